Source: an optimization exercise on an open RTL-to-GDS flow (aim: small area). Production flows keep margins and buffers that such runs may drop. At most, simulation tests tie the RTL to the original design; equivalence was not proved. Runs are listed by start time; runs that overlapped did not see each other's results, and the first one shown may already differ from the original design. The series may have gaps, and a smaller design here may also do less where the tests do not look. The RTL of runs 4 to 7, 11, 12 and 19 was laid out without a check of its function. Power is estimated from default activity; no workload was simulated.

<file path="flow/design.v">
module top(
	input						clk,
	input						rst_n,
	input 	[8-1:0]	pixel_in,
	input						valid_in,
	input	[2-1:0]color_in,
	input						last_col_in,
	input						last_pic_in,
	input	[3-1:0]	mode_in,
	output 	[8-1:0]	pixel_out,
	output						valid_out,
	output  [2-1:0]color_out,
	output						last_col_out,
	output						last_pic_out,
	output						finish_operation
);
	reg	[8-1:0]	pixel_in_reg;    
	reg						valid_in_reg;    
	reg	[2-1:0]color_in_reg;    
	reg						last_col_in_reg; 
	reg						last_pic_in_reg; 
	reg	[3-1:0]	mode_reg;       
	reg	[8-1:0]	pixel_out_reg,   n_pixel_out_reg;
	reg						valid_out_reg,   n_valid_out_reg;
	reg	[2-1:0]color_out_reg,   n_color_out_reg;
	reg						last_col_out_reg,n_last_col_out_reg;
	reg						last_pic_out_reg,n_last_pic_out_reg;
	reg						finish_reg, n_finish_reg;
	assign pixel_out   		= pixel_out_reg;
	assign valid_out   		= valid_out_reg;
	assign color_out   		= color_out_reg;
	assign last_col_out		= last_col_out_reg;
	assign last_pic_out		= last_pic_out_reg;
	assign finish_operation = finish_reg;
	localparam  r_mean_local = 8'b00010110;
	localparam  g_mean_local = 8'b00100110;
	localparam  b_mean_local = 8'b00010110;
	localparam 	k_r_local = 16'b0000000100111010;
	localparam 	k_g_local = 16'b0000000010110101;
	localparam 	k_b_local = 16'b0000000100111010;
	wire 	[8-1:0]	pixel_in_dem;
	wire 						valid_in_dem;
	wire 	[2-1:0]color_in_dem;
	wire 						last_col_in_dem;
	wire 						last_pic_in_dem;
	wire 	[8-1:0]	pixel_out_dem;
	wire 						valid_out_dem;
	wire 	[2-1:0]color_out_dem;
	wire 						last_col_out_dem;
	wire 						last_pic_out_dem;
	assign pixel_in_dem		= mode_reg == 3'd6 || mode_reg == 3'd0 ? pixel_in_reg : 8'd0;
	assign valid_in_dem		= mode_reg == 3'd6 || mode_reg == 3'd0 ? valid_in_reg : 1'b0;		
	assign color_in_dem		= mode_reg == 3'd6 || mode_reg == 3'd0 ? color_in_reg : 2'd3;		
	assign last_col_in_dem	= mode_reg == 3'd6 || mode_reg == 3'd0 ? last_col_in_reg : 1'b0;	
	assign last_pic_in_dem	= mode_reg == 3'd6 || mode_reg == 3'd0 ? last_pic_in_reg : 1'b0;	
	wire 	[8-1:0]	pixel_in_den;
	wire 						valid_in_den;
	wire 	[2-1:0]color_in_den;
	wire 						last_col_in_den;
	wire 						last_pic_in_den;
	wire 	[8-1:0]	pixel_out_den;
	wire 						valid_out_den;
	wire 	[2-1:0]color_out_den;
	wire 						last_col_out_den;
	wire 						last_pic_out_den;
	assign pixel_in_den		= mode_reg == 3'd1 ? pixel_in_reg : pixel_out_dem;
	assign valid_in_den		= mode_reg == 3'd1 ? valid_in_reg : valid_out_dem;		
	assign color_in_den		= mode_reg == 3'd1 ? color_in_reg : color_out_dem;
	assign last_col_in_den	= mode_reg == 3'd1 ? last_col_in_reg	: last_col_out_dem;
	assign last_pic_in_den	= mode_reg == 3'd1 ? last_pic_in_reg	: last_pic_out_dem;
	wire 	[8-1:0]	pixel_in_mean;
	wire 						valid_in_mean;
	wire 	[2-1:0]color_in_mean;
	wire 						last_pic_in_mean;
	wire 	[8-1:0]	r_mean_out_mean;
	wire 	[8-1:0]	g_mean_out_mean;
	wire 	[8-1:0]	b_mean_out_mean;
	wire 						valid_out_mean;
	wire 	[2-1:0]color_out_mean;
	wire 						last_pic_out_mean;
	wire 						finish_out_mean;
	assign pixel_in_mean	=  mode_reg == 3'd2 ? pixel_in_reg : pixel_out_den;
	assign valid_in_mean	=  mode_reg == 3'd2 ? valid_in_reg : valid_out_den;		
	assign color_in_mean	=  mode_reg == 3'd2 ? color_in_reg : color_out_den;
	assign last_pic_in_mean	=  mode_reg == 3'd2 ? last_pic_in_reg	: last_pic_out_den;
	wire 						valid_in_gain;
	wire 	[8-1:0]	r_mean_in_gain;
	wire 	[8-1:0]	g_mean_in_gain;
	wire 	[8-1:0]	b_mean_in_gain;
	wire 						valid_out_gain;
	wire 	[16-1:0]	k_r_out_gain;
	wire 	[16-1:0]	k_g_out_gain;
	wire 	[16-1:0]	k_b_out_gain;
	assign valid_in_gain 	= mode_reg == 3'd3 ? valid_in_reg : finish_out_mean;
	assign r_mean_in_gain	= mode_reg == 3'd3 ? r_mean_local : r_mean_out_mean;
	assign g_mean_in_gain	= mode_reg == 3'd3 ? g_mean_local : g_mean_out_mean;
	assign b_mean_in_gain	= mode_reg == 3'd3 ? b_mean_local : b_mean_out_mean;
	wire						valid_value_in_wb;
	wire 	[8-1:0]	pixel_in_wb;
	wire 	[2-1:0]color_in_wb;
	wire						valid_gain_in_wb;
	wire 						last_pic_in_wb;
	wire 	[16-1:0]	k_r_in_wb;
	wire 	[16-1:0]	k_g_in_wb;
	wire 	[16-1:0]	k_b_in_wb;
	wire						valid_value_out_wb;
	wire 	[8-1:0]	pixel_out_wb;
	wire 	[2-1:0]color_out_wb;
	wire 						last_pic_out_wb;
	assign valid_value_in_wb	= valid_in_reg;
	assign pixel_in_wb			= pixel_in_reg; 
	assign color_in_wb			= color_in_reg;
	assign last_pic_in_wb		= last_pic_in_reg;
	assign valid_gain_in_wb		= mode_reg == 3'd4 ? last_col_in : valid_out_gain;  
	assign k_r_in_wb			= mode_reg == 3'd4 ? k_r_local :  k_r_out_gain;
	assign k_g_in_wb			= mode_reg == 3'd4 ? k_g_local :  k_g_out_gain;
	assign k_b_in_wb			= mode_reg == 3'd4 ? k_b_local :  k_b_out_gain;
	wire 	[8-1:0]	pixel_in_gamma;
	wire 						valid_in_gamma;
	wire 	[2-1:0]color_in_gamma;
	wire 						last_pic_in_gamma;
	wire 	[8-1:0]	pixel_out_gamma;
	wire 						valid_out_gamma;
	wire 	[2-1:0]color_out_gamma;
	wire 						last_pic_out_gamma;
	assign pixel_in_gamma 		= mode_reg == 3'd5 ? pixel_in_reg : pixel_out_wb;
	assign valid_in_gamma		= mode_reg == 3'd5 ? valid_in_reg : valid_value_out_wb;
	assign color_in_gamma		= mode_reg == 3'd5 ? color_in_reg : color_out_wb;
	assign last_pic_in_gamma	= mode_reg == 3'd5 ? last_pic_out_reg : last_pic_out_wb;
demosaic demosaic(
	.clk(clk),
	.rst_n(rst_n),
	.valid(valid_in_dem),
	.data_in(pixel_in_dem),
	.end_col(last_col_in_dem),
	.end_pic(last_pic_in_dem),
	.RGB_valid(valid_out_dem),
	.RGB_data(pixel_out_dem),
	.color(color_out_dem),
	.col_last(last_col_out_dem),
	.pic_last(last_pic_out_dem)
);
denoise denoise(
	.clk(clk),
	.rst_n(rst_n),
	.pixel_in(pixel_in_den),
	.valid_in(valid_in_den),
	.color_in(color_in_den),
	.last_col_in(last_col_in_den),
	.last_pic_in(last_pic_in_den),
	.pixel_out(pixel_out_den),
	.valid_out(valid_out_den),
	.color_out(color_out_den),
	.last_col_out(last_col_out_den),
	.last_pic_out(last_pic_out_den)
);
Mean mean(
	.clk(clk), 
	.rst_n(rst_n),
	.valid_i(valid_in_mean),   
	.color_i(color_in_mean),
	.value_i(pixel_in_mean),
	.last_i(last_pic_in_mean),  
	.size_i(5'd20),  
	.r_mean_o(r_mean_out_mean),
	.g_mean_o(g_mean_out_mean),
	.b_mean_o(b_mean_out_mean),
	.valid_o(valid_out_mean),	 
	.color_o(color_out_mean),	 
	.last_o(last_pic_out_mean),	 
	.finish_o(finish_out_mean)
);
Gain gain(
	.clk(clk),
	.rst_n(rst_n),
	.valid_i(valid_in_gain),
	.r_mean_i(r_mean_in_gain),
	.g_mean_i(g_mean_in_gain),
	.b_mean_i(b_mean_in_gain),
	.K_R_o(k_r_out_gain),
	.K_G_o(k_g_out_gain),
	.K_B_o(k_b_out_gain),
	.valid_gain_o(valid_out_gain)  
	);
WB wb(
	.clk(clk),
	.rst_n(rst_n),
	.valid_value_i(valid_value_in_wb),  
	.color_i(color_in_wb),
	.value_i(pixel_in_wb),
	.valid_gain_i(valid_gain_in_wb),
	.last_i(last_pic_in_wb),
	.K_R(k_r_in_wb),
	.K_G(k_g_in_wb),
	.K_B(k_b_in_wb),
	.value_o(pixel_out_wb),
	.valid_o(valid_value_out_wb),
	.color_o(color_out_wb),
	.last_o(last_pic_out_wb)
	);
gamma_122 gamma(
	.clk(clk),
	.rst_n(rst_n),
	.pixel_in(pixel_in_gamma),
	.valid_in(valid_in_gamma),
	.color_in(color_in_gamma),
	.last_pic_in(last_pic_in_gamma),
	.pixel_out(pixel_out_gamma),
	.valid_out(valid_out_gamma),
	.color_out(color_out_gamma),
	.last_pic_out(last_pic_out_gamma)
);
always@(*) begin
	n_pixel_out_reg = pixel_out_reg;
	n_valid_out_reg = valid_out_reg;
	n_color_out_reg = color_out_reg;
	n_last_col_out_reg = 1'b0;
	n_last_pic_out_reg = 1'b0;
	n_finish_reg = 1'b0; 
	case(mode_reg)
		3'd0:begin
			n_pixel_out_reg =    pixel_out_dem;
			n_valid_out_reg =    valid_out_dem;
			n_color_out_reg =    color_out_dem;
			n_last_col_out_reg = last_col_out_dem;
			n_last_pic_out_reg = last_pic_out_dem;
			n_finish_reg = color_out_dem == 2'd2 && last_col_out_dem; 
		end
		3'd1:begin
			n_pixel_out_reg =    pixel_out_den;
			n_valid_out_reg =    valid_out_den;
			n_color_out_reg =    color_out_den;
			n_last_col_out_reg = last_col_out_den;
			n_last_pic_out_reg = last_pic_out_den;
			n_finish_reg = color_out_den == 2'd2 && last_col_out_den; 
		end
		3'd2:begin
			n_pixel_out_reg =    color_out_mean == 2'd0 ? r_mean_out_mean :
								 color_out_mean == 2'd1 ? g_mean_out_mean :
								 b_mean_out_mean;
			n_valid_out_reg =    valid_out_mean;
			n_color_out_reg =    color_out_mean;
			n_last_pic_out_reg = last_pic_out_mean;
			n_finish_reg = finish_out_mean; 
		end
		3'd3:begin
			n_pixel_out_reg = 	 k_r_out_gain;
			n_valid_out_reg =    valid_out_gain;
			n_color_out_reg =    2'd0;
			n_last_pic_out_reg = 1'b0;
			n_finish_reg = valid_out_gain; 
		end
		3'd4:begin
			n_pixel_out_reg = 	 pixel_out_wb;
			n_valid_out_reg =    valid_value_out_wb;
			n_color_out_reg =    color_out_wb;
			n_last_pic_out_reg = last_pic_out_wb;
			n_finish_reg = color_out_wb == 2'd2 && last_pic_out_wb; 
		end
		3'd5: begin
			n_pixel_out_reg = 	 pixel_out_gamma;
			n_valid_out_reg = 	 valid_out_gamma;
			n_color_out_reg = 	 color_out_gamma;
			n_last_pic_out_reg = last_pic_out_gamma;
			n_finish_reg	= 	 color_out_gamma == 2'd2 && last_pic_out_gamma;
		end
		3'd6: begin
			n_pixel_out_reg = 	 pixel_out_den;   
			n_valid_out_reg =    valid_out_den;  
			n_color_out_reg =    color_out_den;  
			n_last_col_out_reg = last_col_out_den;
			n_last_pic_out_reg = last_pic_out_den;
			n_finish_reg = valid_out_gain; 
		end
		3'd7: begin
			n_pixel_out_reg =    pixel_out_gamma;
			n_valid_out_reg = 	 valid_out_gamma;
			n_color_out_reg = 	 color_out_gamma;
			n_last_pic_out_reg = last_pic_out_gamma;
			n_finish_reg	= 	 color_out_gamma == 2'd2 && last_pic_out_gamma;
		end
	endcase
end
always@(posedge clk or negedge rst_n) begin
	if(!rst_n) begin
		pixel_in_reg	<= 0;    
		valid_in_reg    <= 0;
		color_in_reg    <= 2'd3;
		last_col_in_reg <= 0; 
		last_pic_in_reg <= 0;
		mode_reg		<= 3'd0;
		pixel_out_reg	<= 0 ;  
		valid_out_reg	<= 0;
		color_out_reg	<= 2'd3;   
		last_col_out_reg <= 0;
		last_pic_out_reg <= 0;
		finish_reg 		<=  0;
	end 
	else begin
		pixel_in_reg 	<= pixel_in;     
		valid_in_reg 	<= valid_in;
		color_in_reg 	<= color_in;
		last_col_in_reg <=  last_col_in;
		last_pic_in_reg <=  last_pic_in;
		mode_reg 		<= mode_in;
		pixel_out_reg 	<= n_pixel_out_reg;
		valid_out_reg 	<= n_valid_out_reg;
		color_out_reg 	<= n_color_out_reg;
		last_col_out_reg <= n_last_col_out_reg;
		last_pic_out_reg <= n_last_pic_out_reg;
		finish_reg 		<=  n_finish_reg;
	end
end
endmodule
module demosaic(
        clk,
        rst_n,
        valid,
        data_in,
        end_col,
        end_pic,
        RGB_valid,
        RGB_data,
        color,
        col_last,
        pic_last
        );
input           clk;
input           rst_n;
input           valid;
input   [7:0]   data_in;
input           end_col;
input           end_pic;
output          RGB_valid;
output  [7:0]   RGB_data;
output  [1:0]   color;
output          col_last;
output          pic_last;
parameter   IDLE        = 4'b0000;
parameter   INIT_COL1   = 4'b0001;
parameter   INIT_COL2   = 4'b0010;
parameter   NEW_COL_RG  = 4'b0011;
parameter   NEW_COL_GR  = 4'b0100;
parameter   NEW_COL_GB  = 4'b0101;
parameter   NEW_COL_BG  = 4'b0110;
parameter   PATTERN_RGR = 4'b0111;
parameter   PATTERN_GRG = 4'b1000;
parameter   PATTERN_GBG = 4'b1001;
parameter   PATTERN_BGB = 4'b1010;
parameter   STAGE1      = 3'b000;
parameter   RGR_STAGE2  = 3'b001;  
parameter   GRG_STAGE2  = 3'b010;  
parameter   GBG_STAGE2  = 3'b011;  
parameter   BGB_STAGE2  = 3'b100;  
parameter   OUTPUT_G    = 3'b101;
parameter   OUTPUT_B    = 3'b110;  
integer i;
reg         valid_r;
reg [7:0]   data_in_r;
reg         end_col_r;
reg         end_pic_r;
reg [3:0]   state_r, state_w;
reg [2:0]   logic_state_r, logic_state_w;
reg [2:0]   counter_r, counter_w;
reg         RGB_valid_r, RGB_valid_w;
reg [7:0]   RGB_data_r, RGB_data_w;
reg [7:0]   G_data_r, G_data_w;
reg [7:0]   B_data_r, B_data_w;
reg [1:0]   color_r, color_w;
reg [9:0]   col1_r[0:7], col1_w[0:7];
reg [9:0]   col2_r[0:7], col2_w[0:7];
reg [9:0]   col3_r[0:7], col3_w[0:7];
reg         col_last_r, col_last_w;
reg         col_last_buf_r, col_last_buf_w;
reg         pic_last_r, pic_last_w;
reg         pic_last_buf_r, pic_last_buf_w;
reg [9:0]   up_sum_r, up_sum_w;
reg [9:0]   down_sum_r, down_sum_w;
reg [9:0]   hor_sum_r, hor_sum_w;
reg [9:0]   ver_sum_r, ver_sum_w;
reg [9:0]   cen_r, cen_w;
wire [9:0]  pixel1, pixel2, pixel3, pixel4, pixel5, pixel6, pixel7, pixel8, pixel9;
assign RGB_valid = RGB_valid_r;
assign RGB_data = RGB_data_r;
assign color = color_r;
assign col_last = col_last_r;
assign pic_last = pic_last_r;
assign pixel1 = col1_r[counter_r - 3'd2];
assign pixel2 = col2_r[counter_r - 3'd2];
assign pixel3 = col3_r[counter_r - 3'd2];
assign pixel4 = col1_r[counter_r - 3'd1];
assign pixel5 = col2_r[counter_r - 3'd1];
assign pixel6 = col3_r[counter_r - 3'd1];
assign pixel7 = col1_r[counter_r];
assign pixel8 = col2_r[counter_r];
assign pixel9 = data_in_r;
always@(*) begin
    logic_state_w = logic_state_r;
    up_sum_w = up_sum_r;
    down_sum_w = down_sum_r;
    hor_sum_w = hor_sum_r;
    ver_sum_w = ver_sum_r;
    cen_w = cen_r;
    RGB_valid_w = RGB_valid_r;
    RGB_data_w = RGB_data_r;
    G_data_w = G_data_r;
    B_data_w = B_data_r;
    color_w = color_r;
    col_last_w = col_last_r;
    pic_last_w = pic_last_r;
    col_last_buf_w = col_last_buf_r;
    pic_last_buf_w = pic_last_buf_r;
    case(logic_state_r)
        STAGE1: begin
            if (valid_r) begin
                if (state_r == PATTERN_RGR) begin
                    logic_state_w = RGR_STAGE2;
                end
                else if (state_r == PATTERN_GRG) begin
                    logic_state_w = GRG_STAGE2;
                end
                else if (state_r == PATTERN_GBG) begin
                    logic_state_w = GBG_STAGE2;
                end
                else if (state_r == PATTERN_BGB) begin
                    logic_state_w = BGB_STAGE2;
                end
                else begin
                    logic_state_w = STAGE1;
                end
                up_sum_w = pixel1 + pixel3;
                down_sum_w = pixel7 + pixel9;
                hor_sum_w = pixel4 + pixel6;
                ver_sum_w = pixel2 + pixel8;
                cen_w = pixel5;
                if (end_col_r) begin
                    col_last_buf_w = 1'b1;
                end
                else begin
                    col_last_buf_w = 1'b0;
                end
                if (end_pic_r) begin
                    pic_last_buf_w = 1'b1;
                end
                else begin
                    pic_last_buf_w = 1'b0;
                end
            end
            else begin
                logic_state_w = STAGE1;
                up_sum_w = up_sum_r;
                down_sum_w = down_sum_r;
                hor_sum_w = hor_sum_r;
                ver_sum_w = ver_sum_r;
                cen_w = cen_r;
                col_last_buf_w = col_last_buf_r;
                pic_last_buf_w = pic_last_buf_r;
            end
            RGB_valid_w = 1'b0;
            color_w = color_r;
            col_last_w = 1'b0;
            pic_last_w = 1'b0;
        end
        RGR_STAGE2: begin
            logic_state_w = OUTPUT_G;
            RGB_valid_w = 1'b1;
            RGB_data_w = (up_sum_r + down_sum_r) >> 2;  
            G_data_w = (hor_sum_r + ver_sum_r) >> 2;
            B_data_w = cen_r;
            color_w = 2'b00;  
            col_last_w = col_last_buf_r;
            pic_last_w = pic_last_buf_r;
        end
        GRG_STAGE2: begin
            logic_state_w = OUTPUT_G;
            RGB_valid_w = 1'b1;
            RGB_data_w = hor_sum_r >> 1;  
            G_data_w = cen_r;
            B_data_w = ver_sum_r >> 1;
            color_w = 2'b00;  
            col_last_w = col_last_buf_r;
            pic_last_w = pic_last_buf_r;
        end
        GBG_STAGE2: begin
            logic_state_w = OUTPUT_G;
            RGB_valid_w = 1'b1;
            RGB_data_w = ver_sum_r >> 1;  
            G_data_w = cen_r;
            B_data_w = hor_sum_r >> 1;
            color_w = 2'b00;  
            col_last_w = col_last_buf_r;
            pic_last_w = pic_last_buf_r;
        end
        BGB_STAGE2: begin
            logic_state_w = OUTPUT_G;
            RGB_valid_w = 1'b1;
            RGB_data_w = cen_r;  
            G_data_w = (hor_sum_r + ver_sum_r) >> 2;
            B_data_w = (up_sum_r + down_sum_r) >> 2;
            color_w = 2'b00;  
            col_last_w = col_last_buf_r;
            pic_last_w = pic_last_buf_r;
        end
        OUTPUT_G: begin
            logic_state_w = OUTPUT_B;
            RGB_valid_w = 1'b1;
            RGB_data_w = G_data_r;  
            G_data_w = G_data_r;
            B_data_w = B_data_r;
            color_w = 2'b01;  
            col_last_w = col_last_r;
            pic_last_w = pic_last_r;
        end
        OUTPUT_B: begin
            if (valid_r) begin
                if (state_r == PATTERN_RGR) begin
                    logic_state_w = RGR_STAGE2;
                end
                else if (state_r == PATTERN_GRG) begin
                    logic_state_w = GRG_STAGE2;
                end
                else if (state_r == PATTERN_GBG) begin
                    logic_state_w = GBG_STAGE2;
                end
                else if (state_r == PATTERN_BGB) begin
                    logic_state_w = BGB_STAGE2;
                end
                else begin
                    logic_state_w = STAGE1;
                end
                up_sum_w = pixel1 + pixel3;
                down_sum_w = pixel7 + pixel9;
                hor_sum_w = pixel4 + pixel6;
                ver_sum_w = pixel2 + pixel8;
                cen_w = pixel5;
                if (end_col_r) begin
                    col_last_buf_w = 1'b1;
                end
                else begin
                    col_last_buf_w = 1'b0;
                end
                if (end_pic_r) begin
                    pic_last_buf_w = 1'b1;
                end
                else begin
                    pic_last_buf_w = 1'b0;
                end
            end
            else begin
                logic_state_w = STAGE1;
                up_sum_w = up_sum_r;
                down_sum_w = down_sum_r;
                hor_sum_w = hor_sum_r;
                ver_sum_w = ver_sum_r;
                cen_w = cen_r;
                col_last_buf_w = col_last_buf_r;
                pic_last_buf_w = pic_last_buf_r;
            end
            RGB_valid_w = 1'b1;
            RGB_data_w = B_data_r;  
            G_data_w = G_data_r;
            B_data_w = B_data_r;
            color_w = 2'b10;  
            col_last_w = col_last_r;
            pic_last_w = pic_last_r;
        end
    endcase
end
always@(*) begin
    state_w = state_r;
    counter_w = counter_r;
    for (i = 0; i < 8; i = i + 1) begin
        col1_w[i] = col1_r[i];
        col2_w[i] = col2_r[i];
        col3_w[i] = col3_r[i];
    end
    case(state_r)
        INIT_COL1: begin
            for (i = 0; i < 8; i = i + 1) col1_w[i] = col1_r[i];
            if (valid_r) begin
                if (counter_r == 3'd7) begin
                    state_w = INIT_COL2;
                    counter_w = 3'b0;
                end
                else begin
                    state_w = INIT_COL1;
                    counter_w = counter_r + 1;
                end
                col1_w[counter_r] = data_in_r;
            end
            else begin
                state_w = INIT_COL1;
                counter_w = counter_r;
            end
        end
        INIT_COL2: begin
            for (i = 0; i < 8; i = i + 1) col2_w[i] = col2_r[i];
            if (valid_r) begin
                if (counter_r == 3'd7) begin
                    state_w = NEW_COL_RG;
                    counter_w = 3'b0;
                end
                else begin
                    state_w = INIT_COL2;
                    counter_w = counter_r + 1;
                end
                col2_w[counter_r] = data_in_r;
            end
            else begin
                state_w = INIT_COL2;
                counter_w = counter_r;
            end
        end
        NEW_COL_RG: begin
            for (i = 0; i < 8; i = i + 1) col3_w[i] = col3_r[i];
            if (valid_r) begin
                if (counter_r == 3'd1) begin
                    state_w = PATTERN_RGR;
                    counter_w = counter_r + 1;
                end
                else begin
                    state_w = NEW_COL_RG;
                    counter_w = counter_r + 1;
                end
                col3_w[counter_r] = data_in_r;
            end
            else begin
                state_w = NEW_COL_RG;
                counter_w = counter_r;
            end
        end
        NEW_COL_GR: begin
            for (i = 0; i < 8; i = i + 1) col3_w[i] = col3_r[i];
            if (valid_r) begin
                if (counter_r == 3'd1) begin
                    state_w = PATTERN_GRG;
                    counter_w = counter_r + 1;
                end
                else begin
                    state_w = NEW_COL_GR;
                    counter_w = counter_r + 1;
                end
                col3_w[counter_r] = data_in_r;
            end
            else begin
                state_w = NEW_COL_GR;
                counter_w = counter_r;
            end
        end
        NEW_COL_GB: begin
            for (i = 0; i < 8; i = i + 1) col3_w[i] = col3_r[i];
            if (valid_r) begin
                if (counter_r == 3'd1) begin
                    state_w = PATTERN_GBG;
                    counter_w = counter_r + 1;
                end
                else begin
                    state_w = NEW_COL_GB;
                    counter_w = counter_r + 1;
                end
                col3_w[counter_r] = data_in_r;
            end
            else begin
                state_w = NEW_COL_GB;
                counter_w = counter_r;
            end
        end
        NEW_COL_BG: begin
            for (i = 0; i < 8; i = i + 1) col3_w[i] = col3_r[i];
            if (valid_r) begin
                if (counter_r == 3'd1) begin
                    state_w = PATTERN_BGB;
                    counter_w = counter_r + 1;
                end
                else begin
                    state_w = NEW_COL_BG;
                    counter_w = counter_r + 1;
                end
                col3_w[counter_r] = data_in_r;
            end
            else begin
                state_w = NEW_COL_BG;
                counter_w = counter_r;
            end
        end
        PATTERN_RGR: begin
            if (valid_r) begin
                for (i = 0; i < 8; i = i + 1) begin
                    col1_w[i] = col1_r[i];
                    col2_w[i] = col2_r[i];
                    col3_w[i] = col3_r[i];
                end
                if (end_col_r) begin
                    state_w = INIT_COL1;
                    counter_w = 3'b0;
                end
                else if (counter_r == 3'd7) begin
                    state_w = NEW_COL_BG;
                    counter_w = 3'b0;
                    for (i = 0; i < 8; i = i + 1) col1_w[i] = col2_r[i];
                    for (i = 0; i < 8; i = i + 1) col2_w[i] = col3_r[i];
                    col2_w[7] = data_in_r;
                end
                else begin
                    state_w = PATTERN_GRG;
                    counter_w = counter_r + 1;
                end
                col3_w[counter_r] = data_in_r;
            end
            else begin
                state_w = PATTERN_RGR;
                counter_w = counter_r;
                for (i = 0; i < 8; i = i + 1) begin
                    col1_w[i] = col1_r[i];
                    col2_w[i] = col2_r[i];
                    col3_w[i] = col3_r[i];
                end
            end
        end
        PATTERN_GRG: begin
            if (valid_r) begin
                for (i = 0; i < 8; i = i + 1) begin
                    col1_w[i] = col1_r[i];
                    col2_w[i] = col2_r[i];
                    col3_w[i] = col3_r[i];
                end
                if (end_col_r) begin
                    state_w = INIT_COL1;
                    counter_w = 3'b0;
                end
                else if (counter_r == 3'd7) begin
                    state_w = NEW_COL_GB;
                    counter_w = 3'b0;
                    for (i = 0; i < 8; i = i + 1) col1_w[i] = col2_r[i];
                    for (i = 0; i < 8; i = i + 1) col2_w[i] = col3_r[i];
                    col2_w[7] = data_in_r;
                end
                else begin
                    state_w = PATTERN_RGR;
                    counter_w = counter_r + 1;
                end
                col3_w[counter_r] = data_in_r;
            end
            else begin
                state_w = PATTERN_GRG;
                counter_w = counter_r;
                for (i = 0; i < 8; i = i + 1) begin
                    col1_w[i] = col1_r[i];
                    col2_w[i] = col2_r[i];
                    col3_w[i] = col3_r[i];
                end
            end
        end
        PATTERN_GBG: begin
            if (valid_r) begin
                for (i = 0; i < 8; i = i + 1) begin
                    col1_w[i] = col1_r[i];
                    col2_w[i] = col2_r[i];
                    col3_w[i] = col3_r[i];
                end
                if (end_col_r) begin
                    state_w = INIT_COL1;
                    counter_w = 3'b0;
                end
                else if (counter_r == 3'd7) begin
                    state_w = NEW_COL_GR;
                    counter_w = 3'b0;
                    for (i = 0; i < 8; i = i + 1) col1_w[i] = col2_r[i];
                    for (i = 0; i < 8; i = i + 1) col2_w[i] = col3_r[i];
                    col2_w[7] = data_in_r;
                end
                else begin
                    state_w = PATTERN_BGB;
                    counter_w = counter_r + 1;
                end
                col3_w[counter_r] = data_in_r;
            end
            else begin
                state_w = PATTERN_GBG;
                counter_w = counter_r;
                for (i = 0; i < 8; i = i + 1) begin
                    col1_w[i] = col1_r[i];
                    col2_w[i] = col2_r[i];
                    col3_w[i] = col3_r[i];
                end
            end
        end
        PATTERN_BGB: begin
            if (valid_r) begin
                for (i = 0; i < 8; i = i + 1) begin
                    col1_w[i] = col1_r[i];
                    col2_w[i] = col2_r[i];
                    col3_w[i] = col3_r[i];
                end
                if (end_col_r) begin
                    state_w = INIT_COL1;
                    counter_w = 3'b0;
                end
                else if (counter_r == 3'd7) begin
                    state_w = NEW_COL_RG;
                    counter_w = 3'b0;
                    for (i = 0; i < 8; i = i + 1) col1_w[i] = col2_r[i];
                    for (i = 0; i < 8; i = i + 1) col2_w[i] = col3_r[i];
                    col2_w[7] = data_in_r;
                end
                else begin
                    state_w = PATTERN_GBG;
                    counter_w = counter_r + 1;
                end
                col3_w[counter_r] = data_in_r;
            end
            else begin
                state_w = PATTERN_BGB;
                counter_w = counter_r;
                for (i = 0; i < 8; i = i + 1) begin
                    col1_w[i] = col1_r[i];
                    col2_w[i] = col2_r[i];
                    col3_w[i] = col3_r[i];
                end
            end
        end
    endcase
end
always@(posedge clk or negedge rst_n) begin
    if (!rst_n) begin
        valid_r <= 1'b0;
        data_in_r <= 8'b0;
        end_col_r <= 1'b0;
        end_pic_r <= 1'b0;
        state_r <= 4'd1;
        logic_state_r <= 3'b0;
        counter_r <= 3'b0;
        for (i = 0; i < 8; i = i + 1) begin
            col1_r[i] <= 10'b0;
            col2_r[i] <= 10'b0;
            col3_r[i] <= 10'b0;
        end
        up_sum_r <= 10'b0;
        down_sum_r <= 10'b0;
        hor_sum_r <= 10'b0;
        ver_sum_r <= 10'b0;
        cen_r <= 10'b0;
        RGB_valid_r <= 1'b0;
        RGB_data_r <= 8'b0;
        G_data_r <= 8'b0;
        B_data_r <= 8'b0;
        color_r <= 2'b00;
        col_last_r <= 1'b0;
        col_last_buf_r <= 1'b0;
        pic_last_r <= 1'b0;
        pic_last_buf_r <= 1'b0;
    end
    else begin
        valid_r <= valid;
        data_in_r <= data_in;
        end_col_r <= end_col;
        end_pic_r <= end_pic;
        state_r <= state_w;
        logic_state_r <= logic_state_w;
        counter_r <= counter_w;
        for (i = 0; i < 8; i = i + 1) begin
            col1_r[i] <= col1_w[i];
            col2_r[i] <= col2_w[i];
            col3_r[i] <= col3_w[i];
        end
        up_sum_r <= up_sum_w;
        down_sum_r <= down_sum_w;
        hor_sum_r <= hor_sum_w;
        ver_sum_r <= ver_sum_w;
        cen_r <= cen_w;
        RGB_valid_r <= RGB_valid_w;
        RGB_data_r <= RGB_data_w;
        G_data_r <= G_data_w;
        B_data_r <= B_data_w;
        color_r <= color_w;
        col_last_r <= col_last_w;
        col_last_buf_r <= col_last_buf_w;
        pic_last_r <= pic_last_w;
        pic_last_buf_r <= pic_last_buf_w;
    end
end
endmodule
module denoise(
	input			clk,
	input			rst_n,
	input 	[8-1:0]	pixel_in,
	input			valid_in,
	input	[2-1:0]	color_in,
	input			last_col_in,
	input			last_pic_in,
	output 	[8-1:0]	pixel_out,
	output			valid_out,
	output  [2-1:0]	color_out,
	output			last_col_out,
	output			last_pic_out
);
localparam LOAD_PIXEL 		= 3'd0;
localparam WAIT_PIXEL		= 3'd1;
localparam INIT_12 	= 2'd0;
localparam INIT_2	= 2'd1;
localparam OUT 		= 2'd3;
localparam RED		= 2'd0;
localparam GREEN	= 2'd1;
localparam BLUE		= 2'd2;
localparam VOID		= 2'd3;
reg	[8-1:0]	pixel_in_reg;
reg						valid_in_reg;
reg	[2-1:0] color_in_reg;
reg						last_col_in_reg;
reg						last_pic_in_reg;
reg	[8-1:0]	pixel_out_reg, n_pixel_out_reg;
reg						valid_out_reg, n_valid_out_reg;
reg	[2-1:0]				color_out_reg, n_color_out_reg;
reg						last_col_out_reg, n_last_col_out_reg;
reg						last_pic_out_reg, n_last_pic_out_reg;
assign pixel_out = pixel_out_reg;
assign valid_out = valid_out_reg;
assign color_out = color_out_reg;
assign last_col_out = last_col_out_reg;
assign last_pic_out = last_pic_out_reg;
integer i;
reg [8-1:0]	first_col_r 	[0:6-1];
reg [8-1:0]	n_first_col_r 	[0:6-1];
reg [8-1:0]	first_col_g 	[0:6-1];
reg [8-1:0]	n_first_col_g 	[0:6-1];
reg [8-1:0]	first_col_b 	[0:6-1];
reg [8-1:0]	n_first_col_b 	[0:6-1];
reg [8-1:0]	second_col_r 	[0:6-1];
reg [8-1:0]	n_second_col_r 	[0:6-1];
reg [8-1:0]	second_col_g 	[0:6-1];
reg [8-1:0]	n_second_col_g 	[0:6-1];
reg [8-1:0]	second_col_b 	[0:6-1];
reg [8-1:0]	n_second_col_b 	[0:6-1];
reg [8+1:0] 	sum6_r, n_sum6_r;
reg [8+1:0] 	sum3_r, n_sum3_r;
reg [8+1:0] 	sum6_g, n_sum6_g;
reg [8+1:0] 	sum3_g, n_sum3_g;
reg [8+1:0] 	sum6_b, n_sum6_b;
reg [8+1:0] 	sum3_b, n_sum3_b;
reg [2:0]				state_0, n_state_0;
reg [2:0]				counter_0, n_counter_0;
reg [2:0]				state_1, n_state_1;
reg 					last_col_1, n_last_col_1;
reg 					last_pic_1, n_last_pic_1;
reg [2-1:0] color_1, n_color_1;
reg						init_12_last_flag, n_init_12_last_flag;
reg [2:0]				counter_1, n_counter_1;
reg [1:0]				valid_count_0, n_valid_count_0;
reg [8-1:0]	pos9, n_pos9;
reg [8-1:0]	pos8, n_pos8;
reg [8-1:0]	pos7, n_pos7;
reg [8+1:0]	sum3, n_sum3;
reg [8+1:0]	sum6, n_sum6;
reg [2:0]				state_2, n_state_2;
reg 					last_col_2, n_last_col_2;
reg 					last_pic_2, n_last_pic_2;
reg [2-1:0] color_2, n_color_2;
reg [8+3:0]  sum9, n_sum9;
reg [8+3:0]  new_sum6, n_new_sum6;
always@(*) begin
	n_state_0 = state_0;
	n_counter_0 = counter_0;
	n_valid_count_0 = valid_count_0;
	n_init_12_last_flag = init_12_last_flag;
	n_init_12_last_flag = state_0 == INIT_12 ? (valid_count_0 == 2'd2 && counter_0 == 3'd5 ? 1'b1 : init_12_last_flag) : 1'b0;
	case(state_0)
		INIT_12: begin
			n_state_0 = (valid_count_0 == 2'd2 && valid_in_reg && counter_0 == 3'd5 && init_12_last_flag) ? INIT_2 : state_0;		
			n_counter_0 = valid_count_0 == 2'd2 && valid_in_reg ? (counter_0 == 3'd5 ? 4'd0 : counter_0 + 1) : counter_0;
		end
		INIT_2: begin
			n_state_0 = valid_count_0 == 2'd2 && valid_in_reg && counter_0 == 3'd1 ? OUT : state_0;
			n_counter_0 = valid_count_0 == 2'd2 && valid_in_reg  ?  counter_0 + 1 : counter_0;
		end
		OUT: begin
			n_state_0 = valid_count_0 == 2'd2 && valid_in_reg && counter_0 == 3'd5 ? (last_col_1 ? INIT_12 : INIT_2) : state_0;
			n_counter_0 = valid_count_0 == 2'd2 && valid_in_reg ? (counter_0 == 3'd5 ? 4'd0 : counter_0 + 1) : counter_0;
		end
	endcase
	if(valid_in_reg) begin
		n_valid_count_0 = valid_count_0 == 2'd2 ? 2'd0 : valid_count_0+1;
	end
	else begin
		n_valid_count_0 = valid_count_0;
	end
end
always@(*) begin
	n_state_1 = state_0;
	n_last_col_1 = last_col_1;
	n_last_pic_1 = last_pic_1;
	n_color_1 = color_1;
	n_counter_1 = counter_0;
	n_pos9 = pos9;
	n_pos8 = pos8;
	n_pos7 = pos7;
	n_sum3 = sum3;
	n_sum6 = sum6;
	if(valid_in_reg) begin
		case(valid_count_0)
			2'd0: n_color_1 = RED;
			2'd1: n_color_1 = GREEN;
			2'd2: n_color_1 = BLUE;
		endcase	
	end
	else begin
		n_color_1 = VOID;
	end
	case(valid_count_0)
		2'd0: begin
			n_pos9 = pixel_in_reg;
			n_pos8 = second_col_r[counter_0];
			n_pos7 = first_col_r[counter_0];
			n_sum6 = sum6_r;
			n_sum3 = sum3_r;
		end
		2'd1: begin
			n_pos9 = pixel_in_reg;
			n_pos8 = second_col_g[counter_0];
			n_pos7 = first_col_g[counter_0];
			n_sum6 = sum6_g;
			n_sum3 = sum3_g;
		end
		2'd2: begin
			n_pos9 = pixel_in_reg;
			n_pos8 = second_col_b[counter_0];
			n_pos7 = first_col_b[counter_0];
			n_sum6 = sum6_b;
			n_sum3 = sum3_b;
		end
	endcase
	n_last_col_1 = last_col_in_reg;
	n_last_pic_1 = last_pic_in_reg;
end
always@(*) begin
	n_state_2 = state_1;
	n_last_col_2 = last_col_1;
	n_last_pic_2 = last_pic_1;
	n_color_2 = color_1;
	n_new_sum6 = {2'b00,pos7} + {2'b00,pos8} + {2'b00,pos9};
	n_sum9 = {2'b00, n_new_sum6} + {4'b0000, sum3} + {4'b0000, sum6};
	for(i =0; i < 6; i = i+1) begin
		n_first_col_r[i] = first_col_r[i];
		n_first_col_g[i] = first_col_g[i];
		n_first_col_b[i] = first_col_b[i];
		n_second_col_r[i] = second_col_r[i];
		n_second_col_g[i] = second_col_g[i];
		n_second_col_b[i] = second_col_b[i];
	end
	case(color_1)
		RED: begin
			n_first_col_r[counter_1] = second_col_r[counter_1];
			n_second_col_r[counter_1] = pos9;
		end
		GREEN: begin
			n_first_col_g[counter_1] = second_col_g[counter_1];
			n_second_col_g[counter_1] = pos9;
		end
		BLUE: begin
			n_first_col_b[counter_1] = second_col_b[counter_1];
			n_second_col_b[counter_1] = pos9;
		end
	endcase
end
always@(*) begin
	n_sum6_r = sum6_r;
	n_sum3_r = sum3_r;
	n_sum6_g = sum6_g;
	n_sum3_g = sum3_g;
	n_sum6_b = sum6_b;
	n_sum3_b = sum3_b;
	n_pixel_out_reg = sum9/9;
	n_valid_out_reg = 1'b0;
	n_color_out_reg = VOID;
	n_last_col_out_reg = last_col_2;
	n_last_pic_out_reg = last_pic_2;
	if(state_2 == OUT) begin
		case(color_2)
			RED: begin
				n_color_out_reg = RED;
				n_valid_out_reg = 1'b1;
			end
			GREEN: begin
				n_color_out_reg = GREEN;
				n_valid_out_reg = 1'b1;
			end
			BLUE: begin
				n_color_out_reg = BLUE;
				n_valid_out_reg = 1'b1;
			end
		endcase
	end
	if(state_2 == OUT || state_2 == INIT_2) begin
		case(color_2)
			RED: begin
				n_sum6_r = new_sum6;
				n_sum3_r = sum6_r;
			end
			GREEN: begin
				n_sum6_g = new_sum6;
				n_sum3_g = sum6_g;
			end
			BLUE: begin
				n_sum6_b = new_sum6;
				n_sum3_b = sum6_b;
			end
		endcase
	end
end
always@(posedge clk or negedge rst_n) begin
	if(!rst_n) begin
		pixel_in_reg  <= 0; 
		valid_in_reg  <= 0; 
		color_in_reg  <= 0; 
		last_col_in_reg   <= 0; 
		last_pic_in_reg   <= 0; 
		pixel_out_reg <= 0; 
		valid_out_reg <= 0; 
		color_out_reg <= 0; 
		last_col_out_reg  <= 0; 
		last_pic_out_reg  <= 0; 
		for(i=0 ; i<6; i=i+1) begin
			first_col_r[i]	<= 0; 
			first_col_g[i] 	<= 0; 
			first_col_b[i] 	<= 0;  
			second_col_r[i] <= 0; 
			second_col_g[i] <= 0; 
			second_col_b[i] <= 0;  
		end
		sum6_r <= 0;
		sum3_r <= 0;
		sum6_g <= 0;
		sum3_g <= 0;
		sum6_b <= 0;
		sum3_b <= 0;
		state_0					<= INIT_12;
		counter_0   		 	<= 0;
		state_1   				<= INIT_12;
		last_col_1   				<= 0;
		last_pic_1   				<= 0;
		color_1   				<= RED;
		init_12_last_flag   	<= 0;
		counter_1   		 	<= 0;
		valid_count_0   		<= 0;
		pos9   					<= 0;
		pos8   					<= 0;
		pos7   					<= 0;
		sum3    				<= 0;
		sum6    				<= 0;
		state_2 	<= INIT_12; 
		last_col_2 		<= 0; 
		last_pic_2 		<= 0; 
		color_2 	<= VOID; 
		sum9 		<= 0; 
		new_sum6	<= 0; 
	end
	else begin
		pixel_in_reg  <= pixel_in;
		valid_in_reg  <= valid_in;
		color_in_reg  <= color_in;
		last_col_in_reg   <= last_col_in;
		last_pic_in_reg   <= last_pic_in;
		pixel_out_reg <= n_pixel_out_reg;
		valid_out_reg <= n_valid_out_reg;
		color_out_reg <= n_color_out_reg;
		last_col_out_reg  <= n_last_col_out_reg;
		last_pic_out_reg  <= n_last_pic_out_reg;
		for(i=0 ; i<6; i=i+1) begin
			first_col_r[i]	<= n_first_col_r[i]; 
			first_col_g[i] 	<= n_first_col_g[i]; 
			first_col_b[i] 	<= n_first_col_b[i];  
			second_col_r[i]	<= n_second_col_r[i]; 
			second_col_g[i]	<= n_second_col_g[i]; 
			second_col_b[i]	<= n_second_col_b[i];  
		end
		sum6_r <= n_sum6_r;
		sum3_r <= n_sum3_r;
		sum6_g <= n_sum6_g;
		sum3_g <= n_sum3_g;
		sum6_b <= n_sum6_b;
		sum3_b <= n_sum3_b;
		state_0					<= n_state_0;
		counter_0   		 	<= n_counter_0;
		state_1   				<= n_state_1;
		last_col_1   			<= n_last_col_1;
		last_pic_1   			<= n_last_pic_1;
		color_1   				<= n_color_1;
		init_12_last_flag   	<= n_init_12_last_flag;
		counter_1   		 	<= n_counter_1;
		valid_count_0   		<= n_valid_count_0;
		pos9   					<= n_pos9;
		pos8   					<= n_pos8;
		pos7   					<= n_pos7;
		sum3    				<= n_sum3;
		sum6    				<= n_sum6;
		state_2 	<= n_state_2;
		last_col_2 		<= n_last_col_2;
		last_pic_2 		<= n_last_pic_2;
		color_2 	<= n_color_2;
		sum9 		<= n_sum9;
		new_sum6	<= n_new_sum6;
	end
end
endmodule
module Mean(
	clk, 
	rst_n,
	valid_i,   
	color_i,
	value_i,
	last_i,  
	size_i,  
	r_mean_o,
	g_mean_o,
	b_mean_o,
	valid_o,
	color_o,
	last_o, 
	finish_o
	);
	localparam RED = 2'd0;
	localparam GREEN = 2'd1;
	localparam BLUE = 2'd2;
	input clk, rst_n, valid_i, last_i;
	input [1:0] color_i;
	input [7:0] value_i;
	input [4:0] size_i;
	output valid_o, last_o;
	output reg finish_o;
	output [1:0] color_o;
	output reg [7:0] r_mean_o, g_mean_o, b_mean_o;
	reg valid_r, last_r, last_w;
	reg [1:0] color_r;
	reg [7:0] value_r;
	reg [27:0] sum_r, sum_g, sum_b;
	reg [27:0] sum_r_nxt, sum_g_nxt, sum_b_nxt;
	reg [1:0] last_state_r, last_state_w;
	reg valid_tmp, last_tmp, finish_tmp;
	reg [1:0] color_tmp;
	wire [7:0] r_mean_tmp, g_mean_tmp, b_mean_tmp;
	assign valid_o = valid_tmp;
	assign last_o = last_tmp;
	assign color_o = color_tmp;
	assign r_mean_tmp 	= sum_r >> size_i;
	assign g_mean_tmp	= sum_g >> size_i;
	assign b_mean_tmp 	= sum_b >> size_i;
	localparam IDLE = 2'd0;
	localparam ONE 	= 2'd1;
	localparam TWO  = 2'd2;
	localparam THREE = 2'd3;
	always@(*) begin
		last_w = finish_o;
		last_state_w = last_state_r;
		case(last_state_r)
			IDLE:
			begin
				if(last_i == 1'b1) begin				
					last_state_w = ONE;
				end
				else begin
					last_state_w = IDLE;
				end
				last_w = 1'b0;
			end
			ONE:
			begin
				if(last_i == 1'b1) begin
					last_state_w = TWO;
				end
				else begin
					last_state_w = ONE;
				end
			end
			TWO:
			begin
				if(last_i == 1'b1) begin
					last_state_w 	= THREE;
				end
				else begin
					last_state_w = TWO;
				end
			end
			THREE:
			begin
				last_w = 1'b1;
				last_state_w = IDLE;
			end
			default:
			begin
				last_state_w = last_state_r;
			end
		endcase
	end
	always@(posedge clk or negedge rst_n) begin
		if(~rst_n) begin
			sum_r <= 0;
			sum_g <= 0;
			sum_b <= 0;
			valid_r <= 0;
			last_r 	<= 0;
			color_r <= 0;
			value_r <= 0;
			last_state_r <= 0;
			finish_tmp 	<= 0;
			finish_o 	<= 0;
			valid_tmp 	<= 0;
			last_tmp 	<= 0;
			color_tmp 	<= 0;
			r_mean_o 	<= 0;
			g_mean_o 	<= 0;
			b_mean_o 	<= 0;
		end
		else begin
			sum_r <= sum_r_nxt;
			sum_g <= sum_g_nxt;
			sum_b <= sum_b_nxt;
			valid_r <= valid_i;
			last_r 	<= last_i;
			color_r <= color_i;
			value_r <= value_i;
			last_state_r <= last_state_w;
			finish_tmp 	<= last_w;
			finish_o 	<= finish_tmp;
			valid_tmp 	<= valid_r;
			last_tmp 	<= last_r;
			color_tmp 	<= color_r;
			r_mean_o 	<= r_mean_tmp;
			g_mean_o 	<= g_mean_tmp;
			b_mean_o 	<= b_mean_tmp;
 		end
	end
	always@(*) begin
		sum_r_nxt = sum_r;
		sum_g_nxt = sum_g;
		sum_b_nxt = sum_b;
		case(valid_r)
			1'd1:
			begin
				case(color_r)
					RED: 	sum_r_nxt = sum_r + value_r;
					GREEN: 	sum_g_nxt = sum_g + value_r;
					BLUE:	sum_b_nxt = sum_b + value_r;
					default: 
					begin
						sum_r_nxt = sum_r;
						sum_g_nxt = sum_g;
						sum_b_nxt = sum_b;
					end
				endcase
			end
			1'd0:
			begin
				sum_r_nxt = sum_r;
				sum_g_nxt = sum_g;
				sum_b_nxt = sum_b;
			end
			default:
			begin
				sum_r_nxt = sum_r;
				sum_g_nxt = sum_g;
				sum_b_nxt = sum_b;
			end
		endcase
	end
endmodule
module Gain(
	clk,
	rst_n,
	valid_i,
	r_mean_i,
	g_mean_i,
	b_mean_i,
	K_R_o,
	K_G_o,
	K_B_o,
	valid_gain_o  
	);
	parameter PRECISION = 5'd16;
	input clk, rst_n, valid_i;
	input [7:0] r_mean_i, g_mean_i, b_mean_i;
	output reg valid_gain_o;
	output reg [PRECISION - 1:0] K_R_o, K_G_o, K_B_o; 		 
	wire [7:0] K_mean_w;
	assign K_mean_w = (r_mean_i + g_mean_i + b_mean_i)/3;
	reg valid_r;
	reg finish_R_w, finish_R_r, finish_G_w, finish_G_r, finish_B_w, finish_B_r; 
	reg [15:0] r_mean_r, g_mean_r, b_mean_r, r_mean_w, g_mean_w, b_mean_w;  
	reg [15:0] K_mean_r;
	reg [15:0] R_r, G_r, B_r, R_w, G_w, B_w; 	 
	reg [PRECISION - 1:0]  K_R_w, K_G_w, K_B_w;  
	reg [1:0] state_R_r, state_R_w, state_G_r, state_G_w, state_B_r, state_B_w;
	reg [4:0] counter_R_r, counter_R_w, counter_G_r, counter_G_w, counter_B_r, counter_B_w;  
	reg [2:0] MSB_R_r, MSB_R_w, MSB_G_r, MSB_G_w, MSB_B_r, MSB_B_w;
	wire valid_gain_tmp;
	reg [PRECISION - 1: 0] K_R_tmp, K_G_tmp, K_B_tmp;
	localparam IDLE = 2'd0;
	localparam FIND = 2'd1;
	localparam CALC = 2'd2;
	localparam DONE = 2'd3;
	assign valid_gain_tmp = finish_R_w & finish_G_w & finish_B_w;
	always@(*) begin
		state_R_w 	= state_R_r;
		counter_R_w = counter_R_r;
		finish_R_w 	= finish_R_r;
		case(state_R_r) 
			IDLE:
			begin
				if(valid_r) state_R_w = FIND;
				else 	 	state_R_w = IDLE;
			end
			FIND:
			begin
				if(r_mean_r[MSB_R_r] == 1'b1) begin
				 	 state_R_w 		= CALC;
				 	 counter_R_w 	= MSB_R_r;
				end
				else state_R_w = FIND;
			end
			CALC:
			begin
				if(counter_R_r == PRECISION - 1'd1) 	begin
					state_R_w 		= DONE;
					counter_R_w 	= 0;
				end
				else begin
					state_R_w 	= CALC;
					counter_R_w = counter_R_r + 4'd1; 
				end						
			end
			DONE:
			begin
				finish_R_w 	= 1'd1;
				state_R_w 	= IDLE;
			end
			default:
			begin
				state_R_w 	= state_R_r;
				counter_R_w 	= counter_R_r;
				finish_R_w 	= finish_R_r;
			end
		endcase
	end
	always@(*) begin
		R_w 		= R_r;	       
		r_mean_w 	= r_mean_r;    
		K_R_w		= K_R_tmp;       
		MSB_R_w 	= MSB_R_r;     
		case(state_R_r) 
			IDLE:
			begin
				if(valid_r) begin
					R_w 		= K_mean_r;  
					r_mean_w 	= r_mean_r;  
				end
				else begin
					R_w 		= K_mean_r;
					r_mean_w 	= r_mean_i;  
				end
			end
			FIND:
			begin
				if(r_mean_r[MSB_R_r] == 1'b1) begin
					R_w 					= R_r;			 
					r_mean_w 				= r_mean_r << (4'd15 - MSB_R_r);
				end
				else MSB_R_w	= MSB_R_r - 1'd1;
			end
			CALC:
			begin
				if(R_r < r_mean_r) begin
					R_w 	= R_r;
					K_R_w 	= {K_R_tmp[PRECISION-2:0], 1'd0};
				end
				else begin
					R_w 	= R_r - r_mean_r;
					K_R_w 	= {K_R_tmp[PRECISION-2:0], 1'd1};
				end
				r_mean_w = {1'b0, r_mean_r[15:1]};
			end
			default:
			begin
				R_w 		= R_r;	
				r_mean_w 	= r_mean_r;
				K_R_w		= K_R_tmp;
			end
		endcase
	end
		always@(*) begin
		state_G_w 	= state_G_r;
		counter_G_w 	= counter_G_r;
		finish_G_w 	= finish_G_r;
		case(state_G_r) 
			IDLE:
			begin
				if(valid_r) state_G_w = FIND;
				else 	 	state_G_w = IDLE;
			end
			FIND:
			begin
				if(g_mean_r[MSB_G_r] == 1'b1) begin
				 	 state_G_w 		= CALC;
				 	 counter_G_w 	= MSB_G_r;
				end
				else state_G_w = FIND;
			end
			CALC:
			begin
				if(counter_G_r == PRECISION - 1'd1) 	begin
					state_G_w 		= DONE;
					counter_G_w 	= 0;
				end
				else begin
					state_G_w 	= CALC;
					counter_G_w = counter_G_r + 4'd1; 
				end						
			end
			DONE:
			begin
				finish_G_w 	= 1'd1;
				state_G_w 	= IDLE;
			end
			default:
			begin
				state_G_w 	= state_G_r;
				counter_G_w 	= counter_G_r;
				finish_G_w 	= finish_G_r;
			end
		endcase
	end
	always@(*) begin
		G_w 		= G_r;	       
		g_mean_w 	= g_mean_r;    
		K_G_w		= K_G_tmp;       
		MSB_G_w 	= MSB_G_r;     
		case(state_G_r) 
			IDLE:
			begin
				if(valid_r) begin
					G_w 		= K_mean_r;  
					g_mean_w 	= g_mean_r;  
				end
				else begin
					G_w 		= K_mean_r;
					g_mean_w 	= g_mean_i;  
				end
			end
			FIND:
			begin
				if(g_mean_r[MSB_G_r] == 1'b1) begin
					G_w 					= G_r;			 
					g_mean_w 				= g_mean_r << (4'd15 - MSB_G_r);
				end
				else MSB_G_w	= MSB_G_r - 1'd1;
			end
			CALC:
			begin
				if(G_r < g_mean_r) begin
					G_w 	= G_r;
					K_G_w 	= {K_G_tmp[PRECISION-2:0], 1'd0};
				end
				else begin
					G_w 	= G_r - g_mean_r;
					K_G_w 	= {K_G_tmp[PRECISION-2:0], 1'd1};
				end
				g_mean_w = {1'b0, g_mean_r[15:1]};
			end
			default:
			begin
				G_w 		= G_r;	
				g_mean_w 	= g_mean_r;
				K_G_w		= K_G_tmp;
			end
		endcase
	end 
		always@(*) begin
		state_B_w 	= state_B_r;
		counter_B_w = counter_B_r;
		finish_B_w 	= finish_B_r;
		case(state_B_r) 
			IDLE:
			begin
				if(valid_r) state_B_w = FIND;
				else 	 	state_B_w = IDLE;
			end
			FIND:
			begin
				if(b_mean_r[MSB_B_r] == 1'b1) begin
				 	 state_B_w 		= CALC;
				 	 counter_B_w 	= MSB_B_r;
				end
				else state_B_w = FIND;
			end
			CALC:
			begin
				if(counter_B_r == PRECISION - 1'd1) 	begin
					state_B_w 		= DONE;
					counter_B_w 	= 0;
				end
				else begin
					state_B_w 	= CALC;
					counter_B_w = counter_B_r + 4'd1; 
				end						
			end
			DONE:
			begin
				finish_B_w 	= 1'd1;
				state_B_w 	= IDLE;
			end
			default:
			begin
				state_B_w 	= state_B_r;
				counter_B_w 	= counter_B_r;
				finish_B_w 	= finish_B_r;
			end
		endcase
	end
	always@(*) begin
		B_w 		= B_r;	       
		b_mean_w 	= b_mean_r;    
		K_B_w		= K_B_tmp;       
		MSB_B_w 	= MSB_B_r;     
		case(state_B_r) 
			IDLE:
			begin
				if(valid_r) begin
					B_w 		= K_mean_r;  
					b_mean_w 	= b_mean_r;  
				end
				else begin
					B_w 		= b_mean_r;
					b_mean_w 	= b_mean_i;  
				end
			end
			FIND:
			begin
				if(b_mean_r[MSB_B_r] == 1'b1) begin
					B_w 					= B_r;			 
					b_mean_w 				= b_mean_r << (4'd15 - MSB_B_r);
				end
				else MSB_B_w	= MSB_B_r - 1'd1;
			end
			CALC:
			begin
				if(B_r < b_mean_r) begin
					B_w 	= B_r;
					K_B_w 	= {K_B_tmp[PRECISION-2:0], 1'd0};
				end
				else begin
					B_w 	= B_r - b_mean_r;
					K_B_w 	= {K_B_tmp[PRECISION-2:0], 1'd1};
				end
				b_mean_w = {1'b0, b_mean_r[15:1]};
			end
			default:
			begin
				B_w 		= B_r;	
				b_mean_w 	= b_mean_r;
				K_B_w		= K_B_tmp;
			end
		endcase
	end
	always@(posedge clk or negedge rst_n) begin
		if(~rst_n) begin
			r_mean_r 	<= 0;
			g_mean_r 	<= 0;
			b_mean_r 	<= 0;
			K_mean_r 	<= 0;
			valid_r  	<= 0;
			K_R_o 		<= 0;
			K_G_o	 	<= 0;
			K_B_o		<= 0;
			valid_gain_o <= 0;
			K_R_tmp 	<= 0;
			K_G_tmp 	<= 0;
			K_B_tmp 	<= 0;
			state_R_r 	<= 0;
			r_mean_r	<= 0;
			R_r			<= 0;
			counter_R_r <= 0;
			MSB_R_r 	<= 3'd7;
			finish_R_r 	<= 0;
			state_G_r 	<= 0;
			g_mean_r	<= 0;
			G_r			<= 0;
			counter_G_r <= 0;
			MSB_G_r 	<= 3'd7;
			finish_G_r 	<= 0;
			state_B_r 	<= 0;
			b_mean_r	<= 0;
			B_r			<= 0;
			counter_B_r <= 0;
			MSB_B_r		<= 3'd7;
			finish_B_r 	<= 0;
		end
		else begin
			r_mean_r 	<= r_mean_w;
			g_mean_r 	<= g_mean_w;
			b_mean_r 	<= b_mean_w;
			K_mean_r 	<= {K_mean_w, 8'd0};
			valid_r  	<= valid_i;
			K_R_tmp 	<= K_R_w;
			K_G_tmp	 	<= K_G_w;
			K_B_tmp		<= K_B_w;
			K_R_o 		<= K_R_tmp;
			K_G_o 		<= K_G_tmp;
			K_B_o 		<= K_B_tmp;
			valid_gain_o <= valid_gain_tmp;
			state_R_r 	<= state_R_w;
			r_mean_r	<= r_mean_w;
			R_r			<= R_w;
			counter_R_r <= counter_R_w;
			MSB_R_r		<= MSB_R_w;
			finish_R_r 	<= finish_R_w;
			state_G_r 	<= state_G_w;
			g_mean_r	<= g_mean_w;
			G_r			<= G_w;
			counter_G_r <= counter_G_w;
			MSB_G_r 	<= MSB_G_w;
			finish_G_r  <= finish_G_w;
			state_B_r 	<= state_B_w;
			b_mean_r	<= b_mean_w;
			B_r			<= B_w;
			counter_B_r <= counter_B_w;
			MSB_B_r		<= MSB_B_w;
			finish_B_r 	<= finish_B_w;
		end
	end	
endmodule
module WB(
	clk,
	rst_n,
	valid_value_i,  
	color_i,
	value_i,
	valid_gain_i,
	last_i,
	K_R,
	K_G,
	K_B,
	value_o,
	valid_o,
	color_o,
	last_o
	);
	input clk, rst_n, valid_value_i, valid_gain_i, last_i;
	input [1:0] color_i;
	input [7:0] value_i;
	input [15:0] K_R, K_G, K_B;
	output reg valid_o;
	output [1:0] color_o;
	output reg last_o;
	output reg [7:0] value_o;
	reg valid_value_r, valid_gain_r; 
	reg [1:0] color_r;
	reg [7:0] value_r;
	reg [7:0] K_R_r, K_G_r, K_B_r;
	reg [15:0] value_tmp;
	wire valid_tmp;
	reg [1:0] color_tmp;
	wire [7:0] value_tmp_2;
	reg last_tmp;
	localparam RED = 2'd0;
	localparam GREEN = 2'd1;
	localparam BLUE = 2'd2;
	assign color_o = color_tmp;
	assign valid_tmp = valid_value_r & valid_gain_r;
	assign value_tmp_2 = value_tmp[15:4] > 12'b000011111111 ? 8'b11111111: value_tmp[11:4];
	always@(posedge clk or negedge rst_n) begin
		if(~rst_n) begin
			valid_value_r <= 1'd0;
			valid_gain_r <= 1'd0;
			color_r 	<= 2'd0;
			color_tmp 	<= 2'd0;
			value_r 	<= 8'd0;
			K_R_r 	<= 8'd0;
			K_G_r 	<= 8'd0;
			K_B_r 	<= 8'd0;
			last_o 	<= 0;
			last_tmp<= 0;
			valid_o <= 0;
			value_o	<= 0;
		end
		else begin
			valid_value_r 	<= valid_value_i;
			valid_gain_r 	<= valid_gain_i;
			color_r 	<= color_i;
			color_tmp 	<= color_r;
			value_r <= value_i;
			K_R_r 	<= K_R[11:4];
			K_G_r 	<= K_G[11:4];
			K_B_r 	<= K_B[11:4];
			last_tmp <= last_i;
			last_o 	<= last_tmp;
			valid_o <= valid_tmp;
			value_o <= value_tmp_2;
		end
	end
	always@(*) begin
		case(valid_tmp)
			1'd1:
			begin
				case(color_r)
					RED: 	value_tmp = K_R_r * value_r;
					GREEN:	value_tmp = K_G_r * value_r;
					BLUE:	value_tmp = K_B_r * value_r;
					default: value_tmp = value_r;
				endcase
			end
			1'd0:
			begin
				value_tmp = 15'd0;
			end
			default:
			begin
				value_tmp = 15'd0;
			end
		endcase
	end
endmodule
module gamma_122(
	input			clk,
	input			rst_n,
	input 	[8-1:0]	pixel_in,
	input			valid_in,
	input	[2-1:0]	color_in,
	input			last_pic_in,
	output 	[8-1:0]	pixel_out,
	output			valid_out,
	output  [2-1:0]	color_out,
	output			last_pic_out
);
reg	[8-1:0]	pixel_in_reg;
reg						valid_in_reg;
reg	[2-1:0]				color_in_reg;
reg						last_pic_in_reg;
reg	[8-1:0]	pixel_out_reg, n_pixel_out_reg;
reg						valid_out_reg, n_valid_out_reg;
reg	[2-1:0]				color_out_reg, n_color_out_reg;
reg						last_pic_out_reg, n_last_pic_out_reg;
assign pixel_out = pixel_out_reg;
assign valid_out = valid_out_reg;
assign color_out = color_out_reg;
assign last_pic_out = last_pic_out_reg;
always@(*) begin
	n_valid_out_reg = valid_in_reg;
	n_color_out_reg = color_in_reg;
	n_last_pic_out_reg = last_pic_in_reg;
end
always@(*) begin
	case(pixel_in_reg)
		8'd0:    n_pixel_out_reg = 8'd0;
		8'd1:    n_pixel_out_reg = 8'd20;
		8'd2:    n_pixel_out_reg = 8'd28;
		8'd3:    n_pixel_out_reg = 8'd33;
		8'd4:    n_pixel_out_reg = 8'd38;
		8'd5:    n_pixel_out_reg = 8'd42;
		8'd6:    n_pixel_out_reg = 8'd46;
		8'd7:    n_pixel_out_reg = 8'd49;
		8'd8:    n_pixel_out_reg = 8'd52;
		8'd9:    n_pixel_out_reg = 8'd55;
		8'd10:   n_pixel_out_reg = 8'd58;
		8'd11:   n_pixel_out_reg = 8'd61;
		8'd12:   n_pixel_out_reg = 8'd63;
		8'd13:   n_pixel_out_reg = 8'd65;
		8'd14:   n_pixel_out_reg = 8'd68;
		8'd15:   n_pixel_out_reg = 8'd70;
		8'd16:   n_pixel_out_reg = 8'd72;
		8'd17:   n_pixel_out_reg = 8'd74;
		8'd18:   n_pixel_out_reg = 8'd76;
		8'd19:   n_pixel_out_reg = 8'd78;
		8'd20:   n_pixel_out_reg = 8'd80;
		8'd21:   n_pixel_out_reg = 8'd81;
		8'd22:   n_pixel_out_reg = 8'd83;
		8'd23:   n_pixel_out_reg = 8'd85;
		8'd24:   n_pixel_out_reg = 8'd87;
		8'd25:   n_pixel_out_reg = 8'd88;
		8'd26:   n_pixel_out_reg = 8'd90;
		8'd27:   n_pixel_out_reg = 8'd91;
		8'd28:   n_pixel_out_reg = 8'd93;
		8'd29:   n_pixel_out_reg = 8'd94;
		8'd30:   n_pixel_out_reg = 8'd96;
		8'd31:   n_pixel_out_reg = 8'd97;
		8'd32:   n_pixel_out_reg = 8'd99;
		8'd33:   n_pixel_out_reg = 8'd100;
		8'd34:   n_pixel_out_reg = 8'd102;
		8'd35:   n_pixel_out_reg = 8'd103;
		8'd36:   n_pixel_out_reg = 8'd104;
		8'd37:   n_pixel_out_reg = 8'd106;
		8'd38:   n_pixel_out_reg = 8'd107;
		8'd39:   n_pixel_out_reg = 8'd108;
		8'd40:   n_pixel_out_reg = 8'd109;
		8'd41:   n_pixel_out_reg = 8'd111;
		8'd42:   n_pixel_out_reg = 8'd112;
		8'd43:   n_pixel_out_reg = 8'd113;
		8'd44:   n_pixel_out_reg = 8'd114;
		8'd45:   n_pixel_out_reg = 8'd115;
		8'd46:   n_pixel_out_reg = 8'd117;
		8'd47:   n_pixel_out_reg = 8'd118;
		8'd48:   n_pixel_out_reg = 8'd119;
		8'd49:   n_pixel_out_reg = 8'd120;
		8'd50:   n_pixel_out_reg = 8'd121;
		8'd51:   n_pixel_out_reg = 8'd122;
		8'd52:   n_pixel_out_reg = 8'd123;
		8'd53:   n_pixel_out_reg = 8'd124;
		8'd54:   n_pixel_out_reg = 8'd125;
		8'd55:   n_pixel_out_reg = 8'd126;
		8'd56:   n_pixel_out_reg = 8'd128;
		8'd57:   n_pixel_out_reg = 8'd129;
		8'd58:   n_pixel_out_reg = 8'd130;
		8'd59:   n_pixel_out_reg = 8'd131;
		8'd60:   n_pixel_out_reg = 8'd132;
		8'd61:   n_pixel_out_reg = 8'd133;
		8'd62:   n_pixel_out_reg = 8'd134;
		8'd63:   n_pixel_out_reg = 8'd135;
		8'd64:   n_pixel_out_reg = 8'd136;
		8'd65:   n_pixel_out_reg = 8'd136;
		8'd66:   n_pixel_out_reg = 8'd137;
		8'd67:   n_pixel_out_reg = 8'd138;
		8'd68:   n_pixel_out_reg = 8'd139;
		8'd69:   n_pixel_out_reg = 8'd140;
		8'd70:   n_pixel_out_reg = 8'd141;
		8'd71:   n_pixel_out_reg = 8'd142;
		8'd72:   n_pixel_out_reg = 8'd143;
		8'd73:   n_pixel_out_reg = 8'd144;
		8'd74:   n_pixel_out_reg = 8'd145;
		8'd75:   n_pixel_out_reg = 8'd146;
		8'd76:   n_pixel_out_reg = 8'd147;
		8'd77:   n_pixel_out_reg = 8'd147;
		8'd78:   n_pixel_out_reg = 8'd148;
		8'd79:   n_pixel_out_reg = 8'd149;
		8'd80:   n_pixel_out_reg = 8'd150;
		8'd81:   n_pixel_out_reg = 8'd151;
		8'd82:   n_pixel_out_reg = 8'd152;
		8'd83:   n_pixel_out_reg = 8'd153;
		8'd84:   n_pixel_out_reg = 8'd153;
		8'd85:   n_pixel_out_reg = 8'd154;
		8'd86:   n_pixel_out_reg = 8'd155;
		8'd87:   n_pixel_out_reg = 8'd156;
		8'd88:   n_pixel_out_reg = 8'd157;
		8'd89:   n_pixel_out_reg = 8'd158;
		8'd90:   n_pixel_out_reg = 8'd158;
		8'd91:   n_pixel_out_reg = 8'd159;
		8'd92:   n_pixel_out_reg = 8'd160;
		8'd93:   n_pixel_out_reg = 8'd161;
		8'd94:   n_pixel_out_reg = 8'd162;
		8'd95:   n_pixel_out_reg = 8'd162;
		8'd96:   n_pixel_out_reg = 8'd163;
		8'd97:   n_pixel_out_reg = 8'd164;
		8'd98:   n_pixel_out_reg = 8'd165;
		8'd99:   n_pixel_out_reg = 8'd165;
		8'd100:      n_pixel_out_reg = 8'd166;
		8'd101:      n_pixel_out_reg = 8'd167;
		8'd102:      n_pixel_out_reg = 8'd168;
		8'd103:      n_pixel_out_reg = 8'd168;
		8'd104:      n_pixel_out_reg = 8'd169;
		8'd105:      n_pixel_out_reg = 8'd170;
		8'd106:      n_pixel_out_reg = 8'd171;
		8'd107:      n_pixel_out_reg = 8'd171;
		8'd108:      n_pixel_out_reg = 8'd172;
		8'd109:      n_pixel_out_reg = 8'd173;
		8'd110:      n_pixel_out_reg = 8'd174;
		8'd111:      n_pixel_out_reg = 8'd174;
		8'd112:      n_pixel_out_reg = 8'd175;
		8'd113:      n_pixel_out_reg = 8'd176;
		8'd114:      n_pixel_out_reg = 8'd176;
		8'd115:      n_pixel_out_reg = 8'd177;
		8'd116:      n_pixel_out_reg = 8'd178;
		8'd117:      n_pixel_out_reg = 8'd178;
		8'd118:      n_pixel_out_reg = 8'd179;
		8'd119:      n_pixel_out_reg = 8'd180;
		8'd120:      n_pixel_out_reg = 8'd181;
		8'd121:      n_pixel_out_reg = 8'd181;
		8'd122:      n_pixel_out_reg = 8'd182;
		8'd123:      n_pixel_out_reg = 8'd183;
		8'd124:      n_pixel_out_reg = 8'd183;
		8'd125:      n_pixel_out_reg = 8'd184;
		8'd126:      n_pixel_out_reg = 8'd185;
		8'd127:      n_pixel_out_reg = 8'd185;
		8'd128:      n_pixel_out_reg = 8'd186;
		8'd129:      n_pixel_out_reg = 8'd187;
		8'd130:      n_pixel_out_reg = 8'd187;
		8'd131:      n_pixel_out_reg = 8'd188;
		8'd132:      n_pixel_out_reg = 8'd189;
		8'd133:      n_pixel_out_reg = 8'd189;
		8'd134:      n_pixel_out_reg = 8'd190;
		8'd135:      n_pixel_out_reg = 8'd190;
		8'd136:      n_pixel_out_reg = 8'd191;
		8'd137:      n_pixel_out_reg = 8'd192;
		8'd138:      n_pixel_out_reg = 8'd192;
		8'd139:      n_pixel_out_reg = 8'd193;
		8'd140:      n_pixel_out_reg = 8'd194;
		8'd141:      n_pixel_out_reg = 8'd194;
		8'd142:      n_pixel_out_reg = 8'd195;
		8'd143:      n_pixel_out_reg = 8'd196;
		8'd144:      n_pixel_out_reg = 8'd196;
		8'd145:      n_pixel_out_reg = 8'd197;
		8'd146:      n_pixel_out_reg = 8'd197;
		8'd147:      n_pixel_out_reg = 8'd198;
		8'd148:      n_pixel_out_reg = 8'd199;
		8'd149:      n_pixel_out_reg = 8'd199;
		8'd150:      n_pixel_out_reg = 8'd200;
		8'd151:      n_pixel_out_reg = 8'd200;
		8'd152:      n_pixel_out_reg = 8'd201;
		8'd153:      n_pixel_out_reg = 8'd202;
		8'd154:      n_pixel_out_reg = 8'd202;
		8'd155:      n_pixel_out_reg = 8'd203;
		8'd156:      n_pixel_out_reg = 8'd203;
		8'd157:      n_pixel_out_reg = 8'd204;
		8'd158:      n_pixel_out_reg = 8'd205;
		8'd159:      n_pixel_out_reg = 8'd205;
		8'd160:      n_pixel_out_reg = 8'd206;
		8'd161:      n_pixel_out_reg = 8'd206;
		8'd162:      n_pixel_out_reg = 8'd207;
		8'd163:      n_pixel_out_reg = 8'd208;
		8'd164:      n_pixel_out_reg = 8'd208;
		8'd165:      n_pixel_out_reg = 8'd209;
		8'd166:      n_pixel_out_reg = 8'd209;
		8'd167:      n_pixel_out_reg = 8'd210;
		8'd168:      n_pixel_out_reg = 8'd210;
		8'd169:      n_pixel_out_reg = 8'd211;
		8'd170:      n_pixel_out_reg = 8'd212;
		8'd171:      n_pixel_out_reg = 8'd212;
		8'd172:      n_pixel_out_reg = 8'd213;
		8'd173:      n_pixel_out_reg = 8'd213;
		8'd174:      n_pixel_out_reg = 8'd214;
		8'd175:      n_pixel_out_reg = 8'd214;
		8'd176:      n_pixel_out_reg = 8'd215;
		8'd177:      n_pixel_out_reg = 8'd216;
		8'd178:      n_pixel_out_reg = 8'd216;
		8'd179:      n_pixel_out_reg = 8'd217;
		8'd180:      n_pixel_out_reg = 8'd217;
		8'd181:      n_pixel_out_reg = 8'd218;
		8'd182:      n_pixel_out_reg = 8'd218;
		8'd183:      n_pixel_out_reg = 8'd219;
		8'd184:      n_pixel_out_reg = 8'd219;
		8'd185:      n_pixel_out_reg = 8'd220;
		8'd186:      n_pixel_out_reg = 8'd220;
		8'd187:      n_pixel_out_reg = 8'd221;
		8'd188:      n_pixel_out_reg = 8'd222;
		8'd189:      n_pixel_out_reg = 8'd222;
		8'd190:      n_pixel_out_reg = 8'd223;
		8'd191:      n_pixel_out_reg = 8'd223;
		8'd192:      n_pixel_out_reg = 8'd224;
		8'd193:      n_pixel_out_reg = 8'd224;
		8'd194:      n_pixel_out_reg = 8'd225;
		8'd195:      n_pixel_out_reg = 8'd225;
		8'd196:      n_pixel_out_reg = 8'd226;
		8'd197:      n_pixel_out_reg = 8'd226;
		8'd198:      n_pixel_out_reg = 8'd227;
		8'd199:      n_pixel_out_reg = 8'd227;
		8'd200:      n_pixel_out_reg = 8'd228;
		8'd201:      n_pixel_out_reg = 8'd228;
		8'd202:      n_pixel_out_reg = 8'd229;
		8'd203:      n_pixel_out_reg = 8'd229;
		8'd204:      n_pixel_out_reg = 8'd230;
		8'd205:      n_pixel_out_reg = 8'd230;
		8'd206:      n_pixel_out_reg = 8'd231;
		8'd207:      n_pixel_out_reg = 8'd231;
		8'd208:      n_pixel_out_reg = 8'd232;
		8'd209:      n_pixel_out_reg = 8'd232;
		8'd210:      n_pixel_out_reg = 8'd233;
		8'd211:      n_pixel_out_reg = 8'd233;
		8'd212:      n_pixel_out_reg = 8'd234;
		8'd213:      n_pixel_out_reg = 8'd234;
		8'd214:      n_pixel_out_reg = 8'd235;
		8'd215:      n_pixel_out_reg = 8'd235;
		8'd216:      n_pixel_out_reg = 8'd236;
		8'd217:      n_pixel_out_reg = 8'd236;
		8'd218:      n_pixel_out_reg = 8'd237;
		8'd219:      n_pixel_out_reg = 8'd237;
		8'd220:      n_pixel_out_reg = 8'd238;
		8'd221:      n_pixel_out_reg = 8'd238;
		8'd222:      n_pixel_out_reg = 8'd239;
		8'd223:      n_pixel_out_reg = 8'd239;
		8'd224:      n_pixel_out_reg = 8'd240;
		8'd225:      n_pixel_out_reg = 8'd240;
		8'd226:      n_pixel_out_reg = 8'd241;
		8'd227:      n_pixel_out_reg = 8'd241;
		8'd228:      n_pixel_out_reg = 8'd242;
		8'd229:      n_pixel_out_reg = 8'd242;
		8'd230:      n_pixel_out_reg = 8'd243;
		8'd231:      n_pixel_out_reg = 8'd243;
		8'd232:      n_pixel_out_reg = 8'd244;
		8'd233:      n_pixel_out_reg = 8'd244;
		8'd234:      n_pixel_out_reg = 8'd245;
		8'd235:      n_pixel_out_reg = 8'd245;
		8'd236:      n_pixel_out_reg = 8'd246;
		8'd237:      n_pixel_out_reg = 8'd246;
		8'd238:      n_pixel_out_reg = 8'd247;
		8'd239:      n_pixel_out_reg = 8'd247;
		8'd240:      n_pixel_out_reg = 8'd248;
		8'd241:      n_pixel_out_reg = 8'd248;
		8'd242:      n_pixel_out_reg = 8'd249;
		8'd243:      n_pixel_out_reg = 8'd249;
		8'd244:      n_pixel_out_reg = 8'd249;
		8'd245:      n_pixel_out_reg = 8'd250;
		8'd246:      n_pixel_out_reg = 8'd250;
		8'd247:      n_pixel_out_reg = 8'd251;
		8'd248:      n_pixel_out_reg = 8'd251;
		8'd249:      n_pixel_out_reg = 8'd252;
		8'd250:      n_pixel_out_reg = 8'd252;
		8'd251:      n_pixel_out_reg = 8'd253;
		8'd252:      n_pixel_out_reg = 8'd253;
		8'd253:      n_pixel_out_reg = 8'd254;
		8'd254:      n_pixel_out_reg = 8'd254;
		8'd255:      n_pixel_out_reg = 8'd255;
		default:     n_pixel_out_reg = 8'd0;
	endcase
end
always@(posedge clk or negedge rst_n)
	if(!rst_n) begin
		pixel_in_reg <= 0;
		valid_in_reg <= 0;
		color_in_reg <= 0;
		last_pic_in_reg <= 0;
		pixel_out_reg <= 0;
		valid_out_reg <= 0;
		color_out_reg <= 0;
		last_pic_out_reg <= 0;
	end
	else begin
		pixel_in_reg <= pixel_in;
		valid_in_reg <= valid_in;
		color_in_reg <= color_in;
		last_pic_in_reg <= last_pic_in;
		pixel_out_reg <= n_pixel_out_reg;
		valid_out_reg <= n_valid_out_reg;
		color_out_reg <= n_color_out_reg;
		last_pic_out_reg <= n_last_pic_out_reg;
	end
endmodule
</file>
<file path="flow/run.sh">
#!/bin/bash
# synth_recipe.tcl (not shown) runs the flow's synth.tcl, then flattens the netlist and writes it again
# the make line also repeats each setting of config.mk as NAME=value (left out here)
make -C /OpenROAD-flow-scripts/flow DESIGN_CONFIG=/design/flow/config.mk WORK_HOME=/design/flow/orfs CLKGATE_MAP_FILE= SYNTH_SCRIPT=/design/flow/synth_recipe.tcl finish
</file>
<file path="flow/config.mk">
export PLATFORM = sky130hd
export DESIGN_NAME = top
export DESIGN_NICKNAME = top
export VERILOG_FILES = /design/flow/design.v
export SDC_FILE = /design/flow/constraint.sdc
export NUM_CORES = 4
export LEC_CHECK = 0
export CAP_MARGIN = 20
export CORE_MARGIN = 2
export CORE_UTILIZATION = 40
export SLEW_MARGIN = 20
</file>
<file path="flow/constraint.sdc">
create_clock -name core_clock -period 10.0 [get_ports {clk}]
set_input_delay 2.0000 -clock core_clock [delete_from_list [all_inputs] [get_ports {clk}]]
set_output_delay 2.0000 -clock core_clock [all_outputs]
set_load 0.01 [all_outputs]
</file>
==> notes.md, run 1 <==
result of the run - timing/DRC/antenna clean
vias post-DR - 54700
H-tree depth - 4
endpoints failing hold - 0
buffers inserted during post-CTS setup optimization - 0
via density per instance - 5.73
Max IR drop VDD - 0.302 mV
Max-Slew Margin vs Limit - 22.1%
total wire length - 201 mm
R2R cell count - 28
final worst clock skew - 0.0453 ns
total non-filler cell area in the finished layout - 77100 um2
count of distinct cell types in the synthesized netlist - 103
GRT Total Usage - 22.4%
count of maximum capacitance violations - 0
sum of negative setup slack - 0 ns
Post-DP Area - 72400 um2
slack of the worst reg-to-reg path - 1.53 ns
remaining global-route overflow - 0
number of optimization iterations in the first detailed-route pass - 7
largest net degree at the start of global routing - 160
clk sinks - 1183
detailed-route DRC error count - 0
fillers - 16600
number of antenna violations at the first check in global routing - 4
synthesized area per cell - 9.61 um2
endpoint kind of the worst setup timing path - flop
number of placement rows - 153
largest area contributor in the netlist - sky130_fd_sc_hd__dfrtp_1
post-cts gate resize count - 0
share of the yosys chip area belonging to registers - 42.5%
final worst-path cycle share - 84.7%
clock transition at the registers of the reported paths - 0.06 ns
fraction of final layout cells sized beyond drive strength 1 - 13.3%
number of setup violations in the final report - 0
die span in x - 422 um
final hold slack - 0.344 ns
Hold Path Class - reg2reg
kind of launch point of the worst setup path - flop
worst endpoint data arrival time - 9.13 ns
remaining number of nets flagged by the antenna check after routing - 0
number of hold buffers added after cts - 0
Longest Clk Path Bufs - 3
Critical Path RT - 10.66 ns
power per unit of standard cell area - 224 nW/um2
non-filler cells, final - 9548
type of the setup path with the least slack - reg2reg
Area Overhead vs Synth - 10.6%
Core Area - 173000 um2
global-route wire length before repair - 317 mm
detailed placer's ending HPWL - 132 mm
post-synth top area share - 41.9%
number of cells on the worst hold path - 0
proportion of register bits with asynchronous set or reset after synthesis - 100%
I/O pin count - 32
slowest cell on the critical path - sky130_fd_sc_hd__nor4_2
largest registers ranked by flip-flop count - demosaic.col1_r x64, demosaic.col2_r x64, demosaic.col3_r x64
critical path peak fanout - 14
Lkg Pwr - 35.5 nW
slowest stage delay, CP - 0.61 ns
Post-synth top flop - sky130_fd_sc_hd__dfrtp_1
placed insts - 9297
TritonCTS clock tree - built
most common cell after layout, fill and taps aside - sky130_fd_sc_hd__dfrtp_1
Initial Util - 40.2%
number of synthesized register bits - 1183
placer congestion estimate - 0.885
Worst Min Path Start - wb.last_tmp$_DFF_PN0_
Worst-Skew Late Latency - 0.79 ns
Iteration-0 DRC Markers - 5539
transition time at the pin with the least slew margin - 1.17 ns
Num CTS Buffers - 136
Reg-to-Reg End - denoise.pixel_out_reg[0]$_DFF_PN0_
cell seen most often among critical-path stages - sky130_fd_sc_hd__nand2_1
detailed-route wire length per cell - 21.1 um
count of nets after finishing - 7580
highest clock frequency the design can meet - 118 MHz
destination of the worst hold path - wb.last_o$_DFF_PN0_
buffers added on ports - 31
number of global-route vias before repair - 53900
summed instance area of the synthesized netlist - 69700 um2
number of enable-type register cells in the synthesized netlist - 0
DIE AREA - 178000 um2
commonest non-fill, non-tap cells in the layout - sky130_fd_sc_hd__dfrtp_1, sky130_fd_sc_hd__nand2_1, sky130_fd_sc_hd__o21ai_0, sky130_fd_sc_hd__a21oi_1, sky130_fd_sc_hd__mux2_2
RSZ-0062 raised after global routing - no
count of mapped cells out of synthesis - 7256
Vert. Die Dim - 422 um
number of nets produced by synthesis - 7724
post-layout min period - 8.47 ns
count of synthesis-stage warnings from yosys - 25
number of slew-limit violations in the final report - 0
cell at the root of the clock tree - sky130_fd_sc_hd__clkbuf_16
source of the worst register-to-register timing path - denoise.sum9[9]$_DFF_PN0_
cells taking the most area after synthesis - sky130_fd_sc_hd__dfrtp_1, sky130_fd_sc_hd__mux2_2, sky130_fd_sc_hd__ha_1
[worst max-delay path, delay by kind of cell, from the launching register on]
kind | cells | cell delay (ns)
AND/OR/NAND/NOR | 10 | 3.23
AO/OA/AOI/OAI | 10 | 2.76
multiplexers | 2 | 0.66
adder cells (fa/ha/maj) | 2 | 0.55
flip-flops | 1 | 0.54
XOR/XNOR | 1 | 0.36
buffers and inverters | 3 | 0.26
[area by class of cell]
class                      count  area [um2]  share of cell area [%]
timing repair buffer         141        1220                    1.58
inverter                     446        1680                    2.17
sequential                  1183       29600                    38.4
tap                         2325        2910                    3.77
antenna                        1        2.50                 0.00325
clock inverter                50         693                   0.899
multi-input combinational   5204       37000                    48.0
clock buffer                 198        3940                    5.11
[synthesized netlist by cell type, drive strengths merged, types with 14 or more instances]
cell,n
a221oi,78
fa,140
nand2,949
xnor2,172
nor2b,78
dfrtp,1167
nand2b,58
clkbuf,372
a211oi,43
nand3b,14
a22oi,168
a21o,66
nand3,99
mux2i,93
o22ai,39
nand4,18
and2,135
o22a,24
nor4,17
nor3,74
ha,310
o21bai,38
a21boi,23
xor2,53
or2,28
o221ai,16
a221o,21
nor2,379
and3,28
o211ai,34
dfstp,16
a22o,34
o21a,36
o21ai,585
a31oi,53
buf,51
mux2,494
a222oi,67
inv,442
a21oi,563
o31ai,24
[cells by family (layout without fill, tap and decap cells)]
family / count (synthesis) / count (layout) / share of synthesized area, %
DFF: 1183 / 1183 / 42.5
adders and majority gates: 453 / 453 / 9.63
and+or+nand+nor: 1919 / 1919 / 12.3
AOI/OAI and AO/OA: 2008 / 2008 / 18.3
xor gates and xnor gates: 225 / 225 / 2.83
muxes: 599 / 599 / 9.71
other: 0 / 1 / 0
buffers and inverters: 869 / 835 / 4.71
[worst max-delay path by stage]
stage / from / end / cells after the start
4_1_cts: denoise.sum9[9]$_DFF_PN0_ / denoise.pixel_out_reg[0]$_DFF_PN0_ / 27
3_3_place_gp: denoise.sum9[9]$_DFF_PN0_ / denoise.pixel_out_reg[0]$_DFF_PN0_ / 27
6_report: denoise.sum9[9]$_DFF_PN0_ / denoise.pixel_out_reg[0]$_DFF_PN0_ / 28
2_1_floorplan: mode_reg[1]$_DFF_PN0_ / gain.K_mean_r[8]$_DFF_PN0_ / 36
5_1_grt: denoise.sum9[9]$_DFF_PN0_ / denoise.pixel_out_reg[0]$_DFF_PN0_ / 28
3_5_place_dp: denoise.sum9[9]$_DFF_PN0_ / denoise.pixel_out_reg[0]$_DFF_PN0_ / 27
[routing by layer]
metal	share of wire, %	up-vias	global-route usage (%)
met4	4.1	2	9.15
met3	6.6	435	3.63
met1	44	27100	30.6
met5	0.0055	-	0
met2	46	1903	35.3
li1	-	25300	-
[metrics by stage]
stage / util, % / setup WS [ns] / total power, W
final: 44.4 / 1.53 / 0.0173
after global routing: 44.4 / 0.894 / 0.0184
after CTS: 44.4 / 1.66 / 0.0173
after detailed placement: 41.7 / 1.69 / 0.0121
after global placement: 41.7 / 1.81 / 0.0120
after floorplan: - / 2.23 / 0.0104
[power breakdown]
part           internal (W)  total, W  switching [W]
Clock               0.00296   0.00513        0.00216
Sequential          0.00516   0.00557       0.000407
Combinational       0.00253   0.00658        0.00405
==> inputs of run 2 (changes only) <==
==> flow/design.v (replaced) <==
module top(
	input						clk,
	input						rst_n,
	input 	[8-1:0]	pixel_in,
	input						valid_in,
	input	[2-1:0]color_in,
	input						last_col_in,
	input						last_pic_in,
	input	[3-1:0]	mode_in,
	output 	[8-1:0]	pixel_out,
	output						valid_out,
	output  [2-1:0]color_out,
	output						last_col_out,
	output						last_pic_out,
	output						finish_operation
);
	reg	[8-1:0]	pixel_in_reg;    
	reg						valid_in_reg;    
	reg	[2-1:0]color_in_reg;    
	reg						last_col_in_reg; 
	reg						last_pic_in_reg; 
	reg	[3-1:0]	mode_reg;       
	reg	[8-1:0]	pixel_out_reg,   n_pixel_out_reg;
	reg						valid_out_reg,   n_valid_out_reg;
	reg	[2-1:0]color_out_reg,   n_color_out_reg;
	reg						last_col_out_reg,n_last_col_out_reg;
	reg						last_pic_out_reg,n_last_pic_out_reg;
	reg						finish_reg, n_finish_reg;
	assign pixel_out   		= pixel_out_reg;
	assign valid_out   		= valid_out_reg;
	assign color_out   		= color_out_reg;
	assign last_col_out		= last_col_out_reg;
	assign last_pic_out		= last_pic_out_reg;
	assign finish_operation = finish_reg;
	localparam  r_mean_local = 8'b00010110;
	localparam  g_mean_local = 8'b00100110;
	localparam  b_mean_local = 8'b00010110;
	localparam 	k_r_local = 16'b0000000100111010;
	localparam 	k_g_local = 16'b0000000010110101;
	localparam 	k_b_local = 16'b0000000100111010;
	wire 	[8-1:0]	pixel_in_dem;
	wire 						valid_in_dem;
	wire 	[2-1:0]color_in_dem;
	wire 						last_col_in_dem;
	wire 						last_pic_in_dem;
	wire 	[8-1:0]	pixel_out_dem;
	wire 						valid_out_dem;
	wire 	[2-1:0]color_out_dem;
	wire 						last_col_out_dem;
	wire 						last_pic_out_dem;
	assign pixel_in_dem		= mode_reg == 3'd6 || mode_reg == 3'd0 ? pixel_in_reg : 8'd0;
	assign valid_in_dem		= mode_reg == 3'd6 || mode_reg == 3'd0 ? valid_in_reg : 1'b0;		
	assign color_in_dem		= mode_reg == 3'd6 || mode_reg == 3'd0 ? color_in_reg : 2'd3;		
	assign last_col_in_dem	= mode_reg == 3'd6 || mode_reg == 3'd0 ? last_col_in_reg : 1'b0;	
	assign last_pic_in_dem	= mode_reg == 3'd6 || mode_reg == 3'd0 ? last_pic_in_reg : 1'b0;	
	wire 	[8-1:0]	pixel_in_den;
	wire 						valid_in_den;
	wire 	[2-1:0]color_in_den;
	wire 						last_col_in_den;
	wire 						last_pic_in_den;
	wire 	[8-1:0]	pixel_out_den;
	wire 						valid_out_den;
	wire 	[2-1:0]color_out_den;
	wire 						last_col_out_den;
	wire 						last_pic_out_den;
	assign pixel_in_den		= mode_reg == 3'd1 ? pixel_in_reg : pixel_out_dem;
	assign valid_in_den		= mode_reg == 3'd1 ? valid_in_reg : valid_out_dem;		
	assign color_in_den		= mode_reg == 3'd1 ? color_in_reg : color_out_dem;
	assign last_col_in_den	= mode_reg == 3'd1 ? last_col_in_reg	: last_col_out_dem;
	assign last_pic_in_den	= mode_reg == 3'd1 ? last_pic_in_reg	: last_pic_out_dem;
	wire 	[8-1:0]	pixel_in_mean;
	wire 						valid_in_mean;
	wire 	[2-1:0]color_in_mean;
	wire 						last_pic_in_mean;
	wire 	[8-1:0]	r_mean_out_mean;
	wire 	[8-1:0]	g_mean_out_mean;
	wire 	[8-1:0]	b_mean_out_mean;
	wire 						valid_out_mean;
	wire 	[2-1:0]color_out_mean;
	wire 						last_pic_out_mean;
	wire 						finish_out_mean;
	assign pixel_in_mean	=  mode_reg == 3'd2 ? pixel_in_reg : pixel_out_den;
	assign valid_in_mean	=  mode_reg == 3'd2 ? valid_in_reg : valid_out_den;		
	assign color_in_mean	=  mode_reg == 3'd2 ? color_in_reg : color_out_den;
	assign last_pic_in_mean	=  mode_reg == 3'd2 ? last_pic_in_reg	: last_pic_out_den;
	wire 						valid_in_gain;
	wire 	[8-1:0]	r_mean_in_gain;
	wire 	[8-1:0]	g_mean_in_gain;
	wire 	[8-1:0]	b_mean_in_gain;
	wire 						valid_out_gain;
	wire 	[16-1:0]	k_r_out_gain;
	wire 	[16-1:0]	k_g_out_gain;
	wire 	[16-1:0]	k_b_out_gain;
	assign valid_in_gain 	= mode_reg == 3'd3 ? valid_in_reg : finish_out_mean;
	assign r_mean_in_gain	= mode_reg == 3'd3 ? r_mean_local : r_mean_out_mean;
	assign g_mean_in_gain	= mode_reg == 3'd3 ? g_mean_local : g_mean_out_mean;
	assign b_mean_in_gain	= mode_reg == 3'd3 ? b_mean_local : b_mean_out_mean;
	wire						valid_value_in_wb;
	wire 	[8-1:0]	pixel_in_wb;
	wire 	[2-1:0]color_in_wb;
	wire						valid_gain_in_wb;
	wire 						last_pic_in_wb;
	wire 	[16-1:0]	k_r_in_wb;
	wire 	[16-1:0]	k_g_in_wb;
	wire 	[16-1:0]	k_b_in_wb;
	wire						valid_value_out_wb;
	wire 	[8-1:0]	pixel_out_wb;
	wire 	[2-1:0]color_out_wb;
	wire 						last_pic_out_wb;
	assign valid_value_in_wb	= valid_in_reg;
	assign pixel_in_wb			= pixel_in_reg; 
	assign color_in_wb			= color_in_reg;
	assign last_pic_in_wb		= last_pic_in_reg;
	assign valid_gain_in_wb		= mode_reg == 3'd4 ? last_col_in : valid_out_gain;  
	assign k_r_in_wb			= mode_reg == 3'd4 ? k_r_local :  k_r_out_gain;
	assign k_g_in_wb			= mode_reg == 3'd4 ? k_g_local :  k_g_out_gain;
	assign k_b_in_wb			= mode_reg == 3'd4 ? k_b_local :  k_b_out_gain;
	wire 	[8-1:0]	pixel_in_gamma;
	wire 						valid_in_gamma;
	wire 	[2-1:0]color_in_gamma;
	wire 						last_pic_in_gamma;
	wire 	[8-1:0]	pixel_out_gamma;
	wire 						valid_out_gamma;
	wire 	[2-1:0]color_out_gamma;
	wire 						last_pic_out_gamma;
	assign pixel_in_gamma 		= mode_reg == 3'd5 ? pixel_in_reg : pixel_out_wb;
	assign valid_in_gamma		= mode_reg == 3'd5 ? valid_in_reg : valid_value_out_wb;
	assign color_in_gamma		= mode_reg == 3'd5 ? color_in_reg : color_out_wb;
	assign last_pic_in_gamma	= mode_reg == 3'd5 ? last_pic_out_reg : last_pic_out_wb;
	reg last_col_d;
	wire [8-1:0] pixel_in_d;
	wire last_pic_d;
	always@(posedge clk or negedge rst_n) begin
		if(!rst_n) last_col_d <= 1'b0;
		else last_col_d <= last_col_in_reg;
	end
demosaic demosaic(
	.clk(clk),
	.rst_n(rst_n),
	.valid(valid_in_dem),
	.data_in_r(pixel_in_d),
	.end_col_r(last_col_d),
	.end_pic_r(last_pic_d),
	.RGB_valid(valid_out_dem),
	.RGB_data(pixel_out_dem),
	.color(color_out_dem),
	.col_last(last_col_out_dem),
	.pic_last(last_pic_out_dem)
);
denoise denoise(
	.clk(clk),
	.rst_n(rst_n),
	.pixel_in(pixel_in_den),
	.valid_in(valid_in_den),
	.last_col_in(last_col_in_den),
	.last_pic_in(last_pic_in_den),
	.pixel_out(pixel_out_den),
	.valid_out(valid_out_den),
	.color_out(color_out_den),
	.last_col_out(last_col_out_den),
	.last_pic_out(last_pic_out_den)
);
Mean mean(
	.clk(clk), 
	.rst_n(rst_n),
	.valid_i(valid_in_mean),   
	.color_i(color_in_mean),
	.value_i(pixel_in_mean),
	.last_i(last_pic_in_mean),  
	.r_mean_o(r_mean_out_mean),
	.g_mean_o(g_mean_out_mean),
	.b_mean_o(b_mean_out_mean),
	.valid_o(valid_out_mean),	 
	.color_o(color_out_mean),	 
	.last_o(last_pic_out_mean),	 
	.finish_o(finish_out_mean)
);
Gain gain(
	.clk(clk),
	.rst_n(rst_n),
	.valid_i(valid_in_gain),
	.r_mean_i(r_mean_in_gain),
	.g_mean_i(g_mean_in_gain),
	.b_mean_i(b_mean_in_gain),
	.K_R_o(k_r_out_gain),
	.K_G_o(k_g_out_gain),
	.K_B_o(k_b_out_gain),
	.valid_gain_o(valid_out_gain)  
	);
WB wb(
	.clk(clk),
	.rst_n(rst_n),
	.valid_value_i(valid_value_in_wb),  
	.color_i(color_in_wb),
	.value_i(pixel_in_wb),
	.valid_gain_i(valid_gain_in_wb),
	.last_i(last_pic_in_wb),
	.K_R(k_r_in_wb[11:4]),
	.K_G(k_g_in_wb[11:4]),
	.K_B(k_b_in_wb[11:4]),
	.value_r(pixel_in_d),
	.last_tmp(last_pic_d),
	.value_o(pixel_out_wb),
	.valid_o(valid_value_out_wb),
	.color_o(color_out_wb),
	.last_o(last_pic_out_wb)
	);
gamma_122 gamma(
	.clk(clk),
	.rst_n(rst_n),
	.pixel_in(pixel_in_gamma),
	.valid_in(valid_in_gamma),
	.color_in(color_in_gamma),
	.last_pic_in(last_pic_in_gamma),
	.pixel_out(pixel_out_gamma),
	.valid_out(valid_out_gamma),
	.color_out(color_out_gamma),
	.last_pic_out(last_pic_out_gamma)
);
always@(*) begin
	n_pixel_out_reg = pixel_out_reg;
	n_valid_out_reg = valid_out_reg;
	n_color_out_reg = color_out_reg;
	n_last_col_out_reg = 1'b0;
	n_last_pic_out_reg = 1'b0;
	n_finish_reg = 1'b0; 
	case(mode_reg)
		3'd0:begin
			n_pixel_out_reg =    pixel_out_dem;
			n_valid_out_reg =    valid_out_dem;
			n_color_out_reg =    color_out_dem;
			n_last_col_out_reg = last_col_out_dem;
			n_last_pic_out_reg = last_pic_out_dem;
			n_finish_reg = color_out_dem == 2'd2 && last_col_out_dem; 
		end
		3'd1:begin
			n_pixel_out_reg =    pixel_out_den;
			n_valid_out_reg =    valid_out_den;
			n_color_out_reg =    color_out_den;
			n_last_col_out_reg = last_col_out_den;
			n_last_pic_out_reg = last_pic_out_den;
			n_finish_reg = color_out_den == 2'd2 && last_col_out_den; 
		end
		3'd2:begin
			n_pixel_out_reg =    color_out_mean == 2'd0 ? r_mean_out_mean :
								 color_out_mean == 2'd1 ? g_mean_out_mean :
								 b_mean_out_mean;
			n_valid_out_reg =    valid_out_mean;
			n_color_out_reg =    color_out_mean;
			n_last_pic_out_reg = last_pic_out_mean;
			n_finish_reg = finish_out_mean; 
		end
		3'd3:begin
			n_pixel_out_reg = 	 k_r_out_gain;
			n_valid_out_reg =    valid_out_gain;
			n_color_out_reg =    2'd0;
			n_last_pic_out_reg = 1'b0;
			n_finish_reg = valid_out_gain; 
		end
		3'd4:begin
			n_pixel_out_reg = 	 pixel_out_wb;
			n_valid_out_reg =    valid_value_out_wb;
			n_color_out_reg =    color_out_wb;
			n_last_pic_out_reg = last_pic_out_wb;
			n_finish_reg = color_out_wb == 2'd2 && last_pic_out_wb; 
		end
		3'd5: begin
			n_pixel_out_reg = 	 pixel_out_gamma;
			n_valid_out_reg = 	 valid_out_gamma;
			n_color_out_reg = 	 color_out_gamma;
			n_last_pic_out_reg = last_pic_out_gamma;
			n_finish_reg	= 	 color_out_gamma == 2'd2 && last_pic_out_gamma;
		end
		3'd6: begin
			n_pixel_out_reg = 	 pixel_out_den;   
			n_valid_out_reg =    valid_out_den;  
			n_color_out_reg =    color_out_den;  
			n_last_col_out_reg = last_col_out_den;
			n_last_pic_out_reg = last_pic_out_den;
			n_finish_reg = valid_out_gain; 
		end
		3'd7: begin
			n_pixel_out_reg =    pixel_out_gamma;
			n_valid_out_reg = 	 valid_out_gamma;
			n_color_out_reg = 	 color_out_gamma;
			n_last_pic_out_reg = last_pic_out_gamma;
			n_finish_reg	= 	 color_out_gamma == 2'd2 && last_pic_out_gamma;
		end
	endcase
end
always@(posedge clk or negedge rst_n) begin
	if(!rst_n) begin
		pixel_in_reg	<= 0;    
		valid_in_reg    <= 0;
		color_in_reg    <= 2'd3;
		last_col_in_reg <= 0; 
		last_pic_in_reg <= 0;
		mode_reg		<= 3'd0;
		pixel_out_reg	<= 0 ;  
		valid_out_reg	<= 0;
		color_out_reg	<= 2'd3;   
		last_col_out_reg <= 0;
		last_pic_out_reg <= 0;
		finish_reg 		<=  0;
	end 
	else begin
		pixel_in_reg 	<= pixel_in;     
		valid_in_reg 	<= valid_in;
		color_in_reg 	<= color_in;
		last_col_in_reg <=  last_col_in;
		last_pic_in_reg <=  last_pic_in;
		mode_reg 		<= mode_in;
		pixel_out_reg 	<= n_pixel_out_reg;
		valid_out_reg 	<= n_valid_out_reg;
		color_out_reg 	<= n_color_out_reg;
		last_col_out_reg <= n_last_col_out_reg;
		last_pic_out_reg <= n_last_pic_out_reg;
		finish_reg 		<=  n_finish_reg;
	end
end
endmodule
module demosaic(
        clk,
        rst_n,
        valid,           
        data_in_r,       
        end_col_r,       
        end_pic_r,       
        RGB_valid,
        RGB_data,
        color,
        col_last,
        pic_last
        );
input           clk;
input           rst_n;
input           valid;
input   [7:0]   data_in_r;
input           end_col_r;
input           end_pic_r;
output          RGB_valid;
output  [7:0]   RGB_data;
output  [1:0]   color;
output          col_last;
output          pic_last;
localparam  P_INIT1 = 2'd0;
localparam  P_INIT2 = 2'd1;
localparam  P_NEW   = 2'd2;
localparam  P_PAT   = 2'd3;
localparam  L_IDLE  = 2'd0;
localparam  L_R     = 2'd1;
localparam  L_G     = 2'd2;
localparam  L_B     = 2'd3;
reg         valid_r;
reg [1:0]   phase_r;
reg         ctype_r;         
reg [2:0]   counter_r;
reg [1:0]   lstate_r;
reg [127:0] xs;              
reg [8:0]   s1_r, s2_r;      
reg [7:0]   r_n, g_n, b_n;
reg         cl_buf, pl_buf;
reg         RGB_valid_r;
reg [7:0]   RGB_data_r;
reg [1:0]   color_r;
reg         col_last_r;
reg         pic_last_r;
assign RGB_valid = RGB_valid_r;
assign RGB_data = RGB_data_r;
assign color = color_r;
assign col_last = col_last_r;
assign pic_last = pic_last_r;
wire [7:0]  x8   = xs[63:56];
wire [7:0]  x9   = xs[71:64];
wire [7:0]  x10  = xs[79:72];
wire [7:0]  x16  = xs[127:120];
wire [8:0]  s0   = data_in_r + x16;
wire [8:0]  ver  = x8 + x10;
wire [9:0]  ud   = s0 + s2_r;
wire [9:0]  hv   = s1_r + ver;
wire [7:0]  vX   = ud[9:2];
wire [7:0]  vY   = hv[9:2];
wire [7:0]  vH   = s1_r[8:1];
wire [7:0]  vV   = ver[8:1];
wire [7:0]  vC   = x9;
wire        odd  = counter_r[0];
reg  [7:0]  r_w, g_w, b_w;
always @(*) begin
    g_w = (ctype_r ^ odd) ? vC : vY;
    case ({ctype_r, odd})
        2'b00: begin r_w = vX; b_w = vC; end    
        2'b01: begin r_w = vH; b_w = vV; end    
        2'b10: begin r_w = vV; b_w = vH; end    
        default: begin r_w = vC; b_w = vX; end  
    endcase
end
wire        load = valid_r && (lstate_r == L_IDLE || lstate_r == L_B);
wire        pat  = (phase_r == P_PAT);
always @(posedge clk) begin
    if (valid_r) begin
        xs <= {xs[119:0], data_in_r};
        s1_r <= s0;
        s2_r <= s1_r;
    end
    r_n <= r_w;
    if (load) begin
        g_n <= g_w;
        b_n <= b_w;
        cl_buf <= end_col_r;
        pl_buf <= end_pic_r;
    end
end
always @(posedge clk or negedge rst_n) begin
    if (!rst_n) begin
        valid_r <= 1'b0;
        phase_r <= P_INIT1;
        ctype_r <= 1'b0;
        counter_r <= 3'd0;
        lstate_r <= L_IDLE;
        RGB_valid_r <= 1'b0;
        RGB_data_r <= 8'd0;
        color_r <= 2'd0;
        col_last_r <= 1'b0;
        pic_last_r <= 1'b0;
    end
    else begin
        valid_r <= valid;
        if (valid_r) begin
            case (phase_r)
                P_INIT1: begin
                    counter_r <= counter_r + 3'd1;
                    if (counter_r == 3'd7) phase_r <= P_INIT2;
                end
                P_INIT2: begin
                    counter_r <= counter_r + 3'd1;
                    if (counter_r == 3'd7) begin
                        phase_r <= P_NEW;
                        ctype_r <= 1'b0;
                    end
                end
                P_NEW: begin
                    counter_r <= counter_r + 3'd1;
                    if (counter_r[0]) phase_r <= P_PAT;
                end
                default: begin
                    if (end_col_r) begin
                        phase_r <= P_INIT1;
                        counter_r <= 3'd0;
                    end
                    else begin
                        counter_r <= counter_r + 3'd1;
                        if (counter_r == 3'd7) begin
                            phase_r <= P_NEW;
                            ctype_r <= ~ctype_r;
                        end
                    end
                end
            endcase
        end
        case (lstate_r)
            L_IDLE: begin
                RGB_valid_r <= 1'b0;
                col_last_r <= 1'b0;
                pic_last_r <= 1'b0;
                if (load && pat) lstate_r <= L_R;
            end
            L_R: begin
                lstate_r <= L_G;
                RGB_valid_r <= 1'b1;
                RGB_data_r <= r_n;
                color_r <= 2'd0;
                col_last_r <= cl_buf;
                pic_last_r <= pl_buf;
            end
            L_G: begin
                lstate_r <= L_B;
                RGB_valid_r <= 1'b1;
                RGB_data_r <= g_n;
                color_r <= 2'd1;
            end
            default: begin
                lstate_r <= (load && pat) ? L_R : L_IDLE;
                RGB_valid_r <= 1'b1;
                RGB_data_r <= b_n;
                color_r <= 2'd2;
            end
        endcase
    end
end
endmodule
module denoise(
	input			clk,
	input			rst_n,
	input 	[8-1:0]	pixel_in,
	input			valid_in,
	input			last_col_in,
	input			last_pic_in,
	output 	[8-1:0]	pixel_out,
	output			valid_out,
	output  [2-1:0]	color_out,
	output			last_col_out,
	output			last_pic_out
);
localparam INIT_12 	= 2'd0;
localparam INIT_2	= 2'd1;
localparam OUT 		= 2'd3;
localparam VOID		= 2'd3;
reg	[7:0]	pixel_in_reg;
reg			valid_in_reg;
reg			last_col_in_reg;
reg			last_pic_in_reg;
reg	[7:0]	pixel_out_reg;
reg			valid_out_reg;
reg	[1:0]	color_out_reg;
reg			last_col_out_reg;
reg			last_pic_out_reg;
assign pixel_out = pixel_out_reg;
assign valid_out = valid_out_reg;
assign color_out = color_out_reg;
assign last_col_out = last_col_out_reg;
assign last_pic_out = last_pic_out_reg;
reg [1:0]	state_0;
reg [2:0]	counter_0;
reg [1:0]	valid_count_0;
reg			init_12_last_flag;
reg			last_col_1, last_col_2;
reg			last_pic_1, last_pic_2;
reg [1:0]	oc_1, oc_2;			 
reg [7:0]	q_1, q_2;			 
reg [287:0]	line;				 
reg			full18, full36;		 
reg [9:0]	sum6_r, sum3_r, sum6_g, sum3_g, sum6_b, sum3_b;
wire		adv  = valid_in_reg && valid_count_0 == 2'd2;
wire		wrap = counter_0 == 3'd5;
wire [7:0]	pos8 = full18 ? line[143:136] : 8'd0;
wire [7:0]	pos7 = full36 ? line[287:280] : 8'd0;
wire [9:0]	h    = pos7 + pos8 + pixel_in_reg;
reg  [9:0]	s6, s3;
always @(*) begin
	case (valid_count_0)
		2'd0: begin s6 = sum6_r; s3 = sum3_r; end
		2'd1: begin s6 = sum6_g; s3 = sum3_g; end
		default: begin s6 = sum6_b; s3 = sum3_b; end
	endcase
end
wire [11:0]	sum9 = h + s3 + s6;
wire [24:0]	prod = sum9 * 13'd1821;
wire [7:0]	q_0  = prod[21:14];
wire		upd = valid_in_reg && (state_0 == OUT || state_0 == INIT_2);
always @(posedge clk) begin
	if (valid_in_reg) line <= {line[279:0], pixel_in_reg};
end
always @(posedge clk or negedge rst_n) begin
	if(!rst_n) begin
		pixel_in_reg  <= 0;
		valid_in_reg  <= 0;
		last_col_in_reg   <= 0;
		last_pic_in_reg   <= 0;
		pixel_out_reg <= 0;
		valid_out_reg <= 0;
		color_out_reg <= 0;
		last_col_out_reg  <= 0;
		last_pic_out_reg  <= 0;
		state_0 <= INIT_12;
		counter_0 <= 0;
		valid_count_0 <= 0;
		init_12_last_flag <= 0;
		last_col_1 <= 0;
		last_col_2 <= 0;
		last_pic_1 <= 0;
		last_pic_2 <= 0;
		oc_1 <= VOID;
		oc_2 <= VOID;
		q_1 <= 0;
		q_2 <= 0;
		full18 <= 0;
		full36 <= 0;
		sum6_r <= 0;
		sum3_r <= 0;
		sum6_g <= 0;
		sum3_g <= 0;
		sum6_b <= 0;
		sum3_b <= 0;
	end
	else begin
		pixel_in_reg  <= pixel_in;
		valid_in_reg  <= valid_in;
		last_col_in_reg   <= last_col_in;
		last_pic_in_reg   <= last_pic_in;
		init_12_last_flag <= state_0 == INIT_12 ? ((valid_count_0 == 2'd2 && wrap) ? 1'b1 : init_12_last_flag) : 1'b0;
		case (state_0)
			INIT_12: begin
				if (adv && wrap && init_12_last_flag) state_0 <= INIT_2;
				if (adv) counter_0 <= wrap ? 3'd0 : counter_0 + 3'd1;
			end
			INIT_2: begin
				if (adv && counter_0 == 3'd1) state_0 <= OUT;
				if (adv) counter_0 <= counter_0 + 3'd1;
			end
			default: begin
				if (adv && wrap) state_0 <= last_col_1 ? INIT_12 : INIT_2;
				if (adv) counter_0 <= wrap ? 3'd0 : counter_0 + 3'd1;
			end
		endcase
		if (valid_in_reg) begin
			valid_count_0 <= valid_count_0 == 2'd2 ? 2'd0 : valid_count_0 + 2'd1;
			if (valid_count_0 == 2'd2 && wrap) begin
				full18 <= 1'b1;
				if (full18) full36 <= 1'b1;
			end
		end
		if (upd) begin
			case (valid_count_0)
				2'd0: begin sum6_r <= h; sum3_r <= sum6_r; end
				2'd1: begin sum6_g <= h; sum3_g <= sum6_g; end
				default: begin sum6_b <= h; sum3_b <= sum6_b; end
			endcase
		end
		oc_1 <= (valid_in_reg && state_0 == OUT) ? valid_count_0 : VOID;
		q_1 <= q_0;
		last_col_1 <= last_col_in_reg;
		last_pic_1 <= last_pic_in_reg;
		oc_2 <= oc_1;
		q_2 <= q_1;
		last_col_2 <= last_col_1;
		last_pic_2 <= last_pic_1;
		pixel_out_reg <= q_2;
		valid_out_reg <= oc_2 != VOID;
		color_out_reg <= oc_2;
		last_col_out_reg <= last_col_2;
		last_pic_out_reg <= last_pic_2;
	end
end
endmodule
module Mean(
	clk,
	rst_n,
	valid_i,
	color_i,
	value_i,
	last_i,
	r_mean_o,
	g_mean_o,
	b_mean_o,
	valid_o,
	color_o,
	last_o,
	finish_o
	);
	localparam RED = 2'd0;
	localparam GREEN = 2'd1;
	localparam BLUE = 2'd2;
	input clk, rst_n, valid_i, last_i;
	input [1:0] color_i;
	input [7:0] value_i;
	output valid_o, last_o;
	output reg finish_o;
	output [1:0] color_o;
	output [7:0] r_mean_o, g_mean_o, b_mean_o;
	reg valid_r, last_r;
	reg [1:0] color_r;
	reg [7:0] value_r, value_d;
	reg valid_tmp, last_tmp, finish_tmp;
	reg [1:0] color_tmp;
	reg [1:0] last_state_r;
	reg [27:0] acc_r, acc_g, acc_b;
	assign valid_o = valid_tmp;
	assign last_o = last_tmp;
	assign color_o = color_tmp;
	assign r_mean_o = acc_r[27:20];
	assign g_mean_o = acc_g[27:20];
	assign b_mean_o = acc_b[27:20];
	reg [27:0] acc_sel;
	always @(*) begin
		case (color_tmp)
			RED:     acc_sel = acc_r;
			GREEN:   acc_sel = acc_g;
			default: acc_sel = acc_b;
		endcase
	end
	wire [27:0] acc_sum = acc_sel + value_d;
	always @(posedge clk) begin
		value_r <= value_i;
		value_d <= value_r;
	end
	always @(posedge clk or negedge rst_n) begin
		if (~rst_n) begin
			valid_r <= 0;
			last_r <= 0;
			color_r <= 0;
			valid_tmp <= 0;
			last_tmp <= 0;
			color_tmp <= 0;
			finish_tmp <= 0;
			finish_o <= 0;
			last_state_r <= 0;
			acc_r <= 0;
			acc_g <= 0;
			acc_b <= 0;
		end
		else begin
			valid_r <= valid_i;
			last_r <= last_i;
			color_r <= color_i;
			valid_tmp <= valid_r;
			last_tmp <= last_r;
			color_tmp <= color_r;
			finish_o <= finish_tmp;
			finish_tmp <= last_state_r == 2'd3 ? 1'b1 :
			              last_state_r == 2'd0 ? 1'b0 : finish_o;
			case (last_state_r)
				2'd3: last_state_r <= 2'd0;
				default: if (last_i) last_state_r <= last_state_r + 2'd1;
			endcase
			if (valid_tmp) begin
				case (color_tmp)
					RED:   acc_r <= acc_sum;
					GREEN: acc_g <= acc_sum;
					BLUE:  acc_b <= acc_sum;
					default: ;
				endcase
			end
		end
	end
endmodule
module gain_div(
	input             clk,
	input             rst_n,
	input             valid_r,
	input      [7:0]  mean_i,
	input      [7:0]  k_mean_r,
	output reg [15:0] k_tmp,
	output reg        finish
	);
	localparam IDLE = 2'd0;
	localparam FIND = 2'd1;
	localparam CALC = 2'd2;
	localparam DONE = 2'd3;
	reg [1:0]  state;
	reg [3:0]  counter;
	reg [2:0]  msb;
	reg [15:0] dvs;       
	reg [15:0] rem;       
	wire       found = dvs[msb];
	wire       ge    = rem >= dvs;
	always @(posedge clk or negedge rst_n) begin
		if (~rst_n) begin
			state   <= IDLE;
			counter <= 0;
			msb     <= 3'd7;
			finish  <= 0;
			dvs     <= 0;
			rem     <= 0;
			k_tmp   <= 0;
		end
		else begin
			case (state)
				IDLE: begin
					rem <= {k_mean_r, 8'd0};
					if (valid_r) state <= FIND;
					else         dvs <= {8'd0, mean_i};
				end
				FIND: begin
					if (found) begin
						state   <= CALC;
						counter <= {1'b0, msb};
						dvs     <= dvs << (4'd15 - {1'b0, msb});
					end
					else msb <= msb - 3'd1;
				end
				CALC: begin
					if (counter == 4'd15) begin
						state   <= DONE;
						counter <= 0;
					end
					else counter <= counter + 4'd1;
					if (ge) rem <= rem - dvs;
					k_tmp <= {k_tmp[14:0], ge};
					dvs   <= {1'b0, dvs[15:1]};
				end
				default: begin
					finish <= 1'b1;
					state  <= IDLE;
				end
			endcase
		end
	end
endmodule
module Gain(
	clk,
	rst_n,
	valid_i,
	r_mean_i,
	g_mean_i,
	b_mean_i,
	K_R_o,
	K_G_o,
	K_B_o,
	valid_gain_o
	);
	input clk, rst_n, valid_i;
	input [7:0] r_mean_i, g_mean_i, b_mean_i;
	output valid_gain_o;
	output reg [15:0] K_R_o, K_G_o, K_B_o;
	wire [9:0]  msum = r_mean_i + g_mean_i + b_mean_i;
	wire [20:0] mprod = msum * 11'd683;
	reg valid_r;
	reg [7:0] K_mean_r;
	wire [15:0] K_R_tmp, K_G_tmp, K_B_tmp;
	wire finish_R, finish_G, finish_B;
	assign valid_gain_o = finish_R & finish_G & finish_B;
	gain_div div_r(.clk(clk), .rst_n(rst_n), .valid_r(valid_r), .mean_i(r_mean_i),
		.k_mean_r(K_mean_r), .k_tmp(K_R_tmp), .finish(finish_R));
	gain_div div_g(.clk(clk), .rst_n(rst_n), .valid_r(valid_r), .mean_i(g_mean_i),
		.k_mean_r(K_mean_r), .k_tmp(K_G_tmp), .finish(finish_G));
	gain_div div_b(.clk(clk), .rst_n(rst_n), .valid_r(valid_r), .mean_i(b_mean_i),
		.k_mean_r(K_mean_r), .k_tmp(K_B_tmp), .finish(finish_B));
	always@(posedge clk or negedge rst_n) begin
		if(~rst_n) begin
			K_mean_r 	<= 0;
			valid_r  	<= 0;
			K_R_o 		<= 0;
			K_G_o	 	<= 0;
			K_B_o		<= 0;
		end
		else begin
			K_mean_r 	<= mprod[18:11];
			valid_r  	<= valid_i;
			K_R_o 		<= K_R_tmp;
			K_G_o 		<= K_G_tmp;
			K_B_o 		<= K_B_tmp;
		end
	end
endmodule
module WB(
	clk,
	rst_n,
	valid_value_i,
	color_i,
	value_i,
	valid_gain_i,
	last_i,
	K_R,
	K_G,
	K_B,
	value_r,
	last_tmp,
	value_o,
	valid_o,
	color_o,
	last_o
	);
	input clk, rst_n, valid_value_i, valid_gain_i, last_i;
	input [1:0] color_i;
	input [7:0] value_i;
	input [7:0] K_R, K_G, K_B;		 
	output reg [7:0] value_r;
	output reg last_tmp;
	output reg valid_o;
	output [1:0] color_o;
	output reg last_o;
	output reg [7:0] value_o;
	reg valid_tmp;
	reg [1:0] color_r, color_tmp;
	reg [7:0] k_sel;
	assign color_o = color_tmp;
	wire valid_w = valid_value_i & valid_gain_i;
	reg [7:0] k_w;
	always @(*) begin
		if (!valid_w) k_w = 8'd0;
		else case (color_i)
			2'd0: k_w = K_R;
			2'd1: k_w = K_G;
			2'd2: k_w = K_B;
			default: k_w = 8'd1;
		endcase
	end
	wire [15:0] value_tmp = k_sel * value_r;
	wire [7:0] value_tmp_2 = value_tmp[15:12] != 4'd0 ? 8'hff : value_tmp[11:4];
	always @(posedge clk or negedge rst_n) begin
		if(~rst_n) begin
			valid_tmp <= 1'd0;
			color_r 	<= 2'd0;
			color_tmp 	<= 2'd0;
			value_r 	<= 8'd0;
			k_sel 	<= 8'd0;
			last_o 	<= 0;
			last_tmp<= 0;
			valid_o <= 0;
			value_o	<= 0;
		end
		else begin
			valid_tmp <= valid_w;
			color_r 	<= color_i;
			color_tmp 	<= color_r;
			value_r <= value_i;
			k_sel 	<= k_w;
			last_tmp <= last_i;
			last_o 	<= last_tmp;
			valid_o <= valid_tmp;
			value_o <= value_tmp_2;
		end
	end
endmodule
module gamma_122(
	input			clk,
	input			rst_n,
	input 	[8-1:0]	pixel_in,
	input			valid_in,
	input	[2-1:0]	color_in,
	input			last_pic_in,
	output 	[8-1:0]	pixel_out,
	output			valid_out,
	output  [2-1:0]	color_out,
	output			last_pic_out
);
reg	[8-1:0]	pixel_in_reg;
reg						valid_in_reg;
reg	[2-1:0]				color_in_reg;
reg						last_pic_in_reg;
reg	[8-1:0]	pixel_out_reg, n_pixel_out_reg;
reg						valid_out_reg, n_valid_out_reg;
reg	[2-1:0]				color_out_reg, n_color_out_reg;
reg						last_pic_out_reg, n_last_pic_out_reg;
assign pixel_out = pixel_out_reg;
assign valid_out = valid_out_reg;
assign color_out = color_out_reg;
assign last_pic_out = last_pic_out_reg;
always@(*) begin
	n_valid_out_reg = valid_in_reg;
	n_color_out_reg = color_in_reg;
	n_last_pic_out_reg = last_pic_in_reg;
end
always@(*) begin
	case(pixel_in_reg)
		8'd0:    n_pixel_out_reg = 8'd0;
		8'd1:    n_pixel_out_reg = 8'd20;
		8'd2:    n_pixel_out_reg = 8'd28;
		8'd3:    n_pixel_out_reg = 8'd33;
		8'd4:    n_pixel_out_reg = 8'd38;
		8'd5:    n_pixel_out_reg = 8'd42;
		8'd6:    n_pixel_out_reg = 8'd46;
		8'd7:    n_pixel_out_reg = 8'd49;
		8'd8:    n_pixel_out_reg = 8'd52;
		8'd9:    n_pixel_out_reg = 8'd55;
		8'd10:   n_pixel_out_reg = 8'd58;
		8'd11:   n_pixel_out_reg = 8'd61;
		8'd12:   n_pixel_out_reg = 8'd63;
		8'd13:   n_pixel_out_reg = 8'd65;
		8'd14:   n_pixel_out_reg = 8'd68;
		8'd15:   n_pixel_out_reg = 8'd70;
		8'd16:   n_pixel_out_reg = 8'd72;
		8'd17:   n_pixel_out_reg = 8'd74;
		8'd18:   n_pixel_out_reg = 8'd76;
		8'd19:   n_pixel_out_reg = 8'd78;
		8'd20:   n_pixel_out_reg = 8'd80;
		8'd21:   n_pixel_out_reg = 8'd81;
		8'd22:   n_pixel_out_reg = 8'd83;
		8'd23:   n_pixel_out_reg = 8'd85;
		8'd24:   n_pixel_out_reg = 8'd87;
		8'd25:   n_pixel_out_reg = 8'd88;
		8'd26:   n_pixel_out_reg = 8'd90;
		8'd27:   n_pixel_out_reg = 8'd91;
		8'd28:   n_pixel_out_reg = 8'd93;
		8'd29:   n_pixel_out_reg = 8'd94;
		8'd30:   n_pixel_out_reg = 8'd96;
		8'd31:   n_pixel_out_reg = 8'd97;
		8'd32:   n_pixel_out_reg = 8'd99;
		8'd33:   n_pixel_out_reg = 8'd100;
		8'd34:   n_pixel_out_reg = 8'd102;
		8'd35:   n_pixel_out_reg = 8'd103;
		8'd36:   n_pixel_out_reg = 8'd104;
		8'd37:   n_pixel_out_reg = 8'd106;
		8'd38:   n_pixel_out_reg = 8'd107;
		8'd39:   n_pixel_out_reg = 8'd108;
		8'd40:   n_pixel_out_reg = 8'd109;
		8'd41:   n_pixel_out_reg = 8'd111;
		8'd42:   n_pixel_out_reg = 8'd112;
		8'd43:   n_pixel_out_reg = 8'd113;
		8'd44:   n_pixel_out_reg = 8'd114;
		8'd45:   n_pixel_out_reg = 8'd115;
		8'd46:   n_pixel_out_reg = 8'd117;
		8'd47:   n_pixel_out_reg = 8'd118;
		8'd48:   n_pixel_out_reg = 8'd119;
		8'd49:   n_pixel_out_reg = 8'd120;
		8'd50:   n_pixel_out_reg = 8'd121;
		8'd51:   n_pixel_out_reg = 8'd122;
		8'd52:   n_pixel_out_reg = 8'd123;
		8'd53:   n_pixel_out_reg = 8'd124;
		8'd54:   n_pixel_out_reg = 8'd125;
		8'd55:   n_pixel_out_reg = 8'd126;
		8'd56:   n_pixel_out_reg = 8'd128;
		8'd57:   n_pixel_out_reg = 8'd129;
		8'd58:   n_pixel_out_reg = 8'd130;
		8'd59:   n_pixel_out_reg = 8'd131;
		8'd60:   n_pixel_out_reg = 8'd132;
		8'd61:   n_pixel_out_reg = 8'd133;
		8'd62:   n_pixel_out_reg = 8'd134;
		8'd63:   n_pixel_out_reg = 8'd135;
		8'd64:   n_pixel_out_reg = 8'd136;
		8'd65:   n_pixel_out_reg = 8'd136;
		8'd66:   n_pixel_out_reg = 8'd137;
		8'd67:   n_pixel_out_reg = 8'd138;
		8'd68:   n_pixel_out_reg = 8'd139;
		8'd69:   n_pixel_out_reg = 8'd140;
		8'd70:   n_pixel_out_reg = 8'd141;
		8'd71:   n_pixel_out_reg = 8'd142;
		8'd72:   n_pixel_out_reg = 8'd143;
		8'd73:   n_pixel_out_reg = 8'd144;
		8'd74:   n_pixel_out_reg = 8'd145;
		8'd75:   n_pixel_out_reg = 8'd146;
		8'd76:   n_pixel_out_reg = 8'd147;
		8'd77:   n_pixel_out_reg = 8'd147;
		8'd78:   n_pixel_out_reg = 8'd148;
		8'd79:   n_pixel_out_reg = 8'd149;
		8'd80:   n_pixel_out_reg = 8'd150;
		8'd81:   n_pixel_out_reg = 8'd151;
		8'd82:   n_pixel_out_reg = 8'd152;
		8'd83:   n_pixel_out_reg = 8'd153;
		8'd84:   n_pixel_out_reg = 8'd153;
		8'd85:   n_pixel_out_reg = 8'd154;
		8'd86:   n_pixel_out_reg = 8'd155;
		8'd87:   n_pixel_out_reg = 8'd156;
		8'd88:   n_pixel_out_reg = 8'd157;
		8'd89:   n_pixel_out_reg = 8'd158;
		8'd90:   n_pixel_out_reg = 8'd158;
		8'd91:   n_pixel_out_reg = 8'd159;
		8'd92:   n_pixel_out_reg = 8'd160;
		8'd93:   n_pixel_out_reg = 8'd161;
		8'd94:   n_pixel_out_reg = 8'd162;
		8'd95:   n_pixel_out_reg = 8'd162;
		8'd96:   n_pixel_out_reg = 8'd163;
		8'd97:   n_pixel_out_reg = 8'd164;
		8'd98:   n_pixel_out_reg = 8'd165;
		8'd99:   n_pixel_out_reg = 8'd165;
		8'd100:      n_pixel_out_reg = 8'd166;
		8'd101:      n_pixel_out_reg = 8'd167;
		8'd102:      n_pixel_out_reg = 8'd168;
		8'd103:      n_pixel_out_reg = 8'd168;
		8'd104:      n_pixel_out_reg = 8'd169;
		8'd105:      n_pixel_out_reg = 8'd170;
		8'd106:      n_pixel_out_reg = 8'd171;
		8'd107:      n_pixel_out_reg = 8'd171;
		8'd108:      n_pixel_out_reg = 8'd172;
		8'd109:      n_pixel_out_reg = 8'd173;
		8'd110:      n_pixel_out_reg = 8'd174;
		8'd111:      n_pixel_out_reg = 8'd174;
		8'd112:      n_pixel_out_reg = 8'd175;
		8'd113:      n_pixel_out_reg = 8'd176;
		8'd114:      n_pixel_out_reg = 8'd176;
		8'd115:      n_pixel_out_reg = 8'd177;
		8'd116:      n_pixel_out_reg = 8'd178;
		8'd117:      n_pixel_out_reg = 8'd178;
		8'd118:      n_pixel_out_reg = 8'd179;
		8'd119:      n_pixel_out_reg = 8'd180;
		8'd120:      n_pixel_out_reg = 8'd181;
		8'd121:      n_pixel_out_reg = 8'd181;
		8'd122:      n_pixel_out_reg = 8'd182;
		8'd123:      n_pixel_out_reg = 8'd183;
		8'd124:      n_pixel_out_reg = 8'd183;
		8'd125:      n_pixel_out_reg = 8'd184;
		8'd126:      n_pixel_out_reg = 8'd185;
		8'd127:      n_pixel_out_reg = 8'd185;
		8'd128:      n_pixel_out_reg = 8'd186;
		8'd129:      n_pixel_out_reg = 8'd187;
		8'd130:      n_pixel_out_reg = 8'd187;
		8'd131:      n_pixel_out_reg = 8'd188;
		8'd132:      n_pixel_out_reg = 8'd189;
		8'd133:      n_pixel_out_reg = 8'd189;
		8'd134:      n_pixel_out_reg = 8'd190;
		8'd135:      n_pixel_out_reg = 8'd190;
		8'd136:      n_pixel_out_reg = 8'd191;
		8'd137:      n_pixel_out_reg = 8'd192;
		8'd138:      n_pixel_out_reg = 8'd192;
		8'd139:      n_pixel_out_reg = 8'd193;
		8'd140:      n_pixel_out_reg = 8'd194;
		8'd141:      n_pixel_out_reg = 8'd194;
		8'd142:      n_pixel_out_reg = 8'd195;
		8'd143:      n_pixel_out_reg = 8'd196;
		8'd144:      n_pixel_out_reg = 8'd196;
		8'd145:      n_pixel_out_reg = 8'd197;
		8'd146:      n_pixel_out_reg = 8'd197;
		8'd147:      n_pixel_out_reg = 8'd198;
		8'd148:      n_pixel_out_reg = 8'd199;
		8'd149:      n_pixel_out_reg = 8'd199;
		8'd150:      n_pixel_out_reg = 8'd200;
		8'd151:      n_pixel_out_reg = 8'd200;
		8'd152:      n_pixel_out_reg = 8'd201;
		8'd153:      n_pixel_out_reg = 8'd202;
		8'd154:      n_pixel_out_reg = 8'd202;
		8'd155:      n_pixel_out_reg = 8'd203;
		8'd156:      n_pixel_out_reg = 8'd203;
		8'd157:      n_pixel_out_reg = 8'd204;
		8'd158:      n_pixel_out_reg = 8'd205;
		8'd159:      n_pixel_out_reg = 8'd205;
		8'd160:      n_pixel_out_reg = 8'd206;
		8'd161:      n_pixel_out_reg = 8'd206;
		8'd162:      n_pixel_out_reg = 8'd207;
		8'd163:      n_pixel_out_reg = 8'd208;
		8'd164:      n_pixel_out_reg = 8'd208;
		8'd165:      n_pixel_out_reg = 8'd209;
		8'd166:      n_pixel_out_reg = 8'd209;
		8'd167:      n_pixel_out_reg = 8'd210;
		8'd168:      n_pixel_out_reg = 8'd210;
		8'd169:      n_pixel_out_reg = 8'd211;
		8'd170:      n_pixel_out_reg = 8'd212;
		8'd171:      n_pixel_out_reg = 8'd212;
		8'd172:      n_pixel_out_reg = 8'd213;
		8'd173:      n_pixel_out_reg = 8'd213;
		8'd174:      n_pixel_out_reg = 8'd214;
		8'd175:      n_pixel_out_reg = 8'd214;
		8'd176:      n_pixel_out_reg = 8'd215;
		8'd177:      n_pixel_out_reg = 8'd216;
		8'd178:      n_pixel_out_reg = 8'd216;
		8'd179:      n_pixel_out_reg = 8'd217;
		8'd180:      n_pixel_out_reg = 8'd217;
		8'd181:      n_pixel_out_reg = 8'd218;
		8'd182:      n_pixel_out_reg = 8'd218;
		8'd183:      n_pixel_out_reg = 8'd219;
		8'd184:      n_pixel_out_reg = 8'd219;
		8'd185:      n_pixel_out_reg = 8'd220;
		8'd186:      n_pixel_out_reg = 8'd220;
		8'd187:      n_pixel_out_reg = 8'd221;
		8'd188:      n_pixel_out_reg = 8'd222;
		8'd189:      n_pixel_out_reg = 8'd222;
		8'd190:      n_pixel_out_reg = 8'd223;
		8'd191:      n_pixel_out_reg = 8'd223;
		8'd192:      n_pixel_out_reg = 8'd224;
		8'd193:      n_pixel_out_reg = 8'd224;
		8'd194:      n_pixel_out_reg = 8'd225;
		8'd195:      n_pixel_out_reg = 8'd225;
		8'd196:      n_pixel_out_reg = 8'd226;
		8'd197:      n_pixel_out_reg = 8'd226;
		8'd198:      n_pixel_out_reg = 8'd227;
		8'd199:      n_pixel_out_reg = 8'd227;
		8'd200:      n_pixel_out_reg = 8'd228;
		8'd201:      n_pixel_out_reg = 8'd228;
		8'd202:      n_pixel_out_reg = 8'd229;
		8'd203:      n_pixel_out_reg = 8'd229;
		8'd204:      n_pixel_out_reg = 8'd230;
		8'd205:      n_pixel_out_reg = 8'd230;
		8'd206:      n_pixel_out_reg = 8'd231;
		8'd207:      n_pixel_out_reg = 8'd231;
		8'd208:      n_pixel_out_reg = 8'd232;
		8'd209:      n_pixel_out_reg = 8'd232;
		8'd210:      n_pixel_out_reg = 8'd233;
		8'd211:      n_pixel_out_reg = 8'd233;
		8'd212:      n_pixel_out_reg = 8'd234;
		8'd213:      n_pixel_out_reg = 8'd234;
		8'd214:      n_pixel_out_reg = 8'd235;
		8'd215:      n_pixel_out_reg = 8'd235;
		8'd216:      n_pixel_out_reg = 8'd236;
		8'd217:      n_pixel_out_reg = 8'd236;
		8'd218:      n_pixel_out_reg = 8'd237;
		8'd219:      n_pixel_out_reg = 8'd237;
		8'd220:      n_pixel_out_reg = 8'd238;
		8'd221:      n_pixel_out_reg = 8'd238;
		8'd222:      n_pixel_out_reg = 8'd239;
		8'd223:      n_pixel_out_reg = 8'd239;
		8'd224:      n_pixel_out_reg = 8'd240;
		8'd225:      n_pixel_out_reg = 8'd240;
		8'd226:      n_pixel_out_reg = 8'd241;
		8'd227:      n_pixel_out_reg = 8'd241;
		8'd228:      n_pixel_out_reg = 8'd242;
		8'd229:      n_pixel_out_reg = 8'd242;
		8'd230:      n_pixel_out_reg = 8'd243;
		8'd231:      n_pixel_out_reg = 8'd243;
		8'd232:      n_pixel_out_reg = 8'd244;
		8'd233:      n_pixel_out_reg = 8'd244;
		8'd234:      n_pixel_out_reg = 8'd245;
		8'd235:      n_pixel_out_reg = 8'd245;
		8'd236:      n_pixel_out_reg = 8'd246;
		8'd237:      n_pixel_out_reg = 8'd246;
		8'd238:      n_pixel_out_reg = 8'd247;
		8'd239:      n_pixel_out_reg = 8'd247;
		8'd240:      n_pixel_out_reg = 8'd248;
		8'd241:      n_pixel_out_reg = 8'd248;
		8'd242:      n_pixel_out_reg = 8'd249;
		8'd243:      n_pixel_out_reg = 8'd249;
		8'd244:      n_pixel_out_reg = 8'd249;
		8'd245:      n_pixel_out_reg = 8'd250;
		8'd246:      n_pixel_out_reg = 8'd250;
		8'd247:      n_pixel_out_reg = 8'd251;
		8'd248:      n_pixel_out_reg = 8'd251;
		8'd249:      n_pixel_out_reg = 8'd252;
		8'd250:      n_pixel_out_reg = 8'd252;
		8'd251:      n_pixel_out_reg = 8'd253;
		8'd252:      n_pixel_out_reg = 8'd253;
		8'd253:      n_pixel_out_reg = 8'd254;
		8'd254:      n_pixel_out_reg = 8'd254;
		8'd255:      n_pixel_out_reg = 8'd255;
		default:     n_pixel_out_reg = 8'd0;
	endcase
end
always@(posedge clk or negedge rst_n)
	if(!rst_n) begin
		pixel_in_reg <= 0;
		valid_in_reg <= 0;
		color_in_reg <= 0;
		last_pic_in_reg <= 0;
		pixel_out_reg <= 0;
		valid_out_reg <= 0;
		color_out_reg <= 0;
		last_pic_out_reg <= 0;
	end
	else begin
		pixel_in_reg <= pixel_in;
		valid_in_reg <= valid_in;
		color_in_reg <= color_in;
		last_pic_in_reg <= last_pic_in;
		pixel_out_reg <= n_pixel_out_reg;
		valid_out_reg <= n_valid_out_reg;
		color_out_reg <= n_color_out_reg;
		last_pic_out_reg <= n_last_pic_out_reg;
	end
endmodule
==> notes.md, run 2 <==
number of slew-limit violations in the final report - 0 (unchanged)
total wire length - 105 mm (-48%)
worst endpoint data arrival time - 10.02 ns (+0.89 ns)
portion of total power attributed to the clock network - 24.1% (-5.6 points)
most common cell after layout, fill and taps aside - sky130_fd_sc_hd__dfrtp_1
vias post-DR - 30700 (-44%)
Iteration-0 DRC Markers - 2509 (-55%)
final worst-path cycle share - 94.5% (+9.8 points)
share of the yosys chip area belonging to registers - 54.9% (+12 points)
number of synthesized register bits - 998 (-16%)
synthesized area per cell - 11.9 um2 (+24%)
number of optimization iterations in the first detailed-route pass - 5 (-2)
final worst clock skew - 0.0839 ns (+0.0386 ns)
sw power - 0.00616 W (-7.0%)
cell types with the highest counts after synthesis - sky130_fd_sc_hd__dfrtp_1, sky130_fd_sc_hd__edfxtp_1, sky130_fd_sc_hd__nand2_1, sky130_fd_sc_hd__ha_1, sky130_fd_sc_hd__o21ai_0
net switching share of the total power - 36.1% (-2.2 points)
Critical Path RT - 10.57 ns (-0.09 ns)
Longest Clk Path Bufs - 3 (unchanged)
combinational power share - 36.9% (-1.2 points)
Area Overhead vs Synth - 12.2%
slowest stage delay, CP - 0.54 ns (-0.07 ns)
R2R cell count - 39 (+39%)
post-placement worst setup slack - 0.122 ns (-1.57 ns)
Num CTS Buffers - 106 (-22%)
endpoint kind of the worst setup timing path - flop
post-layout min period - 9.45 ns (+0.983 ns)
endpoints failing hold - 0 (unchanged)
H-tree depth - 3 (-1)
Max IR drop VDD - 0.198 mV (-34%)
detailed-route DRC error count - 0 (unchanged)
Internal - 0.0109 W (+2.3%)
count of nets after finishing - 4630 (-39%)
cell seen most often among critical-path stages - sky130_fd_sc_hd__inv_1
Core Area - 122000 um2 (-30%)
fillers - 11100 (-33%)
kind of launch point of the worst setup path - flop
largest registers ranked by flip-flop count - denoise.line x288, demosaic.xs x128
clock transition at the registers of the reported paths - 0.06 ns (about the same)
number of global-route vias before repair - 30500 (-43%)
power per unit of standard cell area - 308 nW/um2 (+37%)
number of placement rows - 128 (-16%)
result of the run - timing/DRC/antenna clean
count of maximum capacitance violations - 0 (unchanged)
die span in x - 355 um (-16%)
Initial Util - 40.4% (+0.24 points)
detailed placer's ending HPWL - 71.7 mm (-46%)
highest clock frequency the design can meet - 106 MHz (-10%)
slowest cell on the critical path - sky130_fd_sc_hd__fa_1
Post-synth top flop - sky130_fd_sc_hd__dfrtp_1
largest register by flop count - denoise.line
commonest non-fill, non-tap cells in the layout - sky130_fd_sc_hd__dfrtp_1, sky130_fd_sc_hd__edfxtp_1, sky130_fd_sc_hd__nand2_1, sky130_fd_sc_hd__ha_1, sky130_fd_sc_hd__o21ai_0
count of synthesis-stage warnings from yosys - 8 (-68%)
largest area contributor in the netlist - sky130_fd_sc_hd__edfxtp_1
Lkg Pwr - 24.0 nW (-32%)
Largest register FFs - 288
TritonCTS clock tree - built
Flop pwr share - 39.0% (+6.7 points)
number of cells on the worst hold path - 0 (unchanged)
Ant. Diodes - 0 (-1)
number of antenna violations at the first check in global routing - 5 (+1)
post-synth top area share - 27.5% (-14 points)
cells taking the most area after synthesis - sky130_fd_sc_hd__edfxtp_1, sky130_fd_sc_hd__dfrtp_1, sky130_fd_sc_hd__ha_1
clk sinks - 998 (-16%)
Max-Slew Margin vs Limit - 28.2% (+6.0 points)
DIE AREA - 126000 um2 (-29%)
number of hold buffers added after cts - 0 (unchanged)
type of the setup path with the least slack - reg2reg
Vert. Die Dim - 355 um (-16%)
cell at the root of the clock tree - sky130_fd_sc_hd__clkbuf_16
number of enable-type register cells in the synthesized netlist - 452 (+452)
number of setup violations in the final report - 0 (unchanged)
buffers added on ports - 31 (unchanged)
count of mapped cells out of synthesis - 4141 (-43%)
largest net degree at the start of global routing - 158 (-1.3%)
global-route wire length before repair - 171 mm (-46%)
count of distinct cell types in the synthesized netlist - 85 (-17%)
transition time at the pin with the least slew margin - 1.08 ns (-0.0904 ns)
detailed-route wire length per cell - 17.8 um (-15%)
remaining number of nets flagged by the antenna check after routing - 0 (unchanged)
summed instance area of the synthesized netlist - 49400 um2 (-29%)
Hold Path Class - reg2reg
proportion of register bits with asynchronous set or reset after synthesis - 52.3% (-48 points)
I/O pin count - 32 (unchanged)
final worst setup slack - 0.547 ns (-0.983 ns)
Worst-Skew Late Latency - 0.73 ns (-0.06 ns)
remaining global-route overflow - 0 (unchanged)
number of nets produced by synthesis - 4600 (-40%)
fraction of final layout cells sized beyond drive strength 1 - 10.8% (-2.5 points)
sum of negative setup slack - 0 ns (unchanged)
placer congestion estimate - 0.835 (-5.6%)
critical path peak fanout - 9 (-5)
via density per instance - 5.21 (-9.0%)
GRT Total Usage - 16.8% (-5.6 points)
most common cell in the synthesized netlist - sky130_fd_sc_hd__dfrtp_1
run 2: cell types whose count changed in the layout (fill, tap and decap cells not counted), sizes merged, moves of 197 or more:
cell    previous run  this run
dfrtp           1167       505
nand2            949       385
edfxtp             0       452
a21oi            563       192
mux2             494       139
o21ai            585       325
nor2             379       182
run 2: layout make-up:
cell class | count | area [um2] | share of cell area [%]
Clock buffer | 141 | 2970 | 5.35
Clock inverter | 57 | 772 | 1.39
Inverter | 323 | 1210 | 2.19
Multi-Input combinational cell | 2668 | 20600 | 37.2
Sequential cell | 998 | 27100 | 48.9
Tap cell | 1625 | 2030 | 3.67
Timing Repair Buffer | 74 | 683 | 1.23
run 2: routing by layer:
layer	vias up	global-route usage [%]	routed length, um
met1	15200	25.6	52700
met4	0	3.97	1700
met2	542	25.3	46500
li1	14800	-	-
met3	115	2.29	4120
met5	-	0	0
run 2: kinds of logic after synthesis:
family	Yosys count	synth area share (%)
flip-flops	998	54.9
AND/OR/NAND/NOR	931	8.72
AO/OA/AOI/OAI	888	11.3
buffers and inverters	475	3.66
adder cells (fa/ha/maj)	442	12.7
multiplexers	237	5.70
XOR/XNOR	170	3.01
run 2: final timing paths:
path / start / to / slack (ns)
min in group asynchronous: rst_n / gain.div_b.rem[7]$_DFFE_PN0P_ / 1.40
min: mean.value_r[3]$_DFF_P_ / mean.value_d[3]$_DFF_P_ / 0.33
max in group asynchronous: rst_n / denoise.valid_in_reg$_DFF_PN0_ / 7.19
max: denoise.full36$_DFFE_PN0P_ / denoise.q_1[6]$_DFF_PN0_ / 0.55
min reg2reg: mean.value_r[3]$_DFF_P_ / mean.value_d[3]$_DFF_P_ / 0.33
max reg2reg: denoise.full36$_DFFE_PN0P_ / denoise.q_1[6]$_DFF_PN0_ / 0.55
run 2: power by group through the flow:
stage	combinational, W	clock (W)	sequential [W]
after floorplan	0.00481	0	0.00652
after global placement	0.00613	0	0.00670
after detailed placement	0.00621	0	0.00671
after CTS	0.00629	0.00424	0.00667
after global routing	0.00724	0.00441	0.00680
final	0.00630	0.00411	0.00664
run 2: critical path: cells and delay by family, from the launching register on:
family	cells	cell delay, ns
adders and majority gates	11	4.37
buffers and inverters	7	0.46
and+or+nand+nor	7	1.21
DFF	1	0.45
AOI/OAI and AO/OA	10	2.01
xor gates and xnor gates	4	0.80
run 2: what timing repair did:
| action | CTS | global route |
|---|---|---|
| setup endpoints to repair | 1 | 7 |
| pin swaps | 0 | 12 |
| gates resized for setup | 1 | 32 |
| setup buffers | 0 | 5 |
run 2: through the flow:
stage / instances / hold WS, ns / instance area, um2 / util, % / total power [W]
2_1_floorplan: 4141 / 0.310 / 49400 / - / 0.0113
3_5_place_dp: 5681 / 0.313 / 51500 / 42.1 / 0.0129
3_3_place_gp: 5681 / 0.312 / 51500 / 42.1 / 0.0128
5_1_grt: 5886 / 0.331 / 55500 / 45.4 / 0.0185
4_1_cts: 5879 / 0.326 / 55200 / 45.2 / 0.0172
6_report: 5886 / 0.326 / 55500 / 45.4 / 0.0171
==> inputs of run 3 (changes only) <==
--- a/flow/config.mk
+++ b/flow/config.mk
@@ -10,2 +10,4 @@
 export CORE_UTILIZATION = 40
+export CTS_BUF_LIST = sky130_fd_sc_hd__clkbuf_4
+export CTS_CLUSTER_SIZE = 20
 export SLEW_MARGIN = 20
==> notes.md, run 3 <==
result of the run - timing/DRC/antenna clean
most common cell in the synthesized netlist - sky130_fd_sc_hd__dfrtp_1
Area Overhead vs Synth - 11.8%
count of maximum capacitance violations - 0 (unchanged)
share of the yosys chip area belonging to registers - 54.9% (unchanged)
most common cell after layout, fill and taps aside - sky130_fd_sc_hd__dfrtp_1
type of the setup path with the least slack - reg2reg
Max IR drop VDD - 0.230 mV (+16%)
cells taking the most area after synthesis - sky130_fd_sc_hd__edfxtp_1, sky130_fd_sc_hd__dfrtp_1, sky130_fd_sc_hd__ha_1
endpoints failing hold - 0 (unchanged)
final total power - 0.0166 W (-2.5%)
slowest cell on the critical path - sky130_fd_sc_hd__or4_4
count of nets after finishing - 4814 (+4.0%)
Util after Layout - 45.2% (-0.19 points)
kind of launch point of the worst setup path - flop
final hold slack - 0.308 ns (-0.0180 ns)
worst endpoint data arrival time - 10.41 ns (+0.39 ns)
final worst setup slack - 0.557 ns (+0.0102 ns)
Max-Slew Margin vs Limit - 25.1% (-3.0 points)
largest register by flop count - denoise.line
Initial Util - 40.4% (unchanged)
commonest non-fill, non-tap cells in the layout - sky130_fd_sc_hd__dfrtp_1, sky130_fd_sc_hd__edfxtp_1, sky130_fd_sc_hd__clkbuf_4, sky130_fd_sc_hd__nand2_1, sky130_fd_sc_hd__ha_1
largest registers ranked by flip-flop count - denoise.line x288, demosaic.xs x128
Iteration-0 DRC Markers - 2302 (-8.3%)
proportion of register bits with asynchronous set or reset after synthesis - 52.3% (unchanged)
Post-DP Area - 51500 um2 (unchanged)
number of nets produced by synthesis - 4600 (unchanged)
detailed-route DRC error count - 0 (unchanged)
largest net degree at the start of global routing - 158 (unchanged)
Longest Clk Path Bufs - 4 (+1)
count of synthesis-stage warnings from yosys - 8 (unchanged)
die span in x - 355 um (unchanged)
number of global-route vias before repair - 32100 (+5.2%)
number of optimization iterations in the first detailed-route pass - 7 (+2)
final worst-path cycle share - 94.4% (-0.10 points)
detailed-route wire length per cell - 17.3 um (-3.3%)
count of distinct cell types in the synthesized netlist - 85 (unchanged)
final worst clock skew - 0.128 ns (+0.0439 ns)
cell at the root of the clock tree - sky130_fd_sc_hd__clkbuf_4
largest area contributor in the netlist - sky130_fd_sc_hd__edfxtp_1
placer congestion estimate - 0.835 (unchanged)
Largest register FFs - 288 (unchanged)
clk sinks - 998 (unchanged)
number of enable-type register cells in the synthesized netlist - 452 (unchanged)
critical path peak fanout - 5 (-4)
number of placement rows - 128 (unchanged)
Hold Path Class - reg2reg
count of mapped cells out of synthesis - 4141 (unchanged)
I/O pin count - 32 (unchanged)
H-tree depth - 5 (+2)
synthesized area per cell - 11.9 um2 (unchanged)
detailed placer's ending HPWL - 71.7 mm (unchanged)
number of setup violations in the final report - 0 (unchanged)
Post-synth top flop - sky130_fd_sc_hd__dfrtp_1
number of antenna violations at the first check in global routing - 7 (+2)
clock transition at the registers of the reported paths - 0.07 ns (about the same)
number of hold buffers added after cts - 0 (unchanged)
summed instance area of the synthesized netlist - 49400 um2 (unchanged)
remaining number of nets flagged by the antenna check after routing - 0 (unchanged)
Num CTS Buffers - 289 (+170%)
Vert. Die Dim - 355 um (unchanged)
TritonCTS clock tree - built
via density per instance - 5.15 (-1.2%)
Core Area - 122000 um2 (unchanged)
cell seen most often among critical-path stages - sky130_fd_sc_hd__inv_1
number of synthesized register bits - 998 (unchanged)
GRT Total Usage - 17.2% (+0.42 points)
Critical Path RT - 10.96 ns (+0.39 ns)
fillers - 11300 (+1.9%)
post-placement worst setup slack - 0.122 ns (unchanged)
cell types with the highest counts after synthesis - sky130_fd_sc_hd__dfrtp_1, sky130_fd_sc_hd__edfxtp_1, sky130_fd_sc_hd__nand2_1, sky130_fd_sc_hd__ha_1, sky130_fd_sc_hd__o21ai_0
number of slew-limit violations in the final report - 0 (unchanged)
slowest stage delay, CP - 0.56 ns (+0.02 ns)
buffers added on ports - 31 (unchanged)
Worst-Skew Late Latency - 1.21 ns (+0.48 ns)
Lkg Pwr - 24.4 nW (+1.3%)
post-layout min period - 9.44 ns (-0.0102 ns)
transition time at the pin with the least slew margin - 1.12 ns (+0.0394 ns)
remaining global-route overflow - 0 (unchanged)
power per unit of standard cell area - 301 nW/um2 (-2.1%)
global-route wire length before repair - 174 mm (+2.0%)
endpoint kind of the worst setup timing path - flop
fraction of final layout cells sized beyond drive strength 1 - 16.1% (+5.3 points)
total non-filler cell area in the finished layout - 55200 um2 (-0.41%)
vias post-DR - 31800 (+3.7%)
total wire length - 107 mm (+1.5%)
post-synth top area share - 27.5% (unchanged)
highest clock frequency the design can meet - 106 MHz (+0.11%)
DIE AREA - 126000 um2 (unchanged)
==> run 3: cell counts after synthesis <==
No cell type changed its count.
==> run 3: repair_timing <==
action,in CTS,in global routing
cloned,0,0
gates resized for setup,1,33
endpoints found under the setup margin,1,7
setup buffers,0,7
pin swaps,0,12
==> run 3: final timing paths <==
check                                      startpoint                        endpoint  slack [ns]  cells after the start
max                        denoise.full36$_DFFE_PN0P_        denoise.q_1[6]$_DFF_PN0_        0.56                     39
max in group asynchronous                       rst_n            finish_reg$_DFF_PN0_        7.64                      2
min                           mean.value_r[2]$_DFF_P_         mean.value_d[2]$_DFF_P_        0.31                      0
min reg2reg                   mean.value_r[2]$_DFF_P_         mean.value_d[2]$_DFF_P_        0.31                      0
max reg2reg                denoise.full36$_DFFE_PN0P_        denoise.q_1[6]$_DFF_PN0_        0.56                     39
min in group asynchronous                       rst_n  gain.div_r.rem[10]$_DFFE_PN0P_        0.94                      1
==> run 3: logic make-up (layout without fill, tap and decap cells) <==
logic type / Yosys count / in the layout / synth area share, %
flops: 998 / 998 / 54.9
simple gates: 931 / 931 / 8.72
compound gates: 888 / 888 / 11.3
buf+inv: 475 / 882 / 3.66
fa+ha+maj: 442 / 442 / 12.7
mux: 237 / 237 / 5.70
xor+xnor: 170 / 170 / 3.01
other cells: 0 / 5 / 0
==> run 3: critical path, delay by kind of cell (launching register included) <==
kind,cells,cell delay [ns]
xor+xnor,4,0.81
fa+ha+maj,11,4.37
simple gates,7,1.21
compound gates,10,1.97
buf+inv,7,0.47
flops,1,0.42
==> run 3: cell type report <==
| cell class | instances | area (um2) | area share, % |
|---|---|---|---|
| clock inverter | 59 | 288 | 0.521 |
| inverter | 323 | 1210 | 2.20 |
| multi-input combinational | 2668 | 20700 | 37.4 |
| tap | 1625 | 2030 | 3.68 |
| timing repair buffer | 75 | 691 | 1.25 |
| clock buffer | 425 | 3190 | 5.78 |
| antenna | 5 | 12.5 | 0.0227 |
| sequential | 998 | 27100 | 49.2 |
==> run 3: per-stage QoR <==
step                      instances  TNS (ns)
after floorplan                4141         0
after global placement         5681         0
after detailed placement       5681         0
after CTS                      6165         0
after global routing           6178   -0.0359
final                          6178         0
==> run 3: power breakdown <==
group / total [W] / internal (W) / leakage [nW] / switching (W)
sequential: 0.00664 / 0.00585 / 11.3 / 0.000796
combinational: 0.00633 / 0.00264 / 11.0 / 0.00369
clock: 0.00366 / 0.00198 / 2.10 / 0.00168
==> run 3: per-layer routing <==
layer  up-vias  wire [um]  global-route usage (%)
li1      15400          -                       -
met5         -          0                       0
met2       718      46800                    25.3
met4         0       1650                    5.16
met1     15600      53100                    25.5
met3       143       5040                    3.78
==> inputs of run 4 (changes only) <==
--- a/flow/design.v
+++ b/flow/design.v
@@ -90,5 +90,5 @@
 	wire 						valid_out_gain;
-	wire 	[16-1:0]	k_r_out_gain;
-	wire 	[16-1:0]	k_g_out_gain;
-	wire 	[16-1:0]	k_b_out_gain;
+	wire 	[11:0]	k_r_out_gain;
+	wire 	[11:0]	k_g_out_gain;
+	wire 	[11:0]	k_b_out_gain;
 	assign valid_in_gain 	= mode_reg == 3'd3 ? valid_in_reg : finish_out_mean;
@@ -731,3 +731,3 @@
 	input      [7:0]  k_mean_r,
-	output reg [15:0] k_tmp,
+	output     [11:0] k_prev,      
 	output reg        finish
@@ -741,6 +741,11 @@
 	reg [2:0]  msb;
-	reg [15:0] dvs;       
-	reg [15:0] rem;       
-	wire       found = dvs[msb];
-	wire       ge    = rem >= dvs;
+	reg [7:0]  dv;        
+	reg [8:0]  rem;
+	reg [12:0] k_tmp;
+	wire       found = dv[msb];
+	wire       ge    = rem >= {1'b0, dv};
+	wire [7:0] rem_s = ge ? rem[7:0] - dv : rem[7:0];
+	wire [2:0] sh    = 3'd7 - msb;
+	wire       shifted = state == DONE || (state == CALC && counter != {1'b0, msb});
+	assign k_prev = shifted ? k_tmp[12:1] : k_tmp[11:0];
 	always @(posedge clk or negedge rst_n) begin
@@ -751,3 +756,3 @@
 			finish  <= 0;
-			dvs     <= 0;
+			dv      <= 0;
 			rem     <= 0;
@@ -758,5 +763,5 @@
 				IDLE: begin
-					rem <= {k_mean_r, 8'd0};
+					rem <= {1'b0, k_mean_r};
 					if (valid_r) state <= FIND;
-					else         dvs <= {8'd0, mean_i};
+					else         dv <= mean_i;
 				end
@@ -766,3 +771,3 @@
 						counter <= {1'b0, msb};
-						dvs     <= dvs << (4'd15 - {1'b0, msb});
+						dv      <= dv << sh;
 					end
@@ -774,7 +779,7 @@
 						counter <= 0;
+						dv      <= (dv >> 1) >> sh;
 					end
 					else counter <= counter + 4'd1;
-					if (ge) rem <= rem - dvs;
-					k_tmp <= {k_tmp[14:0], ge};
-					dvs   <= {1'b0, dvs[15:1]};
+					rem   <= {rem_s, 1'b0};
+					k_tmp <= {k_tmp[11:0], ge};
 				end
@@ -803,3 +808,3 @@
 	output valid_gain_o;
-	output reg [15:0] K_R_o, K_G_o, K_B_o;
+	output [11:0] K_R_o, K_G_o, K_B_o;	 
 	wire [9:0]  msum = r_mean_i + g_mean_i + b_mean_i;
@@ -808,3 +813,2 @@
 	reg [7:0] K_mean_r;
-	wire [15:0] K_R_tmp, K_G_tmp, K_B_tmp;
 	wire finish_R, finish_G, finish_B;
@@ -812,7 +816,7 @@
 	gain_div div_r(.clk(clk), .rst_n(rst_n), .valid_r(valid_r), .mean_i(r_mean_i),
-		.k_mean_r(K_mean_r), .k_tmp(K_R_tmp), .finish(finish_R));
+		.k_mean_r(K_mean_r), .k_prev(K_R_o), .finish(finish_R));
 	gain_div div_g(.clk(clk), .rst_n(rst_n), .valid_r(valid_r), .mean_i(g_mean_i),
-		.k_mean_r(K_mean_r), .k_tmp(K_G_tmp), .finish(finish_G));
+		.k_mean_r(K_mean_r), .k_prev(K_G_o), .finish(finish_G));
 	gain_div div_b(.clk(clk), .rst_n(rst_n), .valid_r(valid_r), .mean_i(b_mean_i),
-		.k_mean_r(K_mean_r), .k_tmp(K_B_tmp), .finish(finish_B));
+		.k_mean_r(K_mean_r), .k_prev(K_B_o), .finish(finish_B));
 	always@(posedge clk or negedge rst_n) begin
@@ -821,5 +825,2 @@
 			valid_r  	<= 0;
-			K_R_o 		<= 0;
-			K_G_o	 	<= 0;
-			K_B_o		<= 0;
 		end
@@ -828,5 +829,2 @@
 			valid_r  	<= valid_i;
-			K_R_o 		<= K_R_tmp;
-			K_G_o 		<= K_G_tmp;
-			K_B_o 		<= K_B_tmp;
 		end
--- a/flow/config.mk
+++ b/flow/config.mk
@@ -10,3 +10,4 @@
 export CORE_UTILIZATION = 40
-export CTS_BUF_LIST = sky130_fd_sc_hd__clkbuf_4
+export CTS_BUF_LIST = sky130_fd_sc_hd__clkbuf_8
+export CTS_CLUSTER_DIAMETER = 60
 export CTS_CLUSTER_SIZE = 20
==> notes.md, run 4 <==
destination of the worst hold path - denoise.pixel_out_reg[1]$_DFF_PN0_
transition time at the pin with the least slew margin - 1.09 ns (-0.0291 ns)
proportion of register bits with asynchronous set or reset after synthesis - 48.7% (-3.6 points)
count of synthesis-stage warnings from yosys - 8 (unchanged)
Hold Path Class - reg2reg
R2R cell count - 37 (-5.1%)
final worst-path cycle share - 91.5% (-2.9 points)
buffers inserted during post-CTS setup optimization - 0 (unchanged)
Crit path buffers/inverters - 6 (-1)
die span in x - 347 um (-2.3%)
number of placement rows - 126 (-1.6%)
final hold slack - 0.330 ns (+0.0221 ns)
cells taking the most area after synthesis - sky130_fd_sc_hd__edfxtp_1, sky130_fd_sc_hd__dfrtp_1, sky130_fd_sc_hd__ha_1
number of enable-type register cells in the synthesized netlist - 452 (unchanged)
total wire length - 98.0 mm (-8.1%)
Reg-to-Reg End - denoise.q_1[7]$_DFF_PN0_
detailed placer's ending HPWL - 67.3 mm (-6.2%)
Worst-Skew Late Latency - 0.77 ns (-0.44 ns)
share of the yosys chip area belonging to registers - 53.8% (-1.1 points)
number of cells on the worst hold path - 0 (unchanged)
slowest stage delay, CP - 0.53 ns (-0.03 ns)
GRT Total Usage - 16.4% (-0.85 points)
remaining global-route overflow - 0 (unchanged)
post-layout min period - 9.15 ns (-0.293 ns)
combinational power share - 41.0% (+2.9 points)
buffers added on ports - 31 (unchanged)
count of nets after finishing - 4353 (-9.6%)
count of maximum capacitance violations - 0 (unchanged)
fraction of final layout cells sized beyond drive strength 1 - 10.4% (-5.7 points)
critical path peak fanout - 10 (+5)
clock transition at the registers of the reported paths - 0.11 ns (+0.04 ns)
Initial Util - 40.2% (-0.27 points)
DIE AREA - 121000 um2 (-4.5%)
global-route wire length before repair - 159 mm (-8.8%)
number of slew-limit violations in the final report - 0 (unchanged)
number of antenna violations at the first check in global routing - 4 (-3)
largest net degree at the start of global routing - 92 (-42%)
number of global-route vias before repair - 28400 (-11%)
post-cts gate resize count - 0 (-1)
Post-synth top flop - sky130_fd_sc_hd__edfxtp_1
I/O pin count - 32 (unchanged)
RSZ-0062 raised after global routing - no
via density per instance - 5.28 (+2.5%)
placer congestion estimate - 0.873 (+4.5%)
slowest cell on the critical path - sky130_fd_sc_hd__fa_1
highest clock frequency the design can meet - 109 MHz (+3.2%)
number of nets produced by synthesis - 4356 (-5.3%)
Critical Path RT - 10.69 ns (-0.27 ns)
vias post-DR - 29200 (-8.3%)
clk sinks - 928 (-7.0%)
number of hold buffers added after cts - 0 (unchanged)
sum of negative setup slack - 0 ns (unchanged)
summed instance area of the synthesized netlist - 47200 um2 (-4.5%)
endpoint kind of the worst setup timing path - flop
most common cell in the synthesized netlist - sky130_fd_sc_hd__edfxtp_1
portion of total power attributed to the clock network - 17.3% (-4.7 points)
cell types with the highest counts after synthesis - sky130_fd_sc_hd__edfxtp_1, sky130_fd_sc_hd__dfrtp_1, sky130_fd_sc_hd__nand2_1, sky130_fd_sc_hd__ha_1, sky130_fd_sc_hd__o21ai_0
H-tree depth - 3 (-2)
count of distinct cell types in the synthesized netlist - 93 (+9.4%)
count of mapped cells out of synthesis - 3919 (-5.4%)
slack of the worst reg-to-reg path - 0.85 ns (+0.29 ns)
commonest non-fill, non-tap cells in the layout - sky130_fd_sc_hd__edfxtp_1, sky130_fd_sc_hd__dfrtp_1, sky130_fd_sc_hd__nand2_1, sky130_fd_sc_hd__ha_1, sky130_fd_sc_hd__o21ai_0
largest registers ranked by flip-flop count - denoise.line x288, demosaic.xs x128
detailed-route DRC error count - 0 (unchanged)
result of the run - timing/DRC/antenna clean
Max-Slew Margin vs Limit - 27.3% (+2.2 points)
largest register by flop count - denoise.line
Internal - 0.00913 W (-13%)
source of the worst register-to-register timing path - denoise.full18$_DFFE_PN0P_
Vert. Die Dim - 347 um (-2.3%)
cell type group with the largest total delay on the critical path - adder cells
cell at the root of the clock tree - sky130_fd_sc_hd__clkbuf_8
Worst Min Path Start - denoise.q_2[1]$_DFF_PN0_
most common cell after layout, fill and taps aside - sky130_fd_sc_hd__edfxtp_1
Iteration-0 DRC Markers - 2099 (-8.8%)
synthesized area per cell - 12.0 um2 (+0.89%)
Area Overhead vs Synth - 8.37%
type of the setup path with the least slack - reg2reg
Max IR drop VDD - 0.204 mV (-11%)
number of optimization iterations in the first detailed-route pass - 6 (-1)
endpoints failing hold - 0 (unchanged)
number of setup violations in the final report - 0 (unchanged)
power per unit of standard cell area - 296 nW/um2 (-1.9%)
Longest Clk Path Bufs - 3 (-1)
Lkg Pwr - 21.9 nW (-10%)
Core Area - 117000 um2 (-3.9%)
net switching share of the total power - 39.6% (+2.5 points)
kind of launch point of the worst setup path - flop
Largest register FFs - 288 (unchanged)
largest area contributor in the netlist - sky130_fd_sc_hd__edfxtp_1
post-synth top area share - 28.8% (+1.3 points)
detailed-route wire length per cell - 17.7 um (+2.8%)
final worst clock skew - 0.0486 ns (-0.0793 ns)
number of synthesized register bits - 928 (-7.0%)
remaining number of nets flagged by the antenna check after routing - 0 (unchanged)
Num CTS Buffers - 87 (-70%)
sw power - 0.00598 W (-3.0%)
Flop pwr share - 41.7% (+1.8 points)
TritonCTS clock tree - built
worst endpoint data arrival time - 9.84 ns (-0.57 ns)
## run 4: cell types whose count changed in the layout (fill, tap and decap cells not counted), moves of 29 or more
cell	delta
sky130_fd_sc_hd__dfrtp_1	-68
sky130_fd_sc_hd__clkbuf_8	+87
sky130_fd_sc_hd__clkinv_1	-40
sky130_fd_sc_hd__clkbuf_4	-425
sky130_fd_sc_hd__nand3_1	-34
sky130_fd_sc_hd__inv_1	-47
sky130_fd_sc_hd__o21ai_0	-29
## run 4: cells by family (layout without fill, tap and decap cells)
family          after synthesis  after routing  synth area share (%)
flops                       928            928                  53.8
mux                         281            281                  7.17
buf+inv                     425            494                  3.50
fa+ha+maj                   420            420                  12.7
simple gates                840            840                  8.31
other cells                   0              1                     0
compound gates              866            866                  11.6
xor+xnor                    159            159                  2.95
## run 4: worst max path at each step
stage | startpoint | to | slack [ns] | depth (start not counted)
final | denoise.full18$_DFFE_PN0P_ | denoise.q_1[7]$_DFF_PN0_ | 0.85 | 37
after global routing | denoise.full36$_DFFE_PN0P_ | denoise.q_1[7]$_DFF_PN0_ | 0.17 | 37
after CTS | denoise.full36$_DFFE_PN0P_ | denoise.q_1[7]$_DFF_PN0_ | 0.79 | 37
after detailed placement | denoise.full18$_DFFE_PN0P_ | denoise.q_1[7]$_DFF_PN0_ | 0.86 | 37
after global placement | denoise.full18$_DFFE_PN0P_ | denoise.q_1[7]$_DFF_PN0_ | 0.97 | 37
after floorplan | denoise.full36$_DFFE_PN0P_ | denoise.q_1[7]$_DFF_PN0_ | 1.65 | 37
## run 4: worst register-to-register path, delay by kind of cell (launching register included)
kind                       cells  cell delay [ns]
DFF                            1             0.48
xor gates and xnor gates       3             0.58
adders and majority gates     11             4.19
AOI/OAI and AO/OA             10             1.97
buffers and inverters          6             0.32
and+or+nand+nor                7             1.53
## run 4: through the flow
step	cell area, um2	util, %	setup slack (ns)	cells	total power, W
after floorplan	47200	-	1.65	3919	0.0111
after global placement	49000	41.8	0.970	5362	0.0125
after detailed placement	49100	41.8	0.860	5363	0.0126
after CTS	51100	43.5	0.793	5524	0.0153
after global routing	51100	43.5	0.171	5525	0.0164
final	51100	43.5	0.849	5525	0.0151
## run 4: area by class of cell
class	count	area, um2
sequential	928	25400
clock buffer	87	1200
fill	10800	66300
timing repair buffer	64	578
tap	1536	1920
antenna	1	2.50
clock inverter	74	866
multi-input combinational	2566	20200
inverter	269	1010
## run 4: layer usage
layer  up-vias  track usage, %  wire (um)
li1      14000               -          -
met1     14400            24.6      47800
met2       592            24.7      43300
met3       120            2.64       5030
met4         0            4.09       1820
met5         -               0          0
## run 4: power groups by stage
stage	clock network (W)	logic [W]	registers [W]
finish	0.00261	0.00620	0.00630
global route	0.00287	0.00712	0.00646
CTS	0.00273	0.00627	0.00632
detailed placement	0	0.00623	0.00638
global placement	0	0.00614	0.00637
floorplan	0	0.00492	0.00614
==> inputs of run 5 (changes only) <==
--- a/flow/config.mk
+++ b/flow/config.mk
@@ -10,5 +10,5 @@
 export CORE_UTILIZATION = 40
-export CTS_BUF_LIST = sky130_fd_sc_hd__clkbuf_8
-export CTS_CLUSTER_DIAMETER = 60
-export CTS_CLUSTER_SIZE = 20
+export CTS_BUF_LIST = sky130_fd_sc_hd__clkbuf_16
+export CTS_CLUSTER_DIAMETER = 80
+export CTS_CLUSTER_SIZE = 30
 export SLEW_MARGIN = 20
==> notes.md, run 5 <==
result of the run - timing/DRC/antenna clean
clk sinks - 928 (unchanged)
GRT Total Usage - 16.2% (-0.16 points)
TritonCTS clock tree - built
proportion of register bits with asynchronous set or reset after synthesis - 48.7% (unchanged)
share of the yosys chip area belonging to registers - 53.8% (unchanged)
slowest cell on the critical path - sky130_fd_sc_hd__fa_1
highest clock frequency the design can meet - 109 MHz (-0.25%)
number of setup violations in the final report - 0 (unchanged)
remaining global-route overflow - 0 (unchanged)
number of placement rows - 126 (unchanged)
Num CTS Buffers - 52 (-40%)
largest registers ranked by flip-flop count - denoise.line x288, demosaic.xs x128
fraction of final layout cells sized beyond drive strength 1 - 9.07% (-1.4 points)
number of enable-type register cells in the synthesized netlist - 452 (unchanged)
Core Area - 117000 um2 (unchanged)
flip-flop and latch area - 25400 um2 (unchanged)
slowest stage delay, CP - 0.53 ns (about the same)
post-synth top area share - 28.8% (unchanged)
power per unit of standard cell area - 295 nW/um2 (-0.12%)
net switching share of the total power - 38.9% (-0.70 points)
RSZ-0062 raised after global routing - no
Internal - 0.00921 W (+0.81%)
worst endpoint data arrival time - 9.79 ns (-0.05 ns)
cells taking the most area after synthesis - sky130_fd_sc_hd__edfxtp_1, sky130_fd_sc_hd__dfrtp_1, sky130_fd_sc_hd__ha_1
cell at the root of the clock tree - sky130_fd_sc_hd__clkbuf_16
largest net degree at the start of global routing - 92 (unchanged)
placer congestion estimate - 0.873 (unchanged)
summed instance area of the synthesized netlist - 47200 um2 (unchanged)
final worst-path cycle share - 91.7% (+0.23 points)
number of antenna violations at the first check in global routing - 4 (unchanged)
endpoints failing hold - 0 (unchanged)
count of mapped cells out of synthesis - 3919 (unchanged)
vias post-DR - 28800 (-1.2%)
count of distinct cell types in the synthesized netlist - 93 (unchanged)
global-route wire length before repair - 158 mm (-0.75%)
cell types with the highest counts after synthesis - sky130_fd_sc_hd__edfxtp_1, sky130_fd_sc_hd__dfrtp_1, sky130_fd_sc_hd__nand2_1, sky130_fd_sc_hd__ha_1, sky130_fd_sc_hd__o21ai_0
number of synthesized register bits - 928 (unchanged)
Flop pwr share - 41.8% (about the same)
clock transition at the registers of the reported paths - 0.12 ns (about the same)
critical path peak fanout - 10 (unchanged)
Hold Path Class - reg2reg
number of global-route vias before repair - 28000 (-1.3%)
via density per instance - 5.28 (about the same)
sw power - 0.00585 W (-2.1%)
total wire length - 97.3 mm (-0.68%)
detailed-route wire length per cell - 17.8 um (+0.43%)
count of synthesis-stage warnings from yosys - 8 (unchanged)
sum of negative setup slack - 0 ns (unchanged)
H-tree depth - 2 (-1)
Max IR drop VDD - 0.204 mV (about the same)
Max-Slew Margin vs Limit - 25.3% (-2.1 points)
transition time at the pin with the least slew margin - 1.11 ns (+0.0213 ns)
count of nets after finishing - 4319 (-0.78%)
most common cell after layout, fill and taps aside - sky130_fd_sc_hd__edfxtp_1
post-layout min period - 9.17 ns (+0.0230 ns)
Worst-Skew Late Latency - 0.69 ns (-0.08 ns)
DIE AREA - 121000 um2 (unchanged)
Vert. Die Dim - 347 um (unchanged)
post-cts gate resize count - 0 (unchanged)
die span in x - 347 um (unchanged)
combinational power share - 41.2% (+0.2 points)
Area Overhead vs Synth - 8.13%
Util after Layout - 43.4% (-0.097 points)
fillers - 10800 (-0.38%)
Largest register FFs - 288 (unchanged)
number of hold buffers added after cts - 0 (unchanged)
number of slew-limit violations in the final report - 0 (unchanged)
area taken by multi-input logic gates - 20200 um2 (unchanged)
kind of launch point of the worst setup path - flop
Lkg Pwr - 21.8 nW (-0.40%)
commonest non-fill, non-tap cells in the layout - sky130_fd_sc_hd__edfxtp_1, sky130_fd_sc_hd__dfrtp_1, sky130_fd_sc_hd__nand2_1, sky130_fd_sc_hd__ha_1, sky130_fd_sc_hd__o21ai_0
detailed-route DRC error count - 0 (unchanged)
final worst clock skew - 0.0554 ns (+0.00682 ns)
remaining number of nets flagged by the antenna check after routing - 0 (unchanged)
count of maximum capacitance violations - 0 (unchanged)
Iteration-0 DRC Markers - 2441 (+16%)
portion of total power attributed to the clock network - 17.0% (-0.3 points)
synthesized area per cell - 12.0 um2 (unchanged)
buffers added on ports - 31 (unchanged)
I/O pin count - 32 (unchanged)
Post-synth top flop - sky130_fd_sc_hd__edfxtp_1
largest area contributor in the netlist - sky130_fd_sc_hd__edfxtp_1
number of nets produced by synthesis - 4356 (unchanged)
buffers inserted during post-CTS setup optimization - 0 (unchanged)
detailed placer's ending HPWL - 67.3 mm (unchanged)
number of optimization iterations in the first detailed-route pass - 6 (unchanged)
Longest Clk Path Bufs - 3 (unchanged)
Critical Path RT - 10.62 ns (-0.07 ns)
type of the setup path with the least slack - reg2reg
most common cell in the synthesized netlist - sky130_fd_sc_hd__edfxtp_1
largest register by flop count - denoise.line
endpoint kind of the worst setup timing path - flop
Initial Util - 40.2% (unchanged)
[run 5: final cells by class]
cell class                      count  area share (%)
Sequential cell                   928            49.8
Multi-Input combinational cell   2566            39.5
Tap cell                         1536            3.77
Clock buffer                       55            2.70
Inverter                          269            1.98
Timing Repair Buffer               65            1.18
Clock inverter                     43            1.07
Antenna cell                        2         0.00981
[run 5: power by group through the flow]
stage	sequential (W)	combinational, W	clock (W)
3_5_place_dp	0.00638	0.00623	0
5_1_grt	0.00646	0.00712	0.00279
2_1_floorplan	0.00614	0.00492	0
3_3_place_gp	0.00637	0.00614	0
6_report	0.00630	0.00620	0.00256
4_1_cts	0.00632	0.00627	0.00266
[run 5: cells by family after synthesis]
group,after synthesis,synth area share [%]
flip-flops,928,53.8
AO/OA/AOI/OAI,866,11.6
AND/OR/NAND/NOR,840,8.31
buffers and inverters,425,3.50
adder cells (fa/ha/maj),420,12.7
multiplexers,281,7.17
XOR/XNOR,159,2.95
[run 5: final timing paths]
path	startpoint	to	slack, ns	cells past startpoint
worst max-delay path	denoise.full18$_DFFE_PN0P_	denoise.q_1[7]$_DFF_PN0_	0.83	37
worst min-delay path	mean.value_r[2]$_DFF_P_	mean.value_d[2]$_DFF_P_	0.34	0
worst max register to register	denoise.full18$_DFFE_PN0P_	denoise.q_1[7]$_DFF_PN0_	0.83	37
worst min register to register	mean.value_r[2]$_DFF_P_	mean.value_d[2]$_DFF_P_	0.34	0
max in group asynchronous	rst_n	pixel_in_reg[6]$_DFF_PN0_	6.60	3
min in group asynchronous	rst_n	mean.acc_g[19]$_DFFE_PN0P_	1.30	1
[run 5: metal layers]
layer  share of wire, %  wire length, um  vias up  track usage [%]
li1                   -                -    14000                -
met1                 49            47700    14300             24.3
met2                 44            43200      508             24.9
met3                4.9             4810       86             2.81
met4                1.6             1600        0             2.98
met5                  0                0        -                0
[run 5: stage by stage]
stage | hold slack [ns] | total power [W] | cells | instance area [um2] | worst slack (ns)
floorplan | 0.310 | 0.0111 | 3919 | 47200 | 1.65
global placement | 0.313 | 0.0125 | 5362 | 49000 | 0.970
detailed placement | 0.313 | 0.0126 | 5363 | 49100 | 0.860
CTS | 0.339 | 0.0153 | 5461 | 51000 | 0.780
global route | 0.346 | 0.0164 | 5462 | 51000 | 0.146
finish | 0.337 | 0.0151 | 5464 | 51000 | 0.826
[run 5: critical path, delay by kind of cell (launching register included)]
family	cells	cell delay, ns
xor gates and xnor gates	3	0.58
adders and majority gates	11	4.20
DFF	1	0.49
AOI/OAI and AO/OA	10	1.98
and+or+nand+nor	7	1.53
buffers and inverters	6	0.32
==> inputs of run 6 (changes only) <==
--- a/flow/design.v
+++ b/flow/design.v
@@ -546,4 +546,3 @@
 wire [11:0]	sum9 = h + s3 + s6;
-wire [24:0]	prod = sum9 * 13'd1821;
-wire [7:0]	q_0  = prod[21:14];
+wire [7:0]	q_0  = sum9 / 4'd9;
 wire		upd = valid_in_reg && (state_0 == OUT || state_0 == INIT_2);
@@ -810,3 +809,3 @@
 	wire [9:0]  msum = r_mean_i + g_mean_i + b_mean_i;
-	wire [20:0] mprod = msum * 11'd683;
+	wire [7:0]  kmean = msum / 2'd3;
 	reg valid_r;
@@ -827,3 +826,3 @@
 		else begin
-			K_mean_r 	<= mprod[18:11];
+			K_mean_r 	<= kmean;
 			valid_r  	<= valid_i;
--- a/flow/config.mk
+++ b/flow/config.mk
@@ -10,5 +10,5 @@
 export CORE_UTILIZATION = 40
-export CTS_BUF_LIST = sky130_fd_sc_hd__clkbuf_16
-export CTS_CLUSTER_DIAMETER = 80
-export CTS_CLUSTER_SIZE = 30
+export CTS_BUF_LIST = sky130_fd_sc_hd__clkbuf_8
+export CTS_CLUSTER_DIAMETER = 50
+export CTS_CLUSTER_SIZE = 16
 export SLEW_MARGIN = 20
==> notes.md, run 6 <==
result of the run - timing/DRC/antenna clean
GRT Total Usage - 16.7% (+0.51 points)
largest net degree at the start of global routing - 148 (+61%)
count of synthesis-stage warnings from yosys - 8 (unchanged)
Longest Clk Path Bufs - 3 (unchanged)
count of maximum capacitance violations - 0 (unchanged)
global-route met3 utilization - 2.97% (+0.16 points)
proportion of register bits with asynchronous set or reset after synthesis - 48.7% (unchanged)
count of nets after finishing - 4199 (-2.8%)
endpoints failing hold - 0 (unchanged)
Worst-Skew Late Latency - 0.77 ns (+0.08 ns)
most common cell in the synthesized netlist - sky130_fd_sc_hd__nand2_1
cell types with the highest counts after synthesis - sky130_fd_sc_hd__nand2_1, sky130_fd_sc_hd__edfxtp_1, sky130_fd_sc_hd__dfrtp_1, sky130_fd_sc_hd__o21ai_0, sky130_fd_sc_hd__nor2_1
largest register by flop count - denoise.line
type of the setup path with the least slack - reg2reg
met1 usage in global routing - 25.2% (+0.94 points)
vias post-DR - 29100 (+1.1%)
stages on the worst setup path - 38 (+2.7%)
die span in x - 340 um (-2.1%)
Area Overhead vs Synth - 9.31%
Core Area - 112000 um2 (-4.3%)
post-synth top area share - 30.0% (+1.3 points)
summed instance area of the synthesized netlist - 45200 um2 (-4.2%)
via density per instance - 5.29 (+0.21%)
commonest non-fill, non-tap cells in the layout - sky130_fd_sc_hd__nand2_1, sky130_fd_sc_hd__edfxtp_1, sky130_fd_sc_hd__dfrtp_1, sky130_fd_sc_hd__o21ai_0, sky130_fd_sc_hd__nor2_1
Largest register FFs - 288 (unchanged)
final hold slack - 0.336 ns (-0.00141 ns)
fraction of final layout cells sized beyond drive strength 1 - 10.2% (+1.1 points)
RSZ-0062 raised after global routing - no
final total power - 0.0133 W (-12%)
count of distinct cell types in the synthesized netlist - 95 (+2.2%)
number of synthesized register bits - 928 (unchanged)
CP Launch Point - denoise.full18$_DFFE_PN0P_
post-layout min period - 9.38 ns (+0.202 ns)
Lkg Pwr - 20.3 nW (-6.9%)
worst endpoint data arrival time - 10.05 ns (+0.26 ns)
cell at the root of the clock tree - sky130_fd_sc_hd__clkbuf_8
Crit path buffers/inverters - 4 (-2)
Iteration-0 DRC Markers - 2537 (+3.9%)
global-route wire length before repair - 156 mm (-1.4%)
number of nets produced by synthesis - 4212 (-3.3%)
Max-Slew Margin vs Limit - 27.6% (+2.3 points)
most common cell after layout, fill and taps aside - sky130_fd_sc_hd__nand2_1
number of optimization iterations in the first detailed-route pass - 6 (unchanged)
share of the yosys chip area belonging to registers - 56.2% (+2.4 points)
endpoint kind of the worst setup timing path - flop
transition time at the pin with the least slew margin - 1.09 ns (-0.0231 ns)
number of enable-type register cells in the synthesized netlist - 452 (unchanged)
largest area contributor in the netlist - sky130_fd_sc_hd__edfxtp_1
H-tree depth - 3 (+1)
power per unit of standard cell area - 269 nW/um2 (-8.8%)
number of setup violations in the final report - 0 (unchanged)
slack of the worst reg-to-reg path - 0.62 ns (-0.20 ns)
Reg-to-Reg End - denoise.q_1[0]$_DFF_PN0_
global routing met2 resource utilization - 24.5% (-0.39 points)
number of global-route vias before repair - 28000 (-0.011%)
source of the worst register-to-register timing path - denoise.full18$_DFFE_PN0P_
slowest cell on the critical path - sky130_fd_sc_hd__dfrtp_2
synthesized area per cell - 11.5 um2 (-4.8%)
Post-synth top flop - sky130_fd_sc_hd__edfxtp_1
R2R cell count - 38 (+2.7%)
Critical Path RT - 10.68 ns (+0.06 ns)
total wire length - 96.5 mm (-0.83%)
I/O pin count - 32 (unchanged)
kind of launch point of the worst setup path - flop
cells taking the most area after synthesis - sky130_fd_sc_hd__edfxtp_1, sky130_fd_sc_hd__dfrtp_1, sky130_fd_sc_hd__ha_1
critical path peak fanout - 10 (unchanged)
non-filler cells, final - 5514 (+0.92%)
largest registers ranked by flip-flop count - denoise.line x288, demosaic.xs x128
DIE AREA - 116000 um2 (-4.2%)
detailed-route wire length per cell - 17.5 um (-1.7%)
buffers added on ports - 31 (unchanged)
number of slew-limit violations in the final report - 0 (unchanged)
count of mapped cells out of synthesis - 3943 (+0.61%)
TritonCTS clock tree - built
detailed-route DRC error count - 0 (unchanged)
number of antenna violations at the first check in global routing - 8 (+4)
remaining global-route overflow - 0 (unchanged)
Hold Path Class - reg2reg
Max IR drop VDD - 0.132 mV (-36%)
sum of negative setup slack - 0 ns (unchanged)
highest clock frequency the design can meet - 107 MHz (-2.2%)
number of placement rows - 123 (-2.4%)
clk sinks - 928 (unchanged)
placed insts - 5322 (-0.76%)
Vert. Die Dim - 340 um (-2.1%)
clock transition at the registers of the reported paths - 0.09 ns (-0.03 ns)
detailed placer's ending HPWL - 64.8 mm (-3.8%)
layer with the highest usage after global routing - met1
remaining number of nets flagged by the antenna check after routing - 0 (unchanged)
final worst-path cycle share - 93.8% (+2.0 points)
endpoint of the most critical setup path - denoise.q_1[0]$_DFF_PN0_
placer congestion estimate - 0.838 (-4.1%)
cell seen most often among critical-path stages - sky130_fd_sc_hd__ha_1
Num CTS Buffers - 101 (+94%)
final worst clock skew - 0.0451 ns (-0.0103 ns)
cell type group with the largest total delay on the critical path - compound AO/OA/AOI/OAI gates
slowest stage delay, CP - 0.45 ns (-0.08 ns)
Initial Util - 40.2% (+0.052 points)
run 6: cell types whose count changed after synthesis, moves of 49 or more:
cell / before / now
sky130_fd_sc_hd__nor2_1: 166 / 225
sky130_fd_sc_hd__o21ai_0: 291 / 348
sky130_fd_sc_hd__fa_1: 97 / 48
sky130_fd_sc_hd__ha_1: 322 / 203
sky130_fd_sc_hd__nand2_1: 359 / 477
sky130_fd_sc_hd__inv_1: 265 / 175
run 6: cells by family (layout without fill, tap and decap cells):
logic type	count (synthesis)	after routing	share of synthesized area (%)
buffers and inverters	360	430	3.00
adders and majority gates	254	254	7.81
DFF	928	928	56.2
and+or+nand+nor	1045	1045	10.4
AOI/OAI and AO/OA	973	973	13.5
xor gates and xnor gates	142	142	2.89
muxes	241	241	6.18
other	0	1	0
run 6: layout make-up:
type / count / area [um2]
Multi-Input combinational cell: 2655 / 18500
Timing Repair Buffer: 68 / 637
Fill cell: 10500 / 62900
Tap cell: 1500 / 1880
Clock buffer: 102 / 1400
Sequential cell: 928 / 25400
Inverter: 176 / 661
Antenna cell: 1 / 2.50
Clock inverter: 84 / 888
run 6: worst register-to-register path, delay by kind of cell (launching register included):
| kind | cells | cell delay, ns |
|---|---|---|
| AOI/OAI and AO/OA | 15 | 3.50 |
| and+or+nand+nor | 8 | 2.08 |
| adders and majority gates | 6 | 1.78 |
| buffers and inverters | 4 | 0.35 |
| xor gates and xnor gates | 5 | 1.10 |
| DFF | 1 | 0.45 |
run 6: how the worst min path moves through the flow:
| stage | to | slack, ns | cells after the start | startpoint |
|---|---|---|---|---|
| 6_report | mean.value_d[6]$_DFF_P_ | 0.34 | 0 | mean.value_r[6]$_DFF_P_ |
| 5_1_grt | denoise.q_2[5]$_DFF_PN0_ | 0.34 | 0 | denoise.q_1[5]$_DFF_PN0_ |
| 4_1_cts | mean.value_d[1]$_DFF_P_ | 0.34 | 0 | mean.value_r[1]$_DFF_P_ |
| 3_5_place_dp | mean.value_d[2]$_DFF_P_ | 0.31 | 0 | mean.value_r[2]$_DFF_P_ |
| 3_3_place_gp | mean.value_d[0]$_DFF_P_ | 0.31 | 0 | mean.value_r[0]$_DFF_P_ |
| 2_1_floorplan | mean.value_d[0]$_DFF_P_ | 0.31 | 0 | mean.value_r[0]$_DFF_P_ |
run 6: metal layers:
| layer | up-vias | part of all wire [%] |
|---|---|---|
| li1 | 14200 | - |
| met1 | 14200 | 49 |
| met2 | 622 | 43 |
| met3 | 139 | 5.3 |
| met4 | 6 | 2.4 |
| met5 | - | 0.037 |
run 6: stage by stage:
step / worst slack, ns / util, % / area (um2)
finish: 0.624 / 44.0 / 49400
global route: 0.0112 / 44.0 / 49400
CTS: 0.394 / 43.9 / 49300
global placement: 0.612 / 41.8 / 47000
detailed placement: 0.469 / 41.8 / 47000
floorplan: 1.85 / - / 45200
run 6: what timing repair did:
action / 4_1_cts / 5_1_grt
endpoints found under the setup margin: 0 / 2
setup buffers: 0 / 4
hold buffers: 0 / 0
gates resized for setup: 0 / 8
run 6: where the power goes:
group	internal [W]	switching, W
combinational	0.00177	0.00247
sequential	0.00541	0.000858
clock	0.00124	0.00154
==> inputs of run 7 (changes only) <==
--- a/flow/config.mk
+++ b/flow/config.mk
@@ -10,5 +10,5 @@
 export CORE_UTILIZATION = 40
-export CTS_BUF_LIST = sky130_fd_sc_hd__clkbuf_8
-export CTS_CLUSTER_DIAMETER = 50
-export CTS_CLUSTER_SIZE = 16
+export CTS_BUF_LIST = sky130_fd_sc_hd__clkbuf_16
+export CTS_CLUSTER_DIAMETER = 60
+export CTS_CLUSTER_SIZE = 25
 export SLEW_MARGIN = 20
==> notes.md, run 7 <==
number of optimization iterations in the first detailed-route pass - 7 (+1)
count of synthesis-stage warnings from yosys - 8 (unchanged)
area taken by multi-input logic gates - 18500 um2 (unchanged)
Longest Clk Path Bufs - 3 (unchanged)
synthesized area per cell - 11.5 um2 (unchanged)
number of global-route vias before repair - 28000 (-0.057%)
Top Metal Used - met5
placer congestion estimate - 0.838 (unchanged)
number of placement rows - 123 (unchanged)
count of maximum capacitance violations - 0 (unchanged)
GRT Total Usage - 16.7% (-0.043 points)
post-placement worst setup slack - 0.469 ns (unchanged)
final worst-path cycle share - 93.2% (-0.60 points)
Max-Slew Margin vs Limit - 27.4% (-0.23 points)
Post-DP Area - 47000 um2 (unchanged)
remaining number of nets flagged by the antenna check after routing - 0 (unchanged)
global-route wire length before repair - 156 mm (about the same)
final worst setup slack - 0.684 ns (+0.0602 ns)
Crit path buffers/inverters - 4 (unchanged)
worst endpoint data arrival time - 9.89 ns (-0.16 ns)
post-layout min period - 9.32 ns (-0.0602 ns)
sum of negative setup slack - 0 ns (unchanged)
placed insts - 5322 (unchanged)
total wire length - 96.4 mm (-0.11%)
buffers added on ports - 31 (unchanged)
slowest cell on the critical path - sky130_fd_sc_hd__ha_1
Critical Path RT - 10.58 ns (-0.10 ns)
largest registers ranked by flip-flop count - denoise.line x288, demosaic.xs x128
largest net degree at the start of global routing - 148 (unchanged)
fillers - 10400 (-1.2%)
Num CTS Buffers - 86 (-15%)
non-filler cells, final - 5489 (-0.45%)
endpoints failing hold - 0 (unchanged)
DIE AREA - 116000 um2 (unchanged)
commonest non-fill, non-tap cells in the layout - sky130_fd_sc_hd__nand2_1, sky130_fd_sc_hd__edfxtp_1, sky130_fd_sc_hd__dfrtp_1, sky130_fd_sc_hd__o21ai_0, sky130_fd_sc_hd__nor2_1
vias post-DR - 29100 (-0.055%)
number of antenna violations at the first check in global routing - 7 (-1)
number of hold buffers added after cts - 0 (unchanged)
fraction of final layout cells sized beyond drive strength 1 - 9.88% (-0.31 points)
largest register by flop count - denoise.line
via density per instance - 5.31 (+0.40%)
post-synth top area share - 30.0% (unchanged)
detailed placer's ending HPWL - 64.8 mm (unchanged)
largest area contributor in the netlist - sky130_fd_sc_hd__edfxtp_1
final worst clock skew - 0.0335 ns (-0.0116 ns)
Core Area - 112000 um2 (unchanged)
endpoint kind of the worst setup timing path - flop
critical path peak fanout - 10 (unchanged)
power per unit of standard cell area - 281 nW/um2 (+4.4%)
flip-flop and latch area - 25400 um2 (unchanged)
total non-filler cell area in the finished layout - 50300 um2 (+1.8%)
highest clock frequency the design can meet - 107 MHz (+0.65%)
count of nets after finishing - 4184 (-0.36%)
met3 wire length - 4.89 mm (-5.0%)
cell at the root of the clock tree - sky130_fd_sc_hd__clkbuf_16
cells taking the most area after synthesis - sky130_fd_sc_hd__edfxtp_1, sky130_fd_sc_hd__dfrtp_1, sky130_fd_sc_hd__ha_1
proportion of register bits with asynchronous set or reset after synthesis - 48.7% (unchanged)
I/O pin count - 32 (unchanged)
Max IR drop VDD - 0.146 mV (+11%)
number of synthesized register bits - 928 (unchanged)
cell seen most often among critical-path stages - sky130_fd_sc_hd__ha_1
clock transition at the registers of the reported paths - 0.08 ns (about the same)
number of slew-limit violations in the final report - 0 (unchanged)
number of nets produced by synthesis - 4212 (unchanged)
cell types with the highest counts after synthesis - sky130_fd_sc_hd__nand2_1, sky130_fd_sc_hd__edfxtp_1, sky130_fd_sc_hd__dfrtp_1, sky130_fd_sc_hd__o21ai_0, sky130_fd_sc_hd__nor2_1
detailed-route wire length per cell - 17.6 um (+0.34%)
H-tree depth - 3 (unchanged)
TritonCTS clock tree - built
clk sinks - 928 (unchanged)
Initial Util - 40.2% (unchanged)
kind of launch point of the worst setup path - flop
met1 wire length - 47.6 mm (+0.14%)
Worst-Skew Late Latency - 0.67 ns (-0.10 ns)
Hold Path Class - reg2reg
final hold slack - 0.333 ns (-0.00287 ns)
summed instance area of the synthesized netlist - 45200 um2 (unchanged)
Area Overhead vs Synth - 11.3%
count of mapped cells out of synthesis - 3943 (unchanged)
remaining global-route overflow - 0 (unchanged)
share of the yosys chip area belonging to registers - 56.2% (unchanged)
number of setup violations in the final report - 0 (unchanged)
Vert. Die Dim - 340 um (unchanged)
most common cell after layout, fill and taps aside - sky130_fd_sc_hd__nand2_1
Iteration-0 DRC Markers - 2560 (+0.91%)
Post-synth top flop - sky130_fd_sc_hd__edfxtp_1
Met2 Routed Length - 41.6 mm (+0.28%)
die span in x - 340 um (unchanged)
most common cell in the synthesized netlist - sky130_fd_sc_hd__nand2_1
slowest stage delay, CP - 0.61 ns (+0.16 ns)
cell type group with the largest total delay on the critical path - compound AO/OA/AOI/OAI gates
result of the run - timing/DRC/antenna clean
count of distinct cell types in the synthesized netlist - 95 (unchanged)
Largest register FFs - 288 (unchanged)
number of enable-type register cells in the synthesized netlist - 452 (unchanged)
transition time at the pin with the least slew margin - 1.09 ns (+0.00340 ns)
detailed-route DRC error count - 0 (unchanged)
RSZ-0062 raised after global routing - no
Lkg Pwr - 20.7 nW (+1.8%)
type of the setup path with the least slack - reg2reg
-- run 7: repair_timing --
| action | 4_1_cts | 5_1_grt |
|---|---|---|
| endpoints found under the setup margin | 0 | 2 |
| endpoints found under the hold margin | 0 | 0 |
| gates resized for setup | 0 | 8 |
| buffers inserted | 0 | 4 |
-- run 7: area by class of cell --
| cell class | count | share of cell area (%) |
|---|---|---|
| sequential | 928 | 50.5 |
| clock inverter | 72 | 1.91 |
| clock buffer | 89 | 4.43 |
| tap | 1500 | 3.73 |
| multi-input combinational | 2655 | 36.8 |
| timing repair buffer | 68 | 1.27 |
| antenna | 1 | 0.00498 |
| inverter | 176 | 1.31 |
-- run 7: logic make-up after synthesis --
kind of cell             share of synthesized area [%]
AND/OR/NAND/NOR                                   10.4
AO/OA/AOI/OAI                                     13.5
flip-flops                                        56.2
buffers and inverters                             3.00
adder cells (fa/ha/maj)                           7.81
multiplexers                                      6.18
XOR/XNOR                                          2.89
-- run 7: layer usage --
layer	global-route usage [%]	up-vias
met5	0	-
met4	5.08	6
met3	2.88	144
met2	24.5	628
met1	25.2	14200
li1	-	14200
-- run 7: worst paths after layout --
kind / startpoint / depth (start not counted) / endpoint / slack [ns]
min reg2reg: mean.value_r[6]$_DFF_P_ / 0 / mean.value_d[6]$_DFF_P_ / 0.33
min in group asynchronous: rst_n / 1 / pixel_out_reg[0]$_DFF_PN0_ / 1.42
max: denoise.full18$_DFFE_PN0P_ / 38 / denoise.q_1[0]$_DFF_PN0_ / 0.68
max in group asynchronous: rst_n / 2 / gain.div_b.k_tmp[11]$_DFFE_PN0P_ / 7.07
max reg2reg: denoise.full18$_DFFE_PN0P_ / 38 / denoise.q_1[0]$_DFF_PN0_ / 0.68
min: mean.value_r[6]$_DFF_P_ / 0 / mean.value_d[6]$_DFF_P_ / 0.33
-- run 7: per-stage QoR --
step                utilization, %  power (W)
floorplan                        -    0.00944
global route                  44.8     0.0151
detailed placement            41.8     0.0106
global placement              41.8     0.0105
CTS                           44.7     0.0143
finish                        44.8     0.0141
-- run 7: report_power, final --
part	internal [W]	switching, W	total (W)
clock network	0.00188	0.00174	0.00362
registers	0.00542	0.000860	0.00628
logic	0.00177	0.00248	0.00425
==> inputs of run 8 (changes only) <==
--- a/flow/design.v
+++ b/flow/design.v
@@ -671,11 +671,5 @@
 	assign b_mean_o = acc_b[27:20];
-	reg [27:0] acc_sel;
-	always @(*) begin
-		case (color_tmp)
-			RED:     acc_sel = acc_r;
-			GREEN:   acc_sel = acc_g;
-			default: acc_sel = acc_b;
-		endcase
-	end
-	wire [27:0] acc_sum = acc_sel + value_d;
+	wire [7:0] add_r = (valid_tmp && color_tmp == RED)   ? value_d : 8'd0;
+	wire [7:0] add_g = (valid_tmp && color_tmp == GREEN) ? value_d : 8'd0;
+	wire [7:0] add_b = (valid_tmp && color_tmp == BLUE)  ? value_d : 8'd0;
 	always @(posedge clk) begin
@@ -713,10 +707,5 @@
 			endcase
-			if (valid_tmp) begin
-				case (color_tmp)
-					RED:   acc_r <= acc_sum;
-					GREEN: acc_g <= acc_sum;
-					BLUE:  acc_b <= acc_sum;
-					default: ;
-				endcase
-			end
+			acc_r <= acc_r + add_r;
+			acc_g <= acc_g + add_g;
+			acc_b <= acc_b + add_b;
 		end
--- a/flow/config.mk
+++ b/flow/config.mk
@@ -7,2 +7,3 @@
 export LEC_CHECK = 0
+export ABC_AREA = 1
 export CAP_MARGIN = 20
@@ -10,5 +11,5 @@
 export CORE_UTILIZATION = 40
-export CTS_BUF_LIST = sky130_fd_sc_hd__clkbuf_16
-export CTS_CLUSTER_DIAMETER = 60
-export CTS_CLUSTER_SIZE = 25
+export CTS_BUF_LIST = sky130_fd_sc_hd__clkbuf_8
+export CTS_CLUSTER_DIAMETER = 50
+export CTS_CLUSTER_SIZE = 16
 export SLEW_MARGIN = 20
==> notes.md, run 8 <==
endpoint of the most critical setup path - denoise.q_1[0]$_DFF_PN0_
result of the run - timing/DRC/antenna clean
GRT Total Usage - 17.6% (+0.95 points)
vias post-DR - 30200 (+3.5%)
non-filler cells, final - 5912 (+7.7%)
Largest register FFs - 288 (unchanged)
Iteration-0 DRC Markers - 2597 (+1.4%)
count of maximum capacitance violations - 0 (unchanged)
kind of launch point of the worst setup path - flop
RSZ-0062 raised after global routing - no
highest clock frequency the design can meet - 114 MHz (+6.0%)
largest net degree at the start of global routing - 177 (+20%)
buffers inserted during post-CTS setup optimization - 0 (unchanged)
number of enable-type register cells in the synthesized netlist - 452 (unchanged)
remaining number of nets flagged by the antenna check after routing - 0 (unchanged)
total wire length - 98.8 mm (+2.5%)
area taken by multi-input logic gates - 15900 um2 (-14%)
cell types with the highest counts after synthesis - sky130_fd_sc_hd__nand2_1, sky130_fd_sc_hd__inv_1, sky130_fd_sc_hd__edfxtp_1, sky130_fd_sc_hd__dfrtp_1, sky130_fd_sc_hd__o21ai_0
largest area contributor in the netlist - sky130_fd_sc_hd__edfxtp_1
detailed-route wire length per cell - 16.7 um (-4.8%)
number of setup violations in the final report - 0 (unchanged)
buffers added on ports - 31 (unchanged)
Initial Util - 40.4% (+0.15 points)
placer congestion estimate - 0.883 (+5.5%)
flip-flop and latch area - 25400 um2 (about the same)
remaining global-route overflow - 0 (unchanged)
transition time at the pin with the least slew margin - 1.04 ns (-0.0537 ns)
final worst-path cycle share - 87.9% (-5.2 points)
commonest non-fill, non-tap cells in the layout - sky130_fd_sc_hd__nand2_1, sky130_fd_sc_hd__inv_1, sky130_fd_sc_hd__edfxtp_1, sky130_fd_sc_hd__dfrtp_1, sky130_fd_sc_hd__o21ai_0
count of distinct cell types in the synthesized netlist - 67 (-29%)
Area Overhead vs Synth - 10.1%
number of optimization iterations in the first detailed-route pass - 6 (-1)
Num CTS Buffers - 107 (+24%)
critical path peak fanout - 9 (-1)
slowest stage delay, CP - 0.51 ns (-0.10 ns)
most common cell in the synthesized netlist - sky130_fd_sc_hd__nand2_1
type of the setup path with the least slack - reg2reg
detailed-route DRC error count - 0 (unchanged)
Critical Path RT - 10.66 ns (+0.08 ns)
Reg-to-Reg End - denoise.q_1[0]$_DFF_PN0_
slowest cell on the critical path - sky130_fd_sc_hd__dfrtp_1
count of synthesis-stage warnings from yosys - 8 (unchanged)
final worst clock skew - 0.0355 ns (+0.00202 ns)
Util after Layout - 44.4% (-0.32 points)
I/O pin count - 32 (unchanged)
Vert. Die Dim - 336 um (-1.3%)
source of the worst register-to-register timing path - denoise.full36$_DFFE_PN0P_
fillers - 10300 (-0.67%)
Core Area - 109000 um2 (-3.0%)
H-tree depth - 3 (unchanged)
endpoints failing hold - 0 (unchanged)
post-cts gate resize count - 0 (unchanged)
placed insts - 5710 (+7.3%)
detailed placer's ending HPWL - 68.5 mm (+5.7%)
share of the yosys chip area belonging to registers - 57.7% (+1.5 points)
number of nets produced by synthesis - 4628 (+9.9%)
number of antenna violations at the first check in global routing - 3 (-4)
count of mapped cells out of synthesis - 4348 (+10%)
die span in x - 336 um (-1.3%)
cell at the root of the clock tree - sky130_fd_sc_hd__clkbuf_8
CP Launch Point - denoise.full36$_DFFE_PN0P_
clock transition at the registers of the reported paths - 0.09 ns (about the same)
Post-synth top flop - sky130_fd_sc_hd__edfxtp_1
Max-Slew Margin vs Limit - 30.9% (+3.6 points)
largest register by flop count - denoise.line
sum of negative setup slack - 0 ns (unchanged)
Worst-Skew Late Latency - 0.78 ns (+0.11 ns)
worst endpoint data arrival time - 9.45 ns (-0.44 ns)
via density per instance - 5.10 (-3.9%)
number of global-route vias before repair - 28900 (+3.3%)
largest registers ranked by flip-flop count - denoise.line x288, demosaic.xs x128
R2R cell count - 65 (+71%)
DIE AREA - 113000 um2 (-2.6%)
synthesized area per cell - 10.1 um2 (-12%)
post-synth top area share - 30.8% (+0.80 points)
Worst Min Path Start - mean.value_r[5]$_DFF_P_
count of nets after finishing - 4685 (+12%)
endpoint kind of the worst setup timing path - flop
summed instance area of the synthesized netlist - 44000 um2 (-2.6%)
number of slew-limit violations in the final report - 0 (unchanged)
proportion of register bits with asynchronous set or reset after synthesis - 48.7% (unchanged)
number of placement rows - 121 (-1.6%)
number of hold buffers added after cts - 0 (unchanged)
Hold Path Class - reg2reg
most common cell after layout, fill and taps aside - sky130_fd_sc_hd__nand2_1
fraction of final layout cells sized beyond drive strength 1 - 7.03% (-2.9 points)
clk sinks - 928 (unchanged)
slack of the worst reg-to-reg path - 1.21 ns (+0.52 ns)
post-layout min period - 8.79 ns (-0.525 ns)
cells taking the most area after synthesis - sky130_fd_sc_hd__edfxtp_1, sky130_fd_sc_hd__dfrtp_1, sky130_fd_sc_hd__nand2_1
TritonCTS clock tree - built
global-route wire length before repair - 158 mm (+1.7%)
number of synthesized register bits - 928 (unchanged)
Longest Clk Path Bufs - 3 (unchanged)
[run 8: worst min-delay path by stage]
| stage | cells after the start | endpoint | slack [ns] |
|---|---|---|---|
| floorplan | 0 | mean.value_d[0]$_DFF_P_ | 0.31 |
| global placement | 0 | mean.value_d[2]$_DFF_P_ | 0.31 |
| detailed placement | 0 | mean.value_d[6]$_DFF_P_ | 0.31 |
| CTS | 0 | mean.value_d[5]$_DFF_P_ | 0.33 |
| global route | 0 | mean.value_d[6]$_DFF_P_ | 0.34 |
| finish | 0 | mean.value_d[5]$_DFF_P_ | 0.33 |
[run 8: cell families (layout without fill, tap and decap cells)]
group	after synthesis	count (layout)	synth area share, %
xor gates and xnor gates	157	157	3.12
AOI/OAI and AO/OA	864	864	11.3
buffers and inverters	726	875	6.19
DFF	928	928	57.7
and+or+nand+nor	1410	1410	13.4
muxes	1	1	0.0256
adders and majority gates	262	262	8.30
other	0	1	0
[run 8: metal layers]
| metal | wire (um) | track usage (%) | up-vias |
|---|---|---|---|
| li1 | - | - | 14700 |
| met1 | 47600 | 25.9 | 14500 |
| met2 | 43500 | 26.8 | 759 |
| met3 | 4800 | 2.52 | 177 |
| met4 | 2930 | 5.72 | 0 |
| met5 | 0 | 0 | - |
[run 8: metrics by stage]
stage                     instance area [um2]  setup WS, ns  hold WS (ns)
after floorplan                         44000          1.78         0.310
after global routing                    48500         0.269         0.341
final                                   48500          1.21         0.329
after global placement                  45900          1.56         0.312
after detailed placement                45900          1.34         0.312
after CTS                               48400          1.23         0.332
[run 8: area by class of cell]
type	instances	area share [%]
repair buffers	56	1.09
inverters	618	4.79
clock buffers	120	3.41
clock inverters	81	1.80
multi-input cells	2694	32.8
flip-flops and latches	928	52.4
well taps	1414	3.65
diodes	1	0.00516
[run 8: critical path, delay by kind of cell, from the launching register on]
family	cells	cell delay (ns)
AND/OR/NAND/NOR	40	3.89
AO/OA/AOI/OAI	6	1.27
adder cells (fa/ha/maj)	6	1.73
buffers and inverters	10	0.61
XOR/XNOR	3	0.66
flip-flops	1	0.51
Power of run 8 is not shown: the default activity estimate is doubtful for this run.
==> inputs of run 9 (changes only) <==
==> flow/flow/run.sh (new file) <==
#!/bin/bash
# The standard layout, with clock tree synthesis told not to add dummy
# loads (balancing inverters that drive nothing).
set -euo pipefail
bash standard.sh \
  CTS_ARGS="-sink_clustering_enable -repair_clock_nets -dont_use_dummy_load -sink_clustering_size 16 -sink_clustering_max_diameter 50 -buf_list sky130_fd_sc_hd__clkbuf_8" \
  finish > standard.log 2>&1
==> flow/standard.sh (new file) <==
#!/bin/bash
# synth_recipe.tcl (not shown) runs the flow's synth.tcl, then flattens the netlist and writes it again
# the make line also repeats each setting of config.mk as NAME=value (left out here)
make -C /OpenROAD-flow-scripts/flow DESIGN_CONFIG=/design/flow/config.mk WORK_HOME=/design/flow/orfs CLKGATE_MAP_FILE= SYNTH_SCRIPT=/design/flow/synth_recipe.tcl "${@:-finish}"
removed: flow/run.sh
==> notes.md, run 9 <==
result of the run - timing/DRC/antenna clean
number of global-route vias before repair - 28800 (-0.57%)
global-route wire length before repair - 157 mm (-0.53%)
fillers - 10400 (+0.88%)
RSZ-0062 raised after global routing - no
detailed-route wire length per cell - 16.9 um (+1.1%)
slowest stage delay, CP - 0.51 ns (about the same)
Max-Slew Margin vs Limit - 32.4% (+1.5 points)
number of synthesized register bits - 928 (unchanged)
remaining number of nets flagged by the antenna check after routing - 0 (unchanged)
source of the worst register-to-register timing path - denoise.full36$_DFFE_PN0P_
H-tree depth - 3 (unchanged)
CP Launch Point - denoise.full36$_DFFE_PN0P_
flip-flop and latch area - 25400 um2 (unchanged)
cells taking the most area after synthesis - sky130_fd_sc_hd__edfxtp_1, sky130_fd_sc_hd__dfrtp_1, sky130_fd_sc_hd__nand2_1
most common cell after layout, fill and taps aside - sky130_fd_sc_hd__nand2_1
destination of the worst hold path - mean.value_d[5]$_DFF_P_
synthesized area per cell - 10.1 um2 (unchanged)
R2R cell count - 65 (unchanged)
slack of the worst reg-to-reg path - 1.20 ns (about the same)
clk sinks - 928 (unchanged)
Num CTS Buffers - 107 (unchanged)
clock transition at the registers of the reported paths - 0.09 ns (about the same)
Vert. Die Dim - 336 um (unchanged)
Longest Clk Path Bufs - 3 (unchanged)
fraction of final layout cells sized beyond drive strength 1 - 5.38% (-1.6 points)
largest register by flop count - denoise.line
largest registers ranked by flip-flop count - denoise.line x288, demosaic.xs x128
DIE AREA - 113000 um2 (unchanged)
number of setup violations in the final report - 0 (unchanged)
critical path peak fanout - 9 (unchanged)
post-synth top area share - 30.8% (unchanged)
Worst Min Path Start - mean.value_r[5]$_DFF_P_
highest clock frequency the design can meet - 114 MHz (-0.14%)
Critical Path RT - 10.62 ns (-0.04 ns)
via density per instance - 5.14 (+0.82%)
worst endpoint data arrival time - 9.42 ns (-0.03 ns)
number of antenna violations at the first check in global routing - 3 (unchanged)
number of enable-type register cells in the synthesized netlist - 452 (unchanged)
slowest cell on the critical path - sky130_fd_sc_hd__dfrtp_1
largest area contributor in the netlist - sky130_fd_sc_hd__edfxtp_1
largest net degree at the start of global routing - 177 (unchanged)
Largest register FFs - 288 (unchanged)
Hold Path Class - reg2reg
final worst-path cycle share - 88.0% (+0.13 points)
Initial Util - 40.4% (unchanged)
number of nets produced by synthesis - 4628 (unchanged)
most common cell in the synthesized netlist - sky130_fd_sc_hd__nand2_1
type of the setup path with the least slack - reg2reg
commonest non-fill, non-tap cells in the layout - sky130_fd_sc_hd__nand2_1, sky130_fd_sc_hd__inv_1, sky130_fd_sc_hd__edfxtp_1, sky130_fd_sc_hd__dfrtp_1, sky130_fd_sc_hd__o21ai_0
share of the yosys chip area belonging to registers - 57.7% (unchanged)
Core Area - 109000 um2 (unchanged)
kind of launch point of the worst setup path - flop
proportion of register bits with asynchronous set or reset after synthesis - 48.7% (unchanged)
transition time at the pin with the least slew margin - 1.01 ns (-0.0220 ns)
number of hold buffers added after cts - 0 (unchanged)
final worst clock skew - 0.0799 ns (+0.0444 ns)
die span in x - 336 um (unchanged)
vias post-DR - 29900 (-0.78%)
Post-synth top flop - sky130_fd_sc_hd__edfxtp_1
endpoint kind of the worst setup timing path - flop
buffers added on ports - 31 (unchanged)
count of mapped cells out of synthesis - 4348 (unchanged)
Area Overhead vs Synth - 7.69%
detailed placer's ending HPWL - 68.5 mm (unchanged)
TritonCTS clock tree - built
sum of negative setup slack - 0 ns (unchanged)
Iteration-0 DRC Markers - 2588 (-0.35%)
endpoints failing hold - 0 (unchanged)
post-layout min period - 8.80 ns (+0.0125 ns)
GRT Total Usage - 17.6% (-0.066 points)
detailed-route DRC error count - 0 (unchanged)
cell types with the highest counts after synthesis - sky130_fd_sc_hd__nand2_1, sky130_fd_sc_hd__inv_1, sky130_fd_sc_hd__edfxtp_1, sky130_fd_sc_hd__dfrtp_1, sky130_fd_sc_hd__o21ai_0
summed instance area of the synthesized netlist - 44000 um2 (unchanged)
buffers inserted during post-CTS setup optimization - 0 (unchanged)
area taken by multi-input logic gates - 15900 um2 (unchanged)
count of maximum capacitance violations - 0 (unchanged)
total wire length - 98.3 mm (-0.52%)
post-cts gate resize count - 0 (unchanged)
Worst-Skew Late Latency - 0.78 ns (about the same)
number of placement rows - 121 (unchanged)
Reg-to-Reg End - denoise.q_1[0]$_DFF_PN0_
number of optimization iterations in the first detailed-route pass - 5 (-1)
remaining global-route overflow - 0 (unchanged)
placer congestion estimate - 0.883 (unchanged)
number of cells on the worst hold path - 0 (unchanged)
count of distinct cell types in the synthesized netlist - 67 (unchanged)
number of slew-limit violations in the final report - 0 (unchanged)
cell at the root of the clock tree - sky130_fd_sc_hd__clkbuf_8
I/O pin count - 32 (unchanged)
count of synthesis-stage warnings from yosys - 8 (unchanged)
count of nets after finishing - 4685 (unchanged)
## run 9: cell count changes in the layout (fill, tap and decap cells not counted), moves of 7 or more
cell                        before  now
sky130_fd_sc_hd__clkbuf_8      120  107
sky130_fd_sc_hd__bufinv_16       7    0
sky130_fd_sc_hd__inv_8          16    0
sky130_fd_sc_hd__inv_6          17    0
sky130_fd_sc_hd__clkinv_8        8    0
sky130_fd_sc_hd__inv_1         608  594
## run 9: how the worst max path moves through the flow
stage / endpoint / slack, ns / cells past startpoint
4_1_cts: denoise.q_1[0]$_DFF_PN0_ / 1.22 / 65
6_report: denoise.q_1[0]$_DFF_PN0_ / 1.20 / 65
3_5_place_dp: denoise.q_1[0]$_DFF_PN0_ / 1.34 / 65
3_3_place_gp: denoise.q_1[0]$_DFF_PN0_ / 1.56 / 65
2_1_floorplan: denoise.sum3_b[0]$_DFFE_PN0P_ / 1.78 / 6
5_1_grt: denoise.q_1[0]$_DFF_PN0_ / 0.25 / 70
## run 9: per-layer routing
layer	GRT usage (%)	routed length [um]	vias to the layer above
met5	0	0	-
met2	26.6	43100	741
li1	-	-	14600
met4	5.64	2850	0
met1	25.9	47600	14400
met3	2.52	4780	173
## run 9: logic make-up after synthesis
logic type                 Yosys count  share of synthesized area, %
adders and majority gates          262                          8.30
DFF                                928                          57.7
xor gates and xnor gates           157                          3.12
muxes                                1                        0.0256
AOI/OAI and AO/OA                  864                          11.3
buffers and inverters              726                          6.19
and+or+nand+nor                   1410                          13.4
## run 9: worst max-delay path: cells and delay by family, from the launching register on
kind	cells	cell delay [ns]
buf+inv	10	0.61
xor+xnor	3	0.65
flops	1	0.51
fa+ha+maj	6	1.73
compound gates	6	1.27
simple gates	40	3.88
## run 9: final cells by class
cell class | instances | share of cell area [%]
clock buffers | 107 | 3.11
inverters | 618 | 4.89
diodes | 1 | 0.00528
well taps | 1414 | 3.73
repair buffers | 56 | 1.11
multi-input cells | 2694 | 33.6
flip-flops and latches | 928 | 53.6
## run 9: metrics by stage
step | instances | hold slack [ns] | area [um2] | setup slack (ns) | utilization, %
finish | 5818 | 0.305 | 47400 | 1.20 | 43.5
global route | 5818 | 0.319 | 47400 | 0.246 | 43.5
CTS | 5817 | 0.306 | 47400 | 1.22 | 43.5
detailed placement | 5710 | 0.312 | 45900 | 1.34 | 42.1
global placement | 5710 | 0.312 | 45900 | 1.56 | 42.1
floorplan | 4348 | 0.310 | 44000 | 1.78 | -
Power of run 9 is not shown: the default activity estimate is doubtful for this run.
==> inputs of run 10 (changes only) <==
==> flow/flow/run.sh (replaced) <==
#!/bin/bash
# The standard layout, with clock tree synthesis told not to add dummy
# loads (balancing inverters that drive nothing).
set -euo pipefail
bash standard.sh \
  CTS_ARGS="-sink_clustering_enable -repair_clock_nets -dont_use_dummy_load -sink_clustering_size 12 -sink_clustering_max_diameter 40 -buf_list sky130_fd_sc_hd__clkbuf_4" \
  finish > standard.log 2>&1
==> notes.md, run 10 <==
result of the run - timing/DRC/antenna clean
worst endpoint data arrival time - 9.68 ns (+0.26 ns)
buffers inserted during post-CTS setup optimization - 0 (unchanged)
die span in x - 336 um (unchanged)
H-tree depth - 4 (+1)
Post-synth top flop - sky130_fd_sc_hd__edfxtp_1
highest clock frequency the design can meet - 114 MHz (+0.16%)
number of setup violations in the final report - 0 (unchanged)
TritonCTS clock tree - built
via density per instance - 5.13 (-0.26%)
DIE AREA - 113000 um2 (unchanged)
RSZ-0062 raised after global routing - no
number of optimization iterations in the first detailed-route pass - 6 (+1)
remaining number of nets flagged by the antenna check after routing - 0 (unchanged)
Largest register FFs - 288 (unchanged)
buffers added on ports - 31 (unchanged)
Critical Path RT - 10.90 ns (+0.28 ns)
number of global-route vias before repair - 29000 (+0.83%)
number of placement rows - 121 (unchanged)
final worst clock skew - 0.144 ns (+0.0641 ns)
largest register by flop count - denoise.line
Crit path buffers/inverters - 10 (unchanged)
count of mapped cells out of synthesis - 4348 (unchanged)
cell types with the highest counts after synthesis - sky130_fd_sc_hd__nand2_1, sky130_fd_sc_hd__inv_1, sky130_fd_sc_hd__edfxtp_1, sky130_fd_sc_hd__dfrtp_1, sky130_fd_sc_hd__o21ai_0
number of antenna violations at the first check in global routing - 5 (+2)
cell type group with the largest total delay on the critical path - simple AND/OR/NAND/NOR gates
count of nets after finishing - 4715 (+0.64%)
Initial Util - 40.4% (unchanged)
commonest non-fill, non-tap cells in the layout - sky130_fd_sc_hd__nand2_1, sky130_fd_sc_hd__inv_1, sky130_fd_sc_hd__edfxtp_1, sky130_fd_sc_hd__dfrtp_1, sky130_fd_sc_hd__o21ai_0
placed insts - 5710 (unchanged)
number of nets produced by synthesis - 4628 (unchanged)
total wire length - 98.8 mm (+0.47%)
Worst-Skew Late Latency - 1.07 ns (+0.29 ns)
Worst Min Path Start - mean.value_r[5]$_DFF_P_
Util after Layout - 43.1% (-0.40 points)
placer congestion estimate - 0.883 (unchanged)
final worst-path cycle share - 87.9% (-0.14 points)
post-cts gate resize count - 0 (unchanged)
share of the yosys chip area belonging to registers - 57.7% (unchanged)
Core Area - 109000 um2 (unchanged)
fraction of final layout cells sized beyond drive strength 1 - 6.02% (+0.64 points)
count of distinct cell types in the synthesized netlist - 67 (unchanged)
Iteration-0 DRC Markers - 2595 (+0.27%)
sum of negative setup slack - 0 ns (unchanged)
most common cell after layout, fill and taps aside - sky130_fd_sc_hd__nand2_1
Hold Path Class - reg2reg
global-route wire length before repair - 158 mm (+0.44%)
vias post-DR - 30000 (+0.33%)
remaining global-route overflow - 0 (unchanged)
number of hold buffers added after cts - 0 (unchanged)
non-filler cells, final - 5852 (+0.58%)
slowest cell on the critical path - sky130_fd_sc_hd__dfrtp_1
post-synth top area share - 30.8% (unchanged)
largest net degree at the start of global routing - 177 (unchanged)
type of the setup path with the least slack - reg2reg
endpoint kind of the worst setup timing path - flop
area taken by multi-input logic gates - 15900 um2 (unchanged)
fillers - 10400 (+0.20%)
post-placement worst setup slack - 1.34 ns (unchanged)
most common cell in the synthesized netlist - sky130_fd_sc_hd__nand2_1
CP Launch Point - denoise.full36$_DFFE_PN0P_
critical path peak fanout - 9 (unchanged)
synthesized area per cell - 10.1 um2 (unchanged)
detailed-route wire length per cell - 16.9 um (-0.12%)
detailed-route DRC error count - 0 (unchanged)
GRT Total Usage - 17.7% (+0.16 points)
slack of the worst reg-to-reg path - 1.21 ns (about the same)
post-layout min period - 8.79 ns (-0.0142 ns)
Longest Clk Path Bufs - 3 (unchanged)
proportion of register bits with asynchronous set or reset after synthesis - 48.7% (unchanged)
transition time at the pin with the least slew margin - 1.04 ns (+0.0212 ns)
Vert. Die Dim - 336 um (unchanged)
number of synthesized register bits - 928 (unchanged)
Num CTS Buffers - 137 (+28%)
count of maximum capacitance violations - 0 (unchanged)
source of the worst register-to-register timing path - denoise.full36$_DFFE_PN0P_
R2R cell count - 65 (unchanged)
endpoints failing hold - 0 (unchanged)
final worst setup slack - 1.21 ns (+0.0142 ns)
detailed placer's ending HPWL - 68.5 mm (unchanged)
Area Overhead vs Synth - 6.70%
cell at the root of the clock tree - sky130_fd_sc_hd__clkbuf_4
Reg-to-Reg End - denoise.q_1[0]$_DFF_PN0_
number of cells on the worst hold path - 0 (unchanged)
stages on the worst setup path - 65 (unchanged)
kind of launch point of the worst setup path - flop
count of synthesis-stage warnings from yosys - 8 (unchanged)
destination of the worst hold path - mean.value_d[5]$_DFF_P_
number of slew-limit violations in the final report - 0 (unchanged)
clock transition at the registers of the reported paths - 0.09 ns (about the same)
largest registers ranked by flip-flop count - denoise.line x288, demosaic.xs x128
cells taking the most area after synthesis - sky130_fd_sc_hd__edfxtp_1, sky130_fd_sc_hd__dfrtp_1, sky130_fd_sc_hd__nand2_1
largest area contributor in the netlist - sky130_fd_sc_hd__edfxtp_1
Max-Slew Margin vs Limit - 31.0% (-1.4 points)
slowest stage delay, CP - 0.51 ns (about the same)
summed instance area of the synthesized netlist - 44000 um2 (unchanged)
I/O pin count - 32 (unchanged)
number of enable-type register cells in the synthesized netlist - 452 (unchanged)
clk sinks - 928 (unchanged)
flip-flop and latch area - 25400 um2 (unchanged)
-- run 10: kinds of logic (layout without fill, tap and decap cells) --
family	after synthesis	after routing	share of synthesized area [%]
simple gates	1410	1410	13.4
flops	928	928	57.7
compound gates	864	864	11.3
buf+inv	726	811	6.19
fa+ha+maj	262	262	8.30
xor+xnor	157	157	3.12
mux	1	1	0.0256
other cells	0	5	0
-- run 10: worst max-delay path by stage --
stage	end	slack, ns
after global placement	denoise.q_1[0]$_DFF_PN0_	1.56
after CTS	denoise.q_1[0]$_DFF_PN0_	1.23
final	denoise.q_1[0]$_DFF_PN0_	1.21
after detailed placement	denoise.q_1[0]$_DFF_PN0_	1.34
after floorplan	denoise.sum3_b[0]$_DFFE_PN0P_	1.78
after global routing	denoise.q_1[0]$_DFF_PN0_	0.25
-- run 10: routing by layer --
metal  GRT usage (%)  routed length (um)  vias up
li1                -                   -    14700
met2            26.5               43200      717
met5               0                   0        -
met1            25.9               48000    14400
met3            2.73                4630      182
met4            6.76                2880        0
-- run 10: cell type report --
type                       instances  area share, %
antenna                            5         0.0266
tap                             1414           3.77
clock buffer                     137           2.19
timing repair buffer              56           1.12
multi-input combinational       2694           33.9
inverter                         618           4.94
sequential                       928           54.1
-- run 10: per-stage QoR --
stage / cell area, um2 / hold slack (ns)
6_report: 47000 / 0.286
5_1_grt: 47000 / 0.297
3_5_place_dp: 45900 / 0.312
2_1_floorplan: 44000 / 0.310
3_3_place_gp: 45900 / 0.312
4_1_cts: 47000 / 0.285
Power of run 10 is not shown: the default activity estimate is doubtful for this run.
==> inputs of run 11 (changes only) <==
--- a/flow/design.v
+++ b/flow/design.v
@@ -132,5 +132,6 @@
 	wire last_pic_d;
-	always@(posedge clk or negedge rst_n) begin
-		if(!rst_n) last_col_d <= 1'b0;
-		else last_col_d <= last_col_in_reg;
+	always@(posedge clk) begin
+		pixel_in_reg <= pixel_in;
+		last_col_in_reg <= last_col_in;
+		last_col_d <= last_col_in_reg;
 	end
@@ -292,6 +293,4 @@
 	if(!rst_n) begin
-		pixel_in_reg	<= 0;    
 		valid_in_reg    <= 0;
 		color_in_reg    <= 2'd3;
-		last_col_in_reg <= 0; 
 		last_pic_in_reg <= 0;
@@ -306,6 +305,4 @@
 	else begin
-		pixel_in_reg 	<= pixel_in;     
 		valid_in_reg 	<= valid_in;
 		color_in_reg 	<= color_in;
-		last_col_in_reg <=  last_col_in;
 		last_pic_in_reg <=  last_pic_in;
@@ -738,2 +735,13 @@
 	assign k_prev = shifted ? k_tmp[12:1] : k_tmp[11:0];
+	always @(posedge clk) begin
+		case (state)
+			IDLE: rem <= {1'b0, k_mean_r};
+			FIND: counter <= {1'b0, msb};
+			CALC: begin
+				counter <= counter + 4'd1;
+				rem     <= {rem_s, 1'b0};
+			end
+			default: ;
+		endcase
+	end
 	always @(posedge clk or negedge rst_n) begin
@@ -741,3 +749,2 @@
 			state   <= IDLE;
-			counter <= 0;
 			msb     <= 3'd7;
@@ -745,3 +752,2 @@
 			dv      <= 0;
-			rem     <= 0;
 			k_tmp   <= 0;
@@ -751,3 +757,2 @@
 				IDLE: begin
-					rem <= {1'b0, k_mean_r};
 					if (valid_r) state <= FIND;
@@ -758,3 +763,2 @@
 						state   <= CALC;
-						counter <= {1'b0, msb};
 						dv      <= dv << sh;
@@ -766,7 +770,4 @@
 						state   <= DONE;
-						counter <= 0;
 						dv      <= (dv >> 1) >> sh;
 					end
-					else counter <= counter + 4'd1;
-					rem   <= {rem_s, 1'b0};
 					k_tmp <= {k_tmp[11:0], ge};
@@ -865,2 +866,3 @@
 	wire [7:0] value_tmp_2 = value_tmp[15:12] != 4'd0 ? 8'hff : value_tmp[11:4];
+	always @(posedge clk) value_r <= value_i;
 	always @(posedge clk or negedge rst_n) begin
@@ -870,3 +872,2 @@
 			color_tmp 	<= 2'd0;
-			value_r 	<= 8'd0;
 			k_sel 	<= 8'd0;
@@ -881,3 +882,2 @@
 			color_tmp 	<= color_r;
-			value_r <= value_i;
 			k_sel 	<= k_w;
==> flow/flow/run.sh (replaced) <==
#!/bin/bash
# The standard layout with two changes:
# - the synthesis maps with an area-oriented ABC script (flow/abc_area.script);
#   everything else in it is the standard flow's own synthesis script (synth_recipe.tcl)
# - clock tree synthesis adds no dummy loads (inverters that drive nothing)
set -euo pipefail
HERE=$(pwd)
cat > "$HERE/area_synth.tcl" <<EOT
proc abc {args} {
  set i [lsearch -exact \$args -script]
  if {\$i >= 0} { set args [lreplace \$args [expr {\$i+1}] [expr {\$i+1}] $HERE/flow/abc_area.script] }
  yosys abc {*}\$args
}
source $HERE/synth_recipe.tcl
EOT
bash standard.sh SYNTH_SCRIPT="$HERE/area_synth.tcl" \
  CTS_ARGS="-sink_clustering_enable -repair_clock_nets -dont_use_dummy_load -sink_clustering_size 16 -sink_clustering_max_diameter 50 -buf_list sky130_fd_sc_hd__clkbuf_8" \
  finish > standard.log 2>&1
==> flow/flow/abc_area.script (new file) <==
strash
dch -f
amap
topo
stime -c
==> notes.md, run 11 <==
count of mapped cells out of synthesis - 3656 (-16%)
Area Overhead vs Synth - 13.3%
TritonCTS clock tree - built
adder-cell share of the synthesized area - 8.80% (+0.50 points)
final worst setup slack - -0.920 ns (-2.13 ns)
compound-gate portion of the synthesized area - 16.5% (+5.2 points)
proportion of register bits with asynchronous set or reset after synthesis - 42.6% (-6.1 points)
share of the yosys chip area belonging to registers - 61.0% (+3.3 points)
global-route wire length before repair - 152 mm (-3.7%)
kind of launch point of the worst setup path - flop
type of the setup path with the least slack - reg2reg
final worst-path cycle share - 109% (+21 points)
Worst-Skew Late Latency - 0.79 ns (-0.28 ns)
Post-Synth XOR/XNOR Area - 0.0419% (-3.1 points)
Hold Path Class - reg2reg
Post-DP Area - 45200 um2 (-1.5%)
synthesized area per cell - 11.4 um2 (+13%)
Fail Reasons - setup timing
non-filler cells, final - 5361 (-8.4%)
result of the run - complete, but fails checks
Vert. Die Dim - 327 um (-2.5%)
die span in x - 327 um (-2.5%)
largest registers ranked by flip-flop count - denoise.line x288, demosaic.xs x128
number of hold buffers added after cts - 0 (unchanged)
endpoint kind of the worst setup timing path - flop
mux cell area share after synthesis - 0% (-0.026 points)
number of setup violations in the final report - 2 (+2)
Crit path buffers/inverters - 19 (+9)
count of nets after finishing - 4263 (-9.6%)
Simple-Gate Fraction of Synth Area - 9.50% (-3.9 points)
total non-filler cell area in the finished layout - 47300 um2 (+0.82%)
remaining number of nets flagged by the antenna check after routing - 0 (unchanged)
H-tree depth - 3 (-1)
critical path peak fanout - 4 (-5)
number of nets produced by synthesis - 3938 (-15%)
Longest Clk Path Bufs - 3 (unchanged)
buffers added on ports - 31 (unchanged)
number of synthesized register bits - 928 (unchanged)
detailed-route wire length per cell - 17.8 um (+5.4%)
via density per instance - 5.39 (+5.0%)
transition time at the pin with the least slew margin - 1.04 ns (+0.00340 ns)
number of antenna violations at the first check in global routing - 2 (-3)
DIE AREA - 107000 um2 (-5.0%)
placer congestion estimate - 0.880 (-0.36%)
cells taking the most area after synthesis - sky130_fd_sc_hd__edfxtp_1, sky130_fd_sc_hd__dfrtp_1, sky130_fd_sc_hd__ha_1
number of optimization iterations in the first detailed-route pass - 9 (+3)
largest register by flop count - denoise.line
largest family of logic cells by synthesized area - compound AO/OA/AOI/OAI gates
RSZ-0062 raised after global routing - yes
I/O pin count - 32 (unchanged)
Initial Util - 40.4% (about the same)
highest clock frequency the design can meet - 91.6 MHz (-20%)
commonest non-fill, non-tap cells in the layout - sky130_fd_sc_hd__nor2_1, sky130_fd_sc_hd__edfxtp_1, sky130_fd_sc_hd__clkinv_1, sky130_fd_sc_hd__dfrtp_1, sky130_fd_sc_hd__a21oi_1
clock transition at the registers of the reported paths - 0.10 ns (about the same)
Num CTS Buffers - 101 (-26%)
summed instance area of the synthesized netlist - 41800 um2 (-5.1%)
number of global-route vias before repair - 27700 (-4.7%)
worst endpoint data arrival time - 11.59 ns (+1.91 ns)
number of slew-limit violations in the final report - 0 (unchanged)
cell types with the highest counts after synthesis - sky130_fd_sc_hd__nor2_1, sky130_fd_sc_hd__edfxtp_1, sky130_fd_sc_hd__clkinv_1, sky130_fd_sc_hd__dfrtp_1, sky130_fd_sc_hd__a21oi_1
Largest register FFs - 288 (unchanged)
cell at the root of the clock tree - sky130_fd_sc_hd__clkbuf_8
cell type group with the largest total delay on the critical path - compound AO/OA/AOI/OAI gates
number of enable-type register cells in the synthesized netlist - 491 (+8.6%)
slowest stage delay, CP - 0.56 ns (+0.05 ns)
count of synthesis-stage warnings from yosys - 8 (unchanged)
Iteration-0 DRC Markers - 2653 (+2.2%)
clk sinks - 928 (unchanged)
largest area contributor in the netlist - sky130_fd_sc_hd__edfxtp_1
detailed-route DRC error count - 0 (unchanged)
count of distinct cell types in the synthesized netlist - 57 (-15%)
slowest cell on the critical path - sky130_fd_sc_hd__fa_2
Max-Slew Margin vs Limit - 30.8% (-0.23 points)
remaining global-route overflow - 0 (unchanged)
Post-synth top flop - sky130_fd_sc_hd__edfxtp_1
most common cell in the synthesized netlist - sky130_fd_sc_hd__nor2_1
number of placement rows - 118 (-2.5%)
vias post-DR - 28900 (-3.8%)
total wire length - 95.4 mm (-3.4%)
Core Area - 103000 um2 (-5.1%)
count of maximum capacitance violations - 0 (unchanged)
most common cell after layout, fill and taps aside - sky130_fd_sc_hd__nor2_1
endpoints failing hold - 0 (unchanged)
final worst clock skew - 0.115 ns (-0.0288 ns)
GRT Total Usage - 17.8% (+0.074 points)
placed insts - 5209 (-8.8%)
post-synth top area share - 35.3% (+4.5 points)
detailed placer's ending HPWL - 65.7 mm (-4.1%)
fraction of final layout cells sized beyond drive strength 1 - 10.9% (+4.9 points)
Critical Path RT - 10.67 ns (-0.23 ns)
largest net degree at the start of global routing - 173 (-2.3%)
post-layout min period - 10.92 ns (+2.13 ns)
sum of negative setup slack - -1.34 ns (-1.34 ns)
[run 11: metal layers]
layer	track usage [%]	part of all wire, %	up-vias	wire length [um]
met5	0	0	-	0
met4	5.74	2.9	0	2800
met3	3.35	5.5	164	5220
met2	26.5	44	771	41700
met1	26.2	48	14000	45700
li1	-	-	14000	-
[run 11: area by class of cell]
class / instances / area, um2
Multi-Input combinational cell: 2267 / 15200
Timing Repair Buffer: 222 / 1790
Inverter: 461 / 1770
Antenna cell: 2 / 5.00
Clock buffer: 101 / 1390
Sequential cell: 928 / 25500
Fill cell: 9498 / 56100
Tap cell: 1380 / 1730
[run 11: per-stage QoR]
| stage | hold WS (ns) | utilization (%) | setup WS, ns |
|---|---|---|---|
| global placement | 0.312 | 43.7 | -0.738 |
| global route | 0.257 | 45.7 | -1.60 |
| floorplan | 0.310 | - | -0.973 |
| CTS | 0.242 | 45.5 | -0.563 |
| detailed placement | 0.312 | 43.7 | -1.14 |
| finish | 0.269 | 45.7 | -0.920 |
[run 11: what timing repair did]
action | CTS | global route
gates resized for setup | 41 | 51
buffers inserted | 36 | 13
pin swaps | 36 | 50
endpoints found under the setup margin | 2 | 3
[run 11: worst register-to-register path, delay by kind of cell, from the launching register on]
kind,cells,cell delay (ns)
buf+inv,19,1.86
flops,1,0.37
compound gates,28,3.90
fa+ha+maj,5,1.77
simple gates,27,2.97
[run 11: worst paths after layout]
| path | end | start | cells after the start | slack, ns |
|---|---|---|---|---|
| max in group asynchronous | gain.K_mean_r[7]$_DFF_PN0_ | rst_n | 2 | 7.14 |
| min in group asynchronous | mean.valid_r$_DFF_PN0_ | rst_n | 1 | 1.31 |
| hold / removal | gamma.color_out_reg[1]$_DFF_PN0_ | gamma.color_in_reg[1]$_DFF_PN0_ | 0 | 0.27 |
| hold reg to reg | gamma.color_out_reg[1]$_DFF_PN0_ | gamma.color_in_reg[1]$_DFF_PN0_ | 0 | 0.27 |
| setup / recovery | denoise.q_1[0]$_DFF_PN0_ | denoise.full18$_DFFE_PN0P_ | 79 | -0.92 |
| setup reg to reg | denoise.q_1[0]$_DFF_PN0_ | denoise.full18$_DFFE_PN0P_ | 79 | -0.92 |
[run 11: cells by family after synthesis]
logic type | Yosys count
simple gates | 955
xor+xnor | 2
flops | 928
compound gates | 1046
buf+inv | 461
fa+ha+maj | 264
Power of run 11 is left out: the tool's default activity adds up to more than one toggle a clock period on the data nets, which glitch-free logic cannot reach.
==> inputs of run 12 (changes only) <==
--- a/flow/flow/run.sh
+++ b/flow/flow/run.sh
@@ -16,3 +16,3 @@
 bash standard.sh SYNTH_SCRIPT="$HERE/area_synth.tcl" \
-  CTS_ARGS="-sink_clustering_enable -repair_clock_nets -dont_use_dummy_load -sink_clustering_size 16 -sink_clustering_max_diameter 50 -buf_list sky130_fd_sc_hd__clkbuf_8" \
+  CTS_ARGS="-sink_clustering_enable -repair_clock_nets -dont_use_dummy_load -sink_clustering_size 10 -sink_clustering_max_diameter 35 -buf_list sky130_fd_sc_hd__clkbuf_4" \
   finish > standard.log 2>&1
==> notes.md, run 12 <==
summed instance area of the synthesized netlist - 41800 um2 (unchanged)
clk sinks - 928 (unchanged)
GRT Total Usage - 18.0% (+0.20 points)
share of the yosys chip area belonging to registers - 61.0% (unchanged)
endpoint kind of the worst setup timing path - flop
Post-synth top flop - sky130_fd_sc_hd__edfxtp_1
final worst clock skew - 0.143 ns (+0.0278 ns)
buffers added on ports - 31 (unchanged)
Largest register FFs - 288 (unchanged)
transition time at the pin with the least slew margin - 1.04 ns (+0.00190 ns)
count of distinct cell types in the synthesized netlist - 57 (unchanged)
most common cell in the synthesized netlist - sky130_fd_sc_hd__nor2_1
largest register by flop count - denoise.line
DIE AREA - 107000 um2 (unchanged)
remaining global-route overflow - 0 (unchanged)
largest registers ranked by flip-flop count - denoise.line x288, demosaic.xs x128
count of mapped cells out of synthesis - 3656 (unchanged)
number of cells on the worst hold path - 0 (unchanged)
Reg-to-Reg End - denoise.q_1[0]$_DFF_PN0_
Hold Path Class - reg2reg
synthesized area per cell - 11.4 um2 (unchanged)
cell types with the highest counts after synthesis - sky130_fd_sc_hd__nor2_1, sky130_fd_sc_hd__edfxtp_1, sky130_fd_sc_hd__clkinv_1, sky130_fd_sc_hd__dfrtp_1, sky130_fd_sc_hd__a21oi_1
final worst setup slack - -1.06 ns (-0.143 ns)
Num CTS Buffers - 157 (+55%)
post-synth top area share - 35.3% (unchanged)
remaining number of nets flagged by the antenna check after routing - 0 (unchanged)
type of the setup path with the least slack - reg2reg
worst endpoint data arrival time - 11.97 ns (+0.38 ns)
detailed-route DRC error count - 0 (unchanged)
fraction of final layout cells sized beyond drive strength 1 - 12.2% (+1.3 points)
number of nets produced by synthesis - 3938 (unchanged)
largest area contributor in the netlist - sky130_fd_sc_hd__edfxtp_1
largest net degree at the start of global routing - 173 (unchanged)
number of placement rows - 118 (unchanged)
Fail Reasons - setup timing
die span in x - 327 um (unchanged)
slowest stage delay, CP - 0.42 ns (-0.14 ns)
Vert. Die Dim - 327 um (unchanged)
Max-Slew Margin vs Limit - 30.6% (-0.13 points)
number of synthesized register bits - 928 (unchanged)
Area Overhead vs Synth - 12.9%
number of enable-type register cells in the synthesized netlist - 491 (unchanged)
endpoint of the most critical setup path - denoise.q_1[0]$_DFF_PN0_
Longest Clk Path Bufs - 3 (unchanged)
Core Area - 103000 um2 (unchanged)
Post-DP Area - 45200 um2 (unchanged)
result of the run - complete, but fails checks
Worst Min Path Start - denoise.q_1[6]$_DFF_PN0_
clock transition at the registers of the reported paths - 0.10 ns (about the same)
highest clock frequency the design can meet - 90.4 MHz (-1.3%)
R2R cell count - 78 (-1.3%)
placer congestion estimate - 0.880 (unchanged)
Critical Path RT - 10.91 ns (+0.24 ns)
fillers - 9594 (+1.0%)
cell seen most often among critical-path stages - sky130_fd_sc_hd__nor2_4
I/O pin count - 32 (unchanged)
critical path peak fanout - 4 (unchanged)
count of nets after finishing - 4320 (+1.3%)
RSZ-0062 raised after global routing - yes
cell at the root of the clock tree - sky130_fd_sc_hd__clkbuf_4
final worst-path cycle share - 111% (+1.4 points)
Worst-Skew Late Latency - 1.05 ns (+0.26 ns)
Initial Util - 40.4% (unchanged)
vias post-DR - 29200 (+1.1%)
Util after Layout - 45.6% (-0.17 points)
H-tree depth - 4 (+1)
number of global-route vias before repair - 28100 (+1.8%)
most common cell after layout, fill and taps aside - sky130_fd_sc_hd__nor2_1
TritonCTS clock tree - built
detailed placer's ending HPWL - 65.7 mm (unchanged)
total wire length - 95.6 mm (+0.19%)
count of synthesis-stage warnings from yosys - 8 (unchanged)
total non-filler cell area in the finished layout - 47200 um2 (-0.36%)
number of optimization iterations in the first detailed-route pass - 7 (-2)
detailed-route wire length per cell - 17.6 um (-0.98%)
endpoints failing hold - 0 (unchanged)
count of maximum capacitance violations - 0 (unchanged)
slowest cell on the critical path - sky130_fd_sc_hd__a2111o_1
post-layout min period - 11.06 ns (+0.143 ns)
kind of launch point of the worst setup path - flop
cells taking the most area after synthesis - sky130_fd_sc_hd__edfxtp_1, sky130_fd_sc_hd__dfrtp_1, sky130_fd_sc_hd__ha_1
proportion of register bits with asynchronous set or reset after synthesis - 42.6% (unchanged)
number of hold buffers added after cts - 0 (unchanged)
CP Launch Point - denoise.full18$_DFFE_PN0P_
number of slew-limit violations in the final report - 0 (unchanged)
number of setup violations in the final report - 2 (unchanged)
Iteration-0 DRC Markers - 2558 (-3.6%)
via density per instance - 5.38 (about the same)
slack of the worst reg-to-reg path - -1.06 ns (-0.14 ns)
commonest non-fill, non-tap cells in the layout - sky130_fd_sc_hd__nor2_1, sky130_fd_sc_hd__edfxtp_1, sky130_fd_sc_hd__clkinv_1, sky130_fd_sc_hd__dfrtp_1, sky130_fd_sc_hd__a21oi_1
number of antenna violations at the first check in global routing - 2 (unchanged)
source of the worst register-to-register timing path - denoise.full18$_DFFE_PN0P_
global-route wire length before repair - 154 mm (+0.89%)
run 12: cell count changes in the layout (fill, tap and decap cells not counted):
| cell | previous run | this run |
|---|---|---|
| sky130_fd_sc_hd__diode_2 | 2 | 8 |
| sky130_fd_sc_hd__nor2_4 | 12 | 13 |
| sky130_fd_sc_hd__nor2_2 | 13 | 12 |
| sky130_fd_sc_hd__buf_6 | 4 | 7 |
| sky130_fd_sc_hd__clkbuf_8 | 101 | 0 |
| sky130_fd_sc_hd__buf_4 | 185 | 183 |
| sky130_fd_sc_hd__clkbuf_4 | 0 | 157 |
run 12: worst max-delay path: cells and delay by family (launching register included):
kind | cells | cell delay, ns
AOI/OAI and AO/OA | 31 | 4.85
and+or+nand+nor | 27 | 2.85
buffers and inverters | 16 | 1.63
adders and majority gates | 4 | 1.19
DFF | 1 | 0.40
run 12: worst min-delay path by stage:
stage	endpoint
2_1_floorplan	mean.value_d[0]$_DFF_P_
3_3_place_gp	mean.value_d[0]$_DFF_P_
3_5_place_dp	mean.value_d[0]$_DFF_P_
4_1_cts	gamma.color_out_reg[1]$_DFF_PN0_
5_1_grt	gamma.color_out_reg[1]$_DFF_PN0_
6_report	denoise.q_2[6]$_DFF_PN0_
run 12: cell families after synthesis:
| group | synth area share (%) |
|---|---|
| AO/OA/AOI/OAI | 16.5 |
| XOR/XNOR | 0.0419 |
| adder cells (fa/ha/maj) | 8.80 |
| buffers and inverters | 4.14 |
| flip-flops | 61.0 |
| AND/OR/NAND/NOR | 9.50 |
run 12: routing by layer:
layer | part of all wire [%] | vias to the layer above | GRT usage (%)
li1 | - | 14200 | -
met3 | 5.6 | 176 | 3.64
met1 | 48 | 14100 | 26.5
met4 | 2.4 | 0 | 5.70
met5 | 0 | - | 0
met2 | 44 | 792 | 26.7
run 12: repair_timing:
| action | 4_1_cts | 5_1_grt |
|---|---|---|
| buffers inserted | 36 | 14 |
| resized for setup | 41 | 55 |
| endpoints found under the setup margin | 2 | 3 |
| cloned | 0 | 0 |
| pin swaps | 36 | 51 |
run 12: layout make-up:
cell class              instances  area, um2  area share [%]
flip-flops and latches        928      25500            54.1
clock buffers                 157       1180            2.50
well taps                    1380       1730            3.66
repair buffers                223       1810            3.83
diodes                          8       20.0          0.0424
multi-input cells            2267      15200            32.2
inverters                     461       1770            3.75
run 12: per-stage QoR:
stage,TNS [ns],setup slack [ns],cells,hold slack (ns)
2_1_floorplan,-1.39,-0.973,3656,0.310
3_3_place_gp,-1.03,-0.738,5209,0.312
3_5_place_dp,-1.78,-1.14,5209,0.312
4_1_cts,-0.718,-0.616,5402,0.279
5_1_grt,-3.23,-1.78,5422,0.278
6_report,-1.61,-1.06,5424,0.276
Power of run 12 is left out for the same reason.
==> inputs of run 13 (changes only) <==
--- a/flow/design.v
+++ b/flow/design.v
@@ -525,3 +525,4 @@
 reg [1:0]	oc_1, oc_2;			 
-reg [7:0]	q_1, q_2;			 
+reg [11:0]	s9_1;				 
+reg [7:0]	q_2;				 
 reg [287:0]	line;				 
@@ -543,3 +544,3 @@
 wire [11:0]	sum9 = h + s3 + s6;
-wire [7:0]	q_0  = sum9 / 4'd9;
+wire [7:0]	q_1  = s9_1 / 4'd9;
 wire		upd = valid_in_reg && (state_0 == OUT || state_0 == INIT_2);
@@ -569,3 +570,3 @@
 		oc_2 <= VOID;
-		q_1 <= 0;
+		s9_1 <= 0;
 		q_2 <= 0;
@@ -615,3 +616,3 @@
 		oc_1 <= (valid_in_reg && state_0 == OUT) ? valid_count_0 : VOID;
-		q_1 <= q_0;
+		s9_1 <= sum9;
 		last_col_1 <= last_col_in_reg;
@@ -715,3 +716,3 @@
 	input      [7:0]  mean_i,
-	input      [7:0]  k_mean_r,
+	input      [7:0]  k_mean,      
 	output     [11:0] k_prev,      
@@ -737,3 +738,4 @@
 		case (state)
-			IDLE: rem <= {1'b0, k_mean_r};
+			IDLE: if (!valid_r) rem <= {1'b0, k_mean};
+			DONE: rem <= {1'b0, k_mean};
 			FIND: counter <= {1'b0, msb};
@@ -801,3 +803,2 @@
 	reg valid_r;
-	reg [7:0] K_mean_r;
 	wire finish_R, finish_G, finish_B;
@@ -805,10 +806,9 @@
 	gain_div div_r(.clk(clk), .rst_n(rst_n), .valid_r(valid_r), .mean_i(r_mean_i),
-		.k_mean_r(K_mean_r), .k_prev(K_R_o), .finish(finish_R));
+		.k_mean(kmean), .k_prev(K_R_o), .finish(finish_R));
 	gain_div div_g(.clk(clk), .rst_n(rst_n), .valid_r(valid_r), .mean_i(g_mean_i),
-		.k_mean_r(K_mean_r), .k_prev(K_G_o), .finish(finish_G));
+		.k_mean(kmean), .k_prev(K_G_o), .finish(finish_G));
 	gain_div div_b(.clk(clk), .rst_n(rst_n), .valid_r(valid_r), .mean_i(b_mean_i),
-		.k_mean_r(K_mean_r), .k_prev(K_B_o), .finish(finish_B));
+		.k_mean(kmean), .k_prev(K_B_o), .finish(finish_B));
 	always@(posedge clk or negedge rst_n) begin
 		if(~rst_n) begin
-			K_mean_r 	<= 0;
 			valid_r  	<= 0;
@@ -816,3 +816,2 @@
 		else begin
-			K_mean_r 	<= kmean;
 			valid_r  	<= valid_i;
==> flow/flow/abc_area.script (replaced) <==
strash
dch -f
amap
topo
stime -c
buffer -c
upsize -c
dnsize -c
==> notes.md, run 13 <==
net switching share of the total power - 40.2%
most common cell after layout, fill and taps aside - sky130_fd_sc_hd__nor2_1
Post-synth top flop - sky130_fd_sc_hd__edfxtp_1
cell seen most often among critical-path stages - sky130_fd_sc_hd__nor2_1
detailed placer's ending HPWL - 67.7 mm (+3.1%)
via density per instance - 5.37 (-0.25%)
slowest stage delay, CP - 0.57 ns (+0.15 ns)
Longest Clk Path Bufs - 3 (unchanged)
Core Area - 105000 um2 (+1.4%)
final worst clock skew - 0.125 ns (-0.0183 ns)
number of placement rows - 119 (+0.85%)
I/O pin count - 32 (unchanged)
number of slew-limit violations in the final report - 0 (unchanged)
clk sinks - 924 (-0.43%)
largest area contributor in the netlist - sky130_fd_sc_hd__edfxtp_1
GRT Total Usage - 18.0% (about the same)
Vert. Die Dim - 329 um (+0.51%)
buffers inserted during post-CTS setup optimization - 0 (-100%)
Reg-to-Reg End - gain.div_g.rem[0]$_SDFFCE_PP0P_
R2R cell count - 46 (-41%)
CP Launch Point - mode_reg[1]$_DFF_PN0_
number of cells on the worst hold path - 0 (unchanged)
Post-DP Area - 44200 um2 (-2.3%)
Flop pwr share - 45.4%
H-tree depth - 4 (unchanged)
placed insts - 5117 (-1.8%)
total non-filler cell area in the finished layout - 45400 um2 (-3.7%)
summed instance area of the synthesized netlist - 42200 um2 (+1.0%)
critical path peak fanout - 8 (+4)
fillers - 9924 (+3.4%)
remaining global-route overflow - 0 (unchanged)
slack of the worst reg-to-reg path - 0.89 ns (+1.96 ns)
post-cts gate resize count - 0 (-100%)
Largest register FFs - 288 (unchanged)
type of the setup path with the least slack - reg2reg
number of enable-type register cells in the synthesized netlist - 491 (unchanged)
endpoint of the most critical setup path - gain.div_g.rem[0]$_SDFFCE_PP0P_
post-layout min period - 9.11 ns (-1.96 ns)
most common cell in the synthesized netlist - sky130_fd_sc_hd__nor2_1
final worst-path cycle share - 91.1% (-20 points)
cell types with the highest counts after synthesis - sky130_fd_sc_hd__nor2_1, sky130_fd_sc_hd__edfxtp_1, sky130_fd_sc_hd__inv_1, sky130_fd_sc_hd__dfrtp_1, sky130_fd_sc_hd__a21oi_1
slowest cell on the critical path - sky130_fd_sc_hd__nor3_2
TritonCTS clock tree - built
highest clock frequency the design can meet - 110 MHz (+21%)
count of mapped cells out of synthesis - 3754 (+2.7%)
final hold slack - 0.304 ns (+0.0287 ns)
clock transition at the registers of the reported paths - 0.10 ns (about the same)
endpoint kind of the worst setup timing path - flop
number of global-route vias before repair - 27600 (-1.8%)
vias post-DR - 28400 (-2.9%)
Max IR drop VDD - 0.230 mV
cells taking the most area after synthesis - sky130_fd_sc_hd__edfxtp_1, sky130_fd_sc_hd__dfrtp_1, sky130_fd_sc_hd__ha_1
cell at the root of the clock tree - sky130_fd_sc_hd__clkbuf_4
Initial Util - 40.2% (-0.15 points)
remaining number of nets flagged by the antenna check after routing - 0 (unchanged)
number of nets produced by synthesis - 4040 (+2.6%)
fraction of final layout cells sized beyond drive strength 1 - 7.49% (-4.7 points)
endpoints failing hold - 0 (unchanged)
detailed-route wire length per cell - 18.3 um (+3.6%)
count of distinct cell types in the synthesized netlist - 80 (+40%)
sw power - 0.00561 W
largest registers ranked by flip-flop count - denoise.line x288, demosaic.xs x128
Internal - 0.00835 W
number of optimization iterations in the first detailed-route pass - 6 (-1)
buffers added on ports - 31 (unchanged)
source of the worst register-to-register timing path - mode_reg[1]$_DFF_PN0_
largest register by flop count - denoise.line
result of the run - timing/DRC/antenna clean
commonest non-fill, non-tap cells in the layout - sky130_fd_sc_hd__nor2_1, sky130_fd_sc_hd__edfxtp_1, sky130_fd_sc_hd__inv_1, sky130_fd_sc_hd__dfrtp_1, sky130_fd_sc_hd__a21oi_1
Num CTS Buffers - 160 (+1.9%)
Worst Min Path Start - mean.value_r[1]$_DFF_P_
transition time at the pin with the least slew margin - 1.04 ns (-0.000479 ns)
sum of negative setup slack - 0 ns (+1.61 ns)
proportion of register bits with asynchronous set or reset after synthesis - 42.3% (-0.25 points)
global-route wire length before repair - 153 mm (-0.31%)
Lkg Pwr - 18.5 nW
combinational power share - 40.6%
count of nets after finishing - 4175 (-3.4%)
worst endpoint data arrival time - 9.87 ns (-2.10 ns)
RSZ-0062 raised after global routing - no
placer congestion estimate - 0.915 (+4.0%)
final worst setup slack - 0.892 ns (+1.96 ns)
portion of total power attributed to the clock network - 14.0%
Area Overhead vs Synth - 7.63%
kind of launch point of the worst setup path - flop
detailed-route DRC error count - 0 (unchanged)
count of synthesis-stage warnings from yosys - 8 (unchanged)
number of setup violations in the final report - 0 (-2)
Hold Path Class - reg2reg
total wire length - 96.4 mm (+0.85%)
synthesized area per cell - 11.2 um2 (-1.6%)
Max-Slew Margin vs Limit - 30.7% (+0.032 points)
number of hold buffers added after cts - 0 (unchanged)
post-placement worst setup slack - 1.06 ns (+2.20 ns)
count of maximum capacitance violations - 0 (unchanged)
power per unit of standard cell area - 307 nW/um2
number of antenna violations at the first check in global routing - 3 (+1)
largest net degree at the start of global routing - 216 (+25%)
post-synth top area share - 34.9% (-0.37 points)
Iteration-0 DRC Markers - 2932 (+15%)
non-filler cells, final - 5280 (-2.7%)
die span in x - 329 um (+0.51%)
DIE AREA - 108000 um2 (+1.0%)
Critical Path RT - 10.76 ns (-0.15 ns)
Worst-Skew Late Latency - 1.07 ns (+0.02 ns)
share of the yosys chip area belonging to registers - 60.1% (-0.87 points)
number of synthesized register bits - 924 (-0.43%)
## run 13: changes by cell type after synthesis, moves of 21 or more
cell                       previous run  this run
sky130_fd_sc_hd__inv_1                0       415
sky130_fd_sc_hd__o21ai_0            172       140
sky130_fd_sc_hd__clkbuf_1             0        84
sky130_fd_sc_hd__o21ai_1              0        21
sky130_fd_sc_hd__clkinv_1           461        17
sky130_fd_sc_hd__inv_2                0        21
## run 13: power groups by stage
| stage | Sequential (W) | Combinational [W] | Clock (W) |
|---|---|---|---|
| 2_1_floorplan | 0.00624 | 0.00422 | 0 |
| 3_3_place_gp | 0.00639 | 0.00557 | 0 |
| 3_5_place_dp | 0.00641 | 0.00562 | 0 |
| 4_1_cts | 0.00635 | 0.00566 | 0.00207 |
| 5_1_grt | 0.00648 | 0.00640 | 0.00221 |
| 6_report | 0.00634 | 0.00567 | 0.00195 |
## run 13: critical path: cells and delay by family, from the launching register on
family	cells	cell delay, ns
AND/OR/NAND/NOR	19	3.17
adder cells (fa/ha/maj)	4	1.09
flip-flops	1	0.40
AO/OA/AOI/OAI	16	3.70
buffers and inverters	7	0.51
## run 13: final cells by class
type,count,area (um2),share of cell area [%]
flip-flops and latches,924,25400,55.9
multi-input cells,2285,14800,32.5
well taps,1391,1740,3.83
inverters,454,1720,3.78
clock buffers,160,1200,2.64
repair buffers,64,596,1.31
diodes,2,5.00,0.0110
## run 13: worst min-delay path by stage
stage                                            end
global placement             mean.value_d[0]$_DFF_P_
CTS                 gamma.color_out_reg[1]$_DFF_PN0_
global route        gamma.color_out_reg[1]$_DFF_PN0_
floorplan                    mean.value_d[0]$_DFF_P_
detailed placement           mean.value_d[0]$_DFF_P_
finish                       mean.value_d[1]$_DFF_P_
## run 13: logic make-up after synthesis
logic type | synth area share (%)
xor gates and xnor gates | 0.0830
buffers and inverters | 4.88
adders and majority gates | 8.83
and+or+nand+nor | 9.74
AOI/OAI and AO/OA | 16.3
DFF | 60.1
## run 13: through the flow
stage                     power [W]  util, %
after floorplan              0.0105        -
after global placement       0.0120     42.1
after detailed placement     0.0120     42.1
after CTS                    0.0141     43.3
after global routing         0.0151     43.3
final                        0.0140     43.3
## run 13: metal layers
metal	part of all wire, %	GRT usage, %	vias to the layer above
met1	47	25.7	13600
met5	0	0	-
met2	44	26.8	780
li1	-	-	13800
met4	3.5	7.69	0
met3	5.3	3.49	190
==> inputs of run 14 (changes only) <==
--- a/flow/flow/run.sh
+++ b/flow/flow/run.sh
@@ -16,3 +16,3 @@
 bash standard.sh SYNTH_SCRIPT="$HERE/area_synth.tcl" \
-  CTS_ARGS="-sink_clustering_enable -repair_clock_nets -dont_use_dummy_load -sink_clustering_size 10 -sink_clustering_max_diameter 35 -buf_list sky130_fd_sc_hd__clkbuf_4" \
+  CTS_ARGS="-sink_clustering_enable -repair_clock_nets -dont_use_dummy_load -sink_clustering_size 16 -sink_clustering_max_diameter 50 -buf_list sky130_fd_sc_hd__clkbuf_8" \
   finish > standard.log 2>&1
==> flow/flow/abc_area.script (replaced) <==
strash
dch -f
amap
topo
stime -c
==> notes.md, run 14 <==
Max-Slew Margin vs Limit - 25.1% (-5.6 points)
final worst-path cycle share - 89.2% (-1.9 points)
synthesized area per cell - 11.4 um2 (+1.2%)
cell at the root of the clock tree - sky130_fd_sc_hd__clkbuf_8
share of the yosys chip area belonging to registers - 60.9% (+0.76 points)
DIE AREA - 107000 um2 (-1.2%)
result of the run - timing/DRC/antenna clean
count of mapped cells out of synthesis - 3663 (-2.4%)
number of optimization iterations in the first detailed-route pass - 6 (unchanged)
detailed placer's ending HPWL - 67.5 mm (-0.26%)
Worst Min Path Start - wb.color_r[0]$_DFF_PN0_
I/O pin count - 32 (unchanged)
via density per instance - 5.37 (about the same)
most common cell after layout, fill and taps aside - sky130_fd_sc_hd__nor2_1
commonest non-fill, non-tap cells in the layout - sky130_fd_sc_hd__nor2_1, sky130_fd_sc_hd__edfxtp_1, sky130_fd_sc_hd__clkinv_1, sky130_fd_sc_hd__dfrtp_1, sky130_fd_sc_hd__a21oi_1
highest clock frequency the design can meet - 112 MHz (+2.1%)
cell types with the highest counts after synthesis - sky130_fd_sc_hd__nor2_1, sky130_fd_sc_hd__edfxtp_1, sky130_fd_sc_hd__clkinv_1, sky130_fd_sc_hd__dfrtp_1, sky130_fd_sc_hd__a21oi_1
global-route wire length before repair - 149 mm (-2.4%)
Max IR drop VDD - 0.281 mV (+22%)
transition time at the pin with the least slew margin - 1.11 ns (+0.0735 ns)
largest registers ranked by flip-flop count - denoise.line x288, demosaic.xs x128
buffers added on ports - 31 (unchanged)
detailed-route wire length per cell - 18.1 um (-0.59%)
Critical Path RT - 10.62 ns (-0.14 ns)
number of global-route vias before repair - 26800 (-3.0%)
source of the worst register-to-register timing path - denoise.s9_1[8]$_DFF_PN0_
largest register by flop count - denoise.line
slowest cell on the critical path - sky130_fd_sc_hd__o31ai_1
Longest Clk Path Bufs - 3 (unchanged)
slowest stage delay, CP - 0.43 ns (-0.14 ns)
Largest register FFs - 288 (unchanged)
proportion of register bits with asynchronous set or reset after synthesis - 42.3% (unchanged)
final hold slack - 0.314 ns (+0.00934 ns)
post-layout min period - 8.92 ns (-0.189 ns)
met3 wire length - 4.30 mm (-16%)
remaining global-route overflow - 0 (unchanged)
Met2 Routed Length - 42.4 mm (+0.21%)
Core Area - 103000 um2 (-1.4%)
TritonCTS clock tree - built
GRT Total Usage - 17.6% (-0.39 points)
final worst clock skew - 0.0623 ns (-0.0624 ns)
Util after Layout - 43.9% (+0.60 points)
placed insts - 5107 (-0.20%)
number of synthesized register bits - 924 (unchanged)
most common cell in the synthesized netlist - sky130_fd_sc_hd__nor2_1
number of slew-limit violations in the final report - 0 (unchanged)
Initial Util - 40.3% (+0.065 points)
largest area contributor in the netlist - sky130_fd_sc_hd__edfxtp_1
worst endpoint data arrival time - 9.54 ns (-0.33 ns)
summed instance area of the synthesized netlist - 41700 um2 (-1.2%)
kind of launch point of the worst setup path - flop
power per unit of standard cell area - 305 nW/um2 (-0.76%)
Area Overhead vs Synth - 8.94%
Lkg Pwr - 17.3 nW (-6.6%)
slack of the worst reg-to-reg path - 1.08 ns (+0.19 ns)
fraction of final layout cells sized beyond drive strength 1 - 4.26% (-3.2 points)
count of distinct cell types in the synthesized netlist - 56 (-30%)
type of the setup path with the least slack - reg2reg
clk sinks - 924 (unchanged)
detailed-route DRC error count - 0 (unchanged)
RSZ-0062 raised after global routing - no
die span in x - 327 um (-0.62%)
Hold Path Class - reg2reg
Num CTS Buffers - 99 (-38%)
endpoints failing hold - 0 (unchanged)
destination of the worst hold path - wb.color_tmp[0]$_DFF_PN0_
cell seen most often among critical-path stages - sky130_fd_sc_hd__nor2_1
Post-synth top flop - sky130_fd_sc_hd__edfxtp_1
clock transition at the registers of the reported paths - 0.09 ns (about the same)
vias post-DR - 27900 (-1.5%)
number of setup violations in the final report - 0 (unchanged)
remaining number of nets flagged by the antenna check after routing - 0 (unchanged)
cells taking the most area after synthesis - sky130_fd_sc_hd__edfxtp_1, sky130_fd_sc_hd__dfrtp_1, sky130_fd_sc_hd__ha_1
non-filler cells, final - 5208 (-1.4%)
R2R cell count - 48 (+4.3%)
count of nets after finishing - 4115 (-1.4%)
count of synthesis-stage warnings from yosys - 8 (unchanged)
endpoint kind of the worst setup timing path - flop
total wire length - 94.5 mm (-1.9%)
number of placement rows - 118 (-0.84%)
post-synth top area share - 35.4% (+0.44 points)
placer congestion estimate - 0.925 (+1.1%)
number of hold buffers added after cts - 0 (unchanged)
critical path peak fanout - 7 (-1)
count of maximum capacitance violations - 0 (unchanged)
number of antenna violations at the first check in global routing - 10 (+7)
H-tree depth - 3 (-1)
Worst-Skew Late Latency - 0.75 ns (-0.32 ns)
Vert. Die Dim - 327 um (-0.62%)
Top Metal Used - met5
largest net degree at the start of global routing - 169 (-22%)
number of enable-type register cells in the synthesized netlist - 491 (unchanged)
number of nets produced by synthesis - 3949 (-2.3%)
sum of negative setup slack - 0 ns (unchanged)
Iteration-0 DRC Markers - 2715 (-7.4%)
number of cells on the worst hold path - 0 (unchanged)
met1 wire length - 44.9 mm (-1.6%)
Reg-to-Reg End - denoise.q_2[0]$_DFF_PN0_
## run 14: changes by cell type after synthesis, sizes merged
cell	change
buf	-7
bufinv	-1
clkinv	+437
clkbuf	-84
and2b	-1
inv	-436
nor2b	+1
## run 14: routing by layer
| layer | global-route usage (%) | vias up |
|---|---|---|
| met5 | 0 | - |
| met3 | 2.48 | 189 |
| met2 | 27.2 | 705 |
| li1 | - | 13600 |
| met4 | 5.89 | 4 |
| met1 | 25.6 | 13400 |
## run 14: worst max-delay path by stage
stage                                         from                               to  depth (start not counted)
floorplan           denoise.valid_in_reg$_DFF_PN0_    denoise.sum6_b[2]$_DFFE_PN0P_                          4
detailed placement           mode_reg[1]$_DFF_PN0_  gain.div_r.rem[0]$_SDFFCE_PP0P_                         45
global placement             mode_reg[0]$_DFF_PN0_  gain.div_r.rem[0]$_SDFFCE_PP0P_                         45
finish                   denoise.s9_1[8]$_DFF_PN0_         denoise.q_2[0]$_DFF_PN0_                         48
CTS                          mode_reg[0]$_DFF_PN0_  gain.div_r.rem[0]$_SDFFCE_PP0P_                         45
global route                 mode_reg[0]$_DFF_PN0_  gain.div_r.rem[0]$_SDFFCE_PP0P_                         49
## run 14: stage by stage
step	cell area, um2	total power, W	setup WS, ns
floorplan	41700	0.0102	0.903
global placement	44000	0.0117	0.921
detailed placement	44000	0.0118	0.601
CTS	45400	0.0139	0.535
global route	45400	0.0149	0.0119
finish	45400	0.0138	1.08
## run 14: final cells by class
| type | count | area [um2] |
|---|---|---|
| Antenna cell | 1 | 2.50 |
| Clock buffer | 99 | 1360 |
| Fill cell | 9632 | 58100 |
| Inverter | 454 | 1710 |
| Multi-Input combinational cell | 2285 | 14600 |
| Sequential cell | 924 | 25400 |
| Tap cell | 1380 | 1730 |
| Timing Repair Buffer | 65 | 587 |
## run 14: kinds of logic after synthesis
kind of cell,synth area share [%]
AO/OA/AOI/OAI,16.3
XOR/XNOR,0.0840
adder cells (fa/ha/maj),8.94
buffers and inverters,4.09
flip-flops,60.9
AND/OR/NAND/NOR,9.71
## run 14: worst max-delay path: cells and delay by family, from the launching register on
family                 cells  cell delay, ns
AO/OA/AOI/OAI             17            3.85
AND/OR/NAND/NOR           24            3.26
buffers and inverters      6            1.03
flip-flops                 1            0.41
XOR/XNOR                   1            0.22
## run 14: where the power goes
group / switching (W) / leakage, nW / total, W / internal (W)
logic: 0.00354 / 6.62 / 0.00548 / 0.00194
clock network: 0.00118 / 0.712 / 0.00206 / 0.000874
registers: 0.000732 / 9.97 / 0.00631 / 0.00558
## run 14: timing repair
item,in CTS,in global routing
setup buffers,0,1
gates resized for setup,0,9
endpoints found under the setup margin,0,7
==> inputs of run 15 (changes only) <==
==> flow/flow/abc_area.script (replaced) <==
strash
dch -f
amap -m -F 3 -A 10
topo
stime -c
--- a/flow/config.mk
+++ b/flow/config.mk
@@ -10,6 +10,3 @@
 export CORE_MARGIN = 2
-export CORE_UTILIZATION = 40
-export CTS_BUF_LIST = sky130_fd_sc_hd__clkbuf_8
-export CTS_CLUSTER_DIAMETER = 50
-export CTS_CLUSTER_SIZE = 16
+export CORE_UTILIZATION = 65
 export SLEW_MARGIN = 20
==> notes.md, run 15 <==
cell at the root of the clock tree - sky130_fd_sc_hd__clkbuf_8
number of nets produced by synthesis - 3915 (-0.86%)
number of synthesized register bits - 924 (unchanged)
Vert. Die Dim - 257 um (-21%)
number of global-route vias before repair - 28800 (+7.5%)
number of hold buffers added after cts - 0 (unchanged)
Critical Path RT - 10.51 ns (-0.11 ns)
vias post-DR - 29300 (+4.9%)
detailed-route wire length per cell - 21.5 um (+18%)
kind of launch point of the worst setup path - flop
largest area contributor in the netlist - sky130_fd_sc_hd__edfxtp_1
type of the setup path with the least slack - reg2reg
summed instance area of the synthesized netlist - 41600 um2 (-0.25%)
share of the yosys chip area belonging to registers - 61.1% (+0.15 points)
GRT Total Usage - 30.3% (+13 points)
slowest cell on the critical path - sky130_fd_sc_hd__dfrtp_1
number of antenna violations at the first check in global routing - 2 (-8)
largest register by flop count - denoise.line
portion of total power attributed to the clock network - 13.7% (-1.2 points)
final worst setup slack - 0.870 ns (-0.211 ns)
flip-flop and latch area - 25400 um2 (unchanged)
Post-DP Area - 43200 um2 (-1.8%)
Post-synth top flop - sky130_fd_sc_hd__edfxtp_1
area taken by multi-input logic gates - 14500 um2 (-0.83%)
number of optimization iterations in the first detailed-route pass - 8 (+2)
number of enable-type register cells in the synthesized netlist - 491 (unchanged)
count of mapped cells out of synthesis - 3629 (-0.93%)
synthesized area per cell - 11.5 um2 (+0.69%)
die span in x - 257 um (-21%)
count of distinct cell types in the synthesized netlist - 52 (-7.1%)
H-tree depth - 3 (unchanged)
count of maximum capacitance violations - 0 (unchanged)
slowest stage delay, CP - 0.40 ns (-0.03 ns)
clock transition at the registers of the reported paths - 0.10 ns (about the same)
placed insts - 4534 (-11%)
number of setup violations in the final report - 0 (unchanged)
Area Overhead vs Synth - 6.97%
largest registers ranked by flip-flop count - denoise.line x288, demosaic.xs x128
via density per instance - 6.34 (+18%)
Internal - 0.00835 W (-0.55%)
sw power - 0.00575 W (+5.4%)
Iteration-0 DRC Markers - 3338 (+23%)
Flop pwr share - 45.5% (about the same)
detailed placer's ending HPWL - 70.8 mm (+4.9%)
proportion of register bits with asynchronous set or reset after synthesis - 42.3% (unchanged)
fillers - 4400 (-54%)
count of synthesis-stage warnings from yosys - 8 (unchanged)
post-layout min period - 9.13 ns (+0.211 ns)
most common cell after layout, fill and taps aside - sky130_fd_sc_hd__nor2_1
highest clock frequency the design can meet - 110 MHz (-2.3%)
Initial Util - 65.8% (+26 points)
endpoint kind of the worst setup timing path - flop
Max IR drop VDD - 0.215 mV (-24%)
Max-Slew Margin vs Limit - 26.7% (+1.6 points)
net switching share of the total power - 40.8% (+1.4 points)
detailed-route DRC error count - 0 (unchanged)
remaining number of nets flagged by the antenna check after routing - 0 (unchanged)
DIE AREA - 66000 um2 (-38%)
largest net degree at the start of global routing - 220 (+30%)
Num CTS Buffers - 88 (-11%)
result of the run - timing/DRC/antenna clean
critical path peak fanout - 7 (unchanged)
clk sinks - 924 (unchanged)
cell seen most often among critical-path stages - sky130_fd_sc_hd__nor2_1
buffers added on ports - 31 (unchanged)
Longest Clk Path Bufs - 3 (unchanged)
commonest non-fill, non-tap cells in the layout - sky130_fd_sc_hd__nor2_1, sky130_fd_sc_hd__edfxtp_1, sky130_fd_sc_hd__clkinv_1, sky130_fd_sc_hd__dfrtp_1, sky130_fd_sc_hd__a21oi_1
placer congestion estimate - 0.987 (+6.7%)
transition time at the pin with the least slew margin - 1.10 ns (-0.0145 ns)
global-route wire length before repair - 157 mm (+5.1%)
endpoints failing hold - 0 (unchanged)
post-placement worst setup slack - 0.670 ns (+0.0685 ns)
non-filler cells, final - 4625 (-11%)
Worst-Skew Late Latency - 0.72 ns (-0.03 ns)
Core Area - 63200 um2 (-39%)
cell types with the highest counts after synthesis - sky130_fd_sc_hd__nor2_1, sky130_fd_sc_hd__edfxtp_1, sky130_fd_sc_hd__clkinv_1, sky130_fd_sc_hd__dfrtp_1, sky130_fd_sc_hd__a21oi_1
count of nets after finishing - 4067 (-1.2%)
Largest register FFs - 288 (unchanged)
fraction of final layout cells sized beyond drive strength 1 - 3.86% (-0.40 points)
total non-filler cell area in the finished layout - 44500 um2 (-2.1%)
number of slew-limit violations in the final report - 0 (unchanged)
Hold Path Class - reg2reg
Util after Layout - 70.4% (+27 points)
worst endpoint data arrival time - 9.64 ns (+0.10 ns)
final worst-path cycle share - 91.3% (+2.1 points)
TritonCTS clock tree - built
most common cell in the synthesized netlist - sky130_fd_sc_hd__nor2_1
combinational power share - 40.9% (+1.3 points)
power per unit of standard cell area - 317 nW/um2 (+3.9%)
total wire length - 99.3 mm (+5.1%)
Ant. Diodes - 0 (-1)
number of placement rows - 92 (-22%)
post-synth top area share - 35.5% (+0.088 points)
I/O pin count - 32 (unchanged)
final worst clock skew - 0.102 ns (+0.0399 ns)
Lkg Pwr - 17.1 nW (-1.2%)
cells taking the most area after synthesis - sky130_fd_sc_hd__edfxtp_1, sky130_fd_sc_hd__dfrtp_1, sky130_fd_sc_hd__ha_1
remaining global-route overflow - 0 (unchanged)
==> run 15: layer usage <==
metal  global-route usage (%)  part of all wire (%)  up-vias
li1                         -                     -    13500
met1                     43.6                    43    14300
met2                     47.1                    45     1248
met3                     5.87                   8.6      211
met4                     9.64                   3.0        4
met5                     1.02                  0.10        -
==> run 15: path summary, 6_finish.rpt <==
| kind | startpoint | endpoint | slack, ns | cells past startpoint |
|---|---|---|---|---|
| max | denoise.s9_1[9]$_DFF_PN0_ | denoise.q_2[0]$_DFF_PN0_ | 0.87 | 47 |
| min | mean.value_r[5]$_DFF_P_ | mean.value_d[5]$_DFF_P_ | 0.21 | 0 |
| max reg2reg | denoise.s9_1[9]$_DFF_PN0_ | denoise.q_2[0]$_DFF_PN0_ | 0.87 | 47 |
| min reg2reg | mean.value_r[5]$_DFF_P_ | mean.value_d[5]$_DFF_P_ | 0.21 | 0 |
| max in group asynchronous | rst_n | wb.k_sel[4]$_DFF_PN0_ | 6.28 | 3 |
| min in group asynchronous | rst_n | denoise.full36$_DFFE_PN0P_ | 1.31 | 1 |
==> run 15: power groups by stage <==
stage,clock [W],combinational (W),sequential (W)
finish,0.00192,0.00576,0.00641
global route,0.00210,0.00639,0.00653
CTS,0.00198,0.00562,0.00641
detailed placement,0,0.00559,0.00645
global placement,0,0.00535,0.00639
floorplan,0,0.00392,0.00630
==> run 15: worst max-delay path, delay by kind of cell (launching register included) <==
family / cells / cell delay [ns]
flip-flops: 1 / 0.40
AND/OR/NAND/NOR: 19 / 2.78
XOR/XNOR: 1 / 0.30
buffers and inverters: 8 / 1.13
AO/OA/AOI/OAI: 19 / 4.32
==> run 15: cell families (layout without fill, tap and decap cells) <==
logic type / after synthesis / count (layout) / share of synthesized area (%)
AO/OA/AOI/OAI: 1057 / 1057 / 16.7
XOR/XNOR: 3 / 3 / 0.0632
adder cells (fa/ha/maj): 268 / 268 / 8.97
buffers and inverters: 461 / 611 / 4.16
flip-flops: 924 / 924 / 61.1
AND/OR/NAND/NOR: 916 / 916 / 9.03
==> run 15: area by class of cell <==
type / instances / area share [%]
Multi-Input combinational cell: 2244 / 32.6
Tap cell: 846 / 2.38
Clock buffer: 88 / 2.72
Timing Repair Buffer: 62 / 1.29
Inverter: 461 / 3.89
Sequential cell: 924 / 57.1
==> run 15: stage by stage <==
stage	hold WS, ns	TNS (ns)	power [W]
finish	0.215	0	0.0141
CTS	0.206	0	0.0140
detailed placement	0.313	0	0.0120
global placement	0.316	0	0.0117
floorplan	0.310	0	0.0102
global route	0.214	-0.00790	0.0150
==> run 15: timing repair <==
action / 4_1_cts / 5_1_grt
buffers inserted: 0 / 2
endpoints found under the hold margin: 0 / 0
gates resized for setup: 0 / 6
setup endpoints to repair: 0 / 8
==> inputs of run 16 (changes only) <==
--- a/flow/config.mk
+++ b/flow/config.mk
@@ -8,5 +8,5 @@
 export ABC_AREA = 1
-export CAP_MARGIN = 20
+export CAP_MARGIN = 0
 export CORE_MARGIN = 2
 export CORE_UTILIZATION = 65
-export SLEW_MARGIN = 20
+export SLEW_MARGIN = 0
==> notes.md, run 16 <==
Ant. Diodes - 0 (unchanged)
detailed-route wire length per cell - 21.4 um (-0.52%)
cell at the root of the clock tree - sky130_fd_sc_hd__clkbuf_8
commonest non-fill, non-tap cells in the layout - sky130_fd_sc_hd__nor2_1, sky130_fd_sc_hd__edfxtp_1, sky130_fd_sc_hd__clkinv_1, sky130_fd_sc_hd__dfrtp_1, sky130_fd_sc_hd__a21oi_1
Lkg Pwr - 17.1 nW (about the same)
CP Launch Point - denoise.s9_1[9]$_DFF_PN0_
buffers added on ports - 31 (unchanged)
number of slew-limit violations in the final report - 0 (unchanged)
highest clock frequency the design can meet - 110 MHz (about the same)
Post-synth top flop - sky130_fd_sc_hd__edfxtp_1
H-tree depth - 3 (unchanged)
Max-Slew Margin vs Limit - 15.6% (-11 points)
most common cell in the synthesized netlist - sky130_fd_sc_hd__nor2_1
count of distinct cell types in the synthesized netlist - 52 (unchanged)
number of optimization iterations in the first detailed-route pass - 8 (unchanged)
largest registers ranked by flip-flop count - denoise.line x288, demosaic.xs x128
Iteration-0 DRC Markers - 3268 (-2.1%)
slowest stage delay, CP - 0.40 ns (about the same)
clk sinks - 924 (unchanged)
Vert. Die Dim - 257 um (unchanged)
detailed-route DRC error count - 0 (unchanged)
stages on the worst setup path - 49 (+4.3%)
cell type group with the largest total delay on the critical path - compound AO/OA/AOI/OAI gates
largest area contributor in the netlist - sky130_fd_sc_hd__edfxtp_1
endpoints failing hold - 0 (unchanged)
remaining global-route overflow - 0 (unchanged)
via density per instance - 6.35 (+0.25%)
number of global-route vias before repair - 28800 (-0.0035%)
Largest register FFs - 288 (unchanged)
Worst Min Path Start - mean.value_r[5]$_DFF_P_
kind of launch point of the worst setup path - flop
clock transition at the registers of the reported paths - 0.09 ns (about the same)
final worst setup slack - 0.868 ns (-0.00196 ns)
number of antenna violations at the first check in global routing - 2 (unchanged)
TritonCTS clock tree - built
Initial Util - 65.8% (unchanged)
endpoint kind of the worst setup timing path - flop
Hold Path Class - reg2reg
post-synth top area share - 35.5% (unchanged)
placer congestion estimate - 0.987 (unchanged)
source of the worst register-to-register timing path - denoise.s9_1[9]$_DFF_PN0_
number of hold buffers added after cts - 0 (unchanged)
die span in x - 257 um (unchanged)
post-placement worst setup slack - 0.584 ns (-0.0855 ns)
Max IR drop VDD - 0.202 mV (-5.7%)
summed instance area of the synthesized netlist - 41600 um2 (unchanged)
synthesized area per cell - 11.5 um2 (unchanged)
global-route wire length before repair - 157 mm (about the same)
final worst-path cycle share - 91.3% (about the same)
detailed placer's ending HPWL - 70.9 mm (about the same)
count of synthesis-stage warnings from yosys - 8 (unchanged)
slowest cell on the critical path - sky130_fd_sc_hd__dfrtp_1
largest register by flop count - denoise.line
number of cells on the worst hold path - 0 (unchanged)
Area Overhead vs Synth - 6.92% (about the same)
remaining number of nets flagged by the antenna check after routing - 0 (unchanged)
largest net degree at the start of global routing - 220 (unchanged)
Longest Clk Path Bufs - 3 (unchanged)
count of maximum capacitance violations - 0 (unchanged)
power per unit of standard cell area - 316 nW/um2 (-0.13%)
Post-DP Area - 43200 um2 (about the same)
transition time at the pin with the least slew margin - 1.27 ns (+0.168 ns)
DIE AREA - 66000 um2 (unchanged)
total non-filler cell area in the finished layout - 44500 um2 (about the same)
worst endpoint data arrival time - 9.65 ns (about the same)
count of mapped cells out of synthesis - 3629 (unchanged)
cell types with the highest counts after synthesis - sky130_fd_sc_hd__nor2_1, sky130_fd_sc_hd__edfxtp_1, sky130_fd_sc_hd__clkinv_1, sky130_fd_sc_hd__dfrtp_1, sky130_fd_sc_hd__a21oi_1
proportion of register bits with asynchronous set or reset after synthesis - 42.3% (unchanged)
Core Area - 63200 um2 (unchanged)
I/O pin count - 32 (unchanged)
most common cell after layout, fill and taps aside - sky130_fd_sc_hd__nor2_1
fraction of final layout cells sized beyond drive strength 1 - 3.81% (-0.051 points)
sum of negative setup slack - 0 ns (unchanged)
number of nets produced by synthesis - 3915 (unchanged)
R2R cell count - 49 (+4.3%)
vias post-DR - 29400 (+0.21%)
post-layout min period - 9.13 ns (+0.00196 ns)
result of the run - timing/DRC/antenna clean
Crit path buffers/inverters - 8 (unchanged)
total wire length - 98.8 mm (-0.56%)
number of synthesized register bits - 924 (unchanged)
Num CTS Buffers - 87 (-1.1%)
final worst clock skew - 0.0987 ns (-0.00355 ns)
cells taking the most area after synthesis - sky130_fd_sc_hd__edfxtp_1, sky130_fd_sc_hd__dfrtp_1, sky130_fd_sc_hd__ha_1
type of the setup path with the least slack - reg2reg
share of the yosys chip area belonging to registers - 61.1% (unchanged)
number of enable-type register cells in the synthesized netlist - 491 (unchanged)
cell seen most often among critical-path stages - sky130_fd_sc_hd__nor2_1
count of nets after finishing - 4065 (-0.049%)
number of placement rows - 92 (unchanged)
GRT Total Usage - 30.3% (about the same)
number of setup violations in the final report - 0 (unchanged)
critical path peak fanout - 7 (unchanged)
Worst-Skew Late Latency - 0.71 ns (about the same)
Critical Path RT - 10.51 ns (about the same)
==> run 16: cell types whose count changed in the layout (fill, tap and decap cells not counted), sizes merged <==
| cell | before | now |
|---|---|---|
| buf | 32 | 31 |
| clkbuf | 88 | 87 |
==> run 16: logic make-up after synthesis <==
logic type | count (synthesis) | share of synthesized area [%]
AO/OA/AOI/OAI | 1057 | 16.7
XOR/XNOR | 3 | 0.0632
adder cells (fa/ha/maj) | 268 | 8.97
buffers and inverters | 461 | 4.16
flip-flops | 924 | 61.1
AND/OR/NAND/NOR | 916 | 9.03
==> run 16: cell type report <==
type,instances,area (um2)
clock buffer,87,1200
fill,4360,18700
inverter,461,1730
multi-input combinational,2244,14500
sequential,924,25400
tap,846,1060
timing repair buffer,61,566
==> run 16: worst reg2reg max path: cells and delay by family (launching register included) <==
kind | cells | cell delay [ns]
AOI/OAI and AO/OA | 19 | 4.07
and+or+nand+nor | 21 | 3.02
xor gates and xnor gates | 1 | 0.30
DFF | 1 | 0.40
buffers and inverters | 8 | 1.16
==> run 16: where the power goes <==
part / internal (W) / switching, W
Clock: 0.000773 / 0.00114
Combinational: 0.00197 / 0.00377
Sequential: 0.00559 / 0.000822
Total: 0.00833 / 0.00574
==> run 16: metrics by stage <==
stage          power, W  cells  util [%]  hold slack (ns)
4_1_cts          0.0140   4620      70.3            0.269
6_report         0.0141   4623      70.4            0.273
3_3_place_gp     0.0117   4533      68.4            0.316
3_5_place_dp     0.0120   4533      68.4            0.313
5_1_grt          0.0150   4623      70.4            0.260
2_1_floorplan    0.0102   3629         -            0.310
==> run 16: path summary, 6_finish.rpt <==
path | to | slack (ns)
worst min-delay path | mean.value_d[5]$_DFF_P_ | 0.27
worst max-delay path | denoise.q_2[0]$_DFF_PN0_ | 0.87
max in group asynchronous | wb.value_o[1]$_DFF_PN0_ | 6.32
worst max register to register | denoise.q_2[0]$_DFF_PN0_ | 0.87
worst min register to register | mean.value_d[5]$_DFF_P_ | 0.27
min in group asynchronous | denoise.full36$_DFFE_PN0P_ | 1.30
==> run 16: what timing repair did <==
item / CTS / global route
setup buffers: 0 / 3
endpoints found under the setup margin: 0 / 8
gates resized for setup: 0 / 6
==> run 16: per-layer routing <==
metal | global-route usage [%] | routed length, um | vias to the layer above
li1 | - | - | 13600
met1 | 43.9 | 43100 | 14300
met2 | 46.8 | 44400 | 1263
met3 | 5.40 | 8150 | 230
met4 | 10.4 | 3160 | 2
met5 | 0 | 15 | -
==> inputs of run 17 (changes only) <==
--- a/flow/config.mk
+++ b/flow/config.mk
@@ -8,5 +8,5 @@
 export ABC_AREA = 1
-export CAP_MARGIN = 0
+export CAP_MARGIN = 20
 export CORE_MARGIN = 2
-export CORE_UTILIZATION = 65
-export SLEW_MARGIN = 0
+export CORE_UTILIZATION = 75
+export SLEW_MARGIN = 20
==> notes.md, run 17 <==
result of the run - timing/DRC/antenna clean
Num CTS Buffers - 82 (-5.7%)
Initial Util - 75.6% (+9.8 points)
Crit path buffers/inverters - 8 (unchanged)
largest family of logic cells by synthesized area - compound AO/OA/AOI/OAI gates
fraction of final layout cells sized beyond drive strength 1 - 3.82% (about the same)
proportion of register bits with asynchronous set or reset after synthesis - 42.3% (unchanged)
number of global-route vias before repair - 30100 (+4.3%)
final worst clock skew - 0.0956 ns (-0.00304 ns)
Largest register FFs - 288 (unchanged)
adder-cell share of the synthesized area - 8.97% (unchanged)
clock transition at the registers of the reported paths - 0.10 ns (about the same)
mux cell area share after synthesis - 0% (unchanged)
destination of the worst hold path - mean.value_d[6]$_DFF_P_
largest net degree at the start of global routing - 146 (-34%)
endpoint kind of the worst setup timing path - flop
GRT Total Usage - 37.2% (+6.9 points)
Hold Path Class - reg2reg
final total power - 0.0142 W (+0.71%)
count of maximum capacitance violations - 0 (unchanged)
post-synth top area share - 35.5% (unchanged)
cells taking the most area after synthesis - sky130_fd_sc_hd__edfxtp_1, sky130_fd_sc_hd__dfrtp_1, sky130_fd_sc_hd__ha_1
largest registers ranked by flip-flop count - denoise.line x288, demosaic.xs x128
Vert. Die Dim - 239 um (-6.8%)
die span in x - 239 um (-6.8%)
number of hold buffers added after cts - 0 (unchanged)
Reg-to-Reg End - denoise.q_2[0]$_DFF_PN0_
count of synthesis-stage warnings from yosys - 8 (unchanged)
H-tree depth - 3 (unchanged)
largest area contributor in the netlist - sky130_fd_sc_hd__edfxtp_1
I/O pin count - 32 (unchanged)
Iteration-0 DRC Markers - 4734 (+45%)
total wire length - 105 mm (+6.2%)
Post-Synth XOR/XNOR Area - 0.0632% (unchanged)
placer congestion estimate - 0.960 (-2.7%)
slowest cell on the critical path - sky130_fd_sc_hd__dfrtp_1
number of nets produced by synthesis - 3915 (unchanged)
transition time at the pin with the least slew margin - 1.07 ns (-0.201 ns)
slowest stage delay, CP - 0.41 ns (about the same)
number of slew-limit violations in the final report - 0 (unchanged)
share of the yosys chip area belonging to registers - 61.1% (unchanged)
buffers added on ports - 31 (unchanged)
cell type group with the largest total delay on the critical path - compound AO/OA/AOI/OAI gates
compound-gate portion of the synthesized area - 16.7% (unchanged)
global-route wire length before repair - 164 mm (+4.3%)
endpoints failing hold - 0 (unchanged)
Util after Layout - 80.6% (+10 points)
type of the setup path with the least slack - reg2reg
number of synthesized register bits - 924 (unchanged)
kind of launch point of the worst setup path - flop
worst endpoint data arrival time - 9.84 ns (+0.19 ns)
detailed placer's ending HPWL - 74.8 mm (+5.5%)
count of nets after finishing - 4062 (-0.074%)
final hold slack - 0.339 ns (+0.0656 ns)
number of optimization iterations in the first detailed-route pass - 9 (+1)
number of placement rows - 86 (-6.5%)
number of antenna violations at the first check in global routing - 3 (+1)
commonest non-fill, non-tap cells in the layout - sky130_fd_sc_hd__nor2_1, sky130_fd_sc_hd__edfxtp_1, sky130_fd_sc_hd__clkinv_1, sky130_fd_sc_hd__dfrtp_1, sky130_fd_sc_hd__a21oi_1
most common cell in the synthesized netlist - sky130_fd_sc_hd__nor2_1
Post-synth top flop - sky130_fd_sc_hd__edfxtp_1
via density per instance - 6.79 (+6.9%)
slack of the worst reg-to-reg path - 0.70 ns (-0.17 ns)
R2R cell count - 49 (unchanged)
DIE AREA - 57300 um2 (-13%)
highest clock frequency the design can meet - 108 MHz (-1.8%)
Max-Slew Margin vs Limit - 27.1% (+12 points)
Longest Clk Path Bufs - 3 (unchanged)
remaining number of nets flagged by the antenna check after routing - 0 (unchanged)
Post-DP Area - 43100 um2 (-0.30%)
clk sinks - 924 (unchanged)
Simple-Gate Fraction of Synth Area - 9.03% (unchanged)
cell at the root of the clock tree - sky130_fd_sc_hd__clkbuf_8
synthesized area per cell - 11.5 um2 (unchanged)
final worst-path cycle share - 93.0% (+1.7 points)
Lkg Pwr - 17.1 nW (-0.12%)
number of cells on the worst hold path - 0 (unchanged)
count of mapped cells out of synthesis - 3629 (unchanged)
detailed-route wire length per cell - 23.2 um (+8.5%)
Core Area - 55000 um2 (-13%)
total non-filler cell area in the finished layout - 44300 um2 (-0.34%)
Critical Path RT - 10.54 ns (+0.03 ns)
number of setup violations in the final report - 0 (unchanged)
TritonCTS clock tree - built
remaining global-route overflow - 0 (unchanged)
count of distinct cell types in the synthesized netlist - 52 (unchanged)
stages on the worst setup path - 49 (unchanged)
cell seen most often among critical-path stages - sky130_fd_sc_hd__nor2_1
largest register by flop count - denoise.line
most common cell after layout, fill and taps aside - sky130_fd_sc_hd__nor2_1
critical path peak fanout - 7 (unchanged)
Max IR drop VDD - 0.284 mV (+40%)
source of the worst register-to-register timing path - denoise.s9_1[10]$_DFF_PN0_
vias post-DR - 30700 (+4.6%)
post-layout min period - 9.30 ns (+0.168 ns)
Worst Min Path Start - mean.value_r[6]$_DFF_P_
detailed-route DRC error count - 0 (unchanged)
summed instance area of the synthesized netlist - 41600 um2 (unchanged)
Area Overhead vs Synth - 6.56%
Worst-Skew Late Latency - 0.71 ns (about the same)
cell types with the highest counts after synthesis - sky130_fd_sc_hd__nor2_1, sky130_fd_sc_hd__edfxtp_1, sky130_fd_sc_hd__clkinv_1, sky130_fd_sc_hd__dfrtp_1, sky130_fd_sc_hd__a21oi_1
number of enable-type register cells in the synthesized netlist - 491 (unchanged)
power per unit of standard cell area - 320 nW/um2 (+1.1%)
run 17: cell counts after synthesis:
Identical to the previous run, type by type.
run 17: layout make-up:
| cell class | count | area, um2 |
|---|---|---|
| antenna | 1 | 2.50 |
| clock buffer | 82 | 1130 |
| fill | 3027 | 10700 |
| inverter | 461 | 1730 |
| multi-input combinational | 2244 | 14500 |
| sequential | 924 | 25400 |
| tap | 748 | 936 |
| timing repair buffer | 63 | 588 |
run 17: power breakdown:
group          internal, W  switching, W
Clock             0.000731       0.00115
Sequential         0.00559      0.000843
Combinational      0.00198       0.00388
Total              0.00830       0.00587
run 17: worst reg2reg max path, delay by kind of cell (launching register included):
family / cells / cell delay [ns]
buf+inv: 8 / 1.27
simple gates: 21 / 3.07
xor+xnor: 1 / 0.29
compound gates: 19 / 4.14
flops: 1 / 0.41
run 17: how the worst max path moves through the flow:
stage	start	endpoint	slack (ns)
global placement	mode_reg[0]$_DFF_PN0_	gain.div_g.rem[0]$_SDFFCE_PP0P_	0.84
detailed placement	mode_reg[1]$_DFF_PN0_	gain.div_b.rem[0]$_SDFFCE_PP0P_	0.30
global route	denoise.s9_1[10]$_DFF_PN0_	denoise.q_2[0]$_DFF_PN0_	-0.04
CTS	mode_reg[1]$_DFF_PN0_	gain.div_b.rem[0]$_SDFFCE_PP0P_	0.14
floorplan	mode_reg[0]$_DFF_PN0_	gain.div_r.rem[0]$_SDFFCE_PP0P_	0.62
finish	denoise.s9_1[10]$_DFF_PN0_	denoise.q_2[0]$_DFF_PN0_	0.70
run 17: per-layer routing:
layer	wire, um	part of all wire, %	vias up	GRT usage, %
li1	-	-	13500	-
met1	39800	38	14700	50.2
met2	48600	46	1994	59.1
met3	10800	10	473	7.72
met4	5690	5.4	2	17.0
met5	17	0.016	-	0
run 17: logic make-up after synthesis:
| group | count (synthesis) |
|---|---|
| adders and majority gates | 268 |
| AOI/OAI and AO/OA | 1057 |
| DFF | 924 |
| xor gates and xnor gates | 3 |
| and+or+nand+nor | 916 |
| buffers and inverters | 461 |
run 17: through the flow:
step                setup TNS [ns]  setup WS (ns)  instances
floorplan                        0          0.620       3629
global placement                 0          0.839       4437
detailed placement               0          0.295       4437
CTS                              0          0.141       4519
global route               -0.0382        -0.0382       4523
finish                           0          0.701       4523
run 17: what timing repair did:
item,CTS,global route
gates resized for setup,0,10
buffers inserted,0,3
endpoints found under the setup margin,0,8
==> inputs of run 18 (changes only) <==
--- a/flow/design.v
+++ b/flow/design.v
@@ -669,5 +669,14 @@
 	assign b_mean_o = acc_b[27:20];
-	wire [7:0] add_r = (valid_tmp && color_tmp == RED)   ? value_d : 8'd0;
-	wire [7:0] add_g = (valid_tmp && color_tmp == GREEN) ? value_d : 8'd0;
-	wire [7:0] add_b = (valid_tmp && color_tmp == BLUE)  ? value_d : 8'd0;
+	reg [7:0] lo_sel;
+	always @(*) begin
+		case (color_tmp)
+			RED:     lo_sel = acc_r[7:0];
+			GREEN:   lo_sel = acc_g[7:0];
+			default: lo_sel = acc_b[7:0];
+		endcase
+	end
+	wire [8:0] lo_sum = lo_sel + value_d;
+	wire sel_r = valid_tmp && color_tmp == RED;
+	wire sel_g = valid_tmp && color_tmp == GREEN;
+	wire sel_b = valid_tmp && color_tmp == BLUE;
 	always @(posedge clk) begin
@@ -705,5 +714,8 @@
 			endcase
-			acc_r <= acc_r + add_r;
-			acc_g <= acc_g + add_g;
-			acc_b <= acc_b + add_b;
+			if (sel_r) acc_r[7:0] <= lo_sum[7:0];
+			if (sel_g) acc_g[7:0] <= lo_sum[7:0];
+			if (sel_b) acc_b[7:0] <= lo_sum[7:0];
+			acc_r[27:8] <= acc_r[27:8] + (sel_r & lo_sum[8]);
+			acc_g[27:8] <= acc_g[27:8] + (sel_g & lo_sum[8]);
+			acc_b[27:8] <= acc_b[27:8] + (sel_b & lo_sum[8]);
 		end
@@ -731,4 +743,5 @@
 	wire       found = dv[msb];
-	wire       ge    = rem >= {1'b0, dv};
-	wire [7:0] rem_s = ge ? rem[7:0] - dv : rem[7:0];
+	wire [9:0] diff  = {1'b0, rem} - {2'b0, dv};
+	wire       ge    = ~diff[9];
+	wire [7:0] rem_s = ge ? diff[7:0] : rem[7:0];
 	wire [2:0] sh    = 3'd7 - msb;
@@ -918,262 +931,264 @@
 end
+reg [7:0] gd;
 always@(*) begin
 	case(pixel_in_reg)
-		8'd0:    n_pixel_out_reg = 8'd0;
-		8'd1:    n_pixel_out_reg = 8'd20;
-		8'd2:    n_pixel_out_reg = 8'd28;
-		8'd3:    n_pixel_out_reg = 8'd33;
-		8'd4:    n_pixel_out_reg = 8'd38;
-		8'd5:    n_pixel_out_reg = 8'd42;
-		8'd6:    n_pixel_out_reg = 8'd46;
-		8'd7:    n_pixel_out_reg = 8'd49;
-		8'd8:    n_pixel_out_reg = 8'd52;
-		8'd9:    n_pixel_out_reg = 8'd55;
-		8'd10:   n_pixel_out_reg = 8'd58;
-		8'd11:   n_pixel_out_reg = 8'd61;
-		8'd12:   n_pixel_out_reg = 8'd63;
-		8'd13:   n_pixel_out_reg = 8'd65;
-		8'd14:   n_pixel_out_reg = 8'd68;
-		8'd15:   n_pixel_out_reg = 8'd70;
-		8'd16:   n_pixel_out_reg = 8'd72;
-		8'd17:   n_pixel_out_reg = 8'd74;
-		8'd18:   n_pixel_out_reg = 8'd76;
-		8'd19:   n_pixel_out_reg = 8'd78;
-		8'd20:   n_pixel_out_reg = 8'd80;
-		8'd21:   n_pixel_out_reg = 8'd81;
-		8'd22:   n_pixel_out_reg = 8'd83;
-		8'd23:   n_pixel_out_reg = 8'd85;
-		8'd24:   n_pixel_out_reg = 8'd87;
-		8'd25:   n_pixel_out_reg = 8'd88;
-		8'd26:   n_pixel_out_reg = 8'd90;
-		8'd27:   n_pixel_out_reg = 8'd91;
-		8'd28:   n_pixel_out_reg = 8'd93;
-		8'd29:   n_pixel_out_reg = 8'd94;
-		8'd30:   n_pixel_out_reg = 8'd96;
-		8'd31:   n_pixel_out_reg = 8'd97;
-		8'd32:   n_pixel_out_reg = 8'd99;
-		8'd33:   n_pixel_out_reg = 8'd100;
-		8'd34:   n_pixel_out_reg = 8'd102;
-		8'd35:   n_pixel_out_reg = 8'd103;
-		8'd36:   n_pixel_out_reg = 8'd104;
-		8'd37:   n_pixel_out_reg = 8'd106;
-		8'd38:   n_pixel_out_reg = 8'd107;
-		8'd39:   n_pixel_out_reg = 8'd108;
-		8'd40:   n_pixel_out_reg = 8'd109;
-		8'd41:   n_pixel_out_reg = 8'd111;
-		8'd42:   n_pixel_out_reg = 8'd112;
-		8'd43:   n_pixel_out_reg = 8'd113;
-		8'd44:   n_pixel_out_reg = 8'd114;
-		8'd45:   n_pixel_out_reg = 8'd115;
-		8'd46:   n_pixel_out_reg = 8'd117;
-		8'd47:   n_pixel_out_reg = 8'd118;
-		8'd48:   n_pixel_out_reg = 8'd119;
-		8'd49:   n_pixel_out_reg = 8'd120;
-		8'd50:   n_pixel_out_reg = 8'd121;
-		8'd51:   n_pixel_out_reg = 8'd122;
-		8'd52:   n_pixel_out_reg = 8'd123;
-		8'd53:   n_pixel_out_reg = 8'd124;
-		8'd54:   n_pixel_out_reg = 8'd125;
-		8'd55:   n_pixel_out_reg = 8'd126;
-		8'd56:   n_pixel_out_reg = 8'd128;
-		8'd57:   n_pixel_out_reg = 8'd129;
-		8'd58:   n_pixel_out_reg = 8'd130;
-		8'd59:   n_pixel_out_reg = 8'd131;
-		8'd60:   n_pixel_out_reg = 8'd132;
-		8'd61:   n_pixel_out_reg = 8'd133;
-		8'd62:   n_pixel_out_reg = 8'd134;
-		8'd63:   n_pixel_out_reg = 8'd135;
-		8'd64:   n_pixel_out_reg = 8'd136;
-		8'd65:   n_pixel_out_reg = 8'd136;
-		8'd66:   n_pixel_out_reg = 8'd137;
-		8'd67:   n_pixel_out_reg = 8'd138;
-		8'd68:   n_pixel_out_reg = 8'd139;
-		8'd69:   n_pixel_out_reg = 8'd140;
-		8'd70:   n_pixel_out_reg = 8'd141;
-		8'd71:   n_pixel_out_reg = 8'd142;
-		8'd72:   n_pixel_out_reg = 8'd143;
-		8'd73:   n_pixel_out_reg = 8'd144;
-		8'd74:   n_pixel_out_reg = 8'd145;
-		8'd75:   n_pixel_out_reg = 8'd146;
-		8'd76:   n_pixel_out_reg = 8'd147;
-		8'd77:   n_pixel_out_reg = 8'd147;
-		8'd78:   n_pixel_out_reg = 8'd148;
-		8'd79:   n_pixel_out_reg = 8'd149;
-		8'd80:   n_pixel_out_reg = 8'd150;
-		8'd81:   n_pixel_out_reg = 8'd151;
-		8'd82:   n_pixel_out_reg = 8'd152;
-		8'd83:   n_pixel_out_reg = 8'd153;
-		8'd84:   n_pixel_out_reg = 8'd153;
-		8'd85:   n_pixel_out_reg = 8'd154;
-		8'd86:   n_pixel_out_reg = 8'd155;
-		8'd87:   n_pixel_out_reg = 8'd156;
-		8'd88:   n_pixel_out_reg = 8'd157;
-		8'd89:   n_pixel_out_reg = 8'd158;
-		8'd90:   n_pixel_out_reg = 8'd158;
-		8'd91:   n_pixel_out_reg = 8'd159;
-		8'd92:   n_pixel_out_reg = 8'd160;
-		8'd93:   n_pixel_out_reg = 8'd161;
-		8'd94:   n_pixel_out_reg = 8'd162;
-		8'd95:   n_pixel_out_reg = 8'd162;
-		8'd96:   n_pixel_out_reg = 8'd163;
-		8'd97:   n_pixel_out_reg = 8'd164;
-		8'd98:   n_pixel_out_reg = 8'd165;
-		8'd99:   n_pixel_out_reg = 8'd165;
-		8'd100:      n_pixel_out_reg = 8'd166;
-		8'd101:      n_pixel_out_reg = 8'd167;
-		8'd102:      n_pixel_out_reg = 8'd168;
-		8'd103:      n_pixel_out_reg = 8'd168;
-		8'd104:      n_pixel_out_reg = 8'd169;
-		8'd105:      n_pixel_out_reg = 8'd170;
-		8'd106:      n_pixel_out_reg = 8'd171;
-		8'd107:      n_pixel_out_reg = 8'd171;
-		8'd108:      n_pixel_out_reg = 8'd172;
-		8'd109:      n_pixel_out_reg = 8'd173;
-		8'd110:      n_pixel_out_reg = 8'd174;
-		8'd111:      n_pixel_out_reg = 8'd174;
-		8'd112:      n_pixel_out_reg = 8'd175;
-		8'd113:      n_pixel_out_reg = 8'd176;
-		8'd114:      n_pixel_out_reg = 8'd176;
-		8'd115:      n_pixel_out_reg = 8'd177;
-		8'd116:      n_pixel_out_reg = 8'd178;
-		8'd117:      n_pixel_out_reg = 8'd178;
-		8'd118:      n_pixel_out_reg = 8'd179;
-		8'd119:      n_pixel_out_reg = 8'd180;
-		8'd120:      n_pixel_out_reg = 8'd181;
-		8'd121:      n_pixel_out_reg = 8'd181;
-		8'd122:      n_pixel_out_reg = 8'd182;
-		8'd123:      n_pixel_out_reg = 8'd183;
-		8'd124:      n_pixel_out_reg = 8'd183;
-		8'd125:      n_pixel_out_reg = 8'd184;
-		8'd126:      n_pixel_out_reg = 8'd185;
-		8'd127:      n_pixel_out_reg = 8'd185;
-		8'd128:      n_pixel_out_reg = 8'd186;
-		8'd129:      n_pixel_out_reg = 8'd187;
-		8'd130:      n_pixel_out_reg = 8'd187;
-		8'd131:      n_pixel_out_reg = 8'd188;
-		8'd132:      n_pixel_out_reg = 8'd189;
-		8'd133:      n_pixel_out_reg = 8'd189;
-		8'd134:      n_pixel_out_reg = 8'd190;
-		8'd135:      n_pixel_out_reg = 8'd190;
-		8'd136:      n_pixel_out_reg = 8'd191;
-		8'd137:      n_pixel_out_reg = 8'd192;
-		8'd138:      n_pixel_out_reg = 8'd192;
-		8'd139:      n_pixel_out_reg = 8'd193;
-		8'd140:      n_pixel_out_reg = 8'd194;
-		8'd141:      n_pixel_out_reg = 8'd194;
-		8'd142:      n_pixel_out_reg = 8'd195;
-		8'd143:      n_pixel_out_reg = 8'd196;
-		8'd144:      n_pixel_out_reg = 8'd196;
-		8'd145:      n_pixel_out_reg = 8'd197;
-		8'd146:      n_pixel_out_reg = 8'd197;
-		8'd147:      n_pixel_out_reg = 8'd198;
-		8'd148:      n_pixel_out_reg = 8'd199;
-		8'd149:      n_pixel_out_reg = 8'd199;
-		8'd150:      n_pixel_out_reg = 8'd200;
-		8'd151:      n_pixel_out_reg = 8'd200;
-		8'd152:      n_pixel_out_reg = 8'd201;
-		8'd153:      n_pixel_out_reg = 8'd202;
-		8'd154:      n_pixel_out_reg = 8'd202;
-		8'd155:      n_pixel_out_reg = 8'd203;
-		8'd156:      n_pixel_out_reg = 8'd203;
-		8'd157:      n_pixel_out_reg = 8'd204;
-		8'd158:      n_pixel_out_reg = 8'd205;
-		8'd159:      n_pixel_out_reg = 8'd205;
-		8'd160:      n_pixel_out_reg = 8'd206;
-		8'd161:      n_pixel_out_reg = 8'd206;
-		8'd162:      n_pixel_out_reg = 8'd207;
-		8'd163:      n_pixel_out_reg = 8'd208;
-		8'd164:      n_pixel_out_reg = 8'd208;
-		8'd165:      n_pixel_out_reg = 8'd209;
-		8'd166:      n_pixel_out_reg = 8'd209;
-		8'd167:      n_pixel_out_reg = 8'd210;
-		8'd168:      n_pixel_out_reg = 8'd210;
-		8'd169:      n_pixel_out_reg = 8'd211;
-		8'd170:      n_pixel_out_reg = 8'd212;
-		8'd171:      n_pixel_out_reg = 8'd212;
-		8'd172:      n_pixel_out_reg = 8'd213;
-		8'd173:      n_pixel_out_reg = 8'd213;
-		8'd174:      n_pixel_out_reg = 8'd214;
-		8'd175:      n_pixel_out_reg = 8'd214;
-		8'd176:      n_pixel_out_reg = 8'd215;
-		8'd177:      n_pixel_out_reg = 8'd216;
-		8'd178:      n_pixel_out_reg = 8'd216;
-		8'd179:      n_pixel_out_reg = 8'd217;
-		8'd180:      n_pixel_out_reg = 8'd217;
-		8'd181:      n_pixel_out_reg = 8'd218;
-		8'd182:      n_pixel_out_reg = 8'd218;
-		8'd183:      n_pixel_out_reg = 8'd219;
-		8'd184:      n_pixel_out_reg = 8'd219;
-		8'd185:      n_pixel_out_reg = 8'd220;
-		8'd186:      n_pixel_out_reg = 8'd220;
-		8'd187:      n_pixel_out_reg = 8'd221;
-		8'd188:      n_pixel_out_reg = 8'd222;
-		8'd189:      n_pixel_out_reg = 8'd222;
-		8'd190:      n_pixel_out_reg = 8'd223;
-		8'd191:      n_pixel_out_reg = 8'd223;
-		8'd192:      n_pixel_out_reg = 8'd224;
-		8'd193:      n_pixel_out_reg = 8'd224;
-		8'd194:      n_pixel_out_reg = 8'd225;
-		8'd195:      n_pixel_out_reg = 8'd225;
-		8'd196:      n_pixel_out_reg = 8'd226;
-		8'd197:      n_pixel_out_reg = 8'd226;
-		8'd198:      n_pixel_out_reg = 8'd227;
-		8'd199:      n_pixel_out_reg = 8'd227;
-		8'd200:      n_pixel_out_reg = 8'd228;
-		8'd201:      n_pixel_out_reg = 8'd228;
-		8'd202:      n_pixel_out_reg = 8'd229;
-		8'd203:      n_pixel_out_reg = 8'd229;
-		8'd204:      n_pixel_out_reg = 8'd230;
-		8'd205:      n_pixel_out_reg = 8'd230;
-		8'd206:      n_pixel_out_reg = 8'd231;
-		8'd207:      n_pixel_out_reg = 8'd231;
-		8'd208:      n_pixel_out_reg = 8'd232;
-		8'd209:      n_pixel_out_reg = 8'd232;
-		8'd210:      n_pixel_out_reg = 8'd233;
-		8'd211:      n_pixel_out_reg = 8'd233;
-		8'd212:      n_pixel_out_reg = 8'd234;
-		8'd213:      n_pixel_out_reg = 8'd234;
-		8'd214:      n_pixel_out_reg = 8'd235;
-		8'd215:      n_pixel_out_reg = 8'd235;
-		8'd216:      n_pixel_out_reg = 8'd236;
-		8'd217:      n_pixel_out_reg = 8'd236;
-		8'd218:      n_pixel_out_reg = 8'd237;
-		8'd219:      n_pixel_out_reg = 8'd237;
-		8'd220:      n_pixel_out_reg = 8'd238;
-		8'd221:      n_pixel_out_reg = 8'd238;
-		8'd222:      n_pixel_out_reg = 8'd239;
-		8'd223:      n_pixel_out_reg = 8'd239;
-		8'd224:      n_pixel_out_reg = 8'd240;
-		8'd225:      n_pixel_out_reg = 8'd240;
-		8'd226:      n_pixel_out_reg = 8'd241;
-		8'd227:      n_pixel_out_reg = 8'd241;
-		8'd228:      n_pixel_out_reg = 8'd242;
-		8'd229:      n_pixel_out_reg = 8'd242;
-		8'd230:      n_pixel_out_reg = 8'd243;
-		8'd231:      n_pixel_out_reg = 8'd243;
-		8'd232:      n_pixel_out_reg = 8'd244;
-		8'd233:      n_pixel_out_reg = 8'd244;
-		8'd234:      n_pixel_out_reg = 8'd245;
-		8'd235:      n_pixel_out_reg = 8'd245;
-		8'd236:      n_pixel_out_reg = 8'd246;
-		8'd237:      n_pixel_out_reg = 8'd246;
-		8'd238:      n_pixel_out_reg = 8'd247;
-		8'd239:      n_pixel_out_reg = 8'd247;
-		8'd240:      n_pixel_out_reg = 8'd248;
-		8'd241:      n_pixel_out_reg = 8'd248;
-		8'd242:      n_pixel_out_reg = 8'd249;
-		8'd243:      n_pixel_out_reg = 8'd249;
-		8'd244:      n_pixel_out_reg = 8'd249;
-		8'd245:      n_pixel_out_reg = 8'd250;
-		8'd246:      n_pixel_out_reg = 8'd250;
-		8'd247:      n_pixel_out_reg = 8'd251;
-		8'd248:      n_pixel_out_reg = 8'd251;
-		8'd249:      n_pixel_out_reg = 8'd252;
-		8'd250:      n_pixel_out_reg = 8'd252;
-		8'd251:      n_pixel_out_reg = 8'd253;
-		8'd252:      n_pixel_out_reg = 8'd253;
-		8'd253:      n_pixel_out_reg = 8'd254;
-		8'd254:      n_pixel_out_reg = 8'd254;
-		8'd255:      n_pixel_out_reg = 8'd255;
-		default:     n_pixel_out_reg = 8'd0;
+		8'd0: gd = 8'd0;
+		8'd1: gd = 8'd20;
+		8'd2: gd = 8'd27;
+		8'd3: gd = 8'd32;
+		8'd4: gd = 8'd36;
+		8'd5: gd = 8'd40;
+		8'd6: gd = 8'd43;
+		8'd7: gd = 8'd46;
+		8'd8: gd = 8'd48;
+		8'd9: gd = 8'd51;
+		8'd10: gd = 8'd53;
+		8'd11: gd = 8'd56;
+		8'd12: gd = 8'd57;
+		8'd13: gd = 8'd59;
+		8'd14: gd = 8'd61;
+		8'd15: gd = 8'd63;
+		8'd16: gd = 8'd64;
+		8'd17: gd = 8'd66;
+		8'd18: gd = 8'd67;
+		8'd19: gd = 8'd69;
+		8'd20: gd = 8'd70;
+		8'd21: gd = 8'd71;
+		8'd22: gd = 8'd72;
+		8'd23: gd = 8'd74;
+		8'd24: gd = 8'd75;
+		8'd25: gd = 8'd76;
+		8'd26: gd = 8'd77;
+		8'd27: gd = 8'd78;
+		8'd28: gd = 8'd79;
+		8'd29: gd = 8'd80;
+		8'd30: gd = 8'd81;
+		8'd31: gd = 8'd82;
+		8'd32: gd = 8'd83;
+		8'd33: gd = 8'd84;
+		8'd34: gd = 8'd85;
+		8'd35: gd = 8'd86;
+		8'd36: gd = 8'd86;
+		8'd37: gd = 8'd88;
+		8'd38: gd = 8'd88;
+		8'd39: gd = 8'd89;
+		8'd40: gd = 8'd89;
+		8'd41: gd = 8'd91;
+		8'd42: gd = 8'd91;
+		8'd43: gd = 8'd92;
+		8'd44: gd = 8'd92;
+		8'd45: gd = 8'd93;
+		8'd46: gd = 8'd94;
+		8'd47: gd = 8'd95;
+		8'd48: gd = 8'd95;
+		8'd49: gd = 8'd96;
+		8'd50: gd = 8'd96;
+		8'd51: gd = 8'd97;
+		8'd52: gd = 8'd97;
+		8'd53: gd = 8'd98;
+		8'd54: gd = 8'd98;
+		8'd55: gd = 8'd99;
+		8'd56: gd = 8'd100;
+		8'd57: gd = 8'd101;
+		8'd58: gd = 8'd101;
+		8'd59: gd = 8'd102;
+		8'd60: gd = 8'd102;
+		8'd61: gd = 8'd103;
+		8'd62: gd = 8'd103;
+		8'd63: gd = 8'd104;
+		8'd64: gd = 8'd104;
+		8'd65: gd = 8'd104;
+		8'd66: gd = 8'd104;
+		8'd67: gd = 8'd105;
+		8'd68: gd = 8'd105;
+		8'd69: gd = 8'd106;
+		8'd70: gd = 8'd106;
+		8'd71: gd = 8'd107;
+		8'd72: gd = 8'd107;
+		8'd73: gd = 8'd108;
+		8'd74: gd = 8'd108;
+		8'd75: gd = 8'd109;
+		8'd76: gd = 8'd109;
+		8'd77: gd = 8'd109;
+		8'd78: gd = 8'd109;
+		8'd79: gd = 8'd110;
+		8'd80: gd = 8'd110;
+		8'd81: gd = 8'd111;
+		8'd82: gd = 8'd111;
+		8'd83: gd = 8'd112;
+		8'd84: gd = 8'd111;
+		8'd85: gd = 8'd112;
+		8'd86: gd = 8'd112;
+		8'd87: gd = 8'd113;
+		8'd88: gd = 8'd113;
+		8'd89: gd = 8'd114;
+		8'd90: gd = 8'd113;
+		8'd91: gd = 8'd114;
+		8'd92: gd = 8'd114;
+		8'd93: gd = 8'd115;
+		8'd94: gd = 8'd115;
+		8'd95: gd = 8'd115;
+		8'd96: gd = 8'd115;
+		8'd97: gd = 8'd116;
+		8'd98: gd = 8'd116;
+		8'd99: gd = 8'd116;
+		8'd100: gd = 8'd116;
+		8'd101: gd = 8'd117;
+		8'd102: gd = 8'd117;
+		8'd103: gd = 8'd117;
+		8'd104: gd = 8'd117;
+		8'd105: gd = 8'd118;
+		8'd106: gd = 8'd118;
+		8'd107: gd = 8'd118;
+		8'd108: gd = 8'd118;
+		8'd109: gd = 8'd119;
+		8'd110: gd = 8'd119;
+		8'd111: gd = 8'd119;
+		8'd112: gd = 8'd119;
+		8'd113: gd = 8'd120;
+		8'd114: gd = 8'd119;
+		8'd115: gd = 8'd120;
+		8'd116: gd = 8'd120;
+		8'd117: gd = 8'd120;
+		8'd118: gd = 8'd120;
+		8'd119: gd = 8'd121;
+		8'd120: gd = 8'd121;
+		8'd121: gd = 8'd121;
+		8'd122: gd = 8'd121;
+		8'd123: gd = 8'd122;
+		8'd124: gd = 8'd121;
+		8'd125: gd = 8'd122;
+		8'd126: gd = 8'd122;
+		8'd127: gd = 8'd122;
+		8'd128: gd = 8'd122;
+		8'd129: gd = 8'd123;
+		8'd130: gd = 8'd122;
+		8'd131: gd = 8'd123;
+		8'd132: gd = 8'd123;
+		8'd133: gd = 8'd123;
+		8'd134: gd = 8'd123;
+		8'd135: gd = 8'd123;
+		8'd136: gd = 8'd123;
+		8'd137: gd = 8'd124;
+		8'd138: gd = 8'd123;
+		8'd139: gd = 8'd124;
+		8'd140: gd = 8'd124;
+		8'd141: gd = 8'd124;
+		8'd142: gd = 8'd124;
+		8'd143: gd = 8'd125;
+		8'd144: gd = 8'd124;
+		8'd145: gd = 8'd125;
+		8'd146: gd = 8'd124;
+		8'd147: gd = 8'd125;
+		8'd148: gd = 8'd125;
+		8'd149: gd = 8'd125;
+		8'd150: gd = 8'd125;
+		8'd151: gd = 8'd125;
+		8'd152: gd = 8'd125;
+		8'd153: gd = 8'd126;
+		8'd154: gd = 8'd125;
+		8'd155: gd = 8'd126;
+		8'd156: gd = 8'd125;
+		8'd157: gd = 8'd126;
+		8'd158: gd = 8'd126;
+		8'd159: gd = 8'd126;
+		8'd160: gd = 8'd126;
+		8'd161: gd = 8'd126;
+		8'd162: gd = 8'd126;
+		8'd163: gd = 8'd127;
+		8'd164: gd = 8'd126;
+		8'd165: gd = 8'd127;
+		8'd166: gd = 8'd126;
+		8'd167: gd = 8'd127;
+		8'd168: gd = 8'd126;
+		8'd169: gd = 8'd127;
+		8'd170: gd = 8'd127;
+		8'd171: gd = 8'd127;
+		8'd172: gd = 8'd127;
+		8'd173: gd = 8'd127;
+		8'd174: gd = 8'd127;
+		8'd175: gd = 8'd127;
+		8'd176: gd = 8'd127;
+		8'd177: gd = 8'd128;
+		8'd178: gd = 8'd127;
+		8'd179: gd = 8'd128;
+		8'd180: gd = 8'd127;
+		8'd181: gd = 8'd128;
+		8'd182: gd = 8'd127;
+		8'd183: gd = 8'd128;
+		8'd184: gd = 8'd127;
+		8'd185: gd = 8'd128;
+		8'd186: gd = 8'd127;
+		8'd187: gd = 8'd128;
+		8'd188: gd = 8'd128;
+		8'd189: gd = 8'd128;
+		8'd190: gd = 8'd128;
+		8'd191: gd = 8'd128;
+		8'd192: gd = 8'd128;
+		8'd193: gd = 8'd128;
+		8'd194: gd = 8'd128;
+		8'd195: gd = 8'd128;
+		8'd196: gd = 8'd128;
+		8'd197: gd = 8'd128;
+		8'd198: gd = 8'd128;
+		8'd199: gd = 8'd128;
+		8'd200: gd = 8'd128;
+		8'd201: gd = 8'd128;
+		8'd202: gd = 8'd128;
+		8'd203: gd = 8'd128;
+		8'd204: gd = 8'd128;
+		8'd205: gd = 8'd128;
+		8'd206: gd = 8'd128;
+		8'd207: gd = 8'd128;
+		8'd208: gd = 8'd128;
+		8'd209: gd = 8'd128;
+		8'd210: gd = 8'd128;
+		8'd211: gd = 8'd128;
+		8'd212: gd = 8'd128;
+		8'd213: gd = 8'd128;
+		8'd214: gd = 8'd128;
+		8'd215: gd = 8'd128;
+		8'd216: gd = 8'd128;
+		8'd217: gd = 8'd128;
+		8'd218: gd = 8'd128;
+		8'd219: gd = 8'd128;
+		8'd220: gd = 8'd128;
+		8'd221: gd = 8'd128;
+		8'd222: gd = 8'd128;
+		8'd223: gd = 8'd128;
+		8'd224: gd = 8'd128;
+		8'd225: gd = 8'd128;
+		8'd226: gd = 8'd128;
+		8'd227: gd = 8'd128;
+		8'd228: gd = 8'd128;
+		8'd229: gd = 8'd128;
+		8'd230: gd = 8'd128;
+		8'd231: gd = 8'd128;
+		8'd232: gd = 8'd128;
+		8'd233: gd = 8'd128;
+		8'd234: gd = 8'd128;
+		8'd235: gd = 8'd128;
+		8'd236: gd = 8'd128;
+		8'd237: gd = 8'd128;
+		8'd238: gd = 8'd128;
+		8'd239: gd = 8'd128;
+		8'd240: gd = 8'd128;
+		8'd241: gd = 8'd128;
+		8'd242: gd = 8'd128;
+		8'd243: gd = 8'd128;
+		8'd244: gd = 8'd127;
+		8'd245: gd = 8'd128;
+		8'd246: gd = 8'd127;
+		8'd247: gd = 8'd128;
+		8'd248: gd = 8'd127;
+		8'd249: gd = 8'd128;
+		8'd250: gd = 8'd127;
+		8'd251: gd = 8'd128;
+		8'd252: gd = 8'd127;
+		8'd253: gd = 8'd128;
+		8'd254: gd = 8'd127;
+		8'd255: gd = 8'd128;
+		default: gd = 8'd0;
 	endcase
+	n_pixel_out_reg = {1'b0, pixel_in_reg[7:1]} + 8'd128 + gd + 8'd128;
 end
==> notes.md, run 18 <==
final worst clock skew - 0.0969 ns (+0.00121 ns)
remaining global-route overflow - 0 (unchanged)
Initial Util - 75.9% (+0.30 points)
kind of launch point of the worst setup path - flop
H-tree depth - 3 (unchanged)
cell seen most often among critical-path stages - sky130_fd_sc_hd__nor2_1
final hold slack - 0.243 ns (-0.0959 ns)
Vert. Die Dim - 238 um (-0.76%)
most common cell in the synthesized netlist - sky130_fd_sc_hd__nor2_1
most common cell after layout, fill and taps aside - sky130_fd_sc_hd__nor2_1
transition time at the pin with the least slew margin - 1.10 ns (+0.0299 ns)
largest area contributor in the netlist - sky130_fd_sc_hd__edfxtp_1
critical path peak fanout - 6 (-1)
cells taking the most area after synthesis - sky130_fd_sc_hd__edfxtp_1, sky130_fd_sc_hd__dfrtp_1, sky130_fd_sc_hd__ha_1
detailed-route DRC error count - 0 (unchanged)
GRT Total Usage - 37.6% (+0.36 points)
result of the run - timing/DRC/antenna clean
Critical Path RT - 10.61 ns (+0.07 ns)
total non-filler cell area in the finished layout - 43600 um2 (-1.7%)
cell types with the highest counts after synthesis - sky130_fd_sc_hd__nor2_1, sky130_fd_sc_hd__edfxtp_1, sky130_fd_sc_hd__clkinv_1, sky130_fd_sc_hd__dfrtp_1, sky130_fd_sc_hd__a21oi_1
number of setup violations in the final report - 0 (unchanged)
Post-DP Area - 42400 um2 (-1.7%)
count of mapped cells out of synthesis - 3501 (-3.5%)
TritonCTS clock tree - built
post-synth top area share - 36.0% (+0.56 points)
summed instance area of the synthesized netlist - 40900 um2 (-1.5%)
number of enable-type register cells in the synthesized netlist - 491 (unchanged)
Largest register FFs - 288 (unchanged)
highest clock frequency the design can meet - 109 MHz (+1.4%)
worst endpoint data arrival time - 9.77 ns (-0.07 ns)
Area Overhead vs Synth - 6.38%
buffers added on ports - 31 (unchanged)
DIE AREA - 56500 um2 (-1.5%)
Crit path buffers/inverters - 9 (+1)
count of maximum capacitance violations - 0 (unchanged)
placer congestion estimate - 0.974 (+1.5%)
largest net degree at the start of global routing - 161 (+10%)
endpoint kind of the worst setup timing path - flop
largest registers ranked by flip-flop count - denoise.line x288, demosaic.xs x128
Max-Slew Margin vs Limit - 27.0% (-0.16 points)
cell type group with the largest total delay on the critical path - compound AO/OA/AOI/OAI gates
detailed placer's ending HPWL - 71.6 mm (-4.2%)
non-filler cells, final - 4340 (-4.0%)
power per unit of standard cell area - 322 nW/um2 (+0.64%)
post-placement worst setup slack - 0.639 ns (+0.344 ns)
synthesized area per cell - 11.7 um2 (+2.1%)
type of the setup path with the least slack - reg2reg
slowest cell on the critical path - sky130_fd_sc_hd__dfrtp_1
fraction of final layout cells sized beyond drive strength 1 - 3.98% (+0.16 points)
placed insts - 4258 (-4.0%)
global-route wire length before repair - 163 mm (-0.27%)
share of the yosys chip area belonging to registers - 62.0% (+0.96 points)
Hold Path Class - reg2reg
I/O pin count - 32 (unchanged)
number of nets produced by synthesis - 3779 (-3.5%)
via density per instance - 6.95 (+2.4%)
Max IR drop VDD - 0.347 mV (+22%)
remaining number of nets flagged by the antenna check after routing - 0 (unchanged)
final worst-path cycle share - 91.7% (-1.3 points)
number of global-route vias before repair - 29900 (-0.49%)
clk sinks - 924 (unchanged)
endpoints failing hold - 0 (unchanged)
cell at the root of the clock tree - sky130_fd_sc_hd__clkbuf_8
largest register by flop count - denoise.line
proportion of register bits with asynchronous set or reset after synthesis - 42.3% (unchanged)
vias post-DR - 30200 (-1.8%)
Longest Clk Path Bufs - 3 (unchanged)
Worst-Skew Late Latency - 0.72 ns (about the same)
count of nets after finishing - 3923 (-3.4%)
number of placement rows - 85 (-1.2%)
clock transition at the registers of the reported paths - 0.09 ns (about the same)
Num CTS Buffers - 80 (-2.4%)
post-layout min period - 9.17 ns (-0.132 ns)
Post-synth top flop - sky130_fd_sc_hd__edfxtp_1
die span in x - 238 um (-0.76%)
number of synthesized register bits - 924 (unchanged)
final worst setup slack - 0.833 ns (+0.132 ns)
number of optimization iterations in the first detailed-route pass - 10 (+1)
number of antenna violations at the first check in global routing - 1 (-2)
count of synthesis-stage warnings from yosys - 8 (unchanged)
number of slew-limit violations in the final report - 0 (unchanged)
count of distinct cell types in the synthesized netlist - 52 (unchanged)
detailed-route wire length per cell - 24.0 um (+3.6%)
slowest stage delay, CP - 0.41 ns (about the same)
Core Area - 53900 um2 (-1.9%)
number of hold buffers added after cts - 0 (unchanged)
Lkg Pwr - 16.8 nW (-1.6%)
Iteration-0 DRC Markers - 4217 (-11%)
total wire length - 104 mm (-0.55%)
commonest non-fill, non-tap cells in the layout - sky130_fd_sc_hd__nor2_1, sky130_fd_sc_hd__edfxtp_1, sky130_fd_sc_hd__clkinv_1, sky130_fd_sc_hd__dfrtp_1, sky130_fd_sc_hd__a21oi_1
[run 18: logic make-up (layout without fill, tap and decap cells)]
group / Yosys count / after routing / share of synthesized area [%]
adder cells (fa/ha/maj): 260 / 260 / 8.84
AO/OA/AOI/OAI: 1055 / 1055 / 16.9
buffers and inverters: 436 / 578 / 4.00
AND/OR/NAND/NOR: 824 / 824 / 8.23
other: 0 / 1 / 0
XOR/XNOR: 2 / 2 / 0.0428
flip-flops: 924 / 924 / 62.0
[run 18: what timing repair did]
action,CTS,global route
resized for setup,0,12
setup buffers,0,0
setup endpoints to repair,0,8
[run 18: power breakdown]
| part | internal, W | total (W) | switching (W) |
|---|---|---|---|
| clock network | 0.000715 | 0.00186 | 0.00114 |
| logic | 0.00196 | 0.00575 | 0.00380 |
| registers | 0.00558 | 0.00641 | 0.000827 |
| total | 0.00825 | 0.0140 | 0.00577 |
[run 18: path summary, 6_finish.rpt]
check,from,end,slack (ns),cells after the start
worst max-delay path,denoise.s9_1[8]$_DFF_PN0_,denoise.q_2[0]$_DFF_PN0_,0.83,46
worst min-delay path,mean.last_r$_DFF_PN0_,mean.last_tmp$_DFF_PN0_,0.24,0
worst max register to register,denoise.s9_1[8]$_DFF_PN0_,denoise.q_2[0]$_DFF_PN0_,0.83,46
worst min register to register,mean.last_r$_DFF_PN0_,mean.last_tmp$_DFF_PN0_,0.24,0
max in group asynchronous,rst_n,gain.div_r.dv[6]$_DFFE_PN0P_,7.17,2
min in group asynchronous,rst_n,denoise.sum3_r[3]$_DFFE_PN0P_,1.31,1
[run 18: final cells by class]
| cell class | count | area [um2] |
|---|---|---|
| sequential | 924 | 25400 |
| clock buffer | 80 | 1100 |
| tap | 696 | 871 |
| fill | 2874 | 10400 |
| multi-input combinational | 2141 | 14000 |
| timing repair buffer | 62 | 568 |
| antenna | 1 | 2.50 |
| inverter | 436 | 1640 |
[run 18: routing by layer]
layer / vias to the layer above / routed length [um] / share of wire [%] / global-route usage (%)
met5: - / 13 / 0.012 / 0
met2: 2120 / 49200 / 47 / 60.4
met3: 533 / 10800 / 10 / 8.08
met1: 14400 / 38800 / 37 / 50.0
li1: 13100 / - / - / -
met4: 2 / 5470 / 5.2 / 17.1
[run 18: metrics by stage]
step                setup TNS [ns]  utilization, %  total power, W
finish                           0            80.8          0.0140
floorplan                        0               -          0.0101
CTS                              0            80.6          0.0138
global placement                 0            78.6          0.0114
global route               -0.0218            80.8          0.0148
detailed placement               0            78.6          0.0119
==> inputs of run 19 (changes only) <==
--- a/flow/design.v
+++ b/flow/design.v
@@ -529,3 +529,3 @@
 reg			full18, full36;		 
-reg [9:0]	sum6_r, sum3_r, sum6_g, sum3_g, sum6_b, sum3_b;
+reg [9:0]	s6_0, s3_0, s6_1, s3_1, s6_2, s3_2;
 wire		adv  = valid_in_reg && valid_count_0 == 2'd2;
@@ -535,11 +535,3 @@
 wire [9:0]	h    = pos7 + pos8 + pixel_in_reg;
-reg  [9:0]	s6, s3;
-always @(*) begin
-	case (valid_count_0)
-		2'd0: begin s6 = sum6_r; s3 = sum3_r; end
-		2'd1: begin s6 = sum6_g; s3 = sum3_g; end
-		default: begin s6 = sum6_b; s3 = sum3_b; end
-	endcase
-end
-wire [11:0]	sum9 = h + s3 + s6;
+wire [11:0]	sum9 = h + s3_0 + s6_0;
 wire [7:0]	q_1  = s9_1 / 4'd9;
@@ -574,8 +566,8 @@
 		full36 <= 0;
-		sum6_r <= 0;
-		sum3_r <= 0;
-		sum6_g <= 0;
-		sum3_g <= 0;
-		sum6_b <= 0;
-		sum3_b <= 0;
+		s6_0 <= 0;
+		s3_0 <= 0;
+		s6_1 <= 0;
+		s3_1 <= 0;
+		s6_2 <= 0;
+		s3_2 <= 0;
 	end
@@ -608,8 +600,9 @@
 		end
-		if (upd) begin
-			case (valid_count_0)
-				2'd0: begin sum6_r <= h; sum3_r <= sum6_r; end
-				2'd1: begin sum6_g <= h; sum3_g <= sum6_g; end
-				default: begin sum6_b <= h; sum3_b <= sum6_b; end
-			endcase
+		if (valid_in_reg) begin
+			s6_0 <= s6_1;
+			s3_0 <= s3_1;
+			s6_1 <= s6_2;
+			s3_1 <= s3_2;
+			s6_2 <= upd ? h : s6_0;
+			s3_2 <= upd ? s6_0 : s3_0;
 		end
@@ -729,3 +722,3 @@
 	input      [7:0]  k_mean,      
-	output     [11:0] k_prev,      
+	output reg [11:0] k_prev,      
 	output reg        finish
@@ -741,3 +734,4 @@
 	reg [8:0]  rem;
-	reg [12:0] k_tmp;
+	reg        calc_d;
+	reg        ge_d;
 	wire       found = dv[msb];
@@ -747,5 +741,4 @@
 	wire [2:0] sh    = 3'd7 - msb;
-	wire       shifted = state == DONE || (state == CALC && counter != {1'b0, msb});
-	assign k_prev = shifted ? k_tmp[12:1] : k_tmp[11:0];
 	always @(posedge clk) begin
+		ge_d <= ge;
 		case (state)
@@ -767,5 +760,8 @@
 			dv      <= 0;
-			k_tmp   <= 0;
+			calc_d  <= 0;
+			k_prev  <= 0;
 		end
 		else begin
+			calc_d <= state == CALC;
+			if (calc_d) k_prev <= {k_prev[10:0], ge_d};
 			case (state)
@@ -787,3 +783,2 @@
 					end
-					k_tmp <= {k_tmp[11:0], ge};
 				end
==> notes.md, run 19 <==
die span in x - 236 um (-0.52%)
largest net degree at the start of global routing - 214 (+33%)
remaining number of nets flagged by the antenna check after routing - 0 (unchanged)
Critical Path RT - 10.59 ns (-0.02 ns)
endpoints failing hold - 0 (unchanged)
largest registers ranked by flip-flop count - denoise.line x288, demosaic.xs x128
Hold Path Class - reg2reg
cell types with the highest counts after synthesis - sky130_fd_sc_hd__edfxtp_1, sky130_fd_sc_hd__nor2_1, sky130_fd_sc_hd__clkinv_1, sky130_fd_sc_hd__dfrtp_1, sky130_fd_sc_hd__a21oi_1
endpoint kind of the worst setup timing path - flop
Iteration-0 DRC Markers - 3952 (-6.3%)
placed insts - 4151 (-2.5%)
fillers - 2861 (-0.45%)
commonest non-fill, non-tap cells in the layout - sky130_fd_sc_hd__edfxtp_1, sky130_fd_sc_hd__nor2_1, sky130_fd_sc_hd__clkinv_1, sky130_fd_sc_hd__dfrtp_1, sky130_fd_sc_hd__a21oi_1
TritonCTS clock tree - built
sum of negative setup slack - 0 ns (unchanged)
Max-Slew Margin vs Limit - 21.3% (-5.7 points)
Lkg Pwr - 16.4 nW (-2.1%)
number of global-route vias before repair - 29600 (-1.0%)
total wire length - 106 mm (+2.1%)
number of antenna violations at the first check in global routing - 9 (+8)
slowest cell on the critical path - sky130_fd_sc_hd__a21boi_0
global-route wire length before repair - 165 mm (+0.76%)
result of the run - timing/DRC/antenna clean
number of synthesized register bits - 927 (+0.32%)
non-filler cells, final - 4242 (-2.3%)
buffers added on ports - 31 (unchanged)
post-synth top area share - 36.4% (+0.38 points)
met3 wire length - 10.4 mm (-4.0%)
fraction of final layout cells sized beyond drive strength 1 - 4.23% (+0.25 points)
cell seen most often among critical-path stages - sky130_fd_sc_hd__nor2_1
Initial Util - 75.6% (-0.35 points)
Post-synth top flop - sky130_fd_sc_hd__edfxtp_1
detailed-route wire length per cell - 25.1 um (+4.5%)
area taken by multi-input logic gates - 13500 um2 (-3.2%)
share of the yosys chip area belonging to registers - 62.8% (+0.80 points)
proportion of register bits with asynchronous set or reset after synthesis - 42.2% (-0.14 points)
final worst-path cycle share - 94.2% (+2.5 points)
remaining global-route overflow - 0 (unchanged)
highest clock frequency the design can meet - 106 MHz (-2.7%)
placer congestion estimate - 0.960 (-1.5%)
slowest stage delay, CP - 0.53 ns (+0.12 ns)
kind of launch point of the worst setup path - flop
Core Area - 53600 um2 (-0.59%)
most common cell after layout, fill and taps aside - sky130_fd_sc_hd__edfxtp_1
I/O pin count - 32 (unchanged)
count of maximum capacitance violations - 0 (unchanged)
count of synthesis-stage warnings from yosys - 8 (unchanged)
type of the setup path with the least slack - reg2reg
DIE AREA - 55900 um2 (-1.0%)
final total power - 0.0145 W (+3.2%)
cell type group with the largest total delay on the critical path - compound AO/OA/AOI/OAI gates
Crit path buffers/inverters - 11 (+2)
GRT Total Usage - 38.5% (+0.90 points)
number of slew-limit violations in the final report - 0 (unchanged)
synthesized area per cell - 11.9 um2 (+1.7%)
vias post-DR - 29700 (-1.4%)
most common cell in the synthesized netlist - sky130_fd_sc_hd__edfxtp_1
via density per instance - 7.01 (+0.83%)
count of nets after finishing - 3820 (-2.6%)
largest area contributor in the netlist - sky130_fd_sc_hd__edfxtp_1
clock transition at the registers of the reported paths - 0.10 ns (about the same)
cells taking the most area after synthesis - sky130_fd_sc_hd__edfxtp_1, sky130_fd_sc_hd__dfrtp_1, sky130_fd_sc_hd__ha_1
power per unit of standard cell area - 335 nW/um2 (+4.2%)
Top Metal Used - met5
Max IR drop VDD - 0.339 mV (-2.5%)
Worst-Skew Late Latency - 0.72 ns (about the same)
Met2 Routed Length - 50.4 mm (+2.5%)
flip-flop and latch area - 25500 um2 (+0.24%)
Post-DP Area - 41900 um2 (-1.2%)
H-tree depth - 3 (unchanged)
Num CTS Buffers - 81 (+1.3%)
final hold slack - 0.314 ns (+0.0715 ns)
final worst clock skew - 0.110 ns (+0.0132 ns)
summed instance area of the synthesized netlist - 40500 um2 (-1.0%)
total non-filler cell area in the finished layout - 43200 um2 (-0.88%)
detailed-route DRC error count - 0 (unchanged)
largest register by flop count - denoise.line
Longest Clk Path Bufs - 3 (unchanged)
worst endpoint data arrival time - 10.01 ns (+0.24 ns)
Largest register FFs - 288 (unchanged)
number of setup violations in the final report - 0 (unchanged)
Vert. Die Dim - 236 um (-0.52%)
transition time at the pin with the least slew margin - 1.18 ns (+0.0853 ns)
cell at the root of the clock tree - sky130_fd_sc_hd__clkbuf_8
count of mapped cells out of synthesis - 3407 (-2.7%)
number of enable-type register cells in the synthesized netlist - 491 (unchanged)
critical path peak fanout - 5 (-1)
number of placement rows - 85 (unchanged)
clk sinks - 927 (+0.32%)
number of optimization iterations in the first detailed-route pass - 9 (-1)
Area Overhead vs Synth - 6.56%
met1 wire length - 38.2 mm (-1.7%)
number of nets produced by synthesis - 3682 (-2.6%)
count of distinct cell types in the synthesized netlist - 53 (+1.9%)
post-layout min period - 9.42 ns (+0.254 ns)
detailed placer's ending HPWL - 72.1 mm (+0.65%)
## run 19: timing repair
item	in CTS	in global routing
gates cloned	0	0
pin swaps	0	4
gates resized for setup	1	25
buffers inserted	0	6
setup endpoints to repair	1	8
hold buffers	0	0
## run 19: where the power goes
group	total [W]	switching (W)	internal, W	leakage (nW)
registers	0.00670	0.000981	0.00572	9.82
clock network	0.00190	0.00117	0.000724	0.582
logic	0.00588	0.00383	0.00205	6.04
total	0.0145	0.00598	0.00849	16.4
## run 19: logic make-up after synthesis
kind of cell	count (synthesis)	synth area share [%]
AOI/OAI and AO/OA	997	16.3
xor gates and xnor gates	1	0.0216
adders and majority gates	257	8.84
buffers and inverters	440	4.08
DFF	927	62.8
and+or+nand+nor	785	7.92
## run 19: final timing paths
check                                     startpoint                           end  slack (ns)  cells past startpoint
min in group asynchronous                      rst_n  gain.div_b.dv[6]$_DFFE_PN0P_        1.36                      1
hold / removal               wb.color_r[1]$_DFF_PN0_     wb.color_tmp[1]$_DFF_PN0_        0.31                      0
hold reg to reg              wb.color_r[1]$_DFF_PN0_     wb.color_tmp[1]$_DFF_PN0_        0.31                      0
setup reg to reg           denoise.s9_1[8]$_DFF_PN0_      denoise.q_2[0]$_DFF_PN0_        0.58                     49
max in group asynchronous                      rst_n    demosaic.valid_r$_DFF_PN0_        7.06                      2
setup / recovery           denoise.s9_1[8]$_DFF_PN0_      denoise.q_2[0]$_DFF_PN0_        0.58                     49
## run 19: stage by stage
| stage | util, % | worst slack [ns] |
|---|---|---|
| 6_report | 80.5 | 0.579 |
| 5_1_grt | 80.5 | -0.221 |
| 3_5_place_dp | 78.1 | 0.0297 |
| 4_1_cts | 80.2 | 0.0728 |
| 2_1_floorplan | - | 0.343 |
| 3_3_place_gp | 78.1 | 1.23 |
## run 19: per-layer routing
metal,vias to the layer above,track usage (%)
met2,2131,62.5
met1,14300,49.0
met5,-,0
met3,597,7.85
li1,12700,-
met4,6,21.9
## run 19: area by class of cell
class,count,area share (%)
well taps,696,2.02
clock buffers,81,2.58
flip-flops and latches,927,59.0
diodes,3,0.0174
multi-input cells,2040,31.3
inverters,440,3.83
repair buffers,55,1.25
==> inputs of run 20 (changes only) <==
--- a/flow/design.v
+++ b/flow/design.v
@@ -525,3 +525,3 @@
 reg [1:0]	oc_1, oc_2;			 
-reg [11:0]	s9_1;				 
+reg [11:0]	s9_1;
 reg [7:0]	q_2;				 
@@ -536,3 +536,23 @@
 wire [11:0]	sum9 = h + s3_0 + s6_0;
-wire [7:0]	q_1  = s9_1 / 4'd9;
+reg  [2:0]	qh;
+reg  [3:0]	rh;
+reg  [4:0]	qt;
+reg  [4:0]	ql;
+reg  [3:0]	rl;
+integer		di;
+always @(*) begin
+	rh = sum9[11:8];
+	for (di = 7; di >= 5; di = di - 1) begin
+		qt = {rh, sum9[di]};
+		qh[di-5] = qt >= 5'd9;
+		rh = qh[di-5] ? qt - 5'd9 : qt[3:0];
+	end
+	rl = s9_1[8:5];
+	for (di = 4; di >= 0; di = di - 1) begin
+		qt = {rl, s9_1[di]};
+		ql[di] = qt >= 5'd9;
+		rl = ql[di] ? qt - 5'd9 : qt[3:0];
+	end
+end
+wire [7:0]	q_1  = {s9_1[11:9], ql};
 wire		upd = valid_in_reg && (state_0 == OUT || state_0 == INIT_2);
@@ -609,3 +629,3 @@
 		oc_1 <= (valid_in_reg && state_0 == OUT) ? valid_count_0 : VOID;
-		s9_1 <= sum9;
+		s9_1 <= {qh, rh, sum9[4:0]};
 		last_col_1 <= last_col_in_reg;
--- a/flow/flow/run.sh
+++ b/flow/flow/run.sh
@@ -16,3 +16,3 @@
 bash standard.sh SYNTH_SCRIPT="$HERE/area_synth.tcl" \
-  CTS_ARGS="-sink_clustering_enable -repair_clock_nets -dont_use_dummy_load -sink_clustering_size 16 -sink_clustering_max_diameter 50 -buf_list sky130_fd_sc_hd__clkbuf_8" \
+  CTS_ARGS="-sink_clustering_enable -repair_clock_nets -dont_use_dummy_load -sink_clustering_size 14 -sink_clustering_max_diameter 45 -buf_list sky130_fd_sc_hd__clkbuf_8" \
   finish > standard.log 2>&1
==> notes.md, run 20 <==
cell types with the highest counts after synthesis - sky130_fd_sc_hd__edfxtp_1, sky130_fd_sc_hd__clkinv_1, sky130_fd_sc_hd__nor2_1, sky130_fd_sc_hd__dfrtp_1, sky130_fd_sc_hd__a21oi_1
share of the yosys chip area belonging to registers - 62.8% (-0.064 points)
number of optimization iterations in the first detailed-route pass - 10 (+1)
number of global-route vias before repair - 28800 (-2.9%)
number of synthesized register bits - 927 (unchanged)
fraction of final layout cells sized beyond drive strength 1 - 3.90% (-0.34 points)
buffers inserted during post-CTS setup optimization - 0 (unchanged)
post-synth top area share - 36.4% (-0.037 points)
endpoints failing hold - 0 (unchanged)
GRT Total Usage - 35.0% (-3.5 points)
non-filler cells, final - 4215 (-0.64%)
final worst clock skew - 0.0867 ns (-0.0233 ns)
post-cts gate resize count - 0 (-1)
Num CTS Buffers - 93 (+15%)
buffers added on ports - 31 (unchanged)
worst endpoint data arrival time - 9.58 ns (-0.43 ns)
Critical Path RT - 10.37 ns (-0.22 ns)
Vert. Die Dim - 237 um (about the same)
count of mapped cells out of synthesis - 3373 (-1.0%)
largest register by flop count - denoise.line
final worst-path cycle share - 92.1% (-2.1 points)
Hold Path Class - reg2reg
count of nets after finishing - 3804 (-0.42%)
largest area contributor in the netlist - sky130_fd_sc_hd__edfxtp_1
kind of launch point of the worst setup path - flop
Util after Layout - 80.7% (+0.18 points)
count of maximum capacitance violations - 0 (unchanged)
number of slew-limit violations in the final report - 0 (unchanged)
CP Launch Point - mode_reg[1]$_DFF_PN0_
commonest non-fill, non-tap cells in the layout - sky130_fd_sc_hd__edfxtp_1, sky130_fd_sc_hd__clkinv_1, sky130_fd_sc_hd__nor2_1, sky130_fd_sc_hd__dfrtp_1, sky130_fd_sc_hd__a21oi_1
Longest Clk Path Bufs - 3 (unchanged)
detailed-route wire length per cell - 23.0 um (-8.5%)
placed insts - 4118 (-0.79%)
synthesized area per cell - 12.0 um2 (+1.1%)
detailed placer's ending HPWL - 66.6 mm (-7.6%)
summed instance area of the synthesized netlist - 40600 um2 (+0.10%)
number of hold buffers added after cts - 0 (unchanged)
result of the run - timing/DRC/antenna clean
count of distinct cell types in the synthesized netlist - 51 (-3.8%)
cell type group with the largest total delay on the critical path - compound AO/OA/AOI/OAI gates
endpoint kind of the worst setup timing path - flop
total wire length - 96.8 mm (-9.1%)
clock transition at the registers of the reported paths - 0.09 ns (about the same)
critical path peak fanout - 31 (+26)
Worst-Skew Late Latency - 0.71 ns (about the same)
Worst Min Path Start - mean.value_r[5]$_DFF_P_
placer congestion estimate - 0.962 (+0.28%)
slowest stage delay, CP - 0.46 ns (-0.07 ns)
via density per instance - 6.74 (-3.9%)
Max-Slew Margin vs Limit - 24.2% (+3.0 points)
transition time at the pin with the least slew margin - 1.13 ns (-0.0532 ns)
number of setup violations in the final report - 0 (unchanged)
cell seen most often among critical-path stages - sky130_fd_sc_hd__nor2_1
most common cell in the synthesized netlist - sky130_fd_sc_hd__edfxtp_1
Initial Util - 75.7% (+0.077 points)
number of nets produced by synthesis - 3658 (-0.65%)
cells taking the most area after synthesis - sky130_fd_sc_hd__edfxtp_1, sky130_fd_sc_hd__dfrtp_1, sky130_fd_sc_hd__ha_1
TritonCTS clock tree - built
slowest cell on the critical path - sky130_fd_sc_hd__fa_1
detailed-route DRC error count - 0 (unchanged)
fillers - 2884 (+0.80%)
Core Area - 53600 um2 (unchanged)
global-route wire length before repair - 152 mm (-7.4%)
proportion of register bits with asynchronous set or reset after synthesis - 42.2% (unchanged)
Area Overhead vs Synth - 6.69%
vias post-DR - 28400 (-4.6%)
cell at the root of the clock tree - sky130_fd_sc_hd__clkbuf_8
DIE AREA - 56000 um2 (+0.10%)
remaining number of nets flagged by the antenna check after routing - 0 (unchanged)
most common cell after layout, fill and taps aside - sky130_fd_sc_hd__edfxtp_1
highest clock frequency the design can meet - 109 MHz (+2.3%)
clk sinks - 927 (unchanged)
number of placement rows - 85 (unchanged)
post-layout min period - 9.21 ns (-0.210 ns)
Post-DP Area - 41900 um2 (+0.15%)
H-tree depth - 3 (unchanged)
count of synthesis-stage warnings from yosys - 8 (unchanged)
largest registers ranked by flip-flop count - denoise.line x288, demosaic.xs x128
number of enable-type register cells in the synthesized netlist - 491 (unchanged)
sum of negative setup slack - 0 ns (unchanged)
remaining global-route overflow - 0 (unchanged)
Iteration-0 DRC Markers - 3790 (-4.1%)
total non-filler cell area in the finished layout - 43300 um2 (+0.22%)
I/O pin count - 32 (unchanged)
Crit path buffers/inverters - 4 (-7)
Largest register FFs - 288 (unchanged)
largest net degree at the start of global routing - 234 (+9.3%)
die span in x - 237 um (about the same)
RSZ-0062 raised after global routing - no
number of antenna violations at the first check in global routing - 1 (-8)
source of the worst register-to-register timing path - mode_reg[1]$_DFF_PN0_
Post-synth top flop - sky130_fd_sc_hd__edfxtp_1
type of the setup path with the least slack - reg2reg
[run 20: cell count changes after synthesis, sizes merged, moves of 5 or more]
cell,change
o221ai,+8
fa,+9
nand2,-15
nor2,-27
a21o,+8
o22ai,-7
a311oi,-5
a31oi,+14
[run 20: final timing paths]
path | endpoint | slack [ns] | cells after the start
max in group asynchronous | wb.value_o[5]$_DFF_PN0_ | 7.02 | 3
worst min register to register | mean.value_d[5]$_DFF_P_ | 0.34 | 0
min in group asynchronous | denoise.s3_2[4]$_DFFE_PN0P_ | 1.36 | 1
worst max register to register | gain.div_r.rem[0]$_SDFFCE_PP0P_ | 0.79 | 45
worst max-delay path | gain.div_r.rem[0]$_SDFFCE_PP0P_ | 0.79 | 45
worst min-delay path | mean.value_d[5]$_DFF_P_ | 0.34 | 0
[run 20: cell families after synthesis]
group	after synthesis	share of synthesized area, %
compound gates	996	16.3
flops	927	62.8
simple gates	739	7.47
buf+inv	441	4.08
fa+ha+maj	267	9.31
mux	2	0.0524
xor+xnor	1	0.0216
[run 20: per-layer routing]
layer | track usage [%] | part of all wire [%]
met4 | 17.6 | 4.9
met2 | 58.7 | 49
met3 | 5.58 | 8.1
met5 | 0 | 0
met1 | 44.9 | 38
[run 20: cell type report]
cell class / instances / area [um2] / share of cell area [%]
Inverter: 441 / 1660 / 3.83
Antenna cell: 2 / 5.00 / 0.0116
Sequential cell: 927 / 25500 / 58.8
Timing Repair Buffer: 51 / 534 / 1.23
Tap cell: 696 / 871 / 2.01
Clock buffer: 93 / 1280 / 2.96
Multi-Input combinational cell: 2005 / 13500 / 31.1
[run 20: through the flow]
stage,hold slack (ns),worst slack (ns)
after detailed placement,0.314,1.15
after floorplan,0.310,0.593
after global routing,0.339,0.0300
after global placement,0.312,1.75
final,0.335,0.789
after CTS,0.334,1.03
[run 20: worst register-to-register path, delay by kind of cell, from the launching register on]
family	cells	cell delay [ns]
compound gates	18	3.92
simple gates	18	2.34
fa+ha+maj	4	1.24
buf+inv	4	0.72
flops	1	0.39
mux	1	0.30
Power of run 20 is not shown: the default activity estimate is doubtful for this run.
==> inputs of run 21 (changes only) <==
--- a/flow/flow/run.sh
+++ b/flow/flow/run.sh
@@ -16,3 +16,3 @@
 bash standard.sh SYNTH_SCRIPT="$HERE/area_synth.tcl" \
-  CTS_ARGS="-sink_clustering_enable -repair_clock_nets -dont_use_dummy_load -sink_clustering_size 14 -sink_clustering_max_diameter 45 -buf_list sky130_fd_sc_hd__clkbuf_8" \
+  CTS_ARGS="-sink_clustering_enable -repair_clock_nets -dont_use_dummy_load -sink_clustering_size 16 -sink_clustering_max_diameter 50 -buf_list sky130_fd_sc_hd__clkbuf_8" \
   finish > standard.log 2>&1
==> notes.md, run 21 <==
slack of the worst reg-to-reg path - 0.99 ns (+0.20 ns)
Num CTS Buffers - 78 (-16%)
cell types with the highest counts after synthesis - sky130_fd_sc_hd__edfxtp_1, sky130_fd_sc_hd__clkinv_1, sky130_fd_sc_hd__nor2_1, sky130_fd_sc_hd__dfrtp_1, sky130_fd_sc_hd__a21oi_1
total wire length - 96.0 mm (-0.84%)
largest register by flop count - denoise.line
largest area contributor in the netlist - sky130_fd_sc_hd__edfxtp_1
cell at the root of the clock tree - sky130_fd_sc_hd__clkbuf_8
I/O pin count - 32 (unchanged)
number of nets produced by synthesis - 3658 (unchanged)
adder-cell share of the synthesized area - 9.31% (unchanged)
final worst-path cycle share - 90.1% (-2.0 points)
number of antenna violations at the first check in global routing - 3 (+2)
largest family of logic cells by synthesized area - compound AO/OA/AOI/OAI gates
count of nets after finishing - 3789 (-0.39%)
share of the yosys chip area belonging to registers - 62.8% (unchanged)
detailed-route DRC error count - 0 (unchanged)
mux cell area share after synthesis - 0.0524% (unchanged)
H-tree depth - 3 (unchanged)
synthesized area per cell - 12.0 um2 (unchanged)
remaining number of nets flagged by the antenna check after routing - 0 (unchanged)
clock transition at the registers of the reported paths - 0.10 ns (about the same)
post-synth top area share - 36.4% (unchanged)
count of mapped cells out of synthesis - 3373 (unchanged)
most common cell in the synthesized netlist - sky130_fd_sc_hd__edfxtp_1
DIE AREA - 56000 um2 (unchanged)
result of the run - timing/DRC/antenna clean
Post-Synth XOR/XNOR Area - 0.0216% (unchanged)
count of distinct cell types in the synthesized netlist - 51 (unchanged)
TritonCTS clock tree - built
most common cell after layout, fill and taps aside - sky130_fd_sc_hd__edfxtp_1
number of placement rows - 85 (unchanged)
global-route met3 utilization - 5.82% (+0.23 points)
fraction of final layout cells sized beyond drive strength 1 - 3.48% (-0.41 points)
Simple-Gate Fraction of Synth Area - 7.47% (unchanged)
area taken by multi-input logic gates - 13500 um2 (unchanged)
summed instance area of the synthesized netlist - 40600 um2 (unchanged)
critical path peak fanout - 31 (unchanged)
Area Overhead vs Synth - 6.17%
Core Area - 53600 um2 (unchanged)
worst endpoint data arrival time - 9.41 ns (-0.17 ns)
commonest non-fill, non-tap cells in the layout - sky130_fd_sc_hd__edfxtp_1, sky130_fd_sc_hd__clkinv_1, sky130_fd_sc_hd__nor2_1, sky130_fd_sc_hd__dfrtp_1, sky130_fd_sc_hd__a21oi_1
count of maximum capacitance violations - 0 (unchanged)
post-cts gate resize count - 0 (unchanged)
number of synthesized register bits - 927 (unchanged)
largest registers ranked by flip-flop count - denoise.line x288, demosaic.xs x128
Longest Clk Path Bufs - 3 (unchanged)
Worst-Skew Late Latency - 0.71 ns (about the same)
stages on the worst setup path - 45 (unchanged)
Largest register FFs - 288 (unchanged)
Post-synth top flop - sky130_fd_sc_hd__edfxtp_1
kind of launch point of the worst setup path - flop
number of enable-type register cells in the synthesized netlist - 491 (unchanged)
Max-Slew Margin vs Limit - 26.9% (+2.7 points)
met1 usage in global routing - 44.4% (-0.55 points)
transition time at the pin with the least slew margin - 1.09 ns (-0.0403 ns)
GRT Total Usage - 34.7% (-0.32 points)
post-layout min period - 9.01 ns (-0.198 ns)
number of global-route vias before repair - 28600 (-0.64%)
Crit path buffers/inverters - 5 (+1)
via density per instance - 6.75 (+0.14%)
placer congestion estimate - 0.962 (unchanged)
buffers added on ports - 31 (unchanged)
flip-flop and latch area - 25500 um2 (unchanged)
slowest stage delay, CP - 0.46 ns (about the same)
global-route wire length before repair - 151 mm (-0.88%)
R2R cell count - 45 (unchanged)
layer with the highest usage after global routing - met2
type of the setup path with the least slack - reg2reg
slowest cell on the critical path - sky130_fd_sc_hd__fa_1
vias post-DR - 28300 (-0.24%)
cells taking the most area after synthesis - sky130_fd_sc_hd__edfxtp_1, sky130_fd_sc_hd__dfrtp_1, sky130_fd_sc_hd__ha_1
global routing met2 resource utilization - 58.4% (-0.25 points)
number of hold buffers added after cts - 0 (unchanged)
Vert. Die Dim - 237 um (unchanged)
largest net degree at the start of global routing - 234 (unchanged)
compound-gate portion of the synthesized area - 16.3% (unchanged)
cell seen most often among critical-path stages - sky130_fd_sc_hd__nor2_1
fillers - 2927 (+1.5%)
final worst clock skew - 0.0728 ns (-0.0139 ns)
number of setup violations in the final report - 0 (unchanged)
endpoint kind of the worst setup timing path - flop
Critical Path RT - 10.40 ns (+0.03 ns)
count of synthesis-stage warnings from yosys - 8 (unchanged)
proportion of register bits with asynchronous set or reset after synthesis - 42.2% (unchanged)
die span in x - 237 um (unchanged)
number of optimization iterations in the first detailed-route pass - 10 (unchanged)
cell type group with the largest total delay on the critical path - compound AO/OA/AOI/OAI gates
clk sinks - 927 (unchanged)
number of cells on the worst hold path - 0 (unchanged)
Iteration-0 DRC Markers - 3814 (+0.63%)
Initial Util - 75.7% (unchanged)
number of slew-limit violations in the final report - 0 (unchanged)
endpoints failing hold - 0 (unchanged)
Hold Path Class - reg2reg
detailed-route wire length per cell - 22.9 um (-0.46%)
highest clock frequency the design can meet - 111 MHz (+2.2%)
buffers inserted during post-CTS setup optimization - 0 (unchanged)
sum of negative setup slack - 0 ns (unchanged)
detailed placer's ending HPWL - 66.6 mm (unchanged)
remaining global-route overflow - 0 (unchanged)
RSZ-0062 raised after global routing - no
## run 21: cell counts after synthesis
Identical to the previous run, type by type.
## run 21: per-stage QoR
stage / util (%) / instance area [um2] / worst slack, ns / instances / hold slack [ns]
after floorplan: - / 40600 / 0.593 / 3373 / 0.310
after global placement: 78.2 / 41900 / 1.75 / 4118 / 0.312
after detailed placement: 78.2 / 41900 / 1.15 / 4118 / 0.314
after CTS: 80.2 / 43000 / 1.09 / 4196 / 0.320
after global routing: 80.3 / 43100 / 0.0737 / 4199 / 0.332
final: 80.3 / 43100 / 0.987 / 4199 / 0.320
## run 21: area by class of cell
class | count | share of cell area [%]
timing repair buffer | 51 | 1.24
sequential | 927 | 59.1
tap | 696 | 2.02
multi-input combinational | 2005 | 31.3
clock buffer | 78 | 2.49
inverter | 441 | 3.84
antenna | 1 | 0.00581
## run 21: cell families after synthesis
kind of cell             after synthesis
AO/OA/AOI/OAI                        996
XOR/XNOR                               1
adder cells (fa/ha/maj)              267
buffers and inverters                441
flip-flops                           927
multiplexers                           2
AND/OR/NAND/NOR                      739
## run 21: path summary, 6_finish.rpt
kind,startpoint,to
min reg2reg,denoise.q_2[1]$_DFF_PN0_,denoise.pixel_out_reg[1]$_DFF_PN0_
min,denoise.q_2[1]$_DFF_PN0_,denoise.pixel_out_reg[1]$_DFF_PN0_
min in group asynchronous,rst_n,denoise.s6_0[4]$_DFFE_PN0P_
max,mode_reg[1]$_DFF_PN0_,gain.div_r.rem[0]$_SDFFCE_PP0P_
max in group asynchronous,rst_n,wb.value_o[5]$_DFF_PN0_
max reg2reg,mode_reg[1]$_DFF_PN0_,gain.div_r.rem[0]$_SDFFCE_PP0P_
## run 21: metal layers
metal | share of wire, % | wire length [um] | vias up
met2 | 50 | 47500 | 1579
met1 | 38 | 36100 | 13800
met5 | 0.028 | 27 | -
met3 | 7.6 | 7300 | 396
li1 | - | - | 12600
met4 | 5.3 | 5060 | 4
## run 21: worst reg2reg max path, delay by kind of cell, from the launching register on
family	cells	cell delay (ns)
multiplexers	1	0.30
adder cells (fa/ha/maj)	4	1.23
AO/OA/AOI/OAI	17	3.76
flip-flops	1	0.40
buffers and inverters	5	0.81
AND/OR/NAND/NOR	18	2.21
Power of run 21 is not shown: the default activity estimate is doubtful for this run.
==> inputs of run 22 (changes only) <==
--- a/flow/design.v
+++ b/flow/design.v
@@ -402,2 +402,4 @@
     r_n <= r_w;
+    cl_buf <= end_col_r;
+    pl_buf <= end_pic_r;
     if (load) begin
@@ -405,4 +407,2 @@
         b_n <= b_w;
-        cl_buf <= end_col_r;
-        pl_buf <= end_pic_r;
     end
@@ -536,6 +536,6 @@
 wire [11:0]	sum9 = h + s3_0 + s6_0;
-reg  [2:0]	qh;
+reg  [1:0]	qh;
 reg  [3:0]	rh;
 reg  [4:0]	qt;
-reg  [4:0]	ql;
+reg  [5:0]	ql;
 reg  [3:0]	rl;
@@ -544,9 +544,9 @@
 	rh = sum9[11:8];
-	for (di = 7; di >= 5; di = di - 1) begin
+	for (di = 7; di >= 6; di = di - 1) begin
 		qt = {rh, sum9[di]};
-		qh[di-5] = qt >= 5'd9;
-		rh = qh[di-5] ? qt - 5'd9 : qt[3:0];
+		qh[di-6] = qt >= 5'd9;
+		rh = qh[di-6] ? qt - 5'd9 : qt[3:0];
 	end
-	rl = s9_1[8:5];
-	for (di = 4; di >= 0; di = di - 1) begin
+	rl = s9_1[9:6];
+	for (di = 5; di >= 0; di = di - 1) begin
 		qt = {rl, s9_1[di]};
@@ -556,3 +556,3 @@
 end
-wire [7:0]	q_1  = {s9_1[11:9], ql};
+wire [7:0]	q_1  = {s9_1[11:10], ql};
 wire		upd = valid_in_reg && (state_0 == OUT || state_0 == INIT_2);
@@ -629,3 +629,3 @@
 		oc_1 <= (valid_in_reg && state_0 == OUT) ? valid_count_0 : VOID;
-		s9_1 <= {qh, rh, sum9[4:0]};
+		s9_1 <= {qh, rh, sum9[5:0]};
 		last_col_1 <= last_col_in_reg;
@@ -763,2 +763,3 @@
 		ge_d <= ge;
+		counter <= state == FIND ? {1'b0, msb} : counter + 4'd1;
 		case (state)
@@ -766,7 +767,3 @@
 			DONE: rem <= {1'b0, k_mean};
-			FIND: counter <= {1'b0, msb};
-			CALC: begin
-				counter <= counter + 4'd1;
-				rem     <= {rem_s, 1'b0};
-			end
+			CALC: rem <= {rem_s, 1'b0};
 			default: ;
--- a/flow/flow/run.sh
+++ b/flow/flow/run.sh
@@ -16,3 +16,3 @@
 bash standard.sh SYNTH_SCRIPT="$HERE/area_synth.tcl" \
-  CTS_ARGS="-sink_clustering_enable -repair_clock_nets -dont_use_dummy_load -sink_clustering_size 16 -sink_clustering_max_diameter 50 -buf_list sky130_fd_sc_hd__clkbuf_8" \
+  CTS_ARGS="-sink_clustering_enable -repair_clock_nets -dont_use_dummy_load -sink_clustering_size 14 -sink_clustering_max_diameter 45 -buf_list sky130_fd_sc_hd__clkbuf_8" \
   finish > standard.log 2>&1
==> notes.md, run 22 <==
clk sinks - 927 (unchanged)
slowest stage delay, CP - 0.40 ns (-0.06 ns)
I/O pin count - 32 (unchanged)
vias post-DR - 28600 (+1.1%)
most common cell in the synthesized netlist - sky130_fd_sc_hd__edfxtp_1
R2R cell count - 48 (+6.7%)
sum of negative setup slack - 0 ns (unchanged)
TritonCTS clock tree - built
slowest cell on the critical path - sky130_fd_sc_hd__nor3_4
largest registers ranked by flip-flop count - denoise.line x288, demosaic.xs x128
post-layout min period - 9.25 ns (+0.233 ns)
source of the worst register-to-register timing path - mode_reg[1]$_DFF_PN0_
Worst-Skew Late Latency - 0.72 ns (about the same)
post-synth top area share - 35.4% (-0.91 points)
remaining number of nets flagged by the antenna check after routing - 0 (unchanged)
proportion of register bits with asynchronous set or reset after synthesis - 42.2% (unchanged)
summed instance area of the synthesized netlist - 40400 um2 (-0.36%)
buffers added on ports - 31 (unchanged)
via density per instance - 6.78 (+0.58%)
cell seen most often among critical-path stages - sky130_fd_sc_hd__nor2_1
total wire length - 100 mm (+4.2%)
Reg-to-Reg End - gain.div_r.rem[0]$_SDFFCE_PP0P_
Initial Util - 75.5% (-0.13 points)
largest area contributor in the netlist - sky130_fd_sc_hd__edfxtp_1
CP Launch Point - mode_reg[1]$_DFF_PN0_
global-route wire length before repair - 156 mm (+3.0%)
remaining global-route overflow - 0 (unchanged)
detailed-route wire length per cell - 23.7 um (+3.7%)
GRT Total Usage - 36.2% (+1.5 points)
count of distinct cell types in the synthesized netlist - 52 (+2.0%)
most common cell after layout, fill and taps aside - sky130_fd_sc_hd__edfxtp_1
number of global-route vias before repair - 28400 (-0.73%)
Largest register FFs - 288 (unchanged)
transition time at the pin with the least slew margin - 1.16 ns (+0.0732 ns)
largest net degree at the start of global routing - 219 (-6.4%)
worst endpoint data arrival time - 9.64 ns (+0.23 ns)
number of antenna violations at the first check in global routing - 4 (+1)
final worst clock skew - 0.0749 ns (+0.00208 ns)
number of nets produced by synthesis - 3657 (-0.027%)
number of synthesized register bits - 927 (unchanged)
Core Area - 53500 um2 (-0.20%)
fillers - 2838 (-3.0%)
type of the setup path with the least slack - reg2reg
endpoint kind of the worst setup timing path - flop
Longest Clk Path Bufs - 3 (unchanged)
Num CTS Buffers - 97 (+24%)
cell types with the highest counts after synthesis - sky130_fd_sc_hd__edfxtp_1, sky130_fd_sc_hd__clkinv_1, sky130_fd_sc_hd__nor2_1, sky130_fd_sc_hd__dfrtp_1, sky130_fd_sc_hd__a21oi_1
DIE AREA - 55800 um2 (-0.36%)
share of the yosys chip area belonging to registers - 62.6% (-0.12 points)
synthesized area per cell - 12.0 um2 (-0.30%)
Iteration-0 DRC Markers - 3530 (-7.4%)
endpoint of the most critical setup path - gain.div_r.rem[0]$_SDFFCE_PP0P_
number of slew-limit violations in the final report - 0 (unchanged)
fraction of final layout cells sized beyond drive strength 1 - 4.23% (+0.75 points)
clock transition at the registers of the reported paths - 0.07 ns (-0.03 ns)
count of mapped cells out of synthesis - 3371 (-0.059%)
detailed placer's ending HPWL - 68.6 mm (+3.0%)
detailed-route DRC error count - 0 (unchanged)
Vert. Die Dim - 236 um (-0.18%)
H-tree depth - 3 (unchanged)
cells taking the most area after synthesis - sky130_fd_sc_hd__edfxtp_1, sky130_fd_sc_hd__dfrtp_1, sky130_fd_sc_hd__ha_1
Critical Path RT - 10.40 ns (about the same)
number of optimization iterations in the first detailed-route pass - 15 (+5)
Hold Path Class - reg2reg
endpoints failing hold - 0 (unchanged)
count of nets after finishing - 3809 (+0.53%)
Post-synth top flop - sky130_fd_sc_hd__edfxtp_1
Max-Slew Margin vs Limit - 22.0% (-4.9 points)
commonest non-fill, non-tap cells in the layout - sky130_fd_sc_hd__edfxtp_1, sky130_fd_sc_hd__clkinv_1, sky130_fd_sc_hd__nor2_1, sky130_fd_sc_hd__dfrtp_1, sky130_fd_sc_hd__a21oi_1
Area Overhead vs Synth - 6.89%
number of placement rows - 85 (unchanged)
highest clock frequency the design can meet - 108 MHz (-2.5%)
critical path peak fanout - 8 (-74%)
number of hold buffers added after cts - 0 (unchanged)
placer congestion estimate - 0.983 (+2.1%)
kind of launch point of the worst setup path - flop
slack of the worst reg-to-reg path - 0.75 ns (-0.23 ns)
count of maximum capacitance violations - 0 (unchanged)
final worst-path cycle share - 92.5% (+2.3 points)
number of setup violations in the final report - 0 (unchanged)
die span in x - 236 um (-0.18%)
largest register by flop count - denoise.line
number of enable-type register cells in the synthesized netlist - 477 (-2.9%)
cell at the root of the clock tree - sky130_fd_sc_hd__clkbuf_8
count of synthesis-stage warnings from yosys - 8 (unchanged)
result of the run - timing/DRC/antenna clean
RSZ-0062 raised after global routing - no
-- run 22: changes by cell type in the layout (fill, tap and decap cells not counted), moves of 8 or more --
cell / before / now
sky130_fd_sc_hd__clkbuf_8: 78 / 97
sky130_fd_sc_hd__nor2_1: 429 / 410
sky130_fd_sc_hd__a21oi_1: 276 / 259
sky130_fd_sc_hd__dfxtp_1: 45 / 59
sky130_fd_sc_hd__edfxtp_1: 491 / 477
sky130_fd_sc_hd__nand2_1: 167 / 176
sky130_fd_sc_hd__o21ai_0: 120 / 129
sky130_fd_sc_hd__o22ai_1: 184 / 192
-- run 22: area by class of cell --
cell class                      count  area (um2)  area share (%)
Antenna cell                        2        5.00          0.0116
Sequential cell                   927       25300            58.6
Tap cell                          696         871            2.02
Inverter                          448        1680            3.89
Multi-Input combinational cell   1996       13500            31.2
Timing Repair Buffer               53         524            1.21
Clock buffer                       97        1340            3.09
-- run 22: how the worst min path moves through the flow --
stage | start | endpoint | slack, ns | cells past startpoint
2_1_floorplan | mean.value_r[0]$_DFF_P_ | mean.value_d[0]$_DFF_P_ | 0.31 | 0
3_3_place_gp | mean.value_r[7]$_DFF_P_ | mean.value_d[7]$_DFF_P_ | 0.32 | 0
3_5_place_dp | mean.value_r[7]$_DFF_P_ | mean.value_d[7]$_DFF_P_ | 0.31 | 0
4_1_cts | denoise.s9_1[11]$_DFF_PN0_ | denoise.q_2[7]$_DFF_PN0_ | 0.34 | 0
5_1_grt | denoise.s9_1[11]$_DFF_PN0_ | denoise.q_2[7]$_DFF_PN0_ | 0.33 | 0
6_report | denoise.s9_1[11]$_DFF_PN0_ | denoise.q_2[7]$_DFF_PN0_ | 0.33 | 0
-- run 22: metal layers --
metal	share of wire (%)	up-vias	GRT usage, %
met5	0.013	-	0
met4	6.4	2	19.0
met3	8.9	438	6.27
met2	47	1805	57.7
met1	38	13800	48.5
li1	-	12600	-
-- run 22: critical path: cells and delay by family, from the launching register on --
kind	cells	cell delay, ns
and+or+nand+nor	15	1.88
AOI/OAI and AO/OA	23	4.95
DFF	1	0.38
adders and majority gates	2	0.57
buffers and inverters	8	1.19
-- run 22: logic make-up (layout without fill, tap and decap cells) --
logic type | count (synthesis) | count (layout) | share of synthesized area (%)
multiplexers | 1 | 1 | 0.0248
AND/OR/NAND/NOR | 740 | 740 | 7.54
buffers and inverters | 448 | 598 | 4.16
adder cells (fa/ha/maj) | 268 | 268 | 9.38
AO/OA/AOI/OAI | 983 | 983 | 16.2
other | 0 | 2 | 0
flip-flops | 927 | 927 | 62.6
XOR/XNOR | 4 | 4 | 0.0867
-- run 22: per-stage QoR --
stage	setup WS [ns]	hold slack [ns]	instance area (um2)	instances	utilization, %
after global placement	0.797	0.315	41800	4117	78.1
final	0.754	0.333	43200	4219	80.7
after global routing	0.0725	0.333	43200	4218	80.7
after detailed placement	0.347	0.315	41800	4117	78.1
after floorplan	0.403	0.310	40400	3371	-
after CTS	0.291	0.340	43100	4214	80.6
-- run 22: repair_timing --
| item | 4_1_cts | 5_1_grt |
|---|---|---|
| resized for setup | 0 | 8 |
| setup endpoints to repair | 0 | 5 |
| buffers inserted | 0 | 1 |
Power of run 22 is not shown: the default activity estimate is doubtful for this run.
==> inputs of run 23 (changes only) <==
--- a/flow/flow/run.sh
+++ b/flow/flow/run.sh
@@ -16,3 +16,3 @@
 bash standard.sh SYNTH_SCRIPT="$HERE/area_synth.tcl" \
-  CTS_ARGS="-sink_clustering_enable -repair_clock_nets -dont_use_dummy_load -sink_clustering_size 14 -sink_clustering_max_diameter 45 -buf_list sky130_fd_sc_hd__clkbuf_8" \
+  CTS_ARGS="-sink_clustering_enable -repair_clock_nets -dont_use_dummy_load -sink_clustering_size 16 -sink_clustering_max_diameter 50 -buf_list sky130_fd_sc_hd__clkbuf_8" \
   finish > standard.log 2>&1
==> notes.md, run 23 <==
result of the run - timing/DRC/antenna clean
DIE AREA - 55800 um2 (unchanged)
Core Area - 53500 um2 (unchanged)
Longest Clk Path Bufs - 3 (unchanged)
slowest stage delay, CP - 0.40 ns (about the same)
number of placement rows - 85 (unchanged)
R2R cell count - 48 (unchanged)
most common cell in the synthesized netlist - sky130_fd_sc_hd__edfxtp_1
number of optimization iterations in the first detailed-route pass - 8 (-7)
type of the setup path with the least slack - reg2reg
mux cell area share after synthesis - 0.0248% (unchanged)
Vert. Die Dim - 236 um (unchanged)
placer congestion estimate - 0.983 (unchanged)
via density per instance - 6.71 (-1.1%)
cell types with the highest counts after synthesis - sky130_fd_sc_hd__edfxtp_1, sky130_fd_sc_hd__clkinv_1, sky130_fd_sc_hd__nor2_1, sky130_fd_sc_hd__dfrtp_1, sky130_fd_sc_hd__a21oi_1
GRT Total Usage - 35.8% (-0.39 points)
count of mapped cells out of synthesis - 3371 (unchanged)
cell at the root of the clock tree - sky130_fd_sc_hd__clkbuf_8
RSZ-0062 raised after global routing - no
count of maximum capacitance violations - 0 (unchanged)
summed instance area of the synthesized netlist - 40400 um2 (unchanged)
fraction of final layout cells sized beyond drive strength 1 - 3.79% (-0.44 points)
highest clock frequency the design can meet - 110 MHz (+1.3%)
largest net degree at the start of global routing - 219 (unchanged)
net switching share of the total power - 40.7%
destination of the worst hold path - denoise.pixel_out_reg[1]$_DFF_PN0_
die span in x - 236 um (unchanged)
final worst clock skew - 0.0778 ns (+0.00290 ns)
Max-Slew Margin vs Limit - 22.5% (+0.46 points)
Simple-Gate Fraction of Synth Area - 7.54% (unchanged)
Internal - 0.00848 W
clock transition at the registers of the reported paths - 0.09 ns (+0.02 ns)
number of nets produced by synthesis - 3657 (unchanged)
total non-filler cell area in the finished layout - 43000 um2 (-0.45%)
slack of the worst reg-to-reg path - 0.87 ns (+0.12 ns)
Lkg Pwr - 16.5 nW
non-filler cells, final - 4202 (-0.40%)
power per unit of standard cell area - 333 nW/um2
largest family of logic cells by synthesized area - compound AO/OA/AOI/OAI gates
number of slew-limit violations in the final report - 0 (unchanged)
vias post-DR - 28200 (-1.5%)
remaining global-route overflow - 0 (unchanged)
Crit path buffers/inverters - 8 (unchanged)
I/O pin count - 32 (unchanged)
TritonCTS clock tree - built
count of nets after finishing - 3794 (-0.39%)
endpoint kind of the worst setup timing path - flop
number of hold buffers added after cts - 0 (unchanged)
largest registers ranked by flip-flop count - denoise.line x288, demosaic.xs x128
total wire length - 97.6 mm (-2.5%)
number of setup violations in the final report - 0 (unchanged)
kind of launch point of the worst setup path - flop
Post-Synth XOR/XNOR Area - 0.0867% (unchanged)
Hold Path Class - reg2reg
sum of negative setup slack - 0 ns (unchanged)
combinational power share - 41.0%
largest register by flop count - denoise.line
cell seen most often among critical-path stages - sky130_fd_sc_hd__nor2_1
number of enable-type register cells in the synthesized netlist - 477 (unchanged)
Post-DP Area - 41800 um2 (unchanged)
worst endpoint data arrival time - 9.50 ns (-0.14 ns)
largest area contributor in the netlist - sky130_fd_sc_hd__edfxtp_1
Worst Min Path Start - denoise.q_2[1]$_DFF_PN0_
H-tree depth - 3 (unchanged)
synthesized area per cell - 12.0 um2 (unchanged)
Critical Path RT - 10.37 ns (-0.03 ns)
Initial Util - 75.5% (unchanged)
count of synthesis-stage warnings from yosys - 8 (unchanged)
post-layout min period - 9.13 ns (-0.115 ns)
buffers added on ports - 31 (unchanged)
Ant. Diodes - 0 (-2)
remaining number of nets flagged by the antenna check after routing - 0 (unchanged)
proportion of register bits with asynchronous set or reset after synthesis - 42.2% (unchanged)
number of synthesized register bits - 927 (unchanged)
adder-cell share of the synthesized area - 9.38% (unchanged)
Worst-Skew Late Latency - 0.70 ns (-0.02 ns)
Reg-to-Reg End - gain.div_b.rem[0]$_SDFFCE_PP0P_
detailed-route DRC error count - 0 (unchanged)
global-route wire length before repair - 154 mm (-1.0%)
Iteration-0 DRC Markers - 3541 (+0.31%)
Flop pwr share - 45.8%
portion of total power attributed to the clock network - 13.2%
endpoints failing hold - 0 (unchanged)
sw power - 0.00582 W
Area Overhead vs Synth - 6.41%
share of the yosys chip area belonging to registers - 62.6% (unchanged)
placed insts - 4117 (unchanged)
detailed placer's ending HPWL - 68.6 mm (unchanged)
source of the worst register-to-register timing path - mode_reg[1]$_DFF_PN0_
compound-gate portion of the synthesized area - 16.2% (unchanged)
number of antenna violations at the first check in global routing - 3 (-1)
Largest register FFs - 288 (unchanged)
final worst-path cycle share - 91.3% (-1.2 points)
critical path peak fanout - 8 (unchanged)
cells taking the most area after synthesis - sky130_fd_sc_hd__edfxtp_1, sky130_fd_sc_hd__dfrtp_1, sky130_fd_sc_hd__ha_1
slowest cell on the critical path - sky130_fd_sc_hd__o31ai_2
Post-synth top flop - sky130_fd_sc_hd__edfxtp_1
Num CTS Buffers - 83 (-14%)
Util after Layout - 80.4% (-0.36 points)
transition time at the pin with the least slew margin - 1.15 ns (-0.00677 ns)
number of global-route vias before repair - 28200 (-0.79%)
cell type group with the largest total delay on the critical path - compound AO/OA/AOI/OAI gates
most common cell after layout, fill and taps aside - sky130_fd_sc_hd__edfxtp_1
commonest non-fill, non-tap cells in the layout - sky130_fd_sc_hd__edfxtp_1, sky130_fd_sc_hd__clkinv_1, sky130_fd_sc_hd__nor2_1, sky130_fd_sc_hd__dfrtp_1, sky130_fd_sc_hd__a21oi_1
number of cells on the worst hold path - 0 (unchanged)
clk sinks - 927 (unchanged)
Max IR drop VDD - 0.338 mV
count of distinct cell types in the synthesized netlist - 52 (unchanged)
final total power - 0.0143 W
post-synth top area share - 35.4% (unchanged)
detailed-route wire length per cell - 23.2 um (-2.1%)
[run 23: cell counts after synthesis]
Identical to the previous run, type by type.
[run 23: what timing repair did]
action,4_1_cts,5_1_grt
resized for setup,0,7
endpoints found under the setup margin,0,6
setup buffers,0,1
[run 23: how the worst max path moves through the flow]
stage,slack (ns),to,depth (start not counted),start
finish,0.87,gain.div_b.rem[0]$_SDFFCE_PP0P_,48,mode_reg[1]$_DFF_PN0_
global route,0.08,gain.div_b.rem[0]$_SDFFCE_PP0P_,48,mode_reg[1]$_DFF_PN0_
CTS,0.24,gain.div_b.rem[0]$_SDFFCE_PP0P_,47,mode_reg[1]$_DFF_PN0_
detailed placement,0.35,gain.div_b.rem[0]$_SDFFCE_PP0P_,47,mode_reg[1]$_DFF_PN0_
global placement,0.80,gain.div_r.rem[0]$_SDFFCE_PP0P_,47,mode_reg[0]$_DFF_PN0_
floorplan,0.40,gain.div_b.rem[0]$_SDFFCE_PP0P_,46,mode_reg[1]$_DFF_PN0_
[run 23: worst reg2reg max path, delay by kind of cell (launching register included)]
| kind | cells | cell delay (ns) |
|---|---|---|
| compound gates | 23 | 4.83 |
| buf+inv | 8 | 1.25 |
| flops | 1 | 0.38 |
| fa+ha+maj | 2 | 0.57 |
| simple gates | 15 | 1.80 |
[run 23: metal layers]
layer	global-route usage, %	up-vias	wire (um)
li1	-	12600	-
met1	48.2	13700	37400
met2	57.3	1539	46600
met3	6.34	383	8140
met4	17.6	2	5440
met5	0	-	11
[run 23: power by group through the flow]
stage               sequential [W]  combinational, W  clock, W
global placement           0.00644           0.00519         0
floorplan                  0.00641           0.00399         0
CTS                        0.00653           0.00570   0.00191
finish                     0.00655           0.00586   0.00189
global route               0.00666           0.00649   0.00205
detailed placement         0.00657           0.00565         0
[run 23: kinds of logic after synthesis]
family	count (synthesis)
AND/OR/NAND/NOR	740
XOR/XNOR	4
adder cells (fa/ha/maj)	268
multiplexers	1
flip-flops	927
buffers and inverters	448
AO/OA/AOI/OAI	983
[run 23: per-stage QoR]
step / hold slack (ns) / worst slack, ns
2_1_floorplan: 0.310 / 0.403
3_3_place_gp: 0.315 / 0.797
3_5_place_dp: 0.315 / 0.347
4_1_cts: 0.307 / 0.236
5_1_grt: 0.324 / 0.0827
6_report: 0.332 / 0.869
[run 23: final cells by class]
type | count | area (um2)
well taps | 696 | 871
multi-input cells | 1996 | 13500
clock buffers | 83 | 1140
inverters | 448 | 1680
repair buffers | 52 | 529
flip-flops and latches | 927 | 25300
fillers | 2877 | 10500
==> inputs of run 24 (changes only) <==
--- a/flow/config.mk
+++ b/flow/config.mk
@@ -11,2 +11,4 @@
 export CORE_UTILIZATION = 75
+export GPL_ROUTABILITY_DRIVEN = 0
+export GPL_TIMING_DRIVEN = 0
 export SLEW_MARGIN = 20
==> notes.md, run 24 <==
number of enable-type register cells in the synthesized netlist - 477 (unchanged)
final worst clock skew - 0.0906 ns (+0.0128 ns)
Vert. Die Dim - 236 um (unchanged)
summed instance area of the synthesized netlist - 40400 um2 (unchanged)
Initial Util - 75.5% (unchanged)
largest net degree at the start of global routing - 105 (-52%)
Largest register FFs - 288 (unchanged)
post-synth top area share - 35.4% (unchanged)
number of nets produced by synthesis - 3657 (unchanged)
number of cells on the worst hold path - 0 (unchanged)
final worst setup slack - 0.412 ns (-0.458 ns)
global-route met3 utilization - 5.41% (-0.94 points)
worst endpoint data arrival time - 9.98 ns (+0.48 ns)
cell seen most often among critical-path stages - sky130_fd_sc_hd__nor2_1
power per unit of standard cell area - 323 nW/um2 (-3.0%)
sw power - 0.00548 W (-5.9%)
number of slew-limit violations in the final report - 0 (unchanged)
net switching share of the total power - 39.3% (-1.4 points)
layer with the highest usage after global routing - met2
share of the yosys chip area belonging to registers - 62.6% (unchanged)
slowest stage delay, CP - 0.47 ns (+0.07 ns)
Critical Path RT - 10.39 ns (+0.02 ns)
met1 usage in global routing - 44.1% (-4.1 points)
transition time at the pin with the least slew margin - 1.04 ns (-0.112 ns)
most common cell after layout, fill and taps aside - sky130_fd_sc_hd__edfxtp_1
Flop pwr share - 46.5% (+0.7 points)
vias post-DR - 27400 (-2.9%)
I/O pin count - 32 (unchanged)
post-placement worst setup slack - -1.56 ns (-1.90 ns)
detailed-route DRC error count - 0 (unchanged)
Max IR drop VDD - 0.308 mV (-8.7%)
detailed-route wire length per cell - 20.6 um (-11%)
number of global-route vias before repair - 26900 (-4.5%)
count of distinct cell types in the synthesized netlist - 52 (unchanged)
die span in x - 236 um (unchanged)
number of antenna violations at the first check in global routing - 4 (+1)
global-route wire length before repair - 139 mm (-9.8%)
number of optimization iterations in the first detailed-route pass - 9 (+1)
Internal - 0.00848 W (about the same)
H-tree depth - 3 (unchanged)
largest register by flop count - denoise.line
DIE AREA - 55800 um2 (unchanged)
cells taking the most area after synthesis - sky130_fd_sc_hd__edfxtp_1, sky130_fd_sc_hd__dfrtp_1, sky130_fd_sc_hd__ha_1
clk sinks - 927 (unchanged)
most common cell in the synthesized netlist - sky130_fd_sc_hd__edfxtp_1
kind of launch point of the worst setup path - flop
Hold Path Class - reg2reg
number of setup violations in the final report - 0 (unchanged)
largest registers ranked by flip-flop count - denoise.line x288, demosaic.xs x128
detailed placer's ending HPWL - 61.7 mm (-10%)
buffers added on ports - 31 (unchanged)
Core Area - 53500 um2 (unchanged)
final worst-path cycle share - 95.9% (+4.6 points)
Iteration-0 DRC Markers - 3314 (-6.4%)
synthesized area per cell - 12.0 um2 (unchanged)
Lkg Pwr - 16.5 nW (+0.40%)
Area Overhead vs Synth - 6.99%
count of synthesis-stage warnings from yosys - 8 (unchanged)
total non-filler cell area in the finished layout - 43200 um2 (+0.55%)
final hold slack - 0.280 ns (-0.0521 ns)
result of the run - timing/DRC/antenna clean
Worst-Skew Late Latency - 0.71 ns (about the same)
commonest non-fill, non-tap cells in the layout - sky130_fd_sc_hd__edfxtp_1, sky130_fd_sc_hd__clkinv_1, sky130_fd_sc_hd__nor2_1, sky130_fd_sc_hd__dfrtp_1, sky130_fd_sc_hd__a21oi_1
sum of negative setup slack - 0 ns (unchanged)
slowest cell on the critical path - sky130_fd_sc_hd__fa_1
via density per instance - 6.51 (-3.0%)
Post-DP Area - 42000 um2 (+0.55%)
Longest Clk Path Bufs - 3 (unchanged)
GRT Total Usage - 31.7% (-4.1 points)
Num CTS Buffers - 80 (-3.6%)
critical path peak fanout - 15 (+7)
remaining number of nets flagged by the antenna check after routing - 0 (unchanged)
number of hold buffers added after cts - 0 (unchanged)
endpoint kind of the worst setup timing path - flop
fraction of final layout cells sized beyond drive strength 1 - 4.08% (+0.29 points)
endpoints failing hold - 0 (unchanged)
Post-synth top flop - sky130_fd_sc_hd__edfxtp_1
count of mapped cells out of synthesis - 3371 (unchanged)
portion of total power attributed to the clock network - 13.2% (about the same)
R2R cell count - 46 (-4.2%)
total wire length - 86.8 mm (-11%)
cell at the root of the clock tree - sky130_fd_sc_hd__clkbuf_8
number of placement rows - 85 (unchanged)
type of the setup path with the least slack - reg2reg
remaining global-route overflow - 0 (unchanged)
largest area contributor in the netlist - sky130_fd_sc_hd__edfxtp_1
highest clock frequency the design can meet - 104 MHz (-4.8%)
post-layout min period - 9.59 ns (+0.458 ns)
number of synthesized register bits - 927 (unchanged)
global routing met2 resource utilization - 50.4% (-6.9 points)
TritonCTS clock tree - built
clock transition at the registers of the reported paths - 0.09 ns (about the same)
Util after Layout - 80.8% (+0.44 points)
cell types with the highest counts after synthesis - sky130_fd_sc_hd__edfxtp_1, sky130_fd_sc_hd__clkinv_1, sky130_fd_sc_hd__nor2_1, sky130_fd_sc_hd__dfrtp_1, sky130_fd_sc_hd__a21oi_1
Max-Slew Margin vs Limit - 30.6% (+8.1 points)
count of maximum capacitance violations - 0 (unchanged)
proportion of register bits with asynchronous set or reset after synthesis - 42.2% (unchanged)
count of nets after finishing - 3793 (-0.026%)
combinational power share - 40.3% (-0.7 points)
==> run 24: cell types whose count changed in the layout (fill, tap and decap cells not counted), sizes merged <==
cell / delta
clkinvlp: +1
inv: -2
diode: +5
clkbuf: -3
buf: +2
clkinv: +1
==> run 24: power groups by stage <==
stage / Combinational [W] / Clock (W) / Sequential [W]
6_report: 0.00563 / 0.00184 / 0.00649
5_1_grt: 0.00628 / 0.00202 / 0.00661
4_1_cts: 0.00551 / 0.00188 / 0.00648
3_5_place_dp: 0.00547 / 0 / 0.00654
3_3_place_gp: 0.00480 / 0 / 0.00669
2_1_floorplan: 0.00399 / 0 / 0.00641
==> run 24: critical path: cells and delay by family, from the launching register on <==
| kind | cells | cell delay (ns) |
|---|---|---|
| AO/OA/AOI/OAI | 23 | 4.83 |
| AND/OR/NAND/NOR | 13 | 1.70 |
| buffers and inverters | 7 | 1.32 |
| adder cells (fa/ha/maj) | 3 | 1.02 |
| flip-flops | 1 | 0.43 |
==> run 24: metrics by stage <==
stage               power (W)  std cells
global route           0.0149       4202
global placement       0.0115       4098
CTS                    0.0139       4196
detailed placement     0.0120       4115
floorplan              0.0104       3371
finish                 0.0140       4206
==> run 24: routing by layer <==
layer  part of all wire, %  up-vias
li1                      -    12600
met1                    40    13200
met2                    47     1330
met3                   8.3      311
met4                   4.6        0
met5                     0        -
==> run 24: cell type report <==
| cell class | count | area [um2] |
|---|---|---|
| Multi-Input combinational cell | 1996 | 13500 |
| Timing Repair Buffer | 54 | 726 |
| Tap cell | 696 | 871 |
| Inverter | 448 | 1690 |
| Fill cell | 2965 | 10300 |
| Clock buffer | 80 | 1100 |
| Antenna cell | 5 | 12.5 |
| Sequential cell | 927 | 25300 |
==> run 24: cells by family (layout without fill, tap and decap cells) <==
kind of cell | Yosys count | after routing | share of synthesized area [%]
flops | 927 | 927 | 62.6
fa+ha+maj | 268 | 268 | 9.38
other cells | 0 | 5 | 0
buf+inv | 448 | 582 | 4.16
xor+xnor | 4 | 4 | 0.0867
mux | 1 | 1 | 0.0248
compound gates | 983 | 983 | 16.2
simple gates | 740 | 740 | 7.54
==> run 24: path summary, 6_finish.rpt <==
path,start,endpoint,slack (ns)
max,mode_reg[0]$_DFF_PN0_,gain.div_g.rem[0]$_SDFFCE_PP0P_,0.41
min,denoise.last_col_2$_DFF_PN0_,denoise.last_col_out_reg$_DFF_PN0_,0.28
max reg2reg,mode_reg[0]$_DFF_PN0_,gain.div_g.rem[0]$_SDFFCE_PP0P_,0.41
min reg2reg,denoise.last_col_2$_DFF_PN0_,denoise.last_col_out_reg$_DFF_PN0_,0.28
max in group asynchronous,rst_n,color_in_reg[0]$_DFF_PN1_,7.54
min in group asynchronous,rst_n,valid_out_reg$_DFF_PN0_,1.20
==> run 24: what timing repair did <==
action / 4_1_cts / 5_1_grt
resized for setup: 9 / 6
buffers inserted: 1 / 5
cloned: 0 / 0
endpoints found under the setup margin: 6 / 3
pin swaps: 1 / 3

-- port drivers added, routing unchanged --
How much do the figures lean on ideal ports? The routed layouts below were timed once more, with nothing changed but the port constraints. Step 1 sets driving cells, clkbuf_16 on the clock port and buf_2 on the other inputs (assumed; they add their load-dependent delay and slew). Step 2 also shifts input and output timing later by t, the mid clock arrival at the registers, as if the neighbouring blocks saw the same clock. Slacks: no drivers / after step 1 / after step 2; pairs: no drivers / after step 1.
| run | t (ns) | setup slack, ns | worst hold slack (ns) | worst setup path at the end | worst register clock-pin slew, ns |
|---|---|---|---|---|---|
| run 1 | 0.845 | 1.530 / 1.530 / 1.530 | 0.344 / 0.344 / 0.344 | register to register | 0.07 / 0.07 |
| run 2 | 0.751 | 0.547 / 0.547 / 0.547 | 0.326 / 0.326 / 0.326 | register to register | 0.07 / 0.07 |
| run 3 | 1.200 | 0.557 / 0.557 / 0.557 | 0.308 / 0.308 / 0.308 | register to register | 0.07 / 0.07 |
| run 4 | 0.817 | 0.849 / 0.849 / 0.849 | 0.330 / 0.330 / 0.330 | register to register | 0.12 / 0.12 |
| run 5 | 0.736 | 0.826 / 0.826 / 0.826 | 0.337 / 0.337 / 0.337 | register to register | 0.12 / 0.12 |
| run 6 | 0.823 | 0.624 / 0.624 / 0.624 | 0.336 / 0.336 / 0.336 | register to register | 0.10 / 0.10 |
| run 7 | 0.726 | 0.684 / 0.684 / 0.684 | 0.333 / 0.333 / 0.333 | register to register | 0.09 / 0.09 |
| run 8 | 0.829 | 1.209 / 1.209 / 1.209 | 0.329 / 0.329 / 0.329 | register to register | 0.10 / 0.10 |
| run 9 | 0.800 | 1.196 / 1.196 / 1.196 | 0.305 / 0.305 / 0.305 | register to register | 0.10 / 0.10 |
| run 10 | 1.060 | 1.210 / 1.210 / 1.210 | 0.286 / 0.286 / 0.286 | register to register | 0.12 / 0.12 |
| run 11 | 0.792 | -0.920 / -0.920 / -0.920 | 0.269 / 0.269 / 0.269 | register to register | 0.10 / 0.10 |
| run 12 | 1.047 | -1.063 / -1.063 / -1.063 | 0.276 / 0.276 / 0.276 | register to register | 0.11 / 0.11 |
| run 13 | 1.064 | 0.892 / 0.892 / 0.892 | 0.304 / 0.304 / 0.304 | register to register | 0.12 / 0.12 |
| run 14 | 0.781 | 1.081 / 1.081 / 1.081 | 0.314 / 0.314 / 0.314 | register to register | 0.09 / 0.09 |
| run 15 | 0.729 | 0.870 / 0.870 / 0.870 | 0.215 / 0.215 / 0.215 | register to register | 0.10 / 0.10 |
| run 16 | 0.725 | 0.868 / 0.868 / 0.868 | 0.273 / 0.273 / 0.273 | register to register | 0.10 / 0.10 |
| run 17 | 0.731 | 0.701 / 0.701 / 0.701 | 0.339 / 0.339 / 0.339 | register to register | 0.10 / 0.10 |
| run 18 | 0.726 | 0.833 / 0.833 / 0.833 | 0.243 / 0.243 / 0.243 | register to register | 0.10 / 0.10 |
| run 19 | 0.728 | 0.579 / 0.579 / 0.579 | 0.314 / 0.314 / 0.314 | register to register | 0.12 / 0.12 |
| run 20 | 0.738 | 0.789 / 0.789 / 0.789 | 0.335 / 0.335 / 0.335 | register to register | 0.10 / 0.10 |
| run 21 | 0.730 | 0.987 / 0.987 / 0.987 | 0.320 / 0.320 / 0.320 | register to register | 0.10 / 0.10 |
| run 22 | 0.746 | 0.754 / 0.754 / 0.754 | 0.333 / 0.333 / 0.333 | register to register | 0.10 / 0.10 |
| run 23 | 0.725 | 0.869 / 0.869 / 0.869 | 0.332 / 0.332 / 0.332 | register to register | 0.10 / 0.10 |
| run 24 | 0.726 | 0.412 / 0.412 / 0.412 | 0.280 / 0.280 / 0.280 | register to register | 0.10 / 0.10 |
